From an optimization exercise on the open Yosys and OpenROAD flow, aimed at small area, a short achievable clock period and few clock cycles per item; shortcuts taken in it are not production practice.
Where RTL was checked, it was by simulation tests only, not by an equivalence proof against the original.
Order is by start time. A run may have started before the one above it ended, and the first run may already hold edits.
Not every run is shown, and edits may drop behaviour that the tests do not exercise.
The RTL of runs 6, 7, 9, 11, 14, 18 to 23 and 44 was laid out without a check of its function.
The clock cells of runs 38 to 49 come from the design's own scripts or RTL, not from TritonCTS.
No driver is modelled on the clock port, so clock power and skew are understated where the tree is cut down; a real chip needs a root buffer or a tree.
Power is estimated from default activity; no workload was simulated.

--- flow/design.v ---
`timescale 1ns / 1ps
module Adder(input[17:0] a, input[17:0] b, output reg[17:0] out);
   always @(a or b)
    begin
      out = a + b;
     end
endmodule
`timescale 1ns / 1ps
(*ram_style ="block"*)
module Memory18  (input clk, input rst, input[17:0] data_in,input[4:0] addr,input memWrite,input memRead, output reg[17:0] out);
 reg [17:0] dataMem [8:0];    
 integer i;
 always@(posedge clk, posedge rst)
  begin
    if(rst)
      begin
        for(i = 0; i< 9 ; i = i + 1)
          dataMem[i] <= 18'd0;
      end
   else if(memWrite) begin
      dataMem[addr] <= data_in;
      end 
  end
 always@ (*)
  begin
    if(memRead && addr <= 5'd8)
      out = dataMem[addr];
		else
		begin out = 18'd0; end
  end
endmodule
`timescale 1ns / 1ps
(*ram_style ="block"*)
module Memory8 (input clk, input rst, input[7:0] data_in,input[4:0] addr,
                 input memWrite,input memRead, output reg[7:0] out);
 reg [7:0] dataMem [17:0];    
 integer i;
 always@(posedge clk, posedge rst)
  begin
    if(rst)
      begin
        for(i = 0; i< 18 ; i = i + 1)
          dataMem[i] <= 8'd0;
      end
    else if(memWrite)
      dataMem[addr] <= data_in;
  end
 always@ (*)
  begin
    if(memRead) begin
      out = dataMem[addr];
      end
		else
		begin out = 8'd0; end
  end
endmodule
`timescale 1ns / 1ps
module MultOperand(input clk, input rst, input[7:0] data_in, input Write, output[7:0] out);
   reg[7:0] data;
   always@(posedge clk)
    begin
      if(rst)
        data <= 8'd0;
      if(Write)
        data <= data_in;
    end
  assign out = data;
endmodule
module Multiplier(input [7:0] a, input [7:0] b, output [17:0] out);
  assign out = a * b;
endmodule
`timescale 1ns / 1ps
module Res(input clk, input rst,input clearRes, input[17:0] data_in, input Reswrite, output[17:0] res_out);
  reg[17:0] data;
   always@(posedge clk)
    begin
      if(rst)
        data<= 18'd0;
      if(clearRes)
	data <= 18'd0;
      if(Reswrite)
        data <= data_in;
     end
  assign res_out = data;
endmodule
`timescale 1ns / 1ps
module controller(input st,rst,clk,output reg memin_read,memin_write,Awrite,Bwrite,Reswrite,memout_read,
                  memout_write,clearRes,done , output reg[4:0]addr , output reg[4:0]addr18 ,output reg[1:0]part);
reg [3:0] ps;
reg [3:0] ns;
reg [4:0] count18;
wire c18 = (count18 == 5'd17);
reg [1:0] count3;
wire c3 = (count3 == 2'd2);
reg [3:0] count9;
wire c9 = (count9 == 4'd8);
reg [4:0] count27;
wire c27 = (count27 == 5'd26);
always@( * ) begin
  ns = 4'd0;
  case(ps)
  4'b0000: ns = (st)? 4'b0001 : 4'b0000;
  4'b0001: ns = (~st)? 4'b0010 : 4'b0001;
  4'b0010: ns = (c18)? 4'b0011 : 4'b0010;
  4'b0011: ns = 4'b0100;
  4'b0100: ns = 4'b0101;
  4'b0101: ns = 4'b0110;
  4'b0110: ns = (c3) ? 4'b0111 : 4'b0011;
  4'b0111: ns=4'b1000;
  4'b1000: ns = (c9)?4'b1001 : 4'b0011;
  4'b1001: ns = 4'b1010;
  4'b1010: ns = (c27)? 4'b0000 : 4'b1010;
  default: ns = 4'b0000;
  endcase
end
always@( * ) begin
  memin_read=0;
  memin_write=0;
  Awrite=0;
  Bwrite=0;
  Reswrite=0;
  memout_read=0;
  memout_write=0;
  clearRes=0;
  done=0;
  addr = 5'd0; addr18 = 5'd0; part = 2'd0;
  case(ps)
  4'b0000: begin clearRes = 1; end
  4'b0010: begin
           memin_write = 1;
           addr = count18;
           end
  4'b0011: begin
           memin_read = 1;
           Awrite = 1;
           if ( count9 < 4'd3)
          	 addr = {3'd0, count3};
	   else if ( count9 < 4'd6 )
	  	 addr = 5'd3 + count3;
	   else
	  	 addr = 5'd6 + count3;
           end
  4'b0100: begin
           memin_read = 1;
           Bwrite = 1;
	   if ( count9 < 4'd3)
	   	addr = (count3*3) + count9 + 9;
	   else if ( count9 < 4'd6 )
		addr = (count3*3) + count9 + 6;
	   else
		addr = (count3*3) + count9 + 3;
          end
  4'b0110: begin
           Reswrite = 1;
           end
  4'b0111: begin memout_write = 1; addr18 = {1'b0, count9}; end
  4'b1000: begin
          clearRes = 1;
          end
  4'b1001: begin done = 1; end
  4'b1010: begin
          memout_read =1;
          if( count27 < 5'd3)
            addr18 = 5'd0;
          else if  ( count27 < 5'd6)
            addr18 = 5'd1;
          else if  ( count27 < 5'd9)
            addr18 = 5'd2;
          else if  ( count27 < 5'd12)
            addr18 = 5'd3;
          else if  ( count27 < 5'd15)
            addr18 = 5'd4;
          else if  ( count27 < 5'd18)
            addr18 = 5'd5;
          else if  ( count27 < 5'd21)
            addr18 = 5'd6;
          else if  ( count27 < 5'd24)
            addr18 = 5'd7;
          else
            addr18 = 5'd8;
           part = count27-(addr18*3);
       end
  default: ;
  endcase
end
always@(posedge clk , posedge rst) begin
  if(rst) begin
    count18 <= 5'd0; count3 <= 2'd0; count9 <= 4'd0; count27 <= 5'd0;
  end
  else begin
    case(ps)
    4'b0000: begin count18 <= 5'd0; count3 <= 2'd0; count9 <= 4'd0; count27 <= 5'd0; end
    4'b0010: count18 <= (c18) ? 5'd0 : count18 + 5'd1;
    4'b0110: count3 <= (c3) ? 2'd0 : count3 + 2'd1;
    4'b1000: count9 <= (c9) ? 4'd0 : count9 + 4'd1;
    4'b1010: count27 <= (c27) ? 5'd0 : count27 + 5'd1;
    default: ;
    endcase
  end
end
always@(posedge clk , posedge rst) begin
  if(rst) ps<= 4'b0;
  else ps <= ns;
end
endmodule
`timescale 1ns / 1ps
module dp  (input clk, input rst, input memin_read,input memin_write,
            input memout_read, input memout_write,
            input Reswrite, input Awrite, input Bwrite, input clearRes,
            input[4:0] addr, input[7:0] data_in , input[4:0]memout_addr,input[1:0]part,
	    output [7:0]Dataout
    );
    wire[17:0] add_res, res_out, memout_out, mult_res;
    wire [7:0] memin_out, A_out, B_out;
    Adder add(res_out, mult_res, add_res);
    Res result(clk, rst, clearRes, add_res, Reswrite, res_out);
    MultOperand A(clk, rst, memin_out, Awrite,A_out);
    Multiplier mult (A_out, B_out, mult_res);
    Memory8 memin(clk, rst, data_in, addr, memin_write, memin_read, memin_out);
    Memory18 memout(clk, rst, res_out, memout_addr, memout_write, memout_read, memout_out);
    MultOperand B(clk, rst, memin_out, Bwrite, B_out);
 assign Dataout = part[0]? memout_out[15:8]:
						part[1]? {6'd0,memout_out[17:16]}:
						(~(part[0]||part[1]))? memout_out[7:0]:
						8'b0;
endmodule
`timescale 1ns / 1ps
module matrixMultiplier(input st,rst,clk  , input[7:0] data_in   , output  done ,output [7:0]dataout);
    wire Reswrite,Awrite,Bwrite,memin_read,memin_write,memout_read,memout_write;
    wire clearRes;
    wire[4:0]addr;
    wire[4:0]addr18;
     wire[1:0] part;
   dp  datapath(clk,rst,memin_read,memin_write,memout_read,memout_write,Reswrite,Awrite,Bwrite,clearRes,addr,data_in,addr18, part,dataout);
   controller control(st,rst,clk,memin_read,memin_write,Awrite,Bwrite,Reswrite,memout_read,memout_write,clearRes,done,addr,addr18 , part);
endmodule
--- flow/run.sh ---
#!/bin/bash
# synth_recipe.tcl (not shown) runs the flow's synth.tcl, then flattens the netlist and writes it again
# the make line also repeats each setting of config.mk as NAME=value (left out here)
make -C /OpenROAD-flow-scripts/flow DESIGN_CONFIG=/design/flow/config.mk WORK_HOME=/design/flow/orfs CLKGATE_MAP_FILE= SYNTH_SCRIPT=/design/flow/synth_recipe.tcl finish
--- flow/constraint.sdc ---
create_clock -name core_clock -period 10.0 [get_ports {clk}]
set_input_delay 2.0000 -clock core_clock [delete_from_list [all_inputs] [get_ports {clk}]]
set_output_delay 2.0000 -clock core_clock [all_outputs]
set_load 0.01 [all_outputs]
--- flow/config.mk ---
export PLATFORM = sky130hd
export DESIGN_NAME = matrixMultiplier
export DESIGN_NICKNAME = matrixMultiplier
export VERILOG_FILES = /design/flow/design.v
export SDC_FILE = /design/flow/constraint.sdc
export NUM_CORES = 4
export LEC_CHECK = 0
export CAP_MARGIN = 20
export CORE_MARGIN = 2
export CORE_UTILIZATION = 40
export SLEW_MARGIN = 20
==> results of run 1 <==
-- final timing paths --
kind	start	endpoint	slack [ps]
max in group asynchronous	rst	datapath.memout.dataMem[6][11]$_DFFE_PP0P_	5650
setup reg to reg	control.count9[1]$_DFFE_PP0P_	datapath.memin.dataMem[9][5]$_DFFE_PP0P_	4440
min in group asynchronous	rst	datapath.memin.dataMem[15][1]$_DFFE_PP0P_	2020
setup / recovery	control.ps[3]$_DFF_PP0_	dataout[5]	2480
hold / removal	datapath.memout.dataMem[3][7]$_DFFE_PP0P_	datapath.memout.dataMem[3][7]$_DFFE_PP0P_	490
hold reg to reg	datapath.memout.dataMem[3][7]$_DFFE_PP0P_	datapath.memout.dataMem[3][7]$_DFFE_PP0P_	490
-- registers in the layout, indices dropped and copies added (netlist names) --
| name | flops |
|---|---|
| datapath.A.data | 8 |
| control.count3 | 2 |
| datapath.memin.dataMem | 144 |
| datapath.memout.dataMem | 162 |
| datapath.B.data | 8 |
| control.ps | 4 |
| control.count9 | 4 |
| control.count27 | 5 |
| datapath.result.data | 18 |
| control.count18 | 5 |
-- metrics by stage --
step                      std cells  hold WS (ps)  worst slack [ps]  total power, W
final                          2464         485.5              2476        0.003744
after global routing           2464         500.2              2168        0.003929
after CTS                      2462         484.5              2537        0.003779
after detailed placement       2388         470.9              3181        0.002223
after global placement         2388         462.0              3329        0.002205
after floorplan                1780         444.7             887.2        0.002089
-- power breakdown --
group	total (W)	switching [W]	internal [W]
clock	0.00155	0.000617	0.000932
combinational	0.000531	0.000287	0.000245
sequential	0.00166	0.0000673	0.00160
-- synth_stat cells, types with 8 or more instances --
master,n
xor2_1,9
fa_1,52
a2111oi_0,9
nand2_1,167
o32ai_1,8
buf_2,43
inv_1,91
and2_1,48
nor4_1,8
nor3_1,26
or3_1,8
dfrtp_1,326
ha_1,64
a21oi_1,45
edfxtp_1,34
clkbuf_1,45
xnor2_1,14
a22o_1,23
a21o_1,8
mux2i_1,18
o21ai_0,92
mux2_2,282
a221oi_1,14
a22oi_1,35
nor2_1,70
and3_1,11
nand3_1,77
-- layout make-up --
type                            instances  share of cell area (%)
Inverter                               92                   1.575
Multi-Input combinational cell       1232                   45.31
Tap cell                              664                   3.748
Timing Repair Buffer                   42                   1.671
Clock buffer                           59                   5.532
Clock inverter                         15                  0.7507
Sequential cell                       360                   41.41
-- per-layer routing --
| metal | wire, um | track usage, % | up-vias |
|---|---|---|---|
| met5 | 0 | 0 | - |
| met3 | 3314 | 3.846 | 91 |
| met1 | 23550 | 28.35 | 7197 |
| met2 | 24990 | 34.82 | 465 |
| met4 | 1295 | 6.030 | 0 |
| li1 | - | - | 6379 |
-- critical path, stage by stage (launching register included) --
cell and delay (ps):
dfrtp_1 730, nor4bb_2 980, a22o_1 430, and2_1 620, and3_1 720, nand2_1 150, nand3_1 120, a2111oi_0 80
o32ai_1 490, clkdlybuf4s50_1 620
-- logic make-up after synthesis --
logic type | count (synthesis)
AOI/OAI and AO/OA | 321
muxes | 301
xor gates and xnor gates | 23
buffers and inverters | 188
DFF | 360
and+or+nand+nor | 470
adders and majority gates | 117
==> results.cfg, run 1 <==
[routing]
vias = 14130
routedWlPerCell_um = 21.57
ant_nets = 0
drtPass1Iterations = 7
drcViolationCount = 0
wirelength_um = 53150
viasPerCell = 5.735
drt-initial-drc-count = 1295

[clock_network]
hold_buffers = 0
cts_root_buf = clkbuf_16
clockBufferDepth = 3
clkTransAtPathRegs_ps = 60
cts_setup_buffers = 0
cts_tree = done
insertion_delay_ps = 570
clkSinkCount = 360
cts_max_level = 2
cts_buffers = 42
cts_resized = 0

[timing]
tightest_slew_ps = 1111
fmax_ghz = 0.1329
fin_tns_setup_ps = 0
finalCritPeriodShare_pct = 75.24
finalClockSkew_ps = 35.97
grt_setup_unrepaired = false
slew_headroom_pct = 25.93
hold_viol = 0
fin_crit_ps = 7524
slew_viol_final = 0
setup_violations = 0

[setup_path]
cp_max_fo = 20
cp-start-kind = register
arrival_ps = 5520
r2r_cells = 12
cp-end-kind = output port
crit_required_ps = 8000
critPathKind = reg2out

[placed_design]
routabilityCongestion = 0.8851
place_area_mm2 = 0.02075
portBuffers = 19
dpl.hpwl_um = 36110

[finish]
antenna_cells = 0
num-fill-cells = 4534
final_util_pct = 45.10
area_growth_pct = 11.01
final_area_mm2 = 0.02217
multiInputGateArea_mm2 = 0.01004
nets = 1897
final_cell_mix = 326 x dfrtp_1, 282 x mux2_2, 167 x nand2_1
seq_area_mm2 = 0.009179
final_common_cell = dfrtp_1
drive_gt1_share_pct = 22.17

[yosys]
synth_area_leaders = dfrtp_1 41%, mux2_2 16%, fa_1 5.2%
netlist_area_mm2 = 0.01997
synth_nets = 1907
syn-instance-count = 1780
synth_top_family_by_area = multiplexers
synth_mux_area_share_pct = 16.92
synth_xor_area_share_pct = 1.009
synth_cell_types = 88
yosysSeqAreaShare_pct = 45.97
ys_warn_count = 8
synth-seq-cells = 360
synth_top_area_share_pct = 40.85
synth_top_area_cell = dfrtp_1
yosys.area_share.simple_pct = 11.69
synth-edff-count = 34
async_reset_ff_share_pct = 90.56
syn_avg_cell_area_um2 = 11.22
synthAdderAreaFrac_pct = 9.274
synth_compound_area_share_pct = 11.22
ys.flop_type = dfrtp_1

[power]
power.leakage_nw = 9.963
worst_ir_drop_vdd_mv = 0.1154
power-per-cell-area_mw_per_mm2 = 168.9

[die]
dieArea_mm2 = 0.05172
io_pins = 20
core_mm2 = 0.04915
floorplan.initialDensity_pct = 40.62
rows = 81
dieHeight_um = 227.4
die-width_um = 227.4

[global_routing]
antenna_found_initial = 0
grt_pass1_wl_um = 83910
grt_max_degree = 75
grt_pass1_vias = 14470
grtUsageTotal_pct = 21.07
grt-ovfl-total = 0

[flow_run]
drv_cap = 0

[worst_hold_path]
hold_depth = 2
min_path_type = reg2reg

[outcome]
status = no timing/DRC/antenna violations
Testbench counts, summed over its fixed seeds: cycles 27,840, items 160.
==> inputs of run 2 (changes only) <==
==> flow/design.v (replaced) <==
module matrixMultiplier(input st, rst, clk, input [7:0] data_in, output done, output [7:0] dataout);
  reg run, wt, done_r;
  reg [5:0] t;             
  reg [1:0] ph;            
  wire start = wt & ~st;
  always @(posedge clk or posedge rst)
    if (rst) begin run <= 1'b0; wt <= 1'b0; done_r <= 1'b0; end
    else begin
      wt <= wt ? st : (~run & st);
      run <= start | (run & (t != 6'd45));
      done_r <= run & (t == 6'd17);
    end
  assign done = done_r;
  always @(posedge clk) begin
    t <= start ? 6'd0 : t + 6'd1;
    ph <= (start | ph == 2'd2) ? 2'd0 : ph + 2'd1;
  end
  reg [7:0] ra0,ra1,ra2,ra3,ra4,ra5,ra6,ra7,ra8;
  reg [7:0] rb0,rb1,rb2,rb3,rb4,rb5,rb6,rb7,rb8;
  wire lda = (t < 6'd9);
  wire ldb = (t >= 6'd9) & (t < 6'd18);
  always @(posedge clk) begin
    ra0 <= lda ? data_in : ra8;
    {ra8,ra7,ra6,ra5,ra4,ra3,ra2,ra1} <= {ra7,ra6,ra5,ra4,ra3,ra2,ra1,ra0};
    rb0 <= ldb ? data_in : rb8;
    {rb8,rb7,rb6,rb5,rb4,rb3,rb2,rb1} <= {rb7,rb6,rb5,rb4,rb3,rb2,rb1,rb0};
  end
  reg [7:0] a, b;
  always @(*) begin
    case (t)
      6'd0: begin a = ra3; b = rb2; end
      6'd1: begin a = ra6; b = rb8; end
      6'd2: begin a = ra6; b = rb6; end
      6'd3: begin a = ra6; b = rb4; end
      6'd4: begin a = ra0; b = rb1; end
      6'd5: begin a = ra0; b = rb8; end
      6'd6: begin a = ra0; b = rb6; end
      6'd7: begin a = ra0; b = rb6; end
      6'd8: begin a = ra0; b = rb4; end
      6'd9: begin a = ra0; b = rb2; end
      6'd10: begin a = ra3; b = rb8; end
      6'd11: begin a = ra3; b = rb6; end
      6'd12: begin a = ra3; b = rb4; end
      6'd13: begin a = ra6; b = rb1; end
      6'd14: begin a = ra6; b = rb8; end
      6'd15: begin a = ra6; b = rb6; end
      6'd16: begin a = ra6; b = rb6; end
      6'd17: begin a = ra6; b = rb4; end
      6'd18: begin a = ra6; b = rb2; end
      6'd19: begin a = ra0; b = rb8; end
      6'd20: begin a = ra0; b = rb6; end
      6'd21: begin a = ra0; b = rb4; end
      6'd22: begin a = ra3; b = rb1; end
      6'd23: begin a = ra3; b = rb8; end
      6'd24: begin a = ra3; b = rb6; end
      6'd25: begin a = ra3; b = rb6; end
      6'd26: begin a = ra3; b = rb4; end
      6'd27: begin a = ra3; b = rb2; end
      6'd28: begin a = ra6; b = rb8; end
      6'd29: begin a = ra6; b = rb6; end
      6'd30: begin a = ra6; b = rb4; end
      6'd31: begin a = ra0; b = rb1; end
      6'd32: begin a = ra0; b = rb8; end
      6'd33: begin a = ra0; b = rb6; end
      6'd34: begin a = ra0; b = rb6; end
      6'd35: begin a = ra0; b = rb4; end
      6'd36: begin a = ra0; b = rb2; end
      6'd37: begin a = ra3; b = rb8; end
      6'd38: begin a = ra3; b = rb6; end
      6'd39: begin a = ra3; b = rb4; end
      6'd40: begin a = ra6; b = rb1; end
      6'd41: begin a = ra6; b = rb8; end
      6'd42: begin a = ra6; b = rb6; end
      6'd43: begin a = ra6; b = rb6; end
      6'd44: begin a = ra6; b = rb4; end
      6'd45: begin a = ra6; b = rb2; end
      6'd46: begin a = ra0; b = rb8; end
      6'd47: begin a = ra0; b = rb6; end
      6'd48: begin a = ra0; b = rb4; end
      6'd49: begin a = ra3; b = rb1; end
      6'd50: begin a = ra3; b = rb8; end
      6'd51: begin a = ra3; b = rb6; end
      6'd52: begin a = ra3; b = rb6; end
      6'd53: begin a = ra3; b = rb4; end
      6'd54: begin a = ra3; b = rb2; end
      6'd55: begin a = ra6; b = rb8; end
      6'd56: begin a = ra6; b = rb6; end
      6'd57: begin a = ra6; b = rb4; end
      6'd58: begin a = ra0; b = rb1; end
      6'd59: begin a = ra0; b = rb8; end
      6'd60: begin a = ra0; b = rb6; end
      6'd61: begin a = ra0; b = rb6; end
      6'd62: begin a = ra0; b = rb4; end
      6'd63: begin a = ra0; b = rb2; end
      default: begin a = 8'd0; b = 8'd0; end
    endcase
  end
  wire [15:0] mul = a * b;
  wire [15:0] p = mul;
  reg [16:0] acc;
  reg [17:0] res;
  wire [17:0] sum = (ph == 2'd1 ? 17'd0 : acc) + p;
  always @(posedge clk) begin
    acc <= sum[16:0];
    res <= (ph == 2'd0) ? sum : {8'd0, res[17:8]};
  end
  assign dataout = res[7:0];
endmodule
==> run 2 against run 1 <==
Effect of this change: still clean; critical path depth up 14; register-to-register slack worse by 2100 ps; via count down 63%; hold slack worse by 160 ps; sequential cell count down 170; design area down 57%; global-route usage down 5.2 points; synthesized area down 57%.
==> results.cfg, run 2 <==
[routing]
drt-initial-drc-count = 265
ant_nets = 0
drtPass1Iterations = 5
vias = 5207
routedWlPerCell_um = 15.15
viasPerCell = 4.795
wirelength_um = 16450
drcViolationCount = 0

[placed_design]
place_ws_ps = 2338
routabilityCongestion = 0.8117
portBuffers = 19
dpl.hpwl_um = 12260
place_area_mm2 = 0.008904

[clock_network]
cts_root_buf = clkbuf_16
cts_tree = done
cts_max_level = 4
clockBufferDepth = 2
cts_buffers = 17
cts_resized = 0
clkSinkCount = 190
clkTransAtPathRegs_ps = 80
hold_buffers = 0
cts_setup_buffers = 0
insertion_delay_ps = 430

[finish]
area_growth_pct = 11.93
antenna_cells = 0
regMostFlops = res
nets = 907
final_common_cell = dfxtp_1
reg_top3 = res: 18 flops, acc: 17 flops
multiInputGateArea_mm2 = 0.004145
num-fill-cells = 2012
final_area_mm2 = 0.009545
final_cell_mix = 187 x dfxtp_1, 100 x inv_1, 50 x fa_1
largest_reg_flops = 18
seq_area_mm2 = 0.003819
drive_gt1_share_pct = 10.73

[timing]
tightest_slew_ps = 902.7
setup_violations = 0
fin_crit_ps = 7687
fmax_ghz = 0.1301
fin_tns_setup_ps = 0
finalClockSkew_ps = 10.99
setup_ws_ps = 2313
finalCritPeriodShare_pct = 76.87
hold_viol = 0
grt_setup_unrepaired = false
slew_viol_final = 0
slew_headroom_pct = 39.82

[yosys]
synth-seq-cells = 190
synth_top_area_share_pct = 43.90
synth_area_leaders = dfxtp_1 44%, fa_1 12%, ha_1 7.0%
yosysMostFrequentCell = dfxtp_1
synth_common_cells = 187 x dfxtp_1, 100 x inv_1, 50 x fa_1, 48 x ha_1, 43 x nor2_1
synth_cell_types = 72
netlist_area_mm2 = 0.008528
async_reset_ff_share_pct = 1.579
yosysSeqAreaShare_pct = 44.78
syn_avg_cell_area_um2 = 10.82
syn-instance-count = 788
ys.flop_type = dfxtp_1
synth-edff-count = 0
synth_nets = 897
synth_top_area_cell = dfxtp_1
ys_warn_count = 1

[worst_hold_path]
min_path_type = reg2reg
hold_depth = 0

[die]
dieHeight_um = 150.0
dieArea_mm2 = 0.02250
core_mm2 = 0.02096
floorplan.initialDensity_pct = 40.70
io_pins = 20
die-width_um = 150.0
rows = 53

[setup_path]
reg2reg_slack_ps = 2310
r2r_cells = 23
critPathKind = reg2reg
cp-start-kind = register
arrival_ps = 8020
cp-end-kind = register
cp_max_fo = 28
crit_required_ps = 10330

[global_routing]
antenna_found_initial = 0
grt_pass1_wl_um = 27500
grt_pass1_vias = 5357
grt_max_degree = 36
grtUsageTotal_pct = 15.90
grt-ovfl-total = 0

[outcome]
status = no timing/DRC/antenna violations

[flow_run]
drv_cap = 0
==> run 2: cell types whose count changed in the layout (fill, tap and decap cells not counted), sizes merged, moves of 24 or more <==
| cell | previous run | this run |
|---|---|---|
| and2 | 48 | 9 |
| a21oi | 46 | 22 |
| nand3 | 77 | 9 |
| edfxtp | 34 | 0 |
| dfrtp | 326 | 3 |
| mux2 | 282 | 20 |
| nand2 | 167 | 30 |
| nor3 | 32 | 8 |
| nand2b | 6 | 32 |
| nor2 | 77 | 45 |
| o21ai | 94 | 36 |
| a22oi | 35 | 2 |
| clkbuf | 59 | 17 |
| dfxtp | 0 | 187 |
==> run 2: worst max-delay path: stages, from the launching register on <==
cell and delay [ps]:
dfxtp_1 900, nand2_1 150, a2bb2oi_1 190, o32ai_2 750
nand4bb_1 500, nor2_2 190, a21oi_1 520, nor2_1 140
fa_1 560, inv_1 50, fa_1 470, inv_1 50
fa_1 530, inv_1 60, fa_1 530, inv_1 40
ha_1 340, and3_1 170, a221oi_1 420, a211oi_1 190
or3_1 370, a21oi_1 190, xnor2_1 100, and2_1 160
==> run 2: metrics by stage <==
stage          hold slack [ps]  util, %  std cells
6_report                 322.0    45.55       1086
2_1_floorplan            309.6        -        788
5_1_grt                  329.7    45.55       1086
3_3_place_gp             309.5    42.49       1054
3_5_place_dp             312.1    42.49       1054
4_1_cts                  326.0    45.55       1086
==> run 2: final cells by class <==
class,instances,area share (%)
Sequential cell,190,40.01
Clock buffer,17,4.457
Timing Repair Buffer,23,2.307
Inverter,100,3.932
Tap cell,275,3.605
Clock inverter,15,2.268
Multi-Input combinational cell,466,43.43
==> run 2: worst paths after layout <==
check                                     end            start
max                        res[14]$_SDFF_PP0_  t[5]$_SDFF_PP0_
min                            ra8[7]$_DFF_P_   ra7[7]$_DFF_P_
max reg2reg                res[14]$_SDFF_PP0_  t[5]$_SDFF_PP0_
min reg2reg                    ra8[7]$_DFF_P_   ra7[7]$_DFF_P_
max in group asynchronous       run$_DFF_PP0_              rst
min in group asynchronous    done_r$_DFF_PP0_              rst
==> run 2: cells by family after synthesis <==
kind of cell             share of synthesized area (%)
AO/OA/AOI/OAI                                    10.11
XOR/XNOR                                         1.643
adder cells (fa/ha/maj)                          18.78
buffers and inverters                            6.690
flip-flops                                       44.78
multiplexers                                     4.328
AND/OR/NAND/NOR                                  13.67
==> run 2: per-layer routing <==
layer | GRT usage, % | routed length (um)
met1 | 21.31 | 7901
met2 | 25.84 | 7933
met4 | 5.472 | 243
met5 | 0 | 0
met3 | 2.927 | 374
Testbench counts for the RTL of run 2, summed over its fixed seeds: cycles 7,680, items 160.
Power of run 2 is left out: the tool's default activity adds up to more than one toggle a clock period on the data nets, which glitch-free logic cannot reach.
==> inputs of run 3 (changes only) <==
==> flow/design.v (replaced) <==
module matrixMultiplier(input st, rst, clk, input [7:0] data_in, output done, output [7:0] dataout);
  reg run, wt, done_r;
  reg [5:0] t;             
  reg [1:0] ph;            
  wire start = wt & ~st;
  always @(posedge clk or posedge rst)
    if (rst) begin run <= 1'b0; wt <= 1'b0; done_r <= 1'b0; end
    else begin
      wt <= wt ? st : (~run & st);
      run <= start | (run & (t != 6'd45));
      done_r <= run & (t == 6'd17);
    end
  assign done = done_r;
  always @(posedge clk) begin
    t <= start ? 6'd0 : t + 6'd1;
    ph <= (start | ph == 2'd2) ? 2'd0 : ph + 2'd1;
  end
  reg [7:0] ra0,ra1,ra2,ra3,ra4,ra5,ra6,ra7,ra8;
  reg [7:0] rb0,rb1,rb2,rb3,rb4,rb5,rb6,rb7,rb8;
  wire lda = (t < 6'd9);
  wire ldb = (t >= 6'd9) & (t < 6'd18);
  always @(posedge clk) begin
    ra0 <= lda ? data_in : ra8;
    {ra8,ra7,ra6,ra5,ra4,ra3,ra2,ra1} <= {ra7,ra6,ra5,ra4,ra3,ra2,ra1,ra0};
    rb0 <= ldb ? data_in : rb8;
    {rb8,rb7,rb6,rb5,rb4,rb3,rb2,rb1} <= {rb7,rb6,rb5,rb4,rb3,rb2,rb1,rb0};
  end
  reg [7:0] a, b;
  always @(*) begin
    case (t)
      6'd0: begin a = ra5; b = rb7; end
      6'd1: begin a = ra5; b = rb5; end
      6'd2: begin a = ra5; b = rb3; end
      6'd3: begin a = ra8; b = rb0; end
      6'd4: begin a = ra8; b = rb7; end
      6'd5: begin a = ra8; b = rb5; end
      6'd6: begin a = ra8; b = rb5; end
      6'd7: begin a = ra8; b = rb3; end
      6'd8: begin a = ra8; b = rb1; end
      6'd9: begin a = ra2; b = rb7; end
      6'd10: begin a = ra2; b = rb5; end
      6'd11: begin a = ra2; b = rb3; end
      6'd12: begin a = ra5; b = rb0; end
      6'd13: begin a = ra5; b = rb7; end
      6'd14: begin a = ra5; b = rb5; end
      6'd15: begin a = ra5; b = rb5; end
      6'd16: begin a = ra5; b = rb3; end
      6'd17: begin a = ra5; b = rb1; end
      6'd18: begin a = ra8; b = rb7; end
      6'd19: begin a = ra8; b = rb5; end
      6'd20: begin a = ra8; b = rb3; end
      6'd21: begin a = ra2; b = rb0; end
      6'd22: begin a = ra2; b = rb7; end
      6'd23: begin a = ra2; b = rb5; end
      6'd24: begin a = ra2; b = rb5; end
      6'd25: begin a = ra2; b = rb3; end
      6'd26: begin a = ra2; b = rb1; end
      6'd27: begin a = ra5; b = rb7; end
      6'd28: begin a = ra5; b = rb5; end
      6'd29: begin a = ra5; b = rb3; end
      6'd30: begin a = ra8; b = rb0; end
      6'd31: begin a = ra8; b = rb7; end
      6'd32: begin a = ra8; b = rb5; end
      6'd33: begin a = ra8; b = rb5; end
      6'd34: begin a = ra8; b = rb3; end
      6'd35: begin a = ra8; b = rb1; end
      6'd36: begin a = ra2; b = rb7; end
      6'd37: begin a = ra2; b = rb5; end
      6'd38: begin a = ra2; b = rb3; end
      6'd39: begin a = ra5; b = rb0; end
      6'd40: begin a = ra5; b = rb7; end
      6'd41: begin a = ra5; b = rb5; end
      6'd42: begin a = ra5; b = rb5; end
      6'd43: begin a = ra5; b = rb3; end
      6'd44: begin a = ra5; b = rb1; end
      6'd45: begin a = ra8; b = rb7; end
      6'd46: begin a = ra8; b = rb5; end
      6'd47: begin a = ra8; b = rb3; end
      6'd48: begin a = ra2; b = rb0; end
      6'd49: begin a = ra2; b = rb7; end
      6'd50: begin a = ra2; b = rb5; end
      6'd51: begin a = ra2; b = rb5; end
      6'd52: begin a = ra2; b = rb3; end
      6'd53: begin a = ra2; b = rb1; end
      6'd54: begin a = ra5; b = rb7; end
      6'd55: begin a = ra5; b = rb5; end
      6'd56: begin a = ra5; b = rb3; end
      6'd57: begin a = ra8; b = rb0; end
      6'd58: begin a = ra8; b = rb7; end
      6'd59: begin a = ra8; b = rb5; end
      6'd60: begin a = ra8; b = rb5; end
      6'd61: begin a = ra8; b = rb3; end
      6'd62: begin a = ra8; b = rb1; end
      6'd63: begin a = ra2; b = rb7; end
      default: begin a = 8'd0; b = 8'd0; end
    endcase
  end
  wire [15:0] mul = a * b;
  reg [15:0] p;
  always @(posedge clk) p <= mul;
  reg [16:0] acc;
  reg [17:0] res;
  wire [17:0] sum = (ph == 2'd1 ? 17'd0 : acc) + p;
  always @(posedge clk) begin
    acc <= sum[16:0];
    res <= (ph == 2'd0) ? sum : {8'd0, res[17:8]};
  end
  assign dataout = res[7:0];
endmodule
==> run 3 against run 2 <==
Effect of this change: critical path depth is 2 lower; clock skew is 8.5 ps higher; highest routed layer unchanged; still clean on timing, DRC and antenna; sequential share of layout area is 0.46 points higher; critical path type unchanged; die area is 5.2% higher.
==> results.cfg, run 3 <==
[finish]
final_util_pct = 46.58
largest_reg_flops = 18
final_common_cell = dfxtp_1
antenna_cells = 0
stdcell_count = 1135
final_cell_mix = 203 x dfxtp_1, 77 x nor2_1, 71 x inv_1
regMostFlops = res
nets = 948
drive_gt1_share_pct = 10.29
area_growth_pct = 13.89
reg_top3 = res: 18 flops, acc: 17 flops, p: 16 flops

[global_routing]
grt_pass1_vias = 5542
grt-ovfl-total = 0
grtUsageTotal_pct = 14.73
grt_max_degree = 32
antenna_found_initial = 0
grt_pass1_wl_um = 28470

[setup_path]
critPathKind = reg2reg
crit_end = p[15]$_DFF_P_
r2r_start = t[2]$_SDFF_PP0_
reg2reg_slack_ps = 2320
r2r_end = p[15]$_DFF_P_
arrival_ps = 8100
cp_max_fo = 31
r2r_cells = 21
critical_path.slowest_cell = dfxtp_1
cp-start-kind = register
cp-end-kind = register
slowest_delay_ps = 970
crit_required_ps = 10430
crit_chain = or3b_2 -> a21oi_1 -> a311oi_4 -> nand4_2 -> nor4b_4 -> a221oi_2 -> or2_1 -> fa_1 -> inv_1 -> ha_1 -> inv_1 -> fa_1 -> fa_1 -> inv_1 -> ha_1 -> o21ai_0 -> a21oi_1 -> o41a_1 -> a41o_1 -> o41ai_1 -> xnor2_1
cp-startpoint = t[2]$_SDFF_PP0_

[yosys]
async_reset_ff_share_pct = 1.456
yosysSeqAreaShare_pct = 46.09
synth_top_area_share_pct = 45.25
synth-edff-count = 0
synth_area_leaders = dfxtp_1 45%, ha_1 8.6%, fa_1 8.2%
syn-instance-count = 819
synth_top_area_cell = dfxtp_1
synth_common_cells = 203 x dfxtp_1, 77 x nor2_1, 71 x inv_1, 62 x ha_1, 37 x fa_1
synth_cell_types = 68
netlist_area_mm2 = 0.008981
ys.flop_type = dfxtp_1
yosysMostFrequentCell = dfxtp_1
synth-seq-cells = 206
synth_nets = 929
ys_warn_count = 1
syn_avg_cell_area_um2 = 10.97

[routing]
drtPass1Iterations = 4
wirelength_um = 16980
routedWlPerCell_um = 14.96
ant_nets = 0
vias = 5605
viasPerCell = 4.938
drt-initial-drc-count = 202
drcViolationCount = 0

[die]
core_mm2 = 0.02196
dieHeight_um = 153.8
die-width_um = 153.8
floorplan.initialDensity_pct = 40.90
dieArea_mm2 = 0.02367
rows = 54
io_pins = 20

[placed_design]
portBuffers = 19
dp.cells = 1093
routabilityCongestion = 0.8289
place_ws_ps = 2315
dpl.hpwl_um = 12220

[timing]
setup_ws_ps = 2323
setup_violations = 0
grt_setup_unrepaired = false
fin_tns_setup_ps = 0
finalCritPeriodShare_pct = 76.77
tightest_slew_ps = 986.2
fmax_ghz = 0.1303
hold_viol = 0
fin_crit_ps = 7677
slew_headroom_pct = 34.16
slew_viol_final = 0
finalClockSkew_ps = 19.45

[clock_network]
cts_tree = done
hold_buffers = 0
cts_resized = 0
clkSinkCount = 206
cts_setup_buffers = 0
cts_root_buf = clkbuf_16
insertion_delay_ps = 520
cts_max_level = 1
cts_buffers = 23
clkTransAtPathRegs_ps = 60
clockBufferDepth = 3

[worst_hold_path]
min_path_type = reg2reg

[flow_run]
drv_cap = 0

[outcome]
status = no timing/DRC/antenna violations
==> run 3: cell count changes in the layout (fill, tap and decap cells not counted), sizes merged, moves of 16 or more <==
cell,delta
o21ai,-29
a21boi,+18
dfxtp,+16
nor2,+32
nand2b,-21
inv,-34
==> run 3: worst max-delay path: cells and delay by family (launching register included) <==
family          cells  cell delay, ps
compound gates      8            2140
xor+xnor            1             170
fa+ha+maj           5            2160
buf+inv             3             150
flops               1             970
simple gates        4            1990
==> run 3: cell type report <==
| type | count | area [um2] |
|---|---|---|
| repair buffers | 22 | 212.7 |
| flip-flops and latches | 206 | 4139 |
| multi-input cells | 514 | 4404 |
| fillers | 1969 | 11730 |
| clock buffers | 31 | 665.6 |
| clock inverters | 11 | 190.2 |
| well taps | 280 | 350.3 |
| inverters | 71 | 266.5 |
==> run 3: worst min path at each step <==
stage	from	cells after the start	to
2_1_floorplan	ra0[0]$_DFF_P_	0	ra1[0]$_DFF_P_
3_3_place_gp	ra1[2]$_DFF_P_	0	ra2[2]$_DFF_P_
3_5_place_dp	ra0[1]$_DFF_P_	0	ra1[1]$_DFF_P_
4_1_cts	rb6[4]$_DFF_P_	0	rb7[4]$_DFF_P_
5_1_grt	ra6[0]$_DFF_P_	0	ra7[0]$_DFF_P_
6_report	ra0[1]$_DFF_P_	0	ra1[1]$_DFF_P_
==> run 3: per-layer routing <==
metal	track usage, %	part of all wire, %	vias up	wire length [um]
li1	-	-	2824	-
met1	20.66	50	2676	8470
met2	23.77	45	81	7571
met3	2.593	3.9	24	654
met4	3.560	1.7	0	281
met5	0	0	-	0
==> run 3: per-stage QoR <==
stage                     instance area [um2]  hold slack (ps)
after floorplan                          8981            309.6
after global placement                   9373            309.8
after detailed placement                 9373            312.1
after CTS                               10230            322.7
after global routing                    10230            329.1
final                                   10230            320.7
==> run 3: logic make-up after synthesis <==
logic type,Yosys count,synth area share [%]
buffers and inverters,99,4.876
DFF,206,46.09
xor gates and xnor gates,27,2.633
muxes,38,4.569
AOI/OAI and AO/OA,122,11.02
and+or+nand+nor,228,13.93
adders and majority gates,99,16.88
Testbench counts for the RTL of run 3, summed over its fixed seeds: cycles 7,680, items 160.
Power of run 3 is left out for the same reason.
==> inputs of run 4 (changes only) <==
==> flow/design.v: back to that of run 2 <==
--- a/flow/config.mk
+++ b/flow/config.mk
@@ -6,6 +6,8 @@
 export NUM_CORES = 4
 export LEC_CHECK = 0
+export ABC_CLOCK_PERIOD_IN_PS = 3000
 export CAP_MARGIN = 20
 export CORE_MARGIN = 2
 export CORE_UTILIZATION = 40
+export SETUP_SLACK_MARGIN = 5
 export SLEW_MARGIN = 20
==> run 4 against run 3 <==
Effect of this change: critical endpoint is now res[14]$_SDFF_PP0_; hold slack better by 3.0 ps; worst setup slack gained 1400 ps; non-clock buffer count rose by 68; sequential share of layout area fell by 5.3 points; first-iteration DRC count down 6.4%; register-to-register slack better by 1400 ps; clock skew fell by 9.7 ps; largest cell class unchanged; utilization increased by 5.6 points; highest routed layer unchanged.
==> results.cfg, run 4 <==
[timing]
setup_violations = 0
fin_crit_ps = 6253
slew_viol_final = 0
slew_headroom_pct = 46.04
grt_setup_unrepaired = true
fmax_ghz = 0.1599
hold_viol = 0
finalCritPeriodShare_pct = 62.53
fin_tns_setup_ps = 0
finalClockSkew_ps = 9.776
tightest_slew_ps = 806.5

[yosys]
synth_cell_types = 72
synth_nets = 897
synth-edff-count = 0
synth_top_area_share_pct = 43.90
syn-instance-count = 788
async_reset_ff_share_pct = 1.579
yosysMostFrequentCell = dfxtp_1
yosysSeqAreaShare_pct = 44.78
ys_warn_count = 1
netlist_area_mm2 = 0.008528
ys.flop_type = dfxtp_1
synth_area_leaders = dfxtp_1 44%, fa_1 12%, ha_1 7.0%
synth-seq-cells = 190
syn_avg_cell_area_um2 = 10.82
synth_top_area_cell = dfxtp_1
synth_common_cells = 187 x dfxtp_1, 100 x inv_1, 50 x fa_1, 48 x ha_1, 43 x nor2_1

[routing]
ant_nets = 0
drt-initial-drc-count = 189
routedWlPerCell_um = 16.06
wirelength_um = 18560
viasPerCell = 4.811
vias = 5561
drtPass1Iterations = 5
drcViolationCount = 0

[die]
rows = 53
die-width_um = 150.0
core_mm2 = 0.02096
dieHeight_um = 150.0
dieArea_mm2 = 0.02250
io_pins = 20
floorplan.initialDensity_pct = 40.70

[finish]
final_common_cell = dfxtp_1
largest_reg_flops = 18
final_cell_mix = 181 x dfxtp_1, 91 x inv_1, 48 x buf_4
nets = 977
drive_gt1_share_pct = 29.97
regMostFlops = res
area_growth_pct = 28.26
reg_top3 = res: 18 flops, acc: 17 flops
antenna_cells = 0
num-fill-cells = 1815

[clock_network]
clockBufferDepth = 2
hold_buffers = 0
cts_root_buf = clkbuf_16
cts_tree = done
clkTransAtPathRegs_ps = 70
insertion_delay_ps = 430
cts_max_level = 4
clkSinkCount = 190
cts_buffers = 17

[worst_hold_path]
hold_start = ra2[6]$_DFF_P_
min_path_type = reg2reg

[setup_path]
cp_max_fo = 7
reg2reg_slack_ps = 3750
critPathKind = reg2reg
critical_path.slowest_cell = fa_1
cp-startpoint = t[0]$_SDFF_PP0_
crit_buf_inv = 6
arrival_ps = 6580
r2r_start = t[0]$_SDFF_PP0_
crit_required_ps = 10330
path_delay_family = adder cells
crit_path_frequent_cell = fa_1
cp-start-kind = register
slowest_delay_ps = 560
cp-end-kind = register

[placed_design]
routabilityCongestion = 0.8137
dpl.hpwl_um = 12240
portBuffers = 19

[global_routing]
grt_pass1_vias = 5695
grtUsageTotal_pct = 17.50
grt_pass1_wl_um = 29900
grt_max_degree = 35
antenna_found_initial = 0
grt-ovfl-total = 0

[flow_run]
drv_cap = 0

[outcome]
status = no timing/DRC/antenna violations
run 4: repair_timing:
item,CTS,global route
pin swaps,24,27
buffers inserted,52,15
gates resized for setup,74,46
setup endpoints to repair,29,27
cloned,2,1
run 4: per-stage QoR:
step / cells / area (um2) / hold WS [ps] / setup slack (ps) / util [%]
final: 1156 / 10940 / 323.8 / 3747 / 52.20
after CTS: 1140 / 10630 / 325.6 / 3811 / 50.72
after detailed placement: 1054 / 9194 / 312.1 / 2916 / 43.87
after global placement: 1054 / 9194 / 309.7 / 3007 / 43.87
after global routing: 1156 / 10940 / 324.4 / 3507 / 52.20
after floorplan: 788 / 8853 / 309.6 / 4067 / -
run 4: worst register-to-register path, cell delays in order, from the launching register on:
cell	delay [ps]
dfxtp_4	400
inv_4	60
ha_4	190
and2_4	150
a221o_1	320
a211o_4	390
nor2_4	110
nand4_4	150
buf_12	180
mux2i_4	280
nor2b_4	70
fa_1	560
inv_2	40
fa_1	540
inv_1	50
fa_1	490
inv_1	50
fa_1	490
inv_2	50
ha_4	230
and3_4	160
a221oi_4	310
a211oi_2	140
or3_1	350
a21oi_2	140
xnor2_1	90
and2_1	160
run 4: cell families (layout without fill, tap and decap cells):
family                   after synthesis  count (layout)  share of synthesized area, %
multiplexers                          27              27                         4.328
adder cells (fa/ha/maj)               98              98                         18.78
XOR/XNOR                              16              16                         1.643
AO/OA/AOI/OAI                        124             124                         10.11
buffers and inverters                132             222                         6.690
flip-flops                           190             190                         44.78
AND/OR/NAND/NOR                      201             204                         13.67
run 4: worst paths after layout:
kind,to,depth (start not counted)
worst max register to register,res[14]$_SDFF_PP0_,26
worst min-delay path,ra3[6]$_DFF_P_,0
max in group asynchronous,done_r$_DFF_PP0_,2
worst min register to register,ra3[6]$_DFF_P_,0
min in group asynchronous,wt$_DFF_PP0_,2
worst max-delay path,res[14]$_SDFF_PP0_,26
run 4: cell type report:
cell class	instances	area, um2	area share, %
Multi-Input combinational cell	469	4910	44.89
Sequential cell	190	3841	35.12
Timing Repair Buffer	90	862.1	7.881
Clock buffer	19	452.9	4.141
Inverter	100	380.4	3.477
Tap cell	275	344.1	3.146
Clock inverter	13	147.6	1.350
run 4: per-layer routing:
layer	track usage, %	wire (um)	share of wire, %	up-vias
li1	-	-	-	2751
met1	23.48	8709	47	2694
met2	28.47	8942	48	94
met3	3.232	545	2.9	22
met4	5.943	363	2.0	0
met5	0	0	0	-
Testbench counts for the RTL of run 4, summed over its fixed seeds: cycles 7,680, items 160.
Power of run 4 is left out for the same reason.
==> inputs of run 5 (changes only) <==
==> flow/design.v: back to that of run 3 <==
==> run 5 against run 4 <==
Effect of this change: still clean; hold slack worse by 1.5 ps; design area up 5.3%; routed wire length up 5.6%; count of clock-buffer cells in the layout up 12; worst setup slack better by 280 ps; maximum frequency up 4.7%; synthesized cell count up 3.9%; non-clock buffer count up 15; global-route usage down 1.0 points; utilization up 0.27 points; register-to-register slack better by 280 ps; sequential share of layout area up 1.0 points; largest cell class unchanged.
==> results.cfg, run 5 <==
[yosys]
synth_mux_area_share_pct = 4.570
async_reset_ff_share_pct = 1.456
synth_xor_area_share_pct = 2.633
synth_common_cells = 203 x dfxtp_1, 77 x nor2_1, 71 x inv_1, 62 x ha_1, 37 x fa_1
synth_compound_area_share_pct = 11.02
syn-instance-count = 819
ys.flop_type = dfxtp_1
synth_cell_types = 68
synth_top_area_share_pct = 45.25
synth-seq-cells = 206
syn_avg_cell_area_um2 = 10.97
yosysSeqAreaShare_pct = 46.09
synth_area_leaders = dfxtp_1 45%, ha_1 8.6%, fa_1 8.2%
yosys.area_share.simple_pct = 13.93
synth_top_family_by_area = adder cells
ys_warn_count = 1
synth-edff-count = 0
synth_nets = 929
netlist_area_mm2 = 0.008981
synth_top_area_cell = dfxtp_1
synthAdderAreaFrac_pct = 16.88
yosysMostFrequentCell = dfxtp_1

[timing]
setup_violations = 0
fin_crit_ps = 5973
tightest_slew_ps = 764.1
grt_setup_unrepaired = true
finalCritPeriodShare_pct = 59.73
fin_tns_setup_ps = 0
slew_viol_final = 0
slew_headroom_pct = 49.06
fmax_ghz = 0.1674
hold_viol = 0
finalClockSkew_ps = 9.163

[worst_hold_path]
min_path_type = reg2reg
hold_start = rb6[1]$_DFF_P_

[global_routing]
grt_max_degree = 32
grt-ovfl-total = 0
grtUsageTotal_pct = 16.50
antenna_found_initial = 1
grt_pass1_wl_um = 31720
grt_pass1_vias = 6044

[clock_network]
cts_buffers = 22
cts_tree = done
cts_root_buf = clkbuf_16
cts_max_level = 1
hold_buffers = 0
insertion_delay_ps = 500
clockBufferDepth = 3
clkSinkCount = 206
clkTransAtPathRegs_ps = 60

[setup_path]
r2r_start = t[0]$_SDFF_PP0_
cp-startpoint = t[0]$_SDFF_PP0_
cp_max_fo = 8
arrival_ps = 6400
crit_required_ps = 10430
cp-end-kind = register
critPathKind = reg2reg
cp-start-kind = register

[finish]
final_common_cell = dfxtp_1
final_area_mm2 = 0.01152
final_util_pct = 52.47
nets = 1031
largest_reg_flops = 18
drive_gt1_share_pct = 26.74
area_growth_pct = 28.28
regMostFlops = res
final_cell_mix = 197 x dfxtp_1, 70 x buf_4, 69 x nor2_1
reg_top3 = res: 18 flops, acc: 17 flops, p: 16 flops
stdcell_count = 1216

[outcome]
status = no timing/DRC/antenna violations

[flow_run]
drv_cap = 0

[routing]
drcViolationCount = 0
drtPass1Iterations = 5
ant_nets = 0
viasPerCell = 5.015
drt-initial-drc-count = 293
routedWlPerCell_um = 16.12
vias = 6098
wirelength_um = 19600

[placed_design]
routabilityCongestion = 0.8362
dp.cells = 1092
place_area_mm2 = 0.009557
portBuffers = 19
dpl.hpwl_um = 12420

[die]
floorplan.initialDensity_pct = 40.90
core_mm2 = 0.02196
die-width_um = 153.8
dieArea_mm2 = 0.02367
rows = 54
io_pins = 20
dieHeight_um = 153.8
run 5: cell families (layout without fill, tap and decap cells):
kind of cell    Yosys count  after routing
compound gates          122            122
xor+xnor                 27             27
fa+ha+maj                99             99
buf+inv                  99            214
flops                   206            206
mux                      38             38
other cells               0              1
simple gates            228            229
run 5: critical path: stages (launching register included):
cell      delay [ps]
dfxtp_4          390
inv_4             60
ha_4             180
buf_6            130
and4b_1          200
o31ai_4          260
a21boi_4         270
nand4_1          190
nor3_4           210
buf_12           190
mux2i_4          320
buf_6            140
nor2_2            40
fa_1             520
inv_1             50
fa_1             480
inv_1             50
fa_1             490
fa_1             450
ha_4             280
inv_4             60
a21oi_4           30
o41a_1           330
a41o_1           210
o41ai_2          230
xnor2_1          150
run 5: layer usage:
layer  track usage (%)  vias up  share of wire (%)
met5                 0        -                  0
met4             5.029        0                2.6
met3             2.565       40                4.6
met2             26.86      156                 46
met1             22.73     2909                 47
li1                  -     2993                  -
run 5: repair_timing:
action / in CTS / in global routing
endpoints found under the setup margin: 13 / 12
gates cloned: 0 / 1
buffers inserted: 60 / 24
gates resized for setup: 76 / 42
pin swaps: 54 / 40
run 5: worst paths after layout:
| path | endpoint | slack, ps | cells after the start |
|---|---|---|---|
| max in group asynchronous | done_r$_DFF_PP0_ | 8210 | 2 |
| hold reg to reg | rb7[1]$_DFF_P_ | 320 | 0 |
| hold / removal | rb7[1]$_DFF_P_ | 320 | 0 |
| setup / recovery | p[15]$_DFF_P_ | 4030 | 25 |
| min in group asynchronous | wt$_DFF_PP0_ | 1670 | 2 |
| setup reg to reg | p[15]$_DFF_P_ | 4030 | 25 |
run 5: area by class of cell:
| type | count | area, um2 |
|---|---|---|
| Fill cell | 1862 | 10440 |
| Inverter | 71 | 274.0 |
| Clock buffer | 31 | 615.6 |
| Timing Repair Buffer | 105 | 922.1 |
| Clock inverter | 7 | 96.34 |
| Tap cell | 280 | 350.3 |
| Multi-Input combinational cell | 515 | 5099 |
| Antenna cell | 1 | 2.502 |
| Sequential cell | 206 | 4161 |
run 5: through the flow:
stage | hold WS [ps] | setup slack, ps
finish | 322.3 | 4027
global route | 328.4 | 3796
CTS | 320.3 | 4042
detailed placement | 312.1 | 2680
global placement | 309.6 | 2715
floorplan | 309.6 | 3849
Testbench counts for the RTL of run 5, summed over its fixed seeds: cycles 7,680, items 160.
Power of run 5 is left out for the same reason.
==> inputs of run 6 (changes only) <==
==> flow/design.v (replaced) <==
module matrixMultiplier(input st, rst, clk, input [7:0] data_in, output done, output [7:0] dataout);
  reg run, wt, done_r;
  reg [5:0] t;             
  reg [2:0] ph;            
  wire start = wt & ~st;
  always @(posedge clk or posedge rst)
    if (rst) begin run <= 1'b0; wt <= 1'b0; done_r <= 1'b0; end
    else begin
      wt <= wt ? st : (~run & st);
      run <= start | (run & (t != 6'd45));
      done_r <= run & (t == 6'd17);
    end
  assign done = done_r;
  always @(posedge clk) begin
    t <= start ? 6'd0 : t + 6'd1;
    ph <= start ? 3'b001 : {ph[1:0], ph[2]};    
  end
  reg [7:0] ra0,ra1,ra2,ra3,ra4,ra5,ra6,ra7,ra8;
  reg [7:0] rb0,rb1,rb2,rb3,rb4,rb5,rb6,rb7,rb8;
  wire lda = (t < 6'd9);
  wire ldb = (t >= 6'd9) & (t < 6'd18);
  always @(posedge clk) begin
    ra0 <= lda ? data_in : ra8;
    {ra8,ra7,ra6,ra5,ra4,ra3,ra2,ra1} <= {ra7,ra6,ra5,ra4,ra3,ra2,ra1,ra0};
    rb0 <= ldb ? data_in : rb8;
    {rb8,rb7,rb6,rb5,rb4,rb3,rb2,rb1} <= {rb7,rb6,rb5,rb4,rb3,rb2,rb1,rb0};
  end
  reg [2:0] sa;
  reg [4:0] sb;
  always @(posedge clk)
    case (t)
      6'd0: begin sa <= 3'd4; sb <= 5'd16; end
      6'd1: begin sa <= 3'd4; sb <= 5'd8; end
      6'd2: begin sa <= 3'd4; sb <= 5'd4; end
      6'd3: begin sa <= 3'd1; sb <= 5'd1; end
      6'd4: begin sa <= 3'd1; sb <= 5'd16; end
      6'd5: begin sa <= 3'd1; sb <= 5'd8; end
      6'd6: begin sa <= 3'd1; sb <= 5'd8; end
      6'd7: begin sa <= 3'd1; sb <= 5'd4; end
      6'd8: begin sa <= 3'd1; sb <= 5'd2; end
      6'd9: begin sa <= 3'd2; sb <= 5'd16; end
      6'd10: begin sa <= 3'd2; sb <= 5'd8; end
      6'd11: begin sa <= 3'd2; sb <= 5'd4; end
      6'd12: begin sa <= 3'd4; sb <= 5'd1; end
      6'd13: begin sa <= 3'd4; sb <= 5'd16; end
      6'd14: begin sa <= 3'd4; sb <= 5'd8; end
      6'd15: begin sa <= 3'd4; sb <= 5'd8; end
      6'd16: begin sa <= 3'd4; sb <= 5'd4; end
      6'd17: begin sa <= 3'd4; sb <= 5'd2; end
      6'd18: begin sa <= 3'd1; sb <= 5'd16; end
      6'd19: begin sa <= 3'd1; sb <= 5'd8; end
      6'd20: begin sa <= 3'd1; sb <= 5'd4; end
      6'd21: begin sa <= 3'd2; sb <= 5'd1; end
      6'd22: begin sa <= 3'd2; sb <= 5'd16; end
      6'd23: begin sa <= 3'd2; sb <= 5'd8; end
      6'd24: begin sa <= 3'd2; sb <= 5'd8; end
      6'd25: begin sa <= 3'd2; sb <= 5'd4; end
      6'd26: begin sa <= 3'd2; sb <= 5'd2; end
      6'd27: begin sa <= 3'd4; sb <= 5'd16; end
      6'd28: begin sa <= 3'd4; sb <= 5'd8; end
      6'd29: begin sa <= 3'd4; sb <= 5'd4; end
      6'd30: begin sa <= 3'd1; sb <= 5'd1; end
      6'd31: begin sa <= 3'd1; sb <= 5'd16; end
      6'd32: begin sa <= 3'd1; sb <= 5'd8; end
      6'd33: begin sa <= 3'd1; sb <= 5'd8; end
      6'd34: begin sa <= 3'd1; sb <= 5'd4; end
      6'd35: begin sa <= 3'd1; sb <= 5'd2; end
      6'd36: begin sa <= 3'd2; sb <= 5'd16; end
      6'd37: begin sa <= 3'd2; sb <= 5'd8; end
      6'd38: begin sa <= 3'd2; sb <= 5'd4; end
      6'd39: begin sa <= 3'd4; sb <= 5'd1; end
      6'd40: begin sa <= 3'd4; sb <= 5'd16; end
      6'd41: begin sa <= 3'd4; sb <= 5'd8; end
      6'd42: begin sa <= 3'd4; sb <= 5'd8; end
      6'd43: begin sa <= 3'd4; sb <= 5'd4; end
      6'd44: begin sa <= 3'd4; sb <= 5'd2; end
      6'd45: begin sa <= 3'd1; sb <= 5'd16; end
      6'd46: begin sa <= 3'd1; sb <= 5'd8; end
      6'd47: begin sa <= 3'd1; sb <= 5'd4; end
      6'd48: begin sa <= 3'd2; sb <= 5'd1; end
      6'd49: begin sa <= 3'd2; sb <= 5'd16; end
      6'd50: begin sa <= 3'd2; sb <= 5'd8; end
      6'd51: begin sa <= 3'd2; sb <= 5'd8; end
      6'd52: begin sa <= 3'd2; sb <= 5'd4; end
      6'd53: begin sa <= 3'd2; sb <= 5'd2; end
      6'd54: begin sa <= 3'd4; sb <= 5'd16; end
      6'd55: begin sa <= 3'd4; sb <= 5'd8; end
      6'd56: begin sa <= 3'd4; sb <= 5'd4; end
      6'd57: begin sa <= 3'd1; sb <= 5'd1; end
      6'd58: begin sa <= 3'd1; sb <= 5'd16; end
      6'd59: begin sa <= 3'd1; sb <= 5'd8; end
      6'd60: begin sa <= 3'd1; sb <= 5'd8; end
      6'd61: begin sa <= 3'd1; sb <= 5'd4; end
      6'd62: begin sa <= 3'd1; sb <= 5'd2; end
      6'd63: begin sa <= 3'd2; sb <= 5'd2; end
    endcase
  wire [7:0] a = ({8{sa[0]}} & ra0) | ({8{sa[1]}} & ra3) | ({8{sa[2]}} & ra6);
  wire [7:0] b = ({8{sb[0]}} & rb1) | ({8{sb[1]}} & rb2) | ({8{sb[2]}} & rb4) | ({8{sb[3]}} & rb6) | ({8{sb[4]}} & rb8);
  reg [16:0] acc;
  reg [17:0] res;
  wire first = ph[1], last = ph[0];    
  wire [17:0] sum = (first ? 17'd0 : acc) + a * b;
  always @(posedge clk) begin
    acc <= sum[16:0];
    res <= last ? sum : {8'd0, res[17:8]};
  end
  assign dataout = res[7:0];
endmodule
==> run 6 against run 5 <==
Effect of this change: still clean on timing, DRC and antenna; final cell count down 9.5%; maximum frequency grew 20%; sequential cell count shrank 7; non-clock buffer count shrank 46; count of clock-buffer cells in the layout down 14; synthesized cell count fell by 6.1%; register-to-register slack improved by 990 ps; routed wire length shrank 14%; clock skew rose by 3.8 ps; utilization down 4.5 points; global-route usage decreased by 0.11 points; synthesized area decreased by 6.5%; critical path type unchanged; largest cell class unchanged.
==> results.cfg, run 6 <==
[outcome]
status = no timing/DRC/antenna violations

[routing]
routedWlPerCell_um = 15.38
drtPass1Iterations = 5
wirelength_um = 16910
vias = 5325
ant_nets = 0
drcViolationCount = 0
drt-initial-drc-count = 297
viasPerCell = 4.841

[yosys]
async_reset_ff_share_pct = 1.508
synth-edff-count = 0
synth-seq-cells = 199
synth_top_area_share_pct = 46.71
yosysSeqAreaShare_pct = 47.60
syn_avg_cell_area_um2 = 10.92
ys.flop_type = dfxtp_1
synth_area_leaders = dfxtp_1 47%, fa_1 12%, ha_1 7.3%
synth_nets = 879
ys_warn_count = 1
synth_cell_types = 59
synth_common_cells = 196 x dfxtp_1, 107 x inv_1, 65 x nor2_1, 50 x fa_1, 49 x ha_1
synth_top_area_cell = dfxtp_1
netlist_area_mm2 = 0.008401
yosysMostFrequentCell = dfxtp_1
syn-instance-count = 769

[timing]
finalClockSkew_ps = 13.01
fin_crit_ps = 4987
fin_tns_setup_ps = 0
fmax_ghz = 0.2005
slew_headroom_pct = 47.68
slew_viol_final = 0
finalCritPeriodShare_pct = 49.87
setup_violations = 0
hold_viol = 0
grt_setup_unrepaired = true
setup_ws_ps = 5013
tightest_slew_ps = 783.8

[finish]
final_common_cell = dfxtp_1
antenna_cells = 0
final_cell_mix = 191 x dfxtp_1, 103 x inv_1, 63 x nor2_1
drive_gt1_share_pct = 18.06
regMostFlops = res
final_area_mm2 = 0.009990
nets = 922
area_growth_pct = 18.92
reg_top3 = res: 18 flops, acc: 17 flops
largest_reg_flops = 18
num-fill-cells = 1929
stdcell_count = 1100

[setup_path]
cp_max_fo = 8
slowest_delay_ps = 510
path_delay_family = adder cells
cp-start-kind = register
crit_path_frequent_cell = fa_1
cp-startpoint = sb[4]$_DFF_P_
critical_path.slowest_cell = fa_1
arrival_ps = 5330
crit_chain = a222oi_1 -> inv_1 -> a221oi_4 -> buf_4 -> or2_1 -> fa_1 -> fa_1 -> inv_2 -> fa_1 -> inv_1 -> fa_1 -> inv_2 -> ha_4 -> a21o_4 -> a21oi_4 -> a21boi_4 -> or2_4 -> a2111oi_4
r2r_start = sb[4]$_DFF_P_
cp-end-kind = register
crit_buf_inv = 5
crit_required_ps = 10350
critPathKind = reg2reg

[clock_network]
insertion_delay_ps = 440
clockBufferDepth = 2
clkTransAtPathRegs_ps = 80
clkSinkCount = 199
cts_buffers = 17
cts_tree = done
cts_max_level = 4
cts_root_buf = clkbuf_16

[worst_hold_path]
min_path_type = reg2reg
hold_start = rb7[6]$_DFF_P_

[die]
dieArea_mm2 = 0.02218
die-width_um = 148.9
dieHeight_um = 148.9
core_mm2 = 0.02082
floorplan.initialDensity_pct = 40.34
io_pins = 20
rows = 53

[global_routing]
grt-ovfl-total = 0
met2_usage_pct = 25.44
grt_pass1_wl_um = 27940
grt_max_degree = 34
grt_pass1_vias = 5327
grtUsageTotal_pct = 16.39
grt.busiest_layer = met2
use_met3_pct = 3.394
met1_usage_pct = 22.96
antenna_found_initial = 0

[placed_design]
dp.cells = 1034
place_area_mm2 = 0.008798
dpl.hpwl_um = 11760
place_ws_ps = 4462
routabilityCongestion = 0.8112
portBuffers = 19

[flow_run]
drv_cap = 0
-- run 6: cell type report --
cell class | count | area, um2 | area share [%]
Timing Repair Buffer | 59 | 530.5 | 5.311
Multi-Input combinational cell | 427 | 4056 | 40.61
Inverter | 108 | 405.4 | 4.058
Tap cell | 275 | 344.1 | 3.444
Sequential cell | 199 | 4013 | 40.17
Clock inverter | 15 | 215.2 | 2.154
Clock buffer | 17 | 425.4 | 4.259
-- run 6: cell families after synthesis --
kind of cell	share of synthesized area, %
buffers and inverters	6.985
muxes	5.094
adders and majority gates	19.21
DFF	47.60
AOI/OAI and AO/OA	9.473
xor gates and xnor gates	1.043
and+or+nand+nor	10.59
-- run 6: timing repair --
item / CTS / global route
endpoints found under the setup margin: 19 / 16
hold buffers: 0 / 0
pin swaps: 26 / 24
resized for setup: 29 / 24
buffers inserted: 29 / 5
-- run 6: worst paths after layout --
kind	cells after the start	slack [ps]	to
min in group asynchronous	2	1710	done_r$_DFF_PP0_
min	0	320	rb8[6]$_DFF_P_
max reg2reg	18	5010	res[15]$_SDFF_PN0_
max in group asynchronous	2	8170	wt$_DFF_PP0_
min reg2reg	0	320	rb8[6]$_DFF_P_
max	18	5010	res[15]$_SDFF_PN0_
-- run 6: layer usage --
metal | wire length, um | part of all wire, %
met4 | 279 | 1.6
met1 | 8378 | 50
met5 | 0 | 0
met2 | 7737 | 46
met3 | 516 | 3.1
-- run 6: worst register-to-register path, stage by stage, from the launching register on --
cell and delay (ps):
dfxtp_4 390, a222oi_1 350, inv_1 130, a221oi_4 300, buf_4 180, or2_1 100, fa_1 430, fa_1 510
inv_2 40, fa_1 470, inv_1 50, fa_1 500, inv_2 60, ha_4 220, a21o_4 240, a21oi_4 210
a21boi_4 110, or2_4 270, a2111oi_4 320
-- run 6: through the flow --
| step | hold WS (ps) | utilization, % |
|---|---|---|
| global placement | 309.8 | 42.25 |
| detailed placement | 312.1 | 42.25 |
| finish | 324.2 | 47.98 |
| floorplan | 309.6 | - |
| CTS | 324.9 | 47.20 |
| global route | 324.7 | 47.98 |
Power of run 6 is left out for the same reason.
==> inputs of run 7 (changes only) <==
==> flow/design.v (replaced) <==
module matrixMultiplier(input st, rst, clk, input [7:0] data_in, output done, output [7:0] dataout);
  reg run, wt, done_r;
  reg [5:0] t;             
  reg [2:0] ph;            
  wire start = wt & ~st;
  always @(posedge clk or posedge rst)
    if (rst) begin run <= 1'b0; wt <= 1'b0; done_r <= 1'b0; end
    else begin
      wt <= wt ? st : (~run & st);
      run <= start | (run & (t != 6'd45));
      done_r <= run & (t == 6'd17);
    end
  assign done = done_r;
  always @(posedge clk) begin
    t <= start ? 6'd0 : t + 6'd1;
    ph <= start ? 3'b001 : {ph[1:0], ph[2]};    
  end
  reg [7:0] ra0,ra1,ra2,ra3,ra4,ra5,ra6,ra7,ra8;
  reg [7:0] rb0,rb1,rb2,rb3,rb4,rb5,rb6,rb7,rb8;
  wire lda = (t < 6'd9);
  wire ldb = (t >= 6'd9) & (t < 6'd18);
  always @(posedge clk) begin
    ra0 <= lda ? data_in : ra8;
    {ra8,ra7,ra6,ra5,ra4,ra3,ra2,ra1} <= {ra7,ra6,ra5,ra4,ra3,ra2,ra1,ra0};
    rb0 <= ldb ? data_in : rb8;
    {rb8,rb7,rb6,rb5,rb4,rb3,rb2,rb1} <= {rb7,rb6,rb5,rb4,rb3,rb2,rb1,rb0};
  end
  reg [2:0] sa;
  reg [4:0] sb;
  always @(posedge clk)
    case (t)
      6'd0: begin sa <= 3'd2; sb <= 5'd8; end
      6'd1: begin sa <= 3'd2; sb <= 5'd4; end
      6'd2: begin sa <= 3'd4; sb <= 5'd1; end
      6'd3: begin sa <= 3'd4; sb <= 5'd16; end
      6'd4: begin sa <= 3'd4; sb <= 5'd8; end
      6'd5: begin sa <= 3'd4; sb <= 5'd8; end
      6'd6: begin sa <= 3'd4; sb <= 5'd4; end
      6'd7: begin sa <= 3'd4; sb <= 5'd2; end
      6'd8: begin sa <= 3'd1; sb <= 5'd16; end
      6'd9: begin sa <= 3'd1; sb <= 5'd8; end
      6'd10: begin sa <= 3'd1; sb <= 5'd4; end
      6'd11: begin sa <= 3'd2; sb <= 5'd1; end
      6'd12: begin sa <= 3'd2; sb <= 5'd16; end
      6'd13: begin sa <= 3'd2; sb <= 5'd8; end
      6'd14: begin sa <= 3'd2; sb <= 5'd8; end
      6'd15: begin sa <= 3'd2; sb <= 5'd4; end
      6'd16: begin sa <= 3'd2; sb <= 5'd2; end
      6'd17: begin sa <= 3'd4; sb <= 5'd16; end
      6'd18: begin sa <= 3'd4; sb <= 5'd8; end
      6'd19: begin sa <= 3'd4; sb <= 5'd4; end
      6'd20: begin sa <= 3'd1; sb <= 5'd1; end
      6'd21: begin sa <= 3'd1; sb <= 5'd16; end
      6'd22: begin sa <= 3'd1; sb <= 5'd8; end
      6'd23: begin sa <= 3'd1; sb <= 5'd8; end
      6'd24: begin sa <= 3'd1; sb <= 5'd4; end
      6'd25: begin sa <= 3'd1; sb <= 5'd2; end
      6'd26: begin sa <= 3'd2; sb <= 5'd16; end
      6'd27: begin sa <= 3'd2; sb <= 5'd8; end
      6'd28: begin sa <= 3'd2; sb <= 5'd4; end
      6'd29: begin sa <= 3'd4; sb <= 5'd1; end
      6'd30: begin sa <= 3'd4; sb <= 5'd16; end
      6'd31: begin sa <= 3'd4; sb <= 5'd8; end
      6'd32: begin sa <= 3'd4; sb <= 5'd8; end
      6'd33: begin sa <= 3'd4; sb <= 5'd4; end
      6'd34: begin sa <= 3'd4; sb <= 5'd2; end
      6'd35: begin sa <= 3'd1; sb <= 5'd16; end
      6'd36: begin sa <= 3'd1; sb <= 5'd8; end
      6'd37: begin sa <= 3'd1; sb <= 5'd4; end
      6'd38: begin sa <= 3'd2; sb <= 5'd1; end
      6'd39: begin sa <= 3'd2; sb <= 5'd16; end
      6'd40: begin sa <= 3'd2; sb <= 5'd8; end
      6'd41: begin sa <= 3'd2; sb <= 5'd8; end
      6'd42: begin sa <= 3'd2; sb <= 5'd4; end
      6'd43: begin sa <= 3'd2; sb <= 5'd2; end
      6'd44: begin sa <= 3'd4; sb <= 5'd16; end
      6'd45: begin sa <= 3'd4; sb <= 5'd8; end
      6'd46: begin sa <= 3'd4; sb <= 5'd4; end
      6'd47: begin sa <= 3'd1; sb <= 5'd1; end
      6'd48: begin sa <= 3'd1; sb <= 5'd16; end
      6'd49: begin sa <= 3'd1; sb <= 5'd8; end
      6'd50: begin sa <= 3'd1; sb <= 5'd8; end
      6'd51: begin sa <= 3'd1; sb <= 5'd4; end
      6'd52: begin sa <= 3'd1; sb <= 5'd2; end
      6'd53: begin sa <= 3'd2; sb <= 5'd16; end
      6'd54: begin sa <= 3'd2; sb <= 5'd8; end
      6'd55: begin sa <= 3'd2; sb <= 5'd4; end
      6'd56: begin sa <= 3'd4; sb <= 5'd1; end
      6'd57: begin sa <= 3'd4; sb <= 5'd16; end
      6'd58: begin sa <= 3'd4; sb <= 5'd8; end
      6'd59: begin sa <= 3'd4; sb <= 5'd8; end
      6'd60: begin sa <= 3'd4; sb <= 5'd4; end
      6'd61: begin sa <= 3'd4; sb <= 5'd2; end
      6'd62: begin sa <= 3'd1; sb <= 5'd16; end
      6'd63: begin sa <= 3'd2; sb <= 5'd16; end
    endcase
  wire [7:0] a = ({8{sa[0]}} & ra2) | ({8{sa[1]}} & ra5) | ({8{sa[2]}} & ra8);
  wire [7:0] b = ({8{sb[0]}} & rb0) | ({8{sb[1]}} & rb1) | ({8{sb[2]}} & rb3) | ({8{sb[3]}} & rb5) | ({8{sb[4]}} & rb7);
  reg [16:0] acc;
  reg [17:0] res;
  wire first = ph[1], last = ph[0];    
  reg [15:0] p;
  always @(posedge clk) p <= a * b;
  wire [17:0] sum = (first ? 17'd0 : acc) + p;
  always @(posedge clk) begin
    acc <= sum[16:0];
    res <= last ? sum : {8'd0, res[17:8]};
  end
  assign dataout = res[7:0];
endmodule
==> run 7 against run 6 <==
Effect of this change: hold slack is essentially flat; utilization is 1.0 points lower; global-route usage down 1.6 points; routed wire length increased by 3.0%; register-to-register slack better by 140 ps; still clean on timing, DRC and antenna; highest routed layer unchanged; count of clock-buffer cells in the layout rose by 12; critical endpoint is now p[13]$_DFF_P_; critical path type unchanged.
==> results.cfg, run 7 <==
[outcome]
status = no timing/DRC/antenna violations

[routing]
drcViolationCount = 0
vias = 5795
drtPass1Iterations = 5
routedWlPerCell_um = 14.87
viasPerCell = 4.945
drt-initial-drc-count = 391
wirelength_um = 17430
ant_nets = 0

[placed_design]
portBuffers = 19
dp.cells = 1118
dpl.hpwl_um = 12560
place_area_mm2 = 0.009360
routabilityCongestion = 0.8414

[yosys]
synth-edff-count = 0
synthAdderAreaFrac_pct = 16.75
synth_cell_types = 64
syn_avg_cell_area_um2 = 10.50
async_reset_ff_share_pct = 1.395
ys.flop_type = dfxtp_1
yosysSeqAreaShare_pct = 48.10
syn-instance-count = 855
synth_compound_area_share_pct = 10.87
yosys.area_share.simple_pct = 12.60
synth_common_cells = 212 x dfxtp_1, 76 x nor2_1, 66 x inv_1, 61 x ha_1, 53 x nand2_1
synth-seq-cells = 215
synth_nets = 964
synth_xor_area_share_pct = 2.341
synth_mux_area_share_pct = 4.515
netlist_area_mm2 = 0.008979
synth_top_area_cell = dfxtp_1
ys_warn_count = 1
synth_area_leaders = dfxtp_1 47%, ha_1 8.5%, fa_1 8.2%
synth_top_area_share_pct = 47.27
synth_top_family_by_area = adder cells
yosysMostFrequentCell = dfxtp_1

[finish]
final_area_mm2 = 0.01030
antenna_cells = 0
num-fill-cells = 1986
drive_gt1_share_pct = 11.10
regMostFlops = res
stdcell_count = 1172
nets = 987
area_growth_pct = 14.77
final_common_cell = dfxtp_1
largest_reg_flops = 18
final_cell_mix = 204 x dfxtp_1, 76 x nor2_1, 66 x inv_1
reg_top3 = res: 18 flops, acc: 17 flops, p: 16 flops

[timing]
finalCritPeriodShare_pct = 48.48
tightest_slew_ps = 881.4
finalClockSkew_ps = 6.992
setup_violations = 0
fin_crit_ps = 4848
hold_viol = 0
slew_headroom_pct = 41.16
fmax_ghz = 0.2063
slew_viol_final = 0
fin_tns_setup_ps = 0
hold_slack_ps = 324.1
grt_setup_unrepaired = false

[setup_path]
crit_required_ps = 10430
cp-start-kind = register
reg2reg_slack_ps = 5150
cp-end-kind = register
critical_path.slowest_cell = fa_1
critPathKind = reg2reg
slowest_delay_ps = 540
cp_max_fo = 8
arrival_ps = 5270
crit_chain = a22oi_1 -> and2_2 -> or2_2 -> fa_1 -> fa_1 -> inv_1 -> fa_1 -> inv_1 -> fa_1 -> inv_1 -> ha_4 -> o21a_1 -> o31a_1 -> o41a_1 -> or4_4 -> o211ai_2
crit_path_frequent_cell = fa_1

[die]
dieArea_mm2 = 0.02366
rows = 54
dieHeight_um = 153.8
core_mm2 = 0.02196
floorplan.initialDensity_pct = 40.89
io_pins = 20
die-width_um = 153.8

[clock_network]
cts_max_level = 1
clkTransAtPathRegs_ps = 60
cts_buffers = 22
clockBufferDepth = 3
clkSinkCount = 215
insertion_delay_ps = 490
cts_root_buf = clkbuf_16
cts_tree = done

[global_routing]
grt_pass1_wl_um = 28480
antenna_found_initial = 0
grt_pass1_vias = 5500
grt_max_degree = 42
grt-ovfl-total = 0
grtUsageTotal_pct = 14.77

[worst_hold_path]
min_path_type = reg2reg

[flow_run]
drv_cap = 0
[run 7: changes by cell type after synthesis, moves of 12 or more]
cell / change
clkbuf_1: +13
inv_1: -41
a21oi_1: +26
dfxtp_1: +16
nand2_1: +17
fa_1: -13
ha_1: +12
[run 7: final timing paths]
check / from / end / cells past startpoint
setup / recovery: sa[2]$_DFF_P_ / p[13]$_DFF_P_ / 16
hold / removal: rb6[4]$_DFF_P_ / rb7[4]$_DFF_P_ / 0
setup reg to reg: sa[2]$_DFF_P_ / p[13]$_DFF_P_ / 16
hold reg to reg: rb6[4]$_DFF_P_ / rb7[4]$_DFF_P_ / 0
max in group asynchronous: rst / wt$_DFF_PP0_ / 2
min in group asynchronous: rst / run$_DFF_PP0_ / 2
[run 7: area by class of cell]
| type | count | area, um2 | area share (%) |
|---|---|---|---|
| Sequential cell | 215 | 4337 | 42.08 |
| Multi-Input combinational cell | 534 | 4277 | 41.50 |
| Clock buffer | 29 | 648.1 | 6.289 |
| Tap cell | 280 | 350.3 | 3.400 |
| Timing Repair Buffer | 38 | 332.8 | 3.230 |
| Inverter | 67 | 251.5 | 2.440 |
| Clock inverter | 9 | 108.9 | 1.056 |
[run 7: what timing repair did]
action                     CTS  global route
buffers inserted            11             5
setup endpoints to repair    4             4
resized for setup           11            13
hold buffers                 0             0
hold endpoints to repair     0             0
pin swaps                    5            10
[run 7: kinds of logic (layout without fill, tap and decap cells)]
group                    after synthesis  count (layout)
AO/OA/AOI/OAI                        141             141
flip-flops                           215             215
buffers and inverters                106             143
multiplexers                          36              36
AND/OR/NAND/NOR                      235             235
adder cells (fa/ha/maj)               98              98
XOR/XNOR                              24              24
[run 7: through the flow]
stage	worst slack, ps	utilization [%]
finish	5152	46.93
global route	4997	46.93
CTS	5028	46.51
detailed placement	4705	42.63
global placement	4807	42.63
floorplan	5081	-
[run 7: worst max-delay path: cells and delay by family (launching register included)]
kind / cells / cell delay [ps]
adders and majority gates: 5 / 2330
and+or+nand+nor: 3 / 1010
buffers and inverters: 3 / 160
DFF: 1 / 410
AOI/OAI and AO/OA: 5 / 870
[run 7: routing by layer]
metal / wire, um / track usage, % / share of wire, %
met1: 8528 / 20.69 / 49
met2: 7841 / 23.57 / 45
met3: 742 / 2.762 / 4.3
met4: 315 / 3.872 / 1.8
met5: 0 / 0 / 0
Power of run 7 is left out for the same reason.
## Run 8: large edit since run 7, in outline
flow/design.v: 110 -> 261 lines; modules unchanged: 0
  matrixMultiplier: edited, 110 -> 261 lines, shown in part
==> module matrixMultiplier as of run 8, first 46 of 261 lines <==
module matrixMultiplier(input st, rst, clk, input [7:0] data_in, output done, output [7:0] dataout);
  reg run, wt, done_r;
  reg [5:0] t;             
  reg [2:0] ph;            
  wire start = wt & ~st;
  always @(posedge clk or posedge rst)
    if (rst) begin run <= 1'b0; wt <= 1'b0; done_r <= 1'b0; end
    else begin
      wt <= wt ? st : (~run & st);
      run <= start | (run & (t != 6'd45));
      done_r <= run & (t == 6'd17);
    end
  assign done = done_r;
  always @(posedge clk) begin
    t <= start ? 6'd0 : t + 6'd1;
    ph <= start ? 3'b001 : {ph[1:0], ph[2]};    
  end
  reg [7:0] ra0,ra1,ra2,ra3,ra4,ra5,ra6,ra7,ra8;
  reg [7:0] rb0,rb1,rb2,rb3,rb4,rb5,rb6,rb7,rb8;
  wire lda = (t < 6'd9);
  wire ldb = (t >= 6'd9) & (t < 6'd18);
  always @(posedge clk) begin
    ra0 <= lda ? data_in : ra8;
    {ra8,ra7,ra6,ra5,ra4,ra3,ra2,ra1} <= {ra7,ra6,ra5,ra4,ra3,ra2,ra1,ra0};
    rb0 <= ldb ? data_in : rb8;
    {rb8,rb7,rb6,rb5,rb4,rb3,rb2,rb1} <= {rb7,rb6,rb5,rb4,rb3,rb2,rb1,rb0};
  end
  reg [7:0] ar, br;
  always @(posedge clk)
    case (t)
      6'd0: begin ar <= ra4; br <= rb4; end
      6'd1: begin ar <= ra4; br <= rb2; end
      6'd2: begin ar <= ra7; br <= rb8; end
      6'd3: begin ar <= ra7; br <= rb6; end
      6'd4: begin ar <= ra7; br <= rb4; end
      6'd5: begin ar <= ra7; br <= rb4; end
      6'd6: begin ar <= ra7; br <= rb2; end
      6'd7: begin ar <= ra7; br <= rb0; end
      6'd8: begin ar <= ra1; br <= rb6; end
      6'd9: begin ar <= ra1; br <= rb4; end
      6'd10: begin ar <= ra1; br <= rb2; end
      6'd11: begin ar <= ra4; br <= rb8; end
      6'd12: begin ar <= ra4; br <= rb6; end
      6'd13: begin ar <= ra4; br <= rb4; end
      6'd14: begin ar <= ra4; br <= rb4; end
      6'd15: begin ar <= ra4; br <= rb2; end
==> run 8 against run 7 <==
Effect of this change: first-iteration DRC count down 13%; die area fell by 0.91%; routed wire length is 6.7% lower; utilization decreased by 0.68 points; clock skew is 1.2 ps higher; hold slack worse by 3.8 ps; worst setup slack better by 1500 ps; maximum frequency rose by 44%; via count fell by 9.9%; design area is 2.1% lower; sequential cell count is 21 higher; non-clock buffer count shrank 18; critical endpoint is now done; largest cell class unchanged.
==> results.cfg, run 8 <==
[outcome]
status = no timing/DRC/antenna violations

[finish]
antenna_cells = 0
nets = 866
regMostFlops = res
multiInputGateArea_mm2 = 0.003767
final_util_pct = 46.25
final_common_cell = dfxtp_1
area_growth_pct = 13.48
largest_reg_flops = 18
num-fill-cells = 2008
reg_top3 = res: 18 flops, acc: 17 flops, cs0: 15 flops
drive_gt1_share_pct = 10.33
final_cell_mix = 233 x dfxtp_1, 71 x nand2_1, 52 x inv_1
seq_area_mm2 = 0.004740

[setup_path]
r2r_end = br[2]$_DFF_P_
r2r_start = t[3]$_SDFF_PP0_
cp-startpoint = done_r$_DFF_PP0_
crit_end = done
slowest_delay_ps = 530
cp-start-kind = register
critPathKind = reg2out
path_delay_family = buffers and inverters
cp-end-kind = output port
cp_num_cells = 1
cp_max_fo = 1
crit_chain = clkdlybuf4s50_1
crit_buf_inv = 1
arrival_ps = 1360
crit_required_ps = 8000
r2r_cells = 7
reg2reg_slack_ps = 6660
critical_path.slowest_cell = clkdlybuf4s50_1

[placed_design]
portBuffers = 19
routabilityCongestion = 0.8192
dpl.hpwl_um = 11460
place_ws_ps = 6701

[timing]
fmax_ghz = 0.2978
hold_slack_ps = 320.3
slew_viol_final = 0
fin_tns_setup_ps = 0
finalCritPeriodShare_pct = 33.58
setup_violations = 0
fin_crit_ps = 3358
grt_setup_unrepaired = false
tightest_slew_ps = 1057
hold_viol = 0
finalClockSkew_ps = 8.163
setup_ws_ps = 6642
slew_headroom_pct = 29.41

[clock_network]
clkSinkCount = 236
cts_setup_buffers = 0
cts_resized = 0
cts_max_level = 1
hold_buffers = 0
cts_buffers = 24
insertion_delay_ps = 520
clkTransAtPathRegs_ps = 60
cts_root_buf = clkbuf_16
cts_tree = done
clockBufferDepth = 3

[routing]
drtPass1Iterations = 5
drcViolationCount = 0
vias = 5223
viasPerCell = 4.863
drt-initial-drc-count = 340
ant_nets = 0
wirelength_um = 16260
routedWlPerCell_um = 15.14

[yosys]
synth-edff-count = 0
syn-instance-count = 763
ys.flop_type = dfxtp_1
async_reset_ff_share_pct = 1.271
synth_top_area_share_pct = 52.44
ys_warn_count = 1
yosysMostFrequentCell = dfxtp_1
synth-seq-cells = 236
yosysSeqAreaShare_pct = 53.28
synth_top_area_cell = dfxtp_1
synth_area_leaders = dfxtp_1 52%, fa_1 11%, ha_1 3.9%
synth_nets = 852
synth_cell_types = 64
syn_avg_cell_area_um2 = 11.66
netlist_area_mm2 = 0.008895
synth_common_cells = 233 x dfxtp_1, 71 x nand2_1, 52 x inv_1, 50 x fa_1, 47 x and2_1

[global_routing]
grt_max_degree = 37
grt_pass1_wl_um = 27220
grt_pass1_vias = 5400
grtUsageTotal_pct = 14.06
grt-ovfl-total = 0
antenna_found_initial = 0

[die]
rows = 54
dieHeight_um = 153.1
die-width_um = 153.1
dieArea_mm2 = 0.02345
floorplan.initialDensity_pct = 40.76
io_pins = 20
core_mm2 = 0.02182

[flow_run]
drv_cap = 0

[worst_hold_path]
min_path_type = reg2reg
## run 8: changes by cell type in the layout (fill, tap and decap cells not counted), sizes merged, moves of 8 or more
cell   delta
and2     +44
buf      -18
a21oi    -35
fa       +13
or2      -17
dfxtp    +21
nand2    +18
nor2b    -13
o21ai    -12
inv      -15
a22oi     +8
ha       -33
nor2     -42
## run 8: routing by layer
metal / track usage, % / wire [um] / up-vias
met3: 2.750 / 604 / 42
met2: 22.70 / 7344 / 112
met4: 4.189 / 463 / 0
li1: - / - / 2584
met5: 0 / 0 / -
met1: 19.22 / 7846 / 2485
## run 8: cell families after synthesis
kind of cell    share of synthesized area (%)
simple gates                            12.56
fa+ha+maj                               15.19
compound gates                          9.495
flops                                   53.28
buf+inv                                 4.361
mux                                     3.629
xor+xnor                                1.477
## run 8: area by class of cell
cell class | count | area share (%)
well taps | 280 | 3.471
clock inverters | 9 | 1.537
repair buffers | 20 | 1.959
clock buffers | 34 | 6.818
multi-input cells | 443 | 37.32
inverters | 52 | 1.934
flip-flops and latches | 236 | 46.96
## run 8: worst min-delay path by stage
stage                              start        endpoint  cells after the start
after floorplan           ra0[0]$_DFF_P_  ra1[0]$_DFF_P_                      0
after CTS                 rb3[2]$_DFF_P_  rb4[2]$_DFF_P_                      0
final                     rb5[0]$_DFF_P_  rb6[0]$_DFF_P_                      0
after global placement    ra0[0]$_DFF_P_  ra1[0]$_DFF_P_                      0
after global routing      ra0[2]$_DFF_P_  ra1[2]$_DFF_P_                      0
after detailed placement  ra6[7]$_DFF_P_  ra7[7]$_DFF_P_                      0
## run 8: through the flow
step	area (um2)	instances
floorplan	8895	763
global placement	9250	1031
detailed placement	9250	1031
CTS	10090	1074
global route	10090	1074
finish	10090	1074
Testbench counts for the RTL of run 8, summed over its fixed seeds: cycles 7,680, items 160.
Power of run 8 is left out for the same reason.
==> inputs of run 9 (changes only) <==
==> flow/design.v: back to that of run 6 <==
--- a/flow/config.mk
+++ b/flow/config.mk
@@ -9,5 +9,6 @@
 export CAP_MARGIN = 20
 export CORE_MARGIN = 2
-export CORE_UTILIZATION = 40
+export CORE_UTILIZATION = 65
+export PLACE_DENSITY = 0.75
 export SETUP_SLACK_MARGIN = 5
 export SLEW_MARGIN = 20
==> run 9 against run 8 <==
Effect of this change: critical path depth rose by 17; via count up 6.0%; sequential share of layout area fell by 6.3 points; largest cell class is now multi-input combinational cells; die area down 41%; routed wire length rose by 9.3%.
==> results.cfg, run 9 <==
[yosys]
synth_cell_types = 59
synth_top_area_share_pct = 46.71
synth-seq-cells = 199
synth-edff-count = 0
synth_area_leaders = dfxtp_1 47%, fa_1 12%, ha_1 7.3%
netlist_area_mm2 = 0.008401
synth_common_cells = 196 x dfxtp_1, 107 x inv_1, 65 x nor2_1, 50 x fa_1, 49 x ha_1
syn_avg_cell_area_um2 = 10.92
yosysSeqAreaShare_pct = 47.60
ys_warn_count = 1
ys.flop_type = dfxtp_1
yosysMostFrequentCell = dfxtp_1
synth_nets = 879
async_reset_ff_share_pct = 1.508
syn-instance-count = 769
synth_top_area_cell = dfxtp_1

[routing]
ant_nets = 0
drt-initial-drc-count = 605
wl_met2_um = 8651
topRoutingLayerUsed = met4
drtPass1Iterations = 5
routedLengthMet1_um = 7810
wirelength_um = 17770
viasPerCell = 5.548
drcViolationCount = 0
wl_met3_um = 824
routedWlPerCell_um = 17.81
vias = 5537

[finish]
final_cell_mix = 190 x dfxtp_1, 105 x inv_1, 65 x nor2_1
regMostFlops = res
largest_reg_flops = 18
reg_top3 = res: 18 flops, acc: 17 flops
stdcell_count = 998
drive_gt1_share_pct = 18.28
antenna_cells = 0
area_growth_pct = 17.40
nets = 923
final_common_cell = dfxtp_1

[outcome]
status = no timing/DRC/antenna violations

[placed_design]
dp.cells = 925
routabilityCongestion = 0.8631
dpl.hpwl_um = 12020
place_ws_ps = 4429
portBuffers = 19

[worst_hold_path]
hold_depth = 0
hold_start = rb7[6]$_DFF_P_
min_path_type = reg2reg
hold_end = rb8[6]$_DFF_P_

[setup_path]
r2r_start = sb[1]$_DFF_P_
crit_required_ps = 10350
r2r_end = res[15]$_SDFF_PN0_
critPathKind = reg2reg
r2r_cells = 18
cp-start-kind = register
reg2reg_slack_ps = 4970
arrival_ps = 5380
cp-end-kind = register
cp_max_fo = 7

[timing]
hold_viol = 0
slew_headroom_pct = 35.80
tightest_slew_ps = 961.7
setup_ws_ps = 4968
fin_tns_setup_ps = 0
hold_slack_ps = 324.4
fin_crit_ps = 5032
finalClockSkew_ps = 9.465
grt_setup_unrepaired = true
setup_violations = 0
fmax_ghz = 0.1987
slew_viol_final = 0
finalCritPeriodShare_pct = 50.32

[global_routing]
antenna_found_initial = 0
grt_pass1_vias = 5737
grt-ovfl-total = 0
grt_pass1_wl_um = 29390
grt_max_degree = 35
grtUsageTotal_pct = 27.23

[die]
dieHeight_um = 117.7
floorplan.initialDensity_pct = 66.57
io_pins = 20
dieArea_mm2 = 0.01385
core_mm2 = 0.01262
rows = 41
die-width_um = 117.7

[clock_network]
cts_tree = done
cts_buffers = 17
cts_max_level = 4
insertion_delay_ps = 450
clkTransAtPathRegs_ps = 80
clockBufferDepth = 2
cts_root_buf = clkbuf_16
clkSinkCount = 199

[flow_run]
drv_cap = 0
[run 9: layout make-up]
class	instances	area, um2
Fill cell	796	2758
Sequential cell	199	4014
Clock inverter	14	158.9
Tap cell	172	215.2
Clock buffer	18	439.2
Timing Repair Buffer	60	541.8
Inverter	108	405.4
Multi-Input combinational cell	427	4088
[run 9: kinds of logic (layout without fill, tap and decap cells)]
group	after synthesis	in the layout	synth area share, %
AND/OR/NAND/NOR	181	181	10.59
flip-flops	199	199	47.60
multiplexers	35	35	5.094
XOR/XNOR	10	10	1.043
AO/OA/AOI/OAI	102	102	9.473
adder cells (fa/ha/maj)	99	99	19.21
buffers and inverters	143	200	6.985
[run 9: critical path: stages, from the launching register on]
cell       delay (ps)
dfxtp_4           380
a222oi_1          330
inv_1             130
a221oi_4          240
buf_12            160
nor2_1             50
fa_1              520
fa_1              550
inv_1              50
fa_1              480
fa_1              570
inv_1              70
ha_4              290
and2_4            170
and3_4            190
a21boi_4          270
buf_6             150
nor4_4             40
a2111oi_4         310
[run 9: timing repair]
action | in CTS | in global routing
buffers inserted | 33 | 8
pin swaps | 22 | 32
resized for setup | 32 | 23
hold buffers | 0 | 0
endpoints found under the setup margin | 19 | 18
[run 9: metrics by stage]
stage          utilization (%)  instance area [um2]
6_report                 78.15                 9862
5_1_grt                  78.15                 9862
4_1_cts                  76.78                 9689
3_5_place_dp             68.34                 8625
3_3_place_gp             68.34                 8625
2_1_floorplan                -                 8401
[run 9: how the worst max path moves through the flow]
stage / startpoint / endpoint / slack (ps) / cells after the start
floorplan: sb[4]$_DFF_P_ / res[15]$_SDFF_PN0_ / 5020 / 19
global placement: sb[4]$_DFF_P_ / res[15]$_SDFF_PN0_ / 4620 / 17
detailed placement: sb[0]$_DFF_P_ / res[15]$_SDFF_PN0_ / 4430 / 16
CTS: sb[4]$_DFF_P_ / res[15]$_SDFF_PN0_ / 5000 / 17
global route: sb[1]$_DFF_P_ / res[15]$_SDFF_PN0_ / 4790 / 18
finish: sb[1]$_DFF_P_ / res[15]$_SDFF_PN0_ / 4970 / 18
[run 9: metal layers]
| metal | vias to the layer above | GRT usage, % |
|---|---|---|
| li1 | 2610 | - |
| met3 | 40 | 4.942 |
| met5 | - | 0 |
| met2 | 155 | 43.06 |
| met4 | 0 | 11.60 |
| met1 | 2732 | 37.05 |
Power of run 9 is left out for the same reason.
==> inputs of run 10 (changes only) <==
==> flow/design.v: back to that of run 8 <==
--- a/flow/config.mk
+++ b/flow/config.mk
@@ -9,6 +9,8 @@
 export CAP_MARGIN = 20
 export CORE_MARGIN = 2
-export CORE_UTILIZATION = 65
-export PLACE_DENSITY = 0.75
+export CORE_UTILIZATION = 40
+export CTS_BUF_LIST = sky130_fd_sc_hd__clkbuf_4 sky130_fd_sc_hd__clkbuf_8 sky130_fd_sc_hd__clkbuf_16
+export CTS_CLUSTER_DIAMETER = 60
+export CTS_CLUSTER_SIZE = 20
 export SETUP_SLACK_MARGIN = 5
 export SLEW_MARGIN = 20
==> run 10 against run 9 <==
Effect of this change: worst setup slack better by 1700 ps; via count decreased by 6.8%; largest cell class is now flip-flops and latches; clock skew grew 15 ps; highest routed layer unchanged; non-clock buffer count fell by 40; routed wire length is 8.1% lower; count of clock-buffer cells in the layout grew 4; hold slack better by 3.0 ps.
==> results.cfg, run 10 <==
[placed_design]
routabilityCongestion = 0.8192
portBuffers = 19
dpl.hpwl_um = 11460

[setup_path]
crit_chain = inv_1 -> a31o_1 -> a32oi_1 -> nand4_2 -> or3_1 -> and2_4 -> a211oi_2
cp-startpoint = t[5]$_SDFF_PP0_
r2r_end = br[6]$_DFF_P_
r2r_start = t[5]$_SDFF_PP0_
r2r_cells = 7
cp-end-kind = register
critPathKind = reg2reg
cp_max_fo = 28
crit_required_ps = 10410
slowest_delay_ps = 990
crit_buf_inv = 1
cp-start-kind = register
arrival_ps = 3760
critical_path.slowest_cell = dfxtp_1
reg2reg_slack_ps = 6650
path_delay_family = simple AND/OR/NAND/NOR gates

[clock_network]
insertion_delay_ps = 510
cts_buffers = 20
clkSinkCount = 236
cts_tree = done
cts_max_level = 1
cts_root_buf = clkbuf_16
clockBufferDepth = 3
clkTransAtPathRegs_ps = 80
cts_setup_buffers = 0
hold_buffers = 0
cts_resized = 0

[die]
io_pins = 20
core_mm2 = 0.02182
rows = 54
die-width_um = 153.1
dieHeight_um = 153.1
dieArea_mm2 = 0.02345
floorplan.initialDensity_pct = 40.76

[routing]
viasPerCell = 4.857
drt-initial-drc-count = 316
routedWlPerCell_um = 15.39
drcViolationCount = 0
ant_nets = 0
wirelength_um = 16340
drtPass1Iterations = 6
vias = 5158

[yosys]
yosysSeqAreaShare_pct = 53.28
synth_top_area_share_pct = 52.44
synth_area_leaders = dfxtp_1 52%, fa_1 11%, ha_1 3.9%
async_reset_ff_share_pct = 1.271
syn-instance-count = 763
synth-seq-cells = 236
synth_top_area_cell = dfxtp_1
ys.flop_type = dfxtp_1
synth_common_cells = 233 x dfxtp_1, 71 x nand2_1, 52 x inv_1, 50 x fa_1, 47 x and2_1
yosysMostFrequentCell = dfxtp_1
ys_warn_count = 1
syn_avg_cell_area_um2 = 11.66
synth_cell_types = 64
synth_nets = 852
netlist_area_mm2 = 0.008895
synth-edff-count = 0

[finish]
final_common_cell = dfxtp_1
num-fill-cells = 2026
reg_top3 = res: 18 flops, acc: 17 flops, cs0: 15 flops
drive_gt1_share_pct = 9.591
nets = 862
largest_reg_flops = 18
area_growth_pct = 11.42
final_cell_mix = 233 x dfxtp_1, 71 x nand2_1, 52 x inv_1
regMostFlops = res
antenna_cells = 0

[timing]
hold_viol = 0
slew_headroom_pct = 28.79
grt_setup_unrepaired = false
tightest_slew_ps = 1066
fin_tns_setup_ps = 0
fmax_ghz = 0.2987
finalCritPeriodShare_pct = 33.48
fin_crit_ps = 3348
slew_viol_final = 0
setup_violations = 0
finalClockSkew_ps = 24.15

[global_routing]
grt_max_degree = 37
grt_pass1_vias = 5313
grt-ovfl-total = 0
grtUsageTotal_pct = 14.17
grt_pass1_wl_um = 27300
antenna_found_initial = 0

[worst_hold_path]
hold_end = ra3[1]$_DFF_P_
min_path_type = reg2reg
hold_start = ra2[1]$_DFF_P_
hold_depth = 0

[outcome]
status = no timing/DRC/antenna violations

[flow_run]
drv_cap = 0
## run 10: cell types whose count changed after synthesis, sizes merged, moves of 8 or more
cell and delta:
dfxtp +37, a22oi +8, ha -21, and2 +41, nor2 -31, or2 -8
nand2 +35, inv -56, a21oi -10
## run 10: cells by family (layout without fill, tap and decap cells)
kind of cell | count (synthesis) | in the layout | share of synthesized area [%]
fa+ha+maj | 78 | 78 | 15.19
simple gates | 219 | 219 | 12.56
xor+xnor | 15 | 15 | 1.477
compound gates | 102 | 102 | 9.495
flops | 236 | 236 | 53.28
buf+inv | 84 | 103 | 4.361
mux | 29 | 29 | 3.629
## run 10: through the flow
stage                     worst slack (ps)  cells  utilization, %  cell area [um2]  hold slack [ps]
after floorplan                       7225    763               -             8895            309.6
after global placement                6764   1031           42.39             9250            309.6
after detailed placement              6701   1031           42.39             9250            312.1
after CTS                             6639   1062           45.41             9911            328.7
after global routing                  6439   1062           45.41             9911            330.5
final                                 6652   1062           45.41             9911            327.4
## run 10: worst reg2reg max path, stage by stage (launching register included)
cell,delay [ps]
dfxtp_1,990
inv_1,340
a31o_1,270
a32oi_1,300
nand4_2,350
or3_1,560
and2_4,260
a211oi_2,200
## run 10: worst max path at each step
stage / end / depth (start not counted)
6_report: br[6]$_DFF_P_ / 7
3_5_place_dp: br[2]$_DFF_P_ / 7
5_1_grt: br[2]$_DFF_P_ / 7
4_1_cts: dataout[4] / 1
2_1_floorplan: acc[13]$_SDFF_PP0_ / 13
3_3_place_gp: br[2]$_DFF_P_ / 7
## run 10: final cells by class
class / count / area [um2] / share of cell area (%)
Clock buffer: 22 / 539.3 / 5.441
Clock inverter: 9 / 121.4 / 1.225
Inverter: 52 / 195.2 / 1.969
Multi-Input combinational cell: 443 / 3767 / 38.01
Sequential cell: 236 / 4740 / 47.82
Tap cell: 280 / 350.3 / 3.535
Timing Repair Buffer: 20 / 197.7 / 1.995
## run 10: per-layer routing
metal	routed length [um]	global-route usage [%]
met1	7954	19.43
met2	7308	22.83
met3	524	2.382
met4	553	4.806
met5	0	0
Testbench counts for the RTL of run 10, summed over its fixed seeds: cycles 7,680, items 160.
Power of run 10 is left out for the same reason.
==> inputs of run 11 (changes only) <==
--- a/flow/design.v
+++ b/flow/design.v
@@ -26,72 +26,75 @@
     {rb8,rb7,rb6,rb5,rb4,rb3,rb2,rb1} <= {rb7,rb6,rb5,rb4,rb3,rb2,rb1,rb0};
   end
-  reg [7:0] ar, br;
+  reg [2:0] sa;
+  reg [4:0] sb;
   always @(posedge clk)
     case (t)
-      6'd0: begin ar <= ra4; br <= rb4; end
-      6'd1: begin ar <= ra4; br <= rb2; end
-      6'd2: begin ar <= ra7; br <= rb8; end
-      6'd3: begin ar <= ra7; br <= rb6; end
-      6'd4: begin ar <= ra7; br <= rb4; end
-      6'd5: begin ar <= ra7; br <= rb4; end
-      6'd6: begin ar <= ra7; br <= rb2; end
-      6'd7: begin ar <= ra7; br <= rb0; end
-      6'd8: begin ar <= ra1; br <= rb6; end
-      6'd9: begin ar <= ra1; br <= rb4; end
-      6'd10: begin ar <= ra1; br <= rb2; end
-      6'd11: begin ar <= ra4; br <= rb8; end
-      6'd12: begin ar <= ra4; br <= rb6; end
-      6'd13: begin ar <= ra4; br <= rb4; end
-      6'd14: begin ar <= ra4; br <= rb4; end
-      6'd15: begin ar <= ra4; br <= rb2; end
-      6'd16: begin ar <= ra4; br <= rb0; end
-      6'd17: begin ar <= ra7; br <= rb6; end
-      6'd18: begin ar <= ra7; br <= rb4; end
-      6'd19: begin ar <= ra7; br <= rb2; end
-      6'd20: begin ar <= ra1; br <= rb8; end
-      6'd21: begin ar <= ra1; br <= rb6; end
-      6'd22: begin ar <= ra1; br <= rb4; end
-      6'd23: begin ar <= ra1; br <= rb4; end
-      6'd24: begin ar <= ra1; br <= rb2; end
-      6'd25: begin ar <= ra1; br <= rb0; end
-      6'd26: begin ar <= ra4; br <= rb6; end
-      6'd27: begin ar <= ra4; br <= rb4; end
-      6'd28: begin ar <= ra4; br <= rb2; end
-      6'd29: begin ar <= ra7; br <= rb8; end
-      6'd30: begin ar <= ra7; br <= rb6; end
-      6'd31: begin ar <= ra7; br <= rb4; end
-      6'd32: begin ar <= ra7; br <= rb4; end
-      6'd33: begin ar <= ra7; br <= rb2; end
-      6'd34: begin ar <= ra7; br <= rb0; end
-      6'd35: begin ar <= ra1; br <= rb6; end
-      6'd36: begin ar <= ra1; br <= rb4; end
-      6'd37: begin ar <= ra1; br <= rb2; end
-      6'd38: begin ar <= ra4; br <= rb8; end
-      6'd39: begin ar <= ra4; br <= rb6; end
-      6'd40: begin ar <= ra4; br <= rb4; end
-      6'd41: begin ar <= ra4; br <= rb4; end
-      6'd42: begin ar <= ra4; br <= rb2; end
-      6'd43: begin ar <= ra4; br <= rb0; end
-      6'd44: begin ar <= ra7; br <= rb6; end
-      6'd45: begin ar <= ra7; br <= rb4; end
-      6'd46: begin ar <= ra7; br <= rb2; end
-      6'd47: begin ar <= ra1; br <= rb8; end
-      6'd48: begin ar <= ra1; br <= rb6; end
-      6'd49: begin ar <= ra1; br <= rb4; end
-      6'd50: begin ar <= ra1; br <= rb4; end
-      6'd51: begin ar <= ra1; br <= rb2; end
-      6'd52: begin ar <= ra1; br <= rb0; end
-      6'd53: begin ar <= ra4; br <= rb6; end
-      6'd54: begin ar <= ra4; br <= rb4; end
-      6'd55: begin ar <= ra4; br <= rb2; end
-      6'd56: begin ar <= ra7; br <= rb8; end
-      6'd57: begin ar <= ra7; br <= rb6; end
-      6'd58: begin ar <= ra7; br <= rb4; end
-      6'd59: begin ar <= ra7; br <= rb4; end
-      6'd60: begin ar <= ra7; br <= rb2; end
-      6'd61: begin ar <= ra7; br <= rb0; end
-      6'd62: begin ar <= ra1; br <= rb6; end
-      6'd63: begin ar <= ra1; br <= rb4; end
+      6'd0: begin sa <= 3'd2; sb <= 5'd8; end
+      6'd1: begin sa <= 3'd2; sb <= 5'd4; end
+      6'd2: begin sa <= 3'd4; sb <= 5'd1; end
+      6'd3: begin sa <= 3'd4; sb <= 5'd16; end
+      6'd4: begin sa <= 3'd4; sb <= 5'd8; end
+      6'd5: begin sa <= 3'd4; sb <= 5'd8; end
+      6'd6: begin sa <= 3'd4; sb <= 5'd4; end
+      6'd7: begin sa <= 3'd4; sb <= 5'd2; end
+      6'd8: begin sa <= 3'd1; sb <= 5'd16; end
+      6'd9: begin sa <= 3'd1; sb <= 5'd8; end
+      6'd10: begin sa <= 3'd1; sb <= 5'd4; end
+      6'd11: begin sa <= 3'd2; sb <= 5'd1; end
+      6'd12: begin sa <= 3'd2; sb <= 5'd16; end
+      6'd13: begin sa <= 3'd2; sb <= 5'd8; end
+      6'd14: begin sa <= 3'd2; sb <= 5'd8; end
+      6'd15: begin sa <= 3'd2; sb <= 5'd4; end
+      6'd16: begin sa <= 3'd2; sb <= 5'd2; end
+      6'd17: begin sa <= 3'd4; sb <= 5'd16; end
+      6'd18: begin sa <= 3'd4; sb <= 5'd8; end
+      6'd19: begin sa <= 3'd4; sb <= 5'd4; end
+      6'd20: begin sa <= 3'd1; sb <= 5'd1; end
+      6'd21: begin sa <= 3'd1; sb <= 5'd16; end
+      6'd22: begin sa <= 3'd1; sb <= 5'd8; end
+      6'd23: begin sa <= 3'd1; sb <= 5'd8; end
+      6'd24: begin sa <= 3'd1; sb <= 5'd4; end
+      6'd25: begin sa <= 3'd1; sb <= 5'd2; end
+      6'd26: begin sa <= 3'd2; sb <= 5'd16; end
+      6'd27: begin sa <= 3'd2; sb <= 5'd8; end
+      6'd28: begin sa <= 3'd2; sb <= 5'd4; end
+      6'd29: begin sa <= 3'd4; sb <= 5'd1; end
+      6'd30: begin sa <= 3'd4; sb <= 5'd16; end
+      6'd31: begin sa <= 3'd4; sb <= 5'd8; end
+      6'd32: begin sa <= 3'd4; sb <= 5'd8; end
+      6'd33: begin sa <= 3'd4; sb <= 5'd4; end
+      6'd34: begin sa <= 3'd4; sb <= 5'd2; end
+      6'd35: begin sa <= 3'd1; sb <= 5'd16; end
+      6'd36: begin sa <= 3'd1; sb <= 5'd8; end
+      6'd37: begin sa <= 3'd1; sb <= 5'd4; end
+      6'd38: begin sa <= 3'd2; sb <= 5'd1; end
+      6'd39: begin sa <= 3'd2; sb <= 5'd16; end
+      6'd40: begin sa <= 3'd2; sb <= 5'd8; end
+      6'd41: begin sa <= 3'd2; sb <= 5'd8; end
+      6'd42: begin sa <= 3'd2; sb <= 5'd4; end
+      6'd43: begin sa <= 3'd2; sb <= 5'd2; end
+      6'd44: begin sa <= 3'd4; sb <= 5'd16; end
+      6'd45: begin sa <= 3'd4; sb <= 5'd8; end
+      6'd46: begin sa <= 3'd4; sb <= 5'd4; end
+      6'd47: begin sa <= 3'd1; sb <= 5'd1; end
+      6'd48: begin sa <= 3'd1; sb <= 5'd16; end
+      6'd49: begin sa <= 3'd1; sb <= 5'd8; end
+      6'd50: begin sa <= 3'd1; sb <= 5'd8; end
+      6'd51: begin sa <= 3'd1; sb <= 5'd4; end
+      6'd52: begin sa <= 3'd1; sb <= 5'd2; end
+      6'd53: begin sa <= 3'd2; sb <= 5'd16; end
+      6'd54: begin sa <= 3'd2; sb <= 5'd8; end
+      6'd55: begin sa <= 3'd2; sb <= 5'd4; end
+      6'd56: begin sa <= 3'd4; sb <= 5'd1; end
+      6'd57: begin sa <= 3'd4; sb <= 5'd16; end
+      6'd58: begin sa <= 3'd4; sb <= 5'd8; end
+      6'd59: begin sa <= 3'd4; sb <= 5'd8; end
+      6'd60: begin sa <= 3'd4; sb <= 5'd4; end
+      6'd61: begin sa <= 3'd4; sb <= 5'd2; end
+      6'd62: begin sa <= 3'd1; sb <= 5'd16; end
+      6'd63: begin sa <= 3'd2; sb <= 5'd16; end
     endcase
+  wire [7:0] ar = ({8{sa[0]}} & ra2) | ({8{sa[1]}} & ra5) | ({8{sa[2]}} & ra8);
+  wire [7:0] br = ({8{sb[0]}} & rb0) | ({8{sb[1]}} & rb1) | ({8{sb[2]}} & rb3) | ({8{sb[3]}} & rb5) | ({8{sb[4]}} & rb7);
   wire pp0_0 = ar[0] & br[0];
   wire pp0_1 = ar[1] & br[0];
--- a/flow/config.mk
+++ b/flow/config.mk
@@ -10,7 +10,7 @@
 export CORE_MARGIN = 2
 export CORE_UTILIZATION = 40
-export CTS_BUF_LIST = sky130_fd_sc_hd__clkbuf_4 sky130_fd_sc_hd__clkbuf_8 sky130_fd_sc_hd__clkbuf_16
-export CTS_CLUSTER_DIAMETER = 60
-export CTS_CLUSTER_SIZE = 20
+export CTS_BUF_LIST = sky130_fd_sc_hd__clkbuf_8
+export CTS_CLUSTER_DIAMETER = 50
+export CTS_CLUSTER_SIZE = 16
 export SETUP_SLACK_MARGIN = 5
 export SLEW_MARGIN = 20
==> run 11 against run 10 <==
Effect of this change: clock skew grew 1.6 ps; die area shrank 2.1%; count of clock-buffer cells in the layout grew 2; sequential share of layout area grew 0.071 points; maximum frequency shrank 4.9%; first-iteration DRC count shrank 14%; still clean on timing, DRC and antenna; non-clock buffer count grew 5; critical path depth is the same.
==> results.cfg, run 11 <==
[setup_path]
slowest_delay_ps = 900
crit_chain = a222oi_1 -> or2_2 -> fa_1 -> fa_1 -> fa_1 -> inv_1 -> fa_1
r2r_start = sa[2]$_DFF_P_
r2r_cells = 7
r2r_end = cs1[9]$_DFF_P_
crit_path_frequent_cell = fa_1
critPathKind = reg2reg
arrival_ps = 3920
cp-start-kind = register
cp_max_fo = 8
cp-end-kind = register
critical_path.slowest_cell = a222oi_1
crit_required_ps = 10400
reg2reg_slack_ps = 6480

[worst_hold_path]
hold_end = ra2[1]$_DFF_P_
hold_depth = 0
min_path_type = reg2reg
hold_start = ra1[1]$_DFF_P_

[die]
core_mm2 = 0.02115
floorplan.initialDensity_pct = 41.13
die-width_um = 151.5
rows = 53
dieHeight_um = 151.5
dieArea_mm2 = 0.02295
io_pins = 20

[routing]
drcViolationCount = 0
wirelength_um = 15770
drtPass1Iterations = 5
drt-initial-drc-count = 271
viasPerCell = 4.837
vias = 5137
routedWlPerCell_um = 14.85
ant_nets = 0

[yosys]
synth_area_leaders = dfxtp_1 52%, fa_1 12%, ha_1 4.6%
netlist_area_mm2 = 0.008701
synth_nets = 856
synth_top_area_cell = dfxtp_1
ys_warn_count = 1
synth-seq-cells = 228
yosysMostFrequentCell = dfxtp_1
syn-instance-count = 763
yosysSeqAreaShare_pct = 52.63
synth_common_cells = 225 x dfxtp_1, 64 x nor2_1, 57 x nand2_1, 50 x fa_1, 49 x inv_1
async_reset_ff_share_pct = 1.316
synth_top_area_share_pct = 51.77
ys.flop_type = dfxtp_1
synth_cell_types = 60
synth-edff-count = 0
syn_avg_cell_area_um2 = 11.40

[finish]
regMostFlops = res
nets = 867
final_common_cell = dfxtp_1
area_growth_pct = 9.894
reg_top3 = res: 18 flops, acc: 17 flops, cs0: 15 flops
seq_area_mm2 = 0.004579
multiInputGateArea_mm2 = 0.003747
antenna_cells = 0
final_area_mm2 = 0.009562
drive_gt1_share_pct = 11.82
largest_reg_flops = 18
num-fill-cells = 1922
final_cell_mix = 225 x dfxtp_1, 64 x nor2_1, 57 x nand2_1

[timing]
slew_headroom_pct = 28.08
finalClockSkew_ps = 25.77
grt_setup_unrepaired = false
fin_tns_setup_ps = 0
fin_crit_ps = 3519
finalCritPeriodShare_pct = 35.19
setup_violations = 0
tightest_slew_ps = 1079
fmax_ghz = 0.2841
slew_viol_final = 0
hold_viol = 0
setup_ws_ps = 6481

[global_routing]
grtUsageTotal_pct = 14.38
grt_pass1_vias = 4986
grt-ovfl-total = 0
grt_max_degree = 46
grt_pass1_wl_um = 25720
antenna_found_initial = 0

[clock_network]
hold_buffers = 0
cts_setup_buffers = 0
cts_max_level = 1
cts_tree = done
cts_root_buf = clkbuf_8
insertion_delay_ps = 540
clockBufferDepth = 3
cts_resized = 0
clkSinkCount = 228
clkTransAtPathRegs_ps = 90
cts_buffers = 23

[placed_design]
dpl.hpwl_um = 11740
place_area_mm2 = 0.009080
routabilityCongestion = 0.8388
place_ws_ps = 6449
portBuffers = 19

[outcome]
status = no timing/DRC/antenna violations

[flow_run]
drv_cap = 0
## run 11: cell count changes after synthesis, moves of 12 or more
cell / change
a21oi_1: +15
and2_1: -37
clkbuf_1: +12
nand2_1: -14
nor2_1: +30
or2_2: +12
## run 11: kinds of logic after synthesis
family	synth area share, %
muxes	5.335
buffers and inverters	4.300
and+or+nand+nor	12.15
DFF	52.63
xor gates and xnor gates	1.007
AOI/OAI and AO/OA	8.470
adders and majority gates	16.11
## run 11: stage by stage
step | instances | utilization, % | hold WS [ps]
final | 1062 | 45.20 | 313.6
after global routing | 1062 | 45.20 | 328.2
after CTS | 1061 | 45.18 | 316.0
after detailed placement | 1023 | 42.92 | 312.1
after global placement | 1022 | 42.90 | 309.6
after floorplan | 763 | - | 309.6
## run 11: how the worst max path moves through the flow
stage	startpoint	to	slack (ps)	cells after the start
6_report	sa[2]$_DFF_P_	cs1[9]$_DFF_P_	6480	7
5_1_grt	sb[0]$_DFF_P_	cs1[8]$_DFF_P_	6270	10
4_1_cts	sa[2]$_DFF_P_	cs1[9]$_DFF_P_	6410	7
3_5_place_dp	sa[2]$_DFF_P_	cs1[9]$_DFF_P_	6450	7
3_3_place_gp	sa[2]$_DFF_P_	cs1[9]$_DFF_P_	6540	7
2_1_floorplan	sb[1]$_DFF_P_	cs1[8]$_DFF_P_	6730	11
## run 11: area by class of cell
type,instances,share of cell area [%]
timing repair buffer,25,2.408
clock buffer,24,3.455
clock inverter,14,1.531
multi-input combinational,447,39.19
tap,275,3.599
sequential,228,47.89
inverter,49,1.924
## run 11: per-layer routing
metal | part of all wire, % | vias to the layer above | track usage [%] | wire length [um]
met1 | 49 | 2437 | 21.06 | 7736
met3 | 5.1 | 22 | 2.246 | 803
met4 | 1.7 | 0 | 4.206 | 269
met5 | 0 | - | 0 | 0
li1 | - | 2567 | - | -
met2 | 44 | 111 | 22.04 | 6962
## run 11: worst max-delay path, delay by kind of cell, from the launching register on
family,cells,cell delay (ps)
AOI/OAI and AO/OA,1,900
adders and majority gates,4,1780
buffers and inverters,1,50
DFF,1,410
and+or+nand+nor,1,260
Power of run 11 is left out for the same reason.
==> inputs of run 12 (changes only) <==
==> flow/design.v: back to that of run 8 <==
--- a/flow/config.mk
+++ b/flow/config.mk
@@ -11,6 +11,6 @@
 export CORE_UTILIZATION = 40
 export CTS_BUF_LIST = sky130_fd_sc_hd__clkbuf_8
-export CTS_CLUSTER_DIAMETER = 50
-export CTS_CLUSTER_SIZE = 16
+export CTS_CLUSTER_DIAMETER = 60
+export CTS_CLUSTER_SIZE = 22
 export SETUP_SLACK_MARGIN = 5
 export SLEW_MARGIN = 20
==> run 12 against run 11 <==
Effect of this change: design area up 0.89%; register-to-register slack gained 170 ps; final cell count barely moved; die area up 2.2%; count of clock-buffer cells in the layout fell by 5; still clean on timing, DRC and antenna; critical path depth decreased by 6; utilization shrank 1.0 points; routed wire length grew 2.3%; critical path type is now reg2out; global-route usage fell by 0.42 points; clock skew rose by 21 ps.
==> results.cfg, run 12 <==
[setup_path]
cp_max_fo = 1
path_delay_family = buffers and inverters
slowest_delay_ps = 520
arrival_ps = 1370
cp-end-kind = output port
critPathKind = reg2out
crit_buf_inv = 1
crit_chain = clkdlybuf4s50_1
critical_path.slowest_cell = clkdlybuf4s50_1
cp-start-kind = register
crit_required_ps = 8000

[finish]
stdcell_count = 1061
nets = 861
reg_top3 = res: 18 flops, acc: 17 flops, cs0: 15 flops
seq_area_mm2 = 0.004740
regMostFlops = res
area_growth_pct = 8.454
final_common_cell = dfxtp_1
largest_reg_flops = 18
num-fill-cells = 2058
final_cell_mix = 233 x dfxtp_1, 71 x nand2_1, 53 x inv_1
drive_gt1_share_pct = 9.347
antenna_cells = 0
multiInputGateArea_mm2 = 0.003767

[die]
rows = 54
die-width_um = 153.1
io_pins = 20
floorplan.initialDensity_pct = 40.76
dieArea_mm2 = 0.02345
core_mm2 = 0.02182
dieHeight_um = 153.1

[global_routing]
grt_pass1_vias = 5295
use_met3_pct = 2.523
antenna_found_initial = 0
met1_usage_pct = 19.23
grt_max_degree = 37
grtUsageTotal_pct = 13.96
grt_pass1_wl_um = 26980
grt-ovfl-total = 0
grt.busiest_layer = met2
met2_usage_pct = 22.62

[placed_design]
dp.cells = 1031
routabilityCongestion = 0.8192
portBuffers = 19
dpl.hpwl_um = 11460

[outcome]
status = no timing/DRC/antenna violations

[routing]
drtPass1Iterations = 5
wirelength_um = 16140
viasPerCell = 4.840
ant_nets = 0
drcViolationCount = 0
routedWlPerCell_um = 15.21
vias = 5135
drt-initial-drc-count = 387

[timing]
hold_slack_ps = 336.3
fin_crit_ps = 3373
fmax_ghz = 0.2965
setup_violations = 0
grt_setup_unrepaired = false
finalClockSkew_ps = 46.86
finalCritPeriodShare_pct = 33.73
tightest_slew_ps = 1049
slew_viol_final = 0
fin_tns_setup_ps = 0
hold_viol = 0
slew_headroom_pct = 29.96

[yosys]
synth_top_area_share_pct = 52.44
async_reset_ff_share_pct = 1.271
synth-edff-count = 0
synth-seq-cells = 236
synth_area_leaders = dfxtp_1 52%, fa_1 11%, ha_1 3.9%
synth_top_area_cell = dfxtp_1
netlist_area_mm2 = 0.008895
ys_warn_count = 1
synth_nets = 852
ys.flop_type = dfxtp_1
yosysSeqAreaShare_pct = 53.28
syn-instance-count = 763
synth_common_cells = 233 x dfxtp_1, 71 x nand2_1, 52 x inv_1, 50 x fa_1, 47 x and2_1
synth_cell_types = 64
syn_avg_cell_area_um2 = 11.66
yosysMostFrequentCell = dfxtp_1

[clock_network]
cts_tree = done
clkTransAtPathRegs_ps = 110
cts_root_buf = clkbuf_8
hold_buffers = 0
insertion_delay_ps = 540
clockBufferDepth = 3
cts_resized = 0
clkSinkCount = 236
cts_setup_buffers = 0
cts_buffers = 19
cts_max_level = 1

[worst_hold_path]
min_path_type = reg2reg

[flow_run]
drv_cap = 0
[run 12: cell count changes after synthesis, sizes merged, moves of 7 or more]
cell | previous run | this run
a21oi | 26 | 9
and2 | 10 | 48
clkbuf | 21 | 8
dfxtp | 225 | 233
nand2 | 57 | 71
nand2b | 20 | 12
nor2 | 64 | 34
nor2b | 16 | 9
or2 | 13 | 2
[run 12: kinds of logic after synthesis]
kind of cell	Yosys count	share of synthesized area (%)
multiplexers	29	3.629
AO/OA/AOI/OAI	102	9.495
adder cells (fa/ha/maj)	78	15.19
flip-flops	236	53.28
XOR/XNOR	15	1.477
buffers and inverters	84	4.361
AND/OR/NAND/NOR	219	12.56
[run 12: through the flow]
| step | utilization, % | setup slack [ps] | area [um2] |
|---|---|---|---|
| after floorplan | - | 7225 | 8895 |
| after global placement | 42.39 | 6764 | 9250 |
| after detailed placement | 42.39 | 6701 | 9250 |
| after CTS | 44.20 | 6589 | 9647 |
| after global routing | 44.20 | 6429 | 9647 |
| final | 44.20 | 6627 | 9647 |
[run 12: path summary, 6_finish.rpt]
check	from	to	slack, ps	cells after the start
max reg2reg	t[3]$_SDFF_PP0_	br[6]$_DFF_P_	6650	7
max	res[4]$_DFF_P_	dataout[4]	6630	1
min reg2reg	rb3[7]$_DFF_P_	rb4[7]$_DFF_P_	340	0
min	rb3[7]$_DFF_P_	rb4[7]$_DFF_P_	340	0
min in group asynchronous	rst	done_r$_DFF_PP0_	1650	2
max in group asynchronous	rst	run$_DFF_PP0_	8220	2
[run 12: routing by layer]
layer / vias up / part of all wire, %
li1: 2560 / -
met1: 2462 / 49
met2: 90 / 45
met3: 23 / 3.2
met4: 0 / 2.5
met5: - / 0
[run 12: final cells by class]
class / instances / area share [%]
repair buffers: 20 / 2.049
clock buffers: 19 / 2.711
inverters: 52 / 2.023
well taps: 280 / 3.632
flip-flops and latches: 236 / 49.13
clock inverters: 11 / 1.401
multi-input cells: 443 / 39.05
Testbench counts for the RTL of run 12, summed over its fixed seeds: cycles 7,680, items 160.
Power of run 12 is left out for the same reason.
==> inputs of run 13 (changes only) <==
==> flow/flow/run.sh (new file) <==
#!/bin/bash
# Own layout flow: the standard ORFS flow (standard.sh, unchanged synthesis),
# with the port buffers made of sky130_fd_sc_hd__buf_2 instead of the default
# delay-cell buffers and a larger setup-repair margin.  Every make step writes
# its own log under orfs/logs/; make's own output goes to standard.log.
set -euo pipefail
export BUFFER_PORTS_ARGS="-buffer_cell sky130_fd_sc_hd__buf_2"
export SETUP_SLACK_MARGIN=6.6
bash standard.sh > standard.log 2>&1
==> flow/standard.sh (new file) <==
#!/bin/bash
# synth_recipe.tcl (not shown) runs the flow's synth.tcl, then flattens the netlist and writes it again
# the make line also repeats each setting of config.mk as NAME=value (left out here)
make -C /OpenROAD-flow-scripts/flow DESIGN_CONFIG=/design/flow/config.mk WORK_HOME=/design/flow/orfs CLKGATE_MAP_FILE= SYNTH_SCRIPT=/design/flow/synth_recipe.tcl "${@:-finish}"
--- a/flow/config.mk
+++ b/flow/config.mk
@@ -11,6 +11,5 @@
 export CORE_UTILIZATION = 40
 export CTS_BUF_LIST = sky130_fd_sc_hd__clkbuf_8
-export CTS_CLUSTER_DIAMETER = 60
-export CTS_CLUSTER_SIZE = 22
-export SETUP_SLACK_MARGIN = 5
+export CTS_CLUSTER_DIAMETER = 50
+export CTS_CLUSTER_SIZE = 16
 export SLEW_MARGIN = 20
removed: flow/run.sh
==> run 13 against run 12 <==
Effect of this change: count of clock-buffer cells in the layout grew 7; die area stayed put; worst setup slack improved by 160 ps; sequential share of layout area is 0.10 points lower; critical path type is now reg2reg.
==> results.cfg, run 13 <==
[yosys]
ys_warn_count = 1
synth_compound_area_share_pct = 9.495
yosysMostFrequentCell = dfxtp_1
synth_top_family_by_area = adder cells
synth-edff-count = 0
synth_area_leaders = dfxtp_1 52%, fa_1 11%, ha_1 3.9%
yosysSeqAreaShare_pct = 53.28
async_reset_ff_share_pct = 1.271
synth_xor_area_share_pct = 1.477
synth_common_cells = 233 x dfxtp_1, 71 x nand2_1, 52 x inv_1, 50 x fa_1, 47 x and2_1
yosys.area_share.simple_pct = 12.56
ys.flop_type = dfxtp_1
synth_cell_types = 64
synth_mux_area_share_pct = 3.629
netlist_area_mm2 = 0.008895
syn-instance-count = 763
synth-seq-cells = 236
synth_top_area_share_pct = 52.44
synth_top_area_cell = dfxtp_1
synthAdderAreaFrac_pct = 15.19
synth_nets = 852
syn_avg_cell_area_um2 = 11.66

[die]
dieHeight_um = 153.1
dieArea_mm2 = 0.02345
rows = 54
io_pins = 20
floorplan.initialDensity_pct = 40.76
die-width_um = 153.1
core_mm2 = 0.02182

[placed_design]
routabilityCongestion = 0.9024
portBuffers = 19
dpl.hpwl_um = 11460
dp.cells = 1031

[flow_run]
drv_cap = 0

[finish]
final_cell_mix = 231 x dfxtp_1, 71 x nand2_1, 55 x inv_1
area_growth_pct = 8.735
num-fill-cells = 2082
final_util_pct = 44.32
seq_area_mm2 = 0.004742
antenna_cells = 0
stdcell_count = 1071
final_common_cell = dfxtp_1
regMostFlops = res
nets = 866
multiInputGateArea_mm2 = 0.003767
largest_reg_flops = 18
drive_gt1_share_pct = 12.90
reg_top3 = res: 18 flops, acc: 17 flops, cs0: 15 flops

[timing]
fin_crit_ps = 3209
finalClockSkew_ps = 44.33
slew_headroom_pct = 31.06
slew_viol_final = 0
fmax_ghz = 0.3116
finalCritPeriodShare_pct = 32.09
hold_viol = 0
tightest_slew_ps = 1032
fin_tns_setup_ps = 0
setup_violations = 0
grt_setup_unrepaired = false

[global_routing]
antenna_found_initial = 1
grt_pass1_wl_um = 27430
grt-ovfl-total = 0
grt_pass1_vias = 5343
grt_max_degree = 37
grtUsageTotal_pct = 14.22

[setup_path]
critical_path.slowest_cell = dfxtp_1
path_delay_family = simple AND/OR/NAND/NOR gates
crit_required_ps = 10490
slowest_delay_ps = 880
arrival_ps = 3690
crit_chain = or2_1 -> o32ai_1 -> a32oi_1 -> o211ai_1 -> or3_1 -> and2_4 -> a211oi_2
cp-end-kind = register
cp_max_fo = 26
critPathKind = reg2reg
cp-start-kind = register
crit_buf_inv = 0

[routing]
ant_nets = 0
drt-initial-drc-count = 488
drtPass1Iterations = 7
routedLengthMet1_um = 7888
viasPerCell = 4.884
wirelength_um = 16230
drcViolationCount = 0
routedWlPerCell_um = 15.16
wl_met2_um = 7080
vias = 5231
wl_met3_um = 704
topRoutingLayerUsed = met5

[clock_network]
cts_buffers = 24
cts_root_buf = clkbuf_8
clkTransAtPathRegs_ps = 100
insertion_delay_ps = 560
cts_max_level = 1
clockBufferDepth = 3
hold_buffers = 0
clkSinkCount = 236
cts_tree = done

[outcome]
status = no timing/DRC/antenna violations

[worst_hold_path]
min_path_type = reg2reg
==> run 13: cell counts after synthesis <==
No cell type changed its count.
==> run 13: logic make-up (layout without fill, tap and decap cells) <==
family	count (synthesis)	in the layout
DFF	236	236
muxes	29	29
xor gates and xnor gates	15	15
and+or+nand+nor	219	219
adders and majority gates	78	78
buffers and inverters	84	112
AOI/OAI and AO/OA	102	102
==> run 13: what timing repair did <==
item                                    CTS  global route
buffers inserted                          0             0
gates resized for setup                   0             2
endpoints found under the setup margin    0             8
==> run 13: worst paths after layout <==
kind,from,to,slack [ps],depth (start not counted)
worst max-delay path,t[4]$_SDFF_PP0_,br[2]$_DFF_P_,6790,7
worst min-delay path,rb3[0]$_DFF_P_,rb4[0]$_DFF_P_,310,0
worst max register to register,t[4]$_SDFF_PP0_,br[2]$_DFF_P_,6790,7
worst min register to register,rb3[0]$_DFF_P_,rb4[0]$_DFF_P_,310,0
max in group asynchronous,rst,run$_DFF_PP0_,8540,2
min in group asynchronous,rst,done_r$_DFF_PP0_,1330,2
==> run 13: layout make-up <==
class                   instances  area share [%]
clock buffers                  26           3.700
clock inverters                14           1.617
inverters                      52           2.018
multi-input cells             443           38.95
flip-flops and latches        236           49.03
well taps                     280           3.622
repair buffers                 20           1.061
==> run 13: metal layers <==
layer  vias to the layer above  track usage [%]
li1                       2574                -
met1                      2485            19.94
met2                       122            22.11
met3                        48            2.467
met4                         2            5.291
met5                         -                0
==> run 13: stage by stage <==
step | hold slack [ps] | cell area [um2] | setup WS, ps
after floorplan | 309.6 | 8895 | 7225
after global placement | 309.8 | 9155 | 6743
after detailed placement | 312.1 | 9155 | 6696
after CTS | 315.3 | 9669 | 6693
after global routing | 327.3 | 9672 | 6651
final | 311.6 | 9672 | 6791
Power of run 13 is left out for the same reason.
==> inputs of run 14 (changes only) <==
==> flow/design.v: back to that of run 11 <==
--- a/flow/flow/run.sh
+++ b/flow/flow/run.sh
@@ -6,4 +6,4 @@
 set -euo pipefail
 export BUFFER_PORTS_ARGS="-buffer_cell sky130_fd_sc_hd__buf_2"
-export SETUP_SLACK_MARGIN=6.6
+export SETUP_SLACK_MARGIN=7.0
 bash standard.sh > standard.log 2>&1
==> run 14 against run 13 <==
Effect of this change: maximum frequency is 5.0% higher; first-iteration DRC count down 41%; critical endpoint is now cs1[4]$_DFF_P_; still clean on timing, DRC and antenna; critical path depth grew 4; routed wire length up 1.3%; non-clock buffer count increased by 31; worst setup slack improved by 150 ps.
==> results.cfg, run 14 <==
[timing]
fin_crit_ps = 3055
setup_violations = 0
tightest_slew_ps = 859.7
slew_headroom_pct = 42.61
hold_viol = 0
finalCritPeriodShare_pct = 30.55
finalClockSkew_ps = 24.09
slew_viol_final = 0
fin_tns_setup_ps = 0
grt_setup_unrepaired = true
fmax_ghz = 0.3274

[finish]
largest_reg_flops = 18
stdcell_count = 1092
antenna_cells = 0
regMostFlops = res
final_common_cell = dfxtp_1
area_growth_pct = 14.06
nets = 894
num-fill-cells = 1938
reg_top3 = res: 18 flops, acc: 17 flops, cs0: 15 flops
final_cell_mix = 213 x dfxtp_1, 61 x nor2_1, 56 x nand2_1
drive_gt1_share_pct = 22.15

[global_routing]
met1_usage_pct = 20.73
grt_pass1_vias = 5268
grt-ovfl-total = 0
use_met3_pct = 2.904
grt_max_degree = 46
grt_pass1_wl_um = 27010
grtUsageTotal_pct = 15.07
antenna_found_initial = 0
met2_usage_pct = 23.91
grt.busiest_layer = met2

[routing]
routedWlPerCell_um = 15.06
drtPass1Iterations = 6
wirelength_um = 16450
ant_nets = 0
vias = 5287
viasPerCell = 4.842
drcViolationCount = 0
drt-initial-drc-count = 289

[clock_network]
clockBufferDepth = 3
hold_buffers = 0
insertion_delay_ps = 550
cts_tree = done
cts_buffers = 24
cts_root_buf = clkbuf_8
clkTransAtPathRegs_ps = 90
cts_max_level = 1
clkSinkCount = 228

[setup_path]
cp_max_fo = 7
crit_required_ps = 10490
cp-end-kind = register
slowest_delay_ps = 520
arrival_ps = 3550
crit_chain = a222oi_1 -> inv_1 -> a221oi_4 -> buf_6 -> buf_6 -> nor2_2 -> fa_1 -> inv_2 -> fa_2 -> inv_2 -> fa_2
critical_path.slowest_cell = fa_2
cp-start-kind = register
critPathKind = reg2reg

[yosys]
synth_area_leaders = dfxtp_1 52%, fa_1 12%, ha_1 4.6%
syn_avg_cell_area_um2 = 11.40
async_reset_ff_share_pct = 1.316
synth_nets = 856
ys.flop_type = dfxtp_1
synth_top_area_cell = dfxtp_1
netlist_area_mm2 = 0.008701
synth_common_cells = 225 x dfxtp_1, 64 x nor2_1, 57 x nand2_1, 50 x fa_1, 49 x inv_1
synth_cell_types = 60
synth-edff-count = 0
synth-seq-cells = 228
yosysSeqAreaShare_pct = 52.63
ys_warn_count = 1
yosysMostFrequentCell = dfxtp_1
syn-instance-count = 763
synth_top_area_share_pct = 51.77

[worst_hold_path]
min_path_type = reg2reg

[die]
io_pins = 20
dieHeight_um = 151.5
die-width_um = 151.5
core_mm2 = 0.02115
rows = 53
floorplan.initialDensity_pct = 41.13
dieArea_mm2 = 0.02295

[outcome]
status = no timing/DRC/antenna violations

[flow_run]
drv_cap = 0

[placed_design]
dpl.hpwl_um = 11880
dp.cells = 1020
portBuffers = 19
routabilityCongestion = 0.8446
run 14: cell count changes after synthesis, sizes merged, moves of 5 or more:
cell / delta
nand2: -14
buf: -6
or2: +11
nor3: -5
a211oi: -6
nor2b: +7
xnor2: -5
dfxtp: -8
and2: -38
nor2: +30
clkbuf: +13
nand2b: +8
nand4: +6
a21oi: +17
run 14: per-layer routing:
metal  vias to the layer above  part of all wire, %
met2                       102                   46
met1                      2531                   47
met3                        40                  4.4
li1                       2614                    -
met4                         0                  2.8
met5                         -                    0
run 14: repair_timing:
item / in CTS / in global routing
buffers inserted: 23 / 7
resized for setup: 27 / 24
pin swaps: 18 / 13
endpoints found under the setup margin: 24 / 22
run 14: cell families after synthesis:
logic type | after synthesis | synth area share [%]
AO/OA/AOI/OAI | 101 | 8.470
XOR/XNOR | 10 | 1.007
adder cells (fa/ha/maj) | 82 | 16.11
buffers and inverters | 88 | 4.300
flip-flops | 228 | 52.63
multiplexers | 39 | 5.335
AND/OR/NAND/NOR | 215 | 12.15
run 14: through the flow:
stage               hold slack [ps]  area [um2]  setup WS, ps  utilization, %
floorplan                     309.6        8776          6836               -
global placement              309.9        9002          6577           42.56
detailed placement            312.1        9002          6502           42.56
CTS                           324.3        9801          6936           46.33
global route                  337.0        9925          6775           46.92
finish                        325.6        9925          6945           46.92
run 14: layout make-up:
class | instances | area [um2] | area share (%)
clock inverters | 16 | 220.2 | 2.219
multi-input cells | 447 | 3845 | 38.74
flip-flops and latches | 228 | 4612 | 46.47
repair buffers | 51 | 361.6 | 3.643
clock buffers | 26 | 357.8 | 3.606
inverters | 49 | 183.9 | 1.853
well taps | 275 | 344.1 | 3.467
run 14: path summary, 6_finish.rpt:
kind,from,slack [ps],depth (start not counted),endpoint
setup reg to reg,sb[0]$_DFF_P_,6950,11,cs1[4]$_DFF_P_
max in group asynchronous,rst,8560,2,wt$_DFF_PP0_
hold / removal,rb4[2]$_DFF_P_,330,0,rb5[2]$_DFF_P_
hold reg to reg,rb4[2]$_DFF_P_,330,0,rb5[2]$_DFF_P_
setup / recovery,sb[0]$_DFF_P_,6950,11,cs1[4]$_DFF_P_
min in group asynchronous,rst,1310,2,done_r$_DFF_PP0_
run 14: critical path: cells and delay by family (launching register included):
family	cells	cell delay, ps
buffers and inverters	5	470
DFF	1	380
and+or+nand+nor	1	40
adders and majority gates	3	1500
AOI/OAI and AO/OA	2	620
Power of run 14 is left out for the same reason.
==> inputs of run 15 (changes only) <==
==> flow/design.v: back to that of run 8 <==
==> run 15 against run 14 <==
Effect of this change: critical path type is now reg2out; register-to-register slack gained 130 ps; still clean on timing, DRC and antenna; critical path depth fell by 10; utilization fell by 2.0 points; final cell count down 1.4%; synthesized area is 2.2% higher.
==> results.cfg, run 15 <==
[outcome]
status = no timing/DRC/antenna violations

[die]
dieArea_mm2 = 0.02345
io_pins = 20
dieHeight_um = 153.1
rows = 54
die-width_um = 153.1
core_mm2 = 0.02182
floorplan.initialDensity_pct = 40.76

[clock_network]
cts_buffers = 24
clkSinkCount = 236
insertion_delay_ps = 560
clockBufferDepth = 3
cts_max_level = 1
cts_root_buf = clkbuf_8
cts_tree = done
clkTransAtPathRegs_ps = 100
hold_buffers = 0

[setup_path]
path_delay_family = flip-flops
crit_chain = buf_2
r2r_cells = 13
reg2reg_slack_ps = 7080
critical_path.slowest_cell = dfrtp_1
crit_required_ps = 8000
cp-end-kind = output port
cp-start-kind = register
crit_buf_inv = 1
arrival_ps = 1010
slowest_delay_ps = 360
cp_num_cells = 1
cp_max_fo = 1
critPathKind = reg2out

[timing]
fin_tns_setup_ps = 0
fin_crit_ps = 3010
fmax_ghz = 0.3322
tightest_slew_ps = 1055
setup_violations = 0
grt_setup_unrepaired = true
finalCritPeriodShare_pct = 30.10
slew_viol_final = 0
setup_ws_ps = 6990
hold_viol = 0
slew_headroom_pct = 29.54
finalClockSkew_ps = 42.80

[routing]
drt-initial-drc-count = 420
routedWlPerCell_um = 15.19
wirelength_um = 16360
drtPass1Iterations = 8
viasPerCell = 4.909
vias = 5287
ant_nets = 0
drcViolationCount = 0

[yosys]
async_reset_ff_share_pct = 1.271
netlist_area_mm2 = 0.008895
synth_top_area_share_pct = 52.44
synth_top_area_cell = dfxtp_1
yosysMostFrequentCell = dfxtp_1
syn-instance-count = 763
ys_warn_count = 1
synth-seq-cells = 236
synth_common_cells = 233 x dfxtp_1, 71 x nand2_1, 52 x inv_1, 50 x fa_1, 47 x and2_1
syn_avg_cell_area_um2 = 11.66
synth_cell_types = 64
synth-edff-count = 0
synth_nets = 852
synth_area_leaders = dfxtp_1 52%, fa_1 11%, ha_1 3.9%
ys.flop_type = dfxtp_1
yosysSeqAreaShare_pct = 53.28

[global_routing]
grt_pass1_wl_um = 27450
grtUsageTotal_pct = 14.23
grt_pass1_vias = 5342
grt_max_degree = 37
antenna_found_initial = 1
grt-ovfl-total = 0

[worst_hold_path]
min_path_type = reg2reg
hold_depth = 0

[finish]
antenna_cells = 0
num-fill-cells = 2073
final_cell_mix = 223 x dfxtp_1, 70 x nand2_1, 52 x inv_1
final_area_mm2 = 0.009799
area_growth_pct = 10.17
drive_gt1_share_pct = 16.44
reg_top3 = res: 18 flops, acc: 17 flops, cs0: 15 flops
largest_reg_flops = 18
regMostFlops = res
final_common_cell = dfxtp_1
nets = 872

[placed_design]
dpl.hpwl_um = 11460
place_ws_ps = 6696
routabilityCongestion = 0.9024
place_area_mm2 = 0.009155
portBuffers = 19

[flow_run]
drv_cap = 0
run 15: cell count changes after synthesis, moves of 7 or more:
cell      change
nand2b_1      -8
clkbuf_1     -12
dfxtp_1       +8
or2_2        -12
nand2_1      +14
and2_1       +37
nand4_1       -8
nor2_1       -30
a211oi_2      +8
a21oi_1      -15
nor2b_1       -7
run 15: area by class of cell:
class	instances	area [um2]	area share, %
multi-input combinational	443	3827	39.06
sequential	236	4752	48.49
tap	280	350.3	3.575
inverter	52	195.2	1.992
clock inverter	14	156.4	1.596
clock buffer	26	357.8	3.652
timing repair buffer	26	160.2	1.634
run 15: per-stage QoR:
stage	std cells	hold WS (ps)	util (%)
2_1_floorplan	763	309.6	-
3_3_place_gp	1031	309.8	41.95
3_5_place_dp	1031	312.1	41.95
4_1_cts	1071	315.3	44.36
5_1_grt	1077	327.4	44.90
6_report	1077	313.4	44.90
run 15: cells by family (layout without fill, tap and decap cells):
family	Yosys count	after routing	share of synthesized area, %
buf+inv	84	118	4.361
mux	29	29	3.629
xor+xnor	15	15	1.477
simple gates	219	219	12.56
fa+ha+maj	78	78	15.19
compound gates	102	102	9.495
flops	236	236	53.28
run 15: repair_timing:
item	in CTS	in global routing
endpoints found under the setup margin	19	33
setup buffers	0	6
gates resized for setup	5	25
hold endpoints to repair	0	0
pin swaps	1	12
run 15: path summary, 6_finish.rpt:
path | startpoint | to
worst max-delay path | done_r$_DFF_PP0_ | done
worst min-delay path | rb3[0]$_DFF_P_ | rb4[0]$_DFF_P_
worst max register to register | cs1[0]$_DFF_P_ | acc[13]$_SDFF_PP0_
worst min register to register | rb3[0]$_DFF_P_ | rb4[0]$_DFF_P_
max in group asynchronous | rst | run$_DFF_PP0_
min in group asynchronous | rst | done_r$_DFF_PP0_
run 15: routing by layer:
layer	wire length (um)	GRT usage (%)	up-vias
li1	-	-	2590
met1	7866	19.94	2524
met2	7272	22.13	127
met3	667	2.467	44
met4	537	5.291	2
met5	13	0	-
Testbench counts for the RTL of run 15, summed over its fixed seeds: cycles 7,680, items 160.
Power of run 15 is left out for the same reason.
==> inputs of run 16 (changes only) <==
==> flow/run.sh (new file) <==
#!/bin/bash
# synth_recipe.tcl (not shown) runs the flow's synth.tcl, then flattens the netlist and writes it again
# the make line also repeats each setting of config.mk as NAME=value (left out here)
make -C /OpenROAD-flow-scripts/flow DESIGN_CONFIG=/design/flow/config.mk WORK_HOME=/design/flow/orfs CLKGATE_MAP_FILE= SYNTH_SCRIPT=/design/flow/synth_recipe.tcl finish
--- a/flow/config.mk
+++ b/flow/config.mk
@@ -13,3 +13,4 @@
 export CTS_CLUSTER_DIAMETER = 50
 export CTS_CLUSTER_SIZE = 16
+export SETUP_SLACK_MARGIN = 5
 export SLEW_MARGIN = 20
removed: flow/flow/run.sh
removed: flow/standard.sh
==> run 16 against run 15 <==
Effect of this change: highest routed layer is now met4; critical endpoint is now dataout[4]; still clean; hold slack gained 5.0 ps; count of clock-buffer cells in the layout shrank 1; non-clock buffer count shrank 6; sequential share of layout area grew 0.10 points.
==> results.cfg, run 16 <==
[yosys]
synthAdderAreaFrac_pct = 15.19
synth_nets = 852
synth_top_area_share_pct = 52.44
synth_cell_types = 64
async_reset_ff_share_pct = 1.271
synth_top_family_by_area = adder cells
yosys.area_share.simple_pct = 12.56
synth_xor_area_share_pct = 1.477
syn_avg_cell_area_um2 = 11.66
yosysSeqAreaShare_pct = 53.28
yosysMostFrequentCell = dfxtp_1
synth_common_cells = 233 x dfxtp_1, 71 x nand2_1, 52 x inv_1, 50 x fa_1, 47 x and2_1
synth-seq-cells = 236
netlist_area_mm2 = 0.008895
synth_area_leaders = dfxtp_1 52%, fa_1 11%, ha_1 3.9%
synth_top_area_cell = dfxtp_1
syn-instance-count = 763
ys_warn_count = 1
synth_mux_area_share_pct = 3.629
ys.flop_type = dfxtp_1
synth-edff-count = 0
synth_compound_area_share_pct = 9.495

[routing]
drcViolationCount = 0
routedWlPerCell_um = 14.98
wirelength_um = 16030
viasPerCell = 4.854
drt-initial-drc-count = 381
vias = 5194
drtPass1Iterations = 5
ant_nets = 0

[finish]
antenna_cells = 0
final_common_cell = dfxtp_1
largest_reg_flops = 18
stdcell_count = 1070
num-fill-cells = 2049
multiInputGateArea_mm2 = 0.003767
drive_gt1_share_pct = 10.38
nets = 867
seq_area_mm2 = 0.004740
reg_top3 = res: 18 flops, acc: 17 flops, cs0: 15 flops
area_growth_pct = 9.650
regMostFlops = res
final_cell_mix = 233 x dfxtp_1, 71 x nand2_1, 53 x inv_1

[die]
dieHeight_um = 153.1
dieArea_mm2 = 0.02345
die-width_um = 153.1
floorplan.initialDensity_pct = 40.76
rows = 54
core_mm2 = 0.02182
io_pins = 20

[setup_path]
slowest_delay_ps = 520
path_delay_family = buffers and inverters
reg2reg_slack_ps = 6690
cp_max_fo = 1
critical_path.slowest_cell = clkdlybuf4s50_1
crit_buf_inv = 1
cp-end-kind = output port
arrival_ps = 1370
crit_required_ps = 8000
cp-start-kind = register
crit_chain = clkdlybuf4s50_1
critPathKind = reg2out

[outcome]
status = no timing/DRC/antenna violations

[timing]
finalClockSkew_ps = 40.16
slew_headroom_pct = 29.25
grt_setup_unrepaired = false
slew_viol_final = 0
fmax_ghz = 0.2971
tightest_slew_ps = 1059
fin_crit_ps = 3366
hold_viol = 0
fin_tns_setup_ps = 0
setup_ws_ps = 6634
setup_violations = 0
finalCritPeriodShare_pct = 33.66

[clock_network]
cts_tree = done
cts_root_buf = clkbuf_8
cts_max_level = 1
clockBufferDepth = 3
clkSinkCount = 236
cts_buffers = 25
hold_buffers = 0
clkTransAtPathRegs_ps = 90
insertion_delay_ps = 550
cts_resized = 0
cts_setup_buffers = 0

[global_routing]
grt_max_degree = 37
grt_pass1_vias = 5374
grt_pass1_wl_um = 26950
antenna_found_initial = 0
grtUsageTotal_pct = 13.93
grt-ovfl-total = 0

[placed_design]
dp.cells = 1031
dpl.hpwl_um = 11460
place_ws_ps = 6701
portBuffers = 19
routabilityCongestion = 0.8192

[flow_run]
drv_cap = 0

[worst_hold_path]
min_path_type = reg2reg
## run 16: cell count changes in the layout (fill, tap and decap cells not counted), moves of 2 or more
| cell | delta |
|---|---|
| clkdlybuf4s50_1 | +19 |
| inv_2 | -3 |
| dfxtp_2 | -10 |
| nor3_1 | +2 |
| buf_2 | -17 |
| buf_4 | -6 |
| dfxtp_1 | +10 |
| nor3_2 | -2 |
| clkinv_2 | -2 |
| inv_8 | +3 |
| buf_6 | -2 |
## run 16: metrics by stage
stage	util (%)	hold WS, ps	area (um2)
final	44.69	318.3	9753
after global routing	44.69	313.0	9753
after CTS	44.69	313.2	9753
after detailed placement	42.39	312.1	9250
after global placement	42.39	309.6	9250
after floorplan	-	309.6	8895
## run 16: path summary, 6_finish.rpt
check	startpoint	depth (start not counted)	to
hold reg to reg	rb3[4]$_DFF_P_	0	rb4[4]$_DFF_P_
setup reg to reg	t[5]$_SDFF_PP0_	7	br[2]$_DFF_P_
setup / recovery	res[4]$_DFF_P_	1	dataout[4]
max in group asynchronous	rst	2	wt$_DFF_PP0_
hold / removal	rb3[4]$_DFF_P_	0	rb4[4]$_DFF_P_
min in group asynchronous	rst	2	done_r$_DFF_PP0_
## run 16: cell families (layout without fill, tap and decap cells)
kind of cell,after synthesis,count (layout)
AOI/OAI and AO/OA,102,102
DFF,236,236
adders and majority gates,78,78
buffers and inverters,84,111
muxes,29,29
xor gates and xnor gates,15,15
and+or+nand+nor,219,219
## run 16: final cells by class
| cell class | instances | share of cell area (%) |
|---|---|---|
| Sequential cell | 236 | 48.60 |
| Tap cell | 280 | 3.592 |
| Inverter | 52 | 2.001 |
| Multi-Input combinational cell | 443 | 38.63 |
| Timing Repair Buffer | 20 | 2.027 |
| Clock buffer | 25 | 3.528 |
| Clock inverter | 14 | 1.629 |
## run 16: layer usage
metal	up-vias	part of all wire, %	GRT usage [%]
li1	2575	-	-
met1	2481	49	19.02
met2	103	45	22.32
met3	35	3.6	2.722
met4	0	2.8	4.586
met5	-	0	0
Power of run 16 is left out for the same reason.
==> inputs of run 17 (changes only) <==
==> flow/flow/run.sh (new file) <==
#!/bin/bash
# Own layout flow: the standard ORFS flow (standard.sh, unchanged synthesis),
# with the port buffers made of sky130_fd_sc_hd__buf_2 instead of the default
# delay-cell buffers and a larger setup-repair margin.  Every make step writes
# its own log under orfs/logs/; make's own output goes to standard.log.
set -euo pipefail
export BUFFER_PORTS_ARGS="-buffer_cell sky130_fd_sc_hd__buf_2"
export SETUP_SLACK_MARGIN=7.0
bash standard.sh > standard.log 2>&1
==> flow/standard.sh (new file) <==
#!/bin/bash
# synth_recipe.tcl (not shown) runs the flow's synth.tcl, then flattens the netlist and writes it again
# the make line also repeats each setting of config.mk as NAME=value (left out here)
make -C /OpenROAD-flow-scripts/flow DESIGN_CONFIG=/design/flow/config.mk WORK_HOME=/design/flow/orfs CLKGATE_MAP_FILE= SYNTH_SCRIPT=/design/flow/synth_recipe.tcl "${@:-finish}"
--- a/flow/config.mk
+++ b/flow/config.mk
@@ -10,7 +10,6 @@
 export CORE_MARGIN = 2
 export CORE_UTILIZATION = 40
-export CTS_BUF_LIST = sky130_fd_sc_hd__clkbuf_8
-export CTS_CLUSTER_DIAMETER = 50
-export CTS_CLUSTER_SIZE = 16
-export SETUP_SLACK_MARGIN = 5
+export CTS_BUF_LIST = sky130_fd_sc_hd__clkbuf_16
+export CTS_CLUSTER_DIAMETER = 100
+export CTS_CLUSTER_SIZE = 30
 export SLEW_MARGIN = 20
removed: flow/run.sh
==> run 17 against run 16 <==
Effect of this change: global-route usage fell by 0.14 points; non-clock buffer count rose by 7; largest cell class unchanged; via count fell by 0.65%; still clean.
==> results.cfg, run 17 <==
[outcome]
status = no timing/DRC/antenna violations

[setup_path]
slowest_delay_ps = 370
critical_path.slowest_cell = dfrtp_1
crit_buf_inv = 1
cp-startpoint = done_r$_DFF_PP0_
cp-end-kind = output port
path_delay_family = flip-flops
r2r_start = acc[1]$_SDFF_PP0_
critPathKind = reg2out
cp-start-kind = register
crit_chain = buf_2
cp_max_fo = 1
arrival_ps = 980
crit_required_ps = 8000

[placed_design]
dp.cells = 1031
portBuffers = 19
dpl.hpwl_um = 11460
routabilityCongestion = 0.9024

[routing]
vias = 5160
drtPass1Iterations = 6
drt-initial-drc-count = 507
viasPerCell = 4.896
ant_nets = 0
routedWlPerCell_um = 15.12
wirelength_um = 15940
drcViolationCount = 0

[die]
io_pins = 20
core_mm2 = 0.02182
dieArea_mm2 = 0.02345
die-width_um = 153.1
rows = 54
dieHeight_um = 153.1
floorplan.initialDensity_pct = 40.76

[finish]
seq_area_mm2 = 0.004746
nets = 861
stdcell_count = 1054
multiInputGateArea_mm2 = 0.003839
num-fill-cells = 2083
largest_reg_flops = 18
final_cell_mix = 228 x dfxtp_1, 70 x nand2_1, 50 x inv_1
area_growth_pct = 8.693
reg_top3 = res: 18 flops, acc: 17 flops, cs0: 15 flops
drive_gt1_share_pct = 13.70
regMostFlops = res
final_common_cell = dfxtp_1
antenna_cells = 0

[yosys]
synth-edff-count = 0
synth_common_cells = 233 x dfxtp_1, 71 x nand2_1, 52 x inv_1, 50 x fa_1, 47 x and2_1
yosysMostFrequentCell = dfxtp_1
syn-instance-count = 763
synth_area_leaders = dfxtp_1 52%, fa_1 11%, ha_1 3.9%
async_reset_ff_share_pct = 1.271
synth_top_area_cell = dfxtp_1
ys.flop_type = dfxtp_1
synth_nets = 852
synth_cell_types = 64
synth_compound_area_share_pct = 9.495
yosys.area_share.simple_pct = 12.56
syn_avg_cell_area_um2 = 11.66
yosysSeqAreaShare_pct = 53.28
netlist_area_mm2 = 0.008895
synth_xor_area_share_pct = 1.477
synth_top_family_by_area = adder cells
synth_mux_area_share_pct = 3.629
ys_warn_count = 1
synth_top_area_share_pct = 52.44
synth-seq-cells = 236
synthAdderAreaFrac_pct = 15.19

[clock_network]
clkTransAtPathRegs_ps = 110
clkSinkCount = 236
cts_tree = done
insertion_delay_ps = 480
cts_root_buf = clkbuf_16
cts_max_level = 1
cts_buffers = 12
clockBufferDepth = 3

[timing]
fin_tns_setup_ps = 0
setup_violations = 0
grt_setup_unrepaired = true
slew_headroom_pct = 29.47
fin_crit_ps = 2977
finalCritPeriodShare_pct = 29.77
fmax_ghz = 0.3359
hold_slack_ps = 301.8
slew_viol_final = 0
hold_viol = 0
finalClockSkew_ps = 24.78
tightest_slew_ps = 1056

[global_routing]
antenna_found_initial = 0
grt-ovfl-total = 0
grt_max_degree = 37
grt_pass1_vias = 5211
grt_pass1_wl_um = 26780
grtUsageTotal_pct = 13.79

[worst_hold_path]
min_path_type = reg2reg
hold_start = rb5[7]$_DFF_P_

[flow_run]
drv_cap = 0
-- run 17: path summary, 6_finish.rpt --
| path | endpoint | slack (ps) | depth (start not counted) |
|---|---|---|---|
| max reg2reg | acc[13]$_SDFF_PP0_ | 7060 | 13 |
| min | rb6[7]$_DFF_P_ | 300 | 0 |
| min reg2reg | rb6[7]$_DFF_P_ | 300 | 0 |
| max in group asynchronous | run$_DFF_PP0_ | 8510 | 2 |
| max | done | 7020 | 1 |
| min in group asynchronous | done_r$_DFF_PP0_ | 1360 | 2 |
-- run 17: kinds of logic (layout without fill, tap and decap cells) --
family / after synthesis / count (layout)
AOI/OAI and AO/OA: 102 / 102
xor gates and xnor gates: 15 / 15
adders and majority gates: 78 / 78
buffers and inverters: 84 / 95
DFF: 236 / 236
muxes: 29 / 29
and+or+nand+nor: 219 / 219
-- run 17: what timing repair did --
item | 4_1_cts | 5_1_grt
gates resized for setup | 6 | 18
buffers inserted | 0 | 7
hold buffers | 0 | 0
hold endpoints to repair | 0 | 0
setup endpoints to repair | 19 | 27
pin swaps | 1 | 11
-- run 17: metrics by stage --
step / area, um2 / utilization, % / setup slack [ps]
3_5_place_dp: 9155 / 41.95 / 6696
5_1_grt: 9668 / 44.30 / 6908
2_1_floorplan: 8895 / - / 7225
4_1_cts: 9555 / 43.79 / 7001
6_report: 9668 / 44.30 / 7023
3_3_place_gp: 9155 / 41.95 / 6743
-- run 17: area by class of cell --
class | instances | area share, %
flip-flops and latches | 236 | 49.09
multi-input cells | 443 | 39.70
well taps | 280 | 3.624
clock buffers | 12 | 3.106
inverters | 52 | 2.019
repair buffers | 27 | 1.605
clock inverters | 4 | 0.8541
-- run 17: per-layer routing --
metal / global-route usage, % / vias to the layer above / routed length (um)
met5: 0 / - / 0
met2: 21.83 / 113 / 7108
met1: 19.83 / 2461 / 7861
li1: - / 2555 / -
met3: 1.928 / 31 / 595
met4: 3.836 / 0 / 371
Power of run 17 is left out for the same reason.
==> inputs of run 18 (changes only) <==
--- a/flow/design.v
+++ b/flow/design.v
@@ -26,72 +26,19 @@
     {rb8,rb7,rb6,rb5,rb4,rb3,rb2,rb1} <= {rb7,rb6,rb5,rb4,rb3,rb2,rb1,rb0};
   end
+  reg [2:0] sa;
+  reg [4:0] sb;
+  wire ke = ph[1];
+  always @(posedge clk) begin
+    if (start) begin sa <= 3'b010; sb <= 5'b00100; end
+    else begin
+      if (ke & ~sb[2]) sa <= {sa[1:0], sa[2]};
+      sb <= ke ? {sb[1], sb[0], sb[2], 2'b00} : {1'b0, sb[4:1]};
+    end
+  end
   reg [7:0] ar, br;
-  always @(posedge clk)
-    case (t)
-      6'd0: begin ar <= ra4; br <= rb4; end
-      6'd1: begin ar <= ra4; br <= rb2; end
-      6'd2: begin ar <= ra7; br <= rb8; end
-      6'd3: begin ar <= ra7; br <= rb6; end
-      6'd4: begin ar <= ra7; br <= rb4; end
-      6'd5: begin ar <= ra7; br <= rb4; end
-      6'd6: begin ar <= ra7; br <= rb2; end
-      6'd7: begin ar <= ra7; br <= rb0; end
-      6'd8: begin ar <= ra1; br <= rb6; end
-      6'd9: begin ar <= ra1; br <= rb4; end
-      6'd10: begin ar <= ra1; br <= rb2; end
-      6'd11: begin ar <= ra4; br <= rb8; end
-      6'd12: begin ar <= ra4; br <= rb6; end
-      6'd13: begin ar <= ra4; br <= rb4; end
-      6'd14: begin ar <= ra4; br <= rb4; end
-      6'd15: begin ar <= ra4; br <= rb2; end
-      6'd16: begin ar <= ra4; br <= rb0; end
-      6'd17: begin ar <= ra7; br <= rb6; end
-      6'd18: begin ar <= ra7; br <= rb4; end
-      6'd19: begin ar <= ra7; br <= rb2; end
-      6'd20: begin ar <= ra1; br <= rb8; end
-      6'd21: begin ar <= ra1; br <= rb6; end
-      6'd22: begin ar <= ra1; br <= rb4; end
-      6'd23: begin ar <= ra1; br <= rb4; end
-      6'd24: begin ar <= ra1; br <= rb2; end
-      6'd25: begin ar <= ra1; br <= rb0; end
-      6'd26: begin ar <= ra4; br <= rb6; end
-      6'd27: begin ar <= ra4; br <= rb4; end
-      6'd28: begin ar <= ra4; br <= rb2; end
-      6'd29: begin ar <= ra7; br <= rb8; end
-      6'd30: begin ar <= ra7; br <= rb6; end
-      6'd31: begin ar <= ra7; br <= rb4; end
-      6'd32: begin ar <= ra7; br <= rb4; end
-      6'd33: begin ar <= ra7; br <= rb2; end
-      6'd34: begin ar <= ra7; br <= rb0; end
-      6'd35: begin ar <= ra1; br <= rb6; end
-      6'd36: begin ar <= ra1; br <= rb4; end
-      6'd37: begin ar <= ra1; br <= rb2; end
-      6'd38: begin ar <= ra4; br <= rb8; end
-      6'd39: begin ar <= ra4; br <= rb6; end
-      6'd40: begin ar <= ra4; br <= rb4; end
-      6'd41: begin ar <= ra4; br <= rb4; end
-      6'd42: begin ar <= ra4; br <= rb2; end
-      6'd43: begin ar <= ra4; br <= rb0; end
-      6'd44: begin ar <= ra7; br <= rb6; end
-      6'd45: begin ar <= ra7; br <= rb4; end
-      6'd46: begin ar <= ra7; br <= rb2; end
-      6'd47: begin ar <= ra1; br <= rb8; end
-      6'd48: begin ar <= ra1; br <= rb6; end
-      6'd49: begin ar <= ra1; br <= rb4; end
-      6'd50: begin ar <= ra1; br <= rb4; end
-      6'd51: begin ar <= ra1; br <= rb2; end
-      6'd52: begin ar <= ra1; br <= rb0; end
-      6'd53: begin ar <= ra4; br <= rb6; end
-      6'd54: begin ar <= ra4; br <= rb4; end
-      6'd55: begin ar <= ra4; br <= rb2; end
-      6'd56: begin ar <= ra7; br <= rb8; end
-      6'd57: begin ar <= ra7; br <= rb6; end
-      6'd58: begin ar <= ra7; br <= rb4; end
-      6'd59: begin ar <= ra7; br <= rb4; end
-      6'd60: begin ar <= ra7; br <= rb2; end
-      6'd61: begin ar <= ra7; br <= rb0; end
-      6'd62: begin ar <= ra1; br <= rb6; end
-      6'd63: begin ar <= ra1; br <= rb4; end
-    endcase
+  always @(posedge clk) begin
+    ar <= ({8{sa[0]}} & ra1) | ({8{sa[1]}} & ra4) | ({8{sa[2]}} & ra7);
+    br <= ({8{sb[0]}} & rb0) | ({8{sb[1]}} & rb2) | ({8{sb[2]}} & rb4) | ({8{sb[3]}} & rb6) | ({8{sb[4]}} & rb8);
+  end
   wire pp0_0 = ar[0] & br[0];
   wire pp0_1 = ar[1] & br[0];
@@ -253,5 +200,149 @@
   reg [17:0] res;
   wire last = ph[0];       
-  wire [17:0] sum = acc + x0 + x1;
+  wire [17:0] sum;
+  wire s0 = acc[0] ^ x0[0] ^ x1[0];
+  wire c0 = (acc[0] & x0[0]) | (acc[0] & x1[0]) | (x0[0] & x1[0]);
+  wire s1 = acc[1] ^ x0[1] ^ x1[1];
+  wire c1 = (acc[1] & x0[1]) | (acc[1] & x1[1]) | (x0[1] & x1[1]);
+  wire s2 = acc[2] ^ x0[2] ^ x1[2];
+  wire c2 = (acc[2] & x0[2]) | (acc[2] & x1[2]) | (x0[2] & x1[2]);
+  wire s3 = acc[3] ^ x0[3] ^ x1[3];
+  wire c3 = (acc[3] & x0[3]) | (acc[3] & x1[3]) | (x0[3] & x1[3]);
+  wire s4 = acc[4] ^ x0[4] ^ x1[4];
+  wire c4 = (acc[4] & x0[4]) | (acc[4] & x1[4]) | (x0[4] & x1[4]);
+  wire s5 = acc[5] ^ x0[5] ^ x1[5];
+  wire c5 = (acc[5] & x0[5]) | (acc[5] & x1[5]) | (x0[5] & x1[5]);
+  wire s6 = acc[6] ^ x0[6] ^ x1[6];
+  wire c6 = (acc[6] & x0[6]) | (acc[6] & x1[6]) | (x0[6] & x1[6]);
+  wire s7 = acc[7] ^ x0[7] ^ x1[7];
+  wire c7 = (acc[7] & x0[7]) | (acc[7] & x1[7]) | (x0[7] & x1[7]);
+  wire s8 = acc[8] ^ x0[8] ^ x1[8];
+  wire c8 = (acc[8] & x0[8]) | (acc[8] & x1[8]) | (x0[8] & x1[8]);
+  wire s9 = acc[9] ^ x0[9] ^ x1[9];
+  wire c9 = (acc[9] & x0[9]) | (acc[9] & x1[9]) | (x0[9] & x1[9]);
+  wire s10 = acc[10] ^ x0[10] ^ x1[10];
+  wire c10 = (acc[10] & x0[10]) | (acc[10] & x1[10]) | (x0[10] & x1[10]);
+  wire s11 = acc[11] ^ x0[11] ^ x1[11];
+  wire c11 = (acc[11] & x0[11]) | (acc[11] & x1[11]) | (x0[11] & x1[11]);
+  wire s12 = acc[12] ^ x0[12] ^ x1[12];
+  wire c12 = (acc[12] & x0[12]) | (acc[12] & x1[12]) | (x0[12] & x1[12]);
+  wire s13 = acc[13] ^ x0[13] ^ x1[13];
+  wire c13 = (acc[13] & x0[13]) | (acc[13] & x1[13]) | (x0[13] & x1[13]);
+  wire s14 = acc[14] ^ x0[14] ^ x1[14];
+  wire c14 = (acc[14] & x0[14]) | (acc[14] & x1[14]) | (x0[14] & x1[14]);
+  wire s15 = acc[15] ^ x0[15] ^ x1[15];
+  wire c15 = (acc[15] & x0[15]) | (acc[15] & x1[15]) | (x0[15] & x1[15]);
+  wire kg0_0 = s0 & 1'b0;
+  wire kp0_0 = s0 ^ 1'b0;
+  wire kg1_0 = s1 & c0;
+  wire kp1_0 = s1 ^ c0;
+  wire kg2_0 = s2 & c1;
+  wire kp2_0 = s2 ^ c1;
+  wire kg3_0 = s3 & c2;
+  wire kp3_0 = s3 ^ c2;
+  wire kg4_0 = s4 & c3;
+  wire kp4_0 = s4 ^ c3;
+  wire kg5_0 = s5 & c4;
+  wire kp5_0 = s5 ^ c4;
+  wire kg6_0 = s6 & c5;
+  wire kp6_0 = s6 ^ c5;
+  wire kg7_0 = s7 & c6;
+  wire kp7_0 = s7 ^ c6;
+  wire kg8_0 = s8 & c7;
+  wire kp8_0 = s8 ^ c7;
+  wire kg9_0 = s9 & c8;
+  wire kp9_0 = s9 ^ c8;
+  wire kg10_0 = s10 & c9;
+  wire kp10_0 = s10 ^ c9;
+  wire kg11_0 = s11 & c10;
+  wire kp11_0 = s11 ^ c10;
+  wire kg12_0 = s12 & c11;
+  wire kp12_0 = s12 ^ c11;
+  wire kg13_0 = s13 & c12;
+  wire kp13_0 = s13 ^ c12;
+  wire kg14_0 = s14 & c13;
+  wire kp14_0 = s14 ^ c13;
+  wire kg15_0 = s15 & c14;
+  wire kp15_0 = s15 ^ c14;
+  wire kg16_0 = acc[16] & c15;
+  wire kp16_0 = acc[16] ^ c15;
+  wire kg17_0 = 1'b0 & 1'b0;
+  wire kp17_0 = 1'b0 ^ 1'b0;
+  wire kG1_1 = kg1_0 | (kp1_0 & kg0_0);
+  wire kP1_1 = kp1_0 & kp0_0;
+  wire kG3_2 = kg3_0 | (kp3_0 & kg2_0);
+  wire kP3_2 = kp3_0 & kp2_0;
+  wire kG5_3 = kg5_0 | (kp5_0 & kg4_0);
+  wire kP5_3 = kp5_0 & kp4_0;
+  wire kG7_4 = kg7_0 | (kp7_0 & kg6_0);
+  wire kP7_4 = kp7_0 & kp6_0;
+  wire kG9_5 = kg9_0 | (kp9_0 & kg8_0);
+  wire kP9_5 = kp9_0 & kp8_0;
+  wire kG11_6 = kg11_0 | (kp11_0 & kg10_0);
+  wire kP11_6 = kp11_0 & kp10_0;
+  wire kG13_7 = kg13_0 | (kp13_0 & kg12_0);
+  wire kP13_7 = kp13_0 & kp12_0;
+  wire kG15_8 = kg15_0 | (kp15_0 & kg14_0);
+  wire kP15_8 = kp15_0 & kp14_0;
+  wire kG17_9 = kg17_0 | (kp17_0 & kg16_0);
+  wire kP17_9 = kp17_0 & kp16_0;
+  wire kG3_10 = kG3_2 | (kP3_2 & kG1_1);
+  wire kP3_10 = kP3_2 & kP1_1;
+  wire kG7_11 = kG7_4 | (kP7_4 & kG5_3);
+  wire kP7_11 = kP7_4 & kP5_3;
+  wire kG11_12 = kG11_6 | (kP11_6 & kG9_5);
+  wire kP11_12 = kP11_6 & kP9_5;
+  wire kG15_13 = kG15_8 | (kP15_8 & kG13_7);
+  wire kP15_13 = kP15_8 & kP13_7;
+  wire kG7_14 = kG7_11 | (kP7_11 & kG3_10);
+  wire kP7_14 = kP7_11 & kP3_10;
+  wire kG15_15 = kG15_13 | (kP15_13 & kG11_12);
+  wire kP15_15 = kP15_13 & kP11_12;
+  wire kG15_16 = kG15_15 | (kP15_15 & kG7_14);
+  wire kP15_16 = kP15_15 & kP7_14;
+  wire kG11_17 = kG11_12 | (kP11_12 & kG7_14);
+  wire kP11_17 = kP11_12 & kP7_14;
+  wire kG5_18 = kG5_3 | (kP5_3 & kG3_10);
+  wire kP5_18 = kP5_3 & kP3_10;
+  wire kG9_19 = kG9_5 | (kP9_5 & kG7_14);
+  wire kP9_19 = kP9_5 & kP7_14;
+  wire kG13_20 = kG13_7 | (kP13_7 & kG11_17);
+  wire kP13_20 = kP13_7 & kP11_17;
+  wire kG17_21 = kG17_9 | (kP17_9 & kG15_16);
+  wire kP17_21 = kP17_9 & kP15_16;
+  wire kG2_22 = kg2_0 | (kp2_0 & kG1_1);
+  wire kP2_22 = kp2_0 & kP1_1;
+  wire kG4_23 = kg4_0 | (kp4_0 & kG3_10);
+  wire kP4_23 = kp4_0 & kP3_10;
+  wire kG6_24 = kg6_0 | (kp6_0 & kG5_18);
+  wire kP6_24 = kp6_0 & kP5_18;
+  wire kG8_25 = kg8_0 | (kp8_0 & kG7_14);
+  wire kP8_25 = kp8_0 & kP7_14;
+  wire kG10_26 = kg10_0 | (kp10_0 & kG9_19);
+  wire kP10_26 = kp10_0 & kP9_19;
+  wire kG12_27 = kg12_0 | (kp12_0 & kG11_17);
+  wire kP12_27 = kp12_0 & kP11_17;
+  wire kG14_28 = kg14_0 | (kp14_0 & kG13_20);
+  wire kP14_28 = kp14_0 & kP13_20;
+  wire kG16_29 = kg16_0 | (kp16_0 & kG15_16);
+  wire kP16_29 = kp16_0 & kP15_16;
+  assign sum[0] = kp0_0;
+  assign sum[1] = kp1_0 ^ kg0_0;
+  assign sum[2] = kp2_0 ^ kG1_1;
+  assign sum[3] = kp3_0 ^ kG2_22;
+  assign sum[4] = kp4_0 ^ kG3_10;
+  assign sum[5] = kp5_0 ^ kG4_23;
+  assign sum[6] = kp6_0 ^ kG5_18;
+  assign sum[7] = kp7_0 ^ kG6_24;
+  assign sum[8] = kp8_0 ^ kG7_14;
+  assign sum[9] = kp9_0 ^ kG8_25;
+  assign sum[10] = kp10_0 ^ kG9_19;
+  assign sum[11] = kp11_0 ^ kG10_26;
+  assign sum[12] = kp12_0 ^ kG11_17;
+  assign sum[13] = kp13_0 ^ kG12_27;
+  assign sum[14] = kp14_0 ^ kG13_20;
+  assign sum[15] = kp15_0 ^ kG14_28;
+  assign sum[16] = kp16_0 ^ kG15_16;
+  assign sum[17] = kp17_0 ^ kG16_29;
   always @(posedge clk) begin
     acc <= last ? 17'd0 : sum[16:0];
--- a/flow/config.mk
+++ b/flow/config.mk
@@ -10,6 +10,6 @@
 export CORE_MARGIN = 2
 export CORE_UTILIZATION = 40
-export CTS_BUF_LIST = sky130_fd_sc_hd__clkbuf_16
-export CTS_CLUSTER_DIAMETER = 100
-export CTS_CLUSTER_SIZE = 30
+export CTS_BUF_LIST = sky130_fd_sc_hd__clkbuf_8
+export CTS_CLUSTER_DIAMETER = 50
+export CTS_CLUSTER_SIZE = 16
 export SLEW_MARGIN = 20
==> run 18 against run 17 <==
Effect of this change: synthesized cell count down 16%; critical path depth stayed put; maximum frequency shrank 1.4%; count of clock-buffer cells in the layout increased by 12; sequential share of layout area increased by 5.0 points; final cell count shrank 11%; sequential cell count increased by 8; via count is 17% lower; die area shrank 6.3%; first-iteration DRC count decreased by 60%; synthesized area shrank 6.4%; non-clock buffer count decreased by 7; largest cell class unchanged.
==> results.cfg, run 18 <==
[timing]
finalCritPeriodShare_pct = 30.20
fin_crit_ps = 3020
setup_violations = 0
slew_headroom_pct = 51.53
grt_setup_unrepaired = true
tightest_slew_ps = 724.4
hold_viol = 0
fin_tns_setup_ps = 0
fmax_ghz = 0.3311
slew_viol_final = 0
finalClockSkew_ps = 25.04

[routing]
vias = 4279
drtPass1Iterations = 5
ant_nets = 0
drt-initial-drc-count = 204
wl_met2_um = 6099
viasPerCell = 4.542
wirelength_um = 13210
routedWlPerCell_um = 14.02
drcViolationCount = 0
topRoutingLayerUsed = met4
wl_met3_um = 501
routedLengthMet1_um = 6338

[setup_path]
r2r_start = cs0[7]$_DFF_P_
r2r_cells = 11
critical_path.slowest_cell = dfrtp_1
slowest_delay_ps = 370
crit_buf_inv = 1
crit_required_ps = 8000
path_delay_family = flip-flops
cp_max_fo = 1
cp-start-kind = register
critPathKind = reg2out
cp_num_cells = 1
cp-end-kind = output port
crit_chain = buf_2
arrival_ps = 1020
r2r_end = res[15]$_SDFF_PN0_
reg2reg_slack_ps = 7180
crit_end = done
cp-startpoint = done_r$_DFF_PP0_

[yosys]
ys_warn_count = 1
syn_avg_cell_area_um2 = 12.92
ys.flop_type = dfxtp_1
synth_area_leaders = dfxtp_1 58%, fa_1 13%, and2_1 4.7%
netlist_area_mm2 = 0.008322
synth-edff-count = 0
synth_top_area_cell = dfxtp_1
synth_top_area_share_pct = 57.98
synth_nets = 738
yosysMostFrequentCell = dfxtp_1
synth-seq-cells = 244
async_reset_ff_share_pct = 1.230
synth_common_cells = 241 x dfxtp_1, 62 x and2_1, 61 x inv_1, 56 x fa_1, 30 x nand2_1
syn-instance-count = 644
synth_cell_types = 40
yosysSeqAreaShare_pct = 58.88

[die]
io_pins = 20
floorplan.initialDensity_pct = 40.99
rows = 52
dieArea_mm2 = 0.02197
core_mm2 = 0.02030
dieHeight_um = 148.2
die-width_um = 148.2

[finish]
final_area_mm2 = 0.009065
final_cell_mix = 239 x dfxtp_1, 62 x and2_1, 62 x inv_1
final_common_cell = dfxtp_1
area_growth_pct = 8.931
regMostFlops = res
drive_gt1_share_pct = 11.46
antenna_cells = 0
num-fill-cells = 1892
reg_top3 = res: 18 flops, acc: 17 flops, cs0: 15 flops
stdcell_count = 942
largest_reg_flops = 18
final_util_pct = 44.66
nets = 758

[global_routing]
grt_pass1_vias = 4585
grt-ovfl-total = 0
grt_pass1_wl_um = 22600
grtUsageTotal_pct = 12.55
antenna_found_initial = 0
grt_max_degree = 41

[placed_design]
dpl.hpwl_um = 9675
routabilityCongestion = 0.8074
place_area_mm2 = 0.008630
dp.cells = 911
portBuffers = 19

[flow_run]
drv_cap = 0

[clock_network]
clockBufferDepth = 3
insertion_delay_ps = 520
cts_max_level = 1
cts_buffers = 21
clkSinkCount = 244
cts_root_buf = clkbuf_8
clkTransAtPathRegs_ps = 90
cts_tree = done
hold_buffers = 0

[outcome]
status = no timing/DRC/antenna violations

[worst_hold_path]
min_path_type = reg2reg
[run 18: cell types whose count changed after synthesis, sizes merged, moves of 9 or more]
| cell | delta |
|---|---|
| nand2 | -41 |
| and2 | +14 |
| buf | -12 |
| nor2 | -12 |
| nor3 | -12 |
| inv | +9 |
| nand2b | -9 |
| o21ai | -9 |
[run 18: cell families (layout without fill, tap and decap cells)]
| family | count (synthesis) | after routing | synth area share [%] |
|---|---|---|---|
| compound gates | 53 | 53 | 5.007 |
| fa+ha+maj | 83 | 83 | 17.53 |
| buf+inv | 84 | 112 | 4.345 |
| xor+xnor | 11 | 11 | 1.158 |
| flops | 244 | 244 | 58.88 |
| mux | 26 | 26 | 3.819 |
| simple gates | 143 | 143 | 9.262 |
[run 18: through the flow]
stage               setup slack [ps]  hold WS, ps
CTS                             6939        333.3
global placement                7087        310.4
floorplan                       7316        309.6
finish                          6980        331.5
global route                    6922        338.3
detailed placement              7042        312.1
[run 18: layout make-up]
cell class | instances | area [um2] | area share (%)
clock buffer | 24 | 330.3 | 3.644
sequential | 244 | 4902 | 54.08
tap | 270 | 337.8 | 3.727
timing repair buffer | 20 | 115.1 | 1.270
clock inverter | 7 | 82.58 | 0.9110
multi-input combinational | 316 | 3068 | 33.84
inverter | 61 | 229.0 | 2.526
[run 18: worst min-delay path by stage]
stage,to,start,slack [ps],depth (start not counted)
after floorplan,ra1[0]$_DFF_P_,ra0[0]$_DFF_P_,310,0
after global placement,ra6[0]$_DFF_P_,ra5[0]$_DFF_P_,310,0
after detailed placement,ra1[7]$_DFF_P_,ra0[7]$_DFF_P_,310,0
after CTS,ra1[7]$_DFF_P_,ra0[7]$_DFF_P_,330,0
after global routing,ra4[7]$_DFF_P_,ra3[7]$_DFF_P_,340,0
final,ra3[0]$_DFF_P_,ra2[0]$_DFF_P_,330,0
[run 18: metal layers]
layer / track usage (%) / vias to the layer above
li1: - / 2093
met1: 16.98 / 2084
met5: 0 / -
met4: 2.762 / 0
met2: 20.86 / 78
met3: 2.669 / 24
[run 18: what timing repair did]
| action | in CTS | in global routing |
|---|---|---|
| resized for setup | 2 | 3 |
| hold endpoints to repair | 0 | 0 |
| buffers inserted | 0 | 0 |
| gates cloned | 0 | 0 |
| pin swaps | 0 | 1 |
| setup endpoints to repair | 3 | 12 |
Power of run 18 is not shown: the default activity estimate is doubtful for this run.
==> inputs of run 19 (changes only) <==
--- a/flow/config.mk
+++ b/flow/config.mk
@@ -10,6 +10,6 @@
 export CORE_MARGIN = 2
 export CORE_UTILIZATION = 40
-export CTS_BUF_LIST = sky130_fd_sc_hd__clkbuf_8
-export CTS_CLUSTER_DIAMETER = 50
-export CTS_CLUSTER_SIZE = 16
+export CTS_BUF_LIST = sky130_fd_sc_hd__clkbuf_16
+export CTS_CLUSTER_DIAMETER = 100
+export CTS_CLUSTER_SIZE = 30
 export SLEW_MARGIN = 20
==> run 19 against run 18 <==
Effect of this change: die area is the same; routed wire length shrank 0.55%; critical path depth is the same; first-iteration DRC count grew 19%; via count shrank 1.8%; final cell count shrank 1.6%; sequential share of layout area grew 0.30 points; non-clock buffer count is the same; hold slack lost 6.7 ps.
==> results.cfg, run 19 <==
[outcome]
status = no timing/DRC/antenna violations

[yosys]
synth_cell_types = 40
ys_warn_count = 1
syn_avg_cell_area_um2 = 12.92
syn-instance-count = 644
synth-edff-count = 0
synth_top_area_share_pct = 57.98
synth_area_leaders = dfxtp_1 58%, fa_1 13%, and2_1 4.7%
synth_common_cells = 241 x dfxtp_1, 62 x and2_1, 61 x inv_1, 56 x fa_1, 30 x nand2_1
synth-seq-cells = 244
async_reset_ff_share_pct = 1.230
netlist_area_mm2 = 0.008322
ys.flop_type = dfxtp_1
synth_nets = 738
yosysMostFrequentCell = dfxtp_1
yosysSeqAreaShare_pct = 58.88
synth_top_area_cell = dfxtp_1

[routing]
drt-initial-drc-count = 242
drcViolationCount = 0
drtPass1Iterations = 7
ant_nets = 0
viasPerCell = 4.532
wirelength_um = 13140
routedWlPerCell_um = 14.17
vias = 4201

[die]
dieArea_mm2 = 0.02197
dieHeight_um = 148.2
die-width_um = 148.2
rows = 52
floorplan.initialDensity_pct = 40.99
core_mm2 = 0.02030
io_pins = 20

[finish]
nets = 749
drive_gt1_share_pct = 9.285
final_common_cell = dfxtp_1
reg_top3 = res: 18 flops, acc: 17 flops, cs0: 15 flops
final_cell_mix = 241 x dfxtp_1, 62 x and2_1, 61 x inv_1
area_growth_pct = 8.284
largest_reg_flops = 18
regMostFlops = res
antenna_cells = 0

[setup_path]
cp_max_fo = 1
crit_required_ps = 8000
path_delay_family = flip-flops
cp-end-kind = output port
crit_buf_inv = 1
cp-start-kind = register
slowest_delay_ps = 370
critPathKind = reg2out
crit_chain = buf_2
arrival_ps = 970
critical_path.slowest_cell = dfrtp_1

[worst_hold_path]
min_path_type = reg2reg

[clock_network]
cts_setup_buffers = 0
insertion_delay_ps = 490
cts_tree = done
clockBufferDepth = 3
cts_max_level = 1
clkTransAtPathRegs_ps = 110
cts_root_buf = clkbuf_16
cts_buffers = 12
clkSinkCount = 244

[placed_design]
routabilityCongestion = 0.8074
portBuffers = 19
dpl.hpwl_um = 9675

[global_routing]
grt_pass1_vias = 4515
grtUsageTotal_pct = 12.52
grt_max_degree = 41
grt-ovfl-total = 0
grt_pass1_wl_um = 22450
antenna_found_initial = 0

[timing]
tightest_slew_ps = 707.3
slew_headroom_pct = 52.67
finalCritPeriodShare_pct = 29.66
setup_violations = 0
slew_viol_final = 0
hold_viol = 0
grt_setup_unrepaired = false
finalClockSkew_ps = 19.19
fmax_ghz = 0.3372
fin_crit_ps = 2966
fin_tns_setup_ps = 0

[flow_run]
drv_cap = 0
## run 19: cell counts after synthesis
Identical to the previous run, type by type.
## run 19: what timing repair did
item | in CTS | in global routing
gates resized for setup | 0 | 2
hold buffers | 0 | 0
endpoints found under the setup margin | 0 | 6
## run 19: cells by family (layout without fill, tap and decap cells)
| family | Yosys count | after routing | synth area share (%) |
|---|---|---|---|
| muxes | 26 | 26 | 3.819 |
| DFF | 244 | 244 | 58.88 |
| xor gates and xnor gates | 11 | 11 | 1.158 |
| buffers and inverters | 84 | 97 | 4.345 |
| AOI/OAI and AO/OA | 53 | 53 | 5.007 |
| and+or+nand+nor | 143 | 143 | 9.262 |
| adders and majority gates | 83 | 83 | 17.53 |
## run 19: metrics by stage
step | utilization, % | hold slack (ps) | instance area [um2] | instances | setup slack, ps
6_report | 44.39 | 324.8 | 9011 | 927 | 7034
5_1_grt | 44.39 | 337.2 | 9011 | 927 | 7003
4_1_cts | 44.34 | 328.6 | 9000 | 927 | 7009
3_5_place_dp | 42.51 | 312.1 | 8630 | 911 | 7042
3_3_place_gp | 42.51 | 310.4 | 8630 | 911 | 7087
2_1_floorplan | - | 309.6 | 8322 | 644 | 7316
## run 19: worst paths after layout
path                                       to  slack, ps             start  depth (start not counted)
max                                      done       7030  done_r$_DFF_PP0_                          1
min                            rb2[5]$_DFF_P_        320    rb1[5]$_DFF_P_                          0
max reg2reg                res[15]$_SDFF_PN0_       7170    cs0[2]$_DFF_P_                          9
min reg2reg                    rb2[5]$_DFF_P_        320    rb1[5]$_DFF_P_                          0
max in group asynchronous    done_r$_DFF_PP0_       8500               rst                          2
min in group asynchronous       run$_DFF_PP0_       1370               rst                          2
## run 19: final cells by class
type	count	area (um2)
multi-input cells	316	3072
well taps	270	337.8
clock buffers	12	300.3
repair buffers	20	102.6
clock inverters	4	70.07
flip-flops and latches	244	4900
inverters	61	229.0
fillers	1883	11290
## run 19: layer usage
metal | part of all wire [%] | wire length [um] | track usage, % | vias up
li1 | - | - | - | 2072
met1 | 49 | 6399 | 17.14 | 2048
met2 | 46 | 6060 | 20.86 | 65
met3 | 3.4 | 443 | 2.117 | 16
met4 | 1.8 | 235 | 3.000 | 0
met5 | 0 | 0 | 0 | -
Power of run 19 is not shown: the default activity estimate is doubtful for this run.
==> inputs of run 20 (changes only) <==
--- a/flow/config.mk
+++ b/flow/config.mk
@@ -9,5 +9,5 @@
 export CAP_MARGIN = 20
 export CORE_MARGIN = 2
-export CORE_UTILIZATION = 40
+export CORE_UTILIZATION = 60
 export CTS_BUF_LIST = sky130_fd_sc_hd__clkbuf_16
 export CTS_CLUSTER_DIAMETER = 100
==> run 20 against run 19 <==
Effect of this change: die area shrank 33%; design area down 1.3%; critical path type unchanged; global-route usage rose by 6.6 points; worst setup slack worse by 5.3 ps.
==> results.cfg, run 20 <==
[outcome]
status = no timing/DRC/antenna violations

[yosys]
synth_compound_area_share_pct = 5.007
ys.flop_type = dfxtp_1
synth_top_family_by_area = adder cells
netlist_area_mm2 = 0.008322
synth_top_area_cell = dfxtp_1
yosys.area_share.simple_pct = 9.262
synthAdderAreaFrac_pct = 17.53
syn-instance-count = 644
synth-edff-count = 0
async_reset_ff_share_pct = 1.230
synth-seq-cells = 244
yosysSeqAreaShare_pct = 58.88
synth_common_cells = 241 x dfxtp_1, 62 x and2_1, 61 x inv_1, 56 x fa_1, 30 x nand2_1
syn_avg_cell_area_um2 = 12.92
synth_nets = 738
synth_mux_area_share_pct = 3.819
synth_cell_types = 40
yosysMostFrequentCell = dfxtp_1
synth_area_leaders = dfxtp_1 58%, fa_1 13%, and2_1 4.7%
synth_top_area_share_pct = 57.98
ys_warn_count = 1
synth_xor_area_share_pct = 1.158

[timing]
fin_tns_setup_ps = 0
grt_setup_unrepaired = true
slew_headroom_pct = 52.39
tightest_slew_ps = 711.6
finalClockSkew_ps = 27.73
fin_crit_ps = 2971
fmax_ghz = 0.3366
hold_viol = 0
finalCritPeriodShare_pct = 29.71
slew_viol_final = 0
setup_violations = 0

[setup_path]
r2r_end = acc[15]$_SDFF_PP0_
crit_required_ps = 8000
reg2reg_slack_ps = 7170
cp-end-kind = output port
crit_chain = buf_2
arrival_ps = 970
path_delay_family = flip-flops
critPathKind = reg2out
cp-start-kind = register
r2r_start = cs0[7]$_DFF_P_
cp_max_fo = 1
slowest_delay_ps = 370
r2r_cells = 11
crit_buf_inv = 1
critical_path.slowest_cell = dfrtp_1

[worst_hold_path]
hold_start = ra3[6]$_DFF_P_
min_path_type = reg2reg
hold_end = ra4[6]$_DFF_P_
hold_depth = 0

[routing]
ant_nets = 0
viasPerCell = 5.098
vias = 4267
drtPass1Iterations = 5
drt-initial-drc-count = 176
drcViolationCount = 0
routedWlPerCell_um = 15.86
wirelength_um = 13280

[clock_network]
insertion_delay_ps = 470
cts_buffers = 12
cts_max_level = 1
clkTransAtPathRegs_ps = 110
hold_buffers = 0
cts_root_buf = clkbuf_16
cts_tree = done
clkSinkCount = 244
clockBufferDepth = 3

[global_routing]
grt_pass1_vias = 4570
antenna_found_initial = 0
grt_max_degree = 41
grtUsageTotal_pct = 19.16
grt-ovfl-total = 0
grt_pass1_wl_um = 22540

[die]
floorplan.initialDensity_pct = 60.66
dieArea_mm2 = 0.01483
die-width_um = 121.8
core_mm2 = 0.01372
io_pins = 20
dieHeight_um = 121.8
rows = 43

[finish]
nets = 750
drive_gt1_share_pct = 9.437
area_growth_pct = 6.841
final_common_cell = dfxtp_1
antenna_cells = 0
regMostFlops = res
final_cell_mix = 241 x dfxtp_1, 62 x and2_1, 62 x inv_1
reg_top3 = res: 18 flops, acc: 17 flops, cs0: 15 flops
largest_reg_flops = 18

[flow_run]
drv_cap = 0

[placed_design]
dpl.hpwl_um = 9573
portBuffers = 19
routabilityCongestion = 0.8036
[run 20: cell counts after synthesis]
Identical to the previous run, type by type.
[run 20: repair_timing]
item,CTS,global route
setup endpoints to repair,2,6
buffers inserted,0,1
resized for setup,1,2
pin swaps,0,1
[run 20: area by class of cell]
type                            instances  area, um2
Sequential cell                       244       4900
Fill cell                            1070       4828
Multi-Input combinational cell        316       3077
Clock buffer                           12      300.3
Inverter                               61      229.0
Tap cell                              180      225.2
Timing Repair Buffer                   21      110.1
Clock inverter                          3      50.05
[run 20: kinds of logic after synthesis]
kind of cell	count (synthesis)
adder cells (fa/ha/maj)	83
AND/OR/NAND/NOR	143
buffers and inverters	84
AO/OA/AOI/OAI	53
multiplexers	26
flip-flops	244
XOR/XNOR	11
[run 20: worst max-delay path by stage]
stage | start | end | slack (ps) | cells past startpoint
final | done_r$_DFF_PP0_ | done | 7030 | 1
after CTS | done_r$_DFF_PP0_ | done | 7010 | 1
after global placement | cs0[2]$_DFF_P_ | res[15]$_SDFF_PN0_ | 7050 | 9
after global routing | cs0[7]$_DFF_P_ | res[15]$_SDFF_PN0_ | 6980 | 11
after floorplan | cs0[7]$_DFF_P_ | res[15]$_SDFF_PN0_ | 7320 | 11
after detailed placement | cs0[2]$_DFF_P_ | acc[15]$_SDFF_PP0_ | 7000 | 9
[run 20: worst register-to-register path, delay by kind of cell, from the launching register on]
kind,cells,cell delay (ps)
xor gates and xnor gates,1,150
adders and majority gates,3,1270
DFF,1,320
and+or+nand+nor,1,130
buffers and inverters,2,100
AOI/OAI and AO/OA,4,750
[run 20: per-layer routing]
metal,GRT usage [%],up-vias,wire length [um]
li1,-,2071,-
met1,26.10,2100,6058
met2,32.51,75,6449
met3,2.481,21,462
met4,5.244,0,308
met5,0,-,0
[run 20: per-stage QoR]
step | worst slack [ps] | utilization [%] | hold slack, ps | instances | area (um2)
after global placement | 7046 | 62.08 | 311.2 | 821 | 8517
after detailed placement | 7003 | 62.08 | 312.1 | 821 | 8517
after CTS | 7010 | 64.69 | 307.9 | 836 | 8875
final | 7029 | 64.81 | 303.1 | 837 | 8891
after floorplan | 7316 | - | 309.6 | 644 | 8322
after global routing | 6980 | 64.81 | 301.7 | 837 | 8891
Power of run 20 is not shown: the default activity estimate is doubtful for this run.
==> inputs of run 21 (changes only) <==
--- a/flow/design.v
+++ b/flow/design.v
@@ -28,7 +28,7 @@
   reg [2:0] sa;
   reg [4:0] sb;
-  wire ke = ph[1];
+  wire ke = ph[2];
   always @(posedge clk) begin
-    if (start) begin sa <= 3'b010; sb <= 5'b00100; end
+    if (start) begin sa <= 3'd2; sb <= 5'd8; end
     else begin
       if (ke & ~sb[2]) sa <= {sa[1:0], sa[2]};
@@ -36,9 +36,6 @@
     end
   end
-  reg [7:0] ar, br;
-  always @(posedge clk) begin
-    ar <= ({8{sa[0]}} & ra1) | ({8{sa[1]}} & ra4) | ({8{sa[2]}} & ra7);
-    br <= ({8{sb[0]}} & rb0) | ({8{sb[1]}} & rb2) | ({8{sb[2]}} & rb4) | ({8{sb[3]}} & rb6) | ({8{sb[4]}} & rb8);
-  end
+  wire [7:0] ar = ({8{sa[0]}} & ra2) | ({8{sa[1]}} & ra5) | ({8{sa[2]}} & ra8);
+  wire [7:0] br = ({8{sb[0]}} & rb1) | ({8{sb[1]}} & rb3) | ({8{sb[2]}} & rb5) | ({8{sb[3]}} & rb7) | ({8{sb[4]}} & rb0);
   wire pp0_0 = ar[0] & br[0];
   wire pp0_1 = ar[1] & br[0];
--- a/flow/config.mk
+++ b/flow/config.mk
@@ -9,5 +9,5 @@
 export CAP_MARGIN = 20
 export CORE_MARGIN = 2
-export CORE_UTILIZATION = 60
+export CORE_UTILIZATION = 40
 export CTS_BUF_LIST = sky130_fd_sc_hd__clkbuf_16
 export CTS_CLUSTER_DIAMETER = 100
==> run 21 against run 20 <==
Effect of this change: critical path depth is 9 higher; sequential cell count decreased by 16; first-iteration DRC count increased by 13%; design area down 1.1%; routed wire length up 6.2%; maximum frequency fell by 5.8%; global-route usage decreased by 5.4 points; still clean; critical endpoint is now cs1[8]$_DFF_P_; register-to-register slack got worse by 320 ps; synthesized area is 4.4% lower; die area up 42%; non-clock buffer count grew 14.
==> results.cfg, run 21 <==
[outcome]
status = no timing/DRC/antenna violations

[finish]
num-fill-cells = 1806
seq_area_mm2 = 0.004598
reg_top3 = res: 18 flops, acc: 17 flops, cs0: 15 flops
area_growth_pct = 10.60
drive_gt1_share_pct = 17.89
regMostFlops = res
final_cell_mix = 216 x dfxtp_1, 55 x nand2_1, 53 x nor2_1
final_common_cell = dfxtp_1
largest_reg_flops = 18
antenna_cells = 0
multiInputGateArea_mm2 = 0.003173
final_util_pct = 45.20
nets = 758

[global_routing]
grt_pass1_vias = 4496
grtUsageTotal_pct = 13.74
antenna_found_initial = 0
grt_max_degree = 40
grt-ovfl-total = 0
grt_pass1_wl_um = 23250

[placed_design]
dpl.hpwl_um = 10570
routabilityCongestion = 0.8061
place_ws_ps = 6511
portBuffers = 19

[clock_network]
cts_tree = done
insertion_delay_ps = 460
cts_buffers = 11
clockBufferDepth = 3
cts_max_level = 1
clkTransAtPathRegs_ps = 100
cts_root_buf = clkbuf_16
hold_buffers = 0
clkSinkCount = 228

[timing]
tightest_slew_ps = 696.9
grt_setup_unrepaired = true
fin_crit_ps = 3154
finalClockSkew_ps = 9.801
slew_headroom_pct = 53.37
setup_violations = 0
fmax_ghz = 0.3170
hold_slack_ps = 327.9
fin_tns_setup_ps = 0
setup_ws_ps = 6846
hold_viol = 0
slew_viol_final = 0
finalCritPeriodShare_pct = 31.54

[yosys]
synth_cell_types = 44
ys.flop_type = dfxtp_1
synth_top_area_cell = dfxtp_1
synth_area_leaders = dfxtp_1 57%, fa_1 14%, ha_1 4.2%
synth_top_area_share_pct = 56.63
synth_common_cells = 225 x dfxtp_1, 56 x fa_1, 55 x nand2_1, 55 x nor2_1, 48 x inv_1
yosysMostFrequentCell = dfxtp_1
netlist_area_mm2 = 0.007954
yosysSeqAreaShare_pct = 57.57
syn-instance-count = 641
async_reset_ff_share_pct = 1.316
synth-edff-count = 0
synth-seq-cells = 228
syn_avg_cell_area_um2 = 12.41
synth_nets = 735
ys_warn_count = 1

[die]
io_pins = 20
rows = 51
die-width_um = 145.0
dieArea_mm2 = 0.02103
core_mm2 = 0.01946
dieHeight_um = 145.0
floorplan.initialDensity_pct = 40.87

[routing]
drcViolationCount = 0
routedWlPerCell_um = 15.16
wirelength_um = 14100
drt-initial-drc-count = 199
routedLengthMet1_um = 6715
vias = 4286
ant_nets = 0
viasPerCell = 4.609
drtPass1Iterations = 7
wl_met3_um = 477
topRoutingLayerUsed = met4
wl_met2_um = 6595

[setup_path]
critical_path.slowest_cell = fa_1
r2r_cells = 10
slowest_delay_ps = 510
reg2reg_slack_ps = 6850
r2r_start = sb[1]$_SDFF_PP0_
crit_required_ps = 10350
r2r_end = cs1[8]$_DFF_P_
critPathKind = reg2reg
cp-start-kind = register
arrival_ps = 3510
cp-startpoint = sb[1]$_SDFF_PP0_
cp-end-kind = register
crit_chain = buf_4 -> a222oi_1 -> and3_4 -> nor2_1 -> fa_1 -> fa_2 -> inv_2 -> fa_1 -> inv_2 -> fa_2
cp_max_fo = 4

[worst_hold_path]
hold_start = rb6[3]$_DFF_P_
hold_depth = 0
min_path_type = reg2reg
hold_end = rb7[3]$_DFF_P_

[flow_run]
drv_cap = 0
==> run 21: worst max path at each step <==
stage | cells past startpoint | slack, ps | end
after floorplan | 11 | 6830 | cs1[8]$_DFF_P_
after global placement | 7 | 6660 | cs1[9]$_DFF_P_
after detailed placement | 8 | 6510 | cs1[8]$_DFF_P_
after CTS | 12 | 6840 | cs1[7]$_DFF_P_
after global routing | 12 | 6690 | cs1[7]$_DFF_P_
final | 10 | 6850 | cs1[8]$_DFF_P_
==> run 21: worst max-delay path: cells and delay by family, from the launching register on <==
family / cells / cell delay, ps
AOI/OAI and AO/OA: 1 / 330
adders and majority gates: 4 / 1710
buffers and inverters: 3 / 270
DFF: 1 / 370
and+or+nand+nor: 2 / 370
==> run 21: metal layers <==
metal / vias up / global-route usage (%)
met4: 0 / 3.564
met2: 77 / 22.43
met3: 19 / 2.075
li1: 2094 / -
met1: 2096 / 19.23
met5: - / 0
==> run 21: cell type report <==
cell class	instances	area share, %
flip-flops and latches	228	52.27
multi-input cells	340	36.07
well taps	265	3.769
clock buffers	11	3.129
repair buffers	35	2.489
inverters	48	2.048
clock inverters	3	0.2276
==> run 21: cells by family (layout without fill, tap and decap cells) <==
kind of cell,Yosys count,after routing,share of synthesized area (%)
muxes,27,27,4.122
buffers and inverters,73,97,4.043
AOI/OAI and AO/OA,47,47,4.530
and+or+nand+nor,173,173,10.29
adders and majority gates,83,83,18.34
xor gates and xnor gates,10,10,1.101
DFF,228,228,57.57
==> run 21: through the flow <==
stage	instances	cell area [um2]
floorplan	641	8033
finish	930	8797
global placement	901	8285
CTS	930	8752
detailed placement	901	8285
global route	930	8797
==> run 21: timing repair <==
| item | in CTS | in global routing |
|---|---|---|
| endpoints found under the hold margin | 0 | 0 |
| pin swaps | 12 | 10 |
| cloned | 0 | 0 |
| buffers inserted | 15 | 0 |
| setup endpoints to repair | 19 | 19 |
| gates resized for setup | 24 | 21 |
Power of run 21 is not shown: the default activity estimate is doubtful for this run.
==> inputs of run 22 (changes only) <==
--- a/flow/flow/run.sh
+++ b/flow/flow/run.sh
@@ -6,4 +6,4 @@
 set -euo pipefail
 export BUFFER_PORTS_ARGS="-buffer_cell sky130_fd_sc_hd__buf_2"
-export SETUP_SLACK_MARGIN=7.0
+export SETUP_SLACK_MARGIN=6.8
 bash standard.sh > standard.log 2>&1
==> run 22 against run 21 <==
Effect of this change: final cell count decreased by 0.32%; highest routed layer unchanged; synthesized area unchanged; critical path depth increased by 2; design area down 0.68%; sequential cell count unchanged; via count shrank 0.63%; maximum frequency is 0.14% higher; still clean; sequential share of layout area is 0.36 points higher.
==> results.cfg, run 22 <==
[setup_path]
slowest_delay_ps = 490
cp_max_fo = 7
critical_path.slowest_cell = fa_1
crit_chain = a222oi_1 -> inv_1 -> a221oi_4 -> buf_6 -> nand2b_4 -> fa_1 -> inv_2 -> fa_2 -> inv_1 -> fa_1 -> inv_1 -> fa_1
reg2reg_slack_ps = 6850
cp-start-kind = register
crit_buf_inv = 5
arrival_ps = 3500
critPathKind = reg2reg
path_delay_family = adder cells
r2r_cells = 12
cp-end-kind = register
crit_required_ps = 10350
r2r_end = cs1[7]$_DFF_P_
r2r_start = sb[0]$_SDFF_PP0_

[die]
floorplan.initialDensity_pct = 40.87
rows = 51
die-width_um = 145.0
dieArea_mm2 = 0.02103
io_pins = 20
dieHeight_um = 145.0
core_mm2 = 0.01946

[clock_network]
hold_buffers = 0
clockBufferDepth = 3
cts_max_level = 1
cts_buffers = 11
clkTransAtPathRegs_ps = 110
clkSinkCount = 228
cts_root_buf = clkbuf_16
cts_tree = done
insertion_delay_ps = 460

[timing]
fmax_ghz = 0.3175
tightest_slew_ps = 755.9
slew_viol_final = 0
hold_viol = 0
finalCritPeriodShare_pct = 31.50
fin_crit_ps = 3150
grt_setup_unrepaired = true
slew_headroom_pct = 49.42
fin_tns_setup_ps = 0
finalClockSkew_ps = 17.07
setup_violations = 0

[placed_design]
dpl.hpwl_um = 10450
portBuffers = 19
routabilityCongestion = 0.8348

[routing]
ant_nets = 0
drcViolationCount = 0
vias = 4259
routedWlPerCell_um = 14.96
drt-initial-drc-count = 221
wirelength_um = 13870
drtPass1Iterations = 5
viasPerCell = 4.594

[yosys]
synth_top_area_share_pct = 56.63
synth-edff-count = 0
synth_nets = 735
yosysMostFrequentCell = dfxtp_1
synth_cell_types = 44
syn-instance-count = 641
synth_common_cells = 225 x dfxtp_1, 56 x fa_1, 55 x nand2_1, 55 x nor2_1, 48 x inv_1
synth_area_leaders = dfxtp_1 57%, fa_1 14%, ha_1 4.2%
yosysSeqAreaShare_pct = 57.57
async_reset_ff_share_pct = 1.316
ys_warn_count = 1
synth-seq-cells = 228
ys.flop_type = dfxtp_1
netlist_area_mm2 = 0.007954
synth_top_area_cell = dfxtp_1
syn_avg_cell_area_um2 = 12.41

[finish]
nets = 756
antenna_cells = 0
largest_reg_flops = 18
final_common_cell = dfxtp_1
regMostFlops = res
reg_top3 = res: 18 flops, acc: 17 flops, cs0: 15 flops
final_cell_mix = 218 x dfxtp_1, 55 x nand2_1, 54 x nor2_1
area_growth_pct = 9.847
drive_gt1_share_pct = 14.50

[global_routing]
grt_pass1_vias = 4406
grtUsageTotal_pct = 13.33
grt_pass1_wl_um = 22890
grt_max_degree = 40
grt-ovfl-total = 0
antenna_found_initial = 0

[worst_hold_path]
hold_start = rb4[6]$_DFF_P_
hold_depth = 0
min_path_type = reg2reg
hold_end = rb5[6]$_DFF_P_

[outcome]
status = no timing/DRC/antenna violations

[flow_run]
drv_cap = 0
==> run 22: layout make-up <==
type,instances,area [um2]
multi-input combinational,340,3124
sequential,228,4598
clock inverter,2,20.02
fill,1733,10730
tap,265,331.6
inverter,48,180.2
clock buffer,11,275.3
timing repair buffer,33,207.7
==> run 22: cells by family after synthesis <==
logic type,synth area share [%]
and+or+nand+nor,10.29
xor gates and xnor gates,1.101
muxes,4.122
AOI/OAI and AO/OA,4.530
adders and majority gates,18.34
DFF,57.57
buffers and inverters,4.043
==> run 22: timing repair <==
item,CTS,global route
endpoints found under the setup margin,12,10
resized for setup,11,17
pin swaps,2,6
setup buffers,6,7
cloned,0,0
==> run 22: worst max path at each step <==
stage | from | to | cells past startpoint | slack (ps)
4_1_cts | sb[2]$_SDFFE_PP0N_ | cs1[7]$_DFF_P_ | 10 | 6820
3_3_place_gp | sb[1]$_SDFF_PP0_ | cs1[8]$_DFF_P_ | 10 | 6610
3_5_place_dp | sb[0]$_SDFF_PP0_ | cs1[8]$_DFF_P_ | 10 | 6530
2_1_floorplan | sb[0]$_SDFF_PP0_ | cs1[8]$_DFF_P_ | 11 | 6770
6_report | sb[0]$_SDFF_PP0_ | cs1[7]$_DFF_P_ | 12 | 6850
5_1_grt | sb[0]$_SDFF_PP0_ | cs1[7]$_DFF_P_ | 12 | 6750
==> run 22: per-layer routing <==
layer / vias to the layer above / share of wire [%] / track usage (%)
li1: 2081 / - / -
met1: 2065 / 47 / 18.57
met2: 91 / 45 / 21.79
met3: 22 / 4.3 / 1.887
met4: 0 / 2.7 / 3.762
met5: - / 0 / 0
==> run 22: through the flow <==
step	hold WS (ps)	cell area, um2	instances	setup WS (ps)	util [%]
CTS	322.0	8638	920	6821	44.38
global placement	309.9	8258	901	6605	42.43
floorplan	309.6	7968	641	6771	-
finish	317.0	8737	927	6850	44.89
detailed placement	312.1	8258	901	6529	42.43
global route	323.6	8737	927	6753	44.89
==> run 22: worst reg2reg max path, delay by kind of cell (launching register included) <==
| family | cells | cell delay [ps] |
|---|---|---|
| fa+ha+maj | 4 | 1510 |
| compound gates | 2 | 600 |
| buf+inv | 5 | 450 |
| flops | 1 | 380 |
| simple gates | 1 | 110 |
Power of run 22 is not shown: the default activity estimate is doubtful for this run.
==> inputs of run 23 (changes only) <==
--- a/flow/design.v
+++ b/flow/design.v
@@ -28,7 +28,7 @@
   reg [2:0] sa;
   reg [4:0] sb;
-  wire ke = ph[2];
+  wire ke = ph[1];
   always @(posedge clk) begin
-    if (start) begin sa <= 3'd2; sb <= 5'd8; end
+    if (start) begin sa <= 3'b010; sb <= 5'b00100; end
     else begin
       if (ke & ~sb[2]) sa <= {sa[1:0], sa[2]};
@@ -36,6 +36,9 @@
     end
   end
-  wire [7:0] ar = ({8{sa[0]}} & ra2) | ({8{sa[1]}} & ra5) | ({8{sa[2]}} & ra8);
-  wire [7:0] br = ({8{sb[0]}} & rb1) | ({8{sb[1]}} & rb3) | ({8{sb[2]}} & rb5) | ({8{sb[3]}} & rb7) | ({8{sb[4]}} & rb0);
+  reg [7:0] ar, br;
+  always @(posedge clk) begin
+    ar <= ({8{sa[0]}} & ra1) | ({8{sa[1]}} & ra4) | ({8{sa[2]}} & ra7);
+    br <= ({8{sb[0]}} & rb0) | ({8{sb[1]}} & rb2) | ({8{sb[2]}} & rb4) | ({8{sb[3]}} & rb6) | ({8{sb[4]}} & rb8);
+  end
   wire pp0_0 = ar[0] & br[0];
   wire pp0_1 = ar[1] & br[0];
--- a/flow/flow/run.sh
+++ b/flow/flow/run.sh
@@ -6,4 +6,4 @@
 set -euo pipefail
 export BUFFER_PORTS_ARGS="-buffer_cell sky130_fd_sc_hd__buf_2"
-export SETUP_SLACK_MARGIN=6.8
+export SETUP_SLACK_MARGIN=7.3
 bash standard.sh > standard.log 2>&1
==> run 23 against run 22 <==
Effect of this change: maximum frequency grew 6.2%; worst setup slack gained 180 ps; non-clock buffer count shrank 10; sequential cell count grew 16; utilization grew 0.17 points; via count shrank 0.70%.
==> results.cfg, run 23 <==
[outcome]
status = no timing/DRC/antenna violations

[die]
core_mm2 = 0.02030
rows = 52
floorplan.initialDensity_pct = 40.99
io_pins = 20
dieHeight_um = 148.2
die-width_um = 148.2
dieArea_mm2 = 0.02197

[finish]
drive_gt1_share_pct = 13.48
final_cell_mix = 229 x dfxtp_1, 62 x and2_1, 61 x inv_1
area_growth_pct = 9.923
regMostFlops = res
reg_top3 = res: 18 flops, acc: 17 flops, cs0: 15 flops
final_area_mm2 = 0.009148
nets = 752
antenna_cells = 0
largest_reg_flops = 18
stdcell_count = 930
final_common_cell = dfxtp_1

[setup_path]
cp_max_fo = 1
r2r_cells = 9
critical_path.slowest_cell = dfrtp_1
crit_required_ps = 8000
critPathKind = reg2out
cp_num_cells = 1
crit_chain = buf_2
cp-end-kind = output port
cp-start-kind = register
path_delay_family = flip-flops
slowest_delay_ps = 370
arrival_ps = 970
crit_buf_inv = 1

[timing]
finalCritPeriodShare_pct = 29.66
slew_headroom_pct = 52.57
fin_tns_setup_ps = 0
finalClockSkew_ps = 18.71
slew_viol_final = 0
hold_viol = 0
fmax_ghz = 0.3372
tightest_slew_ps = 708.9
setup_violations = 0
fin_crit_ps = 2966
grt_setup_unrepaired = true

[yosys]
async_reset_ff_share_pct = 1.230
synth_top_area_cell = dfxtp_1
synth_xor_area_share_pct = 1.158
synth_top_family_by_area = adder cells
synth-seq-cells = 244
synthAdderAreaFrac_pct = 17.53
synth_common_cells = 241 x dfxtp_1, 62 x and2_1, 61 x inv_1, 56 x fa_1, 30 x nand2_1
yosys.area_share.simple_pct = 9.262
syn-instance-count = 644
synth_mux_area_share_pct = 3.819
ys.flop_type = dfxtp_1
ys_warn_count = 1
yosysSeqAreaShare_pct = 58.88
synth_compound_area_share_pct = 5.007
netlist_area_mm2 = 0.008322
syn_avg_cell_area_um2 = 12.92
synth-edff-count = 0
synth_area_leaders = dfxtp_1 58%, fa_1 13%, and2_1 4.7%
synth_nets = 738
synth_cell_types = 40
yosysMostFrequentCell = dfxtp_1
synth_top_area_share_pct = 57.98

[clock_network]
clkTransAtPathRegs_ps = 100
insertion_delay_ps = 490
hold_buffers = 0
cts_buffers = 12
clockBufferDepth = 3
clkSinkCount = 244
cts_tree = done
cts_max_level = 1
cts_root_buf = clkbuf_16

[routing]
ant_nets = 0
drt-initial-drc-count = 232
drcViolationCount = 0
viasPerCell = 4.547
wirelength_um = 13380
drtPass1Iterations = 5
routedWlPerCell_um = 14.39
vias = 4229

[global_routing]
grt_pass1_wl_um = 22630
grt-ovfl-total = 0
antenna_found_initial = 0
grt_max_degree = 41
grt_pass1_vias = 4540
grtUsageTotal_pct = 12.63

[placed_design]
dpl.hpwl_um = 9675
portBuffers = 19
dp.cells = 911
place_area_mm2 = 0.008630
routabilityCongestion = 0.8074

[worst_hold_path]
min_path_type = reg2reg
hold_depth = 0

[flow_run]
drv_cap = 0
[run 23: changes by cell type after synthesis, moves of 3 or more]
cell	delta
dfxtp_1	+16
nand2b_1	-6
nor2_1	-33
a222oi_1	+9
inv_1	+13
nand2_1	-25
or2_2	-6
and2_1	+45
and4_1	-3
[run 23: cell type report]
type	count	area, um2
fill	1871	11150
sequential	244	4917
multi-input combinational	316	3156
tap	270	337.8
clock buffer	12	300.3
inverter	61	229.0
timing repair buffer	23	137.6
clock inverter	4	70.07
[run 23: kinds of logic (layout without fill, tap and decap cells)]
| family | after synthesis | count (layout) |
|---|---|---|
| AOI/OAI and AO/OA | 53 | 53 |
| and+or+nand+nor | 143 | 143 |
| DFF | 244 | 244 |
| muxes | 26 | 26 |
| buffers and inverters | 84 | 100 |
| adders and majority gates | 83 | 83 |
| xor gates and xnor gates | 11 | 11 |
[run 23: worst paths after layout]
kind	slack, ps	start	to
max in group asynchronous	8500	rst	done_r$_DFF_PP0_
max reg2reg	7280	cs0[2]$_DFF_P_	res[15]$_SDFF_PN0_
max	7030	done_r$_DFF_PP0_	done
min	330	ra3[6]$_DFF_P_	ra4[6]$_DFF_P_
min in group asynchronous	1370	rst	run$_DFF_PP0_
min reg2reg	330	ra3[6]$_DFF_P_	ra4[6]$_DFF_P_
[run 23: through the flow]
stage,utilization [%],setup slack [ps],hold slack (ps)
floorplan,-,7316,309.6
global placement,42.51,7087,310.4
detailed placement,42.51,7042,312.1
CTS,44.79,7009,328.6
global route,45.06,7003,337.2
finish,45.06,7034,325.1
[run 23: repair_timing]
action                                  4_1_cts  5_1_grt
buffers inserted                              2        1
endpoints found under the setup margin       21       22
resized for setup                            14       16
pin swaps                                     8       10
[run 23: layer usage]
| metal | part of all wire, % | vias up | GRT usage [%] |
|---|---|---|---|
| met3 | 2.9 | 16 | 2.117 |
| met4 | 1.8 | 0 | 3.000 |
| met1 | 49 | 2077 | 17.18 |
| met2 | 47 | 57 | 21.20 |
| li1 | - | 2079 | - |
| met5 | 0 | - | 0 |
Power of run 23 is not shown: the default activity estimate is doubtful for this run.
==> inputs of run 24 (changes only) <==
--- a/flow/design.v
+++ b/flow/design.v
@@ -1,5 +1,5 @@
 module matrixMultiplier(input st, rst, clk, input [7:0] data_in, output done, output [7:0] dataout);
   reg run, wt, done_r;
-  reg [5:0] t;             
+  reg [3:0] u;             
   reg [2:0] ph;            
   wire start = wt & ~st;
@@ -8,16 +8,16 @@
     else begin
       wt <= wt ? st : (~run & st);
-      run <= start | (run & (t != 6'd45));
-      done_r <= run & (t == 6'd17);
+      run <= start | (run & ~((u == 4'd15) & ph[0]));    
+      done_r <= run & (u == 4'd5) & ph[2];               
     end
   assign done = done_r;
   always @(posedge clk) begin
-    t <= start ? 6'd0 : t + 6'd1;
+    u <= start ? 4'd0 : u + {3'd0, ph[2]};
     ph <= start ? 3'b001 : {ph[1:0], ph[2]};    
   end
   reg [7:0] ra0,ra1,ra2,ra3,ra4,ra5,ra6,ra7,ra8;
   reg [7:0] rb0,rb1,rb2,rb3,rb4,rb5,rb6,rb7,rb8;
-  wire lda = (t < 6'd9);
-  wire ldb = (t >= 6'd9) & (t < 6'd18);
+  wire lda = (u < 4'd3);                 
+  wire ldb = (u >= 4'd3) & (u < 4'd6);   
   always @(posedge clk) begin
     ra0 <= lda ? data_in : ra8;
@@ -30,5 +30,5 @@
   wire ke = ph[1];
   always @(posedge clk) begin
-    if (start) begin sa <= 3'b010; sb <= 5'b00100; end
+    if (start) begin sa <= 3'd2; sb <= 5'd4; end
     else begin
       if (ke & ~sb[2]) sa <= {sa[1:0], sa[2]};
@@ -198,5 +198,6 @@
   wire [15:0] x1 = {1'b0, cs1[13], cs1[12], cs1[11], cs1[10], cs1[9], cs1[8], cs1[7], cs1[6], cs1[5], cs1[4], cs1[3], cs1[2], cs1[1], cs1[0], 1'b0};
   reg [16:0] acc;
-  reg [17:0] res;
+  reg [7:0] lo, mid;       
+  reg [1:0] hi;
   wire last = ph[0];       
   wire [17:0] sum;
@@ -347,6 +348,8 @@
   always @(posedge clk) begin
     acc <= last ? 17'd0 : sum[16:0];
-    res <= last ? sum : {8'd0, res[17:8]};
+    lo <= last ? sum[7:0] : mid;
+    mid <= last ? sum[15:8] : {6'd0, hi};
+    hi <= sum[17:16];
   end
-  assign dataout = res[7:0];
+  assign dataout = lo;
 endmodule
--- a/flow/flow/run.sh
+++ b/flow/flow/run.sh
@@ -6,4 +6,4 @@
 set -euo pipefail
 export BUFFER_PORTS_ARGS="-buffer_cell sky130_fd_sc_hd__buf_2"
-export SETUP_SLACK_MARGIN=7.3
+export SETUP_SLACK_MARGIN=7.0
 bash standard.sh > standard.log 2>&1
==> run 24 against run 23 <==
Effect of this change: still clean on timing, DRC and antenna; global-route usage is 0.41 points higher; first-iteration DRC count is 0.86% lower; count of clock-buffer cells in the layout stayed put; synthesized cell count is 3.9% lower.
==> results.cfg, run 24 <==
[routing]
drcViolationCount = 0
vias = 4211
drt-initial-drc-count = 230
drtPass1Iterations = 5
routedWlPerCell_um = 14.72
wirelength_um = 13440
ant_nets = 0
viasPerCell = 4.612

[setup_path]
r2r_end = mid[5]$_SDFF_PN0_
critPathKind = reg2out
crit_buf_inv = 1
cp-end-kind = output port
slowest_delay_ps = 380
cp_max_fo = 1
arrival_ps = 980
cp_num_cells = 1
cp-start-kind = register
crit_required_ps = 8000
r2r_start = cs0[7]$_DFF_P_
cp-startpoint = done_r$_DFF_PP0_
crit_chain = buf_2
reg2reg_slack_ps = 7180
r2r_cells = 11
path_delay_family = flip-flops
critical_path.slowest_cell = dfrtp_1
crit_end = done

[placed_design]
routabilityCongestion = 0.8088
dpl.hpwl_um = 9773
portBuffers = 19

[clock_network]
clkSinkCount = 242
cts_tree = done
insertion_delay_ps = 480
clockBufferDepth = 3
hold_buffers = 0
cts_root_buf = clkbuf_16
clkTransAtPathRegs_ps = 110
cts_buffers = 12
cts_max_level = 1

[yosys]
synth_area_leaders = dfxtp_1 59%, fa_1 14%, and2_1 4.6%
syn-instance-count = 619
synth_cell_types = 35
yosysSeqAreaShare_pct = 60.09
synth-seq-cells = 242
synth_common_cells = 239 x dfxtp_1, 60 x and2_1, 59 x inv_1, 56 x fa_1, 30 x nand2_1
netlist_area_mm2 = 0.008088
ys_warn_count = 1
yosysMostFrequentCell = dfxtp_1
synth_top_area_share_pct = 59.16
synth_nets = 712
synth_top_area_cell = dfxtp_1
ys.flop_type = dfxtp_1
async_reset_ff_share_pct = 1.240
syn_avg_cell_area_um2 = 13.07
synth-edff-count = 0

[finish]
drive_gt1_share_pct = 9.642
area_growth_pct = 9.406
final_cell_mix = 239 x dfxtp_1, 60 x inv_1, 60 x and2_1
nets = 734
regMostFlops = acc
largest_reg_flops = 17
reg_top3 = acc: 17 flops, cs0: 15 flops, cs1: 14 flops
antenna_cells = 0
final_common_cell = dfxtp_1

[die]
rows = 52
io_pins = 20
die-width_um = 146.2
floorplan.initialDensity_pct = 40.36
core_mm2 = 0.02004
dieArea_mm2 = 0.02137
dieHeight_um = 146.2

[global_routing]
grtUsageTotal_pct = 13.04
grt_max_degree = 38
grt_pass1_vias = 4428
antenna_found_initial = 0
grt_pass1_wl_um = 22630
grt-ovfl-total = 0

[timing]
fmax_ghz = 0.3352
hold_viol = 0
finalCritPeriodShare_pct = 29.83
grt_setup_unrepaired = true
fin_tns_setup_ps = 0
setup_violations = 0
fin_crit_ps = 2983
slew_headroom_pct = 55.30
finalClockSkew_ps = 26.28
tightest_slew_ps = 668.3
slew_viol_final = 0

[outcome]
status = no timing/DRC/antenna violations

[flow_run]
drv_cap = 0

[worst_hold_path]
min_path_type = reg2reg
==> run 24: cell count changes in the layout (fill, tap and decap cells not counted), sizes merged, moves of 2 or more <==
cell   change
dfxtp      -2
xor2       -3
buf        -3
inv        -2
and2       -2
==> run 24: logic make-up after synthesis <==
kind of cell / Yosys count / share of synthesized area (%)
adder cells (fa/ha/maj): 82 / 17.88
XOR/XNOR: 9 / 0.9747
buffers and inverters: 71 / 3.311
AND/OR/NAND/NOR: 136 / 9.050
multiplexers: 26 / 3.558
AO/OA/AOI/OAI: 53 / 5.136
flip-flops: 242 / 60.09
==> run 24: area by class of cell <==
class	instances	area (um2)
clock buffer	12	300.3
clock inverter	4	53.80
fill	1871	11190
inverter	59	221.5
multi-input combinational	306	2973
sequential	242	4860
tap	270	337.8
timing repair buffer	20	102.6
==> run 24: worst min path at each step <==
stage                     endpoint  slack [ps]  cells past startpoint           start
floorplan           ra1[0]$_DFF_P_         310                      0  ra0[0]$_DFF_P_
global placement    ra6[1]$_DFF_P_         310                      0  ra5[1]$_DFF_P_
CTS                 rb2[2]$_DFF_P_         300                      0  rb1[2]$_DFF_P_
finish              rb2[2]$_DFF_P_         300                      0  rb1[2]$_DFF_P_
detailed placement  ra4[0]$_DFF_P_         310                      0  ra3[0]$_DFF_P_
global route        rb2[2]$_DFF_P_         310                      0  rb1[2]$_DFF_P_
==> run 24: metal layers <==
layer / wire length, um / GRT usage, % / vias up
li1: - / - / 2028
met1: 6426 / 18.07 / 2086
met2: 6264 / 21.49 / 79
met3: 479 / 2.188 / 18
met4: 266 / 3.204 / 0
met5: 0 / 0 / -
==> run 24: worst reg2reg max path: stages (launching register included) <==
cell and delay [ps]:
dfxtp_1 320, inv_1 50, fa_1 530, inv_1 40, ha_1 320, a21oi_1 200, o211ai_1 180, a41oi_2 230
inv_1 100, fa_1 430, xor2_1 170, and2_1 150
==> run 24: metrics by stage <==
stage / hold WS, ps / util, % / cell area, um2 / worst slack, ps / cells
5_1_grt: 314.7 / 44.16 / 8848 / 6975 / 913
6_report: 301.5 / 44.16 / 8848 / 7017 / 913
2_1_floorplan: 309.6 / - / 8088 / 7287 / 619
3_5_place_dp: 312.1 / 42.33 / 8482 / 6996 / 897
3_3_place_gp: 310.1 / 42.33 / 8482 / 7070 / 897
4_1_cts: 304.3 / 44.13 / 8843 / 6996 / 913
==> run 24: timing repair <==
item                       4_1_cts  5_1_grt
setup endpoints to repair        3        7
resized for setup                1        1
pin swaps                        0        1
buffers inserted                 0        0
Testbench counts for the RTL of run 24, summed over its fixed seeds: cycles 7,680, items 160.
Power of run 24 is not shown: the default activity estimate is doubtful for this run.
==> inputs of run 25 (changes only) <==
==> flow/flow/run.sh (replaced) <==
#!/bin/bash
# Own layout flow: the standard ORFS flow (standard.sh, unchanged synthesis),
# with the port buffers made of sky130_fd_sc_hd__buf_2 instead of the default
# delay-cell buffers, a larger setup-repair margin and clock-tree options of our
# own.  Every make step writes its own log under orfs/logs/; make's own output
# goes to standard.log.
set -euo pipefail
export BUFFER_PORTS_ARGS="-buffer_cell sky130_fd_sc_hd__buf_2"
export SETUP_SLACK_MARGIN=7.0
export CTS_ARGS="-sink_clustering_enable -repair_clock_nets -sink_clustering_size 30 -sink_clustering_max_diameter 100 -buf_list sky130_fd_sc_hd__clkbuf_16 -dont_use_dummy_load"
bash standard.sh > standard.log 2>&1
--- a/flow/config.mk
+++ b/flow/config.mk
@@ -6,10 +6,8 @@
 export NUM_CORES = 4
 export LEC_CHECK = 0
+export ABC_AREA = 1
 export ABC_CLOCK_PERIOD_IN_PS = 3000
 export CAP_MARGIN = 20
 export CORE_MARGIN = 2
 export CORE_UTILIZATION = 40
-export CTS_BUF_LIST = sky130_fd_sc_hd__clkbuf_16
-export CTS_CLUSTER_DIAMETER = 100
-export CTS_CLUSTER_SIZE = 30
 export SLEW_MARGIN = 20
==> run 25 against run 24 <==
Effect of this change: still clean; hold slack got worse by 33 ps; via count rose by 5.8%; non-clock buffer count decreased by 1; routed wire length fell by 3.1%; worst setup slack improved by 26 ps; sequential share of layout area decreased by 0.45 points; die area up 2.6%.
==> results.cfg, run 25 <==
[outcome]
status = no timing/DRC/antenna violations

[placed_design]
place_ws_ps = 7246
routabilityCongestion = 0.7705
place_area_mm2 = 0.008612
dpl.hpwl_um = 9519
portBuffers = 19

[flow_run]
drv_cap = 0

[finish]
antenna_cells = 0
multiInputGateArea_mm2 = 0.002815
final_common_cell = dfxtp_1
largest_reg_flops = 17
seq_area_mm2 = 0.004860
drive_gt1_share_pct = 7.614
final_cell_mix = 239 x dfxtp_1, 176 x nand2_1, 124 x inv_1
area_growth_pct = 7.395
num-fill-cells = 1964
regMostFlops = acc
nets = 883
reg_top3 = acc: 17 flops, cs0: 15 flops, cs1: 14 flops
final_area_mm2 = 0.008922

[setup_path]
slowest_delay_ps = 370
arrival_ps = 960
crit_chain = buf_2
cp_max_fo = 1
cp-end-kind = output port
crit_required_ps = 8000
critPathKind = reg2out
critical_path.slowest_cell = dfrtp_1
path_delay_family = flip-flops
cp-start-kind = register
crit_buf_inv = 1

[worst_hold_path]
min_path_type = reg2reg

[timing]
fin_crit_ps = 2957
grt_setup_unrepaired = false
hold_viol = 0
setup_violations = 0
finalClockSkew_ps = 49.53
fmax_ghz = 0.3382
slew_headroom_pct = 47.39
fin_tns_setup_ps = 0
tightest_slew_ps = 788.1
setup_ws_ps = 7043
slew_viol_final = 0
finalCritPeriodShare_pct = 29.57

[global_routing]
grt_pass1_vias = 4472
antenna_found_initial = 0
grt_max_degree = 31
grt-ovfl-total = 0
grtUsageTotal_pct = 12.58
grt_pass1_wl_um = 22350

[yosys]
yosysSeqAreaShare_pct = 58.49
synth_nets = 880
ys.flop_type = dfxtp_1
synth_top_area_cell = dfxtp_1
syn-instance-count = 787
async_reset_ff_share_pct = 1.240
synth_top_area_share_pct = 57.59
yosysMostFrequentCell = dfxtp_1
synth_common_cells = 239 x dfxtp_1, 177 x nand2_1, 124 x inv_1, 56 x fa_1, 37 x nor2_1
synth_area_leaders = dfxtp_1 58%, fa_1 13%, nand2_1 8.0%
synth-seq-cells = 242
netlist_area_mm2 = 0.008308
synth_cell_types = 37
ys_warn_count = 1
syn_avg_cell_area_um2 = 10.56
synth-edff-count = 0

[routing]
drt-initial-drc-count = 111
vias = 4457
wl_met2_um = 5420
routedLengthMet1_um = 6985
viasPerCell = 4.213
topRoutingLayerUsed = met4
drcViolationCount = 0
routedWlPerCell_um = 12.30
drtPass1Iterations = 6
ant_nets = 0
wl_met3_um = 376
wirelength_um = 13020

[clock_network]
cts_buffers = 12
cts_root_buf = clkbuf_16
clkSinkCount = 242
cts_resized = 0
clkTransAtPathRegs_ps = 110
cts_setup_buffers = 0
cts_max_level = 1
hold_buffers = 0
cts_tree = done
clockBufferDepth = 3
insertion_delay_ps = 470

[die]
dieArea_mm2 = 0.02194
dieHeight_um = 148.1
rows = 52
die-width_um = 148.1
io_pins = 20
floorplan.initialDensity_pct = 40.93
core_mm2 = 0.02030
-- run 25: cell count changes in the layout (fill, tap and decap cells not counted), moves of 22 or more --
cell and change:
and2_1 -60, inv_1 +64, mux2_2 -22, nand2_1 +146, o21ai_1 +22
-- run 25: layer usage --
metal	vias to the layer above	GRT usage [%]
met1	2069	19.06
li1	2324	-
met2	45	19.17
met4	0	2.857
met5	-	0
met3	19	1.810
-- run 25: cell type report --
type / instances / share of cell area [%]
inverters: 137 / 5.764
repair buffers: 19 / 1.066
flip-flops and latches: 242 / 54.47
well taps: 270 / 3.786
clock buffers: 12 / 3.366
multi-input cells: 378 / 31.55
-- run 25: cell families after synthesis --
kind of cell               after synthesis  synth area share, %
xor gates and xnor gates                 8               0.8434
adders and majority gates               82                17.41
and+or+nand+nor                        237                11.51
buffers and inverters                  167                7.741
AOI/OAI and AO/OA                       51                4.006
DFF                                    242                58.49
-- run 25: final timing paths --
path	from	endpoint	slack, ps	depth (start not counted)
worst min-delay path	ra6[6]$_DFF_P_	ra7[6]$_DFF_P_	270	0
worst min register to register	ra6[6]$_DFF_P_	ra7[6]$_DFF_P_	270	0
min in group asynchronous	rst	run$_DFF_PP0_	1380	2
max in group asynchronous	rst	done_r$_DFF_PP0_	8500	2
worst max-delay path	done_r$_DFF_PP0_	done	7040	1
worst max register to register	cs0[7]$_DFF_P_	acc[15]$_SDFF_PP0_	7270	15
-- run 25: stage by stage --
stage | utilization (%) | hold WS (ps) | instances
after floorplan | - | 309.6 | 787
after global placement | 42.42 | 309.8 | 1046
after detailed placement | 42.42 | 312.1 | 1046
after CTS | 43.90 | 277.7 | 1058
after global routing | 43.95 | 270.6 | 1058
final | 43.95 | 268.8 | 1058
Power of run 25 is not shown: the default activity estimate is doubtful for this run.
==> inputs of run 26 (changes only) <==
--- a/flow/flow/run.sh
+++ b/flow/flow/run.sh
@@ -8,4 +8,4 @@
 export BUFFER_PORTS_ARGS="-buffer_cell sky130_fd_sc_hd__buf_2"
 export SETUP_SLACK_MARGIN=7.0
-export CTS_ARGS="-sink_clustering_enable -repair_clock_nets -sink_clustering_size 30 -sink_clustering_max_diameter 100 -buf_list sky130_fd_sc_hd__clkbuf_16 -dont_use_dummy_load"
+export CTS_ARGS="-sink_clustering_enable -repair_clock_nets -sink_clustering_size 30 -sink_clustering_max_diameter 100 -buf_list sky130_fd_sc_hd__clkbuf_16 -dont_use_dummy_load -tree_buf sky130_fd_sc_hd__clkbuf_8"
 bash standard.sh > standard.log 2>&1
--- a/flow/config.mk
+++ b/flow/config.mk
@@ -6,5 +6,4 @@
 export NUM_CORES = 4
 export LEC_CHECK = 0
-export ABC_AREA = 1
 export ABC_CLOCK_PERIOD_IN_PS = 3000
 export CAP_MARGIN = 20
==> run 26 against run 25 <==
Effect of this change: sequential share of layout area up 0.79 points; maximum frequency hardly changed; critical path type unchanged; still clean on timing, DRC and antenna; die area down 2.6%; global-route usage rose by 0.36 points; routed wire length up 2.4%; count of clock-buffer cells in the layout unchanged; critical path depth is the same.
==> results.cfg, run 26 <==
[timing]
setup_violations = 0
fin_crit_ps = 2954
fmax_ghz = 0.3385
slew_viol_final = 0
finalCritPeriodShare_pct = 29.54
fin_tns_setup_ps = 0
slew_headroom_pct = 55.31
tightest_slew_ps = 668.1
hold_viol = 0
grt_setup_unrepaired = true
finalClockSkew_ps = 57.89
hold_slack_ps = 257.4

[finish]
antenna_cells = 0
largest_reg_flops = 17
regMostFlops = acc
num-fill-cells = 1873
nets = 734
area_growth_pct = 8.741
final_cell_mix = 239 x dfxtp_1, 60 x and2_1, 59 x inv_1
reg_top3 = acc: 17 flops, cs0: 15 flops, cs1: 14 flops
drive_gt1_share_pct = 9.390
final_common_cell = dfxtp_1
final_util_pct = 43.89

[clock_network]
clkTransAtPathRegs_ps = 100
cts_root_buf = clkbuf_16
clkSinkCount = 242
cts_max_level = 1
cts_setup_buffers = 0
insertion_delay_ps = 480
clockBufferDepth = 3
cts_tree = done
hold_buffers = 0
cts_buffers = 12

[setup_path]
critical_path.slowest_cell = dfrtp_1
crit_required_ps = 8000
crit_chain = buf_2
reg2reg_slack_ps = 7180
cp-start-kind = register
cp-end-kind = output port
slowest_delay_ps = 370
arrival_ps = 950
cp_max_fo = 1
critPathKind = reg2out
path_delay_family = flip-flops
crit_buf_inv = 1

[yosys]
synth_top_family_by_area = adder cells
synthAdderAreaFrac_pct = 17.88
synth-seq-cells = 242
syn_avg_cell_area_um2 = 13.07
synth-edff-count = 0
synth_common_cells = 239 x dfxtp_1, 60 x and2_1, 59 x inv_1, 56 x fa_1, 30 x nand2_1
ys.flop_type = dfxtp_1
yosysMostFrequentCell = dfxtp_1
synth_cell_types = 35
ys_warn_count = 1
synth_xor_area_share_pct = 0.9746
yosysSeqAreaShare_pct = 60.09
synth_top_area_share_pct = 59.16
synth_compound_area_share_pct = 5.136
synth_top_area_cell = dfxtp_1
syn-instance-count = 619
netlist_area_mm2 = 0.008088
synth_mux_area_share_pct = 3.558
async_reset_ff_share_pct = 1.240
yosys.area_share.simple_pct = 9.050
synth_area_leaders = dfxtp_1 59%, fa_1 14%, and2_1 4.6%
synth_nets = 712

[routing]
vias = 4186
routedWlPerCell_um = 14.66
wirelength_um = 13330
drtPass1Iterations = 5
drt-initial-drc-count = 252
ant_nets = 0
viasPerCell = 4.605
drcViolationCount = 0

[worst_hold_path]
min_path_type = reg2reg

[global_routing]
grt_pass1_wl_um = 22460
antenna_found_initial = 0
grt-ovfl-total = 0
grtUsageTotal_pct = 12.94
grt_max_degree = 38
grt_pass1_vias = 4401

[die]
core_mm2 = 0.02004
dieHeight_um = 146.2
floorplan.initialDensity_pct = 40.36
io_pins = 20
die-width_um = 146.2
rows = 52
dieArea_mm2 = 0.02137

[placed_design]
dpl.hpwl_um = 9773
routabilityCongestion = 0.8088
portBuffers = 19

[flow_run]
drv_cap = 0

[outcome]
status = no timing/DRC/antenna violations
-- run 26: worst paths after layout --
check,startpoint,endpoint,cells after the start
max,done_r$_DFF_PP0_,done,1
min,rb1[2]$_DFF_P_,rb2[2]$_DFF_P_,0
max reg2reg,cs0[7]$_DFF_P_,mid[5]$_SDFF_PN0_,11
min reg2reg,rb1[2]$_DFF_P_,rb2[2]$_DFF_P_,0
max in group asynchronous,rst,wt$_DFF_PP0_,2
min in group asynchronous,rst,done_r$_DFF_PP0_,2
-- run 26: worst reg2reg max path, cell delays in order, from the launching register on --
cell	delay, ps
dfxtp_1	320
inv_1	50
fa_1	530
inv_1	40
ha_1	320
a21oi_1	200
o211ai_1	180
a41oi_2	230
inv_1	100
fa_1	430
xor2_1	170
and2_1	150
-- run 26: kinds of logic (layout without fill, tap and decap cells) --
| group | after synthesis | in the layout |
|---|---|---|
| AO/OA/AOI/OAI | 53 | 53 |
| XOR/XNOR | 9 | 9 |
| adder cells (fa/ha/maj) | 82 | 82 |
| buffers and inverters | 71 | 91 |
| flip-flops | 242 | 242 |
| multiplexers | 26 | 26 |
| AND/OR/NAND/NOR | 136 | 136 |
-- run 26: metal layers --
layer  global-route usage, %  wire (um)
met3                   2.250        439
met2                   21.18       6167
met1                   18.05       6463
met4                   3.058        259
met5                       0          0
-- run 26: layout make-up --
type	instances	area (um2)	share of cell area [%]
sequential	242	4860	55.26
multi-input combinational	306	2973	33.80
tap	270	337.8	3.841
clock buffer	12	300.3	3.414
inverter	59	221.5	2.518
timing repair buffer	20	102.6	1.167
-- run 26: timing repair --
action                     CTS  global route
setup endpoints to repair    3             7
pin swaps                    0             1
resized for setup            1             1
-- run 26: per-stage QoR --
| stage | instance area, um2 | worst slack (ps) | std cells |
|---|---|---|---|
| global route | 8795 | 7000 | 909 |
| finish | 8795 | 7046 | 909 |
| detailed placement | 8482 | 6996 | 897 |
| global placement | 8482 | 7070 | 897 |
| CTS | 8790 | 7023 | 909 |
| floorplan | 8088 | 7287 | 619 |
Power of run 26 is not shown: the default activity estimate is doubtful for this run.
==> inputs of run 27 (changes only) <==
--- a/flow/flow/run.sh
+++ b/flow/flow/run.sh
@@ -8,4 +8,4 @@
 export BUFFER_PORTS_ARGS="-buffer_cell sky130_fd_sc_hd__buf_2"
 export SETUP_SLACK_MARGIN=7.0
-export CTS_ARGS="-sink_clustering_enable -repair_clock_nets -sink_clustering_size 30 -sink_clustering_max_diameter 100 -buf_list sky130_fd_sc_hd__clkbuf_16 -dont_use_dummy_load -tree_buf sky130_fd_sc_hd__clkbuf_8"
+export CTS_ARGS="-sink_clustering_enable -repair_clock_nets -sink_clustering_size 34 -sink_clustering_max_diameter 110 -buf_list sky130_fd_sc_hd__clkbuf_16 -dont_use_dummy_load"
 bash standard.sh > standard.log 2>&1
==> run 27 against run 26 <==
Effect of this change: hold slack lost 1.5 ps; design area shrank 0.34%; via count barely moved; first-iteration DRC count grew 2.0%.
==> results.cfg, run 27 <==
[die]
dieHeight_um = 146.2
floorplan.initialDensity_pct = 40.36
die-width_um = 146.2
core_mm2 = 0.02004
rows = 52
io_pins = 20
dieArea_mm2 = 0.02137

[setup_path]
critPathKind = reg2out
path_delay_family = flip-flops
crit_chain = buf_2
cp_max_fo = 1
crit_required_ps = 8000
arrival_ps = 980
cp-start-kind = register
r2r_cells = 11
cp_num_cells = 1
cp-end-kind = output port
crit_buf_inv = 1
slowest_delay_ps = 380
reg2reg_slack_ps = 7180
critical_path.slowest_cell = dfrtp_1

[clock_network]
insertion_delay_ps = 470
clkSinkCount = 242
cts_root_buf = clkbuf_16
cts_buffers = 11
cts_max_level = 1
clockBufferDepth = 3
cts_tree = done
clkTransAtPathRegs_ps = 110
hold_buffers = 0

[yosys]
async_reset_ff_share_pct = 1.240
yosysSeqAreaShare_pct = 60.09
yosysMostFrequentCell = dfxtp_1
synth-edff-count = 0
synth_nets = 712
ys.flop_type = dfxtp_1
netlist_area_mm2 = 0.008088
synth_top_area_cell = dfxtp_1
synth_top_area_share_pct = 59.16
syn-instance-count = 619
syn_avg_cell_area_um2 = 13.07
synth_area_leaders = dfxtp_1 59%, fa_1 14%, and2_1 4.6%
synth_cell_types = 35
synth_common_cells = 239 x dfxtp_1, 60 x and2_1, 59 x inv_1, 56 x fa_1, 30 x nand2_1
synth-seq-cells = 242
ys_warn_count = 1

[finish]
drive_gt1_share_pct = 9.091
num-fill-cells = 1878
final_common_cell = dfxtp_1
final_cell_mix = 239 x dfxtp_1, 60 x and2_1, 59 x inv_1
largest_reg_flops = 17
regMostFlops = acc
reg_top3 = acc: 17 flops, cs0: 15 flops, cs1: 14 flops
antenna_cells = 0
multiInputGateArea_mm2 = 0.002968
nets = 733
seq_area_mm2 = 0.004860
area_growth_pct = 8.369

[placed_design]
dpl.hpwl_um = 9773
routabilityCongestion = 0.8088
portBuffers = 19

[worst_hold_path]
hold_depth = 0
min_path_type = reg2reg

[timing]
tightest_slew_ps = 629.2
fmax_ghz = 0.3356
fin_tns_setup_ps = 0
fin_crit_ps = 2980
finalCritPeriodShare_pct = 29.80
slew_viol_final = 0
hold_viol = 0
grt_setup_unrepaired = true
finalClockSkew_ps = 71.02
slew_headroom_pct = 57.90
setup_violations = 0

[routing]
drtPass1Iterations = 7
vias = 4187
wirelength_um = 13530
drcViolationCount = 0
routedWlPerCell_um = 14.90
drt-initial-drc-count = 257
viasPerCell = 4.611
ant_nets = 0

[global_routing]
antenna_found_initial = 0
grt_pass1_vias = 4411
grtUsageTotal_pct = 13.15
grt-ovfl-total = 0
grt_max_degree = 38
grt_pass1_wl_um = 22730

[outcome]
status = no timing/DRC/antenna violations

[flow_run]
drv_cap = 0
[run 27: through the flow]
stage | worst slack, ps | instances | hold WS, ps | cell area [um2] | util (%)
4_1_cts | 7003 | 908 | 258.3 | 8765 | 43.74
3_5_place_dp | 6996 | 897 | 312.1 | 8482 | 42.33
6_report | 7020 | 908 | 255.9 | 8765 | 43.74
2_1_floorplan | 7287 | 619 | 309.6 | 8088 | -
3_3_place_gp | 7070 | 897 | 310.1 | 8482 | 42.33
5_1_grt | 6978 | 908 | 254.4 | 8765 | 43.74
[run 27: what timing repair did]
| action | CTS | global route |
|---|---|---|
| endpoints found under the setup margin | 2 | 6 |
| cloned | 0 | 0 |
| pin swaps | 0 | 1 |
| buffers inserted | 0 | 0 |
| gates resized for setup | 1 | 0 |
[run 27: logic make-up after synthesis]
kind of cell / after synthesis / share of synthesized area [%]
flip-flops: 242 / 60.09
AND/OR/NAND/NOR: 136 / 9.050
adder cells (fa/ha/maj): 82 / 17.88
buffers and inverters: 71 / 3.311
AO/OA/AOI/OAI: 53 / 5.136
multiplexers: 26 / 3.558
XOR/XNOR: 9 / 0.9747
[run 27: area by class of cell]
cell class | instances | share of cell area [%]
clock buffers | 11 | 3.141
inverters | 59 | 2.527
multi-input cells | 306 | 33.86
flip-flops and latches | 242 | 55.45
well taps | 270 | 3.854
repair buffers | 20 | 1.171
[run 27: worst paths after layout]
check,start,endpoint
worst min-delay path,rb1[7]$_DFF_P_,rb2[7]$_DFF_P_
worst min register to register,rb1[7]$_DFF_P_,rb2[7]$_DFF_P_
worst max-delay path,done_r$_DFF_PP0_,done
min in group asynchronous,rst,run$_DFF_PP0_
worst max register to register,cs0[7]$_DFF_P_,mid[5]$_SDFF_PN0_
max in group asynchronous,rst,wt$_DFF_PP0_
[run 27: layer usage]
metal	track usage, %	share of wire [%]	up-vias
met5	0	0	-
met4	3.447	1.7	0
met1	18.29	48	2058
met2	21.70	47	91
met3	1.969	3.8	16
li1	-	-	2022
Power of run 27 is not shown: the default activity estimate is doubtful for this run.
==> inputs of run 28 (changes only) <==
--- a/flow/flow/run.sh
+++ b/flow/flow/run.sh
@@ -8,4 +8,4 @@
 export BUFFER_PORTS_ARGS="-buffer_cell sky130_fd_sc_hd__buf_2"
 export SETUP_SLACK_MARGIN=7.0
-export CTS_ARGS="-sink_clustering_enable -repair_clock_nets -sink_clustering_size 34 -sink_clustering_max_diameter 110 -buf_list sky130_fd_sc_hd__clkbuf_16 -dont_use_dummy_load"
+export CTS_ARGS="-sink_clustering_enable -repair_clock_nets -sink_clustering_size 30 -sink_clustering_max_diameter 100 -buf_list {sky130_fd_sc_hd__clkbuf_8 sky130_fd_sc_hd__clkbuf_16} -dont_use_dummy_load"
 bash standard.sh > standard.log 2>&1
==> run 28 against run 27 <==
Effect of this change: sequential share of layout area decreased by 0.19 points; register-to-register slack about the same; still clean on timing, DRC and antenna; design area rose by 0.34%; non-clock buffer count did not move; first-iteration DRC count decreased by 1.9%; routed wire length fell by 1.5%; critical endpoint unchanged; utilization up 0.15 points.
==> results.cfg, run 28 <==
[finish]
final_area_mm2 = 0.008795
final_cell_mix = 239 x dfxtp_1, 60 x and2_1, 59 x inv_1
final_common_cell = dfxtp_1
regMostFlops = acc
largest_reg_flops = 17
antenna_cells = 0
reg_top3 = acc: 17 flops, cs0: 15 flops, cs1: 14 flops
area_growth_pct = 8.741
drive_gt1_share_pct = 9.390
nets = 734
num-fill-cells = 1873

[timing]
fmax_ghz = 0.3385
fin_crit_ps = 2954
setup_ws_ps = 7046
finalCritPeriodShare_pct = 29.54
hold_viol = 0
slew_viol_final = 0
tightest_slew_ps = 668.1
setup_violations = 0
fin_tns_setup_ps = 0
grt_setup_unrepaired = true
finalClockSkew_ps = 57.89
slew_headroom_pct = 55.31

[yosys]
synth-seq-cells = 242
synth_top_area_cell = dfxtp_1
synth_cell_types = 35
yosysMostFrequentCell = dfxtp_1
syn_avg_cell_area_um2 = 13.07
ys_warn_count = 1
synth_top_area_share_pct = 59.16
ys.flop_type = dfxtp_1
async_reset_ff_share_pct = 1.240
synth_area_leaders = dfxtp_1 59%, fa_1 14%, and2_1 4.6%
yosysSeqAreaShare_pct = 60.09
synth_nets = 712
netlist_area_mm2 = 0.008088
syn-instance-count = 619
synth_common_cells = 239 x dfxtp_1, 60 x and2_1, 59 x inv_1, 56 x fa_1, 30 x nand2_1
synth-edff-count = 0

[setup_path]
critical_path.slowest_cell = dfrtp_1
path_delay_family = flip-flops
arrival_ps = 950
crit_buf_inv = 1
crit_required_ps = 8000
reg2reg_slack_ps = 7180
critPathKind = reg2out
cp-end-kind = output port
cp_max_fo = 1
crit_chain = buf_2
slowest_delay_ps = 370
cp-start-kind = register

[routing]
drcViolationCount = 0
vias = 4186
ant_nets = 0
drtPass1Iterations = 5
viasPerCell = 4.605
routedWlPerCell_um = 14.66
wirelength_um = 13330
drt-initial-drc-count = 252

[clock_network]
clockBufferDepth = 3
insertion_delay_ps = 480
cts_setup_buffers = 0
hold_buffers = 0
clkTransAtPathRegs_ps = 100
cts_tree = done
cts_max_level = 1
clkSinkCount = 242
cts_root_buf = clkbuf_16
cts_buffers = 12

[die]
dieArea_mm2 = 0.02137
dieHeight_um = 146.2
rows = 52
floorplan.initialDensity_pct = 40.36
io_pins = 20
die-width_um = 146.2
core_mm2 = 0.02004

[global_routing]
grt-ovfl-total = 0
antenna_found_initial = 0
grt_pass1_wl_um = 22460
grtUsageTotal_pct = 12.94
grt_pass1_vias = 4401
grt_max_degree = 38

[worst_hold_path]
min_path_type = reg2reg

[placed_design]
place_area_mm2 = 0.008482
portBuffers = 19
routabilityCongestion = 0.8088
dpl.hpwl_um = 9773
place_ws_ps = 6996

[flow_run]
drv_cap = 0

[outcome]
status = no timing/DRC/antenna violations
-- run 28: cell counts after synthesis --
Identical to the previous run, type by type.
-- run 28: what timing repair did --
item,4_1_cts,5_1_grt
gates resized for setup,1,1
endpoints found under the hold margin,0,0
setup endpoints to repair,3,7
pin swaps,0,1
-- run 28: layout make-up --
| cell class | count | area (um2) | area share (%) |
|---|---|---|---|
| clock buffer | 12 | 300.3 | 3.414 |
| inverter | 59 | 221.5 | 2.518 |
| multi-input combinational | 306 | 2973 | 33.80 |
| sequential | 242 | 4860 | 55.26 |
| tap | 270 | 337.8 | 3.841 |
| timing repair buffer | 20 | 102.6 | 1.167 |
-- run 28: worst reg2reg max path: stages, from the launching register on --
cell and delay, ps:
dfxtp_1 320, inv_1 50, fa_1 530, inv_1 40, ha_1 320, a21oi_1 200, o211ai_1 180, a41oi_2 230
inv_1 100, fa_1 430, xor2_1 170, and2_1 150
-- run 28: layer usage --
metal  global-route usage, %  routed length, um  vias to the layer above
met2                   21.18               6167                       67
met5                       0                  0                        -
li1                        -                  -                     2025
met4                   3.058                259                        0
met1                   18.05               6463                     2077
met3                   2.250                439                       17
-- run 28: final timing paths --
path | startpoint | end | cells past startpoint
min in group asynchronous | rst | done_r$_DFF_PP0_ | 2
max in group asynchronous | rst | wt$_DFF_PP0_ | 2
max reg2reg | cs0[7]$_DFF_P_ | mid[5]$_SDFF_PN0_ | 11
min | rb1[2]$_DFF_P_ | rb2[2]$_DFF_P_ | 0
min reg2reg | rb1[2]$_DFF_P_ | rb2[2]$_DFF_P_ | 0
max | done_r$_DFF_PP0_ | done | 1
-- run 28: kinds of logic after synthesis --
| family | after synthesis | synth area share [%] |
|---|---|---|
| compound gates | 53 | 5.136 |
| xor+xnor | 9 | 0.9747 |
| fa+ha+maj | 82 | 17.88 |
| buf+inv | 71 | 3.311 |
| flops | 242 | 60.09 |
| mux | 26 | 3.558 |
| simple gates | 136 | 9.050 |
-- run 28: metrics by stage --
step                instances  hold slack, ps  utilization, %
floorplan                 619           309.6               -
global placement          897           310.1           42.33
detailed placement        897           312.1           42.33
CTS                       909           256.4           43.86
global route              909           264.8           43.89
finish                    909           257.4           43.89
Power of run 28 is not shown: the default activity estimate is doubtful for this run.
==> inputs of run 29 (changes only) <==
--- a/flow/flow/run.sh
+++ b/flow/flow/run.sh
@@ -8,4 +8,4 @@
 export BUFFER_PORTS_ARGS="-buffer_cell sky130_fd_sc_hd__buf_2"
 export SETUP_SLACK_MARGIN=7.0
-export CTS_ARGS="-sink_clustering_enable -repair_clock_nets -sink_clustering_size 30 -sink_clustering_max_diameter 100 -buf_list {sky130_fd_sc_hd__clkbuf_8 sky130_fd_sc_hd__clkbuf_16} -dont_use_dummy_load"
+export CTS_ARGS="-sink_clustering_enable -repair_clock_nets -sink_clustering_size 30 -sink_clustering_max_diameter 100 -buf_list sky130_fd_sc_hd__clkbuf_16 -dont_use_dummy_load"
 bash standard.sh > standard.log 2>&1
==> run 29 against run 28 <==
Effect of this change: register-to-register slack is essentially flat; clock skew unchanged; still clean on timing, DRC and antenna; die area did not move; critical endpoint unchanged; first-iteration DRC count is the same; maximum frequency unchanged; hold slack unchanged; sequential share of layout area stayed put; design area is the same; largest cell class unchanged; utilization stayed put; non-clock buffer count is the same.
==> results.cfg, run 29 <==
[routing]
routedWlPerCell_um = 14.66
wirelength_um = 13330
drtPass1Iterations = 5
ant_nets = 0
drt-initial-drc-count = 252
vias = 4186
viasPerCell = 4.605
drcViolationCount = 0

[placed_design]
place_area_mm2 = 0.008482
dpl.hpwl_um = 9773
routabilityCongestion = 0.8088
portBuffers = 19

[setup_path]
crit_chain = buf_2
cp-end-kind = output port
slowest_delay_ps = 370
arrival_ps = 950
crit_buf_inv = 1
cp-start-kind = register
critical_path.slowest_cell = dfrtp_1
critPathKind = reg2out
crit_required_ps = 8000
path_delay_family = flip-flops
cp_max_fo = 1

[clock_network]
cts_setup_buffers = 0
clockBufferDepth = 3
hold_buffers = 0
clkSinkCount = 242
cts_tree = done
cts_buffers = 12
insertion_delay_ps = 480
cts_root_buf = clkbuf_16
clkTransAtPathRegs_ps = 100
cts_max_level = 1

[finish]
final_area_mm2 = 0.008795
nets = 734
largest_reg_flops = 17
final_cell_mix = 239 x dfxtp_1, 60 x and2_1, 59 x inv_1
reg_top3 = acc: 17 flops, cs0: 15 flops, cs1: 14 flops
final_util_pct = 43.89
final_common_cell = dfxtp_1
area_growth_pct = 8.741
regMostFlops = acc
antenna_cells = 0
drive_gt1_share_pct = 9.390

[die]
rows = 52
dieHeight_um = 146.2
floorplan.initialDensity_pct = 40.36
core_mm2 = 0.02004
dieArea_mm2 = 0.02137
io_pins = 20
die-width_um = 146.2

[yosys]
ys_warn_count = 1
synth_cell_types = 35
synth_common_cells = 239 x dfxtp_1, 60 x and2_1, 59 x inv_1, 56 x fa_1, 30 x nand2_1
async_reset_ff_share_pct = 1.240
yosysMostFrequentCell = dfxtp_1
syn-instance-count = 619
ys.flop_type = dfxtp_1
netlist_area_mm2 = 0.008088
synth_top_area_share_pct = 59.16
yosysSeqAreaShare_pct = 60.09
synth-edff-count = 0
synth_top_area_cell = dfxtp_1
synth-seq-cells = 242
syn_avg_cell_area_um2 = 13.07
synth_area_leaders = dfxtp_1 59%, fa_1 14%, and2_1 4.6%
synth_nets = 712

[global_routing]
grt_max_degree = 38
antenna_found_initial = 0
grt_pass1_wl_um = 22460
grt_pass1_vias = 4401
grt-ovfl-total = 0
grtUsageTotal_pct = 12.94

[timing]
slew_headroom_pct = 55.31
finalClockSkew_ps = 57.89
fin_crit_ps = 2954
tightest_slew_ps = 668.1
setup_violations = 0
grt_setup_unrepaired = true
slew_viol_final = 0
finalCritPeriodShare_pct = 29.54
hold_viol = 0
fin_tns_setup_ps = 0
fmax_ghz = 0.3385

[worst_hold_path]
min_path_type = reg2reg

[outcome]
status = no timing/DRC/antenna violations

[flow_run]
drv_cap = 0
-- run 29: cell type report --
type / instances / area (um2)
sequential: 242 / 4860
timing repair buffer: 20 / 102.6
clock buffer: 12 / 300.3
tap: 270 / 337.8
multi-input combinational: 306 / 2973
fill: 1873 / 11240
inverter: 59 / 221.5
-- run 29: through the flow --
step	instances	hold WS, ps	setup WS (ps)
3_3_place_gp	897	310.1	7070
4_1_cts	909	256.4	7023
3_5_place_dp	897	312.1	6996
6_report	909	257.4	7046
2_1_floorplan	619	309.6	7287
5_1_grt	909	264.8	7000
-- run 29: timing repair --
| item | CTS | global route |
|---|---|---|
| pin swaps | 0 | 1 |
| endpoints found under the setup margin | 3 | 7 |
| cloned | 0 | 0 |
| resized for setup | 1 | 1 |
-- run 29: cell families (layout without fill, tap and decap cells) --
family	count (synthesis)	in the layout	synth area share, %
muxes	26	26	3.558
and+or+nand+nor	136	136	9.050
adders and majority gates	82	82	17.88
DFF	242	242	60.09
buffers and inverters	71	91	3.311
AOI/OAI and AO/OA	53	53	5.136
xor gates and xnor gates	9	9	0.9747
-- run 29: final timing paths --
kind / from / to / slack [ps] / cells past startpoint
hold reg to reg: rb1[2]$_DFF_P_ / rb2[2]$_DFF_P_ / 260 / 0
max in group asynchronous: rst / wt$_DFF_PP0_ / 8480 / 2
setup / recovery: done_r$_DFF_PP0_ / done / 7050 / 1
min in group asynchronous: rst / done_r$_DFF_PP0_ / 1400 / 2
hold / removal: rb1[2]$_DFF_P_ / rb2[2]$_DFF_P_ / 260 / 0
setup reg to reg: cs0[7]$_DFF_P_ / mid[5]$_SDFF_PN0_ / 7180 / 11
-- run 29: worst register-to-register path: stages, from the launching register on --
cell	delay (ps)
dfxtp_1	320
inv_1	50
fa_1	530
inv_1	40
ha_1	320
a21oi_1	200
o211ai_1	180
a41oi_2	230
inv_1	100
fa_1	430
xor2_1	170
and2_1	150
-- run 29: layer usage --
metal,global-route usage (%),wire length (um)
met5,0,0
met1,18.05,6463
met4,3.058,259
met2,21.18,6167
met3,2.250,439
Power of run 29 is not shown: the default activity estimate is doubtful for this run.
==> inputs of run 30 (changes only) <==
--- a/flow/config.mk
+++ b/flow/config.mk
@@ -6,5 +6,5 @@
 export NUM_CORES = 4
 export LEC_CHECK = 0
-export ABC_CLOCK_PERIOD_IN_PS = 3000
+export ABC_CLOCK_PERIOD_IN_PS = 2000
 export CAP_MARGIN = 20
 export CORE_MARGIN = 2
==> run 30 against run 29 <==
Effect of this change: final cell count stayed put; critical endpoint unchanged; largest cell class unchanged; utilization did not move; design area is the same; global-route usage did not move; synthesized cell count did not move; non-clock buffer count did not move; still clean on timing, DRC and antenna; critical path depth stayed put; count of clock-buffer cells in the layout is the same; clock skew unchanged; worst setup slack stayed put.
==> results.cfg, run 30 <==
[setup_path]
crit_buf_inv = 1
cp-end-kind = output port
cp-start-kind = register
cp_max_fo = 1
critical_path.slowest_cell = dfrtp_1
critPathKind = reg2out
crit_required_ps = 8000
slowest_delay_ps = 370
crit_chain = buf_2
arrival_ps = 950
path_delay_family = flip-flops

[global_routing]
antenna_found_initial = 0
grtUsageTotal_pct = 12.94
grt_pass1_wl_um = 22460
grt-ovfl-total = 0
grt_pass1_vias = 4401
grt_max_degree = 38

[yosys]
netlist_area_mm2 = 0.008088
synth_top_family_by_area = adder cells
syn-instance-count = 619
synth_area_leaders = dfxtp_1 59%, fa_1 14%, and2_1 4.6%
synth_top_area_cell = dfxtp_1
synth_common_cells = 239 x dfxtp_1, 60 x and2_1, 59 x inv_1, 56 x fa_1, 30 x nand2_1
ys_warn_count = 1
synth_cell_types = 35
async_reset_ff_share_pct = 1.240
yosysSeqAreaShare_pct = 60.09
synth_top_area_share_pct = 59.16
synth_xor_area_share_pct = 0.9746
synth_nets = 712
ys.flop_type = dfxtp_1
synth_mux_area_share_pct = 3.558
yosysMostFrequentCell = dfxtp_1
synthAdderAreaFrac_pct = 17.88
synth-seq-cells = 242
syn_avg_cell_area_um2 = 13.07
synth-edff-count = 0
yosys.area_share.simple_pct = 9.050
synth_compound_area_share_pct = 5.136

[clock_network]
cts_buffers = 12
cts_max_level = 1
cts_setup_buffers = 0
clkTransAtPathRegs_ps = 100
insertion_delay_ps = 480
clkSinkCount = 242
clockBufferDepth = 3
cts_tree = done
cts_root_buf = clkbuf_16
hold_buffers = 0

[placed_design]
portBuffers = 19
routabilityCongestion = 0.8088
dp.cells = 897
dpl.hpwl_um = 9773

[routing]
drcViolationCount = 0
routedWlPerCell_um = 14.66
drtPass1Iterations = 5
ant_nets = 0
vias = 4186
viasPerCell = 4.605
wirelength_um = 13330
drt-initial-drc-count = 252

[timing]
slew_viol_final = 0
finalClockSkew_ps = 57.89
finalCritPeriodShare_pct = 29.54
tightest_slew_ps = 668.1
hold_viol = 0
fin_crit_ps = 2954
setup_violations = 0
slew_headroom_pct = 55.31
fin_tns_setup_ps = 0
fmax_ghz = 0.3385
grt_setup_unrepaired = true

[die]
die-width_um = 146.2
io_pins = 20
floorplan.initialDensity_pct = 40.36
rows = 52
dieHeight_um = 146.2
dieArea_mm2 = 0.02137
core_mm2 = 0.02004

[flow_run]
drv_cap = 0

[finish]
final_common_cell = dfxtp_1
final_cell_mix = 239 x dfxtp_1, 60 x and2_1, 59 x inv_1
stdcell_count = 909
reg_top3 = acc: 17 flops, cs0: 15 flops, cs1: 14 flops
largest_reg_flops = 17
drive_gt1_share_pct = 9.390
area_growth_pct = 8.741
antenna_cells = 0
nets = 734
regMostFlops = acc

[outcome]
status = no timing/DRC/antenna violations

[worst_hold_path]
min_path_type = reg2reg
[run 30: cell counts in the layout (fill, tap and decap cells not counted)]
Identical to the previous run, type by type.
[run 30: final timing paths]
check                      slack, ps           endpoint  cells after the start              from
max                             7050               done                      1  done_r$_DFF_PP0_
min                              260     rb2[2]$_DFF_P_                      0    rb1[2]$_DFF_P_
max reg2reg                     7180  mid[5]$_SDFF_PN0_                     11    cs0[7]$_DFF_P_
min reg2reg                      260     rb2[2]$_DFF_P_                      0    rb1[2]$_DFF_P_
max in group asynchronous       8480       wt$_DFF_PP0_                      2               rst
min in group asynchronous       1400   done_r$_DFF_PP0_                      2               rst
[run 30: cells by family (layout without fill, tap and decap cells)]
family,after synthesis,in the layout
flops,242,242
simple gates,136,136
fa+ha+maj,82,82
buf+inv,71,91
compound gates,53,53
mux,26,26
xor+xnor,9,9
[run 30: area by class of cell]
type,count,area [um2]
clock buffer,12,300.3
fill,1873,11240
inverter,59,221.5
multi-input combinational,306,2973
sequential,242,4860
tap,270,337.8
timing repair buffer,20,102.6
[run 30: metal layers]
metal | vias up | routed length [um] | part of all wire (%) | track usage (%)
met4 | 0 | 259 | 1.9 | 3.058
li1 | 2025 | - | - | -
met5 | - | 0 | 0 | 0
met2 | 67 | 6167 | 46 | 21.18
met1 | 2077 | 6463 | 48 | 18.05
met3 | 17 | 439 | 3.3 | 2.250
[run 30: per-stage QoR]
step                worst slack, ps  utilization [%]  hold WS, ps  area, um2
CTS                            7023            43.86        256.4       8790
floorplan                      7287                -        309.6       8088
detailed placement             6996            42.33        312.1       8482
global route                   7000            43.89        264.8       8795
finish                         7046            43.89        257.4       8795
global placement               7070            42.33        310.1       8482
[run 30: timing repair]
action | CTS | global route
pin swaps | 0 | 1
endpoints found under the setup margin | 3 | 7
resized for setup | 1 | 1
Power of run 30 is not shown: the default activity estimate is doubtful for this run.
==> inputs of run 31 (changes only) <==
--- a/flow/flow/run.sh
+++ b/flow/flow/run.sh
@@ -7,5 +7,5 @@
 set -euo pipefail
 export BUFFER_PORTS_ARGS="-buffer_cell sky130_fd_sc_hd__buf_2"
-export SETUP_SLACK_MARGIN=7.0
+export SETUP_SLACK_MARGIN=6.85
 export CTS_ARGS="-sink_clustering_enable -repair_clock_nets -sink_clustering_size 30 -sink_clustering_max_diameter 100 -buf_list sky130_fd_sc_hd__clkbuf_16 -dont_use_dummy_load"
 bash standard.sh > standard.log 2>&1
--- a/flow/config.mk
+++ b/flow/config.mk
@@ -6,5 +6,5 @@
 export NUM_CORES = 4
 export LEC_CHECK = 0
-export ABC_CLOCK_PERIOD_IN_PS = 2000
+export ABC_CLOCK_PERIOD_IN_PS = 3000
 export CAP_MARGIN = 20
 export CORE_MARGIN = 2
==> run 31 against run 30 <==
Effect of this change: global-route usage barely moved; highest routed layer unchanged; count of clock-buffer cells in the layout did not move; clock skew barely moved; utilization barely moved; non-clock buffer count did not move; final cell count did not move; still clean.
==> results.cfg, run 31 <==
[setup_path]
cp-start-kind = register
cp-end-kind = output port
r2r_start = cs0[2]$_DFF_P_
crit_required_ps = 8000
cp_max_fo = 1
r2r_cells = 9
reg2reg_slack_ps = 7120
critPathKind = reg2out
critical_path.slowest_cell = dfrtp_1
slowest_delay_ps = 370
crit_buf_inv = 1
arrival_ps = 960
crit_chain = buf_2
r2r_end = mid[5]$_SDFF_PN0_
path_delay_family = flip-flops

[yosys]
synth_xor_area_share_pct = 0.9746
syn-instance-count = 619
synth_mux_area_share_pct = 3.558
yosysMostFrequentCell = dfxtp_1
synth_top_family_by_area = adder cells
synth_top_area_share_pct = 59.16
synth-seq-cells = 242
synth_nets = 712
synth_cell_types = 35
syn_avg_cell_area_um2 = 13.07
ys_warn_count = 1
async_reset_ff_share_pct = 1.240
yosys.area_share.simple_pct = 9.050
synth_top_area_cell = dfxtp_1
synth_common_cells = 239 x dfxtp_1, 60 x and2_1, 59 x inv_1, 56 x fa_1, 30 x nand2_1
synth-edff-count = 0
synthAdderAreaFrac_pct = 17.88
yosysSeqAreaShare_pct = 60.09
synth_area_leaders = dfxtp_1 59%, fa_1 14%, and2_1 4.6%
netlist_area_mm2 = 0.008088
synth_compound_area_share_pct = 5.136
ys.flop_type = dfxtp_1

[finish]
largest_reg_flops = 17
area_growth_pct = 8.679
drive_gt1_share_pct = 9.233
final_util_pct = 43.86
final_common_cell = dfxtp_1
stdcell_count = 909
antenna_cells = 0
regMostFlops = acc
nets = 734
reg_top3 = acc: 17 flops, cs0: 15 flops, cs1: 14 flops
final_cell_mix = 239 x dfxtp_1, 60 x and2_1, 59 x inv_1

[routing]
drcViolationCount = 0
drt-initial-drc-count = 252
ant_nets = 0
drtPass1Iterations = 5
vias = 4191
viasPerCell = 4.611
routedWlPerCell_um = 14.65
wirelength_um = 13320

[timing]
setup_violations = 0
fmax_ghz = 0.3383
hold_viol = 0
fin_crit_ps = 2956
finalClockSkew_ps = 57.93
slew_headroom_pct = 55.20
tightest_slew_ps = 669.8
slew_viol_final = 0
fin_tns_setup_ps = 0
grt_setup_unrepaired = false
finalCritPeriodShare_pct = 29.56

[clock_network]
cts_setup_buffers = 0
cts_max_level = 1
cts_root_buf = clkbuf_16
cts_buffers = 12
hold_buffers = 0
cts_resized = 0
insertion_delay_ps = 480
clkTransAtPathRegs_ps = 100
cts_tree = done
clkSinkCount = 242
clockBufferDepth = 3

[flow_run]
drv_cap = 0

[die]
dieArea_mm2 = 0.02137
core_mm2 = 0.02004
io_pins = 20
dieHeight_um = 146.2
rows = 52
floorplan.initialDensity_pct = 40.36
die-width_um = 146.2

[global_routing]
grt-ovfl-total = 0
grtUsageTotal_pct = 12.93
grt_max_degree = 38
met2_usage_pct = 21.18
antenna_found_initial = 0
use_met3_pct = 2.250
grt_pass1_wl_um = 22450
met1_usage_pct = 18.03
grt.busiest_layer = met2
grt_pass1_vias = 4403

[placed_design]
routabilityCongestion = 0.8088
dpl.hpwl_um = 9773
dp.cells = 897
portBuffers = 19

[worst_hold_path]
min_path_type = reg2reg
hold_depth = 0
hold_end = rb2[2]$_DFF_P_
hold_start = rb1[2]$_DFF_P_

[outcome]
status = no timing/DRC/antenna violations
## run 31: how the worst max path moves through the flow
stage                                 from            endpoint  slack (ps)  cells past startpoint
final                     done_r$_DFF_PP0_                done        7040                      1
after detailed placement    cs0[7]$_DFF_P_  acc[15]$_SDFF_PP0_        7000                     11
after global placement      cs0[7]$_DFF_P_   mid[5]$_SDFF_PN0_        7070                     11
after floorplan             cs0[7]$_DFF_P_   mid[5]$_SDFF_PN0_        7290                     11
after CTS                   cs0[2]$_DFF_P_  acc[15]$_SDFF_PP0_        6980                      9
after global routing        cs0[2]$_DFF_P_  acc[15]$_SDFF_PP0_        6940                      9
## run 31: kinds of logic (layout without fill, tap and decap cells)
group           count (synthesis)  after routing
flops                         242            242
simple gates                  136            136
fa+ha+maj                      82             82
buf+inv                        71             91
compound gates                 53             53
mux                            26             26
xor+xnor                        9              9
## run 31: area by class of cell
| class | count | area, um2 |
|---|---|---|
| Inverter | 59 | 221.5 |
| Tap cell | 270 | 337.8 |
| Timing Repair Buffer | 20 | 102.6 |
| Multi-Input combinational cell | 306 | 2968 |
| Sequential cell | 242 | 4860 |
| Fill cell | 1873 | 11250 |
| Clock buffer | 12 | 300.3 |
## run 31: routing by layer
metal  vias up  wire length, um  part of all wire [%]
li1       2025                -                     -
met1      2079             6427                    48
met2        70             6166                    46
met3        17              467                   3.5
met4         0              260                   2.0
met5         -                0                     0
## run 31: through the flow
stage | hold slack [ps] | instance area [um2] | setup slack (ps)
after floorplan | 309.6 | 8088 | 7287
after detailed placement | 312.1 | 8482 | 6996
final | 257.2 | 8790 | 7044
after CTS | 256.4 | 8782 | 6981
after global placement | 310.1 | 8482 | 7070
after global routing | 264.8 | 8790 | 6944
Power of run 31 is not shown: the default activity estimate is doubtful for this run.
==> inputs of run 32 (changes only) <==
==> flow/flow/run.sh (replaced) <==
#!/bin/bash
# Own layout flow: the standard ORFS flow (standard.sh, unchanged synthesis),
# with the port buffers made of sky130_fd_sc_hd__buf_2 instead of the default
# delay-cell buffers, a larger setup-repair margin, clock-tree options of our
# own, and a hook after clock-tree synthesis (flow/cts_post.tcl) that drives the
# leaf clock buffers straight from the root clock buffer.  Every make step
# writes its own log under orfs/logs/; make's own output goes to standard.log.
set -euo pipefail
export BUFFER_PORTS_ARGS="-buffer_cell sky130_fd_sc_hd__buf_2"
export SETUP_SLACK_MARGIN=7.25
export CTS_ARGS="-sink_clustering_enable -repair_clock_nets -sink_clustering_size 30 -sink_clustering_max_diameter 100 -buf_list sky130_fd_sc_hd__clkbuf_16 -dont_use_dummy_load"
export POST_CTS_TCL="$PWD/flow/cts_post.tcl"
bash standard.sh > standard.log 2>&1
==> flow/flow/cts_post.tcl (new file) <==
# POST_CTS_TCL hook: drive the leaf clock buffers straight from the root
# clock buffer.  TritonCTS puts one H-tree level of branch buffers between the
# root buffer and the leaf buffers; removing that level makes the clock reach
# every register earlier by the same amount.  Timing is then repaired again
# and the placement legalised, as cts.tcl does after clock_tree_synthesis.
set block [ord::get_db_block]
set clkport [$block findBTerm clk]
set clknet [$clkport getNet]
# the root buffer: the clock port's only load
set root ""
foreach it [$clknet getITerms] { if {[$it isInputSignal]} { set root [$it getInst] } }
set rootnet [[$root findITerm X] getNet]
set removed 0
foreach it [$rootnet getITerms] {
  set inst [$it getInst]
  if {$inst == $root} continue
  if {![string match "*clkbuf*" [[$inst getMaster] getName]]} continue
  set onet [[$inst findITerm X] getNet]
  # bypass it only if it drives nothing but other clock buffers
  set ok 1
  foreach l [$onet getITerms] {
    if {[$l getInst] == $inst} continue
    if {![string match "*clkbuf*" [[[$l getInst] getMaster] getName]]} { set ok 0 }
  }
  if {!$ok} continue
  foreach l [$onet getITerms] {
    if {[$l getInst] == $inst} continue
    $l disconnect
    $l connect $rootnet
  }
  puts "bypassed clock buffer [$inst getName]"
  odb::dbInst_destroy $inst
  odb::dbNet_destroy $onet
  incr removed
}
puts "removed $removed branch clock buffers"
estimate_parasitics -placement
report_clock_skew
repair_timing_helper
detailed_placement
check_placement -verbose
==> run 32 against run 31 <==
Effect of this change: clock skew increased by 3.1 ps; routed wire length increased by 1.7%; still clean on timing, DRC and antenna; critical path depth unchanged; first-iteration DRC count increased by 2.4%; largest cell class unchanged; sequential share of layout area decreased by 0.50 points; utilization increased by 0.52 points; via count increased by 0.41%; synthesized cell count unchanged.
==> results.cfg, run 32 <==
[placed_design]
portBuffers = 19
routabilityCongestion = 0.8088
dpl.hpwl_um = 9773

[clock_network]
clkTransAtPathRegs_ps = 100
insertion_delay_ps = 400
clkSinkCount = 242

[yosys]
synth_top_area_share_pct = 59.16
async_reset_ff_share_pct = 1.240
synth_top_area_cell = dfxtp_1
synth_nets = 712
yosysSeqAreaShare_pct = 60.09
ys_warn_count = 1
ys.flop_type = dfxtp_1
synth-seq-cells = 242
synth_cell_types = 35
syn-instance-count = 619
yosysMostFrequentCell = dfxtp_1
syn_avg_cell_area_um2 = 13.07
synth_common_cells = 239 x dfxtp_1, 60 x and2_1, 59 x inv_1, 56 x fa_1, 30 x nand2_1
synth_area_leaders = dfxtp_1 59%, fa_1 14%, and2_1 4.6%
netlist_area_mm2 = 0.008088
synth-edff-count = 0

[timing]
setup_violations = 0
fmax_ghz = 0.3441
finalClockSkew_ps = 61.02
fin_crit_ps = 2906
tightest_slew_ps = 667.2
slew_viol_final = 0
slew_headroom_pct = 55.38
fin_tns_setup_ps = 0
grt_setup_unrepaired = true
hold_viol = 0
finalCritPeriodShare_pct = 29.06

[worst_hold_path]
hold_start = rb1[2]$_DFF_P_
hold_end = rb2[2]$_DFF_P_
hold_depth = 0
min_path_type = reg2reg

[routing]
drt-initial-drc-count = 258
drtPass1Iterations = 5
ant_nets = 0
viasPerCell = 4.619
vias = 4208
wirelength_um = 13550
drcViolationCount = 0
routedWlPerCell_um = 14.88

[finish]
nets = 736
area_growth_pct = 9.963
largest_reg_flops = 17
regMostFlops = acc
antenna_cells = 0
reg_top3 = acc: 17 flops, cs0: 15 flops, cs1: 14 flops
final_cell_mix = 229 x dfxtp_1, 59 x inv_1, 59 x and2_1
final_common_cell = dfxtp_1
drive_gt1_share_pct = 13.57

[setup_path]
slowest_delay_ps = 370
cp-start-kind = register
r2r_start = acc[4]$_SDFF_PP0_
critical_path.slowest_cell = dfrtp_1
crit_buf_inv = 1
critPathKind = reg2out
r2r_cells = 8
cp_max_fo = 1
cp-startpoint = done_r$_DFF_PP0_
cp-end-kind = output port
arrival_ps = 910
crit_chain = buf_2
reg2reg_slack_ps = 7300
r2r_end = mid[6]$_SDFF_PN0_
path_delay_family = flip-flops
crit_required_ps = 8000

[die]
dieArea_mm2 = 0.02137
core_mm2 = 0.02004
io_pins = 20
dieHeight_um = 146.2
rows = 52
die-width_um = 146.2
floorplan.initialDensity_pct = 40.36

[global_routing]
grt_pass1_vias = 4416
grt-ovfl-total = 0
grtUsageTotal_pct = 13.54
grt_pass1_wl_um = 22640
grt_max_degree = 38
antenna_found_initial = 0

[flow_run]
drv_cap = 0

[outcome]
status = no timing/DRC/antenna violations
[run 32: cell counts after synthesis]
No cell type changed its count.
[run 32: worst max-delay path by stage]
| stage | cells after the start | to | slack (ps) |
|---|---|---|---|
| detailed placement | 11 | acc[15]$_SDFF_PP0_ | 7000 |
| finish | 1 | done | 7090 |
| global placement | 11 | mid[5]$_SDFF_PN0_ | 7070 |
| floorplan | 11 | mid[5]$_SDFF_PN0_ | 7290 |
| global route | 1 | done | 7050 |
[run 32: cells by family after synthesis]
| group | Yosys count | synth area share [%] |
|---|---|---|
| DFF | 242 | 60.09 |
| adders and majority gates | 82 | 17.88 |
| muxes | 26 | 3.558 |
| xor gates and xnor gates | 9 | 0.9747 |
| buffers and inverters | 71 | 3.311 |
| AOI/OAI and AO/OA | 53 | 5.136 |
| and+or+nand+nor | 136 | 9.050 |
[run 32: through the flow]
| stage | utilization, % | std cells | setup slack (ps) | hold slack [ps] | area [um2] |
|---|---|---|---|---|---|
| 2_1_floorplan | - | 619 | 7287 | 309.6 | 8088 |
| 3_3_place_gp | 42.33 | 897 | 7070 | 310.1 | 8482 |
| 5_1_grt | 44.38 | 911 | 7045 | 264.9 | 8894 |
| 3_5_place_dp | 42.33 | 897 | 6996 | 312.1 | 8482 |
| 6_report | 44.38 | 911 | 7094 | 258.5 | 8894 |
[run 32: cell type report]
class / instances / area (um2)
tap: 270 / 337.8
fill: 1870 / 11150
inverter: 59 / 221.5
timing repair buffer: 24 / 138.9
sequential: 242 / 4872
multi-input combinational: 306 / 3073
clock buffer: 10 / 250.2
[run 32: routing by layer]
metal / part of all wire (%) / global-route usage, % / vias to the layer above
met1: 48 / 18.14 / 2092
met3: 3.7 / 3.281 / 18
met5: 0 / 0 / -
met2: 47 / 21.56 / 73
li1: - / - / 2025
met4: 2.0 / 4.806 / 0
Power of run 32 is not shown: the default activity estimate is doubtful for this run.
==> inputs of run 33 (changes only) <==
--- a/flow/flow/run.sh
+++ b/flow/flow/run.sh
@@ -8,5 +8,5 @@
 set -euo pipefail
 export BUFFER_PORTS_ARGS="-buffer_cell sky130_fd_sc_hd__buf_2"
-export SETUP_SLACK_MARGIN=7.25
+export SETUP_SLACK_MARGIN=7.1
 export CTS_ARGS="-sink_clustering_enable -repair_clock_nets -sink_clustering_size 30 -sink_clustering_max_diameter 100 -buf_list sky130_fd_sc_hd__clkbuf_16 -dont_use_dummy_load"
 export POST_CTS_TCL="$PWD/flow/cts_post.tcl"
==> run 33 against run 32 <==
Effect of this change: via count fell by 1.2%; first-iteration DRC count rose by 3.5%; die area did not move; count of clock-buffer cells in the layout did not move; design area fell by 1.4%; sequential cell count did not move; final cell count fell by 0.44%; synthesized cell count did not move; critical endpoint unchanged; highest routed layer unchanged.
==> results.cfg, run 33 <==
[setup_path]
reg2reg_slack_ps = 7240
r2r_cells = 9
r2r_start = cs0[3]$_DFF_P_
cp-start-kind = register
cp-end-kind = output port
crit_buf_inv = 1
r2r_end = mid[5]$_SDFF_PN0_
crit_chain = buf_2
critPathKind = reg2out
crit_end = done
cp_max_fo = 1
slowest_delay_ps = 370
path_delay_family = flip-flops
critical_path.slowest_cell = dfrtp_1
cp_num_cells = 1
crit_required_ps = 8000
cp-startpoint = done_r$_DFF_PP0_
arrival_ps = 910

[die]
floorplan.initialDensity_pct = 40.36
rows = 52
core_mm2 = 0.02004
dieHeight_um = 146.2
dieArea_mm2 = 0.02137
die-width_um = 146.2
io_pins = 20

[routing]
vias = 4159
drt-initial-drc-count = 267
drcViolationCount = 0
ant_nets = 0
wirelength_um = 13330
viasPerCell = 4.585
drtPass1Iterations = 5
routedWlPerCell_um = 14.70

[finish]
stdcell_count = 907
nets = 732
largest_reg_flops = 17
final_util_pct = 43.78
reg_top3 = acc: 17 flops, cs0: 15 flops, cs1: 14 flops
regMostFlops = acc
final_common_cell = dfxtp_1
final_cell_mix = 238 x dfxtp_1, 60 x and2_1, 59 x inv_1
area_growth_pct = 8.478
drive_gt1_share_pct = 9.733
antenna_cells = 0

[global_routing]
grt_pass1_vias = 4372
grt-ovfl-total = 0
grtUsageTotal_pct = 13.37
antenna_found_initial = 0
grt_max_degree = 38
grt_pass1_wl_um = 22370

[yosys]
synth_nets = 712
syn_avg_cell_area_um2 = 13.07
syn-instance-count = 619
yosysMostFrequentCell = dfxtp_1
ys_warn_count = 1
synth_cell_types = 35
synth_area_leaders = dfxtp_1 59%, fa_1 14%, and2_1 4.6%
netlist_area_mm2 = 0.008088
ys.flop_type = dfxtp_1
synth_common_cells = 239 x dfxtp_1, 60 x and2_1, 59 x inv_1, 56 x fa_1, 30 x nand2_1
synth-edff-count = 0
synth_top_area_cell = dfxtp_1
yosysSeqAreaShare_pct = 60.09
synth_top_area_share_pct = 59.16
synth-seq-cells = 242
async_reset_ff_share_pct = 1.240

[placed_design]
dpl.hpwl_um = 9773
dp.cells = 897
portBuffers = 19
routabilityCongestion = 0.8088

[timing]
fin_crit_ps = 2906
slew_headroom_pct = 56.38
setup_violations = 0
fin_tns_setup_ps = 0
finalClockSkew_ps = 61.22
tightest_slew_ps = 652.2
hold_slack_ps = 258.2
grt_setup_unrepaired = true
hold_viol = 0
slew_viol_final = 0
finalCritPeriodShare_pct = 29.06
fmax_ghz = 0.3441

[clock_network]
clkSinkCount = 242
clkTransAtPathRegs_ps = 100
insertion_delay_ps = 400

[flow_run]
drv_cap = 0

[worst_hold_path]
min_path_type = reg2reg
hold_depth = 0

[outcome]
status = no timing/DRC/antenna violations
[run 33: layer usage]
layer	share of wire (%)	routed length (um)	global-route usage, %	up-vias
met5	0	0	0	-
met3	3.5	473	3.281	14
met2	46	6196	21.13	56
li1	-	-	-	2021
met1	48	6449	17.99	2068
met4	1.6	213	4.806	0
[run 33: how the worst min path moves through the flow]
stage / start / end / slack, ps
floorplan: ra0[0]$_DFF_P_ / ra1[0]$_DFF_P_ / 310
global route: rb1[2]$_DFF_P_ / rb2[2]$_DFF_P_ / 260
finish: rb1[2]$_DFF_P_ / rb2[2]$_DFF_P_ / 260
global placement: ra5[1]$_DFF_P_ / ra6[1]$_DFF_P_ / 310
detailed placement: ra3[0]$_DFF_P_ / ra4[0]$_DFF_P_ / 310
[run 33: stage by stage]
step | setup slack [ps] | area (um2)
3_3_place_gp | 7070 | 8482
5_1_grt | 7045 | 8773
6_report | 7094 | 8773
3_5_place_dp | 6996 | 8482
2_1_floorplan | 7287 | 8088
[run 33: cells by family after synthesis]
| group | share of synthesized area [%] |
|---|---|
| adders and majority gates | 17.88 |
| muxes | 3.558 |
| buffers and inverters | 3.311 |
| AOI/OAI and AO/OA | 5.136 |
| xor gates and xnor gates | 0.9747 |
| DFF | 60.09 |
| and+or+nand+nor | 9.050 |
[run 33: cell type report]
cell class              count  area (um2)
clock buffers              10       250.2
flip-flops and latches    242        4861
multi-input cells         306        2994
well taps                 270       337.8
repair buffers             20       108.9
inverters                  59       221.5
fillers                  1879       11270
Power of run 33 is not shown: the default activity estimate is doubtful for this run.
==> inputs of run 34 (changes only) <==
--- a/flow/flow/run.sh
+++ b/flow/flow/run.sh
@@ -9,5 +9,5 @@
 export BUFFER_PORTS_ARGS="-buffer_cell sky130_fd_sc_hd__buf_2"
 export SETUP_SLACK_MARGIN=7.1
-export CTS_ARGS="-sink_clustering_enable -repair_clock_nets -sink_clustering_size 30 -sink_clustering_max_diameter 100 -buf_list sky130_fd_sc_hd__clkbuf_16 -dont_use_dummy_load"
+export CTS_ARGS="-sink_clustering_enable -repair_clock_nets -sink_clustering_size 24 -sink_clustering_max_diameter 80 -buf_list sky130_fd_sc_hd__clkbuf_16 -dont_use_dummy_load"
 export POST_CTS_TCL="$PWD/flow/cts_post.tcl"
 bash standard.sh > standard.log 2>&1
==> run 34 against run 33 <==
Effect of this change: count of clock-buffer cells in the layout is 2 higher; register-to-register slack worse by 70 ps; sequential share of layout area is 0.48 points lower; first-iteration DRC count is 9.7% lower; synthesized cell count stayed put; synthesized area stayed put; critical endpoint unchanged; worst setup slack worse by 16 ps; global-route usage is 0.33 points higher; hold slack better by 71 ps.
==> results.cfg, run 34 <==
[outcome]
status = no timing/DRC/antenna violations

[timing]
finalCritPeriodShare_pct = 29.22
grt_setup_unrepaired = true
fin_tns_setup_ps = 0
fin_crit_ps = 2922
slew_viol_final = 0
tightest_slew_ps = 649.4
slew_headroom_pct = 56.57
setup_violations = 0
finalClockSkew_ps = 37.49
hold_viol = 0
fmax_ghz = 0.3423

[setup_path]
path_delay_family = flip-flops
critical_path.slowest_cell = dfrtp_1
cp_max_fo = 1
crit_chain = buf_2
arrival_ps = 920
crit_buf_inv = 1
cp-end-kind = output port
slowest_delay_ps = 370
crit_required_ps = 8000
critPathKind = reg2out
cp-start-kind = register

[yosys]
yosysSeqAreaShare_pct = 60.09
synth_area_leaders = dfxtp_1 59%, fa_1 14%, and2_1 4.6%
ys_warn_count = 1
syn_avg_cell_area_um2 = 13.07
synth_top_area_cell = dfxtp_1
yosysMostFrequentCell = dfxtp_1
synth_nets = 712
syn-instance-count = 619
synth_top_area_share_pct = 59.16
ys.flop_type = dfxtp_1
async_reset_ff_share_pct = 1.240
synth_cell_types = 35
synth-seq-cells = 242
synth_common_cells = 239 x dfxtp_1, 60 x and2_1, 59 x inv_1, 56 x fa_1, 30 x nand2_1
netlist_area_mm2 = 0.008088
synth-edff-count = 0

[die]
core_mm2 = 0.02004
dieHeight_um = 146.2
rows = 52
dieArea_mm2 = 0.02137
io_pins = 20
floorplan.initialDensity_pct = 40.36
die-width_um = 146.2

[placed_design]
dpl.hpwl_um = 9773
routabilityCongestion = 0.8088
portBuffers = 19

[routing]
drt-initial-drc-count = 241
drtPass1Iterations = 5
wl_met2_um = 6265
routedWlPerCell_um = 14.90
drcViolationCount = 0
wl_met3_um = 419
routedLengthMet1_um = 6574
vias = 4168
viasPerCell = 4.580
topRoutingLayerUsed = met4
wirelength_um = 13560
ant_nets = 0

[clock_network]
clkTransAtPathRegs_ps = 90
insertion_delay_ps = 420
clkSinkCount = 242

[global_routing]
antenna_found_initial = 0
grt_pass1_wl_um = 22660
grt_pass1_vias = 4421
grt_max_degree = 38
grt-ovfl-total = 0
grtUsageTotal_pct = 13.70

[finish]
reg_top3 = acc: 17 flops, cs0: 15 flops, cs1: 14 flops
num-fill-cells = 1867
multiInputGateArea_mm2 = 0.003019
regMostFlops = acc
nets = 735
seq_area_mm2 = 0.004860
drive_gt1_share_pct = 10.47
final_cell_mix = 239 x dfxtp_1, 60 x and2_1, 59 x inv_1
area_growth_pct = 9.406
final_common_cell = dfxtp_1
antenna_cells = 0
largest_reg_flops = 17

[flow_run]
drv_cap = 0

[worst_hold_path]
min_path_type = reg2reg
-- run 34: cell type report --
| cell class | count | area share [%] |
|---|---|---|
| Sequential cell | 242 | 54.92 |
| Multi-Input combinational cell | 306 | 34.12 |
| Tap cell | 270 | 3.818 |
| Clock buffer | 12 | 3.394 |
| Inverter | 59 | 2.503 |
| Timing Repair Buffer | 21 | 1.244 |
-- run 34: stage by stage --
stage	cells	setup WS [ps]	hold WS (ps)	utilization, %	cell area (um2)
2_1_floorplan	619	7287	309.6	-	8088
5_1_grt	910	7037	336.6	44.16	8848
3_3_place_gp	897	7070	310.1	42.33	8482
6_report	910	7078	329.3	44.16	8848
3_5_place_dp	897	6996	312.1	42.33	8482
-- run 34: final timing paths --
kind                                 endpoint  slack, ps              start  cells after the start
setup / recovery                         done       7080   done_r$_DFF_PP0_                      1
hold / removal                 ra4[0]$_DFF_P_        330     ra3[0]$_DFF_P_                      0
setup reg to reg           acc[15]$_SDFF_PP0_       7170  acc[2]$_SDFF_PP0_                      9
hold reg to reg                ra4[0]$_DFF_P_        330     ra3[0]$_DFF_P_                      0
max in group asynchronous       run$_DFF_PP0_       8440                rst                      2
min in group asynchronous        wt$_DFF_PP0_       1430                rst                      2
-- run 34: routing by layer --
layer  vias to the layer above  global-route usage (%)
met2                        60                   21.51
met1                      2061                   18.12
met5                         -                       0
li1                       2023                       -
met4                         0                   5.874
met3                        24                   3.438
-- run 34: cells by family after synthesis --
kind of cell,count (synthesis),synth area share [%]
flops,242,60.09
simple gates,136,9.050
fa+ha+maj,82,17.88
buf+inv,71,3.311
compound gates,53,5.136
mux,26,3.558
xor+xnor,9,0.9747
Power of run 34 is not shown: the default activity estimate is doubtful for this run.
==> inputs of run 35 (changes only) <==
--- a/flow/flow/run.sh
+++ b/flow/flow/run.sh
@@ -9,5 +9,5 @@
 export BUFFER_PORTS_ARGS="-buffer_cell sky130_fd_sc_hd__buf_2"
 export SETUP_SLACK_MARGIN=7.1
-export CTS_ARGS="-sink_clustering_enable -repair_clock_nets -sink_clustering_size 24 -sink_clustering_max_diameter 80 -buf_list sky130_fd_sc_hd__clkbuf_16 -dont_use_dummy_load"
+export CTS_ARGS="-sink_clustering_enable -repair_clock_nets -sink_clustering_size 30 -sink_clustering_max_diameter 100 -buf_list sky130_fd_sc_hd__clkbuf_16 -dont_use_dummy_load"
 export POST_CTS_TCL="$PWD/flow/cts_post.tcl"
 bash standard.sh > standard.log 2>&1
--- a/flow/config.mk
+++ b/flow/config.mk
@@ -9,4 +9,4 @@
 export CAP_MARGIN = 20
 export CORE_MARGIN = 2
-export CORE_UTILIZATION = 40
+export CORE_UTILIZATION = 65
 export SLEW_MARGIN = 20
==> run 35 against run 34 <==
Effect of this change: die area is 38% lower; register-to-register slack improved by 40 ps; sequential share of layout area rose by 1.2 points; synthesized area did not move; via count is 0.67% lower; synthesized cell count unchanged; critical path depth unchanged; critical path type unchanged; utilization rose by 28 points.
==> results.cfg, run 35 <==
[routing]
ant_nets = 0
drcViolationCount = 0
vias = 4140
drtPass1Iterations = 7
wirelength_um = 12770
routedWlPerCell_um = 15.86
drt-initial-drc-count = 315
viasPerCell = 5.143

[yosys]
synth-edff-count = 0
syn-instance-count = 619
synth_cell_types = 35
async_reset_ff_share_pct = 1.240
syn_avg_cell_area_um2 = 13.07
synth_area_leaders = dfxtp_1 59%, fa_1 14%, and2_1 4.6%
synth_nets = 712
ys_warn_count = 1
synth-seq-cells = 242
yosysMostFrequentCell = dfxtp_1
synth_top_area_cell = dfxtp_1
yosysSeqAreaShare_pct = 60.09
netlist_area_mm2 = 0.008088
ys.flop_type = dfxtp_1
synth_top_area_share_pct = 59.16
synth_common_cells = 239 x dfxtp_1, 60 x and2_1, 59 x inv_1, 56 x fa_1, 30 x nand2_1

[timing]
finalCritPeriodShare_pct = 28.90
fmax_ghz = 0.3460
slew_viol_final = 0
tightest_slew_ps = 623.7
hold_viol = 0
setup_violations = 0
fin_crit_ps = 2890
finalClockSkew_ps = 66.21
slew_headroom_pct = 58.29
grt_setup_unrepaired = true
fin_tns_setup_ps = 0
setup_ws_ps = 7110

[die]
io_pins = 20
dieArea_mm2 = 0.01335
dieHeight_um = 115.5
core_mm2 = 0.01206
die-width_um = 115.5
rows = 40
floorplan.initialDensity_pct = 67.05

[outcome]
status = no timing/DRC/antenna violations

[global_routing]
grt.busiest_layer = met2
grt_pass1_wl_um = 21530
grtUsageTotal_pct = 21.37
use_met3_pct = 5.962
grt-ovfl-total = 0
grt_pass1_vias = 4303
antenna_found_initial = 0
met1_usage_pct = 27.21
met2_usage_pct = 35.40
grt_max_degree = 38

[finish]
num-fill-cells = 865
final_area_mm2 = 0.008666
final_common_cell = dfxtp_1
largest_reg_flops = 17
regMostFlops = acc
drive_gt1_share_pct = 10.52
nets = 732
reg_top3 = acc: 17 flops, cs0: 15 flops, cs1: 14 flops
stdcell_count = 805
final_cell_mix = 237 x dfxtp_1, 60 x and2_1, 59 x inv_1
antenna_cells = 0
area_growth_pct = 7.147

[worst_hold_path]
min_path_type = reg2reg

[setup_path]
arrival_ps = 890
cp-end-kind = output port
critPathKind = reg2out
crit_buf_inv = 1
path_delay_family = flip-flops
cp-start-kind = register
cp_max_fo = 1
crit_required_ps = 8000
crit_chain = buf_2
critical_path.slowest_cell = dfrtp_1
slowest_delay_ps = 370

[placed_design]
routabilityCongestion = 0.7613
dpl.hpwl_um = 9201
place_ws_ps = 6945
dp.cells = 795
place_area_mm2 = 0.008354
portBuffers = 19

[flow_run]
drv_cap = 0

[clock_network]
clkSinkCount = 242
insertion_delay_ps = 390
clkTransAtPathRegs_ps = 100
## run 35: cell counts after synthesis
No cell type changed its count.
## run 35: layer usage
layer | share of wire (%) | routed length (um)
met2 | 49 | 6226
met3 | 3.4 | 432
met1 | 45 | 5806
met5 | 0 | 0
met4 | 2.4 | 304
## run 35: path summary, 6_finish.rpt
| path | endpoint | slack (ps) | cells after the start | start |
|---|---|---|---|---|
| max | done | 7110 | 1 | done_r$_DFF_PP0_ |
| min | rb8[4]$_DFF_P_ | 260 | 0 | rb7[4]$_DFF_P_ |
| min in group asynchronous | run$_DFF_PP0_ | 1450 | 2 | rst |
| min reg2reg | rb8[4]$_DFF_P_ | 260 | 0 | rb7[4]$_DFF_P_ |
| max in group asynchronous | done_r$_DFF_PP0_ | 8420 | 2 | rst |
| max reg2reg | acc[11]$_SDFF_PP0_ | 7210 | 9 | acc[2]$_SDFF_PP0_ |
## run 35: layout make-up
type                    instances  area [um2]  share of cell area (%)
well taps                     168       210.2                   2.426
multi-input cells             306        3019                   34.84
flip-flops and latches        242        4862                   56.11
clock buffers                  10       250.2                   2.888
repair buffers                 20       102.6                   1.184
inverters                      59       221.5                   2.556
## run 35: cells by family after synthesis
kind of cell	after synthesis	share of synthesized area (%)
AOI/OAI and AO/OA	53	5.136
xor gates and xnor gates	9	0.9747
adders and majority gates	82	17.88
buffers and inverters	71	3.311
DFF	242	60.09
muxes	26	3.558
and+or+nand+nor	136	9.050
## run 35: through the flow
stage	util, %	hold WS (ps)
6_report	71.85	255.6
5_1_grt	71.85	246.6
3_5_place_dp	69.26	312.1
3_3_place_gp	69.26	310.1
2_1_floorplan	-	309.6
Power of run 35 is not shown: the default activity estimate is doubtful for this run.
==> inputs of run 36 (changes only) <==
--- a/flow/design.v
+++ b/flow/design.v
@@ -1,6 +1,7 @@
 module matrixMultiplier(input st, rst, clk, input [7:0] data_in, output done, output [7:0] dataout);
   reg run, wt, done_r;
-  reg [3:0] u;             
   reg [2:0] ph;            
+  reg la, lb, w;           
+  wire d8, d17, d18, d26;  
   wire start = wt & ~st;
   always @(posedge clk or posedge rst)
@@ -8,16 +9,18 @@
     else begin
       wt <= wt ? st : (~run & st);
-      run <= start | (run & ~((u == 4'd15) & ph[0]));    
-      done_r <= run & (u == 4'd5) & ph[2];               
+      run <= start | (run & ~(w & d18));    
+      done_r <= run & lb & d17;             
     end
   assign done = done_r;
   always @(posedge clk) begin
-    u <= start ? 4'd0 : u + {3'd0, ph[2]};
+    la <= start | (la & ~d8);
+    lb <= ~start & ((lb & ~d17) | (la & d8));
+    w <= ~start & (w | d26);
     ph <= start ? 3'b001 : {ph[1:0], ph[2]};    
   end
   reg [7:0] ra0,ra1,ra2,ra3,ra4,ra5,ra6,ra7,ra8;
   reg [7:0] rb0,rb1,rb2,rb3,rb4,rb5,rb6,rb7,rb8;
-  wire lda = (u < 4'd3);                 
-  wire ldb = (u >= 4'd3) & (u < 4'd6);   
+  wire lda = la;
+  wire ldb = lb;
   always @(posedge clk) begin
     ra0 <= lda ? data_in : ra8;
@@ -36,4 +39,8 @@
     end
   end
+  assign d8 = sa[0] & sb[3] & ph[2];
+  assign d17 = sa[2] & sb[3] & ph[2];
+  assign d18 = sa[2] & sb[2] & ph[0];
+  assign d26 = sa[1] & sb[3] & ph[2];
   reg [7:0] ar, br;
   always @(posedge clk) begin
--- a/flow/config.mk
+++ b/flow/config.mk
@@ -9,4 +9,4 @@
 export CAP_MARGIN = 20
 export CORE_MARGIN = 2
-export CORE_UTILIZATION = 65
+export CORE_UTILIZATION = 40
 export SLEW_MARGIN = 20
==> run 36 against run 35 <==
Effect of this change: sequential share of layout area down 0.50 points; sequential cell count down 1; largest cell class unchanged; critical endpoint unchanged; non-clock buffer count up 1; synthesized cell count down 0.65%; routed wire length up 10%; hold slack better by 29 ps; still clean; critical path depth unchanged.
==> results.cfg, run 36 <==
[timing]
slew_headroom_pct = 62.46
slew_viol_final = 0
fin_tns_setup_ps = 0
fin_crit_ps = 2910
fmax_ghz = 0.3437
hold_viol = 0
grt_setup_unrepaired = true
setup_violations = 0
finalClockSkew_ps = 69.15
finalCritPeriodShare_pct = 29.10
tightest_slew_ps = 562.4

[setup_path]
r2r_start = br[2]$_DFF_P_
cp-start-kind = register
crit_required_ps = 8000
cp-end-kind = output port
reg2reg_slack_ps = 7240
slowest_delay_ps = 370
crit_end = done
crit_buf_inv = 1
cp-startpoint = done_r$_DFF_PP0_
critPathKind = reg2out
r2r_cells = 7
cp_num_cells = 1
critical_path.slowest_cell = dfrtp_1
path_delay_family = flip-flops
r2r_end = cs1[7]$_DFF_P_
crit_chain = buf_2
arrival_ps = 910
cp_max_fo = 1

[clock_network]
clkSinkCount = 241
clkTransAtPathRegs_ps = 110
insertion_delay_ps = 400

[yosys]
ys.flop_type = dfxtp_1
ys_warn_count = 1
synth_nets = 706
async_reset_ff_share_pct = 1.245
synth_cell_types = 38
syn_avg_cell_area_um2 = 13.05
yosysMostFrequentCell = dfxtp_1
synth_top_area_share_pct = 59.39
yosysSeqAreaShare_pct = 60.32
syn-instance-count = 615
synth_common_cells = 238 x dfxtp_1, 59 x inv_1, 58 x and2_1, 56 x fa_1, 34 x nand2_1
synth_top_area_cell = dfxtp_1
synth-seq-cells = 241
synth_area_leaders = dfxtp_1 59%, fa_1 14%, and2_1 4.5%
netlist_area_mm2 = 0.008023
synth-edff-count = 0

[placed_design]
portBuffers = 19
dpl.hpwl_um = 10170
routabilityCongestion = 0.8073

[global_routing]
grt-ovfl-total = 0
antenna_found_initial = 0
grt_pass1_wl_um = 23610
grt_pass1_vias = 4539
grt_max_degree = 38
grtUsageTotal_pct = 14.05

[finish]
area_growth_pct = 8.562
seq_area_mm2 = 0.004843
reg_top3 = acc: 17 flops, cs0: 15 flops, cs1: 14 flops
antenna_cells = 0
regMostFlops = acc
multiInputGateArea_mm2 = 0.002940
largest_reg_flops = 17
num-fill-cells = 1785
drive_gt1_share_pct = 9.968
nets = 725
final_common_cell = dfxtp_1
final_cell_mix = 235 x dfxtp_1, 59 x inv_1, 58 x and2_1

[routing]
drtPass1Iterations = 4
wirelength_um = 14090
ant_nets = 0
drt-initial-drc-count = 184
drcViolationCount = 0
routedWlPerCell_um = 15.71
viasPerCell = 4.629
vias = 4152

[die]
floorplan.initialDensity_pct = 40.95
dieHeight_um = 145.6
io_pins = 20
core_mm2 = 0.01959
dieArea_mm2 = 0.02121
die-width_um = 145.6
rows = 51

[worst_hold_path]
min_path_type = reg2reg

[outcome]
status = no timing/DRC/antenna violations

[flow_run]
drv_cap = 0
-- run 36: changes by cell type in the layout (fill, tap and decap cells not counted), sizes merged, moves of 2 or more --
| cell | change |
|---|---|
| nor2 | -2 |
| nand2 | +4 |
| and2 | -2 |
| nand4 | +2 |
| ha | -2 |
-- run 36: cell type report --
| cell class | count | share of cell area, % |
|---|---|---|
| sequential | 241 | 55.61 |
| multi-input combinational | 301 | 33.76 |
| tap | 265 | 3.807 |
| clock buffer | 10 | 2.873 |
| inverter | 59 | 2.543 |
| timing repair buffer | 21 | 1.408 |
-- run 36: cells by family after synthesis --
logic type / synth area share [%]
multiplexers: 3.587
XOR/XNOR: 0.7642
buffers and inverters: 3.478
AO/OA/AOI/OAI: 5.209
adder cells (fa/ha/maj): 17.72
AND/OR/NAND/NOR: 8.921
flip-flops: 60.32
-- run 36: stage by stage --
stage	setup slack (ps)	hold WS, ps	util (%)	instance area (um2)	std cells
floorplan	7332	309.6	-	8023	615
global placement	7184	310.0	42.88	8399	886
detailed placement	7153	312.1	42.88	8399	886
global route	7049	277.7	44.46	8710	897
finish	7090	284.8	44.46	8710	897
-- run 36: worst min path at each step --
stage,from,to,slack (ps),cells past startpoint
floorplan,ra0[0]$_DFF_P_,ra1[0]$_DFF_P_,310,0
global placement,rb1[0]$_DFF_P_,rb2[0]$_DFF_P_,310,0
detailed placement,ra2[6]$_DFF_P_,ra3[6]$_DFF_P_,310,0
global route,ra4[2]$_DFF_P_,ra5[2]$_DFF_P_,280,0
finish,ra4[2]$_DFF_P_,ra5[2]$_DFF_P_,280,0
-- run 36: metal layers --
metal | wire, um | share of wire [%] | up-vias | track usage (%)
met3 | 508 | 3.6 | 19 | 2.884
met2 | 6794 | 48 | 63 | 23.20
met4 | 257 | 1.8 | 0 | 4.608
li1 | - | - | 2006 | -
met1 | 6534 | 46 | 2064 | 18.58
met5 | 0 | 0 | - | 0
Testbench counts for the RTL of run 36, summed over its fixed seeds: cycles 7,680, items 160.
Power of run 36 is not shown: the default activity estimate is doubtful for this run.
==> inputs of run 37 (changes only) <==
--- a/flow/config.mk
+++ b/flow/config.mk
@@ -9,4 +9,4 @@
 export CAP_MARGIN = 20
 export CORE_MARGIN = 2
-export CORE_UTILIZATION = 40
+export CORE_UTILIZATION = 65
 export SLEW_MARGIN = 20
==> run 37 against run 36 <==
Effect of this change: design area down 2.1%; routed wire length shrank 8.8%; utilization rose by 27 points; synthesized cell count unchanged; first-iteration DRC count rose by 39%; critical path type unchanged; non-clock buffer count unchanged; global-route usage up 7.6 points.
==> results.cfg, run 37 <==
[outcome]
status = no timing/DRC/antenna violations

[setup_path]
arrival_ps = 910
critPathKind = reg2out
critical_path.slowest_cell = dfrtp_1
crit_required_ps = 8000
cp-end-kind = output port
crit_buf_inv = 1
path_delay_family = flip-flops
cp_max_fo = 1
crit_chain = buf_2
slowest_delay_ps = 380
cp-start-kind = register

[yosys]
yosysMostFrequentCell = dfxtp_1
syn_avg_cell_area_um2 = 13.05
synth_top_area_cell = dfxtp_1
async_reset_ff_share_pct = 1.245
ys.flop_type = dfxtp_1
ys_warn_count = 1
synth-edff-count = 0
syn-instance-count = 615
synth-seq-cells = 241
netlist_area_mm2 = 0.008023
synth_nets = 706
synth_top_area_share_pct = 59.39
yosysSeqAreaShare_pct = 60.32
synth_area_leaders = dfxtp_1 59%, fa_1 14%, and2_1 4.5%
synth_common_cells = 238 x dfxtp_1, 59 x inv_1, 58 x and2_1, 56 x fa_1, 34 x nand2_1
synth_cell_types = 38

[routing]
drcViolationCount = 0
vias = 4124
drtPass1Iterations = 5
wirelength_um = 12850
viasPerCell = 5.294
ant_nets = 0
routedWlPerCell_um = 16.50
drt-initial-drc-count = 255

[timing]
hold_viol = 0
finalCritPeriodShare_pct = 29.06
fmax_ghz = 0.3442
finalClockSkew_ps = 69.48
slew_headroom_pct = 59.09
tightest_slew_ps = 612.7
grt_setup_unrepaired = true
fin_crit_ps = 2906
slew_viol_final = 0
fin_tns_setup_ps = 0
setup_violations = 0

[placed_design]
portBuffers = 19
routabilityCongestion = 0.7817
dpl.hpwl_um = 9423

[die]
dieArea_mm2 = 0.01325
core_mm2 = 0.01201
rows = 40
floorplan.initialDensity_pct = 66.79
dieHeight_um = 115.1
die-width_um = 115.1
io_pins = 20

[global_routing]
antenna_found_initial = 0
grt_max_degree = 40
grt_pass1_wl_um = 21710
use_met3_pct = 4.217
met2_usage_pct = 37.92
grt-ovfl-total = 0
grtUsageTotal_pct = 21.66
met1_usage_pct = 27.04
grt_pass1_vias = 4351
grt.busiest_layer = met2

[finish]
reg_top3 = acc: 17 flops, cs0: 15 flops, cs1: 14 flops
drive_gt1_share_pct = 9.177
final_common_cell = dfxtp_1
largest_reg_flops = 17
num-fill-cells = 877
regMostFlops = acc
seq_area_mm2 = 0.004840
nets = 725
multiInputGateArea_mm2 = 0.002920
final_cell_mix = 238 x dfxtp_1, 59 x inv_1, 58 x and2_1
area_growth_pct = 6.270
antenna_cells = 0

[flow_run]
drv_cap = 0

[worst_hold_path]
min_path_type = reg2reg

[clock_network]
insertion_delay_ps = 400
clkSinkCount = 241
clkTransAtPathRegs_ps = 100
==> run 37: final timing paths <==
path | startpoint | endpoint | slack [ps] | cells past startpoint
setup / recovery | done_r$_DFF_PP0_ | done | 7090 | 1
max in group asynchronous | rst | run$_DFF_PP0_ | 8390 | 2
hold reg to reg | ra5[1]$_DFF_P_ | ra6[1]$_DFF_P_ | 260 | 0
min in group asynchronous | rst | done_r$_DFF_PP0_ | 1470 | 2
hold / removal | ra5[1]$_DFF_P_ | ra6[1]$_DFF_P_ | 260 | 0
setup reg to reg | ar[5]$_DFF_P_ | cs1[7]$_DFF_P_ | 7220 | 7
==> run 37: kinds of logic (layout without fill, tap and decap cells) <==
| logic type | count (synthesis) | in the layout | synth area share, % |
|---|---|---|---|
| and+or+nand+nor | 136 | 136 | 8.921 |
| DFF | 241 | 241 | 60.32 |
| muxes | 26 | 26 | 3.587 |
| xor gates and xnor gates | 7 | 7 | 0.7642 |
| AOI/OAI and AO/OA | 52 | 52 | 5.209 |
| buffers and inverters | 73 | 90 | 3.478 |
| adders and majority gates | 80 | 80 | 17.72 |
==> run 37: worst reg2reg max path, stage by stage (launching register included) <==
cell and delay, ps:
dfxtp_1 410, and2_1 220, fa_1 540, inv_1 60
fa_1 420, fa_1 510, inv_1 50, fa_1 520
==> run 37: per-layer routing <==
metal  up-vias  share of wire, %
li1       1999                 -
met1      2031                45
met2        75                50
met3        19               3.5
met4         0               1.6
met5         -                 0
==> run 37: stage by stage <==
stage / worst slack, ps / std cells / utilization (%) / hold slack [ps] / instance area [um2]
after floorplan: 7332 / 615 / - / 309.6 / 8023
after global placement: 7185 / 768 / 68.70 / 310.1 / 8252
after detailed placement: 7104 / 768 / 68.70 / 312.1 / 8252
after global routing: 7067 / 779 / 70.98 / 256.8 / 8526
final: 7094 / 779 / 70.98 / 260.8 / 8526
==> run 37: final cells by class <==
type | count | area share, %
clock buffer | 10 | 2.935
inverter | 59 | 2.598
multi-input combinational | 301 | 34.25
sequential | 241 | 56.77
tap | 147 | 2.157
timing repair buffer | 21 | 1.291
Power of run 37 is not shown: the default activity estimate is doubtful for this run.
==> inputs of run 38 (changes only) <==
==> flow/flow/run.sh (replaced) <==
#!/bin/bash
# Own layout flow: the standard ORFS flow (standard.sh, unchanged synthesis),
# with the port buffers made of sky130_fd_sc_hd__buf_2 instead of the default
# delay-cell buffers, a larger setup-repair margin, and a clock tree of our own:
# a hook after clock-tree synthesis (flow/cts_tree.tcl) rebuilds it as two
# levels of clkbuf_16 (N1 buffers driven by the clock port, N2 leaf buffers
# under each).  Every make step writes its own log under orfs/logs/; make's
# own output goes to standard.log.
set -euo pipefail
export BUFFER_PORTS_ARGS="-buffer_cell sky130_fd_sc_hd__buf_2"
export SETUP_SLACK_MARGIN=7.2
export CTS_ARGS="-sink_clustering_enable -repair_clock_nets -sink_clustering_size 30 -sink_clustering_max_diameter 100 -buf_list sky130_fd_sc_hd__clkbuf_16 -dont_use_dummy_load"
export CLK_TREE_N1=2
export CLK_TREE_N2=5
export POST_CTS_TCL="$PWD/flow/cts_tree.tcl"
bash standard.sh > standard.log 2>&1
==> flow/flow/cts_tree.tcl (new file) <==
# POST_CTS_TCL hook: replace the clock tree that TritonCTS built by a two-level
# tree of our own.  The clock port drives N1 buffers placed at the centres of
# N1 register clusters (k-means on the placed registers); each drives N2 leaf
# buffers at the centres of sub-clusters, which drive the registers.  Every
# register gets the clock through two buffers of the same kind.  Then, as
# cts.tcl does after clock_tree_synthesis, the placement is legalised and
# timing repaired.
proc kmeans {pts nb} {
  # pts: list of {x y payload}; returns list of cluster index per point and centres
  set np [llength $pts]
  set cx 0; set cy 0
  foreach p $pts { set cx [expr {$cx+[lindex $p 0]}]; set cy [expr {$cy+[lindex $p 1]}] }
  set cx [expr {double($cx)/$np}]; set cy [expr {double($cy)/$np}]
  set cent {}
  # init: spread points by angle, pick nb points evenly
  set sorted [lsort -real -index 3 [lmap p $pts {list {*}[lrange $p 0 2] [expr {atan2([lindex $p 1]-$cy,[lindex $p 0]-$cx)}]}]]
  for {set k 0} {$k < $nb} {incr k} {
    set p [lindex $sorted [expr {int(($k+0.5)*$np/$nb)}]]
    lappend cent [list [expr {($cx+[lindex $p 0])/2.0}] [expr {($cy+[lindex $p 1])/2.0}]]
  }
  for {set iter 0} {$iter < 40} {incr iter} {
    set sx [lrepeat $nb 0.0]; set sy [lrepeat $nb 0.0]; set sn [lrepeat $nb 0]
    set asg {}
    foreach p $pts {
      set best 0; set bd 1e30
      for {set k 0} {$k < $nb} {incr k} {
        set c [lindex $cent $k]
        set d [expr {abs([lindex $p 0]-[lindex $c 0])+abs([lindex $p 1]-[lindex $c 1])}]
        if {$d < $bd} { set bd $d; set best $k }
      }
      lappend asg $best
      lset sx $best [expr {[lindex $sx $best]+[lindex $p 0]}]
      lset sy $best [expr {[lindex $sy $best]+[lindex $p 1]}]
      lset sn $best [expr {[lindex $sn $best]+1}]
    }
    for {set k 0} {$k < $nb} {incr k} {
      if {[lindex $sn $k] > 0} { lset cent $k [list [expr {[lindex $sx $k]/[lindex $sn $k]}] [expr {[lindex $sy $k]/[lindex $sn $k]}]] }
    }
  }
  return [list $asg $cent]
}
proc mkbuf {block master name innet x y} {
  set inst [odb::dbInst_create $block $master $name]
  set net [odb::dbNet_create $block "${name}_net"]
  $net setSigType CLOCK
  [$inst findITerm A] connect $innet
  [$inst findITerm X] connect $net
  $inst setLocation [expr {int($x)}] [expr {int($y)}]
  $inst setPlacementStatus PLACED
  return $net
}
proc build_tree2 {n1 n2 bufmaster} {
  set block [ord::get_db_block]
  set master [[ord::get_db] findMaster $bufmaster]
  set clknet [[$block findBTerm clk] getNet]
  set sinks {}; set todo [list $clknet]; set dead {}
  while {[llength $todo]} {
    set n [lindex $todo 0]; set todo [lrange $todo 1 end]
    foreach it [$n getITerms] {
      set inst [$it getInst]; set mn [[$inst getMaster] getName]
      if {[$it isOutputSignal]} continue
      if {[string match "*clkbuf*" $mn] || [string match "*clkinv*" $mn]} {
        lappend todo [[$inst findITerm X] getNet]; lappend dead $inst
      } else { lappend sinks $it }
    }
  }
  foreach inst $dead {
    set on [[$inst findITerm X] getNet]
    foreach it [$on getITerms] { if {[$it getInst] != $inst} { $it disconnect } }
    odb::dbInst_destroy $inst
    if {$on != $clknet} { odb::dbNet_destroy $on }
  }
  set pts {}
  foreach it $sinks {
    set b [[$it getInst] getBBox]
    lappend pts [list [expr {([$b xMin]+[$b xMax])/2}] [expr {([$b yMin]+[$b yMax])/2}] $it]
  }
  lassign [kmeans $pts $n1] asg1 cent1
  set nleaf 0
  for {set a 0} {$a < $n1} {incr a} {
    set sub {}
    foreach p $pts k $asg1 { if {$k == $a} { lappend sub $p } }
    if {![llength $sub]} continue
    set c [lindex $cent1 $a]
    set l1net [mkbuf $block $master "clkbuf_l1_$a" $clknet [lindex $c 0] [lindex $c 1]]
    set m [expr {min($n2, [llength $sub])}]
    lassign [kmeans $sub $m] asg2 cent2
    for {set b 0} {$b < $m} {incr b} {
      set c2 [lindex $cent2 $b]
      set lnet [mkbuf $block $master "clkbuf_l2_${a}_$b" $l1net [lindex $c2 0] [lindex $c2 1]]
      incr nleaf
      foreach p $sub k $asg2 { if {$k == $b} { set it [lindex $p 2]; $it disconnect; $it connect $lnet } }
    }
  }
  puts "my clock tree: $n1 level-1 buffers, $nleaf leaf buffers, [llength $sinks] sinks, removed [llength $dead] buffers"
}
build_tree2 $::env(CLK_TREE_N1) $::env(CLK_TREE_N2) sky130_fd_sc_hd__clkbuf_16
detailed_placement
estimate_parasitics -placement
report_clock_skew
repair_timing_helper
detailed_placement
check_placement -verbose
removed: flow/flow/cts_post.tcl
==> run 38 against run 37 <==
Effect of this change: clock skew decreased by 47 ps; via count decreased by 0.22%; die area unchanged; worst setup slack improved by 66 ps; utilization increased by 1.2 points; hold slack improved by 63 ps; still clean; maximum frequency increased by 2.3%; critical path depth unchanged; synthesized area unchanged; routed wire length increased by 3.4%.
==> results.cfg, run 38 <==
[timing]
finalCritPeriodShare_pct = 28.39
setup_violations = 0
fmax_ghz = 0.3522
fin_tns_setup_ps = 0
setup_ws_ps = 7161
slew_viol_final = 0
fin_crit_ps = 2839
grt_setup_unrepaired = true
tightest_slew_ps = 614.1
hold_viol = 0
finalClockSkew_ps = 22.63
slew_headroom_pct = 59.00

[setup_path]
slowest_delay_ps = 380
arrival_ps = 840
cp-end-kind = output port
crit_chain = buf_2
cp-start-kind = register
crit_buf_inv = 1
cp_max_fo = 1
critical_path.slowest_cell = dfrtp_1
crit_required_ps = 8000
path_delay_family = flip-flops
critPathKind = reg2out

[finish]
regMostFlops = acc
final_common_cell = dfxtp_1
num-fill-cells = 848
stdcell_count = 781
reg_top3 = acc: 17 flops, cs0: 15 flops, cs1: 14 flops
final_cell_mix = 231 x dfxtp_1, 58 x inv_1, 58 x and2_1
final_util_pct = 72.17
largest_reg_flops = 17
drive_gt1_share_pct = 12.30
nets = 727
area_growth_pct = 8.047
antenna_cells = 0

[die]
floorplan.initialDensity_pct = 66.79
dieHeight_um = 115.1
io_pins = 20
die-width_um = 115.1
rows = 40
core_mm2 = 0.01201
dieArea_mm2 = 0.01325

[global_routing]
antenna_found_initial = 0
grt-ovfl-total = 0
grtUsageTotal_pct = 21.46
grt_pass1_vias = 4427
grt_max_degree = 40
grt_pass1_wl_um = 22180

[flow_run]
drv_cap = 0

[routing]
wl_met2_um = 6793
viasPerCell = 5.269
vias = 4115
wl_met3_um = 424
drt-initial-drc-count = 208
routedLengthMet1_um = 5836
drcViolationCount = 0
ant_nets = 0
drtPass1Iterations = 5
routedWlPerCell_um = 17.01
topRoutingLayerUsed = met4
wirelength_um = 13290

[yosys]
syn-instance-count = 615
netlist_area_mm2 = 0.008023
synth_top_area_cell = dfxtp_1
synth_cell_types = 38
synth-seq-cells = 241
ys.flop_type = dfxtp_1
synth_nets = 706
synth_top_area_share_pct = 59.39
synth_common_cells = 238 x dfxtp_1, 59 x inv_1, 58 x and2_1, 56 x fa_1, 34 x nand2_1
yosysSeqAreaShare_pct = 60.32
synth-edff-count = 0
syn_avg_cell_area_um2 = 13.05
async_reset_ff_share_pct = 1.245
yosysMostFrequentCell = dfxtp_1
ys_warn_count = 1
synth_area_leaders = dfxtp_1 59%, fa_1 14%, and2_1 4.5%

[placed_design]
dpl.hpwl_um = 9423
routabilityCongestion = 0.7817
dp.cells = 768
place_ws_ps = 7104
portBuffers = 19

[clock_network]
insertion_delay_ps = 330
clkTransAtPathRegs_ps = 100
clkSinkCount = 241

[worst_hold_path]
min_path_type = reg2reg

[outcome]
status = no timing/DRC/antenna violations
-- run 38: path summary, 6_finish.rpt --
check,startpoint,endpoint,slack (ps),cells after the start
min reg2reg,rb3[6]$_DFF_P_,rb4[6]$_DFF_P_,320,0
max in group asynchronous,rst,done_r$_DFF_PP0_,8330,2
min,rb3[6]$_DFF_P_,rb4[6]$_DFF_P_,320,0
max reg2reg,acc[2]$_SDFF_PP0_,mid[5]$_SDFF_PN0_,7280,9
min in group asynchronous,rst,run$_DFF_PP0_,1530,2
max,done_r$_DFF_PP0_,done,7160,1
-- run 38: worst reg2reg max path, stage by stage, from the launching register on --
cell and delay [ps]:
dfxtp_1 320, fa_1 610, ha_4 230, a211oi_4 240, o211ai_2 150, a41oi_2 250, inv_2 70, fa_1 430
xor2_1 170, and2_1 150
-- run 38: cells by family after synthesis --
group,count (synthesis),share of synthesized area [%]
compound gates,52,5.209
fa+ha+maj,80,17.72
buf+inv,73,3.478
flops,241,60.32
simple gates,136,8.921
xor+xnor,7,0.7642
mux,26,3.587
-- run 38: stage by stage --
step	area, um2	hold slack [ps]
finish	8668	324.1
floorplan	8023	309.6
global route	8668	327.2
detailed placement	8252	312.1
global placement	8252	310.1
-- run 38: metal layers --
metal,GRT usage (%),vias up
li1,-,2005
met1,27.38,2027
met2,38.98,67
met3,2.794,16
met4,5.221,0
met5,0,-
-- run 38: cell type report --
| type | instances | area [um2] | area share (%) |
|---|---|---|---|
| buffer | 12 | 300.3 | 3.464 |
| inverter | 59 | 221.5 | 2.555 |
| multi-input combinational | 301 | 2989 | 34.48 |
| sequential | 241 | 4851 | 55.96 |
| tap | 147 | 183.9 | 2.122 |
| timing repair buffer | 21 | 122.6 | 1.415 |
Power of run 38 is not shown: the default activity estimate is doubtful for this run.
==> inputs of run 39 (changes only) <==
--- a/flow/flow/run.sh
+++ b/flow/flow/run.sh
@@ -11,6 +11,6 @@
 export SETUP_SLACK_MARGIN=7.2
 export CTS_ARGS="-sink_clustering_enable -repair_clock_nets -sink_clustering_size 30 -sink_clustering_max_diameter 100 -buf_list sky130_fd_sc_hd__clkbuf_16 -dont_use_dummy_load"
-export CLK_TREE_N1=2
-export CLK_TREE_N2=5
+export CLK_TREE_N1=3
+export CLK_TREE_N2=4
 export POST_CTS_TCL="$PWD/flow/cts_tree.tcl"
 bash standard.sh > standard.log 2>&1
==> run 39 against run 38 <==
Effect of this change: still clean on timing, DRC and antenna; via count up 0.58%; synthesized area stayed put; sequential share of layout area fell by 0.42 points; maximum frequency increased by 1.3%; sequential cell count did not move; register-to-register slack about the same; utilization up 0.53 points; design area rose by 0.74%; critical path type unchanged.
==> results.cfg, run 39 <==
[outcome]
status = no timing/DRC/antenna violations

[routing]
ant_nets = 0
wirelength_um = 13150
vias = 4139
drtPass1Iterations = 5
routedWlPerCell_um = 16.77
viasPerCell = 5.279
drt-initial-drc-count = 197
drcViolationCount = 0

[die]
dieHeight_um = 115.1
dieArea_mm2 = 0.01325
floorplan.initialDensity_pct = 66.79
die-width_um = 115.1
rows = 40
io_pins = 20
core_mm2 = 0.01201

[clock_network]
clkSinkCount = 241
clkTransAtPathRegs_ps = 90
insertion_delay_ps = 310

[yosys]
syn-instance-count = 615
synth_common_cells = 238 x dfxtp_1, 59 x inv_1, 58 x and2_1, 56 x fa_1, 34 x nand2_1
async_reset_ff_share_pct = 1.245
synth_top_area_cell = dfxtp_1
ys.flop_type = dfxtp_1
synth-edff-count = 0
netlist_area_mm2 = 0.008023
ys_warn_count = 1
synth_nets = 706
synth-seq-cells = 241
yosysSeqAreaShare_pct = 60.32
syn_avg_cell_area_um2 = 13.05
yosysMostFrequentCell = dfxtp_1
synth_top_area_share_pct = 59.39
synth_cell_types = 38
synth_area_leaders = dfxtp_1 59%, fa_1 14%, and2_1 4.5%

[timing]
grt_setup_unrepaired = true
setup_violations = 0
fin_crit_ps = 2803
slew_headroom_pct = 58.85
tightest_slew_ps = 616.4
fin_tns_setup_ps = 0
slew_viol_final = 0
finalCritPeriodShare_pct = 28.03
fmax_ghz = 0.3567
finalClockSkew_ps = 26.80
hold_viol = 0

[setup_path]
r2r_cells = 7
cp_num_cells = 1
critical_path.slowest_cell = dfrtp_1
critPathKind = reg2out
cp-end-kind = output port
path_delay_family = flip-flops
crit_required_ps = 8000
arrival_ps = 800
cp-start-kind = register
crit_chain = buf_2
crit_buf_inv = 1
slowest_delay_ps = 370
cp_max_fo = 1

[finish]
reg_top3 = acc: 17 flops, cs0: 15 flops, cs1: 14 flops
nets = 730
largest_reg_flops = 17
final_common_cell = dfxtp_1
antenna_cells = 0
area_growth_pct = 8.843
final_cell_mix = 232 x dfxtp_1, 58 x inv_1, 58 x and2_1
num-fill-cells = 829
regMostFlops = acc
drive_gt1_share_pct = 12.72

[placed_design]
portBuffers = 19
routabilityCongestion = 0.7817
dpl.hpwl_um = 9423

[global_routing]
met2_usage_pct = 37.65
grt.busiest_layer = met2
grt_pass1_vias = 4428
grtUsageTotal_pct = 21.23
antenna_found_initial = 0
use_met3_pct = 3.163
grt-ovfl-total = 0
grt_max_degree = 40
met1_usage_pct = 27.26
grt_pass1_wl_um = 21950

[worst_hold_path]
min_path_type = reg2reg
hold_depth = 0

[flow_run]
drv_cap = 0
[run 39: cell counts after synthesis]
Identical to the previous run, type by type.
[run 39: through the flow]
step | std cells | utilization (%) | instance area, um2 | setup WS, ps | hold WS (ps)
global route | 784 | 72.70 | 8732 | 7178 | 328.6
floorplan | 615 | - | 8023 | 7332 | 309.6
finish | 784 | 72.70 | 8732 | 7197 | 321.6
detailed placement | 768 | 68.70 | 8252 | 7104 | 312.1
global placement | 768 | 68.70 | 8252 | 7185 | 310.1
[run 39: cell type report]
cell class                      instances  area, um2  area share, %
Buffer                                 15      375.4          4.299
Inverter                               59      221.5          2.536
Multi-Input combinational cell        301       2992          34.26
Sequential cell                       241       4850          55.54
Tap cell                              147      183.9          2.106
Timing Repair Buffer                   21      110.1          1.261
[run 39: final timing paths]
path | endpoint | startpoint | slack (ps)
worst max-delay path | done | done_r$_DFF_PP0_ | 7200
worst min-delay path | rb6[0]$_DFF_P_ | rb5[0]$_DFF_P_ | 320
worst max register to register | cs1[7]$_DFF_P_ | ar[5]$_DFF_P_ | 7280
worst min register to register | rb6[0]$_DFF_P_ | rb5[0]$_DFF_P_ | 320
max in group asynchronous | wt$_DFF_PP0_ | rst | 8290
min in group asynchronous | done_r$_DFF_PP0_ | rst | 1560
[run 39: metal layers]
metal	wire length, um	vias up
li1	-	2009
met1	5894	2040
met2	6583	71
met3	423	19
met4	248	0
met5	0	-
[run 39: cells by family after synthesis]
family	after synthesis	synth area share, %
flip-flops	241	60.32
XOR/XNOR	7	0.7642
AND/OR/NAND/NOR	136	8.921
AO/OA/AOI/OAI	52	5.209
adder cells (fa/ha/maj)	80	17.72
multiplexers	26	3.587
buffers and inverters	73	3.478
Power of run 39 is not shown: the default activity estimate is doubtful for this run.
==> inputs of run 40 (changes only) <==
--- a/flow/flow/run.sh
+++ b/flow/flow/run.sh
@@ -11,6 +11,6 @@
 export SETUP_SLACK_MARGIN=7.2
 export CTS_ARGS="-sink_clustering_enable -repair_clock_nets -sink_clustering_size 30 -sink_clustering_max_diameter 100 -buf_list sky130_fd_sc_hd__clkbuf_16 -dont_use_dummy_load"
-export CLK_TREE_N1=3
-export CLK_TREE_N2=4
+export CLK_TREE_N1=4
+export CLK_TREE_N2=3
 export POST_CTS_TCL="$PWD/flow/cts_tree.tcl"
 bash standard.sh > standard.log 2>&1
==> run 40 against run 39 <==
Effect of this change: synthesized area did not move; sequential cell count unchanged; via count hardly changed; worst setup slack lost 9.0 ps; register-to-register slack is essentially flat; first-iteration DRC count is 2.5% lower; utilization rose by 0.54 points; critical path type unchanged.
==> results.cfg, run 40 <==
[die]
rows = 40
die-width_um = 115.1
dieHeight_um = 115.1
floorplan.initialDensity_pct = 66.79
io_pins = 20
dieArea_mm2 = 0.01325
core_mm2 = 0.01201

[finish]
largest_reg_flops = 17
final_area_mm2 = 0.008797
final_cell_mix = 232 x dfxtp_1, 58 x and2_1, 57 x inv_1
nets = 735
antenna_cells = 0
final_util_pct = 73.24
area_growth_pct = 9.654
regMostFlops = acc
final_common_cell = dfxtp_1
reg_top3 = acc: 17 flops, cs0: 15 flops, cs1: 14 flops
drive_gt1_share_pct = 13.55

[global_routing]
grtUsageTotal_pct = 21.75
grt_pass1_wl_um = 22200
antenna_found_initial = 0
grt_max_degree = 40
grt-ovfl-total = 0
grt_pass1_vias = 4457

[placed_design]
place_area_mm2 = 0.008252
routabilityCongestion = 0.7817
portBuffers = 19
dpl.hpwl_um = 9423

[yosys]
synth_area_leaders = dfxtp_1 59%, fa_1 14%, and2_1 4.5%
ys.flop_type = dfxtp_1
synth_nets = 706
synth_top_area_cell = dfxtp_1
synth-edff-count = 0
yosysSeqAreaShare_pct = 60.32
yosysMostFrequentCell = dfxtp_1
netlist_area_mm2 = 0.008023
syn_avg_cell_area_um2 = 13.05
synth_cell_types = 38
syn-instance-count = 615
synth_top_area_share_pct = 59.39
async_reset_ff_share_pct = 1.245
synth-seq-cells = 241
synth_common_cells = 238 x dfxtp_1, 59 x inv_1, 58 x and2_1, 56 x fa_1, 34 x nand2_1
ys_warn_count = 1

[setup_path]
r2r_start = acc[2]$_SDFF_PP0_
cp_num_cells = 1
crit_chain = buf_2
cp-startpoint = done_r$_DFF_PP0_
crit_buf_inv = 1
critPathKind = reg2out
crit_end = done
r2r_cells = 9
path_delay_family = flip-flops
critical_path.slowest_cell = dfrtp_1
arrival_ps = 810
cp_max_fo = 1
slowest_delay_ps = 380
reg2reg_slack_ps = 7290
cp-end-kind = output port
crit_required_ps = 8000
r2r_end = acc[15]$_SDFF_PP0_
cp-start-kind = register

[timing]
grt_setup_unrepaired = true
fmax_ghz = 0.3556
finalClockSkew_ps = 56.29
slew_headroom_pct = 60.36
hold_slack_ps = 314.4
fin_crit_ps = 2812
setup_violations = 0
finalCritPeriodShare_pct = 28.12
tightest_slew_ps = 593.8
hold_viol = 0
slew_viol_final = 0
fin_tns_setup_ps = 0

[routing]
routedWlPerCell_um = 16.80
wirelength_um = 13250
drcViolationCount = 0
ant_nets = 0
wl_met2_um = 6606
drt-initial-drc-count = 192
viasPerCell = 5.245
vias = 4138
wl_met3_um = 444
routedLengthMet1_um = 5840
drtPass1Iterations = 5
topRoutingLayerUsed = met4

[clock_network]
clkSinkCount = 241
clkTransAtPathRegs_ps = 100
insertion_delay_ps = 310

[worst_hold_path]
hold_depth = 0
min_path_type = reg2reg

[flow_run]
drv_cap = 0

[outcome]
status = no timing/DRC/antenna violations
-- run 40: worst min path at each step --
stage / from / endpoint / slack [ps]
global route: ra2[1]$_DFF_P_ / ra3[1]$_DFF_P_ / 320
detailed placement: ra2[3]$_DFF_P_ / ra3[3]$_DFF_P_ / 310
finish: ra2[1]$_DFF_P_ / ra3[1]$_DFF_P_ / 310
global placement: ra5[5]$_DFF_P_ / ra6[5]$_DFF_P_ / 310
floorplan: ra0[0]$_DFF_P_ / ra1[0]$_DFF_P_ / 310
-- run 40: through the flow --
step / worst slack [ps] / std cells
after global placement: 7185 / 768
after detailed placement: 7104 / 768
after global routing: 7164 / 789
after floorplan: 7332 / 615
final: 7188 / 789
-- run 40: final cells by class --
class                           count  area (um2)
Fill cell                         824        3214
Sequential cell                   241        4855
Multi-Input combinational cell    301        2997
Buffer                             16       400.4
Inverter                           59       221.5
Timing Repair Buffer               25       140.1
Tap cell                          147       183.9
-- run 40: per-layer routing --
layer | GRT usage (%) | vias up
li1 | - | 2022
met2 | 38.47 | 75
met4 | 6.506 | 0
met5 | 0 | -
met3 | 4.217 | 24
met1 | 27.22 | 2017
-- run 40: kinds of logic after synthesis --
group	Yosys count	synth area share (%)
and+or+nand+nor	136	8.921
xor gates and xnor gates	7	0.7642
muxes	26	3.587
AOI/OAI and AO/OA	52	5.209
buffers and inverters	73	3.478
adders and majority gates	80	17.72
DFF	241	60.32
Power of run 40 is not shown: the default activity estimate is doubtful for this run.
==> inputs of run 41 (changes only) <==
--- a/flow/flow/run.sh
+++ b/flow/flow/run.sh
@@ -11,5 +11,5 @@
 export SETUP_SLACK_MARGIN=7.2
 export CTS_ARGS="-sink_clustering_enable -repair_clock_nets -sink_clustering_size 30 -sink_clustering_max_diameter 100 -buf_list sky130_fd_sc_hd__clkbuf_16 -dont_use_dummy_load"
-export CLK_TREE_N1=4
+export CLK_TREE_N1=3
 export CLK_TREE_N2=3
 export POST_CTS_TCL="$PWD/flow/cts_tree.tcl"
==> run 41 against run 40 <==
Effect of this change: still clean; sequential share of layout area rose by 0.89 points; synthesized area did not move; register-to-register slack barely moved; critical path type unchanged; critical endpoint unchanged; largest cell class unchanged.
==> results.cfg, run 41 <==
[global_routing]
grt_max_degree = 40
grt-ovfl-total = 0
grt_pass1_vias = 4413
antenna_found_initial = 0
grtUsageTotal_pct = 21.19
grt_pass1_wl_um = 21910

[setup_path]
crit_end = done
r2r_cells = 9
reg2reg_slack_ps = 7280
path_delay_family = flip-flops
slowest_delay_ps = 370
cp_max_fo = 1
r2r_start = cs0[2]$_DFF_P_
critical_path.slowest_cell = dfrtp_1
r2r_end = mid[5]$_SDFF_PN0_
cp-startpoint = done_r$_DFF_PP0_
crit_buf_inv = 1
arrival_ps = 800
cp-end-kind = output port
critPathKind = reg2out
cp-start-kind = register
crit_required_ps = 8000
cp_num_cells = 1
crit_chain = buf_2

[clock_network]
insertion_delay_ps = 310
clkSinkCount = 241
clkTransAtPathRegs_ps = 100

[yosys]
synth_top_area_share_pct = 59.39
syn-instance-count = 615
ys_warn_count = 1
netlist_area_mm2 = 0.008023
synth_area_leaders = dfxtp_1 59%, fa_1 14%, and2_1 4.5%
synth_nets = 706
syn_avg_cell_area_um2 = 13.05
ys.flop_type = dfxtp_1
synth_common_cells = 238 x dfxtp_1, 59 x inv_1, 58 x and2_1, 56 x fa_1, 34 x nand2_1
yosysMostFrequentCell = dfxtp_1
synth_top_area_cell = dfxtp_1
yosysSeqAreaShare_pct = 60.32
synth-seq-cells = 241
synth_cell_types = 38
synth-edff-count = 0
async_reset_ff_share_pct = 1.245

[routing]
wirelength_um = 13000
drcViolationCount = 0
vias = 4141
drt-initial-drc-count = 253
drtPass1Iterations = 5
routedWlPerCell_um = 16.62
ant_nets = 0
viasPerCell = 5.295

[placed_design]
place_area_mm2 = 0.008252
dpl.hpwl_um = 9423
portBuffers = 19
place_ws_ps = 7104
routabilityCongestion = 0.7817

[worst_hold_path]
min_path_type = reg2reg

[die]
io_pins = 20
dieArea_mm2 = 0.01325
rows = 40
die-width_um = 115.1
core_mm2 = 0.01201
dieHeight_um = 115.1
floorplan.initialDensity_pct = 66.79

[timing]
hold_viol = 0
fin_crit_ps = 2801
finalClockSkew_ps = 26.43
fmax_ghz = 0.3570
grt_setup_unrepaired = true
tightest_slew_ps = 620.4
fin_tns_setup_ps = 0
slew_viol_final = 0
setup_violations = 0
finalCritPeriodShare_pct = 28.01
setup_ws_ps = 7199
slew_headroom_pct = 58.58

[flow_run]
drv_cap = 0

[finish]
final_area_mm2 = 0.008645
final_cell_mix = 234 x dfxtp_1, 59 x inv_1, 58 x and2_1
final_common_cell = dfxtp_1
nets = 728
area_growth_pct = 7.751
regMostFlops = acc
reg_top3 = acc: 17 flops, cs0: 15 flops, cs1: 14 flops
largest_reg_flops = 17
antenna_cells = 0
drive_gt1_share_pct = 11.50

[outcome]
status = no timing/DRC/antenna violations
==> run 41: layout make-up <==
cell class | instances | area [um2]
plain buffers | 12 | 300.3
well taps | 147 | 183.9
inverters | 59 | 221.5
repair buffers | 22 | 117.6
flip-flops and latches | 241 | 4847
multi-input cells | 301 | 2974
fillers | 847 | 3367
==> run 41: worst register-to-register path: cells and delay by family, from the launching register on <==
kind,cells,cell delay (ps)
buf+inv,1,100
xor+xnor,1,170
fa+ha+maj,3,1260
simple gates,1,150
flops,1,330
compound gates,3,600
==> run 41: kinds of logic after synthesis <==
family | Yosys count | synth area share, %
flip-flops | 241 | 60.32
AND/OR/NAND/NOR | 136 | 8.921
adder cells (fa/ha/maj) | 80 | 17.72
buffers and inverters | 73 | 3.478
AO/OA/AOI/OAI | 52 | 5.209
multiplexers | 26 | 3.587
XOR/XNOR | 7 | 0.7642
==> run 41: worst min-delay path by stage <==
| stage | depth (start not counted) | endpoint | from | slack [ps] |
|---|---|---|---|---|
| 6_report | 0 | rb6[0]$_DFF_P_ | rb5[0]$_DFF_P_ | 320 |
| 5_1_grt | 0 | rb6[0]$_DFF_P_ | rb5[0]$_DFF_P_ | 330 |
| 3_5_place_dp | 0 | ra3[3]$_DFF_P_ | ra2[3]$_DFF_P_ | 310 |
| 3_3_place_gp | 0 | ra6[5]$_DFF_P_ | ra5[5]$_DFF_P_ | 310 |
| 2_1_floorplan | 0 | ra1[0]$_DFF_P_ | ra0[0]$_DFF_P_ | 310 |
==> run 41: per-layer routing <==
metal | global-route usage [%] | part of all wire [%]
met5 | 0 | 0
met4 | 6.185 | 2.1
met3 | 3.268 | 3.1
met2 | 37.57 | 50
met1 | 27.06 | 45
==> run 41: per-stage QoR <==
step                      hold slack, ps  utilization [%]  cells
after floorplan                    309.6                -    615
after global placement             310.1            68.70    768
after detailed placement           312.1            68.70    768
after global routing               327.7            71.97    782
final                              318.7            71.97    782
Power of run 41 is not shown: the default activity estimate is doubtful for this run.
==> inputs of run 42 (changes only) <==
--- a/flow/flow/run.sh
+++ b/flow/flow/run.sh
@@ -1,5 +1,5 @@
 #!/bin/bash
 # Own layout flow: the standard ORFS flow (standard.sh, unchanged synthesis),
-# with the port buffers made of sky130_fd_sc_hd__buf_2 instead of the default
+# with the port buffers made of sky130_fd_sc_hd__buf_1 instead of the default
 # delay-cell buffers, a larger setup-repair margin, and a clock tree of our own:
 # a hook after clock-tree synthesis (flow/cts_tree.tcl) rebuilds it as two
@@ -8,5 +8,5 @@
 # own output goes to standard.log.
 set -euo pipefail
-export BUFFER_PORTS_ARGS="-buffer_cell sky130_fd_sc_hd__buf_2"
+export BUFFER_PORTS_ARGS="-buffer_cell sky130_fd_sc_hd__buf_1"
 export SETUP_SLACK_MARGIN=7.2
 export CTS_ARGS="-sink_clustering_enable -repair_clock_nets -sink_clustering_size 30 -sink_clustering_max_diameter 100 -buf_list sky130_fd_sc_hd__clkbuf_16 -dont_use_dummy_load"
==> run 42 against run 41 <==
Effect of this change: maximum frequency decreased by 0.20%; final cell count increased by 0.51%; sequential share of layout area decreased by 0.34 points; design area increased by 0.74%; critical path type unchanged; critical endpoint unchanged; largest cell class unchanged.
==> results.cfg, run 42 <==
[yosys]
synth_xor_area_share_pct = 0.7642
syn-instance-count = 615
synth_compound_area_share_pct = 5.209
syn_avg_cell_area_um2 = 13.05
synthAdderAreaFrac_pct = 17.72
synth-edff-count = 0
synth_top_family_by_area = adder cells
yosysMostFrequentCell = dfxtp_1
synth_top_area_share_pct = 59.39
synth_top_area_cell = dfxtp_1
ys_warn_count = 1
yosysSeqAreaShare_pct = 60.32
synth_nets = 706
synth-seq-cells = 241
async_reset_ff_share_pct = 1.245
synth_cell_types = 38
synth_common_cells = 238 x dfxtp_1, 59 x inv_1, 58 x and2_1, 56 x fa_1, 34 x nand2_1
netlist_area_mm2 = 0.008023
yosys.area_share.simple_pct = 8.921
ys.flop_type = dfxtp_1
synth_area_leaders = dfxtp_1 59%, fa_1 14%, and2_1 4.5%
synth_mux_area_share_pct = 3.587

[routing]
drtPass1Iterations = 5
drcViolationCount = 0
wirelength_um = 13290
vias = 4176
ant_nets = 0
drt-initial-drc-count = 271
viasPerCell = 5.313
routedWlPerCell_um = 16.91

[setup_path]
cp-startpoint = done_r$_DFF_PP0_
crit_chain = clkbuf_2
cp_num_cells = 1
r2r_start = acc[2]$_SDFF_PP0_
arrival_ps = 810
r2r_cells = 9
critPathKind = reg2out
crit_end = done
cp-end-kind = output port
crit_buf_inv = 1
path_delay_family = flip-flops
reg2reg_slack_ps = 7240
critical_path.slowest_cell = dfrtp_1
slowest_delay_ps = 380
cp_max_fo = 1
crit_required_ps = 8000
cp-start-kind = register
r2r_end = mid[5]$_SDFF_PN0_

[timing]
grt_setup_unrepaired = true
hold_viol = 0
slew_viol_final = 0
setup_violations = 0
finalCritPeriodShare_pct = 28.07
fin_crit_ps = 2807
fmax_ghz = 0.3563
finalClockSkew_ps = 32.41
slew_headroom_pct = 59.51
fin_tns_setup_ps = 0
tightest_slew_ps = 606.6

[clock_network]
clkSinkCount = 241
clkTransAtPathRegs_ps = 100
insertion_delay_ps = 320

[finish]
nets = 732
final_area_mm2 = 0.008708
num-fill-cells = 836
antenna_cells = 0
seq_area_mm2 = 0.004853
reg_top3 = acc: 17 flops, cs0: 15 flops, cs1: 14 flops
final_common_cell = dfxtp_1
area_growth_pct = 8.546
largest_reg_flops = 17
drive_gt1_share_pct = 11.89
final_cell_mix = 231 x dfxtp_1, 59 x inv_1, 58 x and2_1
multiInputGateArea_mm2 = 0.003014
regMostFlops = acc

[die]
rows = 40
die-width_um = 115.1
io_pins = 20
dieArea_mm2 = 0.01325
dieHeight_um = 115.1
floorplan.initialDensity_pct = 66.79
core_mm2 = 0.01201

[worst_hold_path]
min_path_type = reg2reg

[placed_design]
routabilityCongestion = 0.8043
place_area_mm2 = 0.008228
portBuffers = 19
dpl.hpwl_um = 9477

[global_routing]
grt_max_degree = 40
grt_pass1_wl_um = 21780
grtUsageTotal_pct = 21.17
grt_pass1_vias = 4370
grt-ovfl-total = 0
antenna_found_initial = 0

[flow_run]
drv_cap = 0

[outcome]
status = no timing/DRC/antenna violations
run 42: changes by cell type in the layout (fill, tap and decap cells not counted), sizes merged:
cell,change
clkbuf,+1
buf,+3
run 42: worst min path at each step:
stage	start	to	slack, ps	depth (start not counted)
global placement	ra5[5]$_DFF_P_	ra6[5]$_DFF_P_	310	0
finish	ra0[7]$_DFF_P_	ra1[7]$_DFF_P_	320	0
floorplan	ra0[0]$_DFF_P_	ra1[0]$_DFF_P_	310	0
detailed placement	rb1[6]$_DFF_P_	rb2[6]$_DFF_P_	310	0
global route	ra0[7]$_DFF_P_	ra1[7]$_DFF_P_	330	0
run 42: cell families (layout without fill, tap and decap cells):
kind of cell | Yosys count | in the layout
XOR/XNOR | 7 | 7
flip-flops | 241 | 241
multiplexers | 26 | 26
buffers and inverters | 73 | 97
adder cells (fa/ha/maj) | 80 | 80
AO/OA/AOI/OAI | 52 | 52
AND/OR/NAND/NOR | 136 | 136
run 42: per-layer routing:
metal / wire [um] / track usage (%) / up-vias
met5: 0 / 0 / -
met4: 221 / 6.988 / 0
met3: 443 / 2.741 / 12
met2: 6743 / 36.94 / 81
met1: 5880 / 27.58 / 2076
li1: - / - / 2007
run 42: cell type report:
type                    instances  area share [%]
plain buffers                  12           3.448
inverters                      59           2.543
multi-input cells             301           34.61
flip-flops and latches        241           55.73
well taps                     147           2.112
repair buffers                 26           1.552
run 42: through the flow:
stage / hold slack (ps) / util [%] / worst slack (ps) / instances
final: 323.8 / 72.50 / 7193 / 786
after global routing: 333.7 / 72.50 / 7094 / 786
after detailed placement: 312.8 / 68.50 / 7106 / 768
after global placement: 309.9 / 68.50 / 7187 / 768
after floorplan: 309.6 / - / 7332 / 615
Power of run 42 is not shown: the default activity estimate is doubtful for this run.
==> inputs of run 43 (changes only) <==
==> flow/flow/run.sh (replaced) <==
#!/bin/bash
# Own layout flow: the standard ORFS flow (standard.sh, unchanged synthesis),
# with the port buffers made of sky130_fd_sc_hd__buf_2 instead of the default
# delay-cell buffers, a larger setup-repair margin, and a clock tree of our own:
# a hook after clock-tree synthesis (flow/cts_tree.tcl) rebuilds it as two
# levels of clkbuf_16 (N1 buffers driven by the clock port, N2 leaf buffers
# under each).  Every make step writes its own log under orfs/logs/; make's
# own output goes to standard.log.
set -euo pipefail
export BUFFER_PORTS_ARGS="-buffer_cell sky130_fd_sc_hd__buf_2"
export SETUP_SLACK_MARGIN=7.12
export CTS_ARGS="-sink_clustering_enable -repair_clock_nets -sink_clustering_size 30 -sink_clustering_max_diameter 100 -buf_list sky130_fd_sc_hd__clkbuf_16 -dont_use_dummy_load"
export CLK_TREE_N1=3
export CLK_TREE_N2=3
export POST_CTS_TCL="$PWD/flow/cts_tree.tcl"
bash standard.sh > standard.log 2>&1
==> run 43 against run 42 <==
Effect of this change: clock skew is 7.1 ps lower; die area stayed put; worst setup slack better by 10 ps; first-iteration DRC count is 14% lower; final cell count is 0.51% lower; register-to-register slack worse by 30 ps; routed wire length is 1.4% lower; synthesized cell count stayed put; largest cell class unchanged; critical path depth stayed put; sequential cell count stayed put; highest routed layer unchanged; utilization is 0.67 points lower.
==> results.cfg, run 43 <==
[placed_design]
dpl.hpwl_um = 9423
portBuffers = 19
routabilityCongestion = 0.7817

[yosys]
synth_mux_area_share_pct = 3.587
synth_area_leaders = dfxtp_1 59%, fa_1 14%, and2_1 4.5%
synth_top_area_cell = dfxtp_1
synth-seq-cells = 241
yosys.area_share.simple_pct = 8.921
syn-instance-count = 615
synth_xor_area_share_pct = 0.7642
netlist_area_mm2 = 0.008023
synth_common_cells = 238 x dfxtp_1, 59 x inv_1, 58 x and2_1, 56 x fa_1, 34 x nand2_1
synth_nets = 706
synth_compound_area_share_pct = 5.209
ys.flop_type = dfxtp_1
synth_cell_types = 38
syn_avg_cell_area_um2 = 13.05
ys_warn_count = 1
async_reset_ff_share_pct = 1.245
synthAdderAreaFrac_pct = 17.72
yosysSeqAreaShare_pct = 60.32
synth_top_family_by_area = adder cells
yosysMostFrequentCell = dfxtp_1
synth-edff-count = 0
synth_top_area_share_pct = 59.39

[setup_path]
cp-start-kind = register
critPathKind = reg2out
arrival_ps = 800
r2r_cells = 9
cp-end-kind = output port
cp_max_fo = 1
crit_required_ps = 8000
path_delay_family = flip-flops
crit_chain = buf_2
slowest_delay_ps = 370
crit_buf_inv = 1
cp_num_cells = 1
critical_path.slowest_cell = dfrtp_1

[timing]
fmax_ghz = 0.3576
grt_setup_unrepaired = true
fin_crit_ps = 2797
hold_viol = 0
slew_headroom_pct = 59.07
setup_violations = 0
slew_viol_final = 0
finalCritPeriodShare_pct = 27.97
tightest_slew_ps = 613.1
fin_tns_setup_ps = 0
finalClockSkew_ps = 25.26

[worst_hold_path]
min_path_type = reg2reg
hold_depth = 0

[routing]
vias = 4166
drcViolationCount = 0
viasPerCell = 5.327
wirelength_um = 13100
drt-initial-drc-count = 232
routedWlPerCell_um = 16.76
drtPass1Iterations = 5
ant_nets = 0

[die]
dieArea_mm2 = 0.01325
floorplan.initialDensity_pct = 66.79
rows = 40
die-width_um = 115.1
core_mm2 = 0.01201
io_pins = 20
dieHeight_um = 115.1

[finish]
final_cell_mix = 238 x dfxtp_1, 58 x inv_1, 58 x and2_1
drive_gt1_share_pct = 10.55
reg_top3 = acc: 17 flops, cs0: 15 flops, cs1: 14 flops
largest_reg_flops = 17
regMostFlops = acc
seq_area_mm2 = 0.004840
num-fill-cells = 853
antenna_cells = 0
nets = 728
area_growth_pct = 7.548
multiInputGateArea_mm2 = 0.002965
final_common_cell = dfxtp_1

[clock_network]
clkSinkCount = 241
clkTransAtPathRegs_ps = 100
insertion_delay_ps = 310

[flow_run]
drv_cap = 0

[global_routing]
grt_pass1_wl_um = 21820
antenna_found_initial = 0
met2_usage_pct = 37.61
grt_max_degree = 40
grt_pass1_vias = 4417
grt.busiest_layer = met2
grtUsageTotal_pct = 21.11
met1_usage_pct = 26.92
grt-ovfl-total = 0
use_met3_pct = 3.005

[outcome]
status = no timing/DRC/antenna violations
[run 43: layout make-up]
| cell class | instances | area share [%] |
|---|---|---|
| sequential | 241 | 56.09 |
| multi-input combinational | 301 | 34.37 |
| buffer | 12 | 3.480 |
| inverter | 59 | 2.567 |
| tap | 147 | 2.132 |
| timing repair buffer | 22 | 1.363 |
[run 43: logic make-up after synthesis]
group	count (synthesis)
multiplexers	26
buffers and inverters	73
XOR/XNOR	7
AND/OR/NAND/NOR	136
AO/OA/AOI/OAI	52
adder cells (fa/ha/maj)	80
flip-flops	241
[run 43: routing by layer]
layer,part of all wire [%],vias up
met5,0,-
met1,44,2061
met3,3.1,23
met4,2.3,0
li1,-,2008
met2,51,74
[run 43: stage by stage]
stage	setup slack, ps	hold WS [ps]	instance area (um2)	utilization, %	instances
2_1_floorplan	7332	309.6	8023	-	615
3_3_place_gp	7185	310.1	8252	68.70	768
3_5_place_dp	7104	312.1	8252	68.70	768
5_1_grt	7091	327.7	8628	71.83	782
6_report	7203	316.4	8628	71.83	782
[run 43: worst paths after layout]
check / start / slack [ps] / endpoint
setup / recovery: done_r$_DFF_PP0_ / 7200 / done
hold / removal: rb5[0]$_DFF_P_ / 320 / rb6[0]$_DFF_P_
setup reg to reg: acc[2]$_SDFF_PP0_ / 7210 / acc[15]$_SDFF_PP0_
hold reg to reg: rb5[0]$_DFF_P_ / 320 / rb6[0]$_DFF_P_
max in group asynchronous: rst / 8290 / run$_DFF_PP0_
min in group asynchronous: rst / 1540 / wt$_DFF_PP0_
Power of run 43 is not shown: the default activity estimate is doubtful for this run.
==> run 44: too many edits to list; what changed since run 43 <==
flow/design.v: 362 -> 368 lines; modules unchanged: 0
  matrixMultiplier: edited, 362 -> 360 lines, shown in part
  fa: new, 4 lines
  ha: new, 4 lines
==> module matrixMultiplier as of run 44, first 50 of 360 lines <==
module matrixMultiplier(input st, rst, clk, input [7:0] data_in, output done, output [7:0] dataout);
  reg run, wt, done_r;
  reg [2:0] ph;            
  reg la, lb, w;           
  wire d8, d17, d18, d26;  
  wire start = wt & ~st;
  always @(posedge clk or posedge rst)
    if (rst) begin run <= 1'b0; wt <= 1'b0; done_r <= 1'b0; end
    else begin
      wt <= wt ? st : (~run & st);
      run <= start | (run & ~(w & d18));    
      done_r <= run & lb & d17;             
    end
  assign done = done_r;
  always @(posedge clk) begin
    la <= start | (la & ~d8);
    lb <= ~start & ((lb & ~d17) | (la & d8));
    w <= ~start & (w | d26);
    ph <= start ? 3'b001 : {ph[1:0], ph[2]};    
  end
  reg [7:0] ra0,ra1,ra2,ra3,ra4,ra5,ra6,ra7,ra8;
  reg [7:0] rb0,rb1,rb2,rb3,rb4,rb5,rb6,rb7,rb8;
  wire lda = la;
  wire ldb = lb;
  always @(posedge clk) begin
    ra0 <= lda ? data_in : ra8;
    {ra8,ra7,ra6,ra5,ra4,ra3,ra2,ra1} <= {ra7,ra6,ra5,ra4,ra3,ra2,ra1,ra0};
    rb0 <= ldb ? data_in : rb8;
    {rb8,rb7,rb6,rb5,rb4,rb3,rb2,rb1} <= {rb7,rb6,rb5,rb4,rb3,rb2,rb1,rb0};
  end
  reg [2:0] sa;
  reg [4:0] sb;
  wire ke = ph[1];
  always @(posedge clk) begin
    if (start) begin sa <= 3'd2; sb <= 5'd4; end
    else begin
      if (ke & ~sb[2]) sa <= {sa[1:0], sa[2]};
      sb <= ke ? {sb[1], sb[0], sb[2], 2'b00} : {1'b0, sb[4:1]};
    end
  end
  assign d8 = sa[0] & sb[3] & ph[2];
  assign d17 = sa[2] & sb[3] & ph[2];
  assign d18 = sa[2] & sb[2] & ph[0];
  assign d26 = sa[1] & sb[3] & ph[2];
  reg [7:0] ar, br;
  always @(posedge clk) begin
    ar <= ({8{sa[0]}} & ra1) | ({8{sa[1]}} & ra4) | ({8{sa[2]}} & ra7);
    br <= ({8{sb[0]}} & rb0) | ({8{sb[1]}} & rb2) | ({8{sb[2]}} & rb4) | ({8{sb[3]}} & rb6) | ({8{sb[4]}} & rb8);
  end
  wire pp0_0 = ar[0] & br[0];
==> module fa as of run 44 <==
module fa(input a, b, c, output s, co);
  assign s = a ^ b ^ c;
  assign co = (a & b) | (a & c) | (b & c);
endmodule
==> module ha as of run 44 <==
module ha(input a, b, output s, co);
  assign s = a ^ b;
  assign co = a & b;
endmodule
--- a/flow/flow/run.sh
+++ b/flow/flow/run.sh
@@ -9,5 +9,5 @@
 set -euo pipefail
 export BUFFER_PORTS_ARGS="-buffer_cell sky130_fd_sc_hd__buf_2"
-export SETUP_SLACK_MARGIN=7.12
+export SETUP_SLACK_MARGIN=7.2
 export CTS_ARGS="-sink_clustering_enable -repair_clock_nets -sink_clustering_size 30 -sink_clustering_max_diameter 100 -buf_list sky130_fd_sc_hd__clkbuf_16 -dont_use_dummy_load"
 export CLK_TREE_N1=3
--- a/flow/config.mk
+++ b/flow/config.mk
@@ -11,2 +11,4 @@
 export CORE_UTILIZATION = 65
 export SLEW_MARGIN = 20
+export SYNTH_HIERARCHICAL = 1
+export SYNTH_MINIMUM_KEEP_SIZE = 0
==> run 44 against run 43 <==
Effect of this change: routed wire length shrank 2.9%; utilization shrank 0.85 points; final cell count shrank 5.6%; via count shrank 4.6%; maximum frequency shrank 2.7%; synthesized area shrank 1.5%; first-iteration DRC count grew 9.1%; sequential cell count is the same; design area shrank 1.6%; highest routed layer unchanged; die area shrank 1.4%; synthesized cell count shrank 7.0%; clock skew grew 13 ps.
==> results.cfg, run 44 <==
[timing]
slew_headroom_pct = 58.09
slew_viol_final = 0
fin_tns_setup_ps = 0
tightest_slew_ps = 627.8
fin_crit_ps = 2873
fmax_ghz = 0.3481
hold_viol = 0
finalClockSkew_ps = 38.25
grt_setup_unrepaired = true
setup_violations = 0
setup_ws_ps = 7127
finalCritPeriodShare_pct = 28.73

[setup_path]
slowest_delay_ps = 420
critical_path.slowest_cell = dfrtp_1
crit_buf_inv = 1
arrival_ps = 870
cp-end-kind = output port
cp-start-kind = register
critPathKind = reg2out
cp_max_fo = 1
crit_chain = buf_6
path_delay_family = flip-flops
crit_required_ps = 8000

[flow_run]
drv_cap = 0

[clock_network]
clkTransAtPathRegs_ps = 110
insertion_delay_ps = 310
clkSinkCount = 241

[routing]
drtPass1Iterations = 7
viasPerCell = 5.385
drt-initial-drc-count = 253
wirelength_um = 12720
drcViolationCount = 0
ant_nets = 0
vias = 3974
routedWlPerCell_um = 17.24

[global_routing]
grt.busiest_layer = met2
grt-ovfl-total = 0
grt_pass1_vias = 4120
met2_usage_pct = 35.44
antenna_found_initial = 0
use_met3_pct = 2.859
grtUsageTotal_pct = 21.08
grt_pass1_wl_um = 21270
met1_usage_pct = 29.38
grt_max_degree = 37

[die]
io_pins = 20
dieHeight_um = 114.3
rows = 40
die-width_um = 114.3
dieArea_mm2 = 0.01306
core_mm2 = 0.01196
floorplan.initialDensity_pct = 66.10

[yosys]
synth_cell_types = 37
synth-seq-cells = 241
synth_area_leaders = dfxtp_1 60%, fa_1 14%, and2_1 5.5%
ys_warn_count = 7
synth_top_area_share_pct = 60.26
yosysSeqAreaShare_pct = 61.21
synth_top_area_cell = dfxtp_1
synth-edff-count = 0
syn-instance-count = 572
syn_avg_cell_area_um2 = 13.82
synth_nets = 663
yosysMostFrequentCell = dfxtp_1
ys.flop_type = dfxtp_1
netlist_area_mm2 = 0.007906
synth_common_cells = 238 x dfxtp_1, 70 x and2_1, 56 x fa_1, 24 x ha_1, 22 x mux2_2
async_reset_ff_share_pct = 1.245

[placed_design]
routabilityCongestion = 0.8038
portBuffers = 19
place_ws_ps = 7221
dpl.hpwl_um = 8941

[worst_hold_path]
min_path_type = reg2reg

[finish]
final_cell_mix = 238 x dfxtp_1, 70 x and2_1, 56 x fa_1
largest_reg_flops = 17
area_growth_pct = 7.390
reg_top3 = acc: 17 flops, cs0: 15 flops, cs1: 14 flops
antenna_cells = 0
nets = 684
drive_gt1_share_pct = 10.83
final_common_cell = dfxtp_1
regMostFlops = acc

[outcome]
status = no timing/DRC/antenna violations
-- run 44: metrics by stage --
stage | hold WS (ps) | instance area [um2] | instances | util (%)
floorplan | 309.6 | 7906 | 572 | -
global placement | 310.1 | 8133 | 725 | 67.99
detailed placement | 312.1 | 8133 | 725 | 67.99
global route | 339.9 | 8491 | 738 | 70.98
finish | 331.8 | 8491 | 738 | 70.98
-- run 44: Yosys stat by module (local to each module, per instance) --
module            cells  times used  area, um2  flops+latches
ha                    1           8      12.51              0
fa                    1          49      20.02              0
matrixMultiplier    515           1       6825            241
-- run 44: cell families (layout without fill, tap and decap cells) --
kind of cell,after synthesis,after routing,synth area share [%]
flip-flops,241,241,61.21
AND/OR/NAND/NOR,132,132,9.274
AO/OA/AOI/OAI,50,50,5.159
adder cells (fa/ha/maj),80,80,17.98
buffers and inverters,34,53,1.709
XOR/XNOR,7,7,0.7755
multiplexers,28,28,3.893
-- run 44: metal layers --
| metal | wire length [um] | part of all wire (%) |
|---|---|---|
| met1 | 5760 | 45 |
| met2 | 6228 | 49 |
| met3 | 529 | 4.2 |
| met4 | 203 | 1.6 |
| met5 | 0 | 0 |
-- run 44: final timing paths --
kind | slack, ps | to | start | cells past startpoint
setup / recovery | 7130 | done | done_r$_DFF_PP0_ | 1
setup reg to reg | 7300 | acc[15]$_SDFF_PP0_ | acc[2]$_SDFF_PP0_ | 9
hold / removal | 330 | rb2[1]$_DFF_P_ | rb1[1]$_DFF_P_ | 0
max in group asynchronous | 8340 | wt$_DFF_PP0_ | rst | 2
hold reg to reg | 330 | rb2[1]$_DFF_P_ | rb1[1]$_DFF_P_ | 0
min in group asynchronous | 1520 | run$_DFF_PP0_ | rst | 2
-- run 44: layout make-up --
| cell class | count | area [um2] |
|---|---|---|
| multi-input combinational | 297 | 2975 |
| tap | 147 | 183.9 |
| fill | 831 | 3471 |
| sequential | 241 | 4840 |
| inverter | 20 | 75.07 |
| buffer | 12 | 300.3 |
| timing repair buffer | 21 | 116.4 |
Power of run 44 is not shown: the default activity estimate is doubtful for this run.
==> inputs of run 45 (changes only) <==
--- a/flow/design.v
+++ b/flow/design.v
@@ -209,34 +209,34 @@
   wire last = ph[0];       
   wire [17:0] sum;
-  wire s0, c0;
-  ha us0 (acc[0], x0[0], s0, c0);
-  wire s1, c1;
-  fa us1 (acc[1], x0[1], x1[1], s1, c1);
-  wire s2, c2;
-  fa us2 (acc[2], x0[2], x1[2], s2, c2);
-  wire s3, c3;
-  fa us3 (acc[3], x0[3], x1[3], s3, c3);
-  wire s4, c4;
-  fa us4 (acc[4], x0[4], x1[4], s4, c4);
-  wire s5, c5;
-  fa us5 (acc[5], x0[5], x1[5], s5, c5);
-  wire s6, c6;
-  fa us6 (acc[6], x0[6], x1[6], s6, c6);
-  wire s7, c7;
-  fa us7 (acc[7], x0[7], x1[7], s7, c7);
-  wire s8, c8;
-  fa us8 (acc[8], x0[8], x1[8], s8, c8);
-  wire s9, c9;
-  fa us9 (acc[9], x0[9], x1[9], s9, c9);
-  wire s10, c10;
-  fa us10 (acc[10], x0[10], x1[10], s10, c10);
-  wire s11, c11;
-  fa us11 (acc[11], x0[11], x1[11], s11, c11);
-  wire s12, c12;
-  fa us12 (acc[12], x0[12], x1[12], s12, c12);
-  wire s13, c13;
-  fa us13 (acc[13], x0[13], x1[13], s13, c13);
-  wire s14, c14;
-  fa us14 (acc[14], x0[14], x1[14], s14, c14);
+  wire s0 = acc[0] ^ x0[0];
+  wire c0 = acc[0] & x0[0];
+  wire s1 = acc[1] ^ x0[1] ^ x1[1];
+  wire c1 = (acc[1] & x0[1]) | (acc[1] & x1[1]) | (x0[1] & x1[1]);
+  wire s2 = acc[2] ^ x0[2] ^ x1[2];
+  wire c2 = (acc[2] & x0[2]) | (acc[2] & x1[2]) | (x0[2] & x1[2]);
+  wire s3 = acc[3] ^ x0[3] ^ x1[3];
+  wire c3 = (acc[3] & x0[3]) | (acc[3] & x1[3]) | (x0[3] & x1[3]);
+  wire s4 = acc[4] ^ x0[4] ^ x1[4];
+  wire c4 = (acc[4] & x0[4]) | (acc[4] & x1[4]) | (x0[4] & x1[4]);
+  wire s5 = acc[5] ^ x0[5] ^ x1[5];
+  wire c5 = (acc[5] & x0[5]) | (acc[5] & x1[5]) | (x0[5] & x1[5]);
+  wire s6 = acc[6] ^ x0[6] ^ x1[6];
+  wire c6 = (acc[6] & x0[6]) | (acc[6] & x1[6]) | (x0[6] & x1[6]);
+  wire s7 = acc[7] ^ x0[7] ^ x1[7];
+  wire c7 = (acc[7] & x0[7]) | (acc[7] & x1[7]) | (x0[7] & x1[7]);
+  wire s8 = acc[8] ^ x0[8] ^ x1[8];
+  wire c8 = (acc[8] & x0[8]) | (acc[8] & x1[8]) | (x0[8] & x1[8]);
+  wire s9 = acc[9] ^ x0[9] ^ x1[9];
+  wire c9 = (acc[9] & x0[9]) | (acc[9] & x1[9]) | (x0[9] & x1[9]);
+  wire s10 = acc[10] ^ x0[10] ^ x1[10];
+  wire c10 = (acc[10] & x0[10]) | (acc[10] & x1[10]) | (x0[10] & x1[10]);
+  wire s11 = acc[11] ^ x0[11] ^ x1[11];
+  wire c11 = (acc[11] & x0[11]) | (acc[11] & x1[11]) | (x0[11] & x1[11]);
+  wire s12 = acc[12] ^ x0[12] ^ x1[12];
+  wire c12 = (acc[12] & x0[12]) | (acc[12] & x1[12]) | (x0[12] & x1[12]);
+  wire s13 = acc[13] ^ x0[13] ^ x1[13];
+  wire c13 = (acc[13] & x0[13]) | (acc[13] & x1[13]) | (x0[13] & x1[13]);
+  wire s14 = acc[14] ^ x0[14] ^ x1[14];
+  wire c14 = (acc[14] & x0[14]) | (acc[14] & x1[14]) | (x0[14] & x1[14]);
   wire kg0_0 = s0 & 1'b0;
   wire kp0_0 = s0 ^ 1'b0;
==> run 45 against run 44 <==
Effect of this change: design area is 0.16% higher; sequential share of layout area is 0.063 points lower; maximum frequency is 3.3% higher; hold slack worse by 12 ps; worst setup slack better by 93 ps; critical endpoint unchanged; synthesized area hardly changed; die area hardly changed; clock skew is 5.9 ps lower; routed wire length is 2.5% higher; first-iteration DRC count is 11% lower; synthesized cell count is 0.87% higher; global-route usage is 0.15 points higher.
==> results.cfg, run 45 <==
[timing]
fin_crit_ps = 2780
slew_viol_final = 0
hold_slack_ps = 319.3
finalClockSkew_ps = 32.40
hold_viol = 0
finalCritPeriodShare_pct = 27.80
fmax_ghz = 0.3597
slew_headroom_pct = 60.11
grt_setup_unrepaired = true
setup_violations = 0
tightest_slew_ps = 597.5
setup_ws_ps = 7220
fin_tns_setup_ps = 0

[yosys]
yosysMostFrequentCell = dfxtp_1
synth_common_cells = 238 x dfxtp_1, 69 x and2_1, 56 x fa_1, 24 x ha_1, 23 x inv_1
synth-seq-cells = 241
synth_top_area_cell = dfxtp_1
syn-instance-count = 577
synth-edff-count = 0
synth_nets = 668
async_reset_ff_share_pct = 1.245
ys_warn_count = 7
netlist_area_mm2 = 0.007914
synth_cell_types = 35
syn_avg_cell_area_um2 = 13.72
yosysSeqAreaShare_pct = 61.15
ys.flop_type = dfxtp_1
synth_top_area_share_pct = 60.21
synth_area_leaders = dfxtp_1 60%, fa_1 14%, and2_1 5.5%

[clock_network]
clkTransAtPathRegs_ps = 110
insertion_delay_ps = 310
clkSinkCount = 241

[routing]
viasPerCell = 5.383
routedWlPerCell_um = 17.58
wirelength_um = 13050
drtPass1Iterations = 6
drt-initial-drc-count = 224
vias = 3994
drcViolationCount = 0
ant_nets = 0

[setup_path]
critPathKind = reg2out
r2r_start = br[0]$_DFF_P_
cp_max_fo = 1
crit_buf_inv = 1
cp-end-kind = output port
cp-start-kind = register
crit_required_ps = 8000
r2r_end = cs1[7]$_DFF_P_
reg2reg_slack_ps = 7290
r2r_cells = 5
critical_path.slowest_cell = dfrtp_1
crit_chain = buf_2
path_delay_family = flip-flops
arrival_ps = 780
slowest_delay_ps = 360

[global_routing]
grt_pass1_wl_um = 21310
grt_max_degree = 38
grt-ovfl-total = 0
antenna_found_initial = 0
grt_pass1_vias = 4190
grtUsageTotal_pct = 21.23

[placed_design]
dp.cells = 730
routabilityCongestion = 0.8100
portBuffers = 19
dpl.hpwl_um = 9389
place_ws_ps = 7101

[die]
floorplan.initialDensity_pct = 66.16
rows = 40
dieHeight_um = 114.3
die-width_um = 114.3
core_mm2 = 0.01196
io_pins = 20
dieArea_mm2 = 0.01307

[finish]
antenna_cells = 0
drive_gt1_share_pct = 11.26
regMostFlops = acc
final_common_cell = dfxtp_1
reg_top3 = acc: 17 flops, cs0: 15 flops, cs1: 14 flops
area_growth_pct = 7.462
largest_reg_flops = 17
final_cell_mix = 236 x dfxtp_1, 69 x and2_1, 55 x fa_1
nets = 688
stdcell_count = 742

[worst_hold_path]
hold_end = ra1[2]$_DFF_P_
hold_start = ra0[2]$_DFF_P_
hold_depth = 0
min_path_type = reg2reg

[flow_run]
drv_cap = 0

[outcome]
status = no timing/DRC/antenna violations
==> run 45: cell count changes after synthesis, moves of 2 or more <==
cell	change
a21oi_1	+2
buf_2	-2
inv_1	+3
mux2i_1	-2
nor2_1	+3
==> run 45: layout make-up <==
class / count / area, um2
plain buffers: 12 / 300.3
multi-input cells: 299 / 2989
flip-flops and latches: 241 / 4842
inverters: 23 / 86.33
well taps: 147 / 183.9
repair buffers: 20 / 102.6
fillers: 796 / 3457
==> run 45: logic make-up (layout without fill, tap and decap cells) <==
logic type | Yosys count | after routing | synth area share (%)
muxes | 26 | 26 | 3.636
AOI/OAI and AO/OA | 53 | 53 | 5.407
buffers and inverters | 37 | 55 | 1.818
DFF | 241 | 241 | 61.15
xor gates and xnor gates | 7 | 7 | 0.7747
adders and majority gates | 80 | 80 | 17.96
and+or+nand+nor | 133 | 133 | 9.249
==> run 45: worst max-delay path by stage <==
stage                                start            endpoint  cells after the start
after floorplan             cs0[7]$_DFF_P_   mid[7]$_SDFF_PN0_                     11
after global placement      cs0[7]$_DFF_P_  acc[15]$_SDFF_PP0_                     11
after detailed placement    cs0[7]$_DFF_P_  acc[15]$_SDFF_PP0_                     11
after global routing        cs0[2]$_DFF_P_  acc[13]$_SDFF_PP0_                      9
final                     done_r$_DFF_PP0_                done                      1
==> run 45: per-layer routing <==
layer / GRT usage [%] / up-vias / routed length (um)
li1: - / 1929 / -
met1: 28.09 / 1973 / 5755
met2: 37.38 / 78 / 6609
met3: 3.176 / 14 / 515
met4: 4.715 / 0 / 165
met5: 0 / - / 0
==> run 45: per-module statistics from Yosys (local to each module, per instance) <==
module | area, um2 | times used | cells
ha | 12.51 | 7 | 1
matrixMultiplier | 7126 | 1 | 535
fa | 20.02 | 35 | 1
==> run 45: stage by stage <==
stage,area [um2],utilization [%]
after global placement,8143,68.08
final,8504,71.10
after floorplan,7914,-
after global routing,8504,71.10
after detailed placement,8143,68.08
Testbench counts for the RTL of run 45, summed over its fixed seeds: cycles 7,680, items 160.
Power of run 45 is not shown: the default activity estimate is doubtful for this run.
==> inputs of run 46 (changes only) <==
--- a/flow/flow/run.sh
+++ b/flow/flow/run.sh
@@ -9,5 +9,5 @@
 set -euo pipefail
 export BUFFER_PORTS_ARGS="-buffer_cell sky130_fd_sc_hd__buf_2"
-export SETUP_SLACK_MARGIN=7.2
+export SETUP_SLACK_MARGIN=7.15
 export CTS_ARGS="-sink_clustering_enable -repair_clock_nets -sink_clustering_size 30 -sink_clustering_max_diameter 100 -buf_list sky130_fd_sc_hd__clkbuf_16 -dont_use_dummy_load"
 export CLK_TREE_N1=3
--- a/flow/config.mk
+++ b/flow/config.mk
@@ -9,5 +9,5 @@
 export CAP_MARGIN = 20
 export CORE_MARGIN = 2
-export CORE_UTILIZATION = 65
+export CORE_UTILIZATION = 75
 export SLEW_MARGIN = 20
 export SYNTH_HIERARCHICAL = 1
==> run 46 against run 45 <==
Effect of this change: sequential share of layout area grew 0.23 points; first-iteration DRC count grew 33%; routed wire length grew 9.9%.
==> results.cfg, run 46 <==
[die]
io_pins = 20
dieArea_mm2 = 0.01139
die-width_um = 106.7
dieHeight_um = 106.7
core_mm2 = 0.01028
rows = 37
floorplan.initialDensity_pct = 77.00

[setup_path]
r2r_end = acc[13]$_SDFF_PP0_
slowest_delay_ps = 380
critPathKind = reg2out
crit_chain = buf_2
reg2reg_slack_ps = 7200
r2r_cells = 9
path_delay_family = flip-flops
critical_path.slowest_cell = dfrtp_1
cp_max_fo = 1
crit_required_ps = 8000
cp-start-kind = register
cp-end-kind = output port
r2r_start = cs0[2]$_DFF_P_
crit_buf_inv = 1
arrival_ps = 810

[yosys]
ys.flop_type = dfxtp_1
yosysMostFrequentCell = dfxtp_1
synth_nets = 668
synth_common_cells = 238 x dfxtp_1, 69 x and2_1, 56 x fa_1, 24 x ha_1, 23 x inv_1
async_reset_ff_share_pct = 1.245
synth_top_area_cell = dfxtp_1
ys_warn_count = 7
synth_cell_types = 35
synth_top_area_share_pct = 60.21
synth-seq-cells = 241
netlist_area_mm2 = 0.007914
synth_area_leaders = dfxtp_1 60%, fa_1 14%, and2_1 5.5%
syn-instance-count = 577
synth-edff-count = 0
yosysSeqAreaShare_pct = 61.15
syn_avg_cell_area_um2 = 13.72

[worst_hold_path]
hold_start = ra0[1]$_DFF_P_
hold_depth = 0
min_path_type = reg2reg
hold_end = ra1[1]$_DFF_P_

[global_routing]
grt_max_degree = 38
antenna_found_initial = 0
grt_pass1_wl_um = 23170
grt_pass1_vias = 4516
grtUsageTotal_pct = 26.74
grt-ovfl-total = 0

[finish]
final_common_cell = dfxtp_1
num-fill-cells = 550
seq_area_mm2 = 0.004841
regMostFlops = acc
final_cell_mix = 237 x dfxtp_1, 69 x and2_1, 55 x fa_1
drive_gt1_share_pct = 11.09
nets = 688
area_growth_pct = 7.004
largest_reg_flops = 17
reg_top3 = acc: 17 flops, cs0: 15 flops, cs1: 14 flops
antenna_cells = 0
multiInputGateArea_mm2 = 0.002962
final_util_pct = 82.40

[routing]
drtPass1Iterations = 7
vias = 4105
wirelength_um = 14330
drt-initial-drc-count = 297
routedWlPerCell_um = 19.61
drcViolationCount = 0
ant_nets = 0
viasPerCell = 5.616

[outcome]
status = no timing/DRC/antenna violations

[clock_network]
clkTransAtPathRegs_ps = 100
clkSinkCount = 241
insertion_delay_ps = 310

[placed_design]
dpl.hpwl_um = 9681
place_ws_ps = 7185
routabilityCongestion = 0.8675
portBuffers = 19

[timing]
fin_tns_setup_ps = 0
setup_violations = 0
finalClockSkew_ps = 25.26
setup_ws_ps = 7194
slew_headroom_pct = 61.49
tightest_slew_ps = 576.9
finalCritPeriodShare_pct = 28.06
fmax_ghz = 0.3563
hold_viol = 0
slew_viol_final = 0
fin_crit_ps = 2806
grt_setup_unrepaired = false

[flow_run]
drv_cap = 0
==> run 46: cell types whose count changed in the layout (fill, tap and decap cells not counted) <==
cell     delta
buf_6       +1
a21oi_1     -2
buf_2       -1
dfxtp_1     +1
dfxtp_2     -1
ha_4        -3
ha_1        +2
ha_2        +1
a21oi_2     +2
==> run 46: area by class of cell <==
type                       instances  share of cell area (%)
sequential                       241                   57.17
multi-input combinational        299                   34.97
buffer                            12                   3.546
tap                              136                   2.009
timing repair buffer              20                   1.285
inverter                          23                   1.020
==> run 46: worst max path at each step <==
stage	from	end	slack [ps]	cells past startpoint
after floorplan	cs0[7]$_DFF_P_	mid[7]$_SDFF_PN0_	7380	11
after global placement	cs0[7]$_DFF_P_	mid[7]$_SDFF_PN0_	7240	11
after detailed placement	cs0[7]$_DFF_P_	acc[15]$_SDFF_PP0_	7180	11
after global routing	cs0[2]$_DFF_P_	acc[13]$_SDFF_PP0_	7090	9
final	done_r$_DFF_PP0_	done	7190	1
==> run 46: logic make-up (layout without fill, tap and decap cells) <==
kind of cell	Yosys count	count (layout)	share of synthesized area, %
mux	26	26	3.636
simple gates	133	133	9.249
buf+inv	37	55	1.818
flops	241	241	61.15
fa+ha+maj	80	80	17.96
xor+xnor	7	7	0.7747
compound gates	53	53	5.407
==> run 46: per-layer routing <==
metal,GRT usage (%),vias to the layer above,share of wire (%)
met5,0,-,0
met4,7.978,0,2.7
met3,3.161,26,3.4
met2,47.63,96,52
met1,34.64,2060,42
li1,-,1923,-
==> run 46: per-module statistics from Yosys, one instance, submodules excluded <==
module            cells  flops+latches  area, um2  copies in the design
fa                    1              0      20.02                    35
ha                    1              0      12.51                     7
matrixMultiplier    535            241       7126                     1
==> run 46: stage by stage <==
stage / hold WS [ps] / cells / instance area, um2
6_report: 323.7 / 731 / 8468
5_1_grt: 329.4 / 731 / 8468
3_5_place_dp: 312.1 / 719 / 8129
3_3_place_gp: 310.7 / 719 / 8129
2_1_floorplan: 309.6 / 577 / 7914
Power of run 46 is not shown: the default activity estimate is doubtful for this run.
==> inputs of run 47 (changes only) <==
--- a/flow/flow/run.sh
+++ b/flow/flow/run.sh
@@ -9,8 +9,8 @@
 set -euo pipefail
 export BUFFER_PORTS_ARGS="-buffer_cell sky130_fd_sc_hd__buf_2"
-export SETUP_SLACK_MARGIN=7.15
+export SETUP_SLACK_MARGIN=7.2
 export CTS_ARGS="-sink_clustering_enable -repair_clock_nets -sink_clustering_size 30 -sink_clustering_max_diameter 100 -buf_list sky130_fd_sc_hd__clkbuf_16 -dont_use_dummy_load"
-export CLK_TREE_N1=3
-export CLK_TREE_N2=3
+export CLK_TREE_N1=2
+export CLK_TREE_N2=5
 export POST_CTS_TCL="$PWD/flow/cts_tree.tcl"
 bash standard.sh > standard.log 2>&1
--- a/flow/config.mk
+++ b/flow/config.mk
@@ -9,5 +9,5 @@
 export CAP_MARGIN = 20
 export CORE_MARGIN = 2
-export CORE_UTILIZATION = 75
+export CORE_UTILIZATION = 65
 export SLEW_MARGIN = 20
 export SYNTH_HIERARCHICAL = 1
==> run 47 against run 46 <==
Effect of this change: first-iteration DRC count is 32% lower; hold slack worse by 6.2 ps; register-to-register slack better by 80 ps; via count is 2.9% lower.
==> results.cfg, run 47 <==
[routing]
routedWlPerCell_um = 17.74
drt-initial-drc-count = 201
viasPerCell = 5.363
drcViolationCount = 0
wirelength_um = 13180
vias = 3985
drtPass1Iterations = 7
ant_nets = 0

[die]
rows = 40
die-width_um = 114.3
dieHeight_um = 114.3
floorplan.initialDensity_pct = 66.16
io_pins = 20
core_mm2 = 0.01196
dieArea_mm2 = 0.01307

[global_routing]
grt_pass1_vias = 4216
grt_max_degree = 38
grt_pass1_wl_um = 21180
grt-ovfl-total = 0
grtUsageTotal_pct = 21.04
antenna_found_initial = 0

[yosys]
syn-instance-count = 577
synth_area_leaders = dfxtp_1 60%, fa_1 14%, and2_1 5.5%
synth_cell_types = 35
synth_top_area_share_pct = 60.21
synth_top_area_cell = dfxtp_1
async_reset_ff_share_pct = 1.245
yosysSeqAreaShare_pct = 61.15
ys_warn_count = 7
synth_nets = 668
synth_common_cells = 238 x dfxtp_1, 69 x and2_1, 56 x fa_1, 24 x ha_1, 23 x inv_1
syn_avg_cell_area_um2 = 13.72
netlist_area_mm2 = 0.007914
synth-seq-cells = 241
ys.flop_type = dfxtp_1
yosysMostFrequentCell = dfxtp_1
synth-edff-count = 0

[setup_path]
cp_num_cells = 1
slowest_delay_ps = 360
crit_required_ps = 8000
cp_max_fo = 1
critical_path.slowest_cell = dfrtp_1
crit_buf_inv = 1
critPathKind = reg2out
cp-start-kind = register
crit_end = done
r2r_cells = 10
r2r_end = mid[6]$_SDFF_PN0_
arrival_ps = 810
cp-end-kind = output port
path_delay_family = flip-flops
reg2reg_slack_ps = 7280
cp-startpoint = done_r$_DFF_PP0_
r2r_start = cs0[7]$_DFF_P_
crit_chain = buf_2

[finish]
drive_gt1_share_pct = 12.25
seq_area_mm2 = 0.004840
regMostFlops = acc
final_common_cell = dfxtp_1
multiInputGateArea_mm2 = 0.003022
largest_reg_flops = 17
area_growth_pct = 7.937
nets = 689
final_area_mm2 = 0.008542
num-fill-cells = 808
final_cell_mix = 238 x dfxtp_1, 69 x and2_1, 53 x fa_1
reg_top3 = acc: 17 flops, cs0: 15 flops, cs1: 14 flops
antenna_cells = 0

[timing]
finalClockSkew_ps = 27.46
grt_setup_unrepaired = true
tightest_slew_ps = 584.3
fin_tns_setup_ps = 0
fmax_ghz = 0.3561
finalCritPeriodShare_pct = 28.09
fin_crit_ps = 2809
slew_viol_final = 0
setup_violations = 0
slew_headroom_pct = 60.99
hold_viol = 0

[flow_run]
drv_cap = 0

[placed_design]
portBuffers = 19
routabilityCongestion = 0.8100
place_area_mm2 = 0.008143
dpl.hpwl_um = 9389

[clock_network]
insertion_delay_ps = 340
clkSinkCount = 241
clkTransAtPathRegs_ps = 110

[outcome]
status = no timing/DRC/antenna violations

[worst_hold_path]
min_path_type = reg2reg
hold_start = rb1[5]$_DFF_P_
[run 47: worst min path at each step]
stage	end	slack [ps]	depth (start not counted)
after floorplan	ra1[0]$_DFF_P_	310	0
after global routing	rb2[5]$_DFF_P_	330	0
final	rb2[5]$_DFF_P_	320	0
after detailed placement	rb6[3]$_DFF_P_	310	0
after global placement	rb2[0]$_DFF_P_	310	0
[run 47: metrics by stage]
| stage | setup slack (ps) | util [%] | instances | hold WS, ps |
|---|---|---|---|---|
| global route | 7167 | 71.41 | 743 | 326.3 |
| detailed placement | 7101 | 68.08 | 730 | 312.1 |
| global placement | 7216 | 68.08 | 730 | 310.2 |
| floorplan | 7378 | - | 577 | 309.6 |
| finish | 7191 | 71.41 | 743 | 317.5 |
[run 47: routing by layer]
layer	routed length [um]	GRT usage [%]	vias up	share of wire, %
li1	-	-	1923	-
met1	5716	27.46	1968	43
met2	6613	36.98	75	50
met3	539	2.594	19	4.1
met4	308	6.504	0	2.3
met5	0	0	-	0
[run 47: kinds of logic (layout without fill, tap and decap cells)]
group | after synthesis | in the layout | synth area share (%)
xor+xnor | 7 | 7 | 0.7747
mux | 26 | 26 | 3.636
buf+inv | 37 | 56 | 1.818
fa+ha+maj | 80 | 80 | 17.96
flops | 241 | 241 | 61.15
compound gates | 53 | 53 | 5.407
simple gates | 133 | 133 | 9.249
[run 47: area by class of cell]
type / count / share of cell area, %
sequential: 241 / 56.66
multi-input combinational: 299 / 35.37
buffer: 12 / 3.515
tap: 147 / 2.153
timing repair buffer: 21 / 1.289
inverter: 23 / 1.011
[run 47: modules after synthesis (local to each module, per instance)]
module	cells	copies in the design	flip-flops and latches
matrixMultiplier	535	1	241
fa	1	35	0
ha	1	7	0
Power of run 47 is not shown: the default activity estimate is doubtful for this run.
==> inputs of run 48 (changes only) <==
--- a/flow/flow/run.sh
+++ b/flow/flow/run.sh
@@ -11,6 +11,6 @@
 export SETUP_SLACK_MARGIN=7.2
 export CTS_ARGS="-sink_clustering_enable -repair_clock_nets -sink_clustering_size 30 -sink_clustering_max_diameter 100 -buf_list sky130_fd_sc_hd__clkbuf_16 -dont_use_dummy_load"
-export CLK_TREE_N1=2
-export CLK_TREE_N2=5
+export CLK_TREE_N1=3
+export CLK_TREE_N2=4
 export POST_CTS_TCL="$PWD/flow/cts_tree.tcl"
 bash standard.sh > standard.log 2>&1
==> run 48 against run 47 <==
Effect of this change: still clean on timing, DRC and antenna; first-iteration DRC count shrank 12%; global-route usage is 0.25 points higher; register-to-register slack worse by 60 ps; clock skew is 8.6 ps lower; maximum frequency up 0.87%; worst setup slack better by 24 ps; synthesized area stayed put; synthesized cell count stayed put; routed wire length decreased by 1.0%; critical path depth is the same; die area is the same.
==> results.cfg, run 48 <==
[setup_path]
critical_path.slowest_cell = dfrtp_1
crit_buf_inv = 1
cp-start-kind = register
crit_chain = buf_2
r2r_cells = 10
cp-end-kind = output port
r2r_end = mid[6]$_SDFF_PN0_
reg2reg_slack_ps = 7220
crit_required_ps = 8000
cp_max_fo = 1
r2r_start = cs0[7]$_DFF_P_
slowest_delay_ps = 360
path_delay_family = flip-flops
arrival_ps = 780
critPathKind = reg2out

[timing]
fmax_ghz = 0.3592
finalClockSkew_ps = 18.84
tightest_slew_ps = 595.4
slew_headroom_pct = 60.25
fin_tns_setup_ps = 0
hold_viol = 0
grt_setup_unrepaired = true
slew_viol_final = 0
fin_crit_ps = 2784
finalCritPeriodShare_pct = 27.84
setup_violations = 0

[die]
rows = 40
core_mm2 = 0.01196
die-width_um = 114.3
dieHeight_um = 114.3
io_pins = 20
dieArea_mm2 = 0.01307
floorplan.initialDensity_pct = 66.16

[finish]
antenna_cells = 0
multiInputGateArea_mm2 = 0.002977
reg_top3 = acc: 17 flops, cs0: 15 flops, cs1: 14 flops
final_common_cell = dfxtp_1
area_growth_pct = 8.221
largest_reg_flops = 17
drive_gt1_share_pct = 11.20
regMostFlops = acc
final_util_pct = 71.60
nets = 691
final_cell_mix = 238 x dfxtp_1, 69 x and2_1, 55 x fa_1
seq_area_mm2 = 0.004840
num-fill-cells = 787
stdcell_count = 745

[global_routing]
grt-ovfl-total = 0
grt_max_degree = 38
grt_pass1_wl_um = 21290
antenna_found_initial = 0
grtUsageTotal_pct = 21.29
grt_pass1_vias = 4239

[placed_design]
dpl.hpwl_um = 9389
portBuffers = 19
dp.cells = 730
routabilityCongestion = 0.8100

[clock_network]
clkTransAtPathRegs_ps = 80
insertion_delay_ps = 300
clkSinkCount = 241

[routing]
drt-initial-drc-count = 176
wirelength_um = 13040
wl_met3_um = 358
ant_nets = 0
topRoutingLayerUsed = met4
routedWlPerCell_um = 17.50
drcViolationCount = 0
viasPerCell = 5.361
routedLengthMet1_um = 5855
vias = 3994
wl_met2_um = 6508
drtPass1Iterations = 5

[worst_hold_path]
min_path_type = reg2reg
hold_depth = 0
hold_start = ra0[2]$_DFF_P_
hold_end = ra1[2]$_DFF_P_

[yosys]
synth-seq-cells = 241
synth_area_leaders = dfxtp_1 60%, fa_1 14%, and2_1 5.5%
synth_nets = 668
synth_common_cells = 238 x dfxtp_1, 69 x and2_1, 56 x fa_1, 24 x ha_1, 23 x inv_1
netlist_area_mm2 = 0.007914
yosysSeqAreaShare_pct = 61.15
ys_warn_count = 7
syn-instance-count = 577
synth_top_area_share_pct = 60.21
synth-edff-count = 0
synth_top_area_cell = dfxtp_1
syn_avg_cell_area_um2 = 13.72
yosysMostFrequentCell = dfxtp_1
ys.flop_type = dfxtp_1
synth_cell_types = 35
async_reset_ff_share_pct = 1.245

[outcome]
status = no timing/DRC/antenna violations

[flow_run]
drv_cap = 0
## run 48: cell families after synthesis
logic type | synth area share (%)
flip-flops | 61.15
AND/OR/NAND/NOR | 9.249
adder cells (fa/ha/maj) | 17.96
AO/OA/AOI/OAI | 5.407
buffers and inverters | 1.818
multiplexers | 3.636
XOR/XNOR | 0.7747
## run 48: worst max path at each step
stage | end | cells past startpoint | startpoint
final | done | 1 | done_r$_DFF_PP0_
after global routing | acc[13]$_SDFF_PP0_ | 11 | cs0[7]$_DFF_P_
after detailed placement | acc[15]$_SDFF_PP0_ | 11 | cs0[7]$_DFF_P_
after global placement | acc[15]$_SDFF_PP0_ | 11 | cs0[7]$_DFF_P_
after floorplan | mid[7]$_SDFF_PN0_ | 11 | cs0[7]$_DFF_P_
## run 48: per-layer routing
layer / vias up / GRT usage (%)
met3: 26 / 3.070
li1: 1927 / -
met2: 59 / 36.98
met5: - / 0
met4: 0 / 6.341
met1: 1982 / 27.98
## run 48: worst register-to-register path, stage by stage (launching register included)
cell      delay, ps
dfxtp_1         310
inv_1            50
fa_1            530
inv_1            40
ha_1            350
o211ai_1        120
nor2_1          190
a41oi_2         210
a21oi_1         260
fa_2            460
and2_1          160
## run 48: per-module statistics from Yosys (local to each module, per instance)
| module | area, um2 | copies in the design |
|---|---|---|
| ha | 12.51 | 7 |
| matrixMultiplier | 7126 | 1 |
| fa | 20.02 | 35 |
## run 48: area by class of cell
type	instances	area share, %
sequential	241	56.51
multi-input combinational	299	34.76
tap	147	2.148
inverter	23	1.008
timing repair buffer	20	1.198
buffer	15	4.383
## run 48: stage by stage
step / hold WS, ps / area (um2) / worst slack (ps)
floorplan: 309.6 / 7914 / 7378
global placement: 310.2 / 8143 / 7216
detailed placement: 312.1 / 8143 / 7101
global route: 336.5 / 8564 / 7145
finish: 330.0 / 8564 / 7216
Power of run 48 is not shown: the default activity estimate is doubtful for this run.
==> inputs of run 49 (changes only) <==
--- a/flow/flow/run.sh
+++ b/flow/flow/run.sh
@@ -12,5 +12,5 @@
 export CTS_ARGS="-sink_clustering_enable -repair_clock_nets -sink_clustering_size 30 -sink_clustering_max_diameter 100 -buf_list sky130_fd_sc_hd__clkbuf_16 -dont_use_dummy_load"
 export CLK_TREE_N1=3
-export CLK_TREE_N2=4
+export CLK_TREE_N2=3
 export POST_CTS_TCL="$PWD/flow/cts_tree.tcl"
 bash standard.sh > standard.log 2>&1
--- a/flow/flow/cts_tree.tcl
+++ b/flow/flow/cts_tree.tcl
@@ -1,4 +1,4 @@
 # POST_CTS_TCL hook: replace the clock tree that TritonCTS built by a two-level
-# tree of our own.  The clock port drives N1 buffers placed at the centres of
+# tree of our own.  The clock port drives N1 buffers (clkbuf_8) placed at the centres of
 # N1 register clusters (k-means on the placed registers); each drives N2 leaf
 # buffers at the centres of sub-clusters, which drive the registers.  Every
@@ -50,7 +50,8 @@
   return $net
 }
-proc build_tree2 {n1 n2 bufmaster} {
+proc build_tree2 {n1 n2 bufmaster l1master} {
   set block [ord::get_db_block]
   set master [[ord::get_db] findMaster $bufmaster]
+  set l1 [[ord::get_db] findMaster $l1master]
   set clknet [[$block findBTerm clk] getNet]
   set sinks {}; set todo [list $clknet]; set dead {}
@@ -83,5 +84,5 @@
     if {![llength $sub]} continue
     set c [lindex $cent1 $a]
-    set l1net [mkbuf $block $master "clkbuf_l1_$a" $clknet [lindex $c 0] [lindex $c 1]]
+    set l1net [mkbuf $block $l1 "clkbuf_l1_$a" $clknet [lindex $c 0] [lindex $c 1]]
     set m [expr {min($n2, [llength $sub])}]
     lassign [kmeans $sub $m] asg2 cent2
@@ -95,5 +96,5 @@
   puts "my clock tree: $n1 level-1 buffers, $nleaf leaf buffers, [llength $sinks] sinks, removed [llength $dead] buffers"
 }
-build_tree2 $::env(CLK_TREE_N1) $::env(CLK_TREE_N2) sky130_fd_sc_hd__clkbuf_16
+build_tree2 $::env(CLK_TREE_N1) $::env(CLK_TREE_N2) sky130_fd_sc_hd__clkbuf_16 sky130_fd_sc_hd__clkbuf_8
 detailed_placement
 estimate_parasitics -placement
==> run 49 against run 48 <==
Effect of this change: design area shrank 1.1%; highest routed layer unchanged; clock skew grew 8.0 ps; first-iteration DRC count rose by 23%; largest cell class unchanged.
==> results.cfg, run 49 <==
[routing]
drt-initial-drc-count = 217
ant_nets = 0
routedWlPerCell_um = 17.58
drtPass1Iterations = 5
vias = 3999
wirelength_um = 13050
viasPerCell = 5.389
drcViolationCount = 0

[finish]
regMostFlops = acc
drive_gt1_share_pct = 11.26
final_cell_mix = 236 x dfxtp_1, 69 x and2_1, 55 x fa_1
antenna_cells = 0
largest_reg_flops = 17
nets = 688
final_util_pct = 70.82
reg_top3 = acc: 17 flops, cs0: 15 flops, cs1: 14 flops
area_growth_pct = 7.036
final_common_cell = dfxtp_1

[die]
dieHeight_um = 114.3
floorplan.initialDensity_pct = 66.16
rows = 40
core_mm2 = 0.01196
dieArea_mm2 = 0.01307
io_pins = 20
die-width_um = 114.3

[worst_hold_path]
min_path_type = reg2reg

[setup_path]
cp_max_fo = 1
critical_path.slowest_cell = dfrtp_1
arrival_ps = 800
slowest_delay_ps = 360
crit_buf_inv = 1
crit_required_ps = 8000
cp-start-kind = register
cp-end-kind = output port
critPathKind = reg2out
crit_chain = buf_2
path_delay_family = flip-flops

[timing]
finalCritPeriodShare_pct = 27.97
fmax_ghz = 0.3576
fin_crit_ps = 2797
slew_headroom_pct = 59.58
hold_viol = 0
hold_slack_ps = 317.6
setup_violations = 0
grt_setup_unrepaired = true
tightest_slew_ps = 605.5
slew_viol_final = 0
finalClockSkew_ps = 26.85
fin_tns_setup_ps = 0

[yosys]
synth_top_area_share_pct = 60.21
synth-edff-count = 0
syn-instance-count = 577
async_reset_ff_share_pct = 1.245
synth-seq-cells = 241
synth_top_area_cell = dfxtp_1
synth_cell_types = 35
synth_common_cells = 238 x dfxtp_1, 69 x and2_1, 56 x fa_1, 24 x ha_1, 23 x inv_1
ys.flop_type = dfxtp_1
syn_avg_cell_area_um2 = 13.72
synth_nets = 668
yosysMostFrequentCell = dfxtp_1
yosysSeqAreaShare_pct = 61.15
ys_warn_count = 7
synth_area_leaders = dfxtp_1 60%, fa_1 14%, and2_1 5.5%
netlist_area_mm2 = 0.007914

[global_routing]
grt_pass1_vias = 4174
grt_pass1_wl_um = 21250
grtUsageTotal_pct = 21.15
grt_max_degree = 38
grt-ovfl-total = 0
antenna_found_initial = 0

[placed_design]
portBuffers = 19
dpl.hpwl_um = 9389
routabilityCongestion = 0.8100

[clock_network]
clkTransAtPathRegs_ps = 110
clkSinkCount = 241
insertion_delay_ps = 340

[outcome]
status = no timing/DRC/antenna violations

[flow_run]
drv_cap = 0
## run 49: cell counts after synthesis
Identical to the previous run, type by type.
## run 49: path summary, 6_finish.rpt
path                             startpoint                 to  slack [ps]  cells after the start
min                          ra0[2]$_DFF_P_     ra1[2]$_DFF_P_         320                      0
max reg2reg                  cs0[7]$_DFF_P_  mid[6]$_SDFF_PN0_        7300                     10
max in group asynchronous               rst   done_r$_DFF_PP0_        8330                      2
min reg2reg                  ra0[2]$_DFF_P_     ra1[2]$_DFF_P_         320                      0
min in group asynchronous               rst       wt$_DFF_PP0_        1530                      2
max                        done_r$_DFF_PP0_               done        7200                      1
## run 49: worst register-to-register path: cells and delay by family, from the launching register on
kind / cells / cell delay, ps
compound gates: 3 / 540
buf+inv: 2 / 110
flops: 1 / 310
fa+ha+maj: 3 / 1290
simple gates: 2 / 360
## run 49: routing by layer
metal  global-route usage, %  vias to the layer above  share of wire (%)
li1                        -                     1924                  -
met1                   27.93                     1984                 44
met2                   37.26                       77                 51
met3                   3.070                       14                3.6
met4                   4.959                        0                1.6
met5                       0                        -                  0
## run 49: through the flow
stage          setup slack (ps)  std cells  area, um2
2_1_floorplan              7378        577       7914
3_3_place_gp               7216        730       8143
3_5_place_dp               7101        730       8143
5_1_grt                    7173        742       8471
6_report                   7203        742       8471
## run 49: cell type report
class	instances	area (um2)
buffer	12	266.5
tap	147	183.9
timing repair buffer	20	102.6
sequential	241	4842
multi-input combinational	299	2989
inverter	23	86.33
fill	799	3491
## run 49: cells by family after synthesis
kind of cell	Yosys count	synth area share, %
and+or+nand+nor	133	9.249
AOI/OAI and AO/OA	53	5.407
muxes	26	3.636
adders and majority gates	80	17.96
buffers and inverters	37	1.818
xor gates and xnor gates	7	0.7747
DFF	241	61.15
## run 49: Yosys stat by module (local to each module, per instance)
module	copies in the design	cells
matrixMultiplier	1	535
fa	35	1
ha	7	1
Power of run 49 is not shown: the default activity estimate is doubtful for this run.

-- static timing again, ports no longer ideal --
How much do the figures lean on ideal ports? The routed layouts below were timed once more, with nothing changed but the port constraints. Step 1 sets driving cells, clkbuf_16 on the clock port and buf_2 on the other inputs (assumed; they add their load-dependent delay and slew). Step 2 also shifts input and output timing later by t, the mid clock arrival at the registers, as if the neighbouring blocks saw the same clock. Slacks: ideal / step 1 / step 2; pairs: ideal / step 1.
run | shift t [ns] | slack for setup (ns) | worst setup path at the end | slew at the worst register clock pin (ns)
run 1 | 0.605 | 2.476 / 2.423 / 3.027 | register to output | 0.06 / 0.06
run 2 | 0.472 | 2.313 / 2.313 / 2.313 | register to register | 0.08 / 0.08
run 3 | 0.553 | 2.323 / 2.323 / 2.323 | register to register | 0.06 / 0.06
run 4 | 0.473 | 3.747 / 3.747 / 3.747 | register to register | 0.07 / 0.07
run 5 | 0.542 | 4.027 / 4.027 / 4.027 | register to register | 0.06 / 0.06
run 6 | 0.479 | 5.013 / 5.013 / 5.013 | register to register | 0.09 / 0.09
run 7 | 0.536 | 5.152 / 5.152 / 5.152 | register to register | 0.06 / 0.06
run 8 | 0.558 | 6.642 / 6.601 / 6.662 | register to register | 0.06 / 0.06
run 9 | 0.482 | 4.968 / 4.968 / 4.968 | register to register | 0.08 / 0.08
run 10 | 0.540 | 6.652 / 6.619 / 6.652 | register to register | 0.08 / 0.08
run 11 | 0.565 | 6.481 / 6.481 / 6.481 | register to register | 0.09 / 0.09
run 12 | 0.560 | 6.627 / 6.591 / 6.652 | register to register | 0.13 / 0.13
run 13 | 0.578 | 6.791 / 6.791 / 6.791 | register to register | 0.10 / 0.10
run 14 | 0.579 | 6.945 / 6.923 / 6.945 | register to register | 0.09 / 0.09
run 15 | 0.577 | 6.990 / 6.949 / 7.078 | register to register | 0.10 / 0.10
run 16 | 0.570 | 6.634 / 6.598 / 6.689 | register to register | 0.09 / 0.09
run 17 | 0.511 | 7.023 / 6.984 / 7.056 | register to register | 0.11 / 0.11
run 18 | 0.549 | 6.980 / 6.944 / 7.090 | input to register | 0.10 / 0.10
run 19 | 0.518 | 7.034 / 6.991 / 7.095 | input to register | 0.11 / 0.11
run 20 | 0.497 | 7.029 / 6.991 / 7.104 | input to register | 0.11 / 0.11
run 21 | 0.499 | 6.846 / 6.846 / 6.846 | register to register | 0.10 / 0.10
run 22 | 0.491 | 6.850 / 6.850 / 6.850 | register to register | 0.11 / 0.11
run 23 | 0.518 | 7.034 / 6.991 / 7.094 | input to register | 0.11 / 0.11
run 24 | 0.504 | 7.017 / 6.978 / 7.130 | input to register | 0.11 / 0.11
run 25 | 0.484 | 7.043 / 7.003 / 7.272 | input to register | 0.11 / 0.11
run 26 | 0.487 | 7.046 / 7.006 / 7.136 | input to register | 0.11 / 0.11
run 27 | 0.479 | 7.020 / 6.980 / 7.157 | input to register | 0.12 / 0.12
run 28 | 0.487 | 7.046 / 7.006 / 7.136 | input to register | 0.11 / 0.11
run 29 | 0.487 | 7.046 / 7.006 / 7.136 | input to register | 0.11 / 0.11
run 30 | 0.487 | 7.046 / 7.006 / 7.136 | input to register | 0.11 / 0.11
run 31 | 0.488 | 7.044 / 7.005 / 7.124 | register to register | 0.11 / 0.11
run 32 | 0.407 | 7.094 / 7.054 / 7.137 | input to register | 0.11 / 0.11
run 33 | 0.408 | 7.094 / 7.054 / 7.152 | input to register | 0.11 / 0.11
run 34 | 0.441 | 7.078 / 7.036 / 7.124 | input to register | 0.09 / 0.09
run 35 | 0.394 | 7.110 / 7.072 / 7.207 | input to register | 0.11 / 0.11
run 36 | 0.405 | 7.090 / 7.051 / 7.240 | register to register | 0.11 / 0.11
run 37 | 0.402 | 7.094 / 7.055 / 7.217 | register to register | 0.11 / 0.11
run 38 | 0.373 | 7.161 / 7.108 / 7.263 | input to register | 0.10 / 0.10
run 39 | 0.360 | 7.197 / 7.129 / 7.260 | input to register | 0.09 / 0.09
run 40 | 0.369 | 7.188 / 7.099 / 7.270 | input to register | 0.11 / 0.11
run 41 | 0.367 | 7.199 / 7.130 / 7.278 | register to register | 0.11 / 0.11
run 42 | 0.368 | 7.193 / 7.125 / 7.212 | input to register | 0.11 / 0.11
run 43 | 0.367 | 7.203 / 7.134 / 7.215 | register to register | 0.11 / 0.11
run 44 | 0.367 | 7.127 / 7.056 / 7.295 | input to register | 0.11 / 0.11
run 45 | 0.372 | 7.220 / 7.149 / 7.270 | input to register | 0.11 / 0.11
run 46 | 0.367 | 7.194 / 7.123 / 7.204 | register to register | 0.11 / 0.11
run 47 | 0.378 | 7.191 / 7.137 / 7.279 | input to register | 0.11 / 0.11
run 48 | 0.365 | 7.216 / 7.146 / 7.216 | register to register | 0.08 / 0.08
run 49 | 0.382 | 7.203 / 7.142 / 7.265 | input to register | 0.11 / 0.11
After both steps setup and hold are still met in every run listed.
